Background: an optimization exercise with open tools, aiming at small area, a short achievable clock period and few clock cycles. Do not read the settings as production practice. RTL that was checked went through simulation tests only; none was proved equivalent to the original. Order is by start time. A run may have started before the one above it ended, and the first run may already hold edits. The series may have gaps, and a smaller design here may also do less where the tests do not look. For runs 2 to 4, 6 to 8 and 19, only the layout was checked, not whether the RTL still works. Power is estimated from default activity; no workload was simulated.

**config.mk**
```make
export PLATFORM = sky130hd
export DESIGN_NAME = mul
export DESIGN_NICKNAME = mul
export VERILOG_FILES = /design/flow/design.v
export SDC_FILE = /design/flow/constraint.sdc
export NUM_CORES = 4
export LEC_CHECK = 0
export CAP_MARGIN = 20
export CORE_MARGIN = 2
export CORE_UTILIZATION = 40
export PLACE_DENSITY = 0.65
export SLEW_MARGIN = 20
```
**constraint.sdc**
```tcl
create_clock -name core_clock -period 10.0 [get_ports {clk}]
set_input_delay 2.0000 -clock core_clock [delete_from_list [all_inputs] [get_ports {clk}]]
set_output_delay 2.0000 -clock core_clock [all_outputs]
set_load 0.01 [all_outputs]
```
**design.v**
```verilog
module mul (
    input wire clk,
    input wire rst_n,
    input wire [32-1:0] multiplicand_i,   
    input wire [32-1:0] multiplier_i,     
    input wire                       valid_in,         
    input wire                       ctrl_ready_i,     
    input wire [                3:0] op_i,             
    input wire [ 5-1:0] reg_waddr_i,     
    input wire [3-1:0] commit_id_i,     
    output reg [32-1:0] result_o,         
    output reg                       valid_o,          
    output reg [ 5-1:0] reg_waddr_o,     
    output reg [3-1:0] commit_id_o      
);
    wire                       pipeline_enable = ctrl_ready_i;
    reg  [                3:0] op_s1;
    reg  [32-1:0] abs_multiplicand_s1;
    reg  [32-1:0] abs_multiplier_s1;
    reg                        result_sign_s1;
    reg [15:0] a_low_s1, a_high_s1;
    reg [15:0] b_low_s1, b_high_s1;
    reg valid_s1;
    reg [ 5-1:0] reg_waddr_s1;
    reg [3-1:0] commit_id_s1;
    reg [3:0] op_s2;
    reg result_sign_s2;
    reg [31:0] mul_blk_s2[0:3];
    reg valid_s2;
    reg [ 5-1:0] reg_waddr_s2;
    reg [3-1:0] commit_id_s2;
    wire mcand_signed = (op_i == 4'b0001) || (op_i == 4'b0010) || (op_i == 4'b0100);
    wire mplier_signed = (op_i == 4'b0001) || (op_i == 4'b0010);
    wire both_unsigned = (op_i == 4'b1000);
    wire mcand_is_neg = mcand_signed && multiplicand_i[32-1];
    wire mplier_is_neg = mplier_signed && multiplier_i[32-1];
    wire [32-1:0] mcand_tmp  = both_unsigned ? multiplicand_i : (mcand_is_neg ? -multiplicand_i : multiplicand_i);
    wire [32-1:0] mplier_tmp = both_unsigned ? multiplier_i   : (mplier_is_neg ? -multiplier_i : multiplier_i);
    always @(posedge clk) begin
        if (!rst_n) begin
            op_s1                                      <= 4'h0;
            abs_multiplicand_s1                        <= 32'h0;
            abs_multiplier_s1                          <= 32'h0;
            result_sign_s1                             <= 1'b0;
            {a_low_s1, a_high_s1, b_low_s1, b_high_s1} <= 0;
            valid_s1                                   <= 1'b0;
            reg_waddr_s1                               <= {5{1'b0}};
            commit_id_s1                               <= {3{1'b0}};
        end else if (pipeline_enable) begin
            op_s1 <= op_i;
            abs_multiplicand_s1 <= mcand_tmp;
            abs_multiplier_s1 <= mplier_tmp;
            result_sign_s1 <= both_unsigned ? 1'b0 : ((mcand_is_neg ^ mplier_is_neg) && (mcand_signed || mplier_signed));
            a_low_s1 <= mcand_tmp[15:0];
            a_high_s1 <= mcand_tmp[31:16];
            b_low_s1 <= mplier_tmp[15:0];
            b_high_s1 <= mplier_tmp[31:16];
            valid_s1 <= valid_in;
            reg_waddr_s1 <= reg_waddr_i;
            commit_id_s1 <= commit_id_i;
        end
    end
    always @(posedge clk) begin
        if (!rst_n) begin
            op_s2          <= 4'h0;
            result_sign_s2 <= 1'b0;
            mul_blk_s2[0]  <= 32'b0;
            mul_blk_s2[1]  <= 32'b0;
            mul_blk_s2[2]  <= 32'b0;
            mul_blk_s2[3]  <= 32'b0;
            valid_s2       <= 1'b0;
            reg_waddr_s2   <= {5{1'b0}};
            commit_id_s2   <= {3{1'b0}};
        end else if (pipeline_enable) begin
            op_s2          <= op_s1;
            result_sign_s2 <= result_sign_s1;
            mul_blk_s2[0]  <= a_low_s1 * b_low_s1;
            mul_blk_s2[1]  <= a_high_s1 * b_low_s1;
            mul_blk_s2[2]  <= a_low_s1 * b_high_s1;
            mul_blk_s2[3]  <= a_high_s1 * b_high_s1;
            valid_s2       <= valid_s1;
            reg_waddr_s2   <= reg_waddr_s1;
            commit_id_s2   <= commit_id_s1;
        end
    end
    always @(posedge clk) begin
        if (!rst_n) begin
            result_o <= 32'h0;
            valid_o  <= 1'b0;
            reg_waddr_o <= {5{1'b0}};
            commit_id_o <= {3{1'b0}};
        end else if (pipeline_enable) begin
            logic [2*32-1:0] final_result;
            final_result = {32'b0, mul_blk_s2[0]} +
                          ({16'b0, mul_blk_s2[1], 16'b0}) +
                          ({16'b0, mul_blk_s2[2], 16'b0}) +
                          ({mul_blk_s2[3], 32'b0});
            if (op_s2 != 4'b1000) begin
                final_result = result_sign_s2 ? -final_result : final_result;
            end
            case (op_s2)
                4'b0001: result_o <= final_result[32-1:0];   
                4'b0010:
                result_o <= final_result[2*32-1:32];   
                4'b0100:
                result_o <= final_result[2*32-1:32];   
                4'b1000:
                result_o <= final_result[2*32-1:32];   
                default: result_o <= final_result[32-1:0];
            endcase
            valid_o <= valid_s2;
            reg_waddr_o <= reg_waddr_s2;
            commit_id_o <= commit_id_s2;
        end
    end
endmodule
```
**run.sh**
```bash
#!/bin/bash
# synth_recipe.tcl (not shown) runs the flow's synth.tcl, then flattens the netlist and writes it again
# the make line also repeats each setting of config.mk as NAME=value (left out here)
make -C /OpenROAD-flow-scripts/flow DESIGN_CONFIG=/design/flow/config.mk WORK_HOME=/design/flow/orfs CLKGATE_MAP_FILE= SYNTH_SCRIPT=/design/flow/synth_recipe.tcl finish
```
==> summary.md, run 1 <==
The die covers 0.1248 mm2. The run gives 8 as the detailed-routing iteration count for the pre-antenna-repair pass. After synthesis, the cell types taking the most area are sky130_fd_sc_hd__fa_1 (33%), sky130_fd_sc_hd__ha_1 (12%), sky130_fd_sc_hd__dfxtp_1 (11%). The kind of end point of the critical path is a flop.

The fraction of final layout cells with drive strength greater than 1 is 0.03404. The initial antenna violation count was 1; the required time of the critical path was 10.48 ns. The logs give 0.58 ns for the clock insertion delay at the later pin of the skew report and 0 for the max-capacitance violation count. The die boundary height works out to 353.3 um. The async set-reset flop share out of synthesis was 0; the worst hold slack across all endpoints was 0.4376 ns. The power density normalized to cell area is 131.0 mW/mm2, and the number of failing setup endpoints in the final timing report is 0. Among all flip-flop cells after synthesis, the most frequent one is sky130_fd_sc_hd__dfxtp_1.

The logs give 0.2199 for the global routing usage summed across all routing layers and 3 for the maximum clock path buffer count. After clock tree synthesis, the clock-pin slew on the worst setup and hold paths is 0.06 ns. For this design the static power due to leakage is 25.87 nW. Final HPWL from detailed placement: 108200 um.

The worst path setup slack after routing came out at 2.381 ns. Cell with the most instances after synthesis: sky130_fd_sc_hd__inv_1. Synthesis produced 5621 cells. Horizontal extent of the die: 353.3 um. The final core utilization is 0.4352.

Setup repair after global routing left no endpoint under its margin. After detailed routing, the number of vias per cell comes to 5.273. The sink count of the clock tree came out at 261.

TritonCTS built the clock tree. The critical path contains buffers and inverters numbering 4 combined. Portion of synthesized cell area occupied by the leading cell type: 0.3319. The tools report the number of endpoints with negative hold slack in the final report as 0.

The final period utilization came out at 0.7619. The logs give 0.04880 mm2 for the post-synthesis instance area and 6.919 mW for the overall power after layout. After synthesis, the most frequently instantiated cells are sky130_fd_sc_hd__inv_1 (937), sky130_fd_sc_hd__fa_1 (809), sky130_fd_sc_hd__nand2_1 (764), sky130_fd_sc_hd__and2_1 (490), sky130_fd_sc_hd__ha_1 (451).

The remaining global-route overflow is 0, and the net count reported at finish is 6897. The critical path goes through buf_4 -> nand2_1 -> fa_1 -> fa_1 -> inv_1 -> fa_1 -> fa_1 -> fa_1 -> inv_1 -> fa_1 -> inv_1 -> ha_1 -> nand3_1 -> or3_1 -> a211o_1 -> a311oi_1 -> or3_1 -> a31o_2 -> a211oi_1 -> o21ai_0 -> o21ai_0 -> xor2_1 -> o21ai_0. The maximum operating frequency was 131.2 MHz; the average wire per cell in the routed design was 18.98 um.

Setup total negative slack on the finished layout was measured at 0 ns. Buffers inserted during clock tree synthesis total 35. For this block, the via count after detailed routing is 38010. The run finished with no timing, DRC or antenna violations. The initial core utilization is 0.4020, and the count of instances resized after the clock tree is built is 0. The root buffer cell was sky130_fd_sc_hd__clkbuf_16. The number of DRC violations after detailed routing is 0, and the area added between synthesis and finish is 8.253%. For this run, the slowest stage of the critical path takes 1.04 ns. The number of port buffers is 120.

The tools report the arrival time at the worst endpoint as 8.10 ns. The core region is 0.1214 mm2. Timing analysis after detailed placement gives a worst setup slack of 2.451 ns. The tools report the clock skew after layout as 0.01805 ns. The clock period could shrink to 7.619 ns. After synthesis the netlist holds a flip-flop and latch count of 261.

STA classifies the critical path startpoint as a flop. Post-synth net total: 6961. Entering global routing, the biggest net connects 113 pins. The run gives 93 as the distinct cell type count of the synthesized netlist. Row generation in the floorplan step produced 128 rows. The standard cell with the maximum stage delay on the critical path is sky130_fd_sc_hd__dfxtp_1. The number of global-route vias before repair is 39190. For this block, the initial DRC count from the detailed router was 2339.

The kind of critical path is flop to flop. Along the worst path, the maximum fanout reaches 20. The first global-routing pass estimated 217900 um of wire.

The final routed wirelength across all metal layers came out at 136800 um. Buffers added to address setup during post-CTS repair amount to 0. Among the stages of the critical path, the cell type that occurs most often is sky130_fd_sc_hd__fa_1. VDD sags by at most 0.1037 mV. For the number of levels the H-tree was split into, the log shows 2. Summed over all instances, the cell type with the most area after synthesis is sky130_fd_sc_hd__fa_1. The number of warnings issued by yosys was 2; the weighted congestion reported at the end of routability-driven placement was 0.9079. The number of pins exceeding their max-slew limit in the final report was 0; the part of the Yosys area used for sequential elements was 0.1071. For this design, the CTS-stage hold fixing added 0 buffers.

The synthesized area divided by synthesized cell count came out at 8.682 um2. The count of boundary I/O pins was 121. Number of synthesized flops with an enable pin: 0.

The worst slew slack as a fraction of its limit came out at 0.2107. The actual slew at the worst max-slew pin is 1.172 ns. On the critical path the largest part of the delay comes from adder cells.

The path category of the worst min-delay check is flop to flop. In this run the remaining antenna-violating nets after routing total 0.
-- per-layer routing --
| metal | up-vias | track usage | share of wire |
|---|---|---|---|
| li1 | 17470 | - | - |
| met1 | 19170 | 0.2768 | 0.40 |
| met2 | 1117 | 0.3716 | 0.48 |
| met3 | 261 | 0.02481 | 0.055 |
| met4 | 0 | 0.1146 | 0.058 |
| met5 | - | 0 | 0 |
-- worst min-delay path, delay by kind of cell, from the launching register on --
family / cells / cell delay, ns
DFF: 1 / 0.31
and+or+nand+nor: 2 / 0.09
-- cell families (layout without fill, tap and decap cells) --
group	Yosys count	after routing	synth area share
adder cells (fa/ha/maj)	1260	1260	0.4475
other	0	1	0
flip-flops	261	261	0.1071
multiplexers	121	121	0.02489
XOR/XNOR	248	248	0.04451
buffers and inverters	1244	1205	0.09604
AND/OR/NAND/NOR	1796	1796	0.1848
AO/OA/AOI/OAI	691	691	0.09520
-- layout by cell type (no fill, tap or decap), types with 133 or more instances in the layout --
cell type / synthesis / routed
sky130_fd_sc_hd__xnor2_1: 144 / 144
sky130_fd_sc_hd__nand2_1: 764 / 763
sky130_fd_sc_hd__o21ai_0: 142 / 142
sky130_fd_sc_hd__nor2b_1: 140 / 139
sky130_fd_sc_hd__inv_1: 937 / 937
sky130_fd_sc_hd__a21oi_1: 193 / 193
sky130_fd_sc_hd__nor2_1: 133 / 133
sky130_fd_sc_hd__dfxtp_1: 261 / 258
sky130_fd_sc_hd__fa_1: 809 / 809
sky130_fd_sc_hd__ha_1: 451 / 451
sky130_fd_sc_hd__and2_1: 490 / 490
-- layout make-up --
cell class                      count  area [um2]
Fill cell                       12040       68570
Timing Repair Buffer              204        1838
Tap cell                         1625        2033
Multi-Input combinational cell   4116       38930
Clock buffer                       46       977.2
Inverter                          939        3525
Clock inverter                     16       292.8
Sequential cell                   261        5229
Antenna cell                        1       2.502
-- state kept, by name, summed over array words and instances, names as in the netlist, 16 cells and up --
name / count
a_high_s1: 16
a_low_s1: 16
b_high_s1: 16
b_low_s1: 16
mul_blk_s2: 128
result_o: 32
-- worst paths after layout --
kind | cells past startpoint | from | endpoint | slack [ns]
max reg2reg | 23 | b_high_s1[2] | mul_blk_s2[2][29] | 2.38
min | 2 | result_o[9] | result_o[9] | 0.44
min reg2reg | 2 | result_o[9] | result_o[9] | 0.44
max | 23 | b_high_s1[2] | mul_blk_s2[2][29] | 2.38
-- power by group --
| group | total [mW] | switching (mW) | internal, mW |
|---|---|---|---|
| clock | 1.42 | 0.564 | 0.855 |
| combinational | 4.11 | 2.56 | 1.55 |
| sequential | 1.39 | 0.201 | 1.19 |
-- stage by stage --
step	cell area (um2)	std cells
global route	52830	7207
global placement	51550	7145
floorplan	48800	5621
finish	52830	7208
CTS	52820	7207
detailed placement	51550	7145
## Run 2: large edit since run 1, in outline
design.v: 116 -> 2931 lines; modules unchanged: 0
  mul: edited, 116 -> 2931 lines, shown in part
==> module mul, changes in run 2, first 45 of 3022 lines <==
@@ -3,57 +3,34 @@
     input wire rst_n,
-    input wire [32-1:0] multiplicand_i,   
-    input wire [32-1:0] multiplier_i,     
-    input wire                       valid_in,         
-    input wire                       ctrl_ready_i,     
-    input wire [                3:0] op_i,             
-    input wire [ 5-1:0] reg_waddr_i,     
-    input wire [3-1:0] commit_id_i,     
-    output reg [32-1:0] result_o,         
-    output reg                       valid_o,          
-    output reg [ 5-1:0] reg_waddr_o,     
-    output reg [3-1:0] commit_id_o      
+    input wire [32-1:0] multiplicand_i,
+    input wire [32-1:0] multiplier_i,
+    input wire                       valid_in,
+    input wire                       ctrl_ready_i,
+    input wire [                3:0] op_i,
+    input wire [ 5-1:0] reg_waddr_i,
+    input wire [3-1:0] commit_id_i,
+    output reg [32-1:0] result_o,
+    output reg                       valid_o,
+    output reg [ 5-1:0] reg_waddr_o,
+    output reg [3-1:0] commit_id_o
 );
-    wire                       pipeline_enable = ctrl_ready_i;
-    reg  [                3:0] op_s1;
-    reg  [32-1:0] abs_multiplicand_s1;
-    reg  [32-1:0] abs_multiplier_s1;
-    reg                        result_sign_s1;
-    reg [15:0] a_low_s1, a_high_s1;
-    reg [15:0] b_low_s1, b_high_s1;
-    reg valid_s1;
-    reg [ 5-1:0] reg_waddr_s1;
+    wire en = ctrl_ready_i;
+    wire op_mulh   = (op_i == 4'b0010);
+    wire op_mulhsu = (op_i == 4'b0100);
+    wire op_mulhu  = (op_i == 4'b1000);
+    wire a_sext = (op_mulh | op_mulhsu) & multiplicand_i[31];
+    wire b_sext = op_mulh & multiplier_i[31];
+    reg [32:0] a;
+    reg        hi_s1, valid_s1;
+    reg [5-1:0]  reg_waddr_s1;
     reg [3-1:0] commit_id_s1;
-    reg [3:0] op_s2;
--- a/config.mk
+++ b/config.mk
@@ -7,2 +7,3 @@
 export LEC_CHECK = 0
+export ABC_CLOCK_PERIOD_IN_PS = 2800
 export CAP_MARGIN = 20
==> run 2 against run 1 <==
Net effect:
- sequential share of layout area is 10 points higher
- wire length shrank 17%
- utilization is 0.96 points higher
- cell area down 29%
- synthesized cell count fell by 42%
- synthesized area fell by 31%
- flip-flop and latch count is 7 lower
==> summary.md, run 2 <==
The horizontal extent of the die is 295.1 um (-16%), and the total negative setup slack is 0 ns (unchanged). The run gives 0 (unchanged) as the number of DRC violations after detailed routing. The launching element type of the critical path was a flop. The peak fanout along the critical path was 19 (-5.0%). The count of boundary I/O pins is 121 (unchanged), and the actual slew at the worst max-slew pin is 1.016 ns (-0.1551 ns). The run gives 2 (+1) as the initial antenna violation count. The kind of end point of the critical path is a flop. The portion of synthesized cell area occupied by the leading cell type is 0.2771 (-0.05481). The worst register-to-register path begins at b[26]. The final routed wirelength across all metal layers is 113400 um (-17%), and the number of pins exceeding their max-slew limit in the final report is 0 (unchanged). The worst reg-to-reg path cell count works out to 12 (-48%). The run gives 4.24 ns (+1.86 ns) as the register-to-register path setup slack. The final HPWL from detailed placement is 72000 um (-33%).

In this run the worst hold path is classified as flop to flop. The flip-flop and latch count after synthesis is 254 (-2.7%), and the total CTS buffers is 35 (unchanged). For the clock skew after layout, the log shows 0.03373 ns (+0.01568 ns). The tools report the number of antenna cells inserted as 0 (-1). For the number of warnings issued by yosys, the log shows 1 (-1). The core area is 0.08382 mm2 (-31%), and the clock period minus worst slack is 5.756 ns (-1.863 ns).

The area added between synthesis and finish was 10.01%. The average wire per cell in the routed design was 26.15 um (+38%); the count of buffers added by post-CTS timing repair for setup was 0 (unchanged). The run gives 27080 (-31%) as the number of global-route vias before repair. In this run the critical register-to-register path is captured at r2_35_0.

The run gives 0 (unchanged) as the number of failing setup endpoints in the final timing report. The cell depth of the worst min-delay path is 0 (-2), and the number of levels the H-tree was split into is 2 (unchanged). The number of synthesized flops with an enable pin is 251 (+251), and the weighted congestion reported at the end of routability-driven placement is 0.9383 (+3.3%). TritonCTS built the clock tree. The tools report the first-pass GRT wire length as 171300 um (-21%). The worst min-delay path endpoint is commit_id_o[0].

The origin of the worst setup path is b[26]. The max-capacitance violation count came out at 0 (unchanged). The post-synthesis instance area is 0.03389 mm2 (-31%).

The net count reported at finish came out at 3858 (-44%). Cell taking the most area after synthesis: sky130_fd_sc_hd__fa_1. The required time of the critical path was 10.32 ns (-0.16 ns); the maximum clock path buffer count was 3 (unchanged). The fraction of final layout cells with drive strength greater than 1 is 0.06149 (+0.02745), and the number of fill cells is 7923 (-34%).

The number of port buffers came out at 120 (unchanged). The flow ran to the end and the layout has no timing, DRC or antenna violations. For this run, the leading register cell type out of synthesis is sky130_fd_sc_hd__edfxtp_1. The detailed-routing iteration count for the pre-antenna-repair pass was 7 (-1). The logs give 3271 (-42%) for the instance count of the mapped netlist and 106 (-17%) for the count of standard-cell rows. Setup repair after global routing left no endpoint under its margin. The total number of vias came out at 25950 (-32%). Maximum operating frequency: 173.7 MHz (+32%).

The die boundary height came out at 295.1 um (-16%). The setup path with the least slack is of type flop to flop. By area the synthesized netlist is led by sky130_fd_sc_hd__fa_1 (28%), sky130_fd_sc_hd__edfxtp_1 (22%), sky130_fd_sc_hd__a22oi_1 (11%).

The run gives 0 (unchanged) as the count of instances resized after the clock tree is built. The distinct cell type count of the synthesized netlist is 67 (-28%). The hold buffer count at CTS was 0 (unchanged); the part of the Yosys area used for sequential elements was 0.2242 (+0.1171). The clock insertion delay at the later pin of the skew report was 0.59 ns (about the same); the DRC violation total after the first TritonRoute iteration was 2922 (+25%).

Sink count of the clock tree: 254 (-2.7%). Leaving out fill and tap cells, the most frequent cell in the layout is sky130_fd_sc_hd__a22oi_1. The clock transition at the registers of the reported paths was 0.06 ns (about the same).

The average via count per standard cell came out at 5.982 (+13%). The tools report the number of nets with antenna violations after routing as 0 (unchanged). The final period utilization was 0.5756 (-0.1863).

The tools report the remaining global-route overflow as 0 (unchanged). sky130_fd_sc_hd__a22oi_1 is the most common cell in the netlist. In the final layout, the registers with the most flip-flops are a x33, b x33, result_o x32.

The synthesized area divided by synthesized cell count was 10.36 um2 (+19%); the post-synth net total was 3951 (-43%). The global routing usage summed across all routing layers is 0.2620 (+0.04209). In the layout the commonest cells are sky130_fd_sc_hd__a22oi_1 (480), sky130_fd_sc_hd__fa_1 (469), sky130_fd_sc_hd__xor2_1 (370).

The root buffer cell was sky130_fd_sc_hd__clkbuf_16. The arrival time at the worst endpoint came out at 6.08 ns (-2.02 ns). Full die area: 0.08707 mm2 (-30%).

The tools report the launch instance of the worst min-delay path as commit_id_s2[0]. After synthesis, the most frequently instantiated cells are sky130_fd_sc_hd__a22oi_1 (480), sky130_fd_sc_hd__fa_1 (469), sky130_fd_sc_hd__xor2_1 (370), sky130_fd_sc_hd__clkbuf_1 (289), sky130_fd_sc_hd__inv_1 (289). The async set-reset flop share out of synthesis is 0 (unchanged).

For the worst slew slack as a fraction of its limit, the log shows 0.3209 (+0.1102). The largest net degree at the start of global routing is 145 (+28%), and the number of endpoints with negative hold slack in the final report is 0 (unchanged). Initial core utilization: 0.4043 (+0.002298).
==> run 2: cell families after synthesis <==
group | after synthesis | share of synthesized area
XOR/XNOR | 621 | 0.1605
flip-flops | 254 | 0.2242
adder cells (fa/ha/maj) | 600 | 0.3254
buffers and inverters | 628 | 0.06956
AND/OR/NAND/NOR | 363 | 0.05320
multiplexers | 14 | 0.004209
AO/OA/AOI/OAI | 791 | 0.1629
==> run 2: critical path, stage by stage (launching register included) <==
cell	delay, ns
sky130_fd_sc_hd__edfxtp_1	0.47
sky130_fd_sc_hd__ha_1	0.25
sky130_fd_sc_hd__nor2b_1	0.51
sky130_fd_sc_hd__clkinv_1	0.66
sky130_fd_sc_hd__buf_4	0.47
sky130_fd_sc_hd__xnor2_1	0.21
sky130_fd_sc_hd__fa_1	0.44
sky130_fd_sc_hd__fa_1	0.50
sky130_fd_sc_hd__fa_1	0.51
sky130_fd_sc_hd__fa_1	0.43
sky130_fd_sc_hd__fa_1	0.49
sky130_fd_sc_hd__fa_1	0.52
sky130_fd_sc_hd__inv_1	0.04
==> run 2: final cells by class <==
class / instances / area (um2) / share of cell area
Tap cell: 1134 / 1419 / 0.03806
Timing Repair Buffer: 206 / 1872 / 0.05021
Clock inverter: 26 / 310.3 / 0.008323
Clock buffer: 37 / 883.3 / 0.02369
Sequential cell: 254 / 7597 / 0.2038
Inverter: 292 / 1096 / 0.02940
Multi-Input combinational cell: 2389 / 24100 / 0.6465
==> run 2: worst max path at each step <==
stage,slack (ns),depth (start not counted),endpoint
3_3_place_gp,4.33,12,r2_35_0
6_report,4.24,12,r2_35_0
2_1_floorplan,5.00,13,r2_34_0
4_1_cts,4.26,12,r2_35_0
5_1_grt,4.01,12,r2_35_0
3_5_place_dp,4.26,12,r2_35_0
==> run 2: layer usage <==
| metal | vias up | wire length (um) | track usage |
|---|---|---|---|
| met1 | 12920 | 43300 | 0.3354 |
| met2 | 1700 | 50740 | 0.4084 |
| met4 | 2 | 5793 | 0.1249 |
| met5 | - | 13 | 0 |
| li1 | 10960 | - | - |
| met3 | 370 | 13580 | 0.07563 |
==> run 2: metrics by stage <==
| stage | hold WS, ns | instances | cell area [um2] | worst slack [ns] | util |
|---|---|---|---|---|---|
| 5_1_grt | 0.4202 | 4338 | 37280 | 4.006 | 0.4448 |
| 2_1_floorplan | 0.4003 | 3271 | 33890 | 5.002 | - |
| 4_1_cts | 0.4168 | 4337 | 37270 | 4.262 | 0.4446 |
| 3_3_place_gp | 0.4005 | 4274 | 36070 | 4.330 | 0.4304 |
| 3_5_place_dp | 0.4045 | 4274 | 36070 | 4.256 | 0.4304 |
| 6_report | 0.4132 | 4338 | 37280 | 4.244 | 0.4448 |
Power of run 2 is not shown: default switching activity piles up to over one toggle a cycle in this logic, so the estimate is an artifact.
==> run 3, diff against run 2 <==
--- a/design.v
+++ b/design.v
@@ -1675,3 +1675,3 @@
     wire c1054;
-    reg r2_0_0, r2_0_1, r2_1_0, r2_2_0, r2_2_1, r2_3_0, r2_3_1, r2_4_0, r2_4_1, r2_5_0, r2_5_1, r2_6_0, r2_6_1, r2_7_0, r2_7_1, r2_8_0, r2_8_1, r2_9_0, r2_9_1, r2_10_0, r2_10_1, r2_11_0, r2_11_1, r2_12_0, r2_12_1, r2_13_0, r2_13_1, r2_14_0, r2_14_1, r2_15_0, r2_15_1, r2_16_0, r2_16_1, r2_17_0, r2_17_1, r2_18_0, r2_18_1, r2_19_0, r2_19_1, r2_20_0, r2_20_1, r2_21_0, r2_21_1, r2_22_0, r2_22_1, r2_23_0, r2_23_1, r2_24_0, r2_24_1, r2_25_0, r2_25_1, r2_26_0, r2_26_1, r2_27_0, r2_27_1, r2_28_0, r2_28_1, r2_29_0, r2_29_1, r2_30_0, r2_30_1, r2_31_0, r2_31_1, r2_32_0, r2_32_1, r2_33_0, r2_33_1, r2_34_0, r2_34_1, r2_35_0, r2_35_1, r2_36_0, r2_36_1, r2_37_0, r2_37_1, r2_38_0, r2_38_1, r2_39_0, r2_39_1, r2_40_0, r2_40_1, r2_41_0, r2_41_1, r2_42_0, r2_42_1, r2_43_0, r2_43_1, r2_44_0, r2_44_1, r2_45_0, r2_45_1, r2_46_0, r2_46_1, r2_47_0, r2_47_1, r2_48_0, r2_48_1, r2_49_0, r2_49_1, r2_50_0, r2_50_1, r2_51_0, r2_51_1, r2_52_0, r2_52_1, r2_53_0, r2_53_1, r2_54_0, r2_54_1, r2_55_0, r2_55_1, r2_56_0, r2_56_1, r2_57_0, r2_57_1, r2_58_0, r2_58_1, r2_59_0, r2_59_1, r2_60_0, r2_60_1, r2_61_0, r2_61_1, r2_62_0, r2_62_1, r2_63_0, r2_63_1;
+    reg r2_0_0, r2_0_1, r2_1_0, r2_2_0, r2_2_1, r2_2_2, r2_3_0, r2_3_1, r2_4_0, r2_4_1, r2_4_2, r2_5_0, r2_5_1, r2_5_2, r2_6_0, r2_6_1, r2_6_2, r2_7_0, r2_7_1, r2_7_2, r2_8_0, r2_8_1, r2_8_2, r2_9_0, r2_9_1, r2_9_2, r2_10_0, r2_10_1, r2_10_2, r2_11_0, r2_11_1, r2_11_2, r2_12_0, r2_12_1, r2_12_2, r2_13_0, r2_13_1, r2_13_2, r2_14_0, r2_14_1, r2_14_2, r2_15_0, r2_15_1, r2_15_2, r2_16_0, r2_16_1, r2_16_2, r2_17_0, r2_17_1, r2_17_2, r2_18_0, r2_18_1, r2_18_2, r2_19_0, r2_19_1, r2_19_2, r2_20_0, r2_20_1, r2_20_2, r2_21_0, r2_21_1, r2_21_2, r2_22_0, r2_22_1, r2_22_2, r2_23_0, r2_23_1, r2_23_2, r2_24_0, r2_24_1, r2_24_2, r2_25_0, r2_25_1, r2_25_2, r2_26_0, r2_26_1, r2_26_2, r2_27_0, r2_27_1, r2_27_2, r2_28_0, r2_28_1, r2_28_2, r2_29_0, r2_29_1, r2_29_2, r2_30_0, r2_30_1, r2_30_2, r2_31_0, r2_31_1, r2_31_2, r2_32_0, r2_32_1, r2_32_2, r2_33_0, r2_33_1, r2_33_2, r2_34_0, r2_34_1, r2_34_2, r2_35_0, r2_35_1, r2_35_2, r2_36_0, r2_36_1, r2_36_2, r2_37_0, r2_37_1, r2_37_2, r2_38_0, r2_38_1, r2_38_2, r2_39_0, r2_39_1, r2_39_2, r2_40_0, r2_40_1, r2_40_2, r2_41_0, r2_41_1, r2_41_2, r2_42_0, r2_42_1, r2_42_2, r2_43_0, r2_43_1, r2_43_2, r2_44_0, r2_44_1, r2_44_2, r2_45_0, r2_45_1, r2_45_2, r2_46_0, r2_46_1, r2_46_2, r2_47_0, r2_47_1, r2_47_2, r2_48_0, r2_48_1, r2_48_2, r2_49_0, r2_49_1, r2_49_2, r2_50_0, r2_50_1, r2_50_2, r2_51_0, r2_51_1, r2_51_2, r2_52_0, r2_52_1, r2_52_2, r2_53_0, r2_53_1, r2_53_2, r2_54_0, r2_54_1, r2_54_2, r2_55_0, r2_55_1, r2_55_2, r2_56_0, r2_56_1, r2_56_2, r2_57_0, r2_57_1, r2_57_2, r2_58_0, r2_58_1, r2_58_2, r2_59_0, r2_59_1, r2_59_2, r2_60_0, r2_60_1, r2_60_2, r2_61_0, r2_61_1, r2_61_2, r2_62_0, r2_62_1, r2_62_2, r2_63_0, r2_63_1, r2_63_2;
     reg        hi_s2, valid_s2;
@@ -2720,64 +2720,64 @@
     assign {c930, s929} = 1'b1 + pp15_32;
-    assign {c932, s931} = neg[1] + pp0_2;
-    assign {c934, s933} = pp0_3 + pp1_1;
-    assign {c936, s935} = pp1_2 + pp2_0 + s813;
-    assign {c938, s937} = pp2_1 + c814 + s815;
-    assign {c940, s939} = c816 + s601 + s817;
-    assign {c942, s941} = s603 + c818 + s819;
-    assign {c944, s943} = s605 + c820 + s821;
-    assign {c946, s945} = s609 + c822 + s823;
-    assign {c948, s947} = s615 + c824 + s825;
-    assign {c950, s949} = s619 + c826 + s827;
-    assign {c952, s951} = s623 + c828 + s829;
-    assign {c954, s953} = s627 + c830 + s831;
-    assign {c956, s955} = s631 + c832 + s833;
-    assign {c958, s957} = s635 + c834 + s835;
-    assign {c960, s959} = s639 + c836 + s837;
-    assign {c962, s961} = s643 + c838 + s839;
-    assign {c964, s963} = s647 + c840 + s841;
-    assign {c966, s965} = s651 + c842 + s843;
-    assign {c968, s967} = s655 + c844 + s845;
-    assign {c970, s969} = s659 + c846 + s847;
-    assign {c972, s971} = s663 + c848 + s849;
-    assign {c974, s973} = s667 + c850 + s851;
-    assign {c976, s975} = s671 + c852 + s853;
-    assign {c978, s977} = s675 + c854 + s855;
-    assign {c980, s979} = s679 + c856 + s857;
-    assign {c982, s981} = s683 + c858 + s859;
-    assign {c984, s983} = s687 + c860 + s861;
-    assign {c986, s985} = s691 + c862 + s863;
-    assign {c988, s987} = s695 + c864 + s865;
-    assign {c990, s989} = s699 + c866 + s867;
-    assign {c992, s991} = s703 + c868 + s869;
-    assign {c994, s993} = s707 + c870 + s871;
-    assign {c996, s995} = s711 + c872 + s873;
-    assign {c998, s997} = s715 + c874 + s875;
-    assign {c1000, s999} = s719 + c876 + s877;
-    assign {c1002, s1001} = s723 + c878 + s879;
-    assign {c1004, s1003} = s727 + c880 + s881;
-    assign {c1006, s1005} = s731 + c882 + s883;
-    assign {c1008, s1007} = s735 + c884 + s885;
-    assign {c1010, s1009} = s739 + c886 + s887;
-    assign {c1012, s1011} = c740 + s889 + c888;
-    assign {c1014, s1013} = c744 + s891 + c890;
-    assign {c1016, s1015} = c748 + s893 + c892;
-    assign {c1018, s1017} = s755 + c894 + s895;
-    assign {c1020, s1019} = s759 + s897 + c896;
-    assign {c1022, s1021} = s763 + c898 + s899;
-    assign {c1024, s1023} = s767 + c900 + s901;
-    assign {c1026, s1025} = c768 + c902 + s903;
-    assign {c1028, s1027} = c772 + s905 + c904;
-    assign {c1030, s1029} = c776 + s907 + c906;
-    assign {c1032, s1031} = c780 + c908 + s909;
-    assign {c1034, s1033} = s787 + s911 + c910;
-    assign {c1036, s1035} = c788 + s913 + c912;
-    assign {c1038, s1037} = s795 + c914 + s915;
-    assign {c1040, s1039} = c796 + s917 + c916;
-    assign {c1042, s1041} = c800 + s919 + c918;
-    assign {c1044, s1043} = c804 + s921 + c920;
-    assign {c1046, s1045} = s809 + s923 + c922;
-    assign {c1048, s1047} = c810 + s925 + c924;
-    assign {c1050, s1049} = c812 + s927 + c926;
-    assign {c1052, s1051} = pp16_30 + s929 + c928;
-    assign {c1054, s1053} = pps15 + pp16_31 + c930;
+    assign {c932, s931} = r2_2_0 + r2_2_1;
+    assign {c934, s933} = r2_3_0 + r2_3_1;
+    assign {c936, s935} = r2_4_0 + r2_4_1 + r2_4_2;
+    assign {c938, s937} = r2_5_0 + r2_5_1 + r2_5_2;
+    assign {c940, s939} = r2_6_0 + r2_6_1 + r2_6_2;
+    assign {c942, s941} = r2_7_0 + r2_7_1 + r2_7_2;
+    assign {c944, s943} = r2_8_0 + r2_8_1 + r2_8_2;
+    assign {c946, s945} = r2_9_0 + r2_9_1 + r2_9_2;
+    assign {c948, s947} = r2_10_0 + r2_10_1 + r2_10_2;
+    assign {c950, s949} = r2_11_0 + r2_11_1 + r2_11_2;
+    assign {c952, s951} = r2_12_0 + r2_12_1 + r2_12_2;
+    assign {c954, s953} = r2_13_0 + r2_13_1 + r2_13_2;
+    assign {c956, s955} = r2_14_0 + r2_14_1 + r2_14_2;
+    assign {c958, s957} = r2_15_0 + r2_15_1 + r2_15_2;
+    assign {c960, s959} = r2_16_0 + r2_16_1 + r2_16_2;
+    assign {c962, s961} = r2_17_0 + r2_17_1 + r2_17_2;
+    assign {c964, s963} = r2_18_0 + r2_18_1 + r2_18_2;
+    assign {c966, s965} = r2_19_0 + r2_19_1 + r2_19_2;
+    assign {c968, s967} = r2_20_0 + r2_20_1 + r2_20_2;
+    assign {c970, s969} = r2_21_0 + r2_21_1 + r2_21_2;
+    assign {c972, s971} = r2_22_0 + r2_22_1 + r2_22_2;
+    assign {c974, s973} = r2_23_0 + r2_23_1 + r2_23_2;
+    assign {c976, s975} = r2_24_0 + r2_24_1 + r2_24_2;
+    assign {c978, s977} = r2_25_0 + r2_25_1 + r2_25_2;
+    assign {c980, s979} = r2_26_0 + r2_26_1 + r2_26_2;
+    assign {c982, s981} = r2_27_0 + r2_27_1 + r2_27_2;
+    assign {c984, s983} = r2_28_0 + r2_28_1 + r2_28_2;
+    assign {c986, s985} = r2_29_0 + r2_29_1 + r2_29_2;
+    assign {c988, s987} = r2_30_0 + r2_30_1 + r2_30_2;
+    assign {c990, s989} = r2_31_0 + r2_31_1 + r2_31_2;
+    assign {c992, s991} = r2_32_0 + r2_32_1 + r2_32_2;
+    assign {c994, s993} = r2_33_0 + r2_33_1 + r2_33_2;
+    assign {c996, s995} = r2_34_0 + r2_34_1 + r2_34_2;
+    assign {c998, s997} = r2_35_0 + r2_35_1 + r2_35_2;
+    assign {c1000, s999} = r2_36_0 + r2_36_1 + r2_36_2;
+    assign {c1002, s1001} = r2_37_0 + r2_37_1 + r2_37_2;
+    assign {c1004, s1003} = r2_38_0 + r2_38_1 + r2_38_2;
+    assign {c1006, s1005} = r2_39_0 + r2_39_1 + r2_39_2;
+    assign {c1008, s1007} = r2_40_0 + r2_40_1 + r2_40_2;
+    assign {c1010, s1009} = r2_41_0 + r2_41_1 + r2_41_2;
+    assign {c1012, s1011} = r2_42_0 + r2_42_1 + r2_42_2;
+    assign {c1014, s1013} = r2_43_0 + r2_43_1 + r2_43_2;
+    assign {c1016, s1015} = r2_44_0 + r2_44_1 + r2_44_2;
+    assign {c1018, s1017} = r2_45_0 + r2_45_1 + r2_45_2;
+    assign {c1020, s1019} = r2_46_0 + r2_46_1 + r2_46_2;
+    assign {c1022, s1021} = r2_47_0 + r2_47_1 + r2_47_2;
+    assign {c1024, s1023} = r2_48_0 + r2_48_1 + r2_48_2;
+    assign {c1026, s1025} = r2_49_0 + r2_49_1 + r2_49_2;
+    assign {c1028, s1027} = r2_50_0 + r2_50_1 + r2_50_2;
+    assign {c1030, s1029} = r2_51_0 + r2_51_1 + r2_51_2;
+    assign {c1032, s1031} = r2_52_0 + r2_52_1 + r2_52_2;
+    assign {c1034, s1033} = r2_53_0 + r2_53_1 + r2_53_2;
+    assign {c1036, s1035} = r2_54_0 + r2_54_1 + r2_54_2;
+    assign {c1038, s1037} = r2_55_0 + r2_55_1 + r2_55_2;
+    assign {c1040, s1039} = r2_56_0 + r2_56_1 + r2_56_2;
+    assign {c1042, s1041} = r2_57_0 + r2_57_1 + r2_57_2;
+    assign {c1044, s1043} = r2_58_0 + r2_58_1 + r2_58_2;
+    assign {c1046, s1045} = r2_59_0 + r2_59_1 + r2_59_2;
+    assign {c1048, s1047} = r2_60_0 + r2_60_1 + r2_60_2;
+    assign {c1050, s1049} = r2_61_0 + r2_61_1 + r2_61_2;
+    assign {c1052, s1051} = r2_62_0 + r2_62_1 + r2_62_2;
+    assign {c1054, s1053} = r2_63_0 + r2_63_1 + r2_63_2;
     always @(posedge clk) begin
@@ -2789,126 +2789,187 @@
             r2_1_0 <= pp0_1;
-            r2_2_0 <= s931;
-            r2_2_1 <= pp1_0;
-            r2_3_0 <= s933;
-            r2_3_1 <= c932;
-            r2_4_0 <= s935;
-            r2_4_1 <= c934;
-            r2_5_0 <= s937;
-            r2_5_1 <= c936;
-            r2_6_0 <= s939;
-            r2_6_1 <= c938;
-            r2_7_0 <= s941;
-            r2_7_1 <= c940;
-            r2_8_0 <= s943;
-            r2_8_1 <= c942;
-            r2_9_0 <= s945;
-            r2_9_1 <= c944;
-            r2_10_0 <= s947;
-            r2_10_1 <= c946;
-            r2_11_0 <= s949;
-            r2_11_1 <= c948;
-            r2_12_0 <= s951;
-            r2_12_1 <= c950;
-            r2_13_0 <= s953;
-            r2_13_1 <= c952;
-            r2_14_0 <= s955;
-            r2_14_1 <= c954;
-            r2_15_0 <= s957;
-            r2_15_1 <= c956;
-            r2_16_0 <= s959;
-            r2_16_1 <= c958;
-            r2_17_0 <= s961;
-            r2_17_1 <= c960;
-            r2_18_0 <= s963;
-            r2_18_1 <= c962;
-            r2_19_0 <= s965;
-            r2_19_1 <= c964;
-            r2_20_0 <= s967;
-            r2_20_1 <= c966;
-            r2_21_0 <= s969;
-            r2_21_1 <= c968;
-            r2_22_0 <= s971;
-            r2_22_1 <= c970;
-            r2_23_0 <= s973;
-            r2_23_1 <= c972;
-            r2_24_0 <= s975;
-            r2_24_1 <= c974;
-            r2_25_0 <= s977;
-            r2_25_1 <= c976;
-            r2_26_0 <= s979;
-            r2_26_1 <= c978;
-            r2_27_0 <= s981;
-            r2_27_1 <= c980;
-            r2_28_0 <= s983;
-            r2_28_1 <= c982;
-            r2_29_0 <= s985;
-            r2_29_1 <= c984;
-            r2_30_0 <= s987;
-            r2_30_1 <= c986;
-            r2_31_0 <= s989;
-            r2_31_1 <= c988;
-            r2_32_0 <= s991;
-            r2_32_1 <= c990;
-            r2_33_0 <= s993;
-            r2_33_1 <= c992;
-            r2_34_0 <= s995;
-            r2_34_1 <= c994;
-            r2_35_0 <= s997;
-            r2_35_1 <= c996;
-            r2_36_0 <= s999;
-            r2_36_1 <= c998;
-            r2_37_0 <= s1001;
-            r2_37_1 <= c1000;
-            r2_38_0 <= s1003;
-            r2_38_1 <= c1002;
-            r2_39_0 <= s1005;
-            r2_39_1 <= c1004;
-            r2_40_0 <= s1007;
-            r2_40_1 <= c1006;
-            r2_41_0 <= s1009;
-            r2_41_1 <= c1008;
-            r2_42_0 <= s1011;
-            r2_42_1 <= c1010;
-            r2_43_0 <= s1013;
-            r2_43_1 <= c1012;
-            r2_44_0 <= s1015;
-            r2_44_1 <= c1014;
-            r2_45_0 <= s1017;
-            r2_45_1 <= c1016;
-            r2_46_0 <= s1019;
-            r2_46_1 <= c1018;
-            r2_47_0 <= s1021;
-            r2_47_1 <= c1020;
-            r2_48_0 <= s1023;
-            r2_48_1 <= c1022;
-            r2_49_0 <= s1025;
-            r2_49_1 <= c1024;
-            r2_50_0 <= s1027;
-            r2_50_1 <= c1026;
-            r2_51_0 <= s1029;
-            r2_51_1 <= c1028;
-            r2_52_0 <= s1031;
-            r2_52_1 <= c1030;
-            r2_53_0 <= s1033;
-            r2_53_1 <= c1032;
-            r2_54_0 <= s1035;
-            r2_54_1 <= c1034;
-            r2_55_0 <= s1037;
-            r2_55_1 <= c1036;
-            r2_56_0 <= s1039;
-            r2_56_1 <= c1038;
-            r2_57_0 <= s1041;
-            r2_57_1 <= c1040;
-            r2_58_0 <= s1043;
-            r2_58_1 <= c1042;
-            r2_59_0 <= s1045;
-            r2_59_1 <= c1044;
-            r2_60_0 <= s1047;
-            r2_60_1 <= c1046;
-            r2_61_0 <= s1049;
-            r2_61_1 <= c1048;
-            r2_62_0 <= s1051;
-            r2_62_1 <= c1050;
-            r2_63_0 <= s1053;
-            r2_63_1 <= c1052;
+            r2_2_0 <= neg[1];
+            r2_2_1 <= pp0_2;
+            r2_2_2 <= pp1_0;
+            r2_3_0 <= pp0_3;
+            r2_3_1 <= pp1_1;
+            r2_4_0 <= s813;
+            r2_4_1 <= pp1_2;
+            r2_4_2 <= pp2_0;
+            r2_5_0 <= s815;
+            r2_5_1 <= pp2_1;
+            r2_5_2 <= c814;
+            r2_6_0 <= s817;
+            r2_6_1 <= s601;
+            r2_6_2 <= c816;
+            r2_7_0 <= s819;
+            r2_7_1 <= s603;
+            r2_7_2 <= c818;
+            r2_8_0 <= s821;
+            r2_8_1 <= s605;
+            r2_8_2 <= c820;
+            r2_9_0 <= s823;
+            r2_9_1 <= s609;
+            r2_9_2 <= c822;
+            r2_10_0 <= s825;
+            r2_10_1 <= s615;
+            r2_10_2 <= c824;
+            r2_11_0 <= s827;
+            r2_11_1 <= s619;
+            r2_11_2 <= c826;
+            r2_12_0 <= s829;
+            r2_12_1 <= s623;
+            r2_12_2 <= c828;
+            r2_13_0 <= s831;
+            r2_13_1 <= s627;
+            r2_13_2 <= c830;
+            r2_14_0 <= s833;
+            r2_14_1 <= s631;
+            r2_14_2 <= c832;
+            r2_15_0 <= s835;
+            r2_15_1 <= s635;
+            r2_15_2 <= c834;
+            r2_16_0 <= s837;
+            r2_16_1 <= s639;
+            r2_16_2 <= c836;
+            r2_17_0 <= s839;
+            r2_17_1 <= s643;
+            r2_17_2 <= c838;
+            r2_18_0 <= s841;
+            r2_18_1 <= s647;
+            r2_18_2 <= c840;
+            r2_19_0 <= s843;
+            r2_19_1 <= s651;
+            r2_19_2 <= c842;
+            r2_20_0 <= s845;
+            r2_20_1 <= s655;
+            r2_20_2 <= c844;
+            r2_21_0 <= s847;
+            r2_21_1 <= s659;
+            r2_21_2 <= c846;
+            r2_22_0 <= s849;
+            r2_22_1 <= s663;
+            r2_22_2 <= c848;
+            r2_23_0 <= s851;
+            r2_23_1 <= s667;
+            r2_23_2 <= c850;
+            r2_24_0 <= s853;
+            r2_24_1 <= s671;
+            r2_24_2 <= c852;
+            r2_25_0 <= s855;
+            r2_25_1 <= s675;
+            r2_25_2 <= c854;
+            r2_26_0 <= s857;
+            r2_26_1 <= s679;
+            r2_26_2 <= c856;
+            r2_27_0 <= s859;
+            r2_27_1 <= s683;
+            r2_27_2 <= c858;
+            r2_28_0 <= s861;
+            r2_28_1 <= s687;
+            r2_28_2 <= c860;
+            r2_29_0 <= s863;
+            r2_29_1 <= s691;
+            r2_29_2 <= c862;
+            r2_30_0 <= s865;
+            r2_30_1 <= s695;
+            r2_30_2 <= c864;
+            r2_31_0 <= s867;
+            r2_31_1 <= s699;
+            r2_31_2 <= c866;
+            r2_32_0 <= s869;
+            r2_32_1 <= s703;
+            r2_32_2 <= c868;
+            r2_33_0 <= s871;
+            r2_33_1 <= s707;
+            r2_33_2 <= c870;
+            r2_34_0 <= s873;
+            r2_34_1 <= s711;
+            r2_34_2 <= c872;
+            r2_35_0 <= s875;
+            r2_35_1 <= s715;
+            r2_35_2 <= c874;
+            r2_36_0 <= s877;
+            r2_36_1 <= s719;
+            r2_36_2 <= c876;
+            r2_37_0 <= s879;
+            r2_37_1 <= s723;
+            r2_37_2 <= c878;
+            r2_38_0 <= s881;
+            r2_38_1 <= s727;
+            r2_38_2 <= c880;
+            r2_39_0 <= s883;
+            r2_39_1 <= s731;
+            r2_39_2 <= c882;
+            r2_40_0 <= s885;
+            r2_40_1 <= s735;
+            r2_40_2 <= c884;
+            r2_41_0 <= s887;
+            r2_41_1 <= s739;
+            r2_41_2 <= c886;
+            r2_42_0 <= s889;
+            r2_42_1 <= c740;
+            r2_42_2 <= c888;
+            r2_43_0 <= s891;
+            r2_43_1 <= c744;
+            r2_43_2 <= c890;
+            r2_44_0 <= s893;
+            r2_44_1 <= c748;
+            r2_44_2 <= c892;
+            r2_45_0 <= s895;
+            r2_45_1 <= s755;
+            r2_45_2 <= c894;
+            r2_46_0 <= s897;
+            r2_46_1 <= s759;
+            r2_46_2 <= c896;
+            r2_47_0 <= s899;
+            r2_47_1 <= s763;
+            r2_47_2 <= c898;
+            r2_48_0 <= s901;
+            r2_48_1 <= s767;
+            r2_48_2 <= c900;
+            r2_49_0 <= s903;
+            r2_49_1 <= c768;
+            r2_49_2 <= c902;
+            r2_50_0 <= s905;
+            r2_50_1 <= c772;
+            r2_50_2 <= c904;
+            r2_51_0 <= s907;
+            r2_51_1 <= c776;
+            r2_51_2 <= c906;
+            r2_52_0 <= s909;
+            r2_52_1 <= c780;
+            r2_52_2 <= c908;
+            r2_53_0 <= s911;
+            r2_53_1 <= s787;
+            r2_53_2 <= c910;
+            r2_54_0 <= s913;
+            r2_54_1 <= c788;
+            r2_54_2 <= c912;
+            r2_55_0 <= s915;
+            r2_55_1 <= s795;
+            r2_55_2 <= c914;
+            r2_56_0 <= s917;
+            r2_56_1 <= c796;
+            r2_56_2 <= c916;
+            r2_57_0 <= s919;
+            r2_57_1 <= c800;
+            r2_57_2 <= c918;
+            r2_58_0 <= s921;
+            r2_58_1 <= c804;
+            r2_58_2 <= c920;
+            r2_59_0 <= s923;
+            r2_59_1 <= s809;
+            r2_59_2 <= c922;
+            r2_60_0 <= s925;
+            r2_60_1 <= c810;
+            r2_60_2 <= c924;
+            r2_61_0 <= s927;
+            r2_61_1 <= c812;
+            r2_61_2 <= c926;
+            r2_62_0 <= s929;
+            r2_62_1 <= pp16_30;
+            r2_62_2 <= c928;
+            r2_63_0 <= pps15;
+            r2_63_1 <= pp16_31;
+            r2_63_2 <= c930;
             hi_s2        <= hi_s1;
@@ -2918,4 +2979,4 @@
     end
-    wire [63:0] row0 = {r2_63_0, r2_62_0, r2_61_0, r2_60_0, r2_59_0, r2_58_0, r2_57_0, r2_56_0, r2_55_0, r2_54_0, r2_53_0, r2_52_0, r2_51_0, r2_50_0, r2_49_0, r2_48_0, r2_47_0, r2_46_0, r2_45_0, r2_44_0, r2_43_0, r2_42_0, r2_41_0, r2_40_0, r2_39_0, r2_38_0, r2_37_0, r2_36_0, r2_35_0, r2_34_0, r2_33_0, r2_32_0, r2_31_0, r2_30_0, r2_29_0, r2_28_0, r2_27_0, r2_26_0, r2_25_0, r2_24_0, r2_23_0, r2_22_0, r2_21_0, r2_20_0, r2_19_0, r2_18_0, r2_17_0, r2_16_0, r2_15_0, r2_14_0, r2_13_0, r2_12_0, r2_11_0, r2_10_0, r2_9_0, r2_8_0, r2_7_0, r2_6_0, r2_5_0, r2_4_0, r2_3_0, r2_2_0, r2_1_0, r2_0_0};
-    wire [63:0] row1 = {r2_63_1, r2_62_1, r2_61_1, r2_60_1, r2_59_1, r2_58_1, r2_57_1, r2_56_1, r2_55_1, r2_54_1, r2_53_1, r2_52_1, r2_51_1, r2_50_1, r2_49_1, r2_48_1, r2_47_1, r2_46_1, r2_45_1, r2_44_1, r2_43_1, r2_42_1, r2_41_1, r2_40_1, r2_39_1, r2_38_1, r2_37_1, r2_36_1, r2_35_1, r2_34_1, r2_33_1, r2_32_1, r2_31_1, r2_30_1, r2_29_1, r2_28_1, r2_27_1, r2_26_1, r2_25_1, r2_24_1, r2_23_1, r2_22_1, r2_21_1, r2_20_1, r2_19_1, r2_18_1, r2_17_1, r2_16_1, r2_15_1, r2_14_1, r2_13_1, r2_12_1, r2_11_1, r2_10_1, r2_9_1, r2_8_1, r2_7_1, r2_6_1, r2_5_1, r2_4_1, r2_3_1, r2_2_1, 1'b0, r2_0_1};
+    wire [63:0] row0 = {s1053, s1051, s1049, s1047, s1045, s1043, s1041, s1039, s1037, s1035, s1033, s1031, s1029, s1027, s1025, s1023, s1021, s1019, s1017, s1015, s1013, s1011, s1009, s1007, s1005, s1003, s1001, s999, s997, s995, s993, s991, s989, s987, s985, s983, s981, s979, s977, s975, s973, s971, s969, s967, s965, s963, s961, s959, s957, s955, s953, s951, s949, s947, s945, s943, s941, s939, s937, s935, s933, s931, r2_1_0, r2_0_0};
+    wire [63:0] row1 = {c1052, c1050, c1048, c1046, c1044, c1042, c1040, c1038, c1036, c1034, c1032, c1030, c1028, c1026, c1024, c1022, c1020, c1018, c1016, c1014, c1012, c1010, c1008, c1006, c1004, c1002, c1000, c998, c996, c994, c992, c990, c988, c986, c984, c982, c980, c978, c976, c974, c972, c970, c968, c966, c964, c962, c960, c958, c956, c954, c952, c950, c948, c946, c944, c942, c940, c938, c936, c934, c932, r2_2_2, 1'b0, r2_0_1};
     wire [63:0] prod = row0 + row1;
==> run 3 against run 2 <==
Net effect:
- flip-flop and latch count grew 61
- still clean on timing, DRC and antenna
- via count up 3.9%
- global-route usage is 0.074 points lower
- clock skew down 0.00058 ns
- cell area grew 5.7%
- wire length up 7.3%
- cell count grew 2.5%
- sequential share of layout area up 3.5 points
- worst hold slack better by 0.0038 ns
- critical path depth down 2
==> summary.md, run 3 <==
The run finished with no timing, DRC or antenna violations. The synthesized-area fraction occupied by adder cells was 0.3067 (-0.01868); the distinct cell type count of the synthesized netlist was 80 (+19%). The run gives 0 (unchanged) as the number of DRC violations after detailed routing. In the synthesized netlist the dominant register cell turns out to be sky130_fd_sc_hd__edfxtp_1. TritonCTS built the clock tree. The final period utilization works out to 0.5198 (-0.05579).

The library cell used most frequently in the layout, excluding fill and tap cells, is sky130_fd_sc_hd__a22oi_1. Clock transition at the registers of the reported paths: 0.06 ns (about the same). The cell taking the most area after synthesis was sky130_fd_sc_hd__fa_1. The post-synthesis compound-gate area fraction came out at 0.1553 (-0.007680). Global routing usage summed across all routing layers: 0.2612 (-0.0007378). Die boundary height: 303.8 um (+3.0%).

The run gives 121 (unchanged) as the count of boundary I/O pins. The average wire per cell in the routed design is 27.39 um (+4.7%). The startpoint identified for the worst register-to-register timing path is b[20].

The required time of the critical path is 10.34 ns (+0.02 ns). The cell area after placement was 0.03805 mm2 (+5.5%). The maximum clock path buffer count was 3 (unchanged); the clock period minus worst slack was 5.198 ns (-0.5579 ns).

The post-synth net total is 4020 (+1.7%), and the fraction of final layout cells with drive strength greater than 1 is 0.06404 (+0.002558). The number of fill cells was 8177 (+3.2%). For the final routed wirelength across all metal layers, the log shows 121700 um (+7.3%). The worst setup path is captured at a flop.

For the total number of vias, the log shows 26970 (+3.9%). The full die area came out at 0.09229 mm2 (+6.0%). The portion of synthesized cell area occupied by the leading cell type was 0.2612 (-0.01590); the worst slew slack as a fraction of its limit was 0.2371 (-0.08384).

Total negative setup slack: 0 ns (unchanged). The tools report the total CTS buffers as 41 (+17%). Clock tree synthesis selected as its root buffer the cell sky130_fd_sc_hd__clkbuf_16. The number of endpoints with negative hold slack in the final report is 0 (unchanged), and the delay of the slowest cell on the worst path is 0.71 ns (+0.05 ns). Actual slew at the worst max-slew pin: 1.144 ns (+0.1279 ns). The area added between synthesis and finish came out at 9.658%. The signal on the critical path passes through ha_1 -> nor2b_1 -> inv_2 -> xnor2_1 -> fa_1 -> fa_1 -> fa_1 -> inv_1 -> fa_1 -> fa_1. Maximum operating frequency: 192.4 MHz (+11%).

The total area of sequential cells is 0.009429 mm2 (+24%). For the finished layout cell area, the log shows 0.03942 mm2 (+5.7%). The number of synthesized flops with an enable pin is 312 (+24%).

Following the worst setup path forward leads to its endpoint at r2_34_0. The largest registers in the layout are a x33, b x33, result_o x32. The logs give 27800 (+2.7%) for the number of global-route vias before repair and 83 (-43%) for the largest net degree at the start of global routing. The flip-flop and latch count after synthesis is 315 (+24%).

Ranked by total cell area, the synthesized netlist is headed by sky130_fd_sc_hd__fa_1 (26%), sky130_fd_sc_hd__edfxtp_1 (26%), sky130_fd_sc_hd__a22oi_1 (10%). The logs give 0.2623 (+0.03808) for the part of the Yosys area used for sequential elements and 0.08878 mm2 (+5.9%) for the core area. The critical path is of the flop to flop type. The net count reported at finish is 3928 (+1.8%). The total area of multi-input combinational cells was 0.02404 mm2 (-0.25%). By area, the combinational part of the netlist is dominated by adder cells.

The logs give 0 (unchanged) for the number of failing setup endpoints in the final timing report and 0 (unchanged) for the number of nets with antenna violations after routing. The remaining global-route overflow was 0 (unchanged). The xor and xnor fraction of the mapped netlist area came out at 0.1467 (-0.01384). The first-pass GRT wire length came out at 181300 um (+5.8%). For the DRC violation total after the first TritonRoute iteration, the log shows 3477 (+19%). STA classifies the critical path startpoint as a flop. The commonest cells after synthesis are sky130_fd_sc_hd__a22oi_1 (488), sky130_fd_sc_hd__fa_1 (469), sky130_fd_sc_hd__inv_1 (342), sky130_fd_sc_hd__xnor2_1 (331), sky130_fd_sc_hd__edfxtp_1 (312). The logs give 0 (unchanged) for the count of buffers added by post-CTS timing repair for setup and 2 (unchanged) for the number of levels the H-tree was split into.

The worst reg-to-reg path cell count works out to 10 (-2). The average via count per standard cell is 6.068 (+1.4%). The hold buffer count at CTS is 0 (unchanged), and the max-capacitance violation count is 0 (unchanged). The count of instances resized after the clock tree is built is 0 (unchanged), and the async set-reset flop share out of synthesis is 0 (unchanged).

The weighted congestion reported at the end of routability-driven placement came out at 0.9095 (-3.1%). In the post-synthesis netlist, the cell with the most instances is sky130_fd_sc_hd__a22oi_1. The run gives 0.03315 ns (-0.0005816 ns) as the clock skew after layout. For the post-synthesis instance area, the log shows 0.03595 mm2 (+6.1%).

The clock insertion delay at the later pin of the skew report came out at 0.60 ns (about the same). The cell that appears most often on the critical path is sky130_fd_sc_hd__fa_1. The tools report the initial antenna violation count as 3 (+1). The peak fanout along the critical path was 28 (+9).

The tools report the number of pins exceeding their max-slew limit in the final report as 0 (unchanged). The basic-gate share of the synthesized area counting and, or, nand and nor cells was 0.04472 (-0.008482); the final cell count without fillers was 4445 (+2.5%). The origin of the worst setup path is b[20]. The slowest stage of the critical path is the sky130_fd_sc_hd__nor2b_1 cell. The tools report the instance count of the mapped netlist as 3340 (+2.1%). The number of port buffers is 120 (unchanged), and the number of warnings issued by yosys is 1 (unchanged). The horizontal extent of the die came out at 303.8 um (+3.0%). In this run the critical register-to-register path is captured at r2_34_0.

The synthesized area divided by synthesized cell count works out to 10.76 um2 (+3.9%). In the layout the commonest cells are sky130_fd_sc_hd__a22oi_1 (488), sky130_fd_sc_hd__fa_1 (469), sky130_fd_sc_hd__inv_1 (342). Setup repair after global routing left no endpoint under its margin.

The sink count of the clock tree is 315 (+24%), and the cell count after placement is 4370 (+2.2%). The run gives 75690 um (+5.1%) as the final HPWL from detailed placement. The count of standard-cell rows was 109 (+2.8%); the detailed-routing iteration count for the pre-antenna-repair pass was 7 (unchanged). The initial core utilization was 0.4049 (+0.0006361); the register-to-register path setup slack was 4.80 ns (+0.56 ns). The arrival time at the worst endpoint is 5.54 ns (-0.54 ns). The min-delay analysis places its worst path in the category flop to flop.

Share of synthesized area spent on multiplexers: 0.01100 (+0.006788).
run 3: worst max-delay path, delay by kind of cell (launching register included):
kind | cells | cell delay (ns)
buf+inv | 2 | 0.73
fa+ha+maj | 6 | 2.62
xor+xnor | 1 | 0.41
flops | 1 | 0.45
simple gates | 1 | 0.71
run 3: cell families after synthesis:
group	Yosys count
buffers and inverters	683
AND/OR/NAND/NOR	315
AO/OA/AOI/OAI	786
flip-flops	315
multiplexers	39
adder cells (fa/ha/maj)	600
XOR/XNOR	602
run 3: stage by stage:
step	hold slack, ns	util	setup slack [ns]
2_1_floorplan	0.4003	-	5.341
3_3_place_gp	0.4008	0.4286	4.930
3_5_place_dp	0.4054	0.4286	4.834
4_1_cts	0.4170	0.4440	4.843
5_1_grt	0.4244	0.4440	4.628
6_report	0.4170	0.4440	4.802
run 3: per-layer routing:
metal  track usage  wire length (um)  part of all wire
met4        0.1259              6789             0.056
met3       0.09262             16820              0.14
met1        0.3430             46710              0.38
met2        0.3833             51320              0.42
met5      0.005168                95           0.00078
run 3: final cells by class:
cell class,count,share of cell area
Multi-Input combinational cell,2342,0.6098
Sequential cell,315,0.2392
Timing Repair Buffer,202,0.04621
Tap cell,1165,0.03697
Inverter,346,0.03294
Clock buffer,48,0.02669
Clock inverter,26,0.008125
Antenna cell,1,0.00006347
run 3: worst min-delay path by stage:
stage | start | end | slack (ns) | cells after the start
2_1_floorplan | commit_id_s2[0] | commit_id_o[0] | 0.40 | 0
3_3_place_gp | reg_waddr_s1[0] | reg_waddr_s2[0] | 0.40 | 0
3_5_place_dp | commit_id_s2[1] | commit_id_o[1] | 0.41 | 0
4_1_cts | reg_waddr_s2[3] | reg_waddr_o[3] | 0.42 | 0
5_1_grt | reg_waddr_s2[3] | reg_waddr_o[3] | 0.42 | 0
6_report | commit_id_s1[1] | commit_id_s2[1] | 0.42 | 0
Power of run 3 is not shown: the default activity estimate is doubtful for this run.
==> run 4, diff against run 3 <==
--- a/design.v
+++ b/design.v
@@ -21,2 +21,12 @@
     wire b_sext = op_mulh & multiplier_i[31];
+    wire [32:0] a_d  = {a_sext, multiplicand_i};
+    wire        hi_d = op_mulh | op_mulhsu | op_mulhu;
+    wire [34:0] bx = {b_sext, b_sext, multiplier_i, 1'b0};   
+    wire [16:0] one_d, two_d, neg_d;
+    genvar g;
+    generate for (g = 0; g < 17; g = g + 1) begin : enc
+        assign neg_d[g] = bx[2*g+2] & ~(bx[2*g+1] & bx[2*g]);
+        assign one_d[g] = bx[2*g+1] ^ bx[2*g];
+        assign two_d[g] = (bx[2*g+2] & ~bx[2*g+1] & ~bx[2*g]) | (~bx[2*g+2] & bx[2*g+1] & bx[2*g]);
+    end endgenerate
     reg [32:0] a;
@@ -25,5 +35,7 @@
     reg [3-1:0] commit_id_s1;
-    wire [34:0] bx = {b_sext, b_sext, multiplier_i, 1'b0};   
-    reg [34:0] b;   
     wire [16:0] one, two, neg;
+    reg [16:0] one_s1, two_s1, neg_s1;
+    assign one = one_s1;
+    assign two = two_s1;
+    assign neg = neg_s1;
     always @(posedge clk) begin
@@ -32,5 +44,7 @@
         if (en) begin
-            a            <= {a_sext, multiplicand_i};
-            b            <= bx;
-            hi_s1        <= op_mulh | op_mulhsu | op_mulhu;
+            a            <= a_d;
+            one_s1       <= one_d;
+            two_s1       <= two_d;
+            neg_s1       <= neg_d;
+            hi_s1        <= hi_d;
             reg_waddr_s1 <= reg_waddr_i;
@@ -39,8 +53,2 @@
     end
-    genvar g;
-    generate for (g = 0; g < 17; g = g + 1) begin : enc
-        assign neg[g] = b[2*g+2] & ~(b[2*g+1] & b[2*g]);
-        assign one[g] = b[2*g+1] ^ b[2*g];
-        assign two[g] = (b[2*g+2] & ~b[2*g+1] & ~b[2*g]) | (~b[2*g+2] & b[2*g+1] & b[2*g]);
-    end endgenerate
     wire pp0_0;
@@ -1675,3 +1683,3 @@
     wire c1054;
-    reg r2_0_0, r2_0_1, r2_1_0, r2_2_0, r2_2_1, r2_2_2, r2_3_0, r2_3_1, r2_4_0, r2_4_1, r2_4_2, r2_5_0, r2_5_1, r2_5_2, r2_6_0, r2_6_1, r2_6_2, r2_7_0, r2_7_1, r2_7_2, r2_8_0, r2_8_1, r2_8_2, r2_9_0, r2_9_1, r2_9_2, r2_10_0, r2_10_1, r2_10_2, r2_11_0, r2_11_1, r2_11_2, r2_12_0, r2_12_1, r2_12_2, r2_13_0, r2_13_1, r2_13_2, r2_14_0, r2_14_1, r2_14_2, r2_15_0, r2_15_1, r2_15_2, r2_16_0, r2_16_1, r2_16_2, r2_17_0, r2_17_1, r2_17_2, r2_18_0, r2_18_1, r2_18_2, r2_19_0, r2_19_1, r2_19_2, r2_20_0, r2_20_1, r2_20_2, r2_21_0, r2_21_1, r2_21_2, r2_22_0, r2_22_1, r2_22_2, r2_23_0, r2_23_1, r2_23_2, r2_24_0, r2_24_1, r2_24_2, r2_25_0, r2_25_1, r2_25_2, r2_26_0, r2_26_1, r2_26_2, r2_27_0, r2_27_1, r2_27_2, r2_28_0, r2_28_1, r2_28_2, r2_29_0, r2_29_1, r2_29_2, r2_30_0, r2_30_1, r2_30_2, r2_31_0, r2_31_1, r2_31_2, r2_32_0, r2_32_1, r2_32_2, r2_33_0, r2_33_1, r2_33_2, r2_34_0, r2_34_1, r2_34_2, r2_35_0, r2_35_1, r2_35_2, r2_36_0, r2_36_1, r2_36_2, r2_37_0, r2_37_1, r2_37_2, r2_38_0, r2_38_1, r2_38_2, r2_39_0, r2_39_1, r2_39_2, r2_40_0, r2_40_1, r2_40_2, r2_41_0, r2_41_1, r2_41_2, r2_42_0, r2_42_1, r2_42_2, r2_43_0, r2_43_1, r2_43_2, r2_44_0, r2_44_1, r2_44_2, r2_45_0, r2_45_1, r2_45_2, r2_46_0, r2_46_1, r2_46_2, r2_47_0, r2_47_1, r2_47_2, r2_48_0, r2_48_1, r2_48_2, r2_49_0, r2_49_1, r2_49_2, r2_50_0, r2_50_1, r2_50_2, r2_51_0, r2_51_1, r2_51_2, r2_52_0, r2_52_1, r2_52_2, r2_53_0, r2_53_1, r2_53_2, r2_54_0, r2_54_1, r2_54_2, r2_55_0, r2_55_1, r2_55_2, r2_56_0, r2_56_1, r2_56_2, r2_57_0, r2_57_1, r2_57_2, r2_58_0, r2_58_1, r2_58_2, r2_59_0, r2_59_1, r2_59_2, r2_60_0, r2_60_1, r2_60_2, r2_61_0, r2_61_1, r2_61_2, r2_62_0, r2_62_1, r2_62_2, r2_63_0, r2_63_1, r2_63_2;
+    reg r2_0_0, r2_0_1, r2_1_0, r2_2_0, r2_2_1, r2_2_2, r2_3_0, r2_3_1, r2_4_0, r2_4_1, r2_4_2, r2_4_3, r2_5_0, r2_5_1, r2_5_2, r2_6_0, r2_6_1, r2_6_2, r2_6_3, r2_7_0, r2_7_1, r2_7_2, r2_7_3, r2_8_0, r2_8_1, r2_8_2, r2_8_3, r2_9_0, r2_9_1, r2_9_2, r2_9_3, r2_10_0, r2_10_1, r2_10_2, r2_10_3, r2_11_0, r2_11_1, r2_11_2, r2_11_3, r2_12_0, r2_12_1, r2_12_2, r2_12_3, r2_13_0, r2_13_1, r2_13_2, r2_13_3, r2_14_0, r2_14_1, r2_14_2, r2_14_3, r2_15_0, r2_15_1, r2_15_2, r2_15_3, r2_16_0, r2_16_1, r2_16_2, r2_16_3, r2_17_0, r2_17_1, r2_17_2, r2_17_3, r2_18_0, r2_18_1, r2_18_2, r2_18_3, r2_19_0, r2_19_1, r2_19_2, r2_19_3, r2_20_0, r2_20_1, r2_20_2, r2_20_3, r2_21_0, r2_21_1, r2_21_2, r2_21_3, r2_22_0, r2_22_1, r2_22_2, r2_22_3, r2_23_0, r2_23_1, r2_23_2, r2_23_3, r2_24_0, r2_24_1, r2_24_2, r2_24_3, r2_25_0, r2_25_1, r2_25_2, r2_25_3, r2_26_0, r2_26_1, r2_26_2, r2_26_3, r2_27_0, r2_27_1, r2_27_2, r2_27_3, r2_28_0, r2_28_1, r2_28_2, r2_28_3, r2_29_0, r2_29_1, r2_29_2, r2_29_3, r2_30_0, r2_30_1, r2_30_2, r2_30_3, r2_31_0, r2_31_1, r2_31_2, r2_31_3, r2_32_0, r2_32_1, r2_32_2, r2_32_3, r2_33_0, r2_33_1, r2_33_2, r2_33_3, r2_34_0, r2_34_1, r2_34_2, r2_34_3, r2_35_0, r2_35_1, r2_35_2, r2_35_3, r2_36_0, r2_36_1, r2_36_2, r2_36_3, r2_37_0, r2_37_1, r2_37_2, r2_37_3, r2_38_0, r2_38_1, r2_38_2, r2_38_3, r2_39_0, r2_39_1, r2_39_2, r2_39_3, r2_40_0, r2_40_1, r2_40_2, r2_40_3, r2_41_0, r2_41_1, r2_41_2, r2_41_3, r2_42_0, r2_42_1, r2_42_2, r2_42_3, r2_43_0, r2_43_1, r2_43_2, r2_43_3, r2_44_0, r2_44_1, r2_44_2, r2_44_3, r2_45_0, r2_45_1, r2_45_2, r2_45_3, r2_46_0, r2_46_1, r2_46_2, r2_46_3, r2_47_0, r2_47_1, r2_47_2, r2_47_3, r2_48_0, r2_48_1, r2_48_2, r2_48_3, r2_49_0, r2_49_1, r2_49_2, r2_49_3, r2_50_0, r2_50_1, r2_50_2, r2_50_3, r2_51_0, r2_51_1, r2_51_2, r2_51_3, r2_52_0, r2_52_1, r2_52_2, r2_52_3, r2_53_0, r2_53_1, r2_53_2, r2_53_3, r2_54_0, r2_54_1, r2_54_2, r2_54_3, r2_55_0, r2_55_1, r2_55_2, r2_55_3, r2_56_0, r2_56_1, r2_56_2, r2_56_3, r2_57_0, r2_57_1, r2_57_2, r2_57_3, r2_58_0, r2_58_1, r2_58_2, r2_58_3, r2_59_0, r2_59_1, r2_59_2, r2_59_3, r2_60_0, r2_60_1, r2_60_2, r2_60_3, r2_61_0, r2_61_1, r2_61_2, r2_61_3, r2_62_1, r2_62_2, r2_63_0, r2_63_1;
     reg        hi_s2, valid_s2;
@@ -2661,123 +2669,123 @@
     assign {c812, s811} = 1'b1 + pp14_32;
-    assign {c814, s813} = neg[2] + pp0_4;
-    assign {c816, s815} = pp0_5 + pp1_3;
-    assign {c818, s817} = pp1_4 + pp2_2 + pp3_0;
-    assign {c820, s819} = pp2_3 + pp3_1 + c602;
-    assign {c822, s821} = pp4_0 + c604 + s607;
-    assign {c824, s823} = c608 + s611 + c606;
-    assign {c826, s825} = c612 + c610 + s613;
-    assign {c828, s827} = c614 + s617 + c616;
-    assign {c830, s829} = c618 + s621 + c620;
-    assign {c832, s831} = c622 + s625 + c624;
-    assign {c834, s833} = c626 + s629 + c628;
-    assign {c836, s835} = c630 + s633 + c632;
-    assign {c838, s837} = c634 + s637 + c636;
-    assign {c840, s839} = c638 + s641 + c640;
-    assign {c842, s841} = c642 + s645 + c644;
-    assign {c844, s843} = c646 + s649 + c648;
-    assign {c846, s845} = c650 + s653 + c652;
-    assign {c848, s847} = c654 + s657 + c656;
-    assign {c850, s849} = c658 + s661 + c660;
-    assign {c852, s851} = c662 + s665 + c664;
-    assign {c854, s853} = c666 + s669 + c668;
-    assign {c856, s855} = c670 + s673 + c672;
-    assign {c858, s857} = c674 + s677 + c676;
-    assign {c860, s859} = c678 + s681 + c680;
-    assign {c862, s861} = c682 + s685 + c684;
-    assign {c864, s863} = c686 + s689 + c688;
-    assign {c866, s865} = c690 + s693 + c692;
-    assign {c868, s867} = c694 + s697 + c696;
-    assign {c870, s869} = c698 + s701 + c700;
-    assign {c872, s871} = c702 + s705 + c704;
-    assign {c874, s873} = c706 + s709 + c708;
-    assign {c876, s875} = c710 + s713 + c712;
-    assign {c878, s877} = s717 + c714 + c716;
-    assign {c880, s879} = s721 + c718 + c720;
-    assign {c882, s881} = c722 + s725 + c724;
-    assign {c884, s883} = s729 + c726 + c728;
-    assign {c886, s885} = c730 + s733 + c732;
-    assign {c888, s887} = c734 + s737 + c736;
-    assign {c890, s889} = c738 + s741 + s743;
-    assign {c892, s891} = c742 + s745 + s747;
-    assign {c894, s893} = s749 + c746 + s751;
-    assign {c896, s895} = s753 + c750 + c752;
-    assign {c898, s897} = c754 + s757 + c756;
-    assign {c900, s899} = s761 + c758 + c760;
-    assign {c902, s901} = s765 + c762 + c764;
-    assign {c904, s903} = c766 + s769 + s771;
-    assign {c906, s905} = s773 + c770 + s775;
-    assign {c908, s907} = c774 + s777 + s779;
-    assign {c910, s909} = c778 + s781 + s783;
-    assign {c912, s911} = s785 + c782 + c784;
-    assign {c914, s913} = s789 + c786 + s791;
-    assign {c916, s915} = s793 + c790 + c792;
-    assign {c918, s917} = c794 + s797 + s799;
-    assign {c920, s919} = c798 + s801 + s803;
-    assign {c922, s921} = s807 + c802 + s805;
-    assign {c924, s923} = pp16_27 + c808 + c806;
-    assign {c926, s925} = pp15_30 + pp16_28 + s811;
-    assign {c928, s927} = pps14 + pp15_31 + pp16_29;
-    assign {c930, s929} = 1'b1 + pp15_32;
+    assign {c814, s813} = r2_4_0 + r2_4_1;
+    assign {c816, s815} = r2_5_0 + r2_5_1;
+    assign {c818, s817} = r2_6_0 + r2_6_1 + r2_6_2;
+    assign {c820, s819} = r2_7_0 + r2_7_1 + r2_7_2;
+    assign {c822, s821} = r2_8_0 + r2_8_1 + r2_8_2;
+    assign {c824, s823} = r2_9_0 + r2_9_1 + r2_9_2;
+    assign {c826, s825} = r2_10_0 + r2_10_1 + r2_10_2;
+    assign {c828, s827} = r2_11_0 + r2_11_1 + r2_11_2;
+    assign {c830, s829} = r2_12_0 + r2_12_1 + r2_12_2;
+    assign {c832, s831} = r2_13_0 + r2_13_1 + r2_13_2;
+    assign {c834, s833} = r2_14_0 + r2_14_1 + r2_14_2;
+    assign {c836, s835} = r2_15_0 + r2_15_1 + r2_15_2;
+    assign {c838, s837} = r2_16_0 + r2_16_1 + r2_16_2;
+    assign {c840, s839} = r2_17_0 + r2_17_1 + r2_17_2;
+    assign {c842, s841} = r2_18_0 + r2_18_1 + r2_18_2;
+    assign {c844, s843} = r2_19_0 + r2_19_1 + r2_19_2;
+    assign {c846, s845} = r2_20_0 + r2_20_1 + r2_20_2;
+    assign {c848, s847} = r2_21_0 + r2_21_1 + r2_21_2;
+    assign {c850, s849} = r2_22_0 + r2_22_1 + r2_22_2;
+    assign {c852, s851} = r2_23_0 + r2_23_1 + r2_23_2;
+    assign {c854, s853} = r2_24_0 + r2_24_1 + r2_24_2;
+    assign {c856, s855} = r2_25_0 + r2_25_1 + r2_25_2;
+    assign {c858, s857} = r2_26_0 + r2_26_1 + r2_26_2;
+    assign {c860, s859} = r2_27_0 + r2_27_1 + r2_27_2;
+    assign {c862, s861} = r2_28_0 + r2_28_1 + r2_28_2;
+    assign {c864, s863} = r2_29_0 + r2_29_1 + r2_29_2;
+    assign {c866, s865} = r2_30_0 + r2_30_1 + r2_30_2;
+    assign {c868, s867} = r2_31_0 + r2_31_1 + r2_31_2;
+    assign {c870, s869} = r2_32_0 + r2_32_1 + r2_32_2;
+    assign {c872, s871} = r2_33_0 + r2_33_1 + r2_33_2;
+    assign {c874, s873} = r2_34_0 + r2_34_1 + r2_34_2;
+    assign {c876, s875} = r2_35_0 + r2_35_1 + r2_35_2;
+    assign {c878, s877} = r2_36_0 + r2_36_1 + r2_36_2;
+    assign {c880, s879} = r2_37_0 + r2_37_1 + r2_37_2;
+    assign {c882, s881} = r2_38_0 + r2_38_1 + r2_38_2;
+    assign {c884, s883} = r2_39_0 + r2_39_1 + r2_39_2;
+    assign {c886, s885} = r2_40_0 + r2_40_1 + r2_40_2;
+    assign {c888, s887} = r2_41_0 + r2_41_1 + r2_41_2;
+    assign {c890, s889} = r2_42_0 + r2_42_1 + r2_42_2;
+    assign {c892, s891} = r2_43_0 + r2_43_1 + r2_43_2;
+    assign {c894, s893} = r2_44_0 + r2_44_1 + r2_44_2;
+    assign {c896, s895} = r2_45_0 + r2_45_1 + r2_45_2;
+    assign {c898, s897} = r2_46_0 + r2_46_1 + r2_46_2;
+    assign {c900, s899} = r2_47_0 + r2_47_1 + r2_47_2;
+    assign {c902, s901} = r2_48_0 + r2_48_1 + r2_48_2;
+    assign {c904, s903} = r2_49_0 + r2_49_1 + r2_49_2;
+    assign {c906, s905} = r2_50_0 + r2_50_1 + r2_50_2;
+    assign {c908, s907} = r2_51_0 + r2_51_1 + r2_51_2;
+    assign {c910, s909} = r2_52_0 + r2_52_1 + r2_52_2;
+    assign {c912, s911} = r2_53_0 + r2_53_1 + r2_53_2;
+    assign {c914, s913} = r2_54_0 + r2_54_1 + r2_54_2;
+    assign {c916, s915} = r2_55_0 + r2_55_1 + r2_55_2;
+    assign {c918, s917} = r2_56_0 + r2_56_1 + r2_56_2;
+    assign {c920, s919} = r2_57_0 + r2_57_1 + r2_57_2;
+    assign {c922, s921} = r2_58_0 + r2_58_1 + r2_58_2;
+    assign {c924, s923} = r2_59_0 + r2_59_1 + r2_59_2;
+    assign {c926, s925} = r2_60_0 + r2_60_1 + r2_60_2;
+    assign {c928, s927} = r2_61_0 + r2_61_1 + r2_61_2;
+    assign {c930, s929} = 1'b1 + r2_62_1;
     assign {c932, s931} = r2_2_0 + r2_2_1;
     assign {c934, s933} = r2_3_0 + r2_3_1;
-    assign {c936, s935} = r2_4_0 + r2_4_1 + r2_4_2;
-    assign {c938, s937} = r2_5_0 + r2_5_1 + r2_5_2;
-    assign {c940, s939} = r2_6_0 + r2_6_1 + r2_6_2;
-    assign {c942, s941} = r2_7_0 + r2_7_1 + r2_7_2;
-    assign {c944, s943} = r2_8_0 + r2_8_1 + r2_8_2;
-    assign {c946, s945} = r2_9_0 + r2_9_1 + r2_9_2;
-    assign {c948, s947} = r2_10_0 + r2_10_1 + r2_10_2;
-    assign {c950, s949} = r2_11_0 + r2_11_1 + r2_11_2;
-    assign {c952, s951} = r2_12_0 + r2_12_1 + r2_12_2;
-    assign {c954, s953} = r2_13_0 + r2_13_1 + r2_13_2;
-    assign {c956, s955} = r2_14_0 + r2_14_1 + r2_14_2;
-    assign {c958, s957} = r2_15_0 + r2_15_1 + r2_15_2;
-    assign {c960, s959} = r2_16_0 + r2_16_1 + r2_16_2;
-    assign {c962, s961} = r2_17_0 + r2_17_1 + r2_17_2;
-    assign {c964, s963} = r2_18_0 + r2_18_1 + r2_18_2;
-    assign {c966, s965} = r2_19_0 + r2_19_1 + r2_19_2;
-    assign {c968, s967} = r2_20_0 + r2_20_1 + r2_20_2;
-    assign {c970, s969} = r2_21_0 + r2_21_1 + r2_21_2;
-    assign {c972, s971} = r2_22_0 + r2_22_1 + r2_22_2;
-    assign {c974, s973} = r2_23_0 + r2_23_1 + r2_23_2;
-    assign {c976, s975} = r2_24_0 + r2_24_1 + r2_24_2;
-    assign {c978, s977} = r2_25_0 + r2_25_1 + r2_25_2;
-    assign {c980, s979} = r2_26_0 + r2_26_1 + r2_26_2;
-    assign {c982, s981} = r2_27_0 + r2_27_1 + r2_27_2;
-    assign {c984, s983} = r2_28_0 + r2_28_1 + r2_28_2;
-    assign {c986, s985} = r2_29_0 + r2_29_1 + r2_29_2;
-    assign {c988, s987} = r2_30_0 + r2_30_1 + r2_30_2;
-    assign {c990, s989} = r2_31_0 + r2_31_1 + r2_31_2;
-    assign {c992, s991} = r2_32_0 + r2_32_1 + r2_32_2;
-    assign {c994, s993} = r2_33_0 + r2_33_1 + r2_33_2;
-    assign {c996, s995} = r2_34_0 + r2_34_1 + r2_34_2;
-    assign {c998, s997} = r2_35_0 + r2_35_1 + r2_35_2;
-    assign {c1000, s999} = r2_36_0 + r2_36_1 + r2_36_2;
-    assign {c1002, s1001} = r2_37_0 + r2_37_1 + r2_37_2;
-    assign {c1004, s1003} = r2_38_0 + r2_38_1 + r2_38_2;
-    assign {c1006, s1005} = r2_39_0 + r2_39_1 + r2_39_2;
-    assign {c1008, s1007} = r2_40_0 + r2_40_1 + r2_40_2;
-    assign {c1010, s1009} = r2_41_0 + r2_41_1 + r2_41_2;
-    assign {c1012, s1011} = r2_42_0 + r2_42_1 + r2_42_2;
-    assign {c1014, s1013} = r2_43_0 + r2_43_1 + r2_43_2;
-    assign {c1016, s1015} = r2_44_0 + r2_44_1 + r2_44_2;
-    assign {c1018, s1017} = r2_45_0 + r2_45_1 + r2_45_2;
-    assign {c1020, s1019} = r2_46_0 + r2_46_1 + r2_46_2;
-    assign {c1022, s1021} = r2_47_0 + r2_47_1 + r2_47_2;
-    assign {c1024, s1023} = r2_48_0 + r2_48_1 + r2_48_2;
-    assign {c1026, s1025} = r2_49_0 + r2_49_1 + r2_49_2;
-    assign {c1028, s1027} = r2_50_0 + r2_50_1 + r2_50_2;
-    assign {c1030, s1029} = r2_51_0 + r2_51_1 + r2_51_2;
-    assign {c1032, s1031} = r2_52_0 + r2_52_1 + r2_52_2;
-    assign {c1034, s1033} = r2_53_0 + r2_53_1 + r2_53_2;
-    assign {c1036, s1035} = r2_54_0 + r2_54_1 + r2_54_2;
-    assign {c1038, s1037} = r2_55_0 + r2_55_1 + r2_55_2;
-    assign {c1040, s1039} = r2_56_0 + r2_56_1 + r2_56_2;
-    assign {c1042, s1041} = r2_57_0 + r2_57_1 + r2_57_2;
-    assign {c1044, s1043} = r2_58_0 + r2_58_1 + r2_58_2;
-    assign {c1046, s1045} = r2_59_0 + r2_59_1 + r2_59_2;
-    assign {c1048, s1047} = r2_60_0 + r2_60_1 + r2_60_2;
-    assign {c1050, s1049} = r2_61_0 + r2_61_1 + r2_61_2;
-    assign {c1052, s1051} = r2_62_0 + r2_62_1 + r2_62_2;
-    assign {c1054, s1053} = r2_63_0 + r2_63_1 + r2_63_2;
+    assign {c936, s935} = r2_4_2 + r2_4_3 + s813;
+    assign {c938, s937} = r2_5_2 + c814 + s815;
+    assign {c940, s939} = r2_6_3 + c816 + s817;
+    assign {c942, s941} = r2_7_3 + c818 + s819;
+    assign {c944, s943} = r2_8_3 + c820 + s821;
+    assign {c946, s945} = r2_9_3 + c822 + s823;
+    assign {c948, s947} = r2_10_3 + c824 + s825;
+    assign {c950, s949} = r2_11_3 + c826 + s827;
+    assign {c952, s951} = r2_12_3 + c828 + s829;
+    assign {c954, s953} = r2_13_3 + c830 + s831;
+    assign {c956, s955} = r2_14_3 + c832 + s833;
+    assign {c958, s957} = r2_15_3 + c834 + s835;
+    assign {c960, s959} = r2_16_3 + c836 + s837;
+    assign {c962, s961} = r2_17_3 + c838 + s839;
+    assign {c964, s963} = r2_18_3 + c840 + s841;
+    assign {c966, s965} = r2_19_3 + c842 + s843;
+    assign {c968, s967} = r2_20_3 + c844 + s845;
+    assign {c970, s969} = r2_21_3 + c846 + s847;
+    assign {c972, s971} = r2_22_3 + c848 + s849;
+    assign {c974, s973} = r2_23_3 + c850 + s851;
+    assign {c976, s975} = r2_24_3 + c852 + s853;
+    assign {c978, s977} = r2_25_3 + c854 + s855;
+    assign {c980, s979} = r2_26_3 + c856 + s857;
+    assign {c982, s981} = r2_27_3 + c858 + s859;
+    assign {c984, s983} = r2_28_3 + c860 + s861;
+    assign {c986, s985} = r2_29_3 + c862 + s863;
+    assign {c988, s987} = r2_30_3 + c864 + s865;
+    assign {c990, s989} = r2_31_3 + c866 + s867;
+    assign {c992, s991} = r2_32_3 + c868 + s869;
+    assign {c994, s993} = r2_33_3 + c870 + s871;
+    assign {c996, s995} = r2_34_3 + c872 + s873;
+    assign {c998, s997} = r2_35_3 + c874 + s875;
+    assign {c1000, s999} = r2_36_3 + c876 + s877;
+    assign {c1002, s1001} = r2_37_3 + c878 + s879;
+    assign {c1004, s1003} = r2_38_3 + c880 + s881;
+    assign {c1006, s1005} = r2_39_3 + c882 + s883;
+    assign {c1008, s1007} = r2_40_3 + c884 + s885;
+    assign {c1010, s1009} = r2_41_3 + c886 + s887;
+    assign {c1012, s1011} = r2_42_3 + c888 + s889;
+    assign {c1014, s1013} = r2_43_3 + c890 + s891;
+    assign {c1016, s1015} = r2_44_3 + c892 + s893;
+    assign {c1018, s1017} = r2_45_3 + c894 + s895;
+    assign {c1020, s1019} = r2_46_3 + c896 + s897;
+    assign {c1022, s1021} = r2_47_3 + c898 + s899;
+    assign {c1024, s1023} = r2_48_3 + c900 + s901;
+    assign {c1026, s1025} = r2_49_3 + c902 + s903;
+    assign {c1028, s1027} = r2_50_3 + c904 + s905;
+    assign {c1030, s1029} = r2_51_3 + c906 + s907;
+    assign {c1032, s1031} = r2_52_3 + c908 + s909;
+    assign {c1034, s1033} = r2_53_3 + c910 + s911;
+    assign {c1036, s1035} = r2_54_3 + c912 + s913;
+    assign {c1038, s1037} = r2_55_3 + c914 + s915;
+    assign {c1040, s1039} = r2_56_3 + c916 + s917;
+    assign {c1042, s1041} = r2_57_3 + c918 + s919;
+    assign {c1044, s1043} = r2_58_3 + c920 + s921;
+    assign {c1046, s1045} = r2_59_3 + c922 + s923;
+    assign {c1048, s1047} = r2_60_3 + c924 + s925;
+    assign {c1050, s1049} = r2_61_3 + c926 + s927;
+    assign {c1052, s1051} = r2_62_2 + s929 + c928;
+    assign {c1054, s1053} = r2_63_0 + r2_63_1 + c930;
     always @(posedge clk) begin
@@ -2794,182 +2802,237 @@
             r2_3_1 <= pp1_1;
-            r2_4_0 <= s813;
-            r2_4_1 <= pp1_2;
-            r2_4_2 <= pp2_0;
-            r2_5_0 <= s815;
-            r2_5_1 <= pp2_1;
-            r2_5_2 <= c814;
-            r2_6_0 <= s817;
-            r2_6_1 <= s601;
-            r2_6_2 <= c816;
-            r2_7_0 <= s819;
-            r2_7_1 <= s603;
-            r2_7_2 <= c818;
-            r2_8_0 <= s821;
-            r2_8_1 <= s605;
-            r2_8_2 <= c820;
-            r2_9_0 <= s823;
-            r2_9_1 <= s609;
-            r2_9_2 <= c822;
-            r2_10_0 <= s825;
+            r2_4_0 <= neg[2];
+            r2_4_1 <= pp0_4;
+            r2_4_2 <= pp1_2;
+            r2_4_3 <= pp2_0;
+            r2_5_0 <= pp0_5;
+            r2_5_1 <= pp1_3;
+            r2_5_2 <= pp2_1;
+            r2_6_0 <= s601;
+            r2_6_1 <= pp1_4;
+            r2_6_2 <= pp2_2;
+            r2_6_3 <= pp3_0;
+            r2_7_0 <= s603;
+            r2_7_1 <= pp2_3;
+            r2_7_2 <= pp3_1;
+            r2_7_3 <= c602;
+            r2_8_0 <= s605;
+            r2_8_1 <= s607;
+            r2_8_2 <= pp4_0;
+            r2_8_3 <= c604;
+            r2_9_0 <= s609;
+            r2_9_1 <= s611;
+            r2_9_2 <= c606;
+            r2_9_3 <= c608;
+            r2_10_0 <= s613;
             r2_10_1 <= s615;
-            r2_10_2 <= c824;
-            r2_11_0 <= s827;
+            r2_10_2 <= c610;
+            r2_10_3 <= c612;
+            r2_11_0 <= s617;
             r2_11_1 <= s619;
-            r2_11_2 <= c826;
-            r2_12_0 <= s829;
+            r2_11_2 <= c614;
+            r2_11_3 <= c616;
+            r2_12_0 <= s621;
             r2_12_1 <= s623;
-            r2_12_2 <= c828;
-            r2_13_0 <= s831;
+            r2_12_2 <= c618;
+            r2_12_3 <= c620;
+            r2_13_0 <= s625;
             r2_13_1 <= s627;
-            r2_13_2 <= c830;
-            r2_14_0 <= s833;
+            r2_13_2 <= c622;
+            r2_13_3 <= c624;
+            r2_14_0 <= s629;
             r2_14_1 <= s631;
-            r2_14_2 <= c832;
-            r2_15_0 <= s835;
+            r2_14_2 <= c626;
+            r2_14_3 <= c628;
+            r2_15_0 <= s633;
             r2_15_1 <= s635;
-            r2_15_2 <= c834;
-            r2_16_0 <= s837;
+            r2_15_2 <= c630;
+            r2_15_3 <= c632;
+            r2_16_0 <= s637;
             r2_16_1 <= s639;
-            r2_16_2 <= c836;
-            r2_17_0 <= s839;
+            r2_16_2 <= c634;
+            r2_16_3 <= c636;
+            r2_17_0 <= s641;
             r2_17_1 <= s643;
-            r2_17_2 <= c838;
-            r2_18_0 <= s841;
+            r2_17_2 <= c638;
+            r2_17_3 <= c640;
+            r2_18_0 <= s645;
             r2_18_1 <= s647;
-            r2_18_2 <= c840;
-            r2_19_0 <= s843;
+            r2_18_2 <= c642;
+            r2_18_3 <= c644;
+            r2_19_0 <= s649;
             r2_19_1 <= s651;
-            r2_19_2 <= c842;
-            r2_20_0 <= s845;
+            r2_19_2 <= c646;
+            r2_19_3 <= c648;
+            r2_20_0 <= s653;
             r2_20_1 <= s655;
-            r2_20_2 <= c844;
-            r2_21_0 <= s847;
+            r2_20_2 <= c650;
+            r2_20_3 <= c652;
+            r2_21_0 <= s657;
             r2_21_1 <= s659;
-            r2_21_2 <= c846;
-            r2_22_0 <= s849;
+            r2_21_2 <= c654;
+            r2_21_3 <= c656;
+            r2_22_0 <= s661;
             r2_22_1 <= s663;
-            r2_22_2 <= c848;
-            r2_23_0 <= s851;
+            r2_22_2 <= c658;
+            r2_22_3 <= c660;
+            r2_23_0 <= s665;
             r2_23_1 <= s667;
-            r2_23_2 <= c850;
-            r2_24_0 <= s853;
+            r2_23_2 <= c662;
+            r2_23_3 <= c664;
+            r2_24_0 <= s669;
             r2_24_1 <= s671;
-            r2_24_2 <= c852;
-            r2_25_0 <= s855;
+            r2_24_2 <= c666;
+            r2_24_3 <= c668;
+            r2_25_0 <= s673;
             r2_25_1 <= s675;
-            r2_25_2 <= c854;
-            r2_26_0 <= s857;
+            r2_25_2 <= c670;
+            r2_25_3 <= c672;
+            r2_26_0 <= s677;
             r2_26_1 <= s679;
-            r2_26_2 <= c856;
-            r2_27_0 <= s859;
+            r2_26_2 <= c674;
+            r2_26_3 <= c676;
+            r2_27_0 <= s681;
             r2_27_1 <= s683;
-            r2_27_2 <= c858;
-            r2_28_0 <= s861;
+            r2_27_2 <= c678;
+            r2_27_3 <= c680;
+            r2_28_0 <= s685;
             r2_28_1 <= s687;
-            r2_28_2 <= c860;
-            r2_29_0 <= s863;
+            r2_28_2 <= c682;
+            r2_28_3 <= c684;
+            r2_29_0 <= s689;
             r2_29_1 <= s691;
-            r2_29_2 <= c862;
-            r2_30_0 <= s865;
+            r2_29_2 <= c686;
+            r2_29_3 <= c688;
+            r2_30_0 <= s693;
             r2_30_1 <= s695;
-            r2_30_2 <= c864;
-            r2_31_0 <= s867;
+            r2_30_2 <= c690;
+            r2_30_3 <= c692;
+            r2_31_0 <= s697;
             r2_31_1 <= s699;
-            r2_31_2 <= c866;
-            r2_32_0 <= s869;
+            r2_31_2 <= c694;
+            r2_31_3 <= c696;
+            r2_32_0 <= s701;
             r2_32_1 <= s703;
-            r2_32_2 <= c868;
-            r2_33_0 <= s871;
+            r2_32_2 <= c698;
+            r2_32_3 <= c700;
+            r2_33_0 <= s705;
             r2_33_1 <= s707;
-            r2_33_2 <= c870;
-            r2_34_0 <= s873;
+            r2_33_2 <= c702;
+            r2_33_3 <= c704;
+            r2_34_0 <= s709;
             r2_34_1 <= s711;
-            r2_34_2 <= c872;
-            r2_35_0 <= s875;
+            r2_34_2 <= c706;
+            r2_34_3 <= c708;
+            r2_35_0 <= s713;
             r2_35_1 <= s715;
-            r2_35_2 <= c874;
-            r2_36_0 <= s877;
+            r2_35_2 <= c710;
+            r2_35_3 <= c712;
+            r2_36_0 <= s717;
             r2_36_1 <= s719;
-            r2_36_2 <= c876;
-            r2_37_0 <= s879;
+            r2_36_2 <= c714;
+            r2_36_3 <= c716;
+            r2_37_0 <= s721;
             r2_37_1 <= s723;
-            r2_37_2 <= c878;
-            r2_38_0 <= s881;
+            r2_37_2 <= c718;
+            r2_37_3 <= c720;
+            r2_38_0 <= s725;
             r2_38_1 <= s727;
-            r2_38_2 <= c880;
-            r2_39_0 <= s883;
+            r2_38_2 <= c722;
+            r2_38_3 <= c724;
+            r2_39_0 <= s729;
             r2_39_1 <= s731;
-            r2_39_2 <= c882;
-            r2_40_0 <= s885;
+            r2_39_2 <= c726;
+            r2_39_3 <= c728;
+            r2_40_0 <= s733;
             r2_40_1 <= s735;
-            r2_40_2 <= c884;
-            r2_41_0 <= s887;
+            r2_40_2 <= c730;
+            r2_40_3 <= c732;
+            r2_41_0 <= s737;
             r2_41_1 <= s739;
-            r2_41_2 <= c886;
-            r2_42_0 <= s889;
-            r2_42_1 <= c740;
-            r2_42_2 <= c888;
-            r2_43_0 <= s891;
-            r2_43_1 <= c744;
-            r2_43_2 <= c890;
-            r2_44_0 <= s893;
-            r2_44_1 <= c748;
-            r2_44_2 <= c892;
-            r2_45_0 <= s895;
+            r2_41_2 <= c734;
+            r2_41_3 <= c736;
+            r2_42_0 <= s741;
+            r2_42_1 <= s743;
+            r2_42_2 <= c738;
+            r2_42_3 <= c740;
+            r2_43_0 <= s745;
+            r2_43_1 <= s747;
+            r2_43_2 <= c742;
+            r2_43_3 <= c744;
+            r2_44_0 <= s749;
+            r2_44_1 <= s751;
+            r2_44_2 <= c746;
+            r2_44_3 <= c748;
+            r2_45_0 <= s753;
             r2_45_1 <= s755;
-            r2_45_2 <= c894;
-            r2_46_0 <= s897;
+            r2_45_2 <= c750;
+            r2_45_3 <= c752;
+            r2_46_0 <= s757;
             r2_46_1 <= s759;
-            r2_46_2 <= c896;
-            r2_47_0 <= s899;
+            r2_46_2 <= c754;
+            r2_46_3 <= c756;
+            r2_47_0 <= s761;
             r2_47_1 <= s763;
-            r2_47_2 <= c898;
-            r2_48_0 <= s901;
+            r2_47_2 <= c758;
+            r2_47_3 <= c760;
+            r2_48_0 <= s765;
             r2_48_1 <= s767;
-            r2_48_2 <= c900;
-            r2_49_0 <= s903;
-            r2_49_1 <= c768;
-            r2_49_2 <= c902;
-            r2_50_0 <= s905;
-            r2_50_1 <= c772;
-            r2_50_2 <= c904;
-            r2_51_0 <= s907;
-            r2_51_1 <= c776;
-            r2_51_2 <= c906;
-            r2_52_0 <= s909;
-            r2_52_1 <= c780;
-            r2_52_2 <= c908;
-            r2_53_0 <= s911;
+            r2_48_2 <= c762;
+            r2_48_3 <= c764;
+            r2_49_0 <= s769;
+            r2_49_1 <= s771;
+            r2_49_2 <= c766;
+            r2_49_3 <= c768;
+            r2_50_0 <= s773;
+            r2_50_1 <= s775;
+            r2_50_2 <= c770;
+            r2_50_3 <= c772;
+            r2_51_0 <= s777;
+            r2_51_1 <= s779;
+            r2_51_2 <= c774;
+            r2_51_3 <= c776;
+            r2_52_0 <= s781;
+            r2_52_1 <= s783;
+            r2_52_2 <= c778;
+            r2_52_3 <= c780;
+            r2_53_0 <= s785;
             r2_53_1 <= s787;
-            r2_53_2 <= c910;
-            r2_54_0 <= s913;
-            r2_54_1 <= c788;
-            r2_54_2 <= c912;
-            r2_55_0 <= s915;
+            r2_53_2 <= c782;
+            r2_53_3 <= c784;
+            r2_54_0 <= s789;
+            r2_54_1 <= s791;
+            r2_54_2 <= c786;
+            r2_54_3 <= c788;
+            r2_55_0 <= s793;
             r2_55_1 <= s795;
-            r2_55_2 <= c914;
-            r2_56_0 <= s917;
-            r2_56_1 <= c796;
-            r2_56_2 <= c916;
-            r2_57_0 <= s919;
-            r2_57_1 <= c800;
-            r2_57_2 <= c918;
-            r2_58_0 <= s921;
-            r2_58_1 <= c804;
-            r2_58_2 <= c920;
-            r2_59_0 <= s923;
-            r2_59_1 <= s809;
-            r2_59_2 <= c922;
-            r2_60_0 <= s925;
-            r2_60_1 <= c810;
-            r2_60_2 <= c924;
-            r2_61_0 <= s927;
-            r2_61_1 <= c812;
-            r2_61_2 <= c926;
-            r2_62_0 <= s929;
-            r2_62_1 <= pp16_30;
-            r2_62_2 <= c928;
+            r2_55_2 <= c790;
+            r2_55_3 <= c792;
+            r2_56_0 <= s797;
+            r2_56_1 <= s799;
+            r2_56_2 <= c794;
+            r2_56_3 <= c796;
+            r2_57_0 <= s801;
+            r2_57_1 <= s803;
+            r2_57_2 <= c798;
+            r2_57_3 <= c800;
+            r2_58_0 <= s805;
+            r2_58_1 <= s807;
+            r2_58_2 <= c802;
+            r2_58_3 <= c804;
+            r2_59_0 <= s809;
+            r2_59_1 <= pp16_27;
+            r2_59_2 <= c806;
+            r2_59_3 <= c808;
+            r2_60_0 <= s811;
+            r2_60_1 <= pp15_30;
+            r2_60_2 <= pp16_28;
+            r2_60_3 <= c810;
+            r2_61_0 <= pps14;
+            r2_61_1 <= pp15_31;
+            r2_61_2 <= pp16_29;
+            r2_61_3 <= c812;
+            r2_62_1 <= pp15_32;
+            r2_62_2 <= pp16_30;
             r2_63_0 <= pps15;
             r2_63_1 <= pp16_31;
-            r2_63_2 <= c930;
             hi_s2        <= hi_s1;
--- a/config.mk
+++ b/config.mk
@@ -12,2 +12,4 @@
 export PLACE_DENSITY = 0.65
+export SETUP_SLACK_MARGIN = 5
 export SLEW_MARGIN = 20
+export TNS_END_PERCENT = 100
==> run 4 against run 3 <==
Net effect:
- clock-buffer cell count increased by 10
- cell area increased by 5.9%
- wire length rose by 2.6%
- largest cell class unchanged
- synthesized cell count up 2.1%
- sequential share of layout area rose by 3.8 points
- die area increased by 5.6%
- fmax up 13%
- first-iteration DRC count grew 3.8%
==> summary.md, run 4 <==
The maximum operating frequency is 217.3 MHz (+13%), and the area added between synthesis and finish is 9.843%. The average via count per standard cell came out at 5.999 (-1.1%). Max-capacitance violation count: 0 (unchanged). The tools report the number of failing setup endpoints in the final timing report as 0 (unchanged).

The global-route track usage on met2 came out at 0.3853 (+0.002011). The total area of multi-input combinational cells is 0.02376 mm2 (-1.2%), and the total negative setup slack is 0 ns (unchanged). The async set-reset flop share out of synthesis was 0 (unchanged); the number of global-route vias before repair was 29180 (+5.0%). The worst setup path is launched from a flop.

The kind of end point of the critical path is a flop. The synthesized area divided by synthesized cell count is 11.14 um2 (+3.5%), and the final core utilization is 0.4414 (-0.002678). Cell taking the most area after synthesis: sky130_fd_sc_hd__edfxtp_1.

The number of pins exceeding their max-slew limit in the final report was 0 (unchanged). The peak fanout along the critical path works out to 5 (-82%). For the final routed wirelength across all metal layers, the log shows 125000 um (+2.6%).

Count of standard-cell rows: 113 (+3.7%). The largest registers in the layout are a x33, result_o x32. The run gives 2 (unchanged) as the number of levels the H-tree was split into. Flip-flop and latch count after synthesis: 387 (+23%).

Post-synth net total: 4090 (+1.7%). The flow ran to the end and the layout has no timing, DRC or antenna violations. The run gives 121 (unchanged) as the count of boundary I/O pins. The run gives 0 (unchanged) as the number of DRC violations after detailed routing.

The logs give 76780 um (+1.4%) for the final HPWL from detailed placement and 0.03801 mm2 (+5.7%) for the post-synthesis instance area. Instance count of the mapped netlist: 3411 (+2.1%). Among all cell types in the netlist, the one instantiated most often is sky130_fd_sc_hd__a22oi_1.

The number of fill cells was 8818 (+7.8%); the largest net degree at the start of global routing was 164 (+98%). The tools report the clock skew after layout as 0.04057 ns (+0.007415 ns). In the layout the commonest cells are sky130_fd_sc_hd__a22oi_1 (514), sky130_fd_sc_hd__fa_1 (469), sky130_fd_sc_hd__edfxtp_1 (384).

The worst slew slack as a fraction of its limit was 0.2514 (+0.01426). The met1 routing resource usage after global routing is 0.3426 (-0.0004574), and the horizontal extent of the die is 312.2 um (+2.8%). Among all flip-flop cells after synthesis, the most frequent one is sky130_fd_sc_hd__edfxtp_1. In this run the worst hold path is classified as flop to flop. The signal on the critical path passes through fa_1 -> fa_1 -> ha_1 -> a21oi_1 -> o21ai_1 -> a2111oi_0 -> a211oi_1 -> a31oi_1 -> o31ai_2 -> a32o_1 -> a21oi_1 -> xor2_1 -> mux2i_1. The number of antenna cells inserted is 0 (-1), and the delay of the slowest cell on the worst path is 0.62 ns (-0.09 ns). The tools report the distinct cell type count of the synthesized netlist as 74 (-7.5%). Number of port buffers: 120 (unchanged).

The finished layout cell area is 0.04175 mm2 (+5.9%). The register with the most flip-flops in the layout has 33 of them. The required time of the critical path is 10.32 ns (-0.02 ns). The standard cell with the maximum stage delay on the critical path was sky130_fd_sc_hd__a31oi_1. The run gives 49 (+20%) as the total CTS buffers. By count the netlist is led by sky130_fd_sc_hd__a22oi_1 (514), sky130_fd_sc_hd__fa_1 (469), sky130_fd_sc_hd__edfxtp_1 (384), sky130_fd_sc_hd__xor2_1 (383), sky130_fd_sc_hd__inv_1 (334).

The final period utilization works out to 0.4603 (-0.05955). The logs give 187900 um (+3.7%) for the first-pass GRT wire length and 4.92 ns (-0.62 ns) for the arrival time at the worst endpoint. The part of the Yosys area used for sequential elements is 0.3050 (+0.04271).

The remaining global-route overflow came out at 0 (unchanged). The tools report the number of endpoints with negative hold slack in the final report as 0 (unchanged). The clock period minus worst slack came out at 4.603 ns (-0.5955 ns). The run gives 3 (unchanged) as the maximum clock path buffer count. After synthesis, the cell types taking the most area are sky130_fd_sc_hd__edfxtp_1 (30%), sky130_fd_sc_hd__fa_1 (25%), sky130_fd_sc_hd__a22oi_1 (10%). The kind of critical path was flop to flop. The logs give 6 (-1) for the detailed-routing iteration count for the pre-antenna-repair pass and 0 (unchanged) for the hold buffer count at CTS. Count of instances resized after the clock tree is built: 0 (unchanged). The total area of sequential cells came out at 0.01159 mm2 (+23%). Setup repair after global routing left no endpoint under its margin.

The weighted congestion reported at the end of routability-driven placement is 0.9275 (+2.0%). The number of synthesized flops with an enable pin was 384 (+23%). Global routing usage summed across all routing layers: 0.2561 (-0.005138). The logs give 5.468 ns (+0.6339 ns) for the post-place setup slack and 3991 (+1.6%) for the net count reported at finish.

The actual slew at the worst max-slew pin is 1.123 ns (-0.02138 ns), and the number of nets with antenna violations after routing is 0 (unchanged). The cell area after placement came out at 0.04007 mm2 (+5.3%). The register containing the most flip-flops in the final layout was a.

The initial antenna violation count was 1 (-2). The tree is rooted in a sky130_fd_sc_hd__clkbuf_16. The global routing stage identified its most utilized layer as met2. The DRC violation total after the first TritonRoute iteration was 3609 (+3.8%); the die boundary height was 312.2 um (+2.8%).

The full die area was 0.09750 mm2 (+5.6%); the clock transition at the registers of the reported paths was 0.06 ns (about the same). The clock insertion delay at the later pin of the skew report was 0.63 ns (+0.03 ns). The library cell used most frequently in the layout, excluding fill and tap cells, is sky130_fd_sc_hd__a22oi_1. The portion of synthesized cell area occupied by the leading cell type came out at 0.3034 (+0.04224). The average wire per cell in the routed design is 27.06 um (-1.2%). The number of warnings issued by yosys was 1 (unchanged). The count of buffers added by post-CTS timing repair for setup is 0 (unchanged). TritonCTS built the clock tree. The fraction of final layout cells with drive strength greater than 1 works out to 0.05668 (-0.007361).

The core area was 0.09459 mm2 (+6.5%). The total number of vias is 27700 (+2.7%). The sink count of the clock tree is 387 (+23%), and the fraction of met3 tracks used by global routing is 0.07558 (-0.01704).

Initial core utilization: 0.4018 (-0.003123). The worst path setup slack after routing was 5.397 ns (+0.5955 ns).
run 4: cell families after synthesis:
family	synth area share
mux	0.002765
compound gates	0.1493
buf+inv	0.06979
other cells	0.00009867
fa+ha+maj	0.2898
xor+xnor	0.1473
flops	0.3050
simple gates	0.03598
run 4: final cells by class:
type                    instances  share of cell area
flip-flops and latches        387              0.2776
well taps                    1265             0.03791
multi-input cells            2333              0.5692
repair buffers                207             0.04514
clock buffers                  58             0.03069
clock inverters                33            0.009381
inverters                     334             0.03003
run 4: final timing paths:
kind / startpoint / endpoint / slack, ns / cells past startpoint
worst max register to register: r2_7_0 / result_o[4] / 5.40 / 13
worst max-delay path: r2_7_0 / result_o[4] / 5.40 / 13
worst min register to register: commit_id_s2[0] / commit_id_o[0] / 0.42 / 0
worst min-delay path: commit_id_s2[0] / commit_id_o[0] / 0.42 / 0
run 4: through the flow:
step	hold slack, ns	instances
5_1_grt	0.4216	4617
4_1_cts	0.4161	4617
3_3_place_gp	0.4008	4526
6_report	0.4184	4617
2_1_floorplan	0.4003	3411
3_5_place_dp	0.4054	4526
run 4: worst max-delay path, delay by kind of cell, from the launching register on:
| family | cells | cell delay, ns |
|---|---|---|
| xor gates and xnor gates | 1 | 0.17 |
| DFF | 1 | 0.40 |
| muxes | 1 | 0.09 |
| AOI/OAI and AO/OA | 8 | 2.27 |
| adders and majority gates | 3 | 1.37 |
run 4: routing by layer:
layer	wire [um]	up-vias
met1	48020	13710
met4	6191	0
met3	16530	439
li1	-	11440
met2	54220	2116
met5	0	-
Power of run 4 is left out: the tool's default activity adds up to more than one toggle a clock period on the data nets, which glitch-free logic cannot reach.
==> run 5, diff against run 4 <==
--- a/design.v
+++ b/design.v
@@ -1683,3 +1683,3 @@
     wire c1054;
-    reg r2_0_0, r2_0_1, r2_1_0, r2_2_0, r2_2_1, r2_2_2, r2_3_0, r2_3_1, r2_4_0, r2_4_1, r2_4_2, r2_4_3, r2_5_0, r2_5_1, r2_5_2, r2_6_0, r2_6_1, r2_6_2, r2_6_3, r2_7_0, r2_7_1, r2_7_2, r2_7_3, r2_8_0, r2_8_1, r2_8_2, r2_8_3, r2_9_0, r2_9_1, r2_9_2, r2_9_3, r2_10_0, r2_10_1, r2_10_2, r2_10_3, r2_11_0, r2_11_1, r2_11_2, r2_11_3, r2_12_0, r2_12_1, r2_12_2, r2_12_3, r2_13_0, r2_13_1, r2_13_2, r2_13_3, r2_14_0, r2_14_1, r2_14_2, r2_14_3, r2_15_0, r2_15_1, r2_15_2, r2_15_3, r2_16_0, r2_16_1, r2_16_2, r2_16_3, r2_17_0, r2_17_1, r2_17_2, r2_17_3, r2_18_0, r2_18_1, r2_18_2, r2_18_3, r2_19_0, r2_19_1, r2_19_2, r2_19_3, r2_20_0, r2_20_1, r2_20_2, r2_20_3, r2_21_0, r2_21_1, r2_21_2, r2_21_3, r2_22_0, r2_22_1, r2_22_2, r2_22_3, r2_23_0, r2_23_1, r2_23_2, r2_23_3, r2_24_0, r2_24_1, r2_24_2, r2_24_3, r2_25_0, r2_25_1, r2_25_2, r2_25_3, r2_26_0, r2_26_1, r2_26_2, r2_26_3, r2_27_0, r2_27_1, r2_27_2, r2_27_3, r2_28_0, r2_28_1, r2_28_2, r2_28_3, r2_29_0, r2_29_1, r2_29_2, r2_29_3, r2_30_0, r2_30_1, r2_30_2, r2_30_3, r2_31_0, r2_31_1, r2_31_2, r2_31_3, r2_32_0, r2_32_1, r2_32_2, r2_32_3, r2_33_0, r2_33_1, r2_33_2, r2_33_3, r2_34_0, r2_34_1, r2_34_2, r2_34_3, r2_35_0, r2_35_1, r2_35_2, r2_35_3, r2_36_0, r2_36_1, r2_36_2, r2_36_3, r2_37_0, r2_37_1, r2_37_2, r2_37_3, r2_38_0, r2_38_1, r2_38_2, r2_38_3, r2_39_0, r2_39_1, r2_39_2, r2_39_3, r2_40_0, r2_40_1, r2_40_2, r2_40_3, r2_41_0, r2_41_1, r2_41_2, r2_41_3, r2_42_0, r2_42_1, r2_42_2, r2_42_3, r2_43_0, r2_43_1, r2_43_2, r2_43_3, r2_44_0, r2_44_1, r2_44_2, r2_44_3, r2_45_0, r2_45_1, r2_45_2, r2_45_3, r2_46_0, r2_46_1, r2_46_2, r2_46_3, r2_47_0, r2_47_1, r2_47_2, r2_47_3, r2_48_0, r2_48_1, r2_48_2, r2_48_3, r2_49_0, r2_49_1, r2_49_2, r2_49_3, r2_50_0, r2_50_1, r2_50_2, r2_50_3, r2_51_0, r2_51_1, r2_51_2, r2_51_3, r2_52_0, r2_52_1, r2_52_2, r2_52_3, r2_53_0, r2_53_1, r2_53_2, r2_53_3, r2_54_0, r2_54_1, r2_54_2, r2_54_3, r2_55_0, r2_55_1, r2_55_2, r2_55_3, r2_56_0, r2_56_1, r2_56_2, r2_56_3, r2_57_0, r2_57_1, r2_57_2, r2_57_3, r2_58_0, r2_58_1, r2_58_2, r2_58_3, r2_59_0, r2_59_1, r2_59_2, r2_59_3, r2_60_0, r2_60_1, r2_60_2, r2_60_3, r2_61_0, r2_61_1, r2_61_2, r2_61_3, r2_62_1, r2_62_2, r2_63_0, r2_63_1;
+    reg r2_0_0, r2_0_1, r2_1_0, r2_2_0, r2_2_1, r2_2_2, r2_3_0, r2_3_1, r2_4_0, r2_4_1, r2_4_2, r2_5_0, r2_5_1, r2_5_2, r2_6_0, r2_6_1, r2_6_2, r2_7_0, r2_7_1, r2_7_2, r2_8_0, r2_8_1, r2_8_2, r2_9_0, r2_9_1, r2_9_2, r2_10_0, r2_10_1, r2_10_2, r2_11_0, r2_11_1, r2_11_2, r2_12_0, r2_12_1, r2_12_2, r2_13_0, r2_13_1, r2_13_2, r2_14_0, r2_14_1, r2_14_2, r2_15_0, r2_15_1, r2_15_2, r2_16_0, r2_16_1, r2_16_2, r2_17_0, r2_17_1, r2_17_2, r2_18_0, r2_18_1, r2_18_2, r2_19_0, r2_19_1, r2_19_2, r2_20_0, r2_20_1, r2_20_2, r2_21_0, r2_21_1, r2_21_2, r2_22_0, r2_22_1, r2_22_2, r2_23_0, r2_23_1, r2_23_2, r2_24_0, r2_24_1, r2_24_2, r2_25_0, r2_25_1, r2_25_2, r2_26_0, r2_26_1, r2_26_2, r2_27_0, r2_27_1, r2_27_2, r2_28_0, r2_28_1, r2_28_2, r2_29_0, r2_29_1, r2_29_2, r2_30_0, r2_30_1, r2_30_2, r2_31_0, r2_31_1, r2_31_2, r2_32_0, r2_32_1, r2_32_2, r2_33_0, r2_33_1, r2_33_2, r2_34_0, r2_34_1, r2_34_2, r2_35_0, r2_35_1, r2_35_2, r2_36_0, r2_36_1, r2_36_2, r2_37_0, r2_37_1, r2_37_2, r2_38_0, r2_38_1, r2_38_2, r2_39_0, r2_39_1, r2_39_2, r2_40_0, r2_40_1, r2_40_2, r2_41_0, r2_41_1, r2_41_2, r2_42_0, r2_42_1, r2_42_2, r2_43_0, r2_43_1, r2_43_2, r2_44_0, r2_44_1, r2_44_2, r2_45_0, r2_45_1, r2_45_2, r2_46_0, r2_46_1, r2_46_2, r2_47_0, r2_47_1, r2_47_2, r2_48_0, r2_48_1, r2_48_2, r2_49_0, r2_49_1, r2_49_2, r2_50_0, r2_50_1, r2_50_2, r2_51_0, r2_51_1, r2_51_2, r2_52_0, r2_52_1, r2_52_2, r2_53_0, r2_53_1, r2_53_2, r2_54_0, r2_54_1, r2_54_2, r2_55_0, r2_55_1, r2_55_2, r2_56_0, r2_56_1, r2_56_2, r2_57_0, r2_57_1, r2_57_2, r2_58_0, r2_58_1, r2_58_2, r2_59_0, r2_59_1, r2_59_2, r2_60_0, r2_60_1, r2_60_2, r2_61_0, r2_61_1, r2_61_2, r2_62_0, r2_62_1, r2_62_2, r2_63_0, r2_63_1, r2_63_2;
     reg        hi_s2, valid_s2;
@@ -2669,123 +2669,123 @@
     assign {c812, s811} = 1'b1 + pp14_32;
-    assign {c814, s813} = r2_4_0 + r2_4_1;
-    assign {c816, s815} = r2_5_0 + r2_5_1;
-    assign {c818, s817} = r2_6_0 + r2_6_1 + r2_6_2;
-    assign {c820, s819} = r2_7_0 + r2_7_1 + r2_7_2;
-    assign {c822, s821} = r2_8_0 + r2_8_1 + r2_8_2;
-    assign {c824, s823} = r2_9_0 + r2_9_1 + r2_9_2;
-    assign {c826, s825} = r2_10_0 + r2_10_1 + r2_10_2;
-    assign {c828, s827} = r2_11_0 + r2_11_1 + r2_11_2;
-    assign {c830, s829} = r2_12_0 + r2_12_1 + r2_12_2;
-    assign {c832, s831} = r2_13_0 + r2_13_1 + r2_13_2;
-    assign {c834, s833} = r2_14_0 + r2_14_1 + r2_14_2;
-    assign {c836, s835} = r2_15_0 + r2_15_1 + r2_15_2;
-    assign {c838, s837} = r2_16_0 + r2_16_1 + r2_16_2;
-    assign {c840, s839} = r2_17_0 + r2_17_1 + r2_17_2;
-    assign {c842, s841} = r2_18_0 + r2_18_1 + r2_18_2;
-    assign {c844, s843} = r2_19_0 + r2_19_1 + r2_19_2;
-    assign {c846, s845} = r2_20_0 + r2_20_1 + r2_20_2;
-    assign {c848, s847} = r2_21_0 + r2_21_1 + r2_21_2;
-    assign {c850, s849} = r2_22_0 + r2_22_1 + r2_22_2;
-    assign {c852, s851} = r2_23_0 + r2_23_1 + r2_23_2;
-    assign {c854, s853} = r2_24_0 + r2_24_1 + r2_24_2;
-    assign {c856, s855} = r2_25_0 + r2_25_1 + r2_25_2;
-    assign {c858, s857} = r2_26_0 + r2_26_1 + r2_26_2;
-    assign {c860, s859} = r2_27_0 + r2_27_1 + r2_27_2;
-    assign {c862, s861} = r2_28_0 + r2_28_1 + r2_28_2;
-    assign {c864, s863} = r2_29_0 + r2_29_1 + r2_29_2;
-    assign {c866, s865} = r2_30_0 + r2_30_1 + r2_30_2;
-    assign {c868, s867} = r2_31_0 + r2_31_1 + r2_31_2;
-    assign {c870, s869} = r2_32_0 + r2_32_1 + r2_32_2;
-    assign {c872, s871} = r2_33_0 + r2_33_1 + r2_33_2;
-    assign {c874, s873} = r2_34_0 + r2_34_1 + r2_34_2;
-    assign {c876, s875} = r2_35_0 + r2_35_1 + r2_35_2;
-    assign {c878, s877} = r2_36_0 + r2_36_1 + r2_36_2;
-    assign {c880, s879} = r2_37_0 + r2_37_1 + r2_37_2;
-    assign {c882, s881} = r2_38_0 + r2_38_1 + r2_38_2;
-    assign {c884, s883} = r2_39_0 + r2_39_1 + r2_39_2;
-    assign {c886, s885} = r2_40_0 + r2_40_1 + r2_40_2;
-    assign {c888, s887} = r2_41_0 + r2_41_1 + r2_41_2;
-    assign {c890, s889} = r2_42_0 + r2_42_1 + r2_42_2;
-    assign {c892, s891} = r2_43_0 + r2_43_1 + r2_43_2;
-    assign {c894, s893} = r2_44_0 + r2_44_1 + r2_44_2;
-    assign {c896, s895} = r2_45_0 + r2_45_1 + r2_45_2;
-    assign {c898, s897} = r2_46_0 + r2_46_1 + r2_46_2;
-    assign {c900, s899} = r2_47_0 + r2_47_1 + r2_47_2;
-    assign {c902, s901} = r2_48_0 + r2_48_1 + r2_48_2;
-    assign {c904, s903} = r2_49_0 + r2_49_1 + r2_49_2;
-    assign {c906, s905} = r2_50_0 + r2_50_1 + r2_50_2;
-    assign {c908, s907} = r2_51_0 + r2_51_1 + r2_51_2;
-    assign {c910, s909} = r2_52_0 + r2_52_1 + r2_52_2;
-    assign {c912, s911} = r2_53_0 + r2_53_1 + r2_53_2;
-    assign {c914, s913} = r2_54_0 + r2_54_1 + r2_54_2;
-    assign {c916, s915} = r2_55_0 + r2_55_1 + r2_55_2;
-    assign {c918, s917} = r2_56_0 + r2_56_1 + r2_56_2;
-    assign {c920, s919} = r2_57_0 + r2_57_1 + r2_57_2;
-    assign {c922, s921} = r2_58_0 + r2_58_1 + r2_58_2;
-    assign {c924, s923} = r2_59_0 + r2_59_1 + r2_59_2;
-    assign {c926, s925} = r2_60_0 + r2_60_1 + r2_60_2;
-    assign {c928, s927} = r2_61_0 + r2_61_1 + r2_61_2;
-    assign {c930, s929} = 1'b1 + r2_62_1;
+    assign {c814, s813} = neg[2] + pp0_4;
+    assign {c816, s815} = pp0_5 + pp1_3;
+    assign {c818, s817} = pp1_4 + pp2_2 + pp3_0;
+    assign {c820, s819} = pp2_3 + pp3_1 + c602;
+    assign {c822, s821} = pp4_0 + c604 + s607;
+    assign {c824, s823} = c608 + s611 + c606;
+    assign {c826, s825} = c612 + c610 + s613;
+    assign {c828, s827} = c614 + s617 + c616;
+    assign {c830, s829} = c618 + s621 + c620;
+    assign {c832, s831} = c622 + s625 + c624;
+    assign {c834, s833} = c626 + s629 + c628;
+    assign {c836, s835} = c630 + s633 + c632;
+    assign {c838, s837} = c634 + s637 + c636;
+    assign {c840, s839} = c638 + s641 + c640;
+    assign {c842, s841} = c642 + s645 + c644;
+    assign {c844, s843} = c646 + s649 + c648;
+    assign {c846, s845} = c650 + s653 + c652;
+    assign {c848, s847} = c654 + s657 + c656;
+    assign {c850, s849} = c658 + s661 + c660;
+    assign {c852, s851} = c662 + s665 + c664;
+    assign {c854, s853} = c666 + s669 + c668;
+    assign {c856, s855} = c670 + s673 + c672;
+    assign {c858, s857} = c674 + s677 + c676;
+    assign {c860, s859} = c678 + s681 + c680;
+    assign {c862, s861} = c682 + s685 + c684;
+    assign {c864, s863} = c686 + s689 + c688;
+    assign {c866, s865} = c690 + s693 + c692;
+    assign {c868, s867} = c694 + s697 + c696;
+    assign {c870, s869} = c698 + s701 + c700;
+    assign {c872, s871} = c702 + s705 + c704;
+    assign {c874, s873} = c706 + s709 + c708;
+    assign {c876, s875} = c710 + s713 + c712;
+    assign {c878, s877} = s717 + c714 + c716;
+    assign {c880, s879} = s721 + c718 + c720;
+    assign {c882, s881} = c722 + s725 + c724;
+    assign {c884, s883} = s729 + c726 + c728;
+    assign {c886, s885} = c730 + s733 + c732;
+    assign {c888, s887} = c734 + s737 + c736;
+    assign {c890, s889} = c738 + s741 + s743;
+    assign {c892, s891} = c742 + s745 + s747;
+    assign {c894, s893} = s749 + c746 + s751;
+    assign {c896, s895} = s753 + c750 + c752;
+    assign {c898, s897} = c754 + s757 + c756;
+    assign {c900, s899} = s761 + c758 + c760;
+    assign {c902, s901} = s765 + c762 + c764;
+    assign {c904, s903} = c766 + s769 + s771;
+    assign {c906, s905} = s773 + c770 + s775;
+    assign {c908, s907} = c774 + s777 + s779;
+    assign {c910, s909} = c778 + s781 + s783;
+    assign {c912, s911} = s785 + c782 + c784;
+    assign {c914, s913} = s789 + c786 + s791;
+    assign {c916, s915} = s793 + c790 + c792;
+    assign {c918, s917} = c794 + s797 + s799;
+    assign {c920, s919} = c798 + s801 + s803;
+    assign {c922, s921} = s807 + c802 + s805;
+    assign {c924, s923} = pp16_27 + c808 + c806;
+    assign {c926, s925} = pp15_30 + pp16_28 + s811;
+    assign {c928, s927} = pps14 + pp15_31 + pp16_29;
+    assign {c930, s929} = 1'b1 + pp15_32;
     assign {c932, s931} = r2_2_0 + r2_2_1;
     assign {c934, s933} = r2_3_0 + r2_3_1;
-    assign {c936, s935} = r2_4_2 + r2_4_3 + s813;
-    assign {c938, s937} = r2_5_2 + c814 + s815;
-    assign {c940, s939} = r2_6_3 + c816 + s817;
-    assign {c942, s941} = r2_7_3 + c818 + s819;
-    assign {c944, s943} = r2_8_3 + c820 + s821;
-    assign {c946, s945} = r2_9_3 + c822 + s823;
-    assign {c948, s947} = r2_10_3 + c824 + s825;
-    assign {c950, s949} = r2_11_3 + c826 + s827;
-    assign {c952, s951} = r2_12_3 + c828 + s829;
-    assign {c954, s953} = r2_13_3 + c830 + s831;
-    assign {c956, s955} = r2_14_3 + c832 + s833;
-    assign {c958, s957} = r2_15_3 + c834 + s835;
-    assign {c960, s959} = r2_16_3 + c836 + s837;
-    assign {c962, s961} = r2_17_3 + c838 + s839;
-    assign {c964, s963} = r2_18_3 + c840 + s841;
-    assign {c966, s965} = r2_19_3 + c842 + s843;
-    assign {c968, s967} = r2_20_3 + c844 + s845;
-    assign {c970, s969} = r2_21_3 + c846 + s847;
-    assign {c972, s971} = r2_22_3 + c848 + s849;
-    assign {c974, s973} = r2_23_3 + c850 + s851;
-    assign {c976, s975} = r2_24_3 + c852 + s853;
-    assign {c978, s977} = r2_25_3 + c854 + s855;
-    assign {c980, s979} = r2_26_3 + c856 + s857;
-    assign {c982, s981} = r2_27_3 + c858 + s859;
-    assign {c984, s983} = r2_28_3 + c860 + s861;
-    assign {c986, s985} = r2_29_3 + c862 + s863;
-    assign {c988, s987} = r2_30_3 + c864 + s865;
-    assign {c990, s989} = r2_31_3 + c866 + s867;
-    assign {c992, s991} = r2_32_3 + c868 + s869;
-    assign {c994, s993} = r2_33_3 + c870 + s871;
-    assign {c996, s995} = r2_34_3 + c872 + s873;
-    assign {c998, s997} = r2_35_3 + c874 + s875;
-    assign {c1000, s999} = r2_36_3 + c876 + s877;
-    assign {c1002, s1001} = r2_37_3 + c878 + s879;
-    assign {c1004, s1003} = r2_38_3 + c880 + s881;
-    assign {c1006, s1005} = r2_39_3 + c882 + s883;
-    assign {c1008, s1007} = r2_40_3 + c884 + s885;
-    assign {c1010, s1009} = r2_41_3 + c886 + s887;
-    assign {c1012, s1011} = r2_42_3 + c888 + s889;
-    assign {c1014, s1013} = r2_43_3 + c890 + s891;
-    assign {c1016, s1015} = r2_44_3 + c892 + s893;
-    assign {c1018, s1017} = r2_45_3 + c894 + s895;
-    assign {c1020, s1019} = r2_46_3 + c896 + s897;
-    assign {c1022, s1021} = r2_47_3 + c898 + s899;
-    assign {c1024, s1023} = r2_48_3 + c900 + s901;
-    assign {c1026, s1025} = r2_49_3 + c902 + s903;
-    assign {c1028, s1027} = r2_50_3 + c904 + s905;
-    assign {c1030, s1029} = r2_51_3 + c906 + s907;
-    assign {c1032, s1031} = r2_52_3 + c908 + s909;
-    assign {c1034, s1033} = r2_53_3 + c910 + s911;
-    assign {c1036, s1035} = r2_54_3 + c912 + s913;
-    assign {c1038, s1037} = r2_55_3 + c914 + s915;
-    assign {c1040, s1039} = r2_56_3 + c916 + s917;
-    assign {c1042, s1041} = r2_57_3 + c918 + s919;
-    assign {c1044, s1043} = r2_58_3 + c920 + s921;
-    assign {c1046, s1045} = r2_59_3 + c922 + s923;
-    assign {c1048, s1047} = r2_60_3 + c924 + s925;
-    assign {c1050, s1049} = r2_61_3 + c926 + s927;
-    assign {c1052, s1051} = r2_62_2 + s929 + c928;
-    assign {c1054, s1053} = r2_63_0 + r2_63_1 + c930;
+    assign {c936, s935} = r2_4_0 + r2_4_1 + r2_4_2;
+    assign {c938, s937} = r2_5_0 + r2_5_1 + r2_5_2;
+    assign {c940, s939} = r2_6_0 + r2_6_1 + r2_6_2;
+    assign {c942, s941} = r2_7_0 + r2_7_1 + r2_7_2;
+    assign {c944, s943} = r2_8_0 + r2_8_1 + r2_8_2;
+    assign {c946, s945} = r2_9_0 + r2_9_1 + r2_9_2;
+    assign {c948, s947} = r2_10_0 + r2_10_1 + r2_10_2;
+    assign {c950, s949} = r2_11_0 + r2_11_1 + r2_11_2;
+    assign {c952, s951} = r2_12_0 + r2_12_1 + r2_12_2;
+    assign {c954, s953} = r2_13_0 + r2_13_1 + r2_13_2;
+    assign {c956, s955} = r2_14_0 + r2_14_1 + r2_14_2;
+    assign {c958, s957} = r2_15_0 + r2_15_1 + r2_15_2;
+    assign {c960, s959} = r2_16_0 + r2_16_1 + r2_16_2;
+    assign {c962, s961} = r2_17_0 + r2_17_1 + r2_17_2;
+    assign {c964, s963} = r2_18_0 + r2_18_1 + r2_18_2;
+    assign {c966, s965} = r2_19_0 + r2_19_1 + r2_19_2;
+    assign {c968, s967} = r2_20_0 + r2_20_1 + r2_20_2;
+    assign {c970, s969} = r2_21_0 + r2_21_1 + r2_21_2;
+    assign {c972, s971} = r2_22_0 + r2_22_1 + r2_22_2;
+    assign {c974, s973} = r2_23_0 + r2_23_1 + r2_23_2;
+    assign {c976, s975} = r2_24_0 + r2_24_1 + r2_24_2;
+    assign {c978, s977} = r2_25_0 + r2_25_1 + r2_25_2;
+    assign {c980, s979} = r2_26_0 + r2_26_1 + r2_26_2;
+    assign {c982, s981} = r2_27_0 + r2_27_1 + r2_27_2;
+    assign {c984, s983} = r2_28_0 + r2_28_1 + r2_28_2;
+    assign {c986, s985} = r2_29_0 + r2_29_1 + r2_29_2;
+    assign {c988, s987} = r2_30_0 + r2_30_1 + r2_30_2;
+    assign {c990, s989} = r2_31_0 + r2_31_1 + r2_31_2;
+    assign {c992, s991} = r2_32_0 + r2_32_1 + r2_32_2;
+    assign {c994, s993} = r2_33_0 + r2_33_1 + r2_33_2;
+    assign {c996, s995} = r2_34_0 + r2_34_1 + r2_34_2;
+    assign {c998, s997} = r2_35_0 + r2_35_1 + r2_35_2;
+    assign {c1000, s999} = r2_36_0 + r2_36_1 + r2_36_2;
+    assign {c1002, s1001} = r2_37_0 + r2_37_1 + r2_37_2;
+    assign {c1004, s1003} = r2_38_0 + r2_38_1 + r2_38_2;
+    assign {c1006, s1005} = r2_39_0 + r2_39_1 + r2_39_2;
+    assign {c1008, s1007} = r2_40_0 + r2_40_1 + r2_40_2;
+    assign {c1010, s1009} = r2_41_0 + r2_41_1 + r2_41_2;
+    assign {c1012, s1011} = r2_42_0 + r2_42_1 + r2_42_2;
+    assign {c1014, s1013} = r2_43_0 + r2_43_1 + r2_43_2;
+    assign {c1016, s1015} = r2_44_0 + r2_44_1 + r2_44_2;
+    assign {c1018, s1017} = r2_45_0 + r2_45_1 + r2_45_2;
+    assign {c1020, s1019} = r2_46_0 + r2_46_1 + r2_46_2;
+    assign {c1022, s1021} = r2_47_0 + r2_47_1 + r2_47_2;
+    assign {c1024, s1023} = r2_48_0 + r2_48_1 + r2_48_2;
+    assign {c1026, s1025} = r2_49_0 + r2_49_1 + r2_49_2;
+    assign {c1028, s1027} = r2_50_0 + r2_50_1 + r2_50_2;
+    assign {c1030, s1029} = r2_51_0 + r2_51_1 + r2_51_2;
+    assign {c1032, s1031} = r2_52_0 + r2_52_1 + r2_52_2;
+    assign {c1034, s1033} = r2_53_0 + r2_53_1 + r2_53_2;
+    assign {c1036, s1035} = r2_54_0 + r2_54_1 + r2_54_2;
+    assign {c1038, s1037} = r2_55_0 + r2_55_1 + r2_55_2;
+    assign {c1040, s1039} = r2_56_0 + r2_56_1 + r2_56_2;
+    assign {c1042, s1041} = r2_57_0 + r2_57_1 + r2_57_2;
+    assign {c1044, s1043} = r2_58_0 + r2_58_1 + r2_58_2;
+    assign {c1046, s1045} = r2_59_0 + r2_59_1 + r2_59_2;
+    assign {c1048, s1047} = r2_60_0 + r2_60_1 + r2_60_2;
+    assign {c1050, s1049} = r2_61_0 + r2_61_1 + r2_61_2;
+    assign {c1052, s1051} = r2_62_0 + r2_62_1 + r2_62_2;
+    assign {c1054, s1053} = r2_63_0 + r2_63_1 + r2_63_2;
     always @(posedge clk) begin
@@ -2802,237 +2802,182 @@
             r2_3_1 <= pp1_1;
-            r2_4_0 <= neg[2];
-            r2_4_1 <= pp0_4;
-            r2_4_2 <= pp1_2;
-            r2_4_3 <= pp2_0;
-            r2_5_0 <= pp0_5;
-            r2_5_1 <= pp1_3;
-            r2_5_2 <= pp2_1;
-            r2_6_0 <= s601;
-            r2_6_1 <= pp1_4;
-            r2_6_2 <= pp2_2;
-            r2_6_3 <= pp3_0;
-            r2_7_0 <= s603;
-            r2_7_1 <= pp2_3;
-            r2_7_2 <= pp3_1;
-            r2_7_3 <= c602;
-            r2_8_0 <= s605;
-            r2_8_1 <= s607;
-            r2_8_2 <= pp4_0;
-            r2_8_3 <= c604;
-            r2_9_0 <= s609;
-            r2_9_1 <= s611;
-            r2_9_2 <= c606;
-            r2_9_3 <= c608;
-            r2_10_0 <= s613;
+            r2_4_0 <= s813;
+            r2_4_1 <= pp1_2;
+            r2_4_2 <= pp2_0;
+            r2_5_0 <= s815;
+            r2_5_1 <= pp2_1;
+            r2_5_2 <= c814;
+            r2_6_0 <= s817;
+            r2_6_1 <= s601;
+            r2_6_2 <= c816;
+            r2_7_0 <= s819;
+            r2_7_1 <= s603;
+            r2_7_2 <= c818;
+            r2_8_0 <= s821;
+            r2_8_1 <= s605;
+            r2_8_2 <= c820;
+            r2_9_0 <= s823;
+            r2_9_1 <= s609;
+            r2_9_2 <= c822;
+            r2_10_0 <= s825;
             r2_10_1 <= s615;
-            r2_10_2 <= c610;
-            r2_10_3 <= c612;
-            r2_11_0 <= s617;
+            r2_10_2 <= c824;
+            r2_11_0 <= s827;
             r2_11_1 <= s619;
-            r2_11_2 <= c614;
-            r2_11_3 <= c616;
-            r2_12_0 <= s621;
+            r2_11_2 <= c826;
+            r2_12_0 <= s829;
             r2_12_1 <= s623;
-            r2_12_2 <= c618;
-            r2_12_3 <= c620;
-            r2_13_0 <= s625;
+            r2_12_2 <= c828;
+            r2_13_0 <= s831;
             r2_13_1 <= s627;
-            r2_13_2 <= c622;
-            r2_13_3 <= c624;
-            r2_14_0 <= s629;
+            r2_13_2 <= c830;
+            r2_14_0 <= s833;
             r2_14_1 <= s631;
-            r2_14_2 <= c626;
-            r2_14_3 <= c628;
-            r2_15_0 <= s633;
+            r2_14_2 <= c832;
+            r2_15_0 <= s835;
             r2_15_1 <= s635;
-            r2_15_2 <= c630;
-            r2_15_3 <= c632;
-            r2_16_0 <= s637;
+            r2_15_2 <= c834;
+            r2_16_0 <= s837;
             r2_16_1 <= s639;
-            r2_16_2 <= c634;
-            r2_16_3 <= c636;
-            r2_17_0 <= s641;
+            r2_16_2 <= c836;
+            r2_17_0 <= s839;
             r2_17_1 <= s643;
-            r2_17_2 <= c638;
-            r2_17_3 <= c640;
-            r2_18_0 <= s645;
+            r2_17_2 <= c838;
+            r2_18_0 <= s841;
             r2_18_1 <= s647;
-            r2_18_2 <= c642;
-            r2_18_3 <= c644;
-            r2_19_0 <= s649;
+            r2_18_2 <= c840;
+            r2_19_0 <= s843;
             r2_19_1 <= s651;
-            r2_19_2 <= c646;
-            r2_19_3 <= c648;
-            r2_20_0 <= s653;
+            r2_19_2 <= c842;
+            r2_20_0 <= s845;
             r2_20_1 <= s655;
-            r2_20_2 <= c650;
-            r2_20_3 <= c652;
-            r2_21_0 <= s657;
+            r2_20_2 <= c844;
+            r2_21_0 <= s847;
             r2_21_1 <= s659;
-            r2_21_2 <= c654;
-            r2_21_3 <= c656;
-            r2_22_0 <= s661;
+            r2_21_2 <= c846;
+            r2_22_0 <= s849;
             r2_22_1 <= s663;
-            r2_22_2 <= c658;
-            r2_22_3 <= c660;
-            r2_23_0 <= s665;
+            r2_22_2 <= c848;
+            r2_23_0 <= s851;
             r2_23_1 <= s667;
-            r2_23_2 <= c662;
-            r2_23_3 <= c664;
-            r2_24_0 <= s669;
+            r2_23_2 <= c850;
+            r2_24_0 <= s853;
             r2_24_1 <= s671;
-            r2_24_2 <= c666;
-            r2_24_3 <= c668;
-            r2_25_0 <= s673;
+            r2_24_2 <= c852;
+            r2_25_0 <= s855;
             r2_25_1 <= s675;
-            r2_25_2 <= c670;
-            r2_25_3 <= c672;
-            r2_26_0 <= s677;
+            r2_25_2 <= c854;
+            r2_26_0 <= s857;
             r2_26_1 <= s679;
-            r2_26_2 <= c674;
-            r2_26_3 <= c676;
-            r2_27_0 <= s681;
+            r2_26_2 <= c856;
+            r2_27_0 <= s859;
             r2_27_1 <= s683;
-            r2_27_2 <= c678;
-            r2_27_3 <= c680;
-            r2_28_0 <= s685;
+            r2_27_2 <= c858;
+            r2_28_0 <= s861;
             r2_28_1 <= s687;
-            r2_28_2 <= c682;
-            r2_28_3 <= c684;
-            r2_29_0 <= s689;
+            r2_28_2 <= c860;
+            r2_29_0 <= s863;
             r2_29_1 <= s691;
-            r2_29_2 <= c686;
-            r2_29_3 <= c688;
-            r2_30_0 <= s693;
+            r2_29_2 <= c862;
+            r2_30_0 <= s865;
             r2_30_1 <= s695;
-            r2_30_2 <= c690;
-            r2_30_3 <= c692;
-            r2_31_0 <= s697;
+            r2_30_2 <= c864;
+            r2_31_0 <= s867;
             r2_31_1 <= s699;
-            r2_31_2 <= c694;
-            r2_31_3 <= c696;
-            r2_32_0 <= s701;
+            r2_31_2 <= c866;
+            r2_32_0 <= s869;
             r2_32_1 <= s703;
-            r2_32_2 <= c698;
-            r2_32_3 <= c700;
-            r2_33_0 <= s705;
+            r2_32_2 <= c868;
+            r2_33_0 <= s871;
             r2_33_1 <= s707;
-            r2_33_2 <= c702;
-            r2_33_3 <= c704;
-            r2_34_0 <= s709;
+            r2_33_2 <= c870;
+            r2_34_0 <= s873;
             r2_34_1 <= s711;
-            r2_34_2 <= c706;
-            r2_34_3 <= c708;
-            r2_35_0 <= s713;
+            r2_34_2 <= c872;
+            r2_35_0 <= s875;
             r2_35_1 <= s715;
-            r2_35_2 <= c710;
-            r2_35_3 <= c712;
-            r2_36_0 <= s717;
+            r2_35_2 <= c874;
+            r2_36_0 <= s877;
             r2_36_1 <= s719;
-            r2_36_2 <= c714;
-            r2_36_3 <= c716;
-            r2_37_0 <= s721;
+            r2_36_2 <= c876;
+            r2_37_0 <= s879;
             r2_37_1 <= s723;
-            r2_37_2 <= c718;
-            r2_37_3 <= c720;
-            r2_38_0 <= s725;
+            r2_37_2 <= c878;
+            r2_38_0 <= s881;
             r2_38_1 <= s727;
-            r2_38_2 <= c722;
-            r2_38_3 <= c724;
-            r2_39_0 <= s729;
+            r2_38_2 <= c880;
+            r2_39_0 <= s883;
             r2_39_1 <= s731;
-            r2_39_2 <= c726;
-            r2_39_3 <= c728;
-            r2_40_0 <= s733;
+            r2_39_2 <= c882;
+            r2_40_0 <= s885;
             r2_40_1 <= s735;
-            r2_40_2 <= c730;
-            r2_40_3 <= c732;
-            r2_41_0 <= s737;
+            r2_40_2 <= c884;
+            r2_41_0 <= s887;
             r2_41_1 <= s739;
-            r2_41_2 <= c734;
-            r2_41_3 <= c736;
-            r2_42_0 <= s741;
-            r2_42_1 <= s743;
-            r2_42_2 <= c738;
-            r2_42_3 <= c740;
-            r2_43_0 <= s745;
-            r2_43_1 <= s747;
-            r2_43_2 <= c742;
-            r2_43_3 <= c744;
-            r2_44_0 <= s749;
-            r2_44_1 <= s751;
-            r2_44_2 <= c746;
-            r2_44_3 <= c748;
-            r2_45_0 <= s753;
+            r2_41_2 <= c886;
+            r2_42_0 <= s889;
+            r2_42_1 <= c740;
+            r2_42_2 <= c888;
+            r2_43_0 <= s891;
+            r2_43_1 <= c744;
+            r2_43_2 <= c890;
+            r2_44_0 <= s893;
+            r2_44_1 <= c748;
+            r2_44_2 <= c892;
+            r2_45_0 <= s895;
             r2_45_1 <= s755;
-            r2_45_2 <= c750;
-            r2_45_3 <= c752;
-            r2_46_0 <= s757;
+            r2_45_2 <= c894;
+            r2_46_0 <= s897;
             r2_46_1 <= s759;
-            r2_46_2 <= c754;
-            r2_46_3 <= c756;
-            r2_47_0 <= s761;
+            r2_46_2 <= c896;
+            r2_47_0 <= s899;
             r2_47_1 <= s763;
-            r2_47_2 <= c758;
-            r2_47_3 <= c760;
-            r2_48_0 <= s765;
+            r2_47_2 <= c898;
+            r2_48_0 <= s901;
             r2_48_1 <= s767;
-            r2_48_2 <= c762;
-            r2_48_3 <= c764;
-            r2_49_0 <= s769;
-            r2_49_1 <= s771;
-            r2_49_2 <= c766;
-            r2_49_3 <= c768;
-            r2_50_0 <= s773;
-            r2_50_1 <= s775;
-            r2_50_2 <= c770;
-            r2_50_3 <= c772;
-            r2_51_0 <= s777;
-            r2_51_1 <= s779;
-            r2_51_2 <= c774;
-            r2_51_3 <= c776;
-            r2_52_0 <= s781;
-            r2_52_1 <= s783;
-            r2_52_2 <= c778;
-            r2_52_3 <= c780;
-            r2_53_0 <= s785;
+            r2_48_2 <= c900;
+            r2_49_0 <= s903;
+            r2_49_1 <= c768;
+            r2_49_2 <= c902;
+            r2_50_0 <= s905;
+            r2_50_1 <= c772;
+            r2_50_2 <= c904;
+            r2_51_0 <= s907;
+            r2_51_1 <= c776;
+            r2_51_2 <= c906;
+            r2_52_0 <= s909;
+            r2_52_1 <= c780;
+            r2_52_2 <= c908;
+            r2_53_0 <= s911;
             r2_53_1 <= s787;
-            r2_53_2 <= c782;
-            r2_53_3 <= c784;
-            r2_54_0 <= s789;
-            r2_54_1 <= s791;
-            r2_54_2 <= c786;
-            r2_54_3 <= c788;
-            r2_55_0 <= s793;
+            r2_53_2 <= c910;
+            r2_54_0 <= s913;
+            r2_54_1 <= c788;
+            r2_54_2 <= c912;
+            r2_55_0 <= s915;
             r2_55_1 <= s795;
-            r2_55_2 <= c790;
-            r2_55_3 <= c792;
-            r2_56_0 <= s797;
-            r2_56_1 <= s799;
-            r2_56_2 <= c794;
-            r2_56_3 <= c796;
-            r2_57_0 <= s801;
-            r2_57_1 <= s803;
-            r2_57_2 <= c798;
-            r2_57_3 <= c800;
-            r2_58_0 <= s805;
-            r2_58_1 <= s807;
-            r2_58_2 <= c802;
-            r2_58_3 <= c804;
-            r2_59_0 <= s809;
-            r2_59_1 <= pp16_27;
-            r2_59_2 <= c806;
-            r2_59_3 <= c808;
-            r2_60_0 <= s811;
-            r2_60_1 <= pp15_30;
-            r2_60_2 <= pp16_28;
-            r2_60_3 <= c810;
-            r2_61_0 <= pps14;
-            r2_61_1 <= pp15_31;
-            r2_61_2 <= pp16_29;
-            r2_61_3 <= c812;
-            r2_62_1 <= pp15_32;
-            r2_62_2 <= pp16_30;
+            r2_55_2 <= c914;
+            r2_56_0 <= s917;
+            r2_56_1 <= c796;
+            r2_56_2 <= c916;
+            r2_57_0 <= s919;
+            r2_57_1 <= c800;
+            r2_57_2 <= c918;
+            r2_58_0 <= s921;
+            r2_58_1 <= c804;
+            r2_58_2 <= c920;
+            r2_59_0 <= s923;
+            r2_59_1 <= s809;
+            r2_59_2 <= c922;
+            r2_60_0 <= s925;
+            r2_60_1 <= c810;
+            r2_60_2 <= c924;
+            r2_61_0 <= s927;
+            r2_61_1 <= c812;
+            r2_61_2 <= c926;
+            r2_62_0 <= s929;
+            r2_62_1 <= pp16_30;
+            r2_62_2 <= c928;
             r2_63_0 <= pps15;
             r2_63_1 <= pp16_31;
+            r2_63_2 <= c930;
             hi_s2        <= hi_s1;
==> flow/run.sh (new file) <==
#!/bin/bash
set -o pipefail
bash standard.sh SETUP_SLACK_MARGIN=7 finish > standard_flow.log 2>&1
==> standard.sh (new file) <==
#!/bin/bash
# synth_recipe.tcl (not shown) runs the flow's synth.tcl, then flattens the netlist and writes it again
# the make line also repeats each setting of config.mk as NAME=value (left out here)
make -C /OpenROAD-flow-scripts/flow DESIGN_CONFIG=/design/flow/config.mk WORK_HOME=/design/flow/orfs CLKGATE_MAP_FILE= SYNTH_SCRIPT=/design/flow/synth_recipe.tcl "${@:-finish}"
removed: run.sh
==> run 5 against run 4 <==
Net effect:
- still clean on timing, DRC and antenna
- clock skew is 0.019 ns lower
- fmax is 22% higher
- flip-flop and latch count is 55 lower
- first-iteration DRC count is 4.6% higher
- synthesized cell count is 0.73% lower
- global-route usage is 4.3 points higher
- wire length is 14% higher
- synthesized area is 4.0% lower
- register-to-register slack better by 0.84 ns
- cell area is 13% higher
- via count is 5.5% higher
==> summary.md, run 5 <==
The top cell types in the final layout, fill and taps aside, are sky130_fd_sc_hd__edfxtp_1 (329), sky130_fd_sc_hd__a22oi_1 (325), sky130_fd_sc_hd__fa_1 (317). The maximum operating frequency came out at 265.9 MHz (+22%). The horizontal extent of the die was 306.0 um (-2.0%); the count of standard-cell rows was 110 (-2.7%). The fraction of final layout cells with drive strength greater than 1 is 0.3080 (+0.2514), and the clock skew after layout is 0.02128 ns (-0.01929 ns). The number of synthesized flops with an enable pin was 329 (-14%). The endpoint identified for the worst register-to-register timing path is r2_34_0.

The worst reg-to-reg path cell count was 10 (-3). Final HPWL from detailed placement: 77230 um (+0.59%). The startpoint identified for the worst hold timing path is commit_id_s2[2].

Relative to the synthesized area, the layout overhead comes to 28.75%. The kind of cell with the highest combined delay along the critical path is adder cells. The actual slew at the worst max-slew pin came out at 0.8047 ns (-0.3183 ns).

The run gives 10.35 ns (+0.03 ns) as the required time of the critical path. For the core area, the log shows 0.09015 mm2 (-4.7%). The average via count per standard cell was 6.154 (+2.6%). The instance count of the mapped netlist was 3386 (-0.73%). Cell taking the most area after synthesis: sky130_fd_sc_hd__edfxtp_1. The run gives 0.4048 (+0.002946) as the initial core utilization. Setup repair after global routing could not meet its margin everywhere. The final period utilization is 0.3762 (-0.08414). Kind of critical path: flop to flop. Number of endpoints with negative hold slack in the final report: 0 (unchanged).

The tools report the worst slew slack as a fraction of its limit as 0.4635 (+0.2122). STA classifies the critical path startpoint as a flop. The total number of vias is 29220 (+5.5%), and the initial antenna violation count is 0 (-1). Number of DRC violations after detailed routing: 0 (unchanged).

The register-to-register path setup slack was 6.24 ns (+0.84 ns); the flip-flop and latch count after synthesis was 332 (-14%). The most repeated library cell on the critical path was sky130_fd_sc_hd__fa_2. For the weighted congestion reported at the end of routability-driven placement, the log shows 0.9041 (-2.5%).

The number of warnings issued by yosys was 1 (unchanged). The critical path goes through buf_6 -> buf_12 -> a22oi_1 -> xor2_1 -> fa_2 -> fa_2 -> fa_1 -> inv_1 -> fa_2 -> fa_2. The full die area is 0.09365 mm2 (-3.9%). For the sink count of the clock tree, the log shows 332 (-14%).

The post-synthesis instance area came out at 0.03649 mm2 (-4.0%). The die boundary height came out at 306.0 um (-2.0%). The global routing usage summed across all routing layers is 0.2988 (+0.04270), and the delay of the slowest cell on the worst path is 0.51 ns (-0.11 ns). The number of nets with antenna violations after routing is 0 (unchanged). The flow ran to the end and the layout has no timing, DRC or antenna violations.

The largest net degree at the start of global routing is 127 (-23%), and the total negative setup slack is 0 ns (unchanged). Root buffer cell: sky130_fd_sc_hd__clkbuf_16. The tools report the launching point of the worst reg2reg path as a[22]. The total CTS buffers is 44 (-10%).

The count of buffer and inverter cells on the critical path was 3 (+3). The number of pins exceeding their max-slew limit in the final report came out at 0 (unchanged). TritonCTS built the clock tree. The first-pass GRT wire length came out at 205500 um (+9.4%). Register containing the most flip-flops in the final layout: a.

The number of global-route vias before repair came out at 30300 (+3.9%). STA classifies the critical path endpoint as a flop. The async set-reset flop share out of synthesis works out to 0 (unchanged). The arrival time at the worst endpoint was 4.12 ns (-0.80 ns).

For the number of failing setup endpoints in the final timing report, the log shows 0 (unchanged). The tools report the DRC violation total after the first TritonRoute iteration as 3775 (+4.6%). By area the synthesized netlist is led by sky130_fd_sc_hd__edfxtp_1 (27%), sky130_fd_sc_hd__fa_1 (26%), sky130_fd_sc_hd__a22oi_1 (11%). The flip-flop count of the largest register, all copies and words added is 33 (unchanged), and the clock insertion delay at the later pin of the skew report is 0.63 ns (about the same). For the detailed-routing iteration count for the pre-antenna-repair pass, the log shows 7 (+1). The clock period minus worst slack is 3.762 ns (-0.8414 ns). The hold buffer count at CTS is 0 (unchanged). Ranked by instance count, the synthesized netlist is headed by sky130_fd_sc_hd__a22oi_1 (512), sky130_fd_sc_hd__fa_1 (469), sky130_fd_sc_hd__inv_1 (342), sky130_fd_sc_hd__edfxtp_1 (329), sky130_fd_sc_hd__xnor2_1 (326). The number of port buffers came out at 120 (unchanged). The cell depth of the worst min-delay path works out to 0 (unchanged).

The logs give 0 (unchanged) for the max-capacitance violation count and 2 (unchanged) for the number of levels the H-tree was split into. The tools report the maximum clock path buffer count as 3 (unchanged). The commonest non-fill, non-tap cell in the layout is sky130_fd_sc_hd__edfxtp_1.

The path category of the worst min-delay check is flop to flop. The peak fanout along the critical path was 7 (+2); the average wire per cell in the routed design was 29.93 um (+11%). The logs give 142100 um (+14%) for the final routed wirelength across all metal layers and 4065 (-0.61%) for the post-synth net total. On the critical path, the stage with the largest delay is an instance of sky130_fd_sc_hd__fa_2.

Clock transition at the registers of the reported paths: 0.06 ns (about the same). The largest registers in the layout are a x33, result_o x32. Number of fill cells: 7553 (-14%). The part of the Yosys area used for sequential elements was 0.2724 (-0.03258). The distinct cell type count of the synthesized netlist was 71 (-4.1%); the net count reported at finish was 4216 (+5.6%). The synthesized area divided by synthesized cell count works out to 10.78 um2 (-3.3%). For the remaining global-route overflow, the log shows 0 (unchanged).

The portion of synthesized cell area occupied by the leading cell type works out to 0.2708 (-0.03264). The cell with the most instances after synthesis was sky130_fd_sc_hd__a22oi_1. The tools report the count of boundary I/O pins as 121 (unchanged). Prevailing post-synth register cell: sky130_fd_sc_hd__edfxtp_1. The worst hold path terminates at commit_id_o[2].
run 5: cell types whose count changed after synthesis, moves of 5 or more:
cell                       change
sky130_fd_sc_hd__edfxtp_1     -55
sky130_fd_sc_hd__nand2b_1      +6
sky130_fd_sc_hd__a21oi_2       +8
sky130_fd_sc_hd__xor2_1       -73
sky130_fd_sc_hd__xnor2_1      +70
sky130_fd_sc_hd__buf_1         +7
sky130_fd_sc_hd__nand2_1       +6
sky130_fd_sc_hd__nand3_1       +5
sky130_fd_sc_hd__nand4_1       +8
sky130_fd_sc_hd__nor2_1       -11
sky130_fd_sc_hd__inv_1         +8
sky130_fd_sc_hd__o21ai_0       -6
run 5: per-stage QoR:
stage	cells	hold slack (ns)	util	worst slack, ns	area, um2
after global placement	4405	0.4007	0.4373	5.661	39420
after CTS	4669	0.4187	0.5043	6.341	45460
after detailed placement	4405	0.4045	0.4373	5.570	39420
after global routing	4747	0.4249	0.5211	6.185	46980
after floorplan	3386	0.4003	-	6.485	38890
final	4748	0.4172	0.5211	6.238	46980
run 5: worst max path at each step:
stage | end | cells past startpoint | startpoint | slack [ns]
after floorplan | r2_36_0 | 10 | a[26] | 6.48
after global placement | r2_36_0 | 8 | neg_s1[4] | 5.66
after detailed placement | r2_36_0 | 8 | neg_s1[4] | 5.57
after CTS | r2_36_0 | 10 | a[25] | 6.34
after global routing | r2_35_0 | 10 | a[8] | 6.18
final | r2_34_0 | 10 | a[22] | 6.24
run 5: area by class of cell:
type	instances	area [um2]	area share
diodes	1	2.502	0.00005327
clock buffers	49	1130	0.02405
clock inverters	31	414.1	0.008815
inverters	345	1331	0.02834
multi-input cells	2346	26840	0.5712
flip-flops and latches	332	9941	0.2116
well taps	1176	1471	0.03132
repair buffers	468	5854	0.1246
run 5: cell families (layout without fill, tap and decap cells):
| kind of cell | after synthesis | after routing | synth area share |
|---|---|---|---|
| AO/OA/AOI/OAI | 789 | 789 | 0.1535 |
| XOR/XNOR | 636 | 636 | 0.1527 |
| adder cells (fa/ha/maj) | 599 | 599 | 0.3019 |
| buffers and inverters | 708 | 893 | 0.07317 |
| flip-flops | 332 | 332 | 0.2724 |
| multiplexers | 15 | 15 | 0.004321 |
| other | 1 | 2 | 0.0001028 |
| AND/OR/NAND/NOR | 306 | 306 | 0.04194 |
run 5: layer usage:
metal	GRT usage	wire length, um	vias up
li1	-	-	11820
met1	0.3755	51770	14530
met2	0.4461	60540	2286
met3	0.1033	19730	579
met4	0.1748	10040	2
met5	0.002067	29	-
run 5: repair_timing:
item	CTS	global route
endpoints found under the setup margin	339	193
setup buffers	148	75
pin swaps	196	164
resized for setup	773	212
cloned	36	3
Testbench counts for the RTL of run 5, summed over its fixed seeds: cycles 8,824.
Power of run 5 is not shown: the default activity estimate is doubtful for this run.
==> run 6, diff against run 5 <==
--- a/design.v
+++ b/design.v
@@ -1683,6 +1683,132 @@
     wire c1054;
-    reg r2_0_0, r2_0_1, r2_1_0, r2_2_0, r2_2_1, r2_2_2, r2_3_0, r2_3_1, r2_4_0, r2_4_1, r2_4_2, r2_5_0, r2_5_1, r2_5_2, r2_6_0, r2_6_1, r2_6_2, r2_7_0, r2_7_1, r2_7_2, r2_8_0, r2_8_1, r2_8_2, r2_9_0, r2_9_1, r2_9_2, r2_10_0, r2_10_1, r2_10_2, r2_11_0, r2_11_1, r2_11_2, r2_12_0, r2_12_1, r2_12_2, r2_13_0, r2_13_1, r2_13_2, r2_14_0, r2_14_1, r2_14_2, r2_15_0, r2_15_1, r2_15_2, r2_16_0, r2_16_1, r2_16_2, r2_17_0, r2_17_1, r2_17_2, r2_18_0, r2_18_1, r2_18_2, r2_19_0, r2_19_1, r2_19_2, r2_20_0, r2_20_1, r2_20_2, r2_21_0, r2_21_1, r2_21_2, r2_22_0, r2_22_1, r2_22_2, r2_23_0, r2_23_1, r2_23_2, r2_24_0, r2_24_1, r2_24_2, r2_25_0, r2_25_1, r2_25_2, r2_26_0, r2_26_1, r2_26_2, r2_27_0, r2_27_1, r2_27_2, r2_28_0, r2_28_1, r2_28_2, r2_29_0, r2_29_1, r2_29_2, r2_30_0, r2_30_1, r2_30_2, r2_31_0, r2_31_1, r2_31_2, r2_32_0, r2_32_1, r2_32_2, r2_33_0, r2_33_1, r2_33_2, r2_34_0, r2_34_1, r2_34_2, r2_35_0, r2_35_1, r2_35_2, r2_36_0, r2_36_1, r2_36_2, r2_37_0, r2_37_1, r2_37_2, r2_38_0, r2_38_1, r2_38_2, r2_39_0, r2_39_1, r2_39_2, r2_40_0, r2_40_1, r2_40_2, r2_41_0, r2_41_1, r2_41_2, r2_42_0, r2_42_1, r2_42_2, r2_43_0, r2_43_1, r2_43_2, r2_44_0, r2_44_1, r2_44_2, r2_45_0, r2_45_1, r2_45_2, r2_46_0, r2_46_1, r2_46_2, r2_47_0, r2_47_1, r2_47_2, r2_48_0, r2_48_1, r2_48_2, r2_49_0, r2_49_1, r2_49_2, r2_50_0, r2_50_1, r2_50_2, r2_51_0, r2_51_1, r2_51_2, r2_52_0, r2_52_1, r2_52_2, r2_53_0, r2_53_1, r2_53_2, r2_54_0, r2_54_1, r2_54_2, r2_55_0, r2_55_1, r2_55_2, r2_56_0, r2_56_1, r2_56_2, r2_57_0, r2_57_1, r2_57_2, r2_58_0, r2_58_1, r2_58_2, r2_59_0, r2_59_1, r2_59_2, r2_60_0, r2_60_1, r2_60_2, r2_61_0, r2_61_1, r2_61_2, r2_62_0, r2_62_1, r2_62_2, r2_63_0, r2_63_1, r2_63_2;
-    reg        hi_s2, valid_s2;
-    reg [5-1:0]  reg_waddr_s2;
-    reg [3-1:0] commit_id_s2;
+    wire r2_0_0 = neg[0];
+    wire r2_0_1 = pp0_0;
+    wire r2_1_0 = pp0_1;
+    wire r2_2_0 = s931;
+    wire r2_2_1 = pp1_0;
+    wire r2_3_0 = s933;
+    wire r2_3_1 = c932;
+    wire r2_4_0 = s935;
+    wire r2_4_1 = c934;
+    wire r2_5_0 = s937;
+    wire r2_5_1 = c936;
+    wire r2_6_0 = s939;
+    wire r2_6_1 = c938;
+    wire r2_7_0 = s941;
+    wire r2_7_1 = c940;
+    wire r2_8_0 = s943;
+    wire r2_8_1 = c942;
+    wire r2_9_0 = s945;
+    wire r2_9_1 = c944;
+    wire r2_10_0 = s947;
+    wire r2_10_1 = c946;
+    wire r2_11_0 = s949;
+    wire r2_11_1 = c948;
+    wire r2_12_0 = s951;
+    wire r2_12_1 = c950;
+    wire r2_13_0 = s953;
+    wire r2_13_1 = c952;
+    wire r2_14_0 = s955;
+    wire r2_14_1 = c954;
+    wire r2_15_0 = s957;
+    wire r2_15_1 = c956;
+    wire r2_16_0 = s959;
+    wire r2_16_1 = c958;
+    wire r2_17_0 = s961;
+    wire r2_17_1 = c960;
+    wire r2_18_0 = s963;
+    wire r2_18_1 = c962;
+    wire r2_19_0 = s965;
+    wire r2_19_1 = c964;
+    wire r2_20_0 = s967;
+    wire r2_20_1 = c966;
+    wire r2_21_0 = s969;
+    wire r2_21_1 = c968;
+    wire r2_22_0 = s971;
+    wire r2_22_1 = c970;
+    wire r2_23_0 = s973;
+    wire r2_23_1 = c972;
+    wire r2_24_0 = s975;
+    wire r2_24_1 = c974;
+    wire r2_25_0 = s977;
+    wire r2_25_1 = c976;
+    wire r2_26_0 = s979;
+    wire r2_26_1 = c978;
+    wire r2_27_0 = s981;
+    wire r2_27_1 = c980;
+    wire r2_28_0 = s983;
+    wire r2_28_1 = c982;
+    wire r2_29_0 = s985;
+    wire r2_29_1 = c984;
+    wire r2_30_0 = s987;
+    wire r2_30_1 = c986;
+    wire r2_31_0 = s989;
+    wire r2_31_1 = c988;
+    wire r2_32_0 = s991;
+    wire r2_32_1 = c990;
+    wire r2_33_0 = s993;
+    wire r2_33_1 = c992;
+    wire r2_34_0 = s995;
+    wire r2_34_1 = c994;
+    wire r2_35_0 = s997;
+    wire r2_35_1 = c996;
+    wire r2_36_0 = s999;
+    wire r2_36_1 = c998;
+    wire r2_37_0 = s1001;
+    wire r2_37_1 = c1000;
+    wire r2_38_0 = s1003;
+    wire r2_38_1 = c1002;
+    wire r2_39_0 = s1005;
+    wire r2_39_1 = c1004;
+    wire r2_40_0 = s1007;
+    wire r2_40_1 = c1006;
+    wire r2_41_0 = s1009;
+    wire r2_41_1 = c1008;
+    wire r2_42_0 = s1011;
+    wire r2_42_1 = c1010;
+    wire r2_43_0 = s1013;
+    wire r2_43_1 = c1012;
+    wire r2_44_0 = s1015;
+    wire r2_44_1 = c1014;
+    wire r2_45_0 = s1017;
+    wire r2_45_1 = c1016;
+    wire r2_46_0 = s1019;
+    wire r2_46_1 = c1018;
+    wire r2_47_0 = s1021;
+    wire r2_47_1 = c1020;
+    wire r2_48_0 = s1023;
+    wire r2_48_1 = c1022;
+    wire r2_49_0 = s1025;
+    wire r2_49_1 = c1024;
+    wire r2_50_0 = s1027;
+    wire r2_50_1 = c1026;
+    wire r2_51_0 = s1029;
+    wire r2_51_1 = c1028;
+    wire r2_52_0 = s1031;
+    wire r2_52_1 = c1030;
+    wire r2_53_0 = s1033;
+    wire r2_53_1 = c1032;
+    wire r2_54_0 = s1035;
+    wire r2_54_1 = c1034;
+    wire r2_55_0 = s1037;
+    wire r2_55_1 = c1036;
+    wire r2_56_0 = s1039;
+    wire r2_56_1 = c1038;
+    wire r2_57_0 = s1041;
+    wire r2_57_1 = c1040;
+    wire r2_58_0 = s1043;
+    wire r2_58_1 = c1042;
+    wire r2_59_0 = s1045;
+    wire r2_59_1 = c1044;
+    wire r2_60_0 = s1047;
+    wire r2_60_1 = c1046;
+    wire r2_61_0 = s1049;
+    wire r2_61_1 = c1048;
+    wire r2_62_0 = s1051;
+    wire r2_62_1 = c1050;
+    wire r2_63_0 = s1053;
+    wire r2_63_1 = c1052;
+    wire        hi_s2 = hi_s1, valid_s2 = valid_s1;
+    wire [5-1:0]  reg_waddr_s2 = reg_waddr_s1;
+    wire [3-1:0] commit_id_s2 = commit_id_s1;
     assign pp0_0 = ((one[0] & a[0]) | (two[0] & 1'b0)) ^ neg[0];
@@ -2728,263 +2854,66 @@
     assign {c930, s929} = 1'b1 + pp15_32;
-    assign {c932, s931} = r2_2_0 + r2_2_1;
-    assign {c934, s933} = r2_3_0 + r2_3_1;
-    assign {c936, s935} = r2_4_0 + r2_4_1 + r2_4_2;
-    assign {c938, s937} = r2_5_0 + r2_5_1 + r2_5_2;
-    assign {c940, s939} = r2_6_0 + r2_6_1 + r2_6_2;
-    assign {c942, s941} = r2_7_0 + r2_7_1 + r2_7_2;
-    assign {c944, s943} = r2_8_0 + r2_8_1 + r2_8_2;
-    assign {c946, s945} = r2_9_0 + r2_9_1 + r2_9_2;
-    assign {c948, s947} = r2_10_0 + r2_10_1 + r2_10_2;
-    assign {c950, s949} = r2_11_0 + r2_11_1 + r2_11_2;
-    assign {c952, s951} = r2_12_0 + r2_12_1 + r2_12_2;
-    assign {c954, s953} = r2_13_0 + r2_13_1 + r2_13_2;
-    assign {c956, s955} = r2_14_0 + r2_14_1 + r2_14_2;
-    assign {c958, s957} = r2_15_0 + r2_15_1 + r2_15_2;
-    assign {c960, s959} = r2_16_0 + r2_16_1 + r2_16_2;
-    assign {c962, s961} = r2_17_0 + r2_17_1 + r2_17_2;
-    assign {c964, s963} = r2_18_0 + r2_18_1 + r2_18_2;
-    assign {c966, s965} = r2_19_0 + r2_19_1 + r2_19_2;
-    assign {c968, s967} = r2_20_0 + r2_20_1 + r2_20_2;
-    assign {c970, s969} = r2_21_0 + r2_21_1 + r2_21_2;
-    assign {c972, s971} = r2_22_0 + r2_22_1 + r2_22_2;
-    assign {c974, s973} = r2_23_0 + r2_23_1 + r2_23_2;
-    assign {c976, s975} = r2_24_0 + r2_24_1 + r2_24_2;
-    assign {c978, s977} = r2_25_0 + r2_25_1 + r2_25_2;
-    assign {c980, s979} = r2_26_0 + r2_26_1 + r2_26_2;
-    assign {c982, s981} = r2_27_0 + r2_27_1 + r2_27_2;
-    assign {c984, s983} = r2_28_0 + r2_28_1 + r2_28_2;
-    assign {c986, s985} = r2_29_0 + r2_29_1 + r2_29_2;
-    assign {c988, s987} = r2_30_0 + r2_30_1 + r2_30_2;
-    assign {c990, s989} = r2_31_0 + r2_31_1 + r2_31_2;
-    assign {c992, s991} = r2_32_0 + r2_32_1 + r2_32_2;
-    assign {c994, s993} = r2_33_0 + r2_33_1 + r2_33_2;
-    assign {c996, s995} = r2_34_0 + r2_34_1 + r2_34_2;
-    assign {c998, s997} = r2_35_0 + r2_35_1 + r2_35_2;
-    assign {c1000, s999} = r2_36_0 + r2_36_1 + r2_36_2;
-    assign {c1002, s1001} = r2_37_0 + r2_37_1 + r2_37_2;
-    assign {c1004, s1003} = r2_38_0 + r2_38_1 + r2_38_2;
-    assign {c1006, s1005} = r2_39_0 + r2_39_1 + r2_39_2;
-    assign {c1008, s1007} = r2_40_0 + r2_40_1 + r2_40_2;
-    assign {c1010, s1009} = r2_41_0 + r2_41_1 + r2_41_2;
-    assign {c1012, s1011} = r2_42_0 + r2_42_1 + r2_42_2;
-    assign {c1014, s1013} = r2_43_0 + r2_43_1 + r2_43_2;
-    assign {c1016, s1015} = r2_44_0 + r2_44_1 + r2_44_2;
-    assign {c1018, s1017} = r2_45_0 + r2_45_1 + r2_45_2;
-    assign {c1020, s1019} = r2_46_0 + r2_46_1 + r2_46_2;
-    assign {c1022, s1021} = r2_47_0 + r2_47_1 + r2_47_2;
-    assign {c1024, s1023} = r2_48_0 + r2_48_1 + r2_48_2;
-    assign {c1026, s1025} = r2_49_0 + r2_49_1 + r2_49_2;
-    assign {c1028, s1027} = r2_50_0 + r2_50_1 + r2_50_2;
-    assign {c1030, s1029} = r2_51_0 + r2_51_1 + r2_51_2;
-    assign {c1032, s1031} = r2_52_0 + r2_52_1 + r2_52_2;
-    assign {c1034, s1033} = r2_53_0 + r2_53_1 + r2_53_2;
-    assign {c1036, s1035} = r2_54_0 + r2_54_1 + r2_54_2;
-    assign {c1038, s1037} = r2_55_0 + r2_55_1 + r2_55_2;
-    assign {c1040, s1039} = r2_56_0 + r2_56_1 + r2_56_2;
-    assign {c1042, s1041} = r2_57_0 + r2_57_1 + r2_57_2;
-    assign {c1044, s1043} = r2_58_0 + r2_58_1 + r2_58_2;
-    assign {c1046, s1045} = r2_59_0 + r2_59_1 + r2_59_2;
-    assign {c1048, s1047} = r2_60_0 + r2_60_1 + r2_60_2;
-    assign {c1050, s1049} = r2_61_0 + r2_61_1 + r2_61_2;
-    assign {c1052, s1051} = r2_62_0 + r2_62_1 + r2_62_2;
-    assign {c1054, s1053} = r2_63_0 + r2_63_1 + r2_63_2;
-    always @(posedge clk) begin
-        if (!rst_n) valid_s2 <= 1'b0;
-        else if (en) valid_s2 <= valid_s1;
-        if (en) begin
-            r2_0_0 <= neg[0];
-            r2_0_1 <= pp0_0;
-            r2_1_0 <= pp0_1;
-            r2_2_0 <= neg[1];
-            r2_2_1 <= pp0_2;
-            r2_2_2 <= pp1_0;
-            r2_3_0 <= pp0_3;
-            r2_3_1 <= pp1_1;
-            r2_4_0 <= s813;
-            r2_4_1 <= pp1_2;
-            r2_4_2 <= pp2_0;
-            r2_5_0 <= s815;
-            r2_5_1 <= pp2_1;
-            r2_5_2 <= c814;
-            r2_6_0 <= s817;
-            r2_6_1 <= s601;
-            r2_6_2 <= c816;
-            r2_7_0 <= s819;
-            r2_7_1 <= s603;
-            r2_7_2 <= c818;
-            r2_8_0 <= s821;
-            r2_8_1 <= s605;
-            r2_8_2 <= c820;
-            r2_9_0 <= s823;
-            r2_9_1 <= s609;
-            r2_9_2 <= c822;
-            r2_10_0 <= s825;
-            r2_10_1 <= s615;
-            r2_10_2 <= c824;
-            r2_11_0 <= s827;
-            r2_11_1 <= s619;
-            r2_11_2 <= c826;
-            r2_12_0 <= s829;
-            r2_12_1 <= s623;
-            r2_12_2 <= c828;
-            r2_13_0 <= s831;
-            r2_13_1 <= s627;
-            r2_13_2 <= c830;
-            r2_14_0 <= s833;
-            r2_14_1 <= s631;
-            r2_14_2 <= c832;
-            r2_15_0 <= s835;
-            r2_15_1 <= s635;
-            r2_15_2 <= c834;
-            r2_16_0 <= s837;
-            r2_16_1 <= s639;
-            r2_16_2 <= c836;
-            r2_17_0 <= s839;
-            r2_17_1 <= s643;
-            r2_17_2 <= c838;
-            r2_18_0 <= s841;
-            r2_18_1 <= s647;
-            r2_18_2 <= c840;
-            r2_19_0 <= s843;
-            r2_19_1 <= s651;
-            r2_19_2 <= c842;
-            r2_20_0 <= s845;
-            r2_20_1 <= s655;
-            r2_20_2 <= c844;
-            r2_21_0 <= s847;
-            r2_21_1 <= s659;
-            r2_21_2 <= c846;
-            r2_22_0 <= s849;
-            r2_22_1 <= s663;
-            r2_22_2 <= c848;
-            r2_23_0 <= s851;
-            r2_23_1 <= s667;
-            r2_23_2 <= c850;
-            r2_24_0 <= s853;
-            r2_24_1 <= s671;
-            r2_24_2 <= c852;
-            r2_25_0 <= s855;
-            r2_25_1 <= s675;
-            r2_25_2 <= c854;
-            r2_26_0 <= s857;
-            r2_26_1 <= s679;
-            r2_26_2 <= c856;
-            r2_27_0 <= s859;
-            r2_27_1 <= s683;
-            r2_27_2 <= c858;
-            r2_28_0 <= s861;
-            r2_28_1 <= s687;
-            r2_28_2 <= c860;
-            r2_29_0 <= s863;
-            r2_29_1 <= s691;
-            r2_29_2 <= c862;
-            r2_30_0 <= s865;
-            r2_30_1 <= s695;
-            r2_30_2 <= c864;
-            r2_31_0 <= s867;
-            r2_31_1 <= s699;
-            r2_31_2 <= c866;
-            r2_32_0 <= s869;
-            r2_32_1 <= s703;
-            r2_32_2 <= c868;
-            r2_33_0 <= s871;
-            r2_33_1 <= s707;
-            r2_33_2 <= c870;
-            r2_34_0 <= s873;
-            r2_34_1 <= s711;
-            r2_34_2 <= c872;
-            r2_35_0 <= s875;
-            r2_35_1 <= s715;
-            r2_35_2 <= c874;
-            r2_36_0 <= s877;
-            r2_36_1 <= s719;
-            r2_36_2 <= c876;
-            r2_37_0 <= s879;
-            r2_37_1 <= s723;
-            r2_37_2 <= c878;
-            r2_38_0 <= s881;
-            r2_38_1 <= s727;
-            r2_38_2 <= c880;
-            r2_39_0 <= s883;
-            r2_39_1 <= s731;
-            r2_39_2 <= c882;
-            r2_40_0 <= s885;
-            r2_40_1 <= s735;
-            r2_40_2 <= c884;
-            r2_41_0 <= s887;
-            r2_41_1 <= s739;
-            r2_41_2 <= c886;
-            r2_42_0 <= s889;
-            r2_42_1 <= c740;
-            r2_42_2 <= c888;
-            r2_43_0 <= s891;
-            r2_43_1 <= c744;
-            r2_43_2 <= c890;
-            r2_44_0 <= s893;
-            r2_44_1 <= c748;
-            r2_44_2 <= c892;
-            r2_45_0 <= s895;
-            r2_45_1 <= s755;
-            r2_45_2 <= c894;
-            r2_46_0 <= s897;
-            r2_46_1 <= s759;
-            r2_46_2 <= c896;
-            r2_47_0 <= s899;
-            r2_47_1 <= s763;
-            r2_47_2 <= c898;
-            r2_48_0 <= s901;
-            r2_48_1 <= s767;
-            r2_48_2 <= c900;
-            r2_49_0 <= s903;
-            r2_49_1 <= c768;
-            r2_49_2 <= c902;
-            r2_50_0 <= s905;
-            r2_50_1 <= c772;
-            r2_50_2 <= c904;
-            r2_51_0 <= s907;
-            r2_51_1 <= c776;
-            r2_51_2 <= c906;
-            r2_52_0 <= s909;
-            r2_52_1 <= c780;
-            r2_52_2 <= c908;
-            r2_53_0 <= s911;
-            r2_53_1 <= s787;
-            r2_53_2 <= c910;
-            r2_54_0 <= s913;
-            r2_54_1 <= c788;
-            r2_54_2 <= c912;
-            r2_55_0 <= s915;
-            r2_55_1 <= s795;
-            r2_55_2 <= c914;
-            r2_56_0 <= s917;
-            r2_56_1 <= c796;
-            r2_56_2 <= c916;
-            r2_57_0 <= s919;
-            r2_57_1 <= c800;
-            r2_57_2 <= c918;
-            r2_58_0 <= s921;
-            r2_58_1 <= c804;
-            r2_58_2 <= c920;
-            r2_59_0 <= s923;
-            r2_59_1 <= s809;
-            r2_59_2 <= c922;
-            r2_60_0 <= s925;
-            r2_60_1 <= c810;
-            r2_60_2 <= c924;
-            r2_61_0 <= s927;
-            r2_61_1 <= c812;
-            r2_61_2 <= c926;
-            r2_62_0 <= s929;
-            r2_62_1 <= pp16_30;
-            r2_62_2 <= c928;
-            r2_63_0 <= pps15;
-            r2_63_1 <= pp16_31;
-            r2_63_2 <= c930;
-            hi_s2        <= hi_s1;
-            reg_waddr_s2 <= reg_waddr_s1;
-            commit_id_s2 <= commit_id_s1;
-        end
-    end
-    wire [63:0] row0 = {s1053, s1051, s1049, s1047, s1045, s1043, s1041, s1039, s1037, s1035, s1033, s1031, s1029, s1027, s1025, s1023, s1021, s1019, s1017, s1015, s1013, s1011, s1009, s1007, s1005, s1003, s1001, s999, s997, s995, s993, s991, s989, s987, s985, s983, s981, s979, s977, s975, s973, s971, s969, s967, s965, s963, s961, s959, s957, s955, s953, s951, s949, s947, s945, s943, s941, s939, s937, s935, s933, s931, r2_1_0, r2_0_0};
-    wire [63:0] row1 = {c1052, c1050, c1048, c1046, c1044, c1042, c1040, c1038, c1036, c1034, c1032, c1030, c1028, c1026, c1024, c1022, c1020, c1018, c1016, c1014, c1012, c1010, c1008, c1006, c1004, c1002, c1000, c998, c996, c994, c992, c990, c988, c986, c984, c982, c980, c978, c976, c974, c972, c970, c968, c966, c964, c962, c960, c958, c956, c954, c952, c950, c948, c946, c944, c942, c940, c938, c936, c934, c932, r2_2_2, 1'b0, r2_0_1};
+    assign {c932, s931} = neg[1] + pp0_2;
+    assign {c934, s933} = pp0_3 + pp1_1;
+    assign {c936, s935} = pp1_2 + pp2_0 + s813;
+    assign {c938, s937} = pp2_1 + c814 + s815;
+    assign {c940, s939} = c816 + s601 + s817;
+    assign {c942, s941} = s603 + c818 + s819;
+    assign {c944, s943} = s605 + c820 + s821;
+    assign {c946, s945} = s609 + c822 + s823;
+    assign {c948, s947} = s615 + c824 + s825;
+    assign {c950, s949} = s619 + c826 + s827;
+    assign {c952, s951} = s623 + c828 + s829;
+    assign {c954, s953} = s627 + c830 + s831;
+    assign {c956, s955} = s631 + c832 + s833;
+    assign {c958, s957} = s635 + c834 + s835;
+    assign {c960, s959} = s639 + c836 + s837;
+    assign {c962, s961} = s643 + c838 + s839;
+    assign {c964, s963} = s647 + c840 + s841;
+    assign {c966, s965} = s651 + c842 + s843;
+    assign {c968, s967} = s655 + c844 + s845;
+    assign {c970, s969} = s659 + c846 + s847;
+    assign {c972, s971} = s663 + c848 + s849;
+    assign {c974, s973} = s667 + c850 + s851;
+    assign {c976, s975} = s671 + c852 + s853;
+    assign {c978, s977} = s675 + c854 + s855;
+    assign {c980, s979} = s679 + c856 + s857;
+    assign {c982, s981} = s683 + c858 + s859;
+    assign {c984, s983} = s687 + c860 + s861;
+    assign {c986, s985} = s691 + c862 + s863;
+    assign {c988, s987} = s695 + c864 + s865;
+    assign {c990, s989} = s699 + c866 + s867;
+    assign {c992, s991} = s703 + c868 + s869;
+    assign {c994, s993} = s707 + c870 + s871;
+    assign {c996, s995} = s711 + c872 + s873;
+    assign {c998, s997} = s715 + c874 + s875;
+    assign {c1000, s999} = s719 + c876 + s877;
+    assign {c1002, s1001} = s723 + c878 + s879;
+    assign {c1004, s1003} = s727 + c880 + s881;
+    assign {c1006, s1005} = s731 + c882 + s883;
+    assign {c1008, s1007} = s735 + c884 + s885;
+    assign {c1010, s1009} = s739 + c886 + s887;
+    assign {c1012, s1011} = c740 + s889 + c888;
+    assign {c1014, s1013} = c744 + s891 + c890;
+    assign {c1016, s1015} = c748 + s893 + c892;
+    assign {c1018, s1017} = s755 + c894 + s895;
+    assign {c1020, s1019} = s759 + s897 + c896;
+    assign {c1022, s1021} = s763 + c898 + s899;
+    assign {c1024, s1023} = s767 + c900 + s901;
+    assign {c1026, s1025} = c768 + c902 + s903;
+    assign {c1028, s1027} = c772 + s905 + c904;
+    assign {c1030, s1029} = c776 + s907 + c906;
+    assign {c1032, s1031} = c780 + c908 + s909;
+    assign {c1034, s1033} = s787 + s911 + c910;
+    assign {c1036, s1035} = c788 + s913 + c912;
+    assign {c1038, s1037} = s795 + c914 + s915;
+    assign {c1040, s1039} = c796 + s917 + c916;
+    assign {c1042, s1041} = c800 + s919 + c918;
+    assign {c1044, s1043} = c804 + s921 + c920;
+    assign {c1046, s1045} = s809 + s923 + c922;
+    assign {c1048, s1047} = c810 + s925 + c924;
+    assign {c1050, s1049} = c812 + s927 + c926;
+    assign {c1052, s1051} = pp16_30 + s929 + c928;
+    assign {c1054, s1053} = pps15 + pp16_31 + c930;
+    wire [63:0] row0 = {r2_63_0, r2_62_0, r2_61_0, r2_60_0, r2_59_0, r2_58_0, r2_57_0, r2_56_0, r2_55_0, r2_54_0, r2_53_0, r2_52_0, r2_51_0, r2_50_0, r2_49_0, r2_48_0, r2_47_0, r2_46_0, r2_45_0, r2_44_0, r2_43_0, r2_42_0, r2_41_0, r2_40_0, r2_39_0, r2_38_0, r2_37_0, r2_36_0, r2_35_0, r2_34_0, r2_33_0, r2_32_0, r2_31_0, r2_30_0, r2_29_0, r2_28_0, r2_27_0, r2_26_0, r2_25_0, r2_24_0, r2_23_0, r2_22_0, r2_21_0, r2_20_0, r2_19_0, r2_18_0, r2_17_0, r2_16_0, r2_15_0, r2_14_0, r2_13_0, r2_12_0, r2_11_0, r2_10_0, r2_9_0, r2_8_0, r2_7_0, r2_6_0, r2_5_0, r2_4_0, r2_3_0, r2_2_0, r2_1_0, r2_0_0};
+    wire [63:0] row1 = {r2_63_1, r2_62_1, r2_61_1, r2_60_1, r2_59_1, r2_58_1, r2_57_1, r2_56_1, r2_55_1, r2_54_1, r2_53_1, r2_52_1, r2_51_1, r2_50_1, r2_49_1, r2_48_1, r2_47_1, r2_46_1, r2_45_1, r2_44_1, r2_43_1, r2_42_1, r2_41_1, r2_40_1, r2_39_1, r2_38_1, r2_37_1, r2_36_1, r2_35_1, r2_34_1, r2_33_1, r2_32_1, r2_31_1, r2_30_1, r2_29_1, r2_28_1, r2_27_1, r2_26_1, r2_25_1, r2_24_1, r2_23_1, r2_22_1, r2_21_1, r2_20_1, r2_19_1, r2_18_1, r2_17_1, r2_16_1, r2_15_1, r2_14_1, r2_13_1, r2_12_1, r2_11_1, r2_10_1, r2_9_1, r2_8_1, r2_7_1, r2_6_1, r2_5_1, r2_4_1, r2_3_1, r2_2_1, 1'b0, r2_0_1};
     wire [63:0] prod = row0 + row1;
==> flow/run.sh (replaced) <==
#!/bin/bash
set -o pipefail
bash standard.sh SETUP_SLACK_MARGIN=5.5 finish > standard_flow.log 2>&1
==> run 6 against run 5 <==
Net effect:
- wire length shrank 21%
- largest cell class unchanged
- worst setup slack worse by 2.6 ns
- sequential share of layout area is 9.9 points lower
- worst hold slack better by 0.0056 ns
- fmax shrank 41%
- critical path type unchanged
- still clean on timing, DRC and antenna
==> summary.md, run 6 <==
The tools report the detailed-routing iteration count for the pre-antenna-repair pass as 6 (-1). The largest registers in the layout are a x33, result_o x32. The tools report the hold buffer count at CTS as 0 (unchanged). The horizontal extent of the die is 279.0 um (-8.8%).

For the first-pass GRT wire length, the log shows 168200 um (-18%). The largest total area in the synthesized netlist belongs to sky130_fd_sc_hd__fa_1. For the cell count after placement, the log shows 3943 (-10%). Sink count of the clock tree: 134 (-60%). The run gives 100 (-9.1%) as the count of standard-cell rows. The distinct cell type count of the synthesized netlist was 73 (+2.8%). The flow ran to the end and the layout has no timing, DRC or antenna violations. The commonest non-fill, non-tap cell in the layout was sky130_fd_sc_hd__a22oi_1.

Number of pins exceeding their max-slew limit in the final report: 0 (unchanged). The initial core utilization was 0.4050 (about the same). The synthesized area divided by synthesized cell count was 9.653 um2 (-10%); the die boundary height was 279.0 um (-8.8%). The logs give 6.65 ns (+2.53 ns) for the arrival time at the worst endpoint and 4 (+2) for the number of levels the H-tree was split into. The final cell count without fillers was 4104 (-14%).

The launching point of the worst reg2reg path is a[27]. The run gives 2 (-1) as the maximum clock path buffer count. Kind of critical path: flop to flop. The instance count of the mapped netlist was 3134 (-7.4%). Peak fanout along the critical path: 15 (+8).

The cell depth of the worst min-delay path is 0 (unchanged), and the number of synthesized flops with an enable pin is 132 (-60%). The clock period minus worst slack works out to 6.410 ns (+2.649 ns). The count of boundary I/O pins was 121 (unchanged).

The async set-reset flop share out of synthesis came out at 0 (unchanged). Xor and xnor fraction of the mapped netlist area: 0.1827 (+0.03003). TritonCTS built the clock tree. The worst register-to-register path ends at result_o[30]. The average wire per cell in the routed design was 27.52 um (-8.1%). The basic-gate share of the synthesized area counting and, or, nand and nor cells was 0.05211 (+0.01018); the number of global-route vias before repair was 27100 (-11%). The required time of the critical path was 10.24 ns (-0.11 ns); the final HPWL from detailed placement was 71780 um (-7.1%).

The launching element type of the critical path is a flop. The worst reg-to-reg path cell count is 22 (+12), and the number of warnings issued by yosys is 1 (unchanged). Setup repair after global routing could not meet its margin everywhere. The fraction of met3 tracks used by global routing was 0.09623 (-0.007112).

The tools report the weighted congestion reported at the end of routability-driven placement as 0.9408 (+4.1%). The total CTS buffers was 17 (-61%). The largest net degree at the start of global routing was 80 (-37%); the total negative setup slack was 0 ns (unchanged).

The number of port buffers was 120 (unchanged). The full die area came out at 0.07784 mm2 (-17%). The register containing the most flip-flops in the final layout is a. STA classifies the critical path endpoint as a flop. The global routing usage summed across all routing layers was 0.2870 (-0.01175). The remaining global-route overflow is 0 (unchanged). Global-route track usage on met2: 0.4368 (-0.009296). The path class of the tightest hold or removal check is flop to flop. The run gives 0 (unchanged) as the max-capacitance violation count.

Compared with the post-synthesis result, the final layout area differs by 17.62%. Counting instances in the post-synthesis netlist gives the leading cell types as sky130_fd_sc_hd__a22oi_1 (513), sky130_fd_sc_hd__fa_1 (469), sky130_fd_sc_hd__xor2_1 (386), sky130_fd_sc_hd__clkbuf_1 (332), sky130_fd_sc_hd__inv_1 (257). The logs give 0 (unchanged) for the number of endpoints with negative hold slack in the final report and 156.0 MHz (-41%) for the maximum operating frequency. The post-synthesis instance area was 0.03025 mm2 (-17%).

The run gives 0 (unchanged) as the number of failing setup endpoints in the final timing report. The post-synthesis compound-gate area fraction is 0.1873 (+0.03376). For the post-synth net total, the log shows 3813 (-6.2%). The met1 routing resource usage after global routing was 0.3623 (-0.01319); the fraction of final layout cells with drive strength greater than 1 was 0.1579 (-0.1501).

Cell with the most instances after synthesis: sky130_fd_sc_hd__a22oi_1. The tools report the launch instance of the worst min-delay path as commit_id_s1[1]. Leaving out fill and tap cells, the most frequent cells in the layout are sky130_fd_sc_hd__a22oi_1 (465), sky130_fd_sc_hd__fa_1 (417), sky130_fd_sc_hd__xor2_1 (382). The number of nets with antenna violations after routing is 0 (unchanged), and the clock transition at the registers of the reported paths is 0.07 ns (about the same).

The number of DRC violations after detailed routing was 0 (unchanged); the post-place setup slack was 2.835 ns (-2.735 ns). The worst slew slack as a fraction of its limit is 0.4189 (-0.04470). Flip-flop and latch count after synthesis: 134 (-60%).

The net count reported at finish is 3800 (-9.9%), and the initial antenna violation count is 5 (+5). By area the synthesized netlist is led by sky130_fd_sc_hd__fa_1 (31%), sky130_fd_sc_hd__edfxtp_1 (13%), sky130_fd_sc_hd__a22oi_1 (13%). The tools report the total number of vias as 25840 (-12%).

In the synthesized netlist the dominant register cell turns out to be sky130_fd_sc_hd__edfxtp_1. The actual slew at the worst max-slew pin came out at 0.8717 ns (+0.06705 ns). Average via count per standard cell: 6.296 (+2.3%).

The root buffer cell was sky130_fd_sc_hd__clkbuf_16. The clock insertion delay at the later pin of the skew report was 0.51 ns (-0.12 ns); the worst hold slack across all endpoints was 0.4228 ns (+0.005642 ns). The global routing stage identified its most utilized layer as met2. Register-to-register path setup slack: 3.59 ns (-2.65 ns).

The final period utilization was 0.6410 (+0.2649); the share of synthesized area spent on multiplexers was 0.003392 (-0.0009290). The tools report the core area as 0.07470 mm2 (-17%). The synthesized-area fraction occupied by adder cells came out at 0.3641 (+0.06224). The clock skew after layout is 0.02502 ns (+0.003743 ns). After synthesis, the largest family of logic cells by area is adder cells. For the worst path setup slack after routing, the log shows 3.590 ns (-2.649 ns). The path with the worst hold slack has its endpoint at commit_id_o[1]. The part of the Yosys area used for sequential elements is 0.1324 (-0.1400).

The DRC violation total after the first TritonRoute iteration is 3554 (-5.9%). The portion of synthesized cell area occupied by the leading cell type came out at 0.3104 (+0.03961). The tools report the final routed wirelength across all metal layers as 112900 um (-21%).

The flip-flop count of the largest register, all copies and words added is 33 (unchanged).
## run 6: cell count changes in the layout (fill, tap and decap cells not counted), sizes merged, moves of 7 or more
cell / before / now
xor2: 310 / 386
clkdlybuf4s50: 78 / 119
edfxtp: 329 / 132
buf: 378 / 210
o21ai: 75 / 88
inv: 345 / 265
xnor2: 326 / 245
nand2: 115 / 124
nor2: 44 / 58
clkbuf: 52 / 20
nand4: 26 / 19
clkinv: 19 / 1
## run 6: per-stage QoR
| step | cell area (um2) | util |
|---|---|---|
| 2_1_floorplan | 31420 | - |
| 3_3_place_gp | 32370 | 0.4333 |
| 3_5_place_dp | 32370 | 0.4333 |
| 4_1_cts | 35070 | 0.4695 |
| 5_1_grt | 35580 | 0.4763 |
| 6_report | 35580 | 0.4763 |
## run 6: how the worst max path moves through the flow
| stage | from | cells past startpoint | slack [ns] | end |
|---|---|---|---|---|
| 2_1_floorplan | a[26] | 22 | 4.17 | result_o[29] |
| 3_3_place_gp | neg_s1[2] | 19 | 2.84 | result_o[27] |
| 3_5_place_dp | neg_s1[2] | 19 | 2.83 | result_o[27] |
| 4_1_cts | a[26] | 23 | 3.67 | result_o[24] |
| 5_1_grt | a[27] | 23 | 3.42 | result_o[26] |
| 6_report | a[27] | 22 | 3.59 | result_o[30] |
## run 6: logic make-up (layout without fill, tap and decap cells)
kind of cell,Yosys count,after routing
compound gates,807,807
xor+xnor,631,631
buf+inv,627,627
fa+ha+maj,599,599
simple gates,325,325
flops,134,134
mux,10,10
other cells,1,2
## run 6: layout make-up
type / instances / area (um2)
tap: 969 / 1212
sequential: 134 / 4004
fill: 6712 / 39120
clock inverter: 14 / 186.4
inverter: 260 / 997.2
antenna: 1 / 2.502
clock buffer: 18 / 429.2
timing repair buffer: 335 / 3558
multi-input combinational: 2373 / 25190
## run 6: what timing repair did
| action | in CTS | in global routing |
|---|---|---|
| cloned | 7 | 2 |
| gates resized for setup | 259 | 67 |
| pin swaps | 106 | 61 |
| endpoints found under the setup margin | 32 | 32 |
| setup buffers | 94 | 25 |
## run 6: routing by layer
metal	up-vias	share of wire
li1	10600	-
met5	-	0.00039
met2	1941	0.44
met3	459	0.13
met4	6	0.056
met1	12830	0.37
## run 6: worst max-delay path: stages, from the launching register on
cell	delay, ns
sky130_fd_sc_hd__edfxtp_1	0.44
sky130_fd_sc_hd__buf_12	0.19
sky130_fd_sc_hd__buf_4	0.15
sky130_fd_sc_hd__a22oi_2	0.19
sky130_fd_sc_hd__xnor2_2	0.10
sky130_fd_sc_hd__fa_1	0.56
sky130_fd_sc_hd__inv_2	0.05
sky130_fd_sc_hd__fa_1	0.51
sky130_fd_sc_hd__fa_2	0.45
sky130_fd_sc_hd__fa_2	0.35
sky130_fd_sc_hd__fa_1	0.48
sky130_fd_sc_hd__fa_2	0.60
sky130_fd_sc_hd__inv_2	0.06
sky130_fd_sc_hd__ha_4	0.23
sky130_fd_sc_hd__buf_4	0.14
sky130_fd_sc_hd__a21oi_1	0.22
sky130_fd_sc_hd__o21ai_2	0.13
sky130_fd_sc_hd__a41oi_2	0.18
sky130_fd_sc_hd__o21ai_1	0.15
sky130_fd_sc_hd__a21oi_2	0.21
sky130_fd_sc_hd__a2bb2oi_1	0.25
sky130_fd_sc_hd__o211ai_1	0.19
sky130_fd_sc_hd__a211o_1	0.31
Power of run 6 is left out: the tool's default activity adds up to more than one toggle a clock period on the data nets, which glitch-free logic cannot reach.
==> run 7, diff against run 6 <==
--- a/design.v
+++ b/design.v
@@ -31,24 +31,7 @@
     end endgenerate
-    reg [32:0] a;
-    reg        hi_s1, valid_s1;
-    reg [5-1:0]  reg_waddr_s1;
-    reg [3-1:0] commit_id_s1;
-    wire [16:0] one, two, neg;
-    reg [16:0] one_s1, two_s1, neg_s1;
-    assign one = one_s1;
-    assign two = two_s1;
-    assign neg = neg_s1;
-    always @(posedge clk) begin
-        if (!rst_n) valid_s1 <= 1'b0;
-        else if (en) valid_s1 <= valid_in;
-        if (en) begin
-            a            <= a_d;
-            one_s1       <= one_d;
-            two_s1       <= two_d;
-            neg_s1       <= neg_d;
-            hi_s1        <= hi_d;
-            reg_waddr_s1 <= reg_waddr_i;
-            commit_id_s1 <= commit_id_i;
-        end
-    end
+    wire [32:0] a = a_d;
+    wire [16:0] one = one_d, two = two_d, neg = neg_d;
+    wire        hi_s1 = hi_d, valid_s1 = valid_in;
+    wire [5-1:0]  reg_waddr_s1 = reg_waddr_i;
+    wire [3-1:0] commit_id_s1 = commit_id_i;
     wire pp0_0;
==> run.sh (new file) <==
#!/bin/bash
# synth_recipe.tcl (not shown) runs the flow's synth.tcl, then flattens the netlist and writes it again
# the make line also repeats each setting of config.mk as NAME=value (left out here)
make -C /OpenROAD-flow-scripts/flow DESIGN_CONFIG=/design/flow/config.mk WORK_HOME=/design/flow/orfs CLKGATE_MAP_FILE= SYNTH_SCRIPT=/design/flow/synth_recipe.tcl finish
--- a/config.mk
+++ b/config.mk
@@ -7,3 +7,3 @@
 export LEC_CHECK = 0
-export ABC_CLOCK_PERIOD_IN_PS = 2800
+export ABC_CLOCK_PERIOD_IN_PS = 5000
 export CAP_MARGIN = 20
@@ -12,3 +12,3 @@
 export PLACE_DENSITY = 0.65
-export SETUP_SLACK_MARGIN = 5
+export SETUP_SLACK_MARGIN = 3
 export SLEW_MARGIN = 20
removed: flow/run.sh
removed: standard.sh
==> run 7 against run 6 <==
Net effect:
- cell area shrank 1.5%
- utilization up 4.4 points
- clock skew decreased by 0.025 ns
- global-route usage is 2.0 points higher
- sequential share of layout area shrank 7.8 points
- register-to-register slack better by 5.8 ns
==> summary.md, run 7 <==
The global routing usage summed across all routing layers is 0.3066 (+0.01953). In this run the worst setup path begins at multiplier_i[5]. The largest net degree at the start of global routing was 52 (-35%); the maximum clock path buffer count was 2 (unchanged).

The number of pins exceeding their max-slew limit in the final report was 0 (unchanged). The commonest cells after synthesis are sky130_fd_sc_hd__fa_1 (469), sky130_fd_sc_hd__a22oi_1 (465), sky130_fd_sc_hd__xor2_1 (378), sky130_fd_sc_hd__clkbuf_1 (278), sky130_fd_sc_hd__inv_1 (261). Final HPWL from detailed placement: 73940 um (+3.0%).

The async set-reset flop share out of synthesis came out at 0 (unchanged). The critical register-to-register path endpoint was valid_o. The number of failing setup endpoints in the final timing report is 0 (unchanged), and the flip-flop and latch count after synthesis is 41 (-69%). In the layout the commonest cells are sky130_fd_sc_hd__a22oi_1 (399), sky130_fd_sc_hd__fa_1 (390), sky130_fd_sc_hd__xor2_1 (373).

The final period utilization was 0.7996 (+0.1586); the fraction of final layout cells with drive strength greater than 1 was 0.2713 (+0.1134). The run gives 95 (-5.0%) as the count of standard-cell rows. The logs give 0.04463 (-0.08772) for the part of the Yosys area used for sequential elements and 0 (unchanged) for the max-capacitance violation count. The most congested layer reported by global routing was met2. For the arrival time at the worst endpoint, the log shows 8.03 ns (+1.38 ns).

For the number of DRC violations after detailed routing, the log shows 0 (unchanged). The average wire per cell in the routed design works out to 26.56 um (-3.5%). The flip-flop count of the largest register, all copies and words added works out to 32 (-3.0%).

Maximum operating frequency: 125.1 MHz (-20%). The die boundary height works out to 265.6 um (-4.8%). The total area of multi-input combinational cells was 0.02600 mm2 (+3.2%); the area added between synthesis and finish was 28.11%. The tools report the first-pass GRT wire length as 165500 um (-1.6%). The actual slew at the worst max-slew pin is 0.9408 ns (+0.06911 ns). The DRC violation total after the first TritonRoute iteration was 3019 (-15%). The path with the worst hold slack has its endpoint at valid_o. Weighted congestion reported at the end of routability-driven placement: 0.9677 (+2.9%).

The run finished with no timing, DRC or antenna violations. The worst reg-to-reg path cell count was 2 (-91%); the peak fanout along the critical path was 7 (-8). The clock transition at the registers of the reported paths is 0.06 ns (about the same). The number of synthesized flops with an enable pin was 40 (-70%); the total negative setup slack was 0 ns (unchanged). sky130_fd_sc_hd__fa_1 takes more of the synthesized area than any other cell. The tools report the launching element type of the critical path as an input port. The global-route track usage on met2 is 0.4695 (+0.03271).

Average via count per standard cell: 6.174 (-1.9%). The logs give 26120 (-3.6%) for the number of global-route vias before repair and 0.4060 (+0.001023) for the initial core utilization. The tools report the number of warnings issued by yosys as 1 (unchanged). The tools report the final routed wirelength across all metal layers as 109200 um (-3.3%). The hold buffer count at CTS is 0 (unchanged), and the sink count of the clock tree is 41 (-69%). More flip-flops sit in one register than any other, and that register is result_o. The cell depth of the worst min-delay path works out to 2 (+2). The run gives 0 (-1) as the number of antenna cells inserted. TritonCTS built the clock tree.

The number of nets with antenna violations after routing is 0 (unchanged). Net count reported at finish: 3919 (+3.1%). Final cell count without fillers: 4113 (+0.22%). The tools report the launching point of the worst reg2reg path as valid_o. For the number of levels the H-tree was split into, the log shows 2 (-2).

The register-to-register path setup slack is 9.41 ns (+5.82 ns), and the number of fill cells is 5960 (-11%). Portion of synthesized cell area occupied by the leading cell type: 0.3431 (+0.03275). The distinct cell type count of the synthesized netlist is 88 (+21%), and the cell count after placement is 3832 (-2.8%). The fraction of met3 tracks used by global routing is 0.07184 (-0.02439), and the clock period minus worst slack is 7.996 ns (+1.586 ns). The library cell used most frequently in the layout, excluding fill and tap cells, is sky130_fd_sc_hd__a22oi_1.

For the core area, the log shows 0.06740 mm2 (-9.8%). Clock tree synthesis selected as its root buffer the cell sky130_fd_sc_hd__clkbuf_16. Ranked by total cell area, the synthesized netlist is headed by sky130_fd_sc_hd__fa_1 (34%), sky130_fd_sc_hd__a22oi_1 (13%), sky130_fd_sc_hd__xor2_1 (12%). The count of boundary I/O pins is 121 (unchanged), and the total CTS buffers is 5 (-12). The number of endpoints with negative hold slack in the final report came out at 0 (unchanged). The run gives 3704 (-2.9%) as the post-synth net total.

The remaining global-route overflow came out at 0 (unchanged). The clock skew after layout is 0 ns (-0.02502 ns). The most used flip-flop cell after synthesis is sky130_fd_sc_hd__edfxtp_1. The met1 routing resource usage after global routing came out at 0.4056 (+0.04331).

The detailed-routing iteration count for the pre-antenna-repair pass was 7 (+1). For the total area of sequential cells, the log shows 0.001221 mm2 (-70%). By instance count, the leading cell after synthesis is sky130_fd_sc_hd__fa_1. The run gives 10.03 ns (-0.21 ns) as the required time of the critical path. The full die area came out at 0.07052 mm2 (-9.4%). The critical path is of the input port to flop type. Setup repair after global routing could not meet its margin everywhere. The run gives 0.3728 (-0.04608) as the worst slew slack as a fraction of its limit. The largest registers in the layout are result_o x32, reg_waddr_o x5, commit_id_o x3. Path category of the worst min-delay check: flop to flop.

The total number of vias came out at 25390 (-1.7%). The number of port buffers is 120 (unchanged). Synthesized area divided by synthesized cell count: 9.046 um2 (-6.3%). Instance count of the mapped netlist: 3025 (-3.5%).

The post-synthesis instance area is 0.02736 mm2 (-9.5%). The worst hold path begins at valid_o. Horizontal extent of the die: 265.6 um (-4.8%).

Initial antenna violation count: 3 (-2). The tools report the clock insertion delay at the later pin of the skew report as 0.27 ns (-0.24 ns). The tools report the kind of end point of the critical path as a flop.
[run 7: metal layers]
metal / part of all wire / vias up
met1: 0.38 / 12550
met3: 0.12 / 407
li1: - / 10640
met2: 0.43 / 1798
met4: 0.066 / 4
met5: 0.00025 / -
[run 7: metrics by stage]
stage / worst slack [ns] / util / cell area [um2] / hold slack, ns
floorplan: 2.297 / - / 28720 / 0.5383
global placement: 0.7863 / 0.4506 / 30370 / 0.5033
detailed placement: 0.6789 / 0.4506 / 30370 / 0.5119
CTS: 2.036 / 0.5088 / 34290 / 0.5241
global route: 1.821 / 0.5201 / 35050 / 0.5504
finish: 2.004 / 0.5201 / 35050 / 0.5193
[run 7: logic make-up (layout without fill, tap and decap cells)]
| kind of cell | after synthesis | in the layout | synth area share |
|---|---|---|---|
| xor+xnor | 594 | 594 | 0.1901 |
| mux | 6 | 6 | 0.002195 |
| compound gates | 811 | 811 | 0.2106 |
| buf+inv | 602 | 817 | 0.08395 |
| flops | 41 | 41 | 0.04463 |
| fa+ha+maj | 599 | 599 | 0.4026 |
| other cells | 1 | 1 | 0.0001370 |
| simple gates | 371 | 371 | 0.06584 |
[run 7: critical path, cell delays in order]
cell and delay, ns:
sky130_fd_sc_hd__buf_4 0.16, sky130_fd_sc_hd__nand2b_4 0.15, sky130_fd_sc_hd__o21ai_4 0.16, sky130_fd_sc_hd__buf_12 0.16, sky130_fd_sc_hd__buf_6 0.15, sky130_fd_sc_hd__buf_4 0.12
sky130_fd_sc_hd__a22oi_2 0.04, sky130_fd_sc_hd__xor2_1 0.23, sky130_fd_sc_hd__fa_1 0.49, sky130_fd_sc_hd__fa_1 0.52, sky130_fd_sc_hd__fa_1 0.45, sky130_fd_sc_hd__fa_2 0.36
sky130_fd_sc_hd__fa_1 0.50, sky130_fd_sc_hd__fa_1 0.59, sky130_fd_sc_hd__inv_2 0.06, sky130_fd_sc_hd__ha_4 0.23, sky130_fd_sc_hd__nand4_1 0.18, sky130_fd_sc_hd__nor3_2 0.08
sky130_fd_sc_hd__buf_4 0.14, sky130_fd_sc_hd__buf_6 0.10, sky130_fd_sc_hd__a32o_2 0.24, sky130_fd_sc_hd__nor2_4 0.26, sky130_fd_sc_hd__a211oi_2 0.12, sky130_fd_sc_hd__or3_1 0.32
sky130_fd_sc_hd__a31o_1 0.20
[run 7: area by class of cell]
| type | instances | share of cell area |
|---|---|---|
| multi-input cells | 2382 | 0.7417 |
| repair buffers | 546 | 0.1600 |
| flip-flops and latches | 41 | 0.03484 |
| well taps | 873 | 0.03116 |
| inverters | 264 | 0.02852 |
| clock buffers | 6 | 0.003676 |
| clock inverters | 1 | 0.0001071 |
[run 7: worst max path at each step]
stage	to	slack, ns	cells past startpoint
final	result_o[27]	2.00	25
after global routing	result_o[27]	1.82	26
after CTS	result_o[31]	2.04	25
after detailed placement	result_o[30]	0.68	24
after global placement	result_o[30]	0.79	22
after floorplan	result_o[27]	2.30	23
[run 7: timing repair]
action                                  4_1_cts  5_1_grt
resized for setup                           537      115
setup buffers                               204       53
cloned                                       17        0
endpoints found under the setup margin       32       32
pin swaps                                   200      143
Power of run 7 is left out for the same reason.
==> run 8, diff against run 7 <==
==> design.v: back to that of run 4 <==
==> flow/run.sh (new file) <==
#!/bin/bash
set -o pipefail
bash standard.sh SETUP_SLACK_MARGIN=6.6 finish > standard_flow.log 2>&1
==> standard.sh (new file) <==
#!/bin/bash
# synth_recipe.tcl (not shown) runs the flow's synth.tcl, then flattens the netlist and writes it again
# the make line also repeats each setting of config.mk as NAME=value (left out here)
make -C /OpenROAD-flow-scripts/flow DESIGN_CONFIG=/design/flow/config.mk WORK_HOME=/design/flow/orfs CLKGATE_MAP_FILE= SYNTH_SCRIPT=/design/flow/synth_recipe.tcl "${@:-finish}"
--- a/config.mk
+++ b/config.mk
@@ -7,3 +7,3 @@
 export LEC_CHECK = 0
-export ABC_CLOCK_PERIOD_IN_PS = 5000
+export ABC_CLOCK_PERIOD_IN_PS = 1500
 export CAP_MARGIN = 20
@@ -12,3 +12,3 @@
 export PLACE_DENSITY = 0.65
-export SETUP_SLACK_MARGIN = 3
+export SETUP_SLACK_MARGIN = 5
 export SLEW_MARGIN = 20
removed: run.sh
==> run 8 against run 7 <==
Net effect:
- via count is 15% higher
- critical path type is now flop to flop
- flip-flop and latch count is 346 higher
- critical endpoint is now result_o[29]
- register-to-register slack worse by 3.5 ns
- cell count is 17% higher
- die area is 38% higher
- sequential share of layout area is 22 points higher
- clock-buffer cell count is 48 higher
==> summary.md, run 8 <==
For the final HPWL from detailed placement, the log shows 77830 um (+5.3%). The number of synthesized flops with an enable pin was 384 (+860%); the maximum operating frequency was 241.8 MHz (+93%). The tools report the number of pins exceeding their max-slew limit in the final report as 0 (unchanged). The tools report the full die area as 0.09750 mm2 (+38%). In the synthesized netlist, the cells that appear most often are sky130_fd_sc_hd__a22oi_1 (514), sky130_fd_sc_hd__fa_1 (469), sky130_fd_sc_hd__edfxtp_1 (384), sky130_fd_sc_hd__xor2_1 (383), sky130_fd_sc_hd__inv_1 (334). The required time of the critical path came out at 10.35 ns (+0.32 ns). The portion of synthesized cell area occupied by the leading cell type is 0.3034 (-0.03972), and the total area of multi-input combinational cells is 0.02522 mm2 (-3.0%). For the total negative setup slack, the log shows 0 ns (unchanged).

For the total area of sequential cells, the log shows 0.01159 mm2 (+850%). The run gives 4090 (+10%) as the post-synth net total. By instance count, the leading cell after synthesis is sky130_fd_sc_hd__a22oi_1. The initial antenna violation count is 2 (-1). The flip-flop and latch count after synthesis is 387 (+840%), and the sink count of the clock tree is 387 (+840%). The number of DRC violations after detailed routing is 0 (unchanged), and the clock insertion delay at the later pin of the skew report is 0.66 ns (+0.39 ns).

The post-synthesis instance area is 0.03801 mm2 (+39%). Maximum clock path buffer count: 3 (+1). The part of the Yosys area used for sequential elements was 0.3050 (+0.2604). The tools report the number of fill cells as 8364 (+40%). The remaining global-route overflow was 0 (unchanged). The DRC violation total after the first TritonRoute iteration is 4177 (+38%). The tools report the launching element type of the critical path as a flop. The peak fanout along the critical path works out to 7 (unchanged). The average wire per cell in the routed design came out at 29.07 um (+9.4%). The number of antenna cells inserted was 0 (unchanged); the arrival time at the worst endpoint was 4.49 ns (-3.54 ns). The run gives 2 (unchanged) as the number of levels the H-tree was split into. The fraction of final layout cells with drive strength greater than 1 is 0.1743 (-0.09704), and the net count reported at finish is 4175 (+6.5%). The number of global-route vias before repair is 30200 (+16%). The largest registers in the layout are a x33, result_o x32. STA classifies the critical path endpoint as a flop.

Horizontal extent of the die: 312.2 um (+18%). Ranked by total cell area, the synthesized netlist is headed by sky130_fd_sc_hd__edfxtp_1 (30%), sky130_fd_sc_hd__fa_1 (25%), sky130_fd_sc_hd__a22oi_1 (10%). The tools report the initial core utilization as 0.4018 (-0.004200). The run gives 0 (unchanged) as the max-capacitance violation count. For the total CTS buffers, the log shows 49 (+44). Leaving out fill and tap cells, the most frequent cell in the layout is sky130_fd_sc_hd__a22oi_1. The largest net degree at the start of global routing is 98 (+88%), and the clock transition at the registers of the reported paths is 0.07 ns (about the same). Number of port buffers: 120 (unchanged).

The tightest min-delay check is of the flop to flop type. Instance count of the mapped netlist: 3411 (+13%). Relative to the synthesized area, the layout overhead comes to 21.37%.

The tools report the weighted congestion reported at the end of routability-driven placement as 0.9743 (+0.68%). For the distinct cell type count of the synthesized netlist, the log shows 74 (-16%). Setup repair after global routing could not meet its margin everywhere. The count of standard-cell rows was 113 (+19%); the count of boundary I/O pins was 121 (unchanged). The synthesized area divided by synthesized cell count came out at 11.14 um2 (+23%). The tools report the first-pass GRT wire length as 200200 um (+21%). Of all cell types, the one taking the most synthesized area is sky130_fd_sc_hd__edfxtp_1. Flip-flop count of the largest register, all copies and words added: 33 (+3.1%).

For the number of failing setup endpoints in the final timing report, the log shows 0 (unchanged). The library cells used most frequently in the layout, excluding fill and tap cells, are sky130_fd_sc_hd__a22oi_1 (463), sky130_fd_sc_hd__fa_1 (442), sky130_fd_sc_hd__edfxtp_1 (384). The async set-reset flop share out of synthesis was 0 (unchanged). The register containing the most flip-flops in the final layout was a.

The core area came out at 0.09459 mm2 (+40%). The number of endpoints with negative hold slack in the final report is 0 (unchanged), and the clock skew after layout is 0.04094 ns (+0.04094 ns). The clock period minus worst slack is 4.135 ns (-3.861 ns), and the number of nets with antenna violations after routing is 0 (unchanged).

Final period utilization: 0.4135 (-0.3861). The number of warnings issued by yosys was 1 (unchanged). The critical path in this run is classified as flop to flop. The logs give 0.4383 (+0.06556) for the worst slew slack as a fraction of its limit and 8 (+1) for the detailed-routing iteration count for the pre-antenna-repair pass. The worst reg-to-reg path cell count came out at 11 (+9). Prevailing post-synth register cell: sky130_fd_sc_hd__edfxtp_1.

The final routed wirelength across all metal layers was 139500 um (+28%); the actual slew at the worst max-slew pin was 0.8425 ns (-0.09834 ns). The cell depth of the worst min-delay path works out to 0 (-2). Average via count per standard cell: 6.077 (-1.6%). The run finished with no timing, DRC or antenna violations. Die boundary height: 312.2 um (+18%). TritonCTS built the clock tree. The tools report the global routing usage summed across all routing layers as 0.2772 (-0.02936).

For the total number of vias, the log shows 29170 (+15%). The root buffer cell is sky130_fd_sc_hd__clkbuf_16.
## run 8: final cells by class
class	instances	share of cell area
Inverter	334	0.02718
Clock buffer	54	0.02699
Tap cell	1265	0.03431
Sequential cell	387	0.2513
Clock inverter	36	0.008436
Multi-Input combinational cell	2333	0.5467
Timing Repair Buffer	391	0.1052
## run 8: logic make-up (layout without fill, tap and decap cells)
| kind of cell | count (synthesis) | in the layout | share of synthesized area |
|---|---|---|---|
| AND/OR/NAND/NOR | 283 | 283 | 0.03598 |
| buffers and inverters | 691 | 815 | 0.06979 |
| multiplexers | 10 | 10 | 0.002765 |
| other | 1 | 1 | 0.00009867 |
| AO/OA/AOI/OAI | 801 | 801 | 0.1493 |
| XOR/XNOR | 639 | 639 | 0.1473 |
| adder cells (fa/ha/maj) | 599 | 599 | 0.2898 |
| flip-flops | 387 | 387 | 0.3050 |
## run 8: metrics by stage
| stage | hold slack [ns] | setup WS [ns] | instances | utilization | instance area [um2] |
|---|---|---|---|---|---|
| floorplan | 0.4003 | 6.236 | 3411 | - | 38530 |
| global placement | 0.4008 | 5.689 | 4527 | 0.4280 | 40480 |
| detailed placement | 0.4045 | 5.696 | 4527 | 0.4280 | 40480 |
| CTS | 0.4176 | 5.886 | 4721 | 0.4731 | 44750 |
| global route | 0.4230 | 5.757 | 4800 | 0.4877 | 46130 |
| finish | 0.4165 | 5.865 | 4800 | 0.4877 | 46130 |
## run 8: final timing paths
| path | start | end | slack [ns] |
|---|---|---|---|
| max | r2_26_0 | result_o[29] | 5.86 |
| min | reg_waddr_s2[0] | reg_waddr_o[0] | 0.42 |
| max reg2reg | r2_26_0 | result_o[29] | 5.86 |
| min reg2reg | reg_waddr_s2[0] | reg_waddr_o[0] | 0.42 |
## run 8: worst max-delay path: stages, from the launching register on
cell                       delay [ns]
sky130_fd_sc_hd__edfxtp_1        0.42
sky130_fd_sc_hd__fa_1            0.60
sky130_fd_sc_hd__fa_1            0.52
sky130_fd_sc_hd__ha_2            0.45
sky130_fd_sc_hd__and2_2          0.22
sky130_fd_sc_hd__nand3_1         0.11
sky130_fd_sc_hd__o41a_4          0.56
sky130_fd_sc_hd__o41ai_4         0.39
sky130_fd_sc_hd__a211oi_2        0.16
sky130_fd_sc_hd__a21oi_2         0.19
sky130_fd_sc_hd__xnor2_1         0.13
sky130_fd_sc_hd__a21oi_1         0.09
## run 8: layer usage
layer	global-route usage	share of wire	up-vias
met5	0	0.00010	-
met4	0.1579	0.067	2
met3	0.1072	0.15	584
met2	0.3997	0.42	2316
met1	0.3554	0.37	14450
li1	-	-	11820
## run 8: repair_timing
item,CTS,global route
pin swaps,78,100
endpoints found under the setup margin,113,138
gates resized for setup,358,135
hold buffers,0,0
setup buffers,79,68
hold endpoints to repair,0,0
cloned,25,11
Power of run 8 is left out for the same reason.
==> run 9, diff against run 8 <==
==> design.v: back to that of run 5 <==
==> run.sh (new file) <==
#!/bin/bash
# synth_recipe.tcl (not shown) runs the flow's synth.tcl, then flattens the netlist and writes it again
# the make line also repeats each setting of config.mk as NAME=value (left out here)
make -C /OpenROAD-flow-scripts/flow DESIGN_CONFIG=/design/flow/config.mk WORK_HOME=/design/flow/orfs CLKGATE_MAP_FILE= SYNTH_SCRIPT=/design/flow/synth_recipe.tcl finish
--- a/config.mk
+++ b/config.mk
@@ -7,3 +7,3 @@
 export LEC_CHECK = 0
-export ABC_CLOCK_PERIOD_IN_PS = 1500
+export ABC_CLOCK_PERIOD_IN_PS = 2800
 export CAP_MARGIN = 20
removed: flow/run.sh
removed: standard.sh
==> run 9 against run 8 <==
Net effect:
- register-to-register slack got worse by 0.43 ns
- sequential share of layout area fell by 0.15 points
- utilization fell by 4.6 points
- synthesized cell count fell by 0.73%
- die area fell by 3.9%
- via count fell by 7.8%
- fmax fell by 9.4%
- critical path type unchanged
- largest cell class unchanged
==> summary.md, run 9 <==
The core area is 0.09015 mm2 (-4.7%). The prevailing post-synth register cell is sky130_fd_sc_hd__edfxtp_1. In the final layout, the registers with the most flip-flops are a x33, result_o x32. For the post-place setup slack, the log shows 5.495 ns (-0.2004 ns). The biggest area contributor in the post-synthesis netlist is sky130_fd_sc_hd__edfxtp_1. The tree is rooted in a sky130_fd_sc_hd__clkbuf_16. The horizontal extent of the die came out at 306.0 um (-2.0%). The synthesized area divided by synthesized cell count was 10.78 um2 (-3.3%). After synthesis, the largest family of logic cells by area is adder cells.

Final routed wirelength across all metal layers: 121900 um (-13%). The remaining global-route overflow is 0 (unchanged), and the arrival time at the worst endpoint is 4.92 ns (+0.43 ns). Maximum operating frequency: 219.2 MHz (-9.4%).

The clock insertion delay at the later pin of the skew report was 0.61 ns (-0.05 ns). The distinct cell type count of the synthesized netlist was 71 (-4.1%); the global routing usage summed across all routing layers was 0.2604 (-0.01684). The clock skew after layout was 0.01514 ns (-0.02580 ns). TritonCTS built the clock tree.

The share of synthesized area spent on multiplexers came out at 0.004321 (+0.001555). The worst setup path is of the flop to flop kind. For the count of standard-cell rows, the log shows 110 (-2.7%).

The hold buffer count at CTS is 0 (unchanged). The die boundary height was 306.0 um (-2.0%); the total number of vias was 26900 (-7.8%). The number of DRC violations after detailed routing is 0 (unchanged), and the post-synthesis compound-gate area fraction is 0.1535 (+0.004221). The flow ran to the end and the layout has no timing, DRC or antenna violations.

The net count reported at finish is 3954 (-5.3%). Number of antenna cells inserted: 0 (unchanged). The final period utilization was 0.4562 (+0.04269); the number of nets with antenna violations after routing was 0 (unchanged).

The part of the Yosys area used for sequential elements is 0.2724 (-0.03258). For the count of instances resized after the clock tree is built, the log shows 0 (-100%). The tools report the worst hold slack across all endpoints as 0.4171 ns (+0.0006540 ns). Walking the worst path, the cells encountered are clkinv_1 -> buf_4 -> xnor2_1 -> fa_1 -> fa_1 -> fa_1 -> inv_1 -> fa_1 -> fa_1.

The number of failing setup endpoints in the final timing report came out at 0 (unchanged). The synthesized-area fraction occupied by adder cells was 0.3019 (+0.01206). Cell with the most instances after synthesis: sky130_fd_sc_hd__a22oi_1. By instance count, the cell type seen most on the critical path is sky130_fd_sc_hd__fa_1.

The xor and xnor fraction of the mapped netlist area is 0.1527 (+0.005405), and the clock period minus worst slack is 4.562 ns (+0.4268 ns). The total CTS buffers is 43 (-12%). The portion of synthesized cell area occupied by the leading cell type was 0.2708 (-0.03264). The logs give 0.4048 (+0.002946) for the initial core utilization and 78800 um (+1.2%) for the final HPWL from detailed placement. The run gives 6 (-2) as the detailed-routing iteration count for the pre-antenna-repair pass. The tools report the number of warnings issued by yosys as 1 (unchanged). The average wire per cell in the routed design works out to 27.18 um (-6.5%). The run gives 1 (-1) as the initial antenna violation count. The register containing the most flip-flops in the final layout is a. The worst slew slack as a fraction of its limit was 0.3313 (-0.1070); the clock transition at the registers of the reported paths was 0.06 ns (about the same). For the DRC violation total after the first TritonRoute iteration, the log shows 3415 (-18%). In this run the worst hold path is classified as flop to flop.

The tools report the first-pass GRT wire length as 183700 um (-8.2%). The logs give 3386 (-0.73%) for the instance count of the mapped netlist and 3 (unchanged) for the maximum clock path buffer count. The run gives 75 (-23%) as the largest net degree at the start of global routing. The commonest non-fill, non-tap cell in the layout is sky130_fd_sc_hd__a22oi_1.

The required time of the critical path was 10.36 ns (about the same). The peak fanout along the critical path is 22 (+15). The run gives 0 ns (unchanged) as the total negative setup slack. Setup repair after global routing left no endpoint under its margin. The tools report the launching element type of the critical path as a flop.

The async set-reset flop share out of synthesis is 0 (unchanged), and the worst path setup slack after routing is 5.438 ns (-0.4268 ns). The number of global-route vias before repair is 28150 (-6.8%). By count the netlist is led by sky130_fd_sc_hd__a22oi_1 (512), sky130_fd_sc_hd__fa_1 (469), sky130_fd_sc_hd__inv_1 (342), sky130_fd_sc_hd__edfxtp_1 (329), sky130_fd_sc_hd__xnor2_1 (326). The average via count per standard cell works out to 5.998 (-1.3%). The flip-flop count of the largest register, all copies and words added is 33 (unchanged), and the post-synth net total is 4065 (-0.61%).

The standard cell with the maximum stage delay on the critical path was sky130_fd_sc_hd__edfxtp_1. The full die area is 0.09365 mm2 (-3.9%), and the count of buffers added by post-CTS timing repair for setup is 0 (-100%). The kind of end point of the critical path was a flop.

The weighted congestion reported at the end of routability-driven placement is 0.8964 (-8.0%). In the post-synthesis netlist, the biggest area contributors are sky130_fd_sc_hd__edfxtp_1 (27%), sky130_fd_sc_hd__fa_1 (26%), sky130_fd_sc_hd__a22oi_1 (11%). The number of endpoints with negative hold slack in the final report came out at 0 (unchanged). In the layout the commonest cells are sky130_fd_sc_hd__a22oi_1 (512), sky130_fd_sc_hd__fa_1 (469), sky130_fd_sc_hd__inv_1 (342). The number of synthesized flops with an enable pin is 329 (-14%), and the basic-gate share of the synthesized area counting and, or, nand and nor cells is 0.04194 (+0.005954). The count of boundary I/O pins came out at 121 (unchanged). The sink count of the clock tree is 332 (-14%), and the number of pins exceeding their max-slew limit in the final report is 0 (unchanged).

The actual slew at the worst max-slew pin was 1.002 ns (+0.1591 ns); the delay of the slowest cell on the worst path was 0.56 ns (-0.04 ns). The logs give 0 (unchanged) for the max-capacitance violation count and 0.03649 mm2 (-4.0%) for the post-synthesis instance area. Fraction of final layout cells with drive strength greater than 1: 0.05381 (-0.1204). Flip-flop and latch count after synthesis: 332 (-14%).

The number of levels the H-tree was split into came out at 2 (unchanged). The number of port buffers was 120 (unchanged); the area added between synthesis and finish was 9.066%.
run 9: changes by cell type after synthesis, sizes merged, moves of 5 or more:
cell / delta
xor2: -73
nand4: +8
inv: +10
buf: +11
nor2: -11
nand3: +5
a21boi: -5
nor3: +5
nand2b: +6
a21oi: +5
nand2: +5
edfxtp: -55
a211oi: -5
xnor2: +70
run 9: stage by stage:
stage | std cells | instance area (um2) | util
floorplan | 3386 | 36490 | -
CTS | 4484 | 39800 | 0.4415
detailed placement | 4406 | 38440 | 0.4265
global placement | 4406 | 38440 | 0.4265
global route | 4484 | 39800 | 0.4415
finish | 4484 | 39800 | 0.4415
run 9: path summary, 6_finish.rpt:
| kind | startpoint | cells past startpoint | to | slack (ns) |
|---|---|---|---|---|
| max reg2reg | neg_s1[7] | 9 | r2_38_0 | 5.44 |
| min | commit_id_s1[2] | 0 | commit_id_s2[2] | 0.42 |
| min reg2reg | commit_id_s1[2] | 0 | commit_id_s2[2] | 0.42 |
| max | neg_s1[7] | 9 | r2_38_0 | 5.44 |
run 9: final cells by class:
class / count / area, um2
Tap cell: 1176 / 1471
Clock buffer: 48 / 1095
Inverter: 345 / 1295
Timing Repair Buffer: 207 / 1859
Sequential cell: 332 / 9940
Fill cell: 8324 / 50350
Multi-Input combinational cell: 2346 / 23880
Clock inverter: 30 / 257.7
run 9: cells by family after synthesis:
family,Yosys count
other,1
AOI/OAI and AO/OA,789
muxes,15
adders and majority gates,599
xor gates and xnor gates,636
and+or+nand+nor,306
buffers and inverters,708
DFF,332
run 9: critical path: cells and delay by family, from the launching register on:
kind,cells,cell delay [ns]
xor gates and xnor gates,1,0.29
buffers and inverters,3,1.03
DFF,1,0.56
adders and majority gates,5,2.40
run 9: routing by layer:
layer / global-route usage / vias to the layer above / wire length (um) / share of wire
li1: - / 11270 / - / -
met1: 0.3458 / 13330 / 47040 / 0.39
met2: 0.3892 / 1950 / 52440 / 0.43
met3: 0.08426 / 346 / 16670 / 0.14
met4: 0.1142 / 2 / 5718 / 0.047
met5: 0 / - / 12 / 0.000098
Testbench counts for the RTL of run 9, summed over its fixed seeds: cycles 8,824.
Power of run 9 is not shown: the default activity estimate is doubtful for this run.
==> run 10, diff against run 9 <==
--- a/design.v
+++ b/design.v
@@ -2989,3 +2989,396 @@
     wire [63:0] row1 = {c1052, c1050, c1048, c1046, c1044, c1042, c1040, c1038, c1036, c1034, c1032, c1030, c1028, c1026, c1024, c1022, c1020, c1018, c1016, c1014, c1012, c1010, c1008, c1006, c1004, c1002, c1000, c998, c996, c994, c992, c990, c988, c986, c984, c982, c980, c978, c976, c974, c972, c970, c968, c966, c964, c962, c960, c958, c956, c954, c952, c950, c948, c946, c944, c942, c940, c938, c936, c934, c932, r2_2_2, 1'b0, r2_0_1};
-    wire [63:0] prod = row0 + row1;
+    wire [63:0] prod;
+    wire [63:0] pg0_g = row0 & row1;
+    wire [63:0] pg0_p = row0 ^ row1;
+    wire [63:0] pg1_g, pg1_p;
+    assign pg1_g[0] = pg0_g[0]; assign pg1_p[0] = pg0_p[0];
+    assign pg1_g[1] = pg0_g[1] | (pg0_p[1] & pg0_g[0]); assign pg1_p[1] = pg0_p[1] & pg0_p[0];
+    assign pg1_g[2] = pg0_g[2]; assign pg1_p[2] = pg0_p[2];
+    assign pg1_g[3] = pg0_g[3] | (pg0_p[3] & pg0_g[2]); assign pg1_p[3] = pg0_p[3] & pg0_p[2];
+    assign pg1_g[4] = pg0_g[4]; assign pg1_p[4] = pg0_p[4];
+    assign pg1_g[5] = pg0_g[5] | (pg0_p[5] & pg0_g[4]); assign pg1_p[5] = pg0_p[5] & pg0_p[4];
+    assign pg1_g[6] = pg0_g[6]; assign pg1_p[6] = pg0_p[6];
+    assign pg1_g[7] = pg0_g[7] | (pg0_p[7] & pg0_g[6]); assign pg1_p[7] = pg0_p[7] & pg0_p[6];
+    assign pg1_g[8] = pg0_g[8]; assign pg1_p[8] = pg0_p[8];
+    assign pg1_g[9] = pg0_g[9] | (pg0_p[9] & pg0_g[8]); assign pg1_p[9] = pg0_p[9] & pg0_p[8];
+    assign pg1_g[10] = pg0_g[10]; assign pg1_p[10] = pg0_p[10];
+    assign pg1_g[11] = pg0_g[11] | (pg0_p[11] & pg0_g[10]); assign pg1_p[11] = pg0_p[11] & pg0_p[10];
+    assign pg1_g[12] = pg0_g[12]; assign pg1_p[12] = pg0_p[12];
+    assign pg1_g[13] = pg0_g[13] | (pg0_p[13] & pg0_g[12]); assign pg1_p[13] = pg0_p[13] & pg0_p[12];
+    assign pg1_g[14] = pg0_g[14]; assign pg1_p[14] = pg0_p[14];
+    assign pg1_g[15] = pg0_g[15] | (pg0_p[15] & pg0_g[14]); assign pg1_p[15] = pg0_p[15] & pg0_p[14];
+    assign pg1_g[16] = pg0_g[16]; assign pg1_p[16] = pg0_p[16];
+    assign pg1_g[17] = pg0_g[17] | (pg0_p[17] & pg0_g[16]); assign pg1_p[17] = pg0_p[17] & pg0_p[16];
+    assign pg1_g[18] = pg0_g[18]; assign pg1_p[18] = pg0_p[18];
+    assign pg1_g[19] = pg0_g[19] | (pg0_p[19] & pg0_g[18]); assign pg1_p[19] = pg0_p[19] & pg0_p[18];
+    assign pg1_g[20] = pg0_g[20]; assign pg1_p[20] = pg0_p[20];
+    assign pg1_g[21] = pg0_g[21] | (pg0_p[21] & pg0_g[20]); assign pg1_p[21] = pg0_p[21] & pg0_p[20];
+    assign pg1_g[22] = pg0_g[22]; assign pg1_p[22] = pg0_p[22];
+    assign pg1_g[23] = pg0_g[23] | (pg0_p[23] & pg0_g[22]); assign pg1_p[23] = pg0_p[23] & pg0_p[22];
+    assign pg1_g[24] = pg0_g[24]; assign pg1_p[24] = pg0_p[24];
+    assign pg1_g[25] = pg0_g[25] | (pg0_p[25] & pg0_g[24]); assign pg1_p[25] = pg0_p[25] & pg0_p[24];
+    assign pg1_g[26] = pg0_g[26]; assign pg1_p[26] = pg0_p[26];
+    assign pg1_g[27] = pg0_g[27] | (pg0_p[27] & pg0_g[26]); assign pg1_p[27] = pg0_p[27] & pg0_p[26];
+    assign pg1_g[28] = pg0_g[28]; assign pg1_p[28] = pg0_p[28];
+    assign pg1_g[29] = pg0_g[29] | (pg0_p[29] & pg0_g[28]); assign pg1_p[29] = pg0_p[29] & pg0_p[28];
+    assign pg1_g[30] = pg0_g[30]; assign pg1_p[30] = pg0_p[30];
+    assign pg1_g[31] = pg0_g[31] | (pg0_p[31] & pg0_g[30]); assign pg1_p[31] = pg0_p[31] & pg0_p[30];
+    assign pg1_g[32] = pg0_g[32]; assign pg1_p[32] = pg0_p[32];
+    assign pg1_g[33] = pg0_g[33] | (pg0_p[33] & pg0_g[32]); assign pg1_p[33] = pg0_p[33] & pg0_p[32];
+    assign pg1_g[34] = pg0_g[34]; assign pg1_p[34] = pg0_p[34];
+    assign pg1_g[35] = pg0_g[35] | (pg0_p[35] & pg0_g[34]); assign pg1_p[35] = pg0_p[35] & pg0_p[34];
+    assign pg1_g[36] = pg0_g[36]; assign pg1_p[36] = pg0_p[36];
+    assign pg1_g[37] = pg0_g[37] | (pg0_p[37] & pg0_g[36]); assign pg1_p[37] = pg0_p[37] & pg0_p[36];
+    assign pg1_g[38] = pg0_g[38]; assign pg1_p[38] = pg0_p[38];
+    assign pg1_g[39] = pg0_g[39] | (pg0_p[39] & pg0_g[38]); assign pg1_p[39] = pg0_p[39] & pg0_p[38];
+    assign pg1_g[40] = pg0_g[40]; assign pg1_p[40] = pg0_p[40];
+    assign pg1_g[41] = pg0_g[41] | (pg0_p[41] & pg0_g[40]); assign pg1_p[41] = pg0_p[41] & pg0_p[40];
+    assign pg1_g[42] = pg0_g[42]; assign pg1_p[42] = pg0_p[42];
+    assign pg1_g[43] = pg0_g[43] | (pg0_p[43] & pg0_g[42]); assign pg1_p[43] = pg0_p[43] & pg0_p[42];
+    assign pg1_g[44] = pg0_g[44]; assign pg1_p[44] = pg0_p[44];
+    assign pg1_g[45] = pg0_g[45] | (pg0_p[45] & pg0_g[44]); assign pg1_p[45] = pg0_p[45] & pg0_p[44];
+    assign pg1_g[46] = pg0_g[46]; assign pg1_p[46] = pg0_p[46];
+    assign pg1_g[47] = pg0_g[47] | (pg0_p[47] & pg0_g[46]); assign pg1_p[47] = pg0_p[47] & pg0_p[46];
+    assign pg1_g[48] = pg0_g[48]; assign pg1_p[48] = pg0_p[48];
+    assign pg1_g[49] = pg0_g[49] | (pg0_p[49] & pg0_g[48]); assign pg1_p[49] = pg0_p[49] & pg0_p[48];
+    assign pg1_g[50] = pg0_g[50]; assign pg1_p[50] = pg0_p[50];
+    assign pg1_g[51] = pg0_g[51] | (pg0_p[51] & pg0_g[50]); assign pg1_p[51] = pg0_p[51] & pg0_p[50];
+    assign pg1_g[52] = pg0_g[52]; assign pg1_p[52] = pg0_p[52];
+    assign pg1_g[53] = pg0_g[53] | (pg0_p[53] & pg0_g[52]); assign pg1_p[53] = pg0_p[53] & pg0_p[52];
+    assign pg1_g[54] = pg0_g[54]; assign pg1_p[54] = pg0_p[54];
+    assign pg1_g[55] = pg0_g[55] | (pg0_p[55] & pg0_g[54]); assign pg1_p[55] = pg0_p[55] & pg0_p[54];
+    assign pg1_g[56] = pg0_g[56]; assign pg1_p[56] = pg0_p[56];
+    assign pg1_g[57] = pg0_g[57] | (pg0_p[57] & pg0_g[56]); assign pg1_p[57] = pg0_p[57] & pg0_p[56];
+    assign pg1_g[58] = pg0_g[58]; assign pg1_p[58] = pg0_p[58];
+    assign pg1_g[59] = pg0_g[59] | (pg0_p[59] & pg0_g[58]); assign pg1_p[59] = pg0_p[59] & pg0_p[58];
+    assign pg1_g[60] = pg0_g[60]; assign pg1_p[60] = pg0_p[60];
+    assign pg1_g[61] = pg0_g[61] | (pg0_p[61] & pg0_g[60]); assign pg1_p[61] = pg0_p[61] & pg0_p[60];
+    assign pg1_g[62] = pg0_g[62]; assign pg1_p[62] = pg0_p[62];
+    assign pg1_g[63] = pg0_g[63] | (pg0_p[63] & pg0_g[62]); assign pg1_p[63] = pg0_p[63] & pg0_p[62];
+    wire [63:0] pg2_g, pg2_p;
+    assign pg2_g[0] = pg1_g[0]; assign pg2_p[0] = pg1_p[0];
+    assign pg2_g[1] = pg1_g[1]; assign pg2_p[1] = pg1_p[1];
+    assign pg2_g[2] = pg1_g[2] | (pg1_p[2] & pg1_g[1]); assign pg2_p[2] = pg1_p[2] & pg1_p[1];
+    assign pg2_g[3] = pg1_g[3] | (pg1_p[3] & pg1_g[1]); assign pg2_p[3] = pg1_p[3] & pg1_p[1];
+    assign pg2_g[4] = pg1_g[4]; assign pg2_p[4] = pg1_p[4];
+    assign pg2_g[5] = pg1_g[5]; assign pg2_p[5] = pg1_p[5];
+    assign pg2_g[6] = pg1_g[6] | (pg1_p[6] & pg1_g[5]); assign pg2_p[6] = pg1_p[6] & pg1_p[5];
+    assign pg2_g[7] = pg1_g[7] | (pg1_p[7] & pg1_g[5]); assign pg2_p[7] = pg1_p[7] & pg1_p[5];
+    assign pg2_g[8] = pg1_g[8]; assign pg2_p[8] = pg1_p[8];
+    assign pg2_g[9] = pg1_g[9]; assign pg2_p[9] = pg1_p[9];
+    assign pg2_g[10] = pg1_g[10] | (pg1_p[10] & pg1_g[9]); assign pg2_p[10] = pg1_p[10] & pg1_p[9];
+    assign pg2_g[11] = pg1_g[11] | (pg1_p[11] & pg1_g[9]); assign pg2_p[11] = pg1_p[11] & pg1_p[9];
+    assign pg2_g[12] = pg1_g[12]; assign pg2_p[12] = pg1_p[12];
+    assign pg2_g[13] = pg1_g[13]; assign pg2_p[13] = pg1_p[13];
+    assign pg2_g[14] = pg1_g[14] | (pg1_p[14] & pg1_g[13]); assign pg2_p[14] = pg1_p[14] & pg1_p[13];
+    assign pg2_g[15] = pg1_g[15] | (pg1_p[15] & pg1_g[13]); assign pg2_p[15] = pg1_p[15] & pg1_p[13];
+    assign pg2_g[16] = pg1_g[16]; assign pg2_p[16] = pg1_p[16];
+    assign pg2_g[17] = pg1_g[17]; assign pg2_p[17] = pg1_p[17];
+    assign pg2_g[18] = pg1_g[18] | (pg1_p[18] & pg1_g[17]); assign pg2_p[18] = pg1_p[18] & pg1_p[17];
+    assign pg2_g[19] = pg1_g[19] | (pg1_p[19] & pg1_g[17]); assign pg2_p[19] = pg1_p[19] & pg1_p[17];
+    assign pg2_g[20] = pg1_g[20]; assign pg2_p[20] = pg1_p[20];
+    assign pg2_g[21] = pg1_g[21]; assign pg2_p[21] = pg1_p[21];
+    assign pg2_g[22] = pg1_g[22] | (pg1_p[22] & pg1_g[21]); assign pg2_p[22] = pg1_p[22] & pg1_p[21];
+    assign pg2_g[23] = pg1_g[23] | (pg1_p[23] & pg1_g[21]); assign pg2_p[23] = pg1_p[23] & pg1_p[21];
+    assign pg2_g[24] = pg1_g[24]; assign pg2_p[24] = pg1_p[24];
+    assign pg2_g[25] = pg1_g[25]; assign pg2_p[25] = pg1_p[25];
+    assign pg2_g[26] = pg1_g[26] | (pg1_p[26] & pg1_g[25]); assign pg2_p[26] = pg1_p[26] & pg1_p[25];
+    assign pg2_g[27] = pg1_g[27] | (pg1_p[27] & pg1_g[25]); assign pg2_p[27] = pg1_p[27] & pg1_p[25];
+    assign pg2_g[28] = pg1_g[28]; assign pg2_p[28] = pg1_p[28];
+    assign pg2_g[29] = pg1_g[29]; assign pg2_p[29] = pg1_p[29];
+    assign pg2_g[30] = pg1_g[30] | (pg1_p[30] & pg1_g[29]); assign pg2_p[30] = pg1_p[30] & pg1_p[29];
+    assign pg2_g[31] = pg1_g[31] | (pg1_p[31] & pg1_g[29]); assign pg2_p[31] = pg1_p[31] & pg1_p[29];
+    assign pg2_g[32] = pg1_g[32]; assign pg2_p[32] = pg1_p[32];
+    assign pg2_g[33] = pg1_g[33]; assign pg2_p[33] = pg1_p[33];
+    assign pg2_g[34] = pg1_g[34] | (pg1_p[34] & pg1_g[33]); assign pg2_p[34] = pg1_p[34] & pg1_p[33];
+    assign pg2_g[35] = pg1_g[35] | (pg1_p[35] & pg1_g[33]); assign pg2_p[35] = pg1_p[35] & pg1_p[33];
+    assign pg2_g[36] = pg1_g[36]; assign pg2_p[36] = pg1_p[36];
+    assign pg2_g[37] = pg1_g[37]; assign pg2_p[37] = pg1_p[37];
+    assign pg2_g[38] = pg1_g[38] | (pg1_p[38] & pg1_g[37]); assign pg2_p[38] = pg1_p[38] & pg1_p[37];
+    assign pg2_g[39] = pg1_g[39] | (pg1_p[39] & pg1_g[37]); assign pg2_p[39] = pg1_p[39] & pg1_p[37];
+    assign pg2_g[40] = pg1_g[40]; assign pg2_p[40] = pg1_p[40];
+    assign pg2_g[41] = pg1_g[41]; assign pg2_p[41] = pg1_p[41];
+    assign pg2_g[42] = pg1_g[42] | (pg1_p[42] & pg1_g[41]); assign pg2_p[42] = pg1_p[42] & pg1_p[41];
+    assign pg2_g[43] = pg1_g[43] | (pg1_p[43] & pg1_g[41]); assign pg2_p[43] = pg1_p[43] & pg1_p[41];
+    assign pg2_g[44] = pg1_g[44]; assign pg2_p[44] = pg1_p[44];
+    assign pg2_g[45] = pg1_g[45]; assign pg2_p[45] = pg1_p[45];
+    assign pg2_g[46] = pg1_g[46] | (pg1_p[46] & pg1_g[45]); assign pg2_p[46] = pg1_p[46] & pg1_p[45];
+    assign pg2_g[47] = pg1_g[47] | (pg1_p[47] & pg1_g[45]); assign pg2_p[47] = pg1_p[47] & pg1_p[45];
+    assign pg2_g[48] = pg1_g[48]; assign pg2_p[48] = pg1_p[48];
+    assign pg2_g[49] = pg1_g[49]; assign pg2_p[49] = pg1_p[49];
+    assign pg2_g[50] = pg1_g[50] | (pg1_p[50] & pg1_g[49]); assign pg2_p[50] = pg1_p[50] & pg1_p[49];
+    assign pg2_g[51] = pg1_g[51] | (pg1_p[51] & pg1_g[49]); assign pg2_p[51] = pg1_p[51] & pg1_p[49];
+    assign pg2_g[52] = pg1_g[52]; assign pg2_p[52] = pg1_p[52];
+    assign pg2_g[53] = pg1_g[53]; assign pg2_p[53] = pg1_p[53];
+    assign pg2_g[54] = pg1_g[54] | (pg1_p[54] & pg1_g[53]); assign pg2_p[54] = pg1_p[54] & pg1_p[53];
+    assign pg2_g[55] = pg1_g[55] | (pg1_p[55] & pg1_g[53]); assign pg2_p[55] = pg1_p[55] & pg1_p[53];
+    assign pg2_g[56] = pg1_g[56]; assign pg2_p[56] = pg1_p[56];
+    assign pg2_g[57] = pg1_g[57]; assign pg2_p[57] = pg1_p[57];
+    assign pg2_g[58] = pg1_g[58] | (pg1_p[58] & pg1_g[57]); assign pg2_p[58] = pg1_p[58] & pg1_p[57];
+    assign pg2_g[59] = pg1_g[59] | (pg1_p[59] & pg1_g[57]); assign pg2_p[59] = pg1_p[59] & pg1_p[57];
+    assign pg2_g[60] = pg1_g[60]; assign pg2_p[60] = pg1_p[60];
+    assign pg2_g[61] = pg1_g[61]; assign pg2_p[61] = pg1_p[61];
+    assign pg2_g[62] = pg1_g[62] | (pg1_p[62] & pg1_g[61]); assign pg2_p[62] = pg1_p[62] & pg1_p[61];
+    assign pg2_g[63] = pg1_g[63] | (pg1_p[63] & pg1_g[61]); assign pg2_p[63] = pg1_p[63] & pg1_p[61];
+    wire [63:0] pg3_g, pg3_p;
+    assign pg3_g[0] = pg2_g[0]; assign pg3_p[0] = pg2_p[0];
+    assign pg3_g[1] = pg2_g[1]; assign pg3_p[1] = pg2_p[1];
+    assign pg3_g[2] = pg2_g[2]; assign pg3_p[2] = pg2_p[2];
+    assign pg3_g[3] = pg2_g[3]; assign pg3_p[3] = pg2_p[3];
+    assign pg3_g[4] = pg2_g[4] | (pg2_p[4] & pg2_g[3]); assign pg3_p[4] = pg2_p[4] & pg2_p[3];
+    assign pg3_g[5] = pg2_g[5] | (pg2_p[5] & pg2_g[3]); assign pg3_p[5] = pg2_p[5] & pg2_p[3];
+    assign pg3_g[6] = pg2_g[6] | (pg2_p[6] & pg2_g[3]); assign pg3_p[6] = pg2_p[6] & pg2_p[3];
+    assign pg3_g[7] = pg2_g[7] | (pg2_p[7] & pg2_g[3]); assign pg3_p[7] = pg2_p[7] & pg2_p[3];
+    assign pg3_g[8] = pg2_g[8]; assign pg3_p[8] = pg2_p[8];
+    assign pg3_g[9] = pg2_g[9]; assign pg3_p[9] = pg2_p[9];
+    assign pg3_g[10] = pg2_g[10]; assign pg3_p[10] = pg2_p[10];
+    assign pg3_g[11] = pg2_g[11]; assign pg3_p[11] = pg2_p[11];
+    assign pg3_g[12] = pg2_g[12] | (pg2_p[12] & pg2_g[11]); assign pg3_p[12] = pg2_p[12] & pg2_p[11];
+    assign pg3_g[13] = pg2_g[13] | (pg2_p[13] & pg2_g[11]); assign pg3_p[13] = pg2_p[13] & pg2_p[11];
+    assign pg3_g[14] = pg2_g[14] | (pg2_p[14] & pg2_g[11]); assign pg3_p[14] = pg2_p[14] & pg2_p[11];
+    assign pg3_g[15] = pg2_g[15] | (pg2_p[15] & pg2_g[11]); assign pg3_p[15] = pg2_p[15] & pg2_p[11];
+    assign pg3_g[16] = pg2_g[16]; assign pg3_p[16] = pg2_p[16];
+    assign pg3_g[17] = pg2_g[17]; assign pg3_p[17] = pg2_p[17];
+    assign pg3_g[18] = pg2_g[18]; assign pg3_p[18] = pg2_p[18];
+    assign pg3_g[19] = pg2_g[19]; assign pg3_p[19] = pg2_p[19];
+    assign pg3_g[20] = pg2_g[20] | (pg2_p[20] & pg2_g[19]); assign pg3_p[20] = pg2_p[20] & pg2_p[19];
+    assign pg3_g[21] = pg2_g[21] | (pg2_p[21] & pg2_g[19]); assign pg3_p[21] = pg2_p[21] & pg2_p[19];
+    assign pg3_g[22] = pg2_g[22] | (pg2_p[22] & pg2_g[19]); assign pg3_p[22] = pg2_p[22] & pg2_p[19];
+    assign pg3_g[23] = pg2_g[23] | (pg2_p[23] & pg2_g[19]); assign pg3_p[23] = pg2_p[23] & pg2_p[19];
+    assign pg3_g[24] = pg2_g[24]; assign pg3_p[24] = pg2_p[24];
+    assign pg3_g[25] = pg2_g[25]; assign pg3_p[25] = pg2_p[25];
+    assign pg3_g[26] = pg2_g[26]; assign pg3_p[26] = pg2_p[26];
+    assign pg3_g[27] = pg2_g[27]; assign pg3_p[27] = pg2_p[27];
+    assign pg3_g[28] = pg2_g[28] | (pg2_p[28] & pg2_g[27]); assign pg3_p[28] = pg2_p[28] & pg2_p[27];
+    assign pg3_g[29] = pg2_g[29] | (pg2_p[29] & pg2_g[27]); assign pg3_p[29] = pg2_p[29] & pg2_p[27];
+    assign pg3_g[30] = pg2_g[30] | (pg2_p[30] & pg2_g[27]); assign pg3_p[30] = pg2_p[30] & pg2_p[27];
+    assign pg3_g[31] = pg2_g[31] | (pg2_p[31] & pg2_g[27]); assign pg3_p[31] = pg2_p[31] & pg2_p[27];
+    assign pg3_g[32] = pg2_g[32]; assign pg3_p[32] = pg2_p[32];
+    assign pg3_g[33] = pg2_g[33]; assign pg3_p[33] = pg2_p[33];
+    assign pg3_g[34] = pg2_g[34]; assign pg3_p[34] = pg2_p[34];
+    assign pg3_g[35] = pg2_g[35]; assign pg3_p[35] = pg2_p[35];
+    assign pg3_g[36] = pg2_g[36] | (pg2_p[36] & pg2_g[35]); assign pg3_p[36] = pg2_p[36] & pg2_p[35];
+    assign pg3_g[37] = pg2_g[37] | (pg2_p[37] & pg2_g[35]); assign pg3_p[37] = pg2_p[37] & pg2_p[35];
+    assign pg3_g[38] = pg2_g[38] | (pg2_p[38] & pg2_g[35]); assign pg3_p[38] = pg2_p[38] & pg2_p[35];
+    assign pg3_g[39] = pg2_g[39] | (pg2_p[39] & pg2_g[35]); assign pg3_p[39] = pg2_p[39] & pg2_p[35];
+    assign pg3_g[40] = pg2_g[40]; assign pg3_p[40] = pg2_p[40];
+    assign pg3_g[41] = pg2_g[41]; assign pg3_p[41] = pg2_p[41];
+    assign pg3_g[42] = pg2_g[42]; assign pg3_p[42] = pg2_p[42];
+    assign pg3_g[43] = pg2_g[43]; assign pg3_p[43] = pg2_p[43];
+    assign pg3_g[44] = pg2_g[44] | (pg2_p[44] & pg2_g[43]); assign pg3_p[44] = pg2_p[44] & pg2_p[43];
+    assign pg3_g[45] = pg2_g[45] | (pg2_p[45] & pg2_g[43]); assign pg3_p[45] = pg2_p[45] & pg2_p[43];
+    assign pg3_g[46] = pg2_g[46] | (pg2_p[46] & pg2_g[43]); assign pg3_p[46] = pg2_p[46] & pg2_p[43];
+    assign pg3_g[47] = pg2_g[47] | (pg2_p[47] & pg2_g[43]); assign pg3_p[47] = pg2_p[47] & pg2_p[43];
+    assign pg3_g[48] = pg2_g[48]; assign pg3_p[48] = pg2_p[48];
+    assign pg3_g[49] = pg2_g[49]; assign pg3_p[49] = pg2_p[49];
+    assign pg3_g[50] = pg2_g[50]; assign pg3_p[50] = pg2_p[50];
+    assign pg3_g[51] = pg2_g[51]; assign pg3_p[51] = pg2_p[51];
+    assign pg3_g[52] = pg2_g[52] | (pg2_p[52] & pg2_g[51]); assign pg3_p[52] = pg2_p[52] & pg2_p[51];
+    assign pg3_g[53] = pg2_g[53] | (pg2_p[53] & pg2_g[51]); assign pg3_p[53] = pg2_p[53] & pg2_p[51];
+    assign pg3_g[54] = pg2_g[54] | (pg2_p[54] & pg2_g[51]); assign pg3_p[54] = pg2_p[54] & pg2_p[51];
+    assign pg3_g[55] = pg2_g[55] | (pg2_p[55] & pg2_g[51]); assign pg3_p[55] = pg2_p[55] & pg2_p[51];
+    assign pg3_g[56] = pg2_g[56]; assign pg3_p[56] = pg2_p[56];
+    assign pg3_g[57] = pg2_g[57]; assign pg3_p[57] = pg2_p[57];
+    assign pg3_g[58] = pg2_g[58]; assign pg3_p[58] = pg2_p[58];
+    assign pg3_g[59] = pg2_g[59]; assign pg3_p[59] = pg2_p[59];
+    assign pg3_g[60] = pg2_g[60] | (pg2_p[60] & pg2_g[59]); assign pg3_p[60] = pg2_p[60] & pg2_p[59];
+    assign pg3_g[61] = pg2_g[61] | (pg2_p[61] & pg2_g[59]); assign pg3_p[61] = pg2_p[61] & pg2_p[59];
+    assign pg3_g[62] = pg2_g[62] | (pg2_p[62] & pg2_g[59]); assign pg3_p[62] = pg2_p[62] & pg2_p[59];
+    assign pg3_g[63] = pg2_g[63] | (pg2_p[63] & pg2_g[59]); assign pg3_p[63] = pg2_p[63] & pg2_p[59];
+    wire [63:0] pg4_g, pg4_p;
+    assign pg4_g[0] = pg3_g[0]; assign pg4_p[0] = pg3_p[0];
+    assign pg4_g[1] = pg3_g[1]; assign pg4_p[1] = pg3_p[1];
+    assign pg4_g[2] = pg3_g[2]; assign pg4_p[2] = pg3_p[2];
+    assign pg4_g[3] = pg3_g[3]; assign pg4_p[3] = pg3_p[3];
+    assign pg4_g[4] = pg3_g[4]; assign pg4_p[4] = pg3_p[4];
+    assign pg4_g[5] = pg3_g[5]; assign pg4_p[5] = pg3_p[5];
+    assign pg4_g[6] = pg3_g[6]; assign pg4_p[6] = pg3_p[6];
+    assign pg4_g[7] = pg3_g[7]; assign pg4_p[7] = pg3_p[7];
+    assign pg4_g[8] = pg3_g[8] | (pg3_p[8] & pg3_g[7]); assign pg4_p[8] = pg3_p[8] & pg3_p[7];
+    assign pg4_g[9] = pg3_g[9] | (pg3_p[9] & pg3_g[7]); assign pg4_p[9] = pg3_p[9] & pg3_p[7];
+    assign pg4_g[10] = pg3_g[10] | (pg3_p[10] & pg3_g[7]); assign pg4_p[10] = pg3_p[10] & pg3_p[7];
+    assign pg4_g[11] = pg3_g[11] | (pg3_p[11] & pg3_g[7]); assign pg4_p[11] = pg3_p[11] & pg3_p[7];
+    assign pg4_g[12] = pg3_g[12] | (pg3_p[12] & pg3_g[7]); assign pg4_p[12] = pg3_p[12] & pg3_p[7];
+    assign pg4_g[13] = pg3_g[13] | (pg3_p[13] & pg3_g[7]); assign pg4_p[13] = pg3_p[13] & pg3_p[7];
+    assign pg4_g[14] = pg3_g[14] | (pg3_p[14] & pg3_g[7]); assign pg4_p[14] = pg3_p[14] & pg3_p[7];
+    assign pg4_g[15] = pg3_g[15] | (pg3_p[15] & pg3_g[7]); assign pg4_p[15] = pg3_p[15] & pg3_p[7];
+    assign pg4_g[16] = pg3_g[16]; assign pg4_p[16] = pg3_p[16];
+    assign pg4_g[17] = pg3_g[17]; assign pg4_p[17] = pg3_p[17];
+    assign pg4_g[18] = pg3_g[18]; assign pg4_p[18] = pg3_p[18];
+    assign pg4_g[19] = pg3_g[19]; assign pg4_p[19] = pg3_p[19];
+    assign pg4_g[20] = pg3_g[20]; assign pg4_p[20] = pg3_p[20];
+    assign pg4_g[21] = pg3_g[21]; assign pg4_p[21] = pg3_p[21];
+    assign pg4_g[22] = pg3_g[22]; assign pg4_p[22] = pg3_p[22];
+    assign pg4_g[23] = pg3_g[23]; assign pg4_p[23] = pg3_p[23];
+    assign pg4_g[24] = pg3_g[24] | (pg3_p[24] & pg3_g[23]); assign pg4_p[24] = pg3_p[24] & pg3_p[23];
+    assign pg4_g[25] = pg3_g[25] | (pg3_p[25] & pg3_g[23]); assign pg4_p[25] = pg3_p[25] & pg3_p[23];
+    assign pg4_g[26] = pg3_g[26] | (pg3_p[26] & pg3_g[23]); assign pg4_p[26] = pg3_p[26] & pg3_p[23];
+    assign pg4_g[27] = pg3_g[27] | (pg3_p[27] & pg3_g[23]); assign pg4_p[27] = pg3_p[27] & pg3_p[23];
+    assign pg4_g[28] = pg3_g[28] | (pg3_p[28] & pg3_g[23]); assign pg4_p[28] = pg3_p[28] & pg3_p[23];
+    assign pg4_g[29] = pg3_g[29] | (pg3_p[29] & pg3_g[23]); assign pg4_p[29] = pg3_p[29] & pg3_p[23];
+    assign pg4_g[30] = pg3_g[30] | (pg3_p[30] & pg3_g[23]); assign pg4_p[30] = pg3_p[30] & pg3_p[23];
+    assign pg4_g[31] = pg3_g[31] | (pg3_p[31] & pg3_g[23]); assign pg4_p[31] = pg3_p[31] & pg3_p[23];
+    assign pg4_g[32] = pg3_g[32]; assign pg4_p[32] = pg3_p[32];
+    assign pg4_g[33] = pg3_g[33]; assign pg4_p[33] = pg3_p[33];
+    assign pg4_g[34] = pg3_g[34]; assign pg4_p[34] = pg3_p[34];
+    assign pg4_g[35] = pg3_g[35]; assign pg4_p[35] = pg3_p[35];
+    assign pg4_g[36] = pg3_g[36]; assign pg4_p[36] = pg3_p[36];
+    assign pg4_g[37] = pg3_g[37]; assign pg4_p[37] = pg3_p[37];
+    assign pg4_g[38] = pg3_g[38]; assign pg4_p[38] = pg3_p[38];
+    assign pg4_g[39] = pg3_g[39]; assign pg4_p[39] = pg3_p[39];
+    assign pg4_g[40] = pg3_g[40] | (pg3_p[40] & pg3_g[39]); assign pg4_p[40] = pg3_p[40] & pg3_p[39];
+    assign pg4_g[41] = pg3_g[41] | (pg3_p[41] & pg3_g[39]); assign pg4_p[41] = pg3_p[41] & pg3_p[39];
+    assign pg4_g[42] = pg3_g[42] | (pg3_p[42] & pg3_g[39]); assign pg4_p[42] = pg3_p[42] & pg3_p[39];
+    assign pg4_g[43] = pg3_g[43] | (pg3_p[43] & pg3_g[39]); assign pg4_p[43] = pg3_p[43] & pg3_p[39];
+    assign pg4_g[44] = pg3_g[44] | (pg3_p[44] & pg3_g[39]); assign pg4_p[44] = pg3_p[44] & pg3_p[39];
+    assign pg4_g[45] = pg3_g[45] | (pg3_p[45] & pg3_g[39]); assign pg4_p[45] = pg3_p[45] & pg3_p[39];
+    assign pg4_g[46] = pg3_g[46] | (pg3_p[46] & pg3_g[39]); assign pg4_p[46] = pg3_p[46] & pg3_p[39];
+    assign pg4_g[47] = pg3_g[47] | (pg3_p[47] & pg3_g[39]); assign pg4_p[47] = pg3_p[47] & pg3_p[39];
+    assign pg4_g[48] = pg3_g[48]; assign pg4_p[48] = pg3_p[48];
+    assign pg4_g[49] = pg3_g[49]; assign pg4_p[49] = pg3_p[49];
+    assign pg4_g[50] = pg3_g[50]; assign pg4_p[50] = pg3_p[50];
+    assign pg4_g[51] = pg3_g[51]; assign pg4_p[51] = pg3_p[51];
+    assign pg4_g[52] = pg3_g[52]; assign pg4_p[52] = pg3_p[52];
+    assign pg4_g[53] = pg3_g[53]; assign pg4_p[53] = pg3_p[53];
+    assign pg4_g[54] = pg3_g[54]; assign pg4_p[54] = pg3_p[54];
+    assign pg4_g[55] = pg3_g[55]; assign pg4_p[55] = pg3_p[55];
+    assign pg4_g[56] = pg3_g[56] | (pg3_p[56] & pg3_g[55]); assign pg4_p[56] = pg3_p[56] & pg3_p[55];
+    assign pg4_g[57] = pg3_g[57] | (pg3_p[57] & pg3_g[55]); assign pg4_p[57] = pg3_p[57] & pg3_p[55];
+    assign pg4_g[58] = pg3_g[58] | (pg3_p[58] & pg3_g[55]); assign pg4_p[58] = pg3_p[58] & pg3_p[55];
+    assign pg4_g[59] = pg3_g[59] | (pg3_p[59] & pg3_g[55]); assign pg4_p[59] = pg3_p[59] & pg3_p[55];
+    assign pg4_g[60] = pg3_g[60] | (pg3_p[60] & pg3_g[55]); assign pg4_p[60] = pg3_p[60] & pg3_p[55];
+    assign pg4_g[61] = pg3_g[61] | (pg3_p[61] & pg3_g[55]); assign pg4_p[61] = pg3_p[61] & pg3_p[55];
+    assign pg4_g[62] = pg3_g[62] | (pg3_p[62] & pg3_g[55]); assign pg4_p[62] = pg3_p[62] & pg3_p[55];
+    assign pg4_g[63] = pg3_g[63] | (pg3_p[63] & pg3_g[55]); assign pg4_p[63] = pg3_p[63] & pg3_p[55];
+    wire [63:0] pg5_g, pg5_p;
+    assign pg5_g[0] = pg4_g[0]; assign pg5_p[0] = pg4_p[0];
+    assign pg5_g[1] = pg4_g[1]; assign pg5_p[1] = pg4_p[1];
+    assign pg5_g[2] = pg4_g[2]; assign pg5_p[2] = pg4_p[2];
+    assign pg5_g[3] = pg4_g[3]; assign pg5_p[3] = pg4_p[3];
+    assign pg5_g[4] = pg4_g[4]; assign pg5_p[4] = pg4_p[4];
+    assign pg5_g[5] = pg4_g[5]; assign pg5_p[5] = pg4_p[5];
+    assign pg5_g[6] = pg4_g[6]; assign pg5_p[6] = pg4_p[6];
+    assign pg5_g[7] = pg4_g[7]; assign pg5_p[7] = pg4_p[7];
+    assign pg5_g[8] = pg4_g[8]; assign pg5_p[8] = pg4_p[8];
+    assign pg5_g[9] = pg4_g[9]; assign pg5_p[9] = pg4_p[9];
+    assign pg5_g[10] = pg4_g[10]; assign pg5_p[10] = pg4_p[10];
+    assign pg5_g[11] = pg4_g[11]; assign pg5_p[11] = pg4_p[11];
+    assign pg5_g[12] = pg4_g[12]; assign pg5_p[12] = pg4_p[12];
+    assign pg5_g[13] = pg4_g[13]; assign pg5_p[13] = pg4_p[13];
+    assign pg5_g[14] = pg4_g[14]; assign pg5_p[14] = pg4_p[14];
+    assign pg5_g[15] = pg4_g[15]; assign pg5_p[15] = pg4_p[15];
+    assign pg5_g[16] = pg4_g[16] | (pg4_p[16] & pg4_g[15]); assign pg5_p[16] = pg4_p[16] & pg4_p[15];
+    assign pg5_g[17] = pg4_g[17] | (pg4_p[17] & pg4_g[15]); assign pg5_p[17] = pg4_p[17] & pg4_p[15];
+    assign pg5_g[18] = pg4_g[18] | (pg4_p[18] & pg4_g[15]); assign pg5_p[18] = pg4_p[18] & pg4_p[15];
+    assign pg5_g[19] = pg4_g[19] | (pg4_p[19] & pg4_g[15]); assign pg5_p[19] = pg4_p[19] & pg4_p[15];
+    assign pg5_g[20] = pg4_g[20] | (pg4_p[20] & pg4_g[15]); assign pg5_p[20] = pg4_p[20] & pg4_p[15];
+    assign pg5_g[21] = pg4_g[21] | (pg4_p[21] & pg4_g[15]); assign pg5_p[21] = pg4_p[21] & pg4_p[15];
+    assign pg5_g[22] = pg4_g[22] | (pg4_p[22] & pg4_g[15]); assign pg5_p[22] = pg4_p[22] & pg4_p[15];
+    assign pg5_g[23] = pg4_g[23] | (pg4_p[23] & pg4_g[15]); assign pg5_p[23] = pg4_p[23] & pg4_p[15];
+    assign pg5_g[24] = pg4_g[24] | (pg4_p[24] & pg4_g[15]); assign pg5_p[24] = pg4_p[24] & pg4_p[15];
+    assign pg5_g[25] = pg4_g[25] | (pg4_p[25] & pg4_g[15]); assign pg5_p[25] = pg4_p[25] & pg4_p[15];
+    assign pg5_g[26] = pg4_g[26] | (pg4_p[26] & pg4_g[15]); assign pg5_p[26] = pg4_p[26] & pg4_p[15];
+    assign pg5_g[27] = pg4_g[27] | (pg4_p[27] & pg4_g[15]); assign pg5_p[27] = pg4_p[27] & pg4_p[15];
+    assign pg5_g[28] = pg4_g[28] | (pg4_p[28] & pg4_g[15]); assign pg5_p[28] = pg4_p[28] & pg4_p[15];
+    assign pg5_g[29] = pg4_g[29] | (pg4_p[29] & pg4_g[15]); assign pg5_p[29] = pg4_p[29] & pg4_p[15];
+    assign pg5_g[30] = pg4_g[30] | (pg4_p[30] & pg4_g[15]); assign pg5_p[30] = pg4_p[30] & pg4_p[15];
+    assign pg5_g[31] = pg4_g[31] | (pg4_p[31] & pg4_g[15]); assign pg5_p[31] = pg4_p[31] & pg4_p[15];
+    assign pg5_g[32] = pg4_g[32]; assign pg5_p[32] = pg4_p[32];
+    assign pg5_g[33] = pg4_g[33]; assign pg5_p[33] = pg4_p[33];
+    assign pg5_g[34] = pg4_g[34]; assign pg5_p[34] = pg4_p[34];
+    assign pg5_g[35] = pg4_g[35]; assign pg5_p[35] = pg4_p[35];
+    assign pg5_g[36] = pg4_g[36]; assign pg5_p[36] = pg4_p[36];
+    assign pg5_g[37] = pg4_g[37]; assign pg5_p[37] = pg4_p[37];
+    assign pg5_g[38] = pg4_g[38]; assign pg5_p[38] = pg4_p[38];
+    assign pg5_g[39] = pg4_g[39]; assign pg5_p[39] = pg4_p[39];
+    assign pg5_g[40] = pg4_g[40]; assign pg5_p[40] = pg4_p[40];
+    assign pg5_g[41] = pg4_g[41]; assign pg5_p[41] = pg4_p[41];
+    assign pg5_g[42] = pg4_g[42]; assign pg5_p[42] = pg4_p[42];
+    assign pg5_g[43] = pg4_g[43]; assign pg5_p[43] = pg4_p[43];
+    assign pg5_g[44] = pg4_g[44]; assign pg5_p[44] = pg4_p[44];
+    assign pg5_g[45] = pg4_g[45]; assign pg5_p[45] = pg4_p[45];
+    assign pg5_g[46] = pg4_g[46]; assign pg5_p[46] = pg4_p[46];
+    assign pg5_g[47] = pg4_g[47]; assign pg5_p[47] = pg4_p[47];
+    assign pg5_g[48] = pg4_g[48] | (pg4_p[48] & pg4_g[47]); assign pg5_p[48] = pg4_p[48] & pg4_p[47];
+    assign pg5_g[49] = pg4_g[49] | (pg4_p[49] & pg4_g[47]); assign pg5_p[49] = pg4_p[49] & pg4_p[47];
+    assign pg5_g[50] = pg4_g[50] | (pg4_p[50] & pg4_g[47]); assign pg5_p[50] = pg4_p[50] & pg4_p[47];
+    assign pg5_g[51] = pg4_g[51] | (pg4_p[51] & pg4_g[47]); assign pg5_p[51] = pg4_p[51] & pg4_p[47];
+    assign pg5_g[52] = pg4_g[52] | (pg4_p[52] & pg4_g[47]); assign pg5_p[52] = pg4_p[52] & pg4_p[47];
+    assign pg5_g[53] = pg4_g[53] | (pg4_p[53] & pg4_g[47]); assign pg5_p[53] = pg4_p[53] & pg4_p[47];
+    assign pg5_g[54] = pg4_g[54] | (pg4_p[54] & pg4_g[47]); assign pg5_p[54] = pg4_p[54] & pg4_p[47];
+    assign pg5_g[55] = pg4_g[55] | (pg4_p[55] & pg4_g[47]); assign pg5_p[55] = pg4_p[55] & pg4_p[47];
+    assign pg5_g[56] = pg4_g[56] | (pg4_p[56] & pg4_g[47]); assign pg5_p[56] = pg4_p[56] & pg4_p[47];
+    assign pg5_g[57] = pg4_g[57] | (pg4_p[57] & pg4_g[47]); assign pg5_p[57] = pg4_p[57] & pg4_p[47];
+    assign pg5_g[58] = pg4_g[58] | (pg4_p[58] & pg4_g[47]); assign pg5_p[58] = pg4_p[58] & pg4_p[47];
+    assign pg5_g[59] = pg4_g[59] | (pg4_p[59] & pg4_g[47]); assign pg5_p[59] = pg4_p[59] & pg4_p[47];
+    assign pg5_g[60] = pg4_g[60] | (pg4_p[60] & pg4_g[47]); assign pg5_p[60] = pg4_p[60] & pg4_p[47];
+    assign pg5_g[61] = pg4_g[61] | (pg4_p[61] & pg4_g[47]); assign pg5_p[61] = pg4_p[61] & pg4_p[47];
+    assign pg5_g[62] = pg4_g[62] | (pg4_p[62] & pg4_g[47]); assign pg5_p[62] = pg4_p[62] & pg4_p[47];
+    assign pg5_g[63] = pg4_g[63] | (pg4_p[63] & pg4_g[47]); assign pg5_p[63] = pg4_p[63] & pg4_p[47];
+    wire [63:0] pg6_g, pg6_p;
+    assign pg6_g[0] = pg5_g[0]; assign pg6_p[0] = pg5_p[0];
+    assign pg6_g[1] = pg5_g[1]; assign pg6_p[1] = pg5_p[1];
+    assign pg6_g[2] = pg5_g[2]; assign pg6_p[2] = pg5_p[2];
+    assign pg6_g[3] = pg5_g[3]; assign pg6_p[3] = pg5_p[3];
+    assign pg6_g[4] = pg5_g[4]; assign pg6_p[4] = pg5_p[4];
+    assign pg6_g[5] = pg5_g[5]; assign pg6_p[5] = pg5_p[5];
+    assign pg6_g[6] = pg5_g[6]; assign pg6_p[6] = pg5_p[6];
+    assign pg6_g[7] = pg5_g[7]; assign pg6_p[7] = pg5_p[7];
+    assign pg6_g[8] = pg5_g[8]; assign pg6_p[8] = pg5_p[8];
+    assign pg6_g[9] = pg5_g[9]; assign pg6_p[9] = pg5_p[9];
+    assign pg6_g[10] = pg5_g[10]; assign pg6_p[10] = pg5_p[10];
+    assign pg6_g[11] = pg5_g[11]; assign pg6_p[11] = pg5_p[11];
+    assign pg6_g[12] = pg5_g[12]; assign pg6_p[12] = pg5_p[12];
+    assign pg6_g[13] = pg5_g[13]; assign pg6_p[13] = pg5_p[13];
+    assign pg6_g[14] = pg5_g[14]; assign pg6_p[14] = pg5_p[14];
+    assign pg6_g[15] = pg5_g[15]; assign pg6_p[15] = pg5_p[15];
+    assign pg6_g[16] = pg5_g[16]; assign pg6_p[16] = pg5_p[16];
+    assign pg6_g[17] = pg5_g[17]; assign pg6_p[17] = pg5_p[17];
+    assign pg6_g[18] = pg5_g[18]; assign pg6_p[18] = pg5_p[18];
+    assign pg6_g[19] = pg5_g[19]; assign pg6_p[19] = pg5_p[19];
+    assign pg6_g[20] = pg5_g[20]; assign pg6_p[20] = pg5_p[20];
+    assign pg6_g[21] = pg5_g[21]; assign pg6_p[21] = pg5_p[21];
+    assign pg6_g[22] = pg5_g[22]; assign pg6_p[22] = pg5_p[22];
+    assign pg6_g[23] = pg5_g[23]; assign pg6_p[23] = pg5_p[23];
+    assign pg6_g[24] = pg5_g[24]; assign pg6_p[24] = pg5_p[24];
+    assign pg6_g[25] = pg5_g[25]; assign pg6_p[25] = pg5_p[25];
+    assign pg6_g[26] = pg5_g[26]; assign pg6_p[26] = pg5_p[26];
+    assign pg6_g[27] = pg5_g[27]; assign pg6_p[27] = pg5_p[27];
+    assign pg6_g[28] = pg5_g[28]; assign pg6_p[28] = pg5_p[28];
+    assign pg6_g[29] = pg5_g[29]; assign pg6_p[29] = pg5_p[29];
+    assign pg6_g[30] = pg5_g[30]; assign pg6_p[30] = pg5_p[30];
+    assign pg6_g[31] = pg5_g[31]; assign pg6_p[31] = pg5_p[31];
+    assign pg6_g[32] = pg5_g[32] | (pg5_p[32] & pg5_g[31]); assign pg6_p[32] = pg5_p[32] & pg5_p[31];
+    assign pg6_g[33] = pg5_g[33] | (pg5_p[33] & pg5_g[31]); assign pg6_p[33] = pg5_p[33] & pg5_p[31];
+    assign pg6_g[34] = pg5_g[34] | (pg5_p[34] & pg5_g[31]); assign pg6_p[34] = pg5_p[34] & pg5_p[31];
+    assign pg6_g[35] = pg5_g[35] | (pg5_p[35] & pg5_g[31]); assign pg6_p[35] = pg5_p[35] & pg5_p[31];
+    assign pg6_g[36] = pg5_g[36] | (pg5_p[36] & pg5_g[31]); assign pg6_p[36] = pg5_p[36] & pg5_p[31];
+    assign pg6_g[37] = pg5_g[37] | (pg5_p[37] & pg5_g[31]); assign pg6_p[37] = pg5_p[37] & pg5_p[31];
+    assign pg6_g[38] = pg5_g[38] | (pg5_p[38] & pg5_g[31]); assign pg6_p[38] = pg5_p[38] & pg5_p[31];
+    assign pg6_g[39] = pg5_g[39] | (pg5_p[39] & pg5_g[31]); assign pg6_p[39] = pg5_p[39] & pg5_p[31];
+    assign pg6_g[40] = pg5_g[40] | (pg5_p[40] & pg5_g[31]); assign pg6_p[40] = pg5_p[40] & pg5_p[31];
+    assign pg6_g[41] = pg5_g[41] | (pg5_p[41] & pg5_g[31]); assign pg6_p[41] = pg5_p[41] & pg5_p[31];
+    assign pg6_g[42] = pg5_g[42] | (pg5_p[42] & pg5_g[31]); assign pg6_p[42] = pg5_p[42] & pg5_p[31];
+    assign pg6_g[43] = pg5_g[43] | (pg5_p[43] & pg5_g[31]); assign pg6_p[43] = pg5_p[43] & pg5_p[31];
+    assign pg6_g[44] = pg5_g[44] | (pg5_p[44] & pg5_g[31]); assign pg6_p[44] = pg5_p[44] & pg5_p[31];
+    assign pg6_g[45] = pg5_g[45] | (pg5_p[45] & pg5_g[31]); assign pg6_p[45] = pg5_p[45] & pg5_p[31];
+    assign pg6_g[46] = pg5_g[46] | (pg5_p[46] & pg5_g[31]); assign pg6_p[46] = pg5_p[46] & pg5_p[31];
+    assign pg6_g[47] = pg5_g[47] | (pg5_p[47] & pg5_g[31]); assign pg6_p[47] = pg5_p[47] & pg5_p[31];
+    assign pg6_g[48] = pg5_g[48] | (pg5_p[48] & pg5_g[31]); assign pg6_p[48] = pg5_p[48] & pg5_p[31];
+    assign pg6_g[49] = pg5_g[49] | (pg5_p[49] & pg5_g[31]); assign pg6_p[49] = pg5_p[49] & pg5_p[31];
+    assign pg6_g[50] = pg5_g[50] | (pg5_p[50] & pg5_g[31]); assign pg6_p[50] = pg5_p[50] & pg5_p[31];
+    assign pg6_g[51] = pg5_g[51] | (pg5_p[51] & pg5_g[31]); assign pg6_p[51] = pg5_p[51] & pg5_p[31];
+    assign pg6_g[52] = pg5_g[52] | (pg5_p[52] & pg5_g[31]); assign pg6_p[52] = pg5_p[52] & pg5_p[31];
+    assign pg6_g[53] = pg5_g[53] | (pg5_p[53] & pg5_g[31]); assign pg6_p[53] = pg5_p[53] & pg5_p[31];
+    assign pg6_g[54] = pg5_g[54] | (pg5_p[54] & pg5_g[31]); assign pg6_p[54] = pg5_p[54] & pg5_p[31];
+    assign pg6_g[55] = pg5_g[55] | (pg5_p[55] & pg5_g[31]); assign pg6_p[55] = pg5_p[55] & pg5_p[31];
+    assign pg6_g[56] = pg5_g[56] | (pg5_p[56] & pg5_g[31]); assign pg6_p[56] = pg5_p[56] & pg5_p[31];
+    assign pg6_g[57] = pg5_g[57] | (pg5_p[57] & pg5_g[31]); assign pg6_p[57] = pg5_p[57] & pg5_p[31];
+    assign pg6_g[58] = pg5_g[58] | (pg5_p[58] & pg5_g[31]); assign pg6_p[58] = pg5_p[58] & pg5_p[31];
+    assign pg6_g[59] = pg5_g[59] | (pg5_p[59] & pg5_g[31]); assign pg6_p[59] = pg5_p[59] & pg5_p[31];
+    assign pg6_g[60] = pg5_g[60] | (pg5_p[60] & pg5_g[31]); assign pg6_p[60] = pg5_p[60] & pg5_p[31];
+    assign pg6_g[61] = pg5_g[61] | (pg5_p[61] & pg5_g[31]); assign pg6_p[61] = pg5_p[61] & pg5_p[31];
+    assign pg6_g[62] = pg5_g[62] | (pg5_p[62] & pg5_g[31]); assign pg6_p[62] = pg5_p[62] & pg5_p[31];
+    assign pg6_g[63] = pg5_g[63] | (pg5_p[63] & pg5_g[31]); assign pg6_p[63] = pg5_p[63] & pg5_p[31];
+    assign prod = pg0_p ^ {pg6_g[62:0], 1'b0};
     always @(posedge clk) begin
--- a/config.mk
+++ b/config.mk
@@ -7,3 +7,2 @@
 export LEC_CHECK = 0
-export ABC_CLOCK_PERIOD_IN_PS = 2800
 export CAP_MARGIN = 20
==> run 10 against run 9 <==
Net effect:
- cell count shrank 4.4%
- worst setup slack gained 0.027 ns
- non-clock buffer count grew 1
- clock skew grew 0.011 ns
- flip-flop and latch count is the same
- synthesized area shrank 3.2%
==> summary.md, run 10 <==
The number of endpoints with negative hold slack in the final report is 0 (unchanged), and the flip-flop and latch count after synthesis is 332 (unchanged). For the total CTS buffers, the log shows 41 (-4.7%). The cell depth of the worst setup path works out to 8 (-1). The worst reg-to-reg path cell count is 8 (-1). The clock transition at the registers of the reported paths works out to 0.06 ns (about the same). The initial core utilization was 0.4017 (-0.003054); the flip-flop count of the largest register, all copies and words added was 33 (unchanged). The tools report the final core utilization as 0.4414 (about the same).

The run gives 0 (unchanged) as the number of pins exceeding their max-slew limit in the final report. The tools report the full die area as 0.09073 mm2 (-3.1%). The die boundary height is 301.2 um (-1.6%), and the detailed-routing iteration count for the pre-antenna-repair pass is 9 (+3). The worst setup path is launched from a flop. The total number of vias is 25540 (-5.1%). The most critical setup path has its startpoint at neg_s1[4]. Clock skew after layout: 0.02584 ns (+0.01070 ns). The run finished with no timing, DRC or antenna violations. The actual slew at the worst max-slew pin was 1.048 ns (+0.04668 ns).

The register-to-register path setup slack was 5.47 ns (+0.03 ns). By area the synthesized netlist is led by sky130_fd_sc_hd__edfxtp_1 (28%), sky130_fd_sc_hd__fa_1 (27%), sky130_fd_sc_hd__a22oi_1 (11%). The run gives 3 (unchanged) as the maximum clock path buffer count.

The largest registers in the layout are a x33, result_o x32. Register containing the most flip-flops in the final layout: a. The fraction of final layout cells with drive strength greater than 1 was 0.05415 (+0.0003404).

Worst setup path endpoint: r2_36_0. The final period utilization was 0.4535 (-0.002712). The required time of the critical path was 10.31 ns (-0.05 ns). The clock insertion delay at the later pin of the skew report is 0.60 ns (about the same), and the core area is 0.08797 mm2 (-2.4%). The number of failing setup endpoints in the final timing report came out at 0 (unchanged).

The worst setup path is captured at a flop. The setup path with the least slack is of type flop to flop. For the global routing usage summed across all routing layers, the log shows 0.2572 (-0.003195). The tools report the final HPWL from detailed placement as 71340 um (-9.5%). The share of synthesized area spent on multiplexers was 0.002372 (-0.001948). Walking the worst path, the cells encountered are inv_2 -> xnor2_1 -> fa_1 -> fa_1 -> fa_1 -> inv_1 -> fa_1 -> fa_1. For the number of antenna cells inserted, the log shows 0 (unchanged). For the total negative setup slack, the log shows 0 ns (unchanged).

The run gives 3774 (-4.6%) as the net count reported at finish. In this run the critical register-to-register path is captured at r2_36_0. The max-capacitance violation count came out at 0 (unchanged).

The met1 routing resource usage after global routing was 0.3425 (-0.003219). Portion of synthesized cell area occupied by the leading cell type: 0.2796 (+0.008830). The cell taking the most area after synthesis is sky130_fd_sc_hd__edfxtp_1. The run gives 0.2813 (+0.008883) as the part of the Yosys area used for sequential elements.

The run gives 0.03534 mm2 (-3.2%) as the post-synthesis instance area. The logs give 3175 (-6.2%) for the instance count of the mapped netlist and 4.84 ns (-0.08 ns) for the arrival time at the worst endpoint. Worst slew slack as a fraction of its limit: 0.2901 (-0.04120).

In the synthesized netlist, the cells that appear most often are sky130_fd_sc_hd__a22oi_1 (513), sky130_fd_sc_hd__fa_1 (474), sky130_fd_sc_hd__xor2_1 (358), sky130_fd_sc_hd__inv_1 (354), sky130_fd_sc_hd__edfxtp_1 (329). The xor and xnor fraction of the mapped netlist area works out to 0.1517 (-0.0009702). The synthesized area divided by synthesized cell count was 11.13 um2 (+3.3%). The weighted congestion reported at the end of routability-driven placement came out at 0.9192 (+2.5%).

The first-pass GRT wire length is 174500 um (-5.0%), and the count of buffer and inverter cells on the critical path is 2 (-1). The maximum operating frequency came out at 220.5 MHz (+0.60%). After synthesis, the largest family of logic cells by area is adder cells. The run gives 2 (+1) as the initial antenna violation count.

The post-synthesis compound-gate area fraction works out to 0.1421 (-0.01139). Count of boundary I/O pins: 121 (unchanged). By instance count, the leading cell after synthesis is sky130_fd_sc_hd__a22oi_1. For the number of warnings issued by yosys, the log shows 1 (unchanged).

Leaving out fill and tap cells, the most frequent cell in the layout is sky130_fd_sc_hd__a22oi_1. For the global-route track usage on met2, the log shows 0.3806 (-0.008540). The number of DRC violations after detailed routing came out at 0 (unchanged). The tree is rooted in a sky130_fd_sc_hd__clkbuf_16.

Hold buffer count at CTS: 0 (unchanged). Number of global-route vias before repair: 27010 (-4.0%). The sink count of the clock tree was 332 (unchanged); the largest net degree at the start of global routing was 142 (+89%). The synthesized-area fraction occupied by adder cells is 0.3146 (+0.01268), and the clock period minus worst slack is 4.535 ns (-0.02712 ns). met2 is the most crowded layer.

The horizontal extent of the die is 301.2 um (-1.6%). For this design, the slowest cell found on the critical path is sky130_fd_sc_hd__inv_2. Setup repair after global routing left no endpoint under its margin. Family with the most delay on the worst path: adder cells. The area added between synthesis and finish is 9.882%, and the distinct cell type count of the synthesized netlist is 70 (-1.4%). The count of instances resized after the clock tree is built came out at 0 (unchanged). The final routed wirelength across all metal layers came out at 115900 um (-4.9%). The tools report the remaining global-route overflow as 0 (unchanged). TritonCTS built the clock tree. The run gives 0.08551 (+0.001252) as the fraction of met3 tracks used by global routing. Number of synthesized flops with an enable pin: 329 (unchanged).

Path category of the worst min-delay check: flop to flop. The peak fanout along the critical path is 25 (+14%). The average via count per standard cell came out at 5.958 (-0.67%). The count of buffers added by post-CTS timing repair for setup was 0 (unchanged); the DRC violation total after the first TritonRoute iteration was 3503 (+2.6%).

Counting stages on the worst path, the most repeated cell is sky130_fd_sc_hd__fa_1. The average wire per cell in the routed design is 27.03 um (-0.53%), and the post-synth net total is 3859 (-5.1%). The basic-gate share of the synthesized area counting and, or, nand and nor cells is 0.03413 (-0.007803). The library cells used most frequently in the layout, excluding fill and tap cells, are sky130_fd_sc_hd__a22oi_1 (513), sky130_fd_sc_hd__fa_1 (474), sky130_fd_sc_hd__xor2_1 (358). Among all flip-flop cells after synthesis, the most frequent one is sky130_fd_sc_hd__edfxtp_1.

The async set-reset flop share out of synthesis is 0 (unchanged). The number of port buffers works out to 120 (unchanged). The worst register-to-register path begins at neg_s1[4]. The tools report the number of nets with antenna violations after routing as 0 (unchanged). The delay of the slowest cell on the worst path works out to 0.80 ns (+0.24 ns).

The run gives 109 (-0.91%) as the count of standard-cell rows. The tools report the number of levels the H-tree was split into as 2 (unchanged).
-- run 10: area by class of cell --
cell class | count | area (um2)
fillers | 8105 | 49140
inverters | 358 | 1344
flip-flops and latches | 332 | 9940
multi-input cells | 2149 | 22790
clock inverters | 25 | 339.1
well taps | 1165 | 1458
clock buffers | 49 | 1077
repair buffers | 208 | 1879
-- run 10: logic make-up (layout without fill, tap and decap cells) --
family	Yosys count	in the layout
buffers and inverters	694	640
adder cells (fa/ha/maj)	604	604
multiplexers	8	8
flip-flops	332	332
AO/OA/AOI/OAI	691	691
XOR/XNOR	612	612
other	1	1
AND/OR/NAND/NOR	233	233
-- run 10: worst min-delay path by stage --
stage                     from         endpoint  slack, ns  cells past startpoint
6_report       commit_id_s1[0]  commit_id_s2[0]       0.42                      0
5_1_grt        commit_id_s1[0]  commit_id_s2[0]       0.43                      0
4_1_cts        reg_waddr_s2[2]   reg_waddr_o[2]       0.42                      0
3_5_place_dp             hi_s1            hi_s2       0.41                      0
3_3_place_gp   reg_waddr_s1[3]  reg_waddr_s2[3]       0.40                      0
2_1_floorplan  commit_id_s2[0]   commit_id_o[0]       0.40                      0
-- run 10: per-layer routing --
metal,vias to the layer above,part of all wire
li1,10560,-
met1,12620,0.38
met2,1956,0.43
met3,400,0.14
met4,2,0.052
met5,-,0.00016
-- run 10: metrics by stage --
stage / std cells / cell area [um2] / setup WS (ns) / hold WS [ns]
after floorplan: 3175 / 35340 / 6.041 / 0.4003
after global placement: 4212 / 37410 / 5.567 / 0.4007
after detailed placement: 4212 / 37410 / 5.525 / 0.4063
after CTS: 4286 / 38830 / 5.511 / 0.4208
after global routing: 4286 / 38830 / 5.343 / 0.4295
final: 4286 / 38830 / 5.465 / 0.4199
Testbench counts for the RTL of run 10, summed over its fixed seeds: cycles 8,824.
Power of run 10 is not shown: the default activity estimate is doubtful for this run.
==> run 11, diff against run 10 <==
==> flow/run.sh (new file) <==
#!/bin/bash
set -o pipefail
bash standard.sh SETUP_SLACK_MARGIN=6.5 finish > standard_flow.log 2>&1
==> standard.sh (new file) <==
#!/bin/bash
# synth_recipe.tcl (not shown) runs the flow's synth.tcl, then flattens the netlist and writes it again
# the make line also repeats each setting of config.mk as NAME=value (left out here)
make -C /OpenROAD-flow-scripts/flow DESIGN_CONFIG=/design/flow/config.mk WORK_HOME=/design/flow/orfs CLKGATE_MAP_FILE= SYNTH_SCRIPT=/design/flow/synth_recipe.tcl "${@:-finish}"
removed: run.sh
==> run 11 against run 10 <==
Net effect:
- still clean
- clock-buffer cell count is the same
- synthesized area is the same
- worst setup slack gained 0.80 ns
- via count grew 7.5%
- global-route usage grew 3.0 points
- die area is the same
- first-iteration DRC count grew 12%
- cell count grew 4.3%
- utilization grew 6.2 points
- critical path type unchanged
==> summary.md, run 11 <==
The first-pass GRT wire length was 190100 um (+8.9%). Prevailing post-synth register cell: sky130_fd_sc_hd__edfxtp_1. The async set-reset flop share out of synthesis came out at 0 (unchanged). The post-synthesis instance area was 0.03534 mm2 (unchanged). The register containing the most flip-flops in the final layout was a.

The tools report the critical register-to-register path endpoint as r2_33_0. The tools report the distinct cell type count of the synthesized netlist as 70 (unchanged). The library cell used most frequently in the layout, excluding fill and tap cells, is sky130_fd_sc_hd__fa_1.

For the count of boundary I/O pins, the log shows 121 (unchanged). For the hold buffer count at CTS, the log shows 0 (unchanged). Die boundary height: 301.2 um (unchanged). Number of global-route vias before repair: 28200 (+4.4%). The run finished with no timing, DRC or antenna violations. In this run the most critical hold path is launched from commit_id_s2[2].

The sink count of the clock tree was 332 (unchanged); the number of pins exceeding their max-slew limit in the final report was 0 (unchanged). The number of warnings issued by yosys was 1 (unchanged); the net count reported at finish was 3953 (+4.7%). On the critical path, the stage with the largest delay is an instance of sky130_fd_sc_hd__fa_1. The logs give 0 (unchanged) for the number of failing setup endpoints in the final timing report and 0.3734 (+0.08329) for the worst slew slack as a fraction of its limit. Total number of vias: 27460 (+7.5%).

The portion of synthesized cell area occupied by the leading cell type was 0.2796 (unchanged); the maximum operating frequency was 268.1 MHz (+22%). The tools report the final HPWL from detailed placement as 71610 um (+0.38%). The most repeated library cell on the critical path was sky130_fd_sc_hd__fa_2. The number of endpoints with negative hold slack in the final report was 0 (unchanged). In the post-synthesis netlist, the biggest area contributors are sky130_fd_sc_hd__edfxtp_1 (28%), sky130_fd_sc_hd__fa_1 (27%), sky130_fd_sc_hd__a22oi_1 (11%).

The instance count of the mapped netlist is 3175 (unchanged), and the final period utilization is 0.3730 (-0.08050). The maximum clock path buffer count is 3 (unchanged), and the DRC violation total after the first TritonRoute iteration is 3926 (+12%). In the final layout, the registers with the most flip-flops are a x33, result_o x32. The worst hold slack across all endpoints came out at 0.4182 ns (-0.001691 ns). In the layout the commonest cells are sky130_fd_sc_hd__fa_1 (374), sky130_fd_sc_hd__a22oi_1 (364), sky130_fd_sc_hd__xor2_1 (339), sky130_fd_sc_hd__inv_1 (339), sky130_fd_sc_hd__edfxtp_1 (329). The logs give 9 (unchanged) for the detailed-routing iteration count for the pre-antenna-repair pass and 0 (unchanged) for the remaining global-route overflow. Kind of end point of the critical path: a flop. The delay of the slowest cell on the worst path is 0.51 ns (-0.29 ns). The kind of critical path is flop to flop. The clock period minus worst slack works out to 3.730 ns (-0.8050 ns). The tools report the largest net degree at the start of global routing as 86 (-39%). The launching point of the worst reg2reg path is a[29]. The clock insertion delay at the later pin of the skew report was 0.62 ns (+0.02 ns). The final core utilization was 0.5032 (+0.06183); the actual slew at the worst max-slew pin was 0.9399 ns (-0.1084 ns).

The flip-flop count of the largest register, all copies and words added was 33 (unchanged); the clock skew after layout was 0.03242 ns (+0.006581 ns). The tools report the origin of the worst setup path as a[29]. Number of synthesized flops with an enable pin: 329 (unchanged). The synthesized area divided by synthesized cell count is 11.13 um2 (unchanged). In this run the worst hold path is classified as flop to flop. The final routed wirelength across all metal layers is 132000 um (+14%). The arrival time at the worst endpoint was 4.09 ns (-0.75 ns); the area added between synthesis and finish was 25.27%. Cell with the most instances after synthesis: sky130_fd_sc_hd__a22oi_1. The worst setup path is launched from a flop. The worst reg-to-reg path cell count works out to 11 (+3).

Setup repair after global routing could not meet its margin everywhere. The tools report the part of the Yosys area used for sequential elements as 0.2813 (unchanged). The required time of the critical path came out at 10.36 ns (+0.05 ns).

For the number of DRC violations after detailed routing, the log shows 0 (unchanged). Walking the worst path, the cells encountered are buf_12 -> buf_6 -> a22oi_2 -> xnor2_1 -> fa_1 -> inv_1 -> fa_2 -> fa_1 -> inv_2 -> fa_2 -> fa_2. The global routing usage summed across all routing layers is 0.2870 (+0.02979). For the count of standard-cell rows, the log shows 109 (unchanged).

The commonest cells after synthesis are sky130_fd_sc_hd__a22oi_1 (513), sky130_fd_sc_hd__fa_1 (474), sky130_fd_sc_hd__xor2_1 (358), sky130_fd_sc_hd__inv_1 (354), sky130_fd_sc_hd__edfxtp_1 (329). The number of port buffers was 120 (unchanged); the number of levels the H-tree was split into was 2 (unchanged). The average via count per standard cell is 6.144 (+3.1%), and the fraction of final layout cells with drive strength greater than 1 is 0.2278 (+0.1737). The run gives 3859 (unchanged) as the post-synth net total. The total negative setup slack was 0 ns (unchanged); the average wire per cell in the routed design was 29.53 um (+9.2%).

The number of nets with antenna violations after routing was 0 (unchanged). In this run the worst setup path terminates at r2_33_0. The initial antenna violation count came out at 5 (+3). Root buffer cell: sky130_fd_sc_hd__clkbuf_16. The clock transition at the registers of the reported paths works out to 0.06 ns (about the same). The core area was 0.08797 mm2 (unchanged). The peak fanout along the critical path is 9 (-64%).

Cell taking the most area after synthesis: sky130_fd_sc_hd__edfxtp_1. The max-capacitance violation count is 0 (unchanged). The full die area is 0.09073 mm2 (unchanged), and the initial core utilization is 0.4017 (unchanged). The horizontal extent of the die is 301.2 um (unchanged).

For the register-to-register path setup slack, the log shows 6.27 ns (+0.80 ns). The run gives 0.9436 (+2.7%) as the weighted congestion reported at the end of routability-driven placement. The total CTS buffers was 42 (+2.4%); the flip-flop and latch count after synthesis was 332 (unchanged). TritonCTS built the clock tree.
==> run 11: cell count changes in the layout (fill, tap and decap cells not counted), moves of 21 or more <==
| cell | previous run | this run |
|---|---|---|
| sky130_fd_sc_hd__a22oi_1 | 513 | 364 |
| sky130_fd_sc_hd__a22oi_2 | 0 | 149 |
| sky130_fd_sc_hd__buf_12 | 1 | 66 |
| sky130_fd_sc_hd__buf_4 | 87 | 108 |
| sky130_fd_sc_hd__buf_6 | 0 | 46 |
| sky130_fd_sc_hd__clkdlybuf4s50_1 | 119 | 84 |
| sky130_fd_sc_hd__dlygate4sd2_1 | 0 | 31 |
| sky130_fd_sc_hd__fa_1 | 474 | 374 |
| sky130_fd_sc_hd__fa_2 | 0 | 100 |
| sky130_fd_sc_hd__ha_1 | 130 | 109 |
==> run 11: metrics by stage <==
step | cell area, um2 | std cells | setup WS, ns
finish | 44270 | 4469 | 6.270
detailed placement | 37700 | 4216 | 5.559
global placement | 37700 | 4216 | 5.608
global route | 44260 | 4467 | 6.180
CTS | 42670 | 4421 | 6.309
floorplan | 36330 | 3175 | 6.463
==> run 11: cells by family after synthesis <==
kind of cell    Yosys count  synth area share
simple gates            233           0.03413
buf+inv                 694           0.07372
flops                   332            0.2813
fa+ha+maj               604            0.3146
other cells               1         0.0001061
xor+xnor                612            0.1517
mux                       8          0.002372
compound gates          691            0.1421
==> run 11: area by class of cell <==
| cell class | instances | area (um2) |
|---|---|---|
| diodes | 3 | 7.507 |
| clock buffers | 49 | 1099 |
| clock inverters | 27 | 354.1 |
| fillers | 7510 | 43700 |
| inverters | 358 | 1364 |
| multi-input cells | 2149 | 24990 |
| flip-flops and latches | 332 | 9940 |
| well taps | 1165 | 1458 |
| repair buffers | 386 | 5061 |
==> run 11: worst max-delay path: cells and delay by family (launching register included) <==
kind            cells  cell delay, ns
fa+ha+maj           5            2.19
buf+inv             4            0.50
flops               1            0.44
compound gates      1            0.16
xor+xnor            1            0.16
==> run 11: repair_timing <==
| item | in CTS | in global routing |
|---|---|---|
| pin swaps | 124 | 129 |
| gates cloned | 33 | 3 |
| resized for setup | 426 | 259 |
| endpoints found under the hold margin | 0 | 0 |
| setup endpoints to repair | 216 | 176 |
| buffers inserted | 96 | 42 |
==> run 11: routing by layer <==
metal	wire, um	global-route usage	vias to the layer above	share of wire
met5	115	0	-	0.00087
met4	8879	0.1577	8	0.067
met3	19690	0.1140	549	0.15
met2	55440	0.4134	2338	0.42
met1	47830	0.3678	13630	0.36
li1	-	-	10940	-
==> run 11: worst min path at each step <==
stage | cells after the start | endpoint | slack (ns)
after global routing | 0 | reg_waddr_o[2] | 0.43
after CTS | 0 | reg_waddr_s2[0] | 0.42
after detailed placement | 0 | reg_waddr_s2[0] | 0.41
final | 0 | commit_id_o[2] | 0.42
after floorplan | 0 | commit_id_o[0] | 0.40
after global placement | 0 | reg_waddr_o[3] | 0.40
Power of run 11 is not shown: the default activity estimate is doubtful for this run.
==> run 12, diff against run 11 <==
==> flow/run.sh (replaced) <==
#!/bin/bash
set -o pipefail
bash standard.sh SETUP_SLACK_MARGIN=6.2 finish > standard_flow.log 2>&1
--- a/config.mk
+++ b/config.mk
@@ -9,4 +9,4 @@
 export CORE_MARGIN = 2
-export CORE_UTILIZATION = 40
-export PLACE_DENSITY = 0.65
+export CORE_UTILIZATION = 55
+export PLACE_DENSITY = 0.75
 export SETUP_SLACK_MARGIN = 5
==> run 12 against run 11 <==
Net effect:
- fmax shrank 2.4%
- clock-buffer cell count shrank 4
- cell count shrank 8.9%
- worst setup slack lost 0.093 ns
- clock skew shrank 0.0044 ns
- register-to-register slack lost 0.09 ns
- synthesized area is the same
- critical path depth grew 1
- non-clock buffer count shrank 79
- worst hold slack lost 0.00084 ns
- highest routed layer unchanged
==> summary.md, run 12 <==
The run finished with no timing, DRC or antenna violations. The count of boundary I/O pins came out at 121 (unchanged). Ranked by total cell area, the synthesized netlist is headed by sky130_fd_sc_hd__edfxtp_1 (28%), sky130_fd_sc_hd__fa_1 (27%), sky130_fd_sc_hd__a22oi_1 (11%).

The tools report the net count reported at finish as 3874 (-2.0%). The number of failing setup endpoints in the final timing report came out at 0 (unchanged). The run gives 0.5581 (+0.1564) as the initial core utilization. The total CTS buffers is 42 (unchanged).

The run gives 0.9235 (-2.1%) as the weighted congestion reported at the end of routability-driven placement. Register containing the most flip-flops in the final layout: a. Setup repair after global routing could not meet its margin everywhere. TritonCTS built the clock tree. The clock period minus worst slack came out at 3.823 ns (+0.09295 ns).

The run gives 0.2813 (unchanged) as the part of the Yosys area used for sequential elements. The clock transition at the registers of the reported paths was 0.06 ns (about the same). Detailed-routing iteration count for the pre-antenna-repair pass: 9 (unchanged). The count of standard-cell rows is 92 (-16%).

The synthesized area divided by synthesized cell count is 11.13 um2 (unchanged), and the total negative setup slack is 0 ns (unchanged). Prevailing post-synth register cell: sky130_fd_sc_hd__edfxtp_1. For the cell area after placement, the log shows 0.03700 mm2 (-1.9%).

The largest registers in the layout are a x33, result_o x32. The run gives 0 (unchanged) as the number of endpoints with negative hold slack in the final report. The logs give 27680 (+0.83%) for the total number of vias and 0 (unchanged) for the hold buffer count at CTS. The distinct cell type count of the synthesized netlist was 70 (unchanged); the clock skew after layout was 0.02805 ns (-0.004366 ns). CTS placed an instance of sky130_fd_sc_hd__clkbuf_16 at the clock tree root.

The maximum clock path buffer count came out at 3 (unchanged). The finished layout cell area came out at 0.04130 mm2 (-6.7%). The kind of critical path was flop to flop. The final period utilization is 0.3823 (+0.009295), and the number of levels the H-tree was split into is 2 (unchanged).

The commonest non-fill, non-tap cell in the layout is sky130_fd_sc_hd__a22oi_1. The run gives 0.60 ns (-0.02 ns) as the clock insertion delay at the later pin of the skew report. The most common cell in the synthesized netlist is sky130_fd_sc_hd__a22oi_1. The fraction of final layout cells with drive strength greater than 1 is 0.1322 (-0.09559), and the full die area is 0.06629 mm2 (-27%). The final core utilization was 0.6523 (+0.1491).

The logs give 261.6 MHz (-2.4%) for the maximum operating frequency and 122700 um (-7.0%) for the final routed wirelength across all metal layers. The number of fill cells was 4615 (-39%). The flip-flop count of the largest register, all copies and words added was 33 (unchanged); the die boundary height was 257.5 um (-15%).

The actual slew at the worst max-slew pin works out to 1.135 ns (+0.1954 ns). The initial antenna violation count is 8 (+3). The post-synth net total was 3859 (unchanged); the flip-flop and latch count after synthesis was 332 (unchanged).

The average via count per standard cell was 6.797 (+11%). Number of warnings issued by yosys: 1 (unchanged). The number of pins exceeding their max-slew limit in the final report was 0 (unchanged); the number of synthesized flops with an enable pin was 329 (unchanged). The average wire per cell in the routed design was 30.12 um (+2.0%). The sink count of the clock tree came out at 332 (unchanged). STA classifies the critical path startpoint as a flop. The worst hold slack across all endpoints is 0.4173 ns (-0.0008400 ns).

The run gives 0.2373 (-0.1361) as the worst slew slack as a fraction of its limit. The peak fanout along the critical path works out to 10 (+1). In the layout the commonest cells are sky130_fd_sc_hd__a22oi_1 (446), sky130_fd_sc_hd__fa_1 (444), sky130_fd_sc_hd__inv_1 (354). Instance count of the mapped netlist: 3175 (unchanged). Max-capacitance violation count: 0 (unchanged). Core area: 0.06331 mm2 (-28%). The worst hold path belongs to the class flop to flop. The commonest cells after synthesis are sky130_fd_sc_hd__a22oi_1 (513), sky130_fd_sc_hd__fa_1 (474), sky130_fd_sc_hd__xor2_1 (358), sky130_fd_sc_hd__inv_1 (354), sky130_fd_sc_hd__edfxtp_1 (329). Number of port buffers: 120 (unchanged). Portion of synthesized cell area occupied by the leading cell type: 0.2796 (unchanged). For the arrival time at the worst endpoint, the log shows 4.14 ns (+0.05 ns). For the post-synthesis instance area, the log shows 0.03534 mm2 (unchanged). The remaining global-route overflow is 0 (unchanged). STA classifies the critical path endpoint as a flop.

The required time of the critical path is 10.32 ns (-0.04 ns), and the area added between synthesis and finish is 16.87%. Global routing usage summed across all routing layers: 0.3640 (+0.07706). For the number of global-route vias before repair, the log shows 29220 (+3.6%). The tools report the DRC violation total after the first TritonRoute iteration as 4422 (+13%).

The logs give 70770 um (-1.2%) for the final HPWL from detailed placement and 180000 um (-5.3%) for the first-pass GRT wire length. The largest net degree at the start of global routing is 113 (+31%). The run gives 0 (unchanged) as the number of nets with antenna violations after routing.

The largest total area in the synthesized netlist belongs to sky130_fd_sc_hd__edfxtp_1. For the number of DRC violations after detailed routing, the log shows 0 (unchanged). The async set-reset flop share out of synthesis works out to 0 (unchanged).

The horizontal extent of the die was 257.5 um (-15%).
## run 12: cell families after synthesis
group	after synthesis	synth area share
buf+inv	694	0.07372
compound gates	691	0.1421
mux	8	0.002372
other cells	1	0.0001061
fa+ha+maj	604	0.3146
xor+xnor	612	0.1517
flops	332	0.2813
simple gates	233	0.03413
## run 12: layer usage
layer  GRT usage  vias up  share of wire
li1            -    10780              -
met1      0.4457    13430           0.33
met2      0.5306     2697           0.42
met3      0.1535      768           0.16
met4      0.2288       10          0.085
met5    0.009503        -         0.0013
## run 12: path summary, 6_finish.rpt
kind                          to  slack, ns  cells past startpoint       startpoint
hold reg to reg   reg_waddr_o[1]       0.42                      0  reg_waddr_s2[1]
hold / removal    reg_waddr_o[1]       0.42                      0  reg_waddr_s2[1]
setup / recovery         r2_42_0       6.18                     12            a[24]
setup reg to reg         r2_42_0       6.18                     12            a[24]
## run 12: layout make-up
cell class | count | area [um2] | share of cell area
multi-input cells | 2149 | 23620 | 0.5718
flip-flops and latches | 332 | 9940 | 0.2407
repair buffers | 307 | 3835 | 0.09286
inverters | 358 | 1354 | 0.03278
clock buffers | 45 | 1062 | 0.02572
well taps | 846 | 1059 | 0.02563
clock inverters | 31 | 421.7 | 0.01021
diodes | 5 | 12.51 | 0.0003030
## run 12: per-stage QoR
step,worst slack [ns],instances
detailed placement,5.596,3893
finish,6.177,4073
floorplan,6.155,3175
global route,6.120,4068
CTS,6.173,4029
global placement,5.654,3893
## run 12: worst max-delay path: stages, from the launching register on
cell	delay, ns
sky130_fd_sc_hd__edfxtp_1	0.41
sky130_fd_sc_hd__buf_6	0.18
sky130_fd_sc_hd__buf_4	0.13
sky130_fd_sc_hd__buf_4	0.15
sky130_fd_sc_hd__clkbuf_16	0.18
sky130_fd_sc_hd__buf_4	0.15
sky130_fd_sc_hd__a22oi_1	0.22
sky130_fd_sc_hd__xor2_1	0.21
sky130_fd_sc_hd__fa_1	0.48
sky130_fd_sc_hd__fa_1	0.44
sky130_fd_sc_hd__inv_1	0.09
sky130_fd_sc_hd__fa_1	0.44
sky130_fd_sc_hd__fa_1	0.46
## run 12: what timing repair did
item                                    4_1_cts  5_1_grt
gates cloned                                 17        8
pin swaps                                    16       77
endpoints found under the setup margin       87       61
resized for setup                           154      208
setup buffers                                43       31
Power of run 12 is not shown: the default activity estimate is doubtful for this run.
==> run 13, diff against run 12 <==
--- a/config.mk
+++ b/config.mk
@@ -9,4 +9,4 @@
 export CORE_MARGIN = 2
-export CORE_UTILIZATION = 55
-export PLACE_DENSITY = 0.75
+export CORE_UTILIZATION = 40
+export PLACE_DENSITY = 0.65
 export SETUP_SLACK_MARGIN = 5
==> run 13 against run 12 <==
Net effect:
- non-clock buffer count decreased by 1
- register-to-register slack got worse by 0.03 ns
- clock-buffer cell count decreased by 2
- flip-flop and latch count unchanged
- first-iteration DRC count decreased by 11%
- wire length increased by 0.42%
- critical path depth decreased by 3
- clock skew decreased by 0.0055 ns
==> summary.md, run 13 <==
The arrival time at the worst endpoint is 4.17 ns (+0.03 ns), and the number of pins exceeding their max-slew limit in the final report is 0 (unchanged). The async set-reset flop share out of synthesis was 0 (unchanged); the final HPWL from detailed placement was 71370 um (+0.85%). Initial antenna violation count: 4 (-4). The final period utilization came out at 0.3849 (+0.002569). Setup repair after global routing could not meet its margin everywhere. Number of synthesized flops with an enable pin: 329 (unchanged). The run gives 0 (unchanged) as the number of failing setup endpoints in the final timing report. The clock skew after layout was 0.02260 ns (-0.005450 ns).

TritonCTS built the clock tree. The average via count per standard cell works out to 5.995 (-12%). Number of port buffers: 120 (unchanged). The required time of the critical path was 10.32 ns (about the same). The synthesized area divided by synthesized cell count is 11.13 um2 (unchanged).

The max-capacitance violation count was 0 (unchanged); the worst slew slack as a fraction of its limit was 0.1664 (-0.07090). The cell with the most instances after synthesis was sky130_fd_sc_hd__a22oi_1. The run gives 0.2565 (-0.1076) as the global routing usage summed across all routing layers. The startpoint identified for the worst hold timing path is commit_id_s1[2]. For the maximum clock path buffer count, the log shows 3 (unchanged).

The logs give 259.8 MHz (-0.67%) for the maximum operating frequency and 173200 um (-3.8%) for the first-pass GRT wire length. The critical path is of the flop to flop type. The horizontal extent of the die was 301.2 um (+17%). The cell depth of the worst min-delay path is 0 (unchanged). The worst setup path is captured at a flop.

For the register-to-register path setup slack, the log shows 6.15 ns (-0.03 ns). The signal on the critical path passes through buf_8 -> a22oi_2 -> xnor2_1 -> fa_1 -> fa_1 -> fa_1 -> inv_1 -> fa_1 -> fa_1. The number of warnings issued by yosys is 1 (unchanged), and the worst reg-to-reg path cell count is 9 (-3). The number of nets with antenna violations after routing is 0 (unchanged), and the full die area is 0.09073 mm2 (+37%). After synthesis, the most frequently instantiated cells are sky130_fd_sc_hd__a22oi_1 (513), sky130_fd_sc_hd__fa_1 (474), sky130_fd_sc_hd__xor2_1 (358), sky130_fd_sc_hd__inv_1 (354), sky130_fd_sc_hd__edfxtp_1 (329).

The run gives 121 (unchanged) as the count of boundary I/O pins. The largest registers in the layout are a x33, result_o x32. The post-synthesis instance area is 0.03534 mm2 (unchanged). The worst hold path terminates at commit_id_s2[2]. The area added between synthesis and finish works out to 17.46%. The tools report the detailed-routing iteration count for the pre-antenna-repair pass as 7 (-2). The actual slew at the worst max-slew pin was 1.241 ns (+0.1055 ns). The most repeated library cell on the critical path is sky130_fd_sc_hd__fa_1. The run gives 6.151 ns (-0.02569 ns) as the worst path setup slack after routing.

Number of levels the H-tree was split into: 2 (unchanged). The startpoint identified for the worst register-to-register timing path is two[4]. The cell sitting at the root of the clock tree is a sky130_fd_sc_hd__clkbuf_16. The tools report the origin of the worst setup path as two[4]. The post-synth net total came out at 3859 (unchanged). The run gives 0.04151 mm2 (+0.50%) as the finished layout cell area. The logs give 3872 (-0.052%) for the net count reported at finish and 0.08797 mm2 (+39%) for the core area. Leaving out fill and tap cells, the most frequent cells in the layout are sky130_fd_sc_hd__a22oi_1 (462), sky130_fd_sc_hd__fa_1 (462), sky130_fd_sc_hd__inv_1 (353).

The tools report the critical register-to-register path endpoint as r2_38_0. The largest net degree at the start of global routing was 97 (-14%). The tools report the instance count of the mapped netlist as 3175 (unchanged). The portion of synthesized cell area occupied by the leading cell type was 0.2796 (unchanged); the post-place setup slack was 5.459 ns (-0.1368 ns). The slowest stage of the critical path is the sky130_fd_sc_hd__fa_1 cell. Part of the Yosys area used for sequential elements: 0.2813 (unchanged). The biggest area contributor in the post-synthesis netlist is sky130_fd_sc_hd__edfxtp_1. The logs give 0.4718 (-0.1805) for the final core utilization and 0.03743 mm2 (+1.2%) for the cell area after placement.

The flip-flop count of the largest register, all copies and words added works out to 33 (unchanged). The peak fanout along the critical path is 33 (+23), and the clock period minus worst slack is 3.849 ns (+0.02569 ns). The run gives 0.4017 (-0.1564) as the initial core utilization. For the number of global-route vias before repair, the log shows 27180 (-7.0%). a holds more flip-flops than any other register. Total negative setup slack: 0 ns (unchanged).

The path category of the worst min-delay check was flop to flop. The most used flip-flop cell after synthesis is sky130_fd_sc_hd__edfxtp_1. The flow ran to the end and the layout has no timing, DRC or antenna violations.

STA classifies the critical path startpoint as a flop. Sink count of the clock tree: 332 (unchanged). The weighted congestion reported at the end of routability-driven placement was 0.9261 (+0.28%); the flip-flop and latch count after synthesis was 332 (unchanged).

Yosys attributes the largest share of cell area to sky130_fd_sc_hd__edfxtp_1 (28%), sky130_fd_sc_hd__fa_1 (27%), sky130_fd_sc_hd__a22oi_1 (11%). The average wire per cell in the routed design is 28.10 um (-6.7%), and the final routed wirelength across all metal layers is 123200 um (+0.42%). The tools report the count of standard-cell rows as 109 (+18%).

The tools report the remaining global-route overflow as 0 (unchanged). The tools report the clock insertion delay at the later pin of the skew report as 0.59 ns (about the same). Number of fill cells: 7774 (+68%).

The clock transition at the registers of the reported paths is 0.06 ns (about the same). The logs give 0 (unchanged) for the number of endpoints with negative hold slack in the final report and 26290 (-5.0%) for the total number of vias. For the number of DRC violations after detailed routing, the log shows 0 (unchanged).

The fraction of final layout cells with drive strength greater than 1 works out to 0.1212 (-0.01102). The DRC violation total after the first TritonRoute iteration is 3932 (-11%). The distinct cell type count of the synthesized netlist came out at 70 (unchanged).

The die boundary height was 301.2 um (+17%). The delay of the slowest cell on the worst path is 0.57 ns (+0.09 ns), and the total CTS buffers is 40 (-4.8%).
run 13: cell types whose count changed in the layout (fill, tap and decap cells not counted), moves of 3 or more:
cell,before,now
sky130_fd_sc_hd__buf_4,91,84
sky130_fd_sc_hd__a22oi_1,446,462
sky130_fd_sc_hd__ha_4,7,2
sky130_fd_sc_hd__a22oi_2,67,51
sky130_fd_sc_hd__fa_2,30,12
sky130_fd_sc_hd__buf_12,36,43
sky130_fd_sc_hd__xnor2_2,6,10
sky130_fd_sc_hd__clkbuf_16,50,67
sky130_fd_sc_hd__diode_2,5,2
sky130_fd_sc_hd__fa_1,444,462
sky130_fd_sc_hd__bufbuf_16,16,3
sky130_fd_sc_hd__buf_6,12,9
sky130_fd_sc_hd__xnor2_1,248,244
sky130_fd_sc_hd__ha_1,117,122
run 13: worst max-delay path: cells and delay by family (launching register included):
kind | cells | cell delay, ns
xor+xnor | 1 | 0.17
compound gates | 1 | 0.14
fa+ha+maj | 5 | 2.52
flops | 1 | 0.35
buf+inv | 2 | 0.35
run 13: how the worst max path moves through the flow:
stage,to,cells past startpoint
2_1_floorplan,r2_37_0,9
3_3_place_gp,r2_36_0,9
3_5_place_dp,r2_33_0,9
4_1_cts,result_o[23],10
5_1_grt,r2_38_0,9
6_report,r2_38_0,9
run 13: cells by family (layout without fill, tap and decap cells):
family / Yosys count / count (layout) / synth area share
AO/OA/AOI/OAI: 691 / 691 / 0.1421
flip-flops: 332 / 332 / 0.2813
multiplexers: 8 / 8 / 0.002372
AND/OR/NAND/NOR: 233 / 233 / 0.03413
other: 1 / 3 / 0.0001061
XOR/XNOR: 612 / 612 / 0.1517
buffers and inverters: 694 / 737 / 0.07372
adder cells (fa/ha/maj): 604 / 604 / 0.3146
run 13: through the flow:
stage | hold slack [ns] | cells
after CTS | 0.4117 | 4303
after global placement | 0.4017 | 4210
final | 0.4196 | 4385
after detailed placement | 0.4052 | 4212
after floorplan | 0.4003 | 3175
after global routing | 0.4172 | 4383
run 13: cell type report:
class                   instances  area (um2)  area share
inverters                     358        1375     0.03313
diodes                          2       5.005   0.0001206
multi-input cells            2149       23430      0.5645
repair inverters                1       8.758   0.0002110
clock buffers                  43        1055     0.02541
repair buffers                306        3847     0.09270
flip-flops and latches        332        9940      0.2395
clock inverters                29       386.6    0.009315
well taps                    1165        1458     0.03512
run 13: timing repair:
| action | 4_1_cts | 5_1_grt |
|---|---|---|
| gates cloned | 3 | 25 |
| gates resized for setup | 126 | 220 |
| pin swaps | 12 | 49 |
| buffers inserted | 16 | 55 |
| endpoints found under the setup margin | 142 | 64 |
| endpoints found under the hold margin | 0 | 0 |
| hold buffers | 0 | 0 |
run 13: per-layer routing:
metal	global-route usage	wire length, um	up-vias
met4	0.1202	8802	6
met5	0	51	-
met1	0.3320	44790	12860
met3	0.09690	17760	513
li1	-	-	10770
met2	0.3788	51800	2133
Power of run 13 is not shown: the default activity estimate is doubtful for this run.
==> run 14, diff against run 13 <==
==> flow/run.sh (replaced) <==
#!/bin/bash
set -o pipefail
bash standard.sh SETUP_SLACK_MARGIN=5.8 finish > standard_flow.log 2>&1
==> run 14 against run 13 <==
Net effect:
- global-route usage up 0.10 points
- flip-flop and latch count unchanged
- critical path depth grew 1
- worst setup slack got worse by 0.29 ns
- via count is 2.7% lower
- cell area shrank 6.3%
==> summary.md, run 14 <==
The synthesized area divided by synthesized cell count works out to 11.13 um2 (unchanged). The tools report the largest net degree at the start of global routing as 142 (+46%). The share of synthesized area spent on multiplexers is 0.002372 (unchanged), and the maximum operating frequency is 241.5 MHz (-7.1%). The flip-flop count of the largest register, all copies and words added was 33 (unchanged).

Root buffer cell: sky130_fd_sc_hd__clkbuf_16. Total negative setup slack: 0 ns (unchanged). The signal on the critical path passes through buf_4 -> a22oi_1 -> xnor2_1 -> ha_1 -> inv_1 -> fa_1 -> fa_1 -> inv_1 -> fa_1 -> fa_1. In the post-synthesis netlist, the biggest area contributors are sky130_fd_sc_hd__edfxtp_1 (28%), sky130_fd_sc_hd__fa_1 (27%), sky130_fd_sc_hd__a22oi_1 (11%). The number of endpoints with negative hold slack in the final report is 0 (unchanged), and the detailed-routing iteration count for the pre-antenna-repair pass is 7 (unchanged). Setup repair after global routing could not meet its margin everywhere. After synthesis, the largest family of logic cells by area is adder cells.

Basic-gate share of the synthesized area counting and, or, nand and nor cells: 0.03413 (unchanged). The run gives 26990 (-0.68%) as the number of global-route vias before repair. Clock skew after layout: 0.02942 ns (+0.006820 ns). For this run, the leading register cell type out of synthesis is sky130_fd_sc_hd__edfxtp_1.

Grouping stages by cell kind, the critical path spends the most delay in adder cells. The tools report the worst slew slack as a fraction of its limit as 0.2969 (+0.1305). In the final layout, the registers with the most flip-flops are a x33, result_o x32. Final routed wirelength across all metal layers: 115900 um (-5.9%). The critical path is of the flop to flop type. The post-synth net total is 3859 (unchanged). Final period utilization: 0.4141 (+0.02921). The standard cell with the maximum stage delay on the critical path is sky130_fd_sc_hd__fa_1.

The post-synthesis instance area was 0.03534 mm2 (unchanged). The clock transition at the registers of the reported paths is 0.06 ns (about the same), and the part of the Yosys area used for sequential elements is 0.2813 (unchanged). The xor and xnor fraction of the mapped netlist area works out to 0.1517 (unchanged).

The total area of multi-input combinational cells came out at 0.02280 mm2 (-2.7%). Horizontal extent of the die: 301.2 um (unchanged). The post-synthesis compound-gate area fraction is 0.1421 (unchanged).

The async set-reset flop share out of synthesis is 0 (unchanged). The portion of synthesized cell area occupied by the leading cell type is 0.2796 (unchanged), and the area added between synthesis and finish is 10.03%. Counting stages on the worst path, the most repeated cell is sky130_fd_sc_hd__fa_1.

For the full die area, the log shows 0.09073 mm2 (unchanged). The count of standard-cell rows was 109 (unchanged); the number of warnings issued by yosys was 1 (unchanged). The DRC violation total after the first TritonRoute iteration was 3489 (-11%); the number of pins exceeding their max-slew limit in the final report was 0 (unchanged).

By count the netlist is led by sky130_fd_sc_hd__a22oi_1 (513), sky130_fd_sc_hd__fa_1 (474), sky130_fd_sc_hd__xor2_1 (358), sky130_fd_sc_hd__inv_1 (354), sky130_fd_sc_hd__edfxtp_1 (329). The peak fanout along the critical path came out at 33 (unchanged). Cell taking the most area after synthesis: sky130_fd_sc_hd__edfxtp_1.

The clock insertion delay at the later pin of the skew report was 0.60 ns (about the same); the initial antenna violation count was 2 (-2). The tools report the number of DRC violations after detailed routing as 0 (unchanged). Average via count per standard cell: 5.961 (-0.56%). Number of synthesized flops with an enable pin: 329 (unchanged). The library cell used most frequently in the layout, excluding fill and tap cells, is sky130_fd_sc_hd__a22oi_1. Net count reported at finish: 3777 (-2.5%).

The hold buffer count at CTS is 0 (unchanged). The instance count of the mapped netlist came out at 3175 (unchanged). The max-capacitance violation count was 0 (unchanged); the fraction of final layout cells with drive strength greater than 1 was 0.05506 (-0.06614).

The run gives 8104 (+4.2%) as the number of fill cells. The count of buffer and inverter cells on the critical path works out to 3 (+1). The maximum clock path buffer count is 3 (unchanged).

The most common cell in the synthesized netlist is sky130_fd_sc_hd__a22oi_1. The number of port buffers came out at 120 (unchanged). The worst setup path is launched from a flop. Delay of the slowest cell on the worst path: 0.54 ns (-0.03 ns). The flip-flop and latch count after synthesis is 332 (unchanged). The total area of sequential cells came out at 0.009940 mm2 (unchanged). Number of levels the H-tree was split into: 2 (unchanged). For the count of boundary I/O pins, the log shows 121 (unchanged). The die boundary height was 301.2 um (unchanged). The register containing the most flip-flops in the final layout is a. Arrival time at the worst endpoint: 4.46 ns (+0.29 ns). The flow ran to the end and the layout has no timing, DRC or antenna violations. The average wire per cell in the routed design was 27.01 um (-3.9%). For the sink count of the clock tree, the log shows 332 (unchanged). The tools report the first-pass GRT wire length as 174600 um (+0.81%).

The actual slew at the worst max-slew pin is 1.044 ns (-0.1972 ns), and the core area is 0.08797 mm2 (unchanged). The total CTS buffers is 41 (+2.5%). Path category of the worst min-delay check: flop to flop. STA classifies the critical path endpoint as a flop. The synthesized-area fraction occupied by adder cells was 0.3146 (unchanged). The tools report the global routing usage summed across all routing layers as 0.2575 (+0.001005).

The weighted congestion reported at the end of routability-driven placement is 0.9192 (-0.75%), and the number of failing setup endpoints in the final timing report is 0 (unchanged). The top cell types in the final layout, fill and taps aside, are sky130_fd_sc_hd__a22oi_1 (513), sky130_fd_sc_hd__fa_1 (474), sky130_fd_sc_hd__xor2_1 (358). The final HPWL from detailed placement came out at 71340 um (about the same).

TritonCTS built the clock tree. The initial core utilization was 0.4017 (unchanged). The remaining global-route overflow was 0 (unchanged); the total number of vias was 25570 (-2.7%). The number of nets with antenna violations after routing is 0 (unchanged), and the clock period minus worst slack is 4.141 ns (+0.2921 ns). For the distinct cell type count of the synthesized netlist, the log shows 70 (unchanged).

For the required time of the critical path, the log shows 10.32 ns (about the same).
run 14: cell types whose count changed in the layout (fill, tap and decap cells not counted), moves of 12 or more:
cell / change
sky130_fd_sc_hd__fa_2: -12
sky130_fd_sc_hd__buf_12: -42
sky130_fd_sc_hd__clkbuf_16: -25
sky130_fd_sc_hd__fa_1: +12
sky130_fd_sc_hd__buf_8: -18
sky130_fd_sc_hd__a22oi_1: +51
sky130_fd_sc_hd__a22oi_2: -51
run 14: cell families (layout without fill, tap and decap cells):
| logic type | Yosys count | count (layout) |
|---|---|---|
| adder cells (fa/ha/maj) | 604 | 604 |
| multiplexers | 8 | 8 |
| flip-flops | 332 | 332 |
| XOR/XNOR | 612 | 612 |
| buffers and inverters | 694 | 643 |
| AO/OA/AOI/OAI | 691 | 691 |
| other | 1 | 2 |
| AND/OR/NAND/NOR | 233 | 233 |
run 14: repair_timing:
item	4_1_cts	5_1_grt
buffers inserted	1	2
hold endpoints to repair	0	0
setup endpoints to repair	24	3
gates resized for setup	2	5
run 14: metal layers:
layer  global-route usage  share of wire  wire, um
met1               0.3430           0.38     44430
met2               0.3817           0.43     49450
met5                    0        0.00016        18
met4               0.1130          0.052      5986
met3              0.08537           0.14     15990
run 14: area by class of cell:
class / instances / area share
repair buffers: 211 / 0.04936
diodes: 1 / 0.00006436
inverters: 358 / 0.03463
well taps: 1165 / 0.03749
multi-input cells: 2149 / 0.5864
clock inverters: 25 / 0.008721
clock buffers: 49 / 0.02771
flip-flops and latches: 332 / 0.2556
run 14: worst reg2reg max path, cell delays in order (launching register included):
cell,delay (ns)
sky130_fd_sc_hd__edfxtp_1,0.32
sky130_fd_sc_hd__buf_4,0.49
sky130_fd_sc_hd__a22oi_1,0.26
sky130_fd_sc_hd__xnor2_1,0.44
sky130_fd_sc_hd__ha_1,0.33
sky130_fd_sc_hd__inv_1,0.11
sky130_fd_sc_hd__fa_1,0.46
sky130_fd_sc_hd__fa_1,0.54
sky130_fd_sc_hd__inv_1,0.05
sky130_fd_sc_hd__fa_1,0.41
sky130_fd_sc_hd__fa_1,0.47
run 14: metrics by stage:
stage / setup WS [ns] / std cells / util / hold WS [ns] / instance area [um2]
2_1_floorplan: 6.041 / 3175 / - / 0.4003 / 35340
3_3_place_gp: 5.567 / 4212 / 0.4253 / 0.4007 / 37410
3_5_place_dp: 5.525 / 4212 / 0.4253 / 0.4063 / 37410
4_1_cts: 5.886 / 4287 / 0.4416 / 0.4208 / 38840
5_1_grt: 5.742 / 4289 / 0.4420 / 0.4295 / 38880
6_report: 5.859 / 4290 / 0.4420 / 0.4189 / 38880
run 14: worst paths after layout:
path	start	end	slack, ns	cells after the start
worst max-delay path	a[15]	r2_30_0	5.86	10
worst min-delay path	commit_id_s1[0]	commit_id_s2[0]	0.42	0
worst max register to register	a[15]	r2_30_0	5.86	10
worst min register to register	commit_id_s1[0]	commit_id_s2[0]	0.42	0
Power of run 14 is not shown: the default activity estimate is doubtful for this run.
==> run 15, diff against run 14 <==
==> flow/run.sh (replaced) <==
#!/bin/bash
set -o pipefail
bash standard.sh SETUP_SLACK_MARGIN=6.0 finish > standard_flow.log 2>&1
--- a/config.mk
+++ b/config.mk
@@ -7,2 +7,3 @@
 export LEC_CHECK = 0
+export ABC_AREA = 1
 export CAP_MARGIN = 20
==> run 15 against run 14 <==
Net effect:
- sequential share of layout area shrank 1.1 points
- worst hold slack lost 0.0030 ns
- wire length rose by 2.6%
- clock-buffer cell count rose by 2
- via count rose by 8.5%
- global-route usage is 0.11 points lower
- critical path depth stayed put
- cell count increased by 12%
- fmax is 3.2% higher
- still clean on timing, DRC and antenna
- non-clock buffer count rose by 33
- synthesized cell count up 13%
==> summary.md, run 15 <==
The tools report the count of boundary I/O pins as 121 (unchanged). For the full die area, the log shows 0.09197 mm2 (+1.4%). The tools report the maximum clock path buffer count as 3 (unchanged). The total number of vias came out at 27750 (+8.5%). Prevailing post-synth register cell: sky130_fd_sc_hd__edfxtp_1. The async set-reset flop share out of synthesis came out at 0 (unchanged).

The fraction of final layout cells with drive strength greater than 1 came out at 0.08301 (+0.02796). The clock insertion delay at the later pin of the skew report is 0.62 ns (+0.02 ns). Required time of the critical path: 10.34 ns (+0.02 ns). The post-synth net total was 4262 (+10%); the die boundary height was 303.3 um (+0.68%). The weighted congestion reported at the end of routability-driven placement is 0.9398 (+2.2%). Clock transition at the registers of the reported paths: 0.06 ns (about the same). Post-synthesis instance area: 0.03583 mm2 (+1.4%). The number of nets with antenna violations after routing was 0 (unchanged); the number of DRC violations after detailed routing was 0 (unchanged).

Net count reported at finish: 4288 (+14%). The clock period minus worst slack is 4.011 ns (-0.1299 ns). The initial antenna violation count was 0 (-2). Kind of critical path: flop to flop. The worst hold slack across all endpoints is 0.4159 ns (-0.003008 ns), and the average via count per standard cell is 5.777 (-3.1%).

The distinct cell type count of the synthesized netlist was 41 (-41%); the number of global-route vias before repair was 27850 (+3.2%). The tools report the initial core utilization as 0.4048 (+0.003051). The portion of synthesized cell area occupied by the leading cell type was 0.2758 (-0.003818); the arrival time at the worst endpoint was 4.35 ns (-0.11 ns). The logs give 7 (unchanged) for the detailed-routing iteration count for the pre-antenna-repair pass and 0.04058 mm2 (+4.4%) for the finished layout cell area.

The worst setup path is captured at a flop. The average wire per cell in the routed design came out at 24.75 um (-8.4%). Ranked by instance count, the synthesized netlist is headed by sky130_fd_sc_hd__xor2_1 (581), sky130_fd_sc_hd__inv_1 (542), sky130_fd_sc_hd__o22ai_1 (513), sky130_fd_sc_hd__fa_1 (474), sky130_fd_sc_hd__nand2_1 (343). The run gives 5.99 ns (+0.13 ns) as the register-to-register path setup slack.

The first-pass GRT wire length was 174800 um (+0.13%). Path category of the worst min-delay check: flop to flop. The cell with the most instances after synthesis is sky130_fd_sc_hd__xor2_1. Of all cell types, the one taking the most synthesized area is sky130_fd_sc_hd__edfxtp_1. The commonest non-fill, non-tap cell in the layout was sky130_fd_sc_hd__xor2_1.

The max-capacitance violation count came out at 0 (unchanged). The synthesized area divided by synthesized cell count is 10.01 um2 (-10%), and the count of standard-cell rows is 109 (unchanged). The largest net degree at the start of global routing is 153 (+7.7%).

The flow ran to the end and the layout has no timing, DRC or antenna violations. The number of failing setup endpoints in the final timing report was 0 (unchanged). Setup repair after global routing could not meet its margin everywhere. For the final routed wirelength across all metal layers, the log shows 118900 um (+2.6%).

The DRC violation total after the first TritonRoute iteration is 3567 (+2.2%). The tools report the remaining global-route overflow as 0 (unchanged). The sink count of the clock tree was 332 (unchanged); the total CTS buffers was 44 (+7.3%). The area added between synthesis and finish came out at 13.26%. The register containing the most flip-flops in the final layout is a. The actual slew at the worst max-slew pin works out to 0.9753 ns (-0.06831 ns). The launching element type of the critical path is a flop. The number of pins exceeding their max-slew limit in the final report came out at 0 (unchanged).

For the number of fill cells, the log shows 8094 (-0.12%). The horizontal extent of the die was 303.3 um (+0.68%); the cell area after placement was 0.03807 mm2 (+1.8%). For the global routing usage summed across all routing layers, the log shows 0.2564 (-0.001111). In the final layout, the registers with the most flip-flops are a x33, result_o x32.

TritonCTS built the clock tree. The number of antenna cells inserted was 0 (-1); the number of endpoints with negative hold slack in the final report was 0 (unchanged). The number of synthesized flops with an enable pin came out at 329 (unchanged).

The final HPWL from detailed placement was 81180 um (+14%); the flip-flop and latch count after synthesis was 332 (unchanged). The instance count of the mapped netlist was 3578 (+13%). In the post-synthesis netlist, the biggest area contributors are sky130_fd_sc_hd__edfxtp_1 (28%), sky130_fd_sc_hd__fa_1 (26%), sky130_fd_sc_hd__xor2_1 (14%). The flip-flop count of the largest register, all copies and words added is 33 (unchanged). The run gives 0.3498 (+0.05289) as the worst slew slack as a fraction of its limit. The logs give 0.2774 (-0.003841) for the part of the Yosys area used for sequential elements and 0 ns (unchanged) for the total negative setup slack. In the layout the commonest cells are sky130_fd_sc_hd__xor2_1 (578), sky130_fd_sc_hd__inv_1 (522), sky130_fd_sc_hd__o22ai_1 (505). Clock tree synthesis selected as its root buffer the cell sky130_fd_sc_hd__clkbuf_16. The number of levels the H-tree was split into was 2 (unchanged). The number of port buffers came out at 120 (unchanged).

The final period utilization was 0.4011 (-0.01299). The maximum operating frequency came out at 249.3 MHz (+3.2%). The run gives 0.08851 mm2 (+0.62%) as the core area. The number of warnings issued by yosys came out at 1 (unchanged). The peak fanout along the critical path was 32 (-3.0%).

The clock skew after layout is 0.02804 ns (-0.001381 ns).
==> run 15: cell types whose count changed in the layout (fill, tap and decap cells not counted), sizes merged, moves of 33 or more <==
cell / previous run / this run
a22oi: 514 / 0
a21oi: 33 / 67
xor2: 358 / 581
o22ai: 2 / 513
inv: 359 / 550
nor2: 28 / 111
xnor2: 254 / 5
nand2: 77 / 367
o21ai: 65 / 32
nand3: 21 / 93
==> run 15: cells by family after synthesis <==
logic type,count (synthesis),synth area share
AO/OA/AOI/OAI,629,0.1084
XOR/XNOR,586,0.1433
adder cells (fa/ha/maj),604,0.3103
buffers and inverters,826,0.08902
flip-flops,332,0.2774
other,1,0.0001047
AND/OR/NAND/NOR,600,0.07146
==> run 15: layer usage <==
metal / part of all wire / GRT usage / vias up
met4: 0.060 / 0.1273 / 0
met3: 0.14 / 0.09402 / 455
met5: 0 / 0 / -
li1: - / - / 11840
met2: 0.43 / 0.3775 / 2075
met1: 0.37 / 0.3324 / 13370
==> run 15: per-stage QoR <==
step	utilization	setup WS [ns]	instances
2_1_floorplan	-	6.043	3578
3_3_place_gp	0.4301	5.490	4685
3_5_place_dp	0.4301	5.450	4685
4_1_cts	0.4514	5.993	4790
5_1_grt	0.4584	5.941	4803
6_report	0.4584	5.989	4803
==> run 15: timing repair <==
action                                  CTS  global route
hold buffers                              0             0
cloned                                    1             5
pin swaps                                 3            19
buffers inserted                         24             8
endpoints found under the setup margin   60            34
gates resized for setup                  70           128
==> run 15: final cells by class <==
type	instances	area, um2	share of cell area
clock buffers	51	1149	0.02831
clock inverters	29	285.3	0.007031
inverters	561	2203	0.05430
multi-input cells	2420	22810	0.5622
flip-flops and latches	332	9940	0.2450
well taps	1165	1458	0.03592
repair buffers	244	2724	0.06713
repair inverters	1	7.507	0.0001850
==> run 15: path summary, 6_finish.rpt <==
path / startpoint / endpoint / depth (start not counted)
worst max-delay path: one_s1[12] / r2_37_0 / 10
worst min-delay path: commit_id_s1[2] / commit_id_s2[2] / 0
worst max register to register: one_s1[12] / r2_37_0 / 10
worst min register to register: commit_id_s1[2] / commit_id_s2[2] / 0
==> run 15: worst max-delay path, stage by stage, from the launching register on <==
cell	delay, ns
sky130_fd_sc_hd__edfxtp_1	0.47
sky130_fd_sc_hd__inv_1	0.11
sky130_fd_sc_hd__buf_6	0.30
sky130_fd_sc_hd__o22ai_1	0.17
sky130_fd_sc_hd__xor2_1	0.19
sky130_fd_sc_hd__fa_1	0.47
sky130_fd_sc_hd__fa_1	0.53
sky130_fd_sc_hd__fa_1	0.52
sky130_fd_sc_hd__inv_1	0.06
sky130_fd_sc_hd__fa_1	0.44
sky130_fd_sc_hd__fa_1	0.48
Power of run 15 is not shown: the default activity estimate is doubtful for this run.
==> run 16, diff against run 15 <==
--- a/config.mk
+++ b/config.mk
@@ -7,3 +7,2 @@
 export LEC_CHECK = 0
-export ABC_AREA = 1
 export CAP_MARGIN = 20
==> run 16 against run 15 <==
Net effect:
- cell count is 11% lower
- non-clock buffer count is 28 lower
- synthesized area is 1.4% lower
- register-to-register slack better by 0.07 ns
- global-route usage is 0.11 points higher
- clock-buffer cell count is 2 lower
- critical endpoint is now result_o[15]
- still clean
- synthesized cell count is 11% lower
- fmax is 1.7% higher
- wire length is 2.4% lower
- critical path depth is 1 higher
- die area is 1.3% lower
- cell area is 3.0% lower
==> summary.md, run 16 <==
The peak fanout along the critical path came out at 3 (-91%). The main combinational cell family by area after synthesis was adder cells. TritonCTS built the clock tree.

The largest individual stage delay along the critical path comes from the cell sky130_fd_sc_hd__or4_1. The post-synthesis compound-gate area fraction works out to 0.1421 (+0.03369). The count of boundary I/O pins is 121 (unchanged). The delay of the slowest cell on the worst path is 0.61 ns (+0.08 ns), and the first-pass GRT wire length is 174600 um (-0.13%). The async set-reset flop share out of synthesis is 0 (unchanged).

For the count of standard-cell rows, the log shows 109 (unchanged). The basic-gate share of the synthesized area counting and, or, nand and nor cells is 0.03413 (-0.03732), and the flip-flop count of the largest register, all copies and words added is 33 (unchanged). The maximum operating frequency was 253.6 MHz (+1.7%); the synthesized area divided by synthesized cell count was 11.13 um2 (+11%).

For the post-synth net total, the log shows 3859 (-9.5%). Maximum clock path buffer count: 3 (unchanged). Number of levels the H-tree was split into: 2 (unchanged). The arrival time at the worst endpoint is 4.24 ns (-0.11 ns), and the initial antenna violation count is 2 (+2). The root buffer cell is sky130_fd_sc_hd__clkbuf_16.

For the number of failing setup endpoints in the final timing report, the log shows 0 (unchanged). The run gives 4212 (-10%) as the cell count after placement. The cell with the most instances after synthesis was sky130_fd_sc_hd__a22oi_1. The part of the Yosys area used for sequential elements is 0.2813 (+0.003841). The final period utilization came out at 0.3944 (-0.006672). The post-place setup slack came out at 5.525 ns (+0.07524 ns).

The tools report the number of warnings issued by yosys as 1 (unchanged). In the final layout, the registers with the most flip-flops are a x33, result_o x32. The global routing usage summed across all routing layers was 0.2574 (+0.001095).

The tools report the distinct cell type count of the synthesized netlist as 70 (+71%). The flip-flop and latch count after synthesis works out to 332 (unchanged). The tightest min-delay check is of the flop to flop type. The commonest cells after synthesis are sky130_fd_sc_hd__a22oi_1 (513), sky130_fd_sc_hd__fa_1 (474), sky130_fd_sc_hd__xor2_1 (358), sky130_fd_sc_hd__inv_1 (354), sky130_fd_sc_hd__edfxtp_1 (329). The run gives 27010 (-3.0%) as the number of global-route vias before repair. The flow ran to the end and the layout has no timing, DRC or antenna violations. The number of fill cells came out at 8047 (-0.58%). The final core utilization is 0.4476 (-0.01087), and the total area of multi-input combinational cells is 0.02287 mm2 (+0.24%). The prevailing post-synth register cell was sky130_fd_sc_hd__edfxtp_1. The logs give 0.59 ns (-0.03 ns) for the clock insertion delay at the later pin of the skew report and 71340 um (-12%) for the final HPWL from detailed placement. The tools report the sink count of the clock tree as 332 (unchanged). The net count reported at finish is 3782 (-12%), and the clock period minus worst slack is 3.944 ns (-0.06672 ns). The tools report the DRC violation total after the first TritonRoute iteration as 3451 (-3.3%). The hold buffer count at CTS is 0 (unchanged). The core area is 0.08797 mm2 (-0.62%). The number of port buffers is 120 (unchanged), and the total area of sequential cells is 0.009940 mm2 (unchanged). The total CTS buffers was 41 (-6.8%); the clock transition at the registers of the reported paths was 0.06 ns (about the same). Yosys attributes the largest share of cell area to sky130_fd_sc_hd__edfxtp_1 (28%), sky130_fd_sc_hd__fa_1 (27%), sky130_fd_sc_hd__a22oi_1 (11%).

The signal on the critical path passes through fa_1 -> ha_1 -> a21oi_1 -> o211ai_1 -> a21boi_1 -> o21ai_1 -> a21oi_1 -> o21ai_1 -> xnor2_1 -> nor2_1 -> or4_1. The final cell count without fillers is 4294 (-11%). Instance count of the mapped netlist: 3175 (-11%). The horizontal extent of the die works out to 301.2 um (-0.68%). For the full die area, the log shows 0.09073 mm2 (-1.3%). The tools report the required time of the critical path as 10.30 ns (-0.04 ns). For the number of pins exceeding their max-slew limit in the final report, the log shows 0 (unchanged).

The clock skew after layout was 0.02670 ns (-0.001342 ns). The top cell types in the final layout, fill and taps aside, are sky130_fd_sc_hd__a22oi_1 (510), sky130_fd_sc_hd__fa_1 (473), sky130_fd_sc_hd__xor2_1 (358). Average wire per cell in the routed design: 27.02 um (+9.2%). For the worst slew slack as a fraction of its limit, the log shows 0.3255 (-0.02430).

The cell taking the most area after synthesis was sky130_fd_sc_hd__edfxtp_1. The fraction of final layout cells with drive strength greater than 1 works out to 0.05944 (-0.02357). The library cell used most frequently in the layout, excluding fill and tap cells, is sky130_fd_sc_hd__a22oi_1. The logs give 0 (unchanged) for the number of antenna cells inserted and 25530 (-8.0%) for the total number of vias. The final routed wirelength across all metal layers is 116000 um (-2.4%), and the portion of synthesized cell area occupied by the leading cell type is 0.2796 (+0.003818). The largest net degree at the start of global routing came out at 142 (-7.2%). The actual slew at the worst max-slew pin is 1.001 ns (+0.02587 ns), and the max-capacitance violation count is 0 (unchanged). Number of nets with antenna violations after routing: 0 (unchanged). The run gives 0.9192 (-2.2%) as the weighted congestion reported at the end of routability-driven placement.

The xor and xnor fraction of the mapped netlist area is 0.1517 (+0.008428), and the die boundary height is 301.2 um (-0.68%). The average via count per standard cell works out to 5.945 (+2.9%). The share of synthesized area spent on multiplexers is 0.002372 (+0.002372). More flip-flops sit in one register than any other, and that register is a. Setup repair after global routing could not meet its margin everywhere.

The synthesized-area fraction occupied by adder cells is 0.3146 (+0.004296). The total negative setup slack is 0 ns (unchanged), and the detailed-routing iteration count for the pre-antenna-repair pass is 7 (unchanged). STA classifies the critical path startpoint as a flop. Area added between synthesis and finish: 11.42%. The run gives 0.4017 (-0.003051) as the initial core utilization.

For the number of endpoints with negative hold slack in the final report, the log shows 0 (unchanged). The worst path setup slack after routing came out at 6.056 ns (+0.06672 ns). The register-to-register path setup slack was 6.06 ns (+0.07 ns). Among cell families on the critical path, the largest total delay comes from compound AO/OA/AOI/OAI gates.

The number of synthesized flops with an enable pin is 329 (unchanged), and the count of buffer and inverter cells on the critical path is 0 (-3). The worst setup path is captured at a flop. The number of DRC violations after detailed routing was 0 (unchanged); the post-synthesis instance area was 0.03534 mm2 (-1.4%). The worst setup path is of the flop to flop kind.

The remaining global-route overflow is 0 (unchanged).
==> run 16: cell count changes in the layout (fill, tap and decap cells not counted), sizes merged, moves of 72 or more <==
cell	delta
inv	-191
xnor2	+249
nor2	-83
a22oi	+514
nand2	-290
o22ai	-511
nand3	-72
xor2	-223
==> run 16: cell families (layout without fill, tap and decap cells) <==
kind of cell             count (synthesis)  count (layout)
adder cells (fa/ha/maj)                604             604
multiplexers                             8               8
XOR/XNOR                               612             612
buffers and inverters                  694             648
AND/OR/NAND/NOR                        233             233
AO/OA/AOI/OAI                          691             691
flip-flops                             332             332
other                                    1               1
==> run 16: final timing paths <==
path                                 startpoint               to  depth (start not counted)
worst max register to register           r2_5_0     result_o[15]                         11
worst max-delay path                     r2_5_0     result_o[15]                         11
worst min-delay path            commit_id_s1[0]  commit_id_s2[0]                          0
worst min register to register  commit_id_s1[0]  commit_id_s2[0]                          0
==> run 16: area by class of cell <==
cell class | count | share of cell area
Clock buffer | 49 | 0.02736
Clock inverter | 25 | 0.008612
Inverter | 358 | 0.03426
Multi-Input combinational cell | 2149 | 0.5808
Sequential cell | 332 | 0.2525
Tap cell | 1165 | 0.03702
Timing Repair Buffer | 216 | 0.05949
==> run 16: timing repair <==
item | 4_1_cts | 5_1_grt
gates resized for setup | 5 | 126
gates cloned | 0 | 2
pin swaps | 0 | 2
hold endpoints to repair | 0 | 0
setup endpoints to repair | 46 | 54
buffers inserted | 1 | 5
==> run 16: layer usage <==
layer,vias to the layer above,GRT usage,wire length [um]
met5,-,0,18
met4,2,0.1136,5862
met3,392,0.08544,15690
met2,1871,0.3812,49630
met1,12680,0.3431,44840
li1,10580,-,-
==> run 16: stage by stage <==
stage / instance area, um2 / hold WS [ns]
3_3_place_gp: 37410 / 0.4007
2_1_floorplan: 35340 / 0.4003
4_1_cts: 38860 / 0.4208
6_report: 39370 / 0.4192
5_1_grt: 39370 / 0.4295
3_5_place_dp: 37410 / 0.4063
Power of run 16 is not shown: the default activity estimate is doubtful for this run.
==> run 17, diff against run 16 <==
==> flow/run.sh (replaced) <==
#!/bin/bash
set -o pipefail
bash standard.sh SETUP_SLACK_MARGIN=6.0 "BUFFER_PORTS_ARGS=-buffer_cell sky130_fd_sc_hd__buf_2" finish > standard_flow.log 2>&1
--- a/config.mk
+++ b/config.mk
@@ -10,2 +10,4 @@
 export CORE_UTILIZATION = 40
+export CTS_BUF_LIST = sky130_fd_sc_hd__clkbuf_4 sky130_fd_sc_hd__clkbuf_8
+export CTS_CLUSTER_SIZE = 30
 export PLACE_DENSITY = 0.65
==> run 17 against run 16 <==
Net effect:
- die area did not move
- cell area fell by 2.3%
- largest cell class unchanged
- non-clock buffer count did not move
- fmax fell by 0.54%
- utilization fell by 1.0 points
- clock skew rose by 0.027 ns
==> summary.md, run 17 <==
The clock period minus worst slack is 3.965 ns (+0.02137 ns). The flip-flop count of the largest register, all copies and words added was 33 (unchanged). Walking the worst path, the cells encountered are buf_4 -> xor2_1 -> fa_1 -> fa_1 -> inv_1 -> fa_1 -> fa_1. The total negative setup slack was 0 ns (unchanged); the global routing usage summed across all routing layers was 0.2573 (about the same). The number of DRC violations after detailed routing was 0 (unchanged).

The synthesized area divided by synthesized cell count works out to 11.13 um2 (unchanged). The number of warnings issued by yosys is 1 (unchanged). The count of boundary I/O pins was 121 (unchanged). Leaving out fill and tap cells, the most frequent cell in the layout is sky130_fd_sc_hd__a22oi_1. The delay of the slowest cell on the worst path works out to 0.93 ns (+0.32 ns). The peak fanout along the critical path came out at 23 (+20). In the final layout, the registers with the most flip-flops are a x33, result_o x32. Setup repair after global routing could not meet its margin everywhere.

The tools report the clock insertion delay at the later pin of the skew report as 0.73 ns (+0.14 ns). Launching element type of the critical path: a flop. The number of synthesized flops with an enable pin came out at 329 (unchanged).

The number of failing setup endpoints in the final timing report is 0 (unchanged), and the core area is 0.08797 mm2 (unchanged). The final period utilization is 0.3965 (+0.002137), and the initial antenna violation count is 5 (+3). Number of fill cells: 8233 (+2.3%). The horizontal extent of the die was 301.2 um (unchanged). Fraction of final layout cells with drive strength greater than 1: 0.1085 (+0.04910).

Prevailing post-synth register cell: sky130_fd_sc_hd__edfxtp_1. Number of endpoints with negative hold slack in the final report: 0 (unchanged). The portion of synthesized cell area occupied by the leading cell type came out at 0.2796 (unchanged).

The DRC violation total after the first TritonRoute iteration was 3338 (-3.3%); the count of standard-cell rows was 109 (unchanged). The largest net degree at the start of global routing is 91 (-36%). For the number of levels the H-tree was split into, the log shows 2 (unchanged). Number of global-route vias before repair: 27060 (+0.17%). The average wire per cell in the routed design came out at 26.80 um (-0.84%).

The clock skew after layout was 0.05378 ns (+0.02708 ns); the initial core utilization was 0.4017 (unchanged). The path category of the worst min-delay check was flop to flop. The die boundary height is 301.2 um (unchanged), and the sink count of the clock tree is 332 (unchanged). The area growth from synthesis to layout is 8.863%. The required time of the critical path came out at 10.46 ns (+0.16 ns). For the worst slew slack as a fraction of its limit, the log shows 0.2616 (-0.06388). Ranked by instance count, the synthesized netlist is headed by sky130_fd_sc_hd__a22oi_1 (513), sky130_fd_sc_hd__fa_1 (474), sky130_fd_sc_hd__xor2_1 (358), sky130_fd_sc_hd__inv_1 (354), sky130_fd_sc_hd__edfxtp_1 (329). The register with the most flip-flops in the final layout is a. The tools report the distinct cell type count of the synthesized netlist as 70 (unchanged).

The remaining global-route overflow is 0 (unchanged), and the average via count per standard cell is 5.933 (-0.21%). The run gives 0.09073 mm2 (unchanged) as the full die area. The tree is rooted in a sky130_fd_sc_hd__clkbuf_8. TritonCTS built the clock tree. For the total number of vias, the log shows 25670 (+0.56%).

The slowest stage of the critical path belongs to the cell sky130_fd_sc_hd__edfxtp_1. The flip-flop and latch count after synthesis was 332 (unchanged). For the weighted congestion reported at the end of routability-driven placement, the log shows 0.9157 (-0.38%). The arrival time at the worst endpoint is 4.42 ns (+0.18 ns). The run gives 3802 (+0.53%) as the net count reported at finish. The max-capacitance violation count is 0 (unchanged). The number of pins exceeding their max-slew limit in the final report was 0 (unchanged). The logs give 3 (unchanged) for the maximum clock path buffer count and 252.2 MHz (-0.54%) for the maximum operating frequency. STA classifies the critical path endpoint as a flop. Sorting the synthesized cells by area gives the leading types as sky130_fd_sc_hd__edfxtp_1 (28%), sky130_fd_sc_hd__fa_1 (27%), sky130_fd_sc_hd__a22oi_1 (11%).

The run finished with no timing, DRC or antenna violations. For the part of the Yosys area used for sequential elements, the log shows 0.2813 (unchanged). The number of port buffers was 120 (unchanged). For the instance count of the mapped netlist, the log shows 3175 (unchanged). The cell that appears most often on the critical path is sky130_fd_sc_hd__fa_1. In the layout the commonest cells are sky130_fd_sc_hd__a22oi_1 (505), sky130_fd_sc_hd__fa_1 (474), sky130_fd_sc_hd__xor2_1 (358). The kind of critical path is flop to flop. The tools report the total CTS buffers as 61 (+49%).

The clock transition at the registers of the reported paths was 0.07 ns (about the same); the hold buffer count at CTS was 0 (unchanged). The number of nets with antenna violations after routing was 0 (unchanged); the final routed wirelength across all metal layers was 116000 um (about the same). Actual slew at the worst max-slew pin: 1.099 ns (+0.09795 ns). The largest total area in the synthesized netlist belongs to sky130_fd_sc_hd__edfxtp_1. In the post-synthesis netlist, the cell with the most instances is sky130_fd_sc_hd__a22oi_1. The post-synth net total is 3859 (unchanged).

The detailed-routing iteration count for the pre-antenna-repair pass is 7 (unchanged), and the post-synthesis instance area is 0.03534 mm2 (unchanged). The final HPWL from detailed placement was 71590 um (+0.35%). Async set-reset flop share out of synthesis: 0 (unchanged). The first-pass GRT wire length came out at 173100 um (-0.87%).
## run 17: metrics by stage
step	worst slack (ns)	area (um2)	std cells	utilization	hold WS (ns)
global route	5.954	38470	4327	0.4373	0.4247
floorplan	6.041	35340	3175	-	0.4003
detailed placement	5.518	36810	4213	0.4185	0.4062
finish	6.035	38470	4327	0.4373	0.4164
CTS	5.983	38070	4322	0.4328	0.4192
global placement	5.552	36810	4213	0.4185	0.4003
## run 17: logic make-up (layout without fill, tap and decap cells)
family                     Yosys count  count (layout)  synth area share
buffers and inverters              694             679           0.07372
AOI/OAI and AO/OA                  691             691            0.1421
xor gates and xnor gates           612             612            0.1517
adders and majority gates          604             604            0.3146
DFF                                332             332            0.2813
and+or+nand+nor                    233             233           0.03413
muxes                                8               8          0.002372
other                                1               3         0.0001061
## run 17: path summary, 6_finish.rpt
kind / end / from / slack (ns) / cells after the start
max: r2_43_0 / neg_s1[16] / 6.03 / 7
min reg2reg: commit_id_o[0] / commit_id_s2[0] / 0.42 / 0
max reg2reg: r2_43_0 / neg_s1[16] / 6.03 / 7
min: commit_id_o[0] / commit_id_s2[0] / 0.42 / 0
## run 17: layout make-up
class	instances	area, um2	share of cell area
Sequential cell	332	9940	0.2584
Tap cell	1165	1458	0.03789
Timing Repair Buffer	216	1624	0.04222
Multi-Input combinational cell	2149	22910	0.5955
Clock inverter	22	160.2	0.004163
Antenna cell	2	5.005	0.0001301
Clock buffer	83	1023	0.02661
Inverter	358	1351	0.03513
## run 17: worst max-delay path, delay by kind of cell (launching register included)
family     cells  cell delay [ns]
xor+xnor       1             0.25
fa+ha+maj      4             1.87
buf+inv        2             0.63
flops          1             0.93
## run 17: repair_timing
item                                    4_1_cts  5_1_grt
setup buffers                                 4        3
gates resized for setup                      11       97
pin swaps                                     1        7
endpoints found under the setup margin       49       43
## run 17: per-layer routing
metal	share of wire	track usage
met1	0.38	0.3362
met3	0.14	0.09329
met2	0.42	0.3743
met4	0.058	0.1317
met5	0.00032	0
Power of run 17 is not shown: the default activity estimate is doubtful for this run.
==> run 18, diff against run 17 <==
--- a/config.mk
+++ b/config.mk
@@ -12,3 +12,3 @@
 export CTS_CLUSTER_SIZE = 30
-export PLACE_DENSITY = 0.65
+export PLACE_DENSITY = 0.8
 export SETUP_SLACK_MARGIN = 5
==> run 18 against run 17 <==
Net effect:
- synthesized cell count stayed put
- sequential share of layout area shrank 0.087 points
- synthesized area unchanged
- cell count is the same
- die area did not move
- via count rose by 2.3%
- global-route usage down 1.1 points
- critical endpoint is now result_o[21]
- critical path depth increased by 3
==> summary.md, run 18 <==
Number of synthesized flops with an enable pin: 329 (unchanged). For this run, the leading register cell type out of synthesis is sky130_fd_sc_hd__edfxtp_1. The peak fanout along the critical path is 5 (-78%). The logs give 1 (unchanged) for the number of warnings issued by yosys and 111500 um (-3.8%) for the final routed wirelength across all metal layers. Root buffer cell: sky130_fd_sc_hd__clkbuf_8. For the clock insertion delay at the later pin of the skew report, the log shows 0.76 ns (+0.03 ns).

The number of endpoints with negative hold slack in the final report is 0 (unchanged). sky130_fd_sc_hd__edfxtp_1 takes more of the synthesized area than any other cell. The portion of synthesized cell area occupied by the leading cell type is 0.2796 (unchanged), and the number of nets with antenna violations after routing is 0 (unchanged).

The horizontal extent of the die is 301.2 um (unchanged). The tools report the number of DRC violations after detailed routing as 0 (unchanged). Yosys attributes the largest share of cell area to sky130_fd_sc_hd__edfxtp_1 (28%), sky130_fd_sc_hd__fa_1 (27%), sky130_fd_sc_hd__a22oi_1 (11%).

The logs give 0.08797 mm2 (unchanged) for the core area and 0.09073 mm2 (unchanged) for the full die area. Yosys instantiated no cell more often than sky130_fd_sc_hd__a22oi_1. Initial antenna violation count: 3 (-2). The part of the Yosys area used for sequential elements was 0.2813 (unchanged); the total negative setup slack was 0 ns (unchanged). The initial core utilization was 0.4017 (unchanged). In the layout the commonest cells are sky130_fd_sc_hd__a22oi_1 (511), sky130_fd_sc_hd__fa_1 (474), sky130_fd_sc_hd__xor2_1 (357). The logs give 26270 (+2.3%) for the total number of vias and 0 (unchanged) for the hold buffer count at CTS.

The average wire per cell in the routed design is 25.77 um (-3.8%), and the post-synthesis instance area is 0.03534 mm2 (unchanged). The logs give 244.4 MHz (-3.1%) for the maximum operating frequency and 121 (unchanged) for the count of boundary I/O pins. The commonest non-fill, non-tap cell in the layout is sky130_fd_sc_hd__a22oi_1.

The clock skew after layout was 0.06193 ns (+0.008154 ns); the post-synth net total was 3859 (unchanged). Final HPWL from detailed placement: 69700 um (-2.6%). The clock transition at the registers of the reported paths came out at 0.07 ns (about the same). The tools report the worst hold slack across all endpoints as 0.4126 ns (-0.003779 ns). The count of standard-cell rows came out at 109 (unchanged). Number of port buffers: 120 (unchanged). The kind of end point of the critical path was a flop.

The maximum clock path buffer count is 3 (unchanged), and the final period utilization is 0.4091 (+0.01261). The tools report the net count reported at finish as 3794 (-0.21%). The path class of the tightest hold or removal check is flop to flop. The synthesized area divided by synthesized cell count came out at 11.13 um2 (unchanged). The flip-flop count of the largest register, all copies and words added was 33 (unchanged).

The fraction of final layout cells with drive strength greater than 1 works out to 0.1076 (-0.0009494). The cell count after placement is 4210 (-0.071%), and the largest net degree at the start of global routing is 153 (+68%). The instance count of the mapped netlist came out at 3175 (unchanged). The DRC violation total after the first TritonRoute iteration is 3656 (+9.5%). The tools report the sink count of the clock tree as 332 (unchanged). In the final layout, the registers with the most flip-flops are a x33, result_o x32. The max-capacitance violation count was 0 (unchanged). TritonCTS built the clock tree.

The remaining global-route overflow was 0 (unchanged); the number of levels the H-tree was split into was 2 (unchanged). The tools report the first-pass GRT wire length as 168800 um (-2.5%). The worst slew slack as a fraction of its limit was 0.2201 (-0.04158). In this run the critical register-to-register path is launched from r2_14_0. Setup repair after global routing could not meet its margin everywhere. The average via count per standard cell is 6.071 (+2.3%), and the number of pins exceeding their max-slew limit in the final report is 0 (unchanged). The kind of critical path is flop to flop.

The tools report the number of global-route vias before repair as 28060 (+3.7%). The flow ran to the end and the layout has no timing, DRC or antenna violations. The arrival time at the worst endpoint was 4.63 ns (+0.21 ns).

The async set-reset flop share out of synthesis is 0 (unchanged), and the flip-flop and latch count after synthesis is 332 (unchanged). Actual slew at the worst max-slew pin: 1.158 ns (+0.05860 ns). The die boundary height works out to 301.2 um (unchanged). In this run the worst setup path begins at r2_14_0. For the global routing usage summed across all routing layers, the log shows 0.2459 (-0.01133). The commonest cells after synthesis are sky130_fd_sc_hd__a22oi_1 (513), sky130_fd_sc_hd__fa_1 (474), sky130_fd_sc_hd__xor2_1 (358), sky130_fd_sc_hd__inv_1 (354), sky130_fd_sc_hd__edfxtp_1 (329).

Relative to the synthesized area, the layout overhead comes to 9.231%. Register containing the most flip-flops in the final layout: a. The required time of the critical path is 10.54 ns (+0.08 ns), and the weighted congestion reported at the end of routability-driven placement is 0.9419 (+2.9%). The total CTS buffers was 60 (-1.6%); the detailed-routing iteration count for the pre-antenna-repair pass was 12 (+5). The number of failing setup endpoints in the final timing report is 0 (unchanged). The run gives 5.91 ns (-0.13 ns) as the register-to-register path setup slack.

The worst hold path begins at reg_waddr_s1[0]. The logs give 70 (unchanged) for the distinct cell type count of the synthesized netlist and 4327 (unchanged) for the final cell count without fillers. The clock period minus worst slack is 4.091 ns (+0.1261 ns).

The worst setup path is launched from a flop.
[run 18: kinds of logic after synthesis]
logic type	count (synthesis)	synth area share
compound gates	691	0.1421
xor+xnor	612	0.1517
fa+ha+maj	604	0.3146
buf+inv	694	0.07372
flops	332	0.2813
mux	8	0.002372
other cells	1	0.0001061
simple gates	233	0.03413
[run 18: final timing paths]
check	cells after the start	endpoint
min	0	reg_waddr_s2[0]
max reg2reg	10	result_o[21]
max	10	result_o[21]
min reg2reg	0	reg_waddr_s2[0]
[run 18: layout make-up]
class | instances | area [um2]
Fill cell | 7970 | 49370
Multi-Input combinational cell | 2149 | 22870
Sequential cell | 332 | 9940
Timing Repair Buffer | 209 | 1529
Tap cell | 1165 | 1458
Inverter | 358 | 1346
Clock buffer | 69 | 893.4
Clock inverter | 43 | 553.0
Antenna cell | 2 | 5.005
[run 18: what timing repair did]
action	4_1_cts	5_1_grt
cloned	0	0
resized for setup	4	76
setup buffers	1	2
endpoints found under the hold margin	0	0
endpoints found under the setup margin	36	38
[run 18: through the flow]
step	setup slack (ns)	util	instance area, um2
CTS	5.963	0.4351	38270
global placement	5.677	0.4184	36800
detailed placement	5.628	0.4184	36800
finish	5.909	0.4388	38600
global route	5.738	0.4388	38600
floorplan	6.041	-	35340
[run 18: per-layer routing]
layer	share of wire	track usage	wire length [um]	vias to the layer above
met5	0.0018	0.009524	196	-
met4	0.078	0.1581	8752	6
met3	0.16	0.09963	17350	642
met2	0.42	0.3558	46450	2378
met1	0.35	0.3027	38780	12630
li1	-	-	-	10620
[run 18: critical path, stage by stage, from the launching register on]
cell	delay (ns)
sky130_fd_sc_hd__edfxtp_1	0.40
sky130_fd_sc_hd__fa_1	0.49
sky130_fd_sc_hd__ha_1	0.38
sky130_fd_sc_hd__a21oi_1	0.27
sky130_fd_sc_hd__nand2_1	0.10
sky130_fd_sc_hd__a221oi_2	0.42
sky130_fd_sc_hd__a21oi_1	0.16
sky130_fd_sc_hd__o21a_1	0.25
sky130_fd_sc_hd__o21a_1	0.21
sky130_fd_sc_hd__o21ai_0	0.91
sky130_fd_sc_hd__a21boi_1	0.31
Power of run 18 is not shown: the default activity estimate is doubtful for this run.
==> run 19, diff against run 18 <==
--- a/design.v
+++ b/design.v
@@ -1683,3 +1683,3 @@
     wire c1054;
-    reg r2_0_0, r2_0_1, r2_1_0, r2_2_0, r2_2_1, r2_2_2, r2_3_0, r2_3_1, r2_4_0, r2_4_1, r2_4_2, r2_5_0, r2_5_1, r2_5_2, r2_6_0, r2_6_1, r2_6_2, r2_7_0, r2_7_1, r2_7_2, r2_8_0, r2_8_1, r2_8_2, r2_9_0, r2_9_1, r2_9_2, r2_10_0, r2_10_1, r2_10_2, r2_11_0, r2_11_1, r2_11_2, r2_12_0, r2_12_1, r2_12_2, r2_13_0, r2_13_1, r2_13_2, r2_14_0, r2_14_1, r2_14_2, r2_15_0, r2_15_1, r2_15_2, r2_16_0, r2_16_1, r2_16_2, r2_17_0, r2_17_1, r2_17_2, r2_18_0, r2_18_1, r2_18_2, r2_19_0, r2_19_1, r2_19_2, r2_20_0, r2_20_1, r2_20_2, r2_21_0, r2_21_1, r2_21_2, r2_22_0, r2_22_1, r2_22_2, r2_23_0, r2_23_1, r2_23_2, r2_24_0, r2_24_1, r2_24_2, r2_25_0, r2_25_1, r2_25_2, r2_26_0, r2_26_1, r2_26_2, r2_27_0, r2_27_1, r2_27_2, r2_28_0, r2_28_1, r2_28_2, r2_29_0, r2_29_1, r2_29_2, r2_30_0, r2_30_1, r2_30_2, r2_31_0, r2_31_1, r2_31_2, r2_32_0, r2_32_1, r2_32_2, r2_33_0, r2_33_1, r2_33_2, r2_34_0, r2_34_1, r2_34_2, r2_35_0, r2_35_1, r2_35_2, r2_36_0, r2_36_1, r2_36_2, r2_37_0, r2_37_1, r2_37_2, r2_38_0, r2_38_1, r2_38_2, r2_39_0, r2_39_1, r2_39_2, r2_40_0, r2_40_1, r2_40_2, r2_41_0, r2_41_1, r2_41_2, r2_42_0, r2_42_1, r2_42_2, r2_43_0, r2_43_1, r2_43_2, r2_44_0, r2_44_1, r2_44_2, r2_45_0, r2_45_1, r2_45_2, r2_46_0, r2_46_1, r2_46_2, r2_47_0, r2_47_1, r2_47_2, r2_48_0, r2_48_1, r2_48_2, r2_49_0, r2_49_1, r2_49_2, r2_50_0, r2_50_1, r2_50_2, r2_51_0, r2_51_1, r2_51_2, r2_52_0, r2_52_1, r2_52_2, r2_53_0, r2_53_1, r2_53_2, r2_54_0, r2_54_1, r2_54_2, r2_55_0, r2_55_1, r2_55_2, r2_56_0, r2_56_1, r2_56_2, r2_57_0, r2_57_1, r2_57_2, r2_58_0, r2_58_1, r2_58_2, r2_59_0, r2_59_1, r2_59_2, r2_60_0, r2_60_1, r2_60_2, r2_61_0, r2_61_1, r2_61_2, r2_62_0, r2_62_1, r2_62_2, r2_63_0, r2_63_1, r2_63_2;
+    reg r2_0_0, r2_0_1, r2_1_0, r2_2_0, r2_2_1, r2_2_2, r2_3_0, r2_3_1, r2_4_0, r2_4_1, r2_4_2, r2_4_3, r2_5_0, r2_5_1, r2_5_2, r2_6_0, r2_6_1, r2_6_2, r2_6_3, r2_7_0, r2_7_1, r2_7_2, r2_7_3, r2_8_0, r2_8_1, r2_8_2, r2_8_3, r2_9_0, r2_9_1, r2_9_2, r2_9_3, r2_10_0, r2_10_1, r2_10_2, r2_10_3, r2_11_0, r2_11_1, r2_11_2, r2_11_3, r2_12_0, r2_12_1, r2_12_2, r2_12_3, r2_13_0, r2_13_1, r2_13_2, r2_13_3, r2_14_0, r2_14_1, r2_14_2, r2_14_3, r2_15_0, r2_15_1, r2_15_2, r2_15_3, r2_16_0, r2_16_1, r2_16_2, r2_16_3, r2_17_0, r2_17_1, r2_17_2, r2_17_3, r2_18_0, r2_18_1, r2_18_2, r2_18_3, r2_19_0, r2_19_1, r2_19_2, r2_19_3, r2_20_0, r2_20_1, r2_20_2, r2_20_3, r2_21_0, r2_21_1, r2_21_2, r2_21_3, r2_22_0, r2_22_1, r2_22_2, r2_22_3, r2_23_0, r2_23_1, r2_23_2, r2_23_3, r2_24_0, r2_24_1, r2_24_2, r2_24_3, r2_25_0, r2_25_1, r2_25_2, r2_25_3, r2_26_0, r2_26_1, r2_26_2, r2_26_3, r2_27_0, r2_27_1, r2_27_2, r2_27_3, r2_28_0, r2_28_1, r2_28_2, r2_28_3, r2_29_0, r2_29_1, r2_29_2, r2_29_3, r2_30_0, r2_30_1, r2_30_2, r2_30_3, r2_31_0, r2_31_1, r2_31_2, r2_31_3, r2_32_0, r2_32_1, r2_32_2, r2_32_3, r2_33_0, r2_33_1, r2_33_2, r2_33_3, r2_34_0, r2_34_1, r2_34_2, r2_34_3, r2_35_0, r2_35_1, r2_35_2, r2_35_3, r2_36_0, r2_36_1, r2_36_2, r2_36_3, r2_37_0, r2_37_1, r2_37_2, r2_37_3, r2_38_0, r2_38_1, r2_38_2, r2_38_3, r2_39_0, r2_39_1, r2_39_2, r2_39_3, r2_40_0, r2_40_1, r2_40_2, r2_40_3, r2_41_0, r2_41_1, r2_41_2, r2_41_3, r2_42_0, r2_42_1, r2_42_2, r2_42_3, r2_43_0, r2_43_1, r2_43_2, r2_43_3, r2_44_0, r2_44_1, r2_44_2, r2_44_3, r2_45_0, r2_45_1, r2_45_2, r2_45_3, r2_46_0, r2_46_1, r2_46_2, r2_46_3, r2_47_0, r2_47_1, r2_47_2, r2_47_3, r2_48_0, r2_48_1, r2_48_2, r2_48_3, r2_49_0, r2_49_1, r2_49_2, r2_49_3, r2_50_0, r2_50_1, r2_50_2, r2_50_3, r2_51_0, r2_51_1, r2_51_2, r2_51_3, r2_52_0, r2_52_1, r2_52_2, r2_52_3, r2_53_0, r2_53_1, r2_53_2, r2_53_3, r2_54_0, r2_54_1, r2_54_2, r2_54_3, r2_55_0, r2_55_1, r2_55_2, r2_55_3, r2_56_0, r2_56_1, r2_56_2, r2_56_3, r2_57_0, r2_57_1, r2_57_2, r2_57_3, r2_58_0, r2_58_1, r2_58_2, r2_58_3, r2_59_0, r2_59_1, r2_59_2, r2_59_3, r2_60_0, r2_60_1, r2_60_2, r2_60_3, r2_61_0, r2_61_1, r2_61_2, r2_61_3, r2_62_1, r2_62_2, r2_63_0, r2_63_1;
     reg        hi_s2, valid_s2;
@@ -2669,123 +2669,123 @@
     assign {c812, s811} = 1'b1 + pp14_32;
-    assign {c814, s813} = neg[2] + pp0_4;
-    assign {c816, s815} = pp0_5 + pp1_3;
-    assign {c818, s817} = pp1_4 + pp2_2 + pp3_0;
-    assign {c820, s819} = pp2_3 + pp3_1 + c602;
-    assign {c822, s821} = pp4_0 + c604 + s607;
-    assign {c824, s823} = c608 + s611 + c606;
-    assign {c826, s825} = c612 + c610 + s613;
-    assign {c828, s827} = c614 + s617 + c616;
-    assign {c830, s829} = c618 + s621 + c620;
-    assign {c832, s831} = c622 + s625 + c624;
-    assign {c834, s833} = c626 + s629 + c628;
-    assign {c836, s835} = c630 + s633 + c632;
-    assign {c838, s837} = c634 + s637 + c636;
-    assign {c840, s839} = c638 + s641 + c640;
-    assign {c842, s841} = c642 + s645 + c644;
-    assign {c844, s843} = c646 + s649 + c648;
-    assign {c846, s845} = c650 + s653 + c652;
-    assign {c848, s847} = c654 + s657 + c656;
-    assign {c850, s849} = c658 + s661 + c660;
-    assign {c852, s851} = c662 + s665 + c664;
-    assign {c854, s853} = c666 + s669 + c668;
-    assign {c856, s855} = c670 + s673 + c672;
-    assign {c858, s857} = c674 + s677 + c676;
-    assign {c860, s859} = c678 + s681 + c680;
-    assign {c862, s861} = c682 + s685 + c684;
-    assign {c864, s863} = c686 + s689 + c688;
-    assign {c866, s865} = c690 + s693 + c692;
-    assign {c868, s867} = c694 + s697 + c696;
-    assign {c870, s869} = c698 + s701 + c700;
-    assign {c872, s871} = c702 + s705 + c704;
-    assign {c874, s873} = c706 + s709 + c708;
-    assign {c876, s875} = c710 + s713 + c712;
-    assign {c878, s877} = s717 + c714 + c716;
-    assign {c880, s879} = s721 + c718 + c720;
-    assign {c882, s881} = c722 + s725 + c724;
-    assign {c884, s883} = s729 + c726 + c728;
-    assign {c886, s885} = c730 + s733 + c732;
-    assign {c888, s887} = c734 + s737 + c736;
-    assign {c890, s889} = c738 + s741 + s743;
-    assign {c892, s891} = c742 + s745 + s747;
-    assign {c894, s893} = s749 + c746 + s751;
-    assign {c896, s895} = s753 + c750 + c752;
-    assign {c898, s897} = c754 + s757 + c756;
-    assign {c900, s899} = s761 + c758 + c760;
-    assign {c902, s901} = s765 + c762 + c764;
-    assign {c904, s903} = c766 + s769 + s771;
-    assign {c906, s905} = s773 + c770 + s775;
-    assign {c908, s907} = c774 + s777 + s779;
-    assign {c910, s909} = c778 + s781 + s783;
-    assign {c912, s911} = s785 + c782 + c784;
-    assign {c914, s913} = s789 + c786 + s791;
-    assign {c916, s915} = s793 + c790 + c792;
-    assign {c918, s917} = c794 + s797 + s799;
-    assign {c920, s919} = c798 + s801 + s803;
-    assign {c922, s921} = s807 + c802 + s805;
-    assign {c924, s923} = pp16_27 + c808 + c806;
-    assign {c926, s925} = pp15_30 + pp16_28 + s811;
-    assign {c928, s927} = pps14 + pp15_31 + pp16_29;
-    assign {c930, s929} = 1'b1 + pp15_32;
+    assign {c814, s813} = r2_4_0 + r2_4_1;
+    assign {c816, s815} = r2_5_0 + r2_5_1;
+    assign {c818, s817} = r2_6_0 + r2_6_1 + r2_6_2;
+    assign {c820, s819} = r2_7_0 + r2_7_1 + r2_7_2;
+    assign {c822, s821} = r2_8_0 + r2_8_1 + r2_8_2;
+    assign {c824, s823} = r2_9_0 + r2_9_1 + r2_9_2;
+    assign {c826, s825} = r2_10_0 + r2_10_1 + r2_10_2;
+    assign {c828, s827} = r2_11_0 + r2_11_1 + r2_11_2;
+    assign {c830, s829} = r2_12_0 + r2_12_1 + r2_12_2;
+    assign {c832, s831} = r2_13_0 + r2_13_1 + r2_13_2;
+    assign {c834, s833} = r2_14_0 + r2_14_1 + r2_14_2;
+    assign {c836, s835} = r2_15_0 + r2_15_1 + r2_15_2;
+    assign {c838, s837} = r2_16_0 + r2_16_1 + r2_16_2;
+    assign {c840, s839} = r2_17_0 + r2_17_1 + r2_17_2;
+    assign {c842, s841} = r2_18_0 + r2_18_1 + r2_18_2;
+    assign {c844, s843} = r2_19_0 + r2_19_1 + r2_19_2;
+    assign {c846, s845} = r2_20_0 + r2_20_1 + r2_20_2;
+    assign {c848, s847} = r2_21_0 + r2_21_1 + r2_21_2;
+    assign {c850, s849} = r2_22_0 + r2_22_1 + r2_22_2;
+    assign {c852, s851} = r2_23_0 + r2_23_1 + r2_23_2;
+    assign {c854, s853} = r2_24_0 + r2_24_1 + r2_24_2;
+    assign {c856, s855} = r2_25_0 + r2_25_1 + r2_25_2;
+    assign {c858, s857} = r2_26_0 + r2_26_1 + r2_26_2;
+    assign {c860, s859} = r2_27_0 + r2_27_1 + r2_27_2;
+    assign {c862, s861} = r2_28_0 + r2_28_1 + r2_28_2;
+    assign {c864, s863} = r2_29_0 + r2_29_1 + r2_29_2;
+    assign {c866, s865} = r2_30_0 + r2_30_1 + r2_30_2;
+    assign {c868, s867} = r2_31_0 + r2_31_1 + r2_31_2;
+    assign {c870, s869} = r2_32_0 + r2_32_1 + r2_32_2;
+    assign {c872, s871} = r2_33_0 + r2_33_1 + r2_33_2;
+    assign {c874, s873} = r2_34_0 + r2_34_1 + r2_34_2;
+    assign {c876, s875} = r2_35_0 + r2_35_1 + r2_35_2;
+    assign {c878, s877} = r2_36_0 + r2_36_1 + r2_36_2;
+    assign {c880, s879} = r2_37_0 + r2_37_1 + r2_37_2;
+    assign {c882, s881} = r2_38_0 + r2_38_1 + r2_38_2;
+    assign {c884, s883} = r2_39_0 + r2_39_1 + r2_39_2;
+    assign {c886, s885} = r2_40_0 + r2_40_1 + r2_40_2;
+    assign {c888, s887} = r2_41_0 + r2_41_1 + r2_41_2;
+    assign {c890, s889} = r2_42_0 + r2_42_1 + r2_42_2;
+    assign {c892, s891} = r2_43_0 + r2_43_1 + r2_43_2;
+    assign {c894, s893} = r2_44_0 + r2_44_1 + r2_44_2;
+    assign {c896, s895} = r2_45_0 + r2_45_1 + r2_45_2;
+    assign {c898, s897} = r2_46_0 + r2_46_1 + r2_46_2;
+    assign {c900, s899} = r2_47_0 + r2_47_1 + r2_47_2;
+    assign {c902, s901} = r2_48_0 + r2_48_1 + r2_48_2;
+    assign {c904, s903} = r2_49_0 + r2_49_1 + r2_49_2;
+    assign {c906, s905} = r2_50_0 + r2_50_1 + r2_50_2;
+    assign {c908, s907} = r2_51_0 + r2_51_1 + r2_51_2;
+    assign {c910, s909} = r2_52_0 + r2_52_1 + r2_52_2;
+    assign {c912, s911} = r2_53_0 + r2_53_1 + r2_53_2;
+    assign {c914, s913} = r2_54_0 + r2_54_1 + r2_54_2;
+    assign {c916, s915} = r2_55_0 + r2_55_1 + r2_55_2;
+    assign {c918, s917} = r2_56_0 + r2_56_1 + r2_56_2;
+    assign {c920, s919} = r2_57_0 + r2_57_1 + r2_57_2;
+    assign {c922, s921} = r2_58_0 + r2_58_1 + r2_58_2;
+    assign {c924, s923} = r2_59_0 + r2_59_1 + r2_59_2;
+    assign {c926, s925} = r2_60_0 + r2_60_1 + r2_60_2;
+    assign {c928, s927} = r2_61_0 + r2_61_1 + r2_61_2;
+    assign {c930, s929} = 1'b1 + r2_62_1;
     assign {c932, s931} = r2_2_0 + r2_2_1;
     assign {c934, s933} = r2_3_0 + r2_3_1;
-    assign {c936, s935} = r2_4_0 + r2_4_1 + r2_4_2;
-    assign {c938, s937} = r2_5_0 + r2_5_1 + r2_5_2;
-    assign {c940, s939} = r2_6_0 + r2_6_1 + r2_6_2;
-    assign {c942, s941} = r2_7_0 + r2_7_1 + r2_7_2;
-    assign {c944, s943} = r2_8_0 + r2_8_1 + r2_8_2;
-    assign {c946, s945} = r2_9_0 + r2_9_1 + r2_9_2;
-    assign {c948, s947} = r2_10_0 + r2_10_1 + r2_10_2;
-    assign {c950, s949} = r2_11_0 + r2_11_1 + r2_11_2;
-    assign {c952, s951} = r2_12_0 + r2_12_1 + r2_12_2;
-    assign {c954, s953} = r2_13_0 + r2_13_1 + r2_13_2;
-    assign {c956, s955} = r2_14_0 + r2_14_1 + r2_14_2;
-    assign {c958, s957} = r2_15_0 + r2_15_1 + r2_15_2;
-    assign {c960, s959} = r2_16_0 + r2_16_1 + r2_16_2;
-    assign {c962, s961} = r2_17_0 + r2_17_1 + r2_17_2;
-    assign {c964, s963} = r2_18_0 + r2_18_1 + r2_18_2;
-    assign {c966, s965} = r2_19_0 + r2_19_1 + r2_19_2;
-    assign {c968, s967} = r2_20_0 + r2_20_1 + r2_20_2;
-    assign {c970, s969} = r2_21_0 + r2_21_1 + r2_21_2;
-    assign {c972, s971} = r2_22_0 + r2_22_1 + r2_22_2;
-    assign {c974, s973} = r2_23_0 + r2_23_1 + r2_23_2;
-    assign {c976, s975} = r2_24_0 + r2_24_1 + r2_24_2;
-    assign {c978, s977} = r2_25_0 + r2_25_1 + r2_25_2;
-    assign {c980, s979} = r2_26_0 + r2_26_1 + r2_26_2;
-    assign {c982, s981} = r2_27_0 + r2_27_1 + r2_27_2;
-    assign {c984, s983} = r2_28_0 + r2_28_1 + r2_28_2;
-    assign {c986, s985} = r2_29_0 + r2_29_1 + r2_29_2;
-    assign {c988, s987} = r2_30_0 + r2_30_1 + r2_30_2;
-    assign {c990, s989} = r2_31_0 + r2_31_1 + r2_31_2;
-    assign {c992, s991} = r2_32_0 + r2_32_1 + r2_32_2;
-    assign {c994, s993} = r2_33_0 + r2_33_1 + r2_33_2;
-    assign {c996, s995} = r2_34_0 + r2_34_1 + r2_34_2;
-    assign {c998, s997} = r2_35_0 + r2_35_1 + r2_35_2;
-    assign {c1000, s999} = r2_36_0 + r2_36_1 + r2_36_2;
-    assign {c1002, s1001} = r2_37_0 + r2_37_1 + r2_37_2;
-    assign {c1004, s1003} = r2_38_0 + r2_38_1 + r2_38_2;
-    assign {c1006, s1005} = r2_39_0 + r2_39_1 + r2_39_2;
-    assign {c1008, s1007} = r2_40_0 + r2_40_1 + r2_40_2;
-    assign {c1010, s1009} = r2_41_0 + r2_41_1 + r2_41_2;
-    assign {c1012, s1011} = r2_42_0 + r2_42_1 + r2_42_2;
-    assign {c1014, s1013} = r2_43_0 + r2_43_1 + r2_43_2;
-    assign {c1016, s1015} = r2_44_0 + r2_44_1 + r2_44_2;
-    assign {c1018, s1017} = r2_45_0 + r2_45_1 + r2_45_2;
-    assign {c1020, s1019} = r2_46_0 + r2_46_1 + r2_46_2;
-    assign {c1022, s1021} = r2_47_0 + r2_47_1 + r2_47_2;
-    assign {c1024, s1023} = r2_48_0 + r2_48_1 + r2_48_2;
-    assign {c1026, s1025} = r2_49_0 + r2_49_1 + r2_49_2;
-    assign {c1028, s1027} = r2_50_0 + r2_50_1 + r2_50_2;
-    assign {c1030, s1029} = r2_51_0 + r2_51_1 + r2_51_2;
-    assign {c1032, s1031} = r2_52_0 + r2_52_1 + r2_52_2;
-    assign {c1034, s1033} = r2_53_0 + r2_53_1 + r2_53_2;
-    assign {c1036, s1035} = r2_54_0 + r2_54_1 + r2_54_2;
-    assign {c1038, s1037} = r2_55_0 + r2_55_1 + r2_55_2;
-    assign {c1040, s1039} = r2_56_0 + r2_56_1 + r2_56_2;
-    assign {c1042, s1041} = r2_57_0 + r2_57_1 + r2_57_2;
-    assign {c1044, s1043} = r2_58_0 + r2_58_1 + r2_58_2;
-    assign {c1046, s1045} = r2_59_0 + r2_59_1 + r2_59_2;
-    assign {c1048, s1047} = r2_60_0 + r2_60_1 + r2_60_2;
-    assign {c1050, s1049} = r2_61_0 + r2_61_1 + r2_61_2;
-    assign {c1052, s1051} = r2_62_0 + r2_62_1 + r2_62_2;
-    assign {c1054, s1053} = r2_63_0 + r2_63_1 + r2_63_2;
+    assign {c936, s935} = r2_4_2 + r2_4_3 + s813;
+    assign {c938, s937} = r2_5_2 + c814 + s815;
+    assign {c940, s939} = r2_6_3 + c816 + s817;
+    assign {c942, s941} = r2_7_3 + c818 + s819;
+    assign {c944, s943} = r2_8_3 + c820 + s821;
+    assign {c946, s945} = r2_9_3 + c822 + s823;
+    assign {c948, s947} = r2_10_3 + c824 + s825;
+    assign {c950, s949} = r2_11_3 + c826 + s827;
+    assign {c952, s951} = r2_12_3 + c828 + s829;
+    assign {c954, s953} = r2_13_3 + c830 + s831;
+    assign {c956, s955} = r2_14_3 + c832 + s833;
+    assign {c958, s957} = r2_15_3 + c834 + s835;
+    assign {c960, s959} = r2_16_3 + c836 + s837;
+    assign {c962, s961} = r2_17_3 + c838 + s839;
+    assign {c964, s963} = r2_18_3 + c840 + s841;
+    assign {c966, s965} = r2_19_3 + c842 + s843;
+    assign {c968, s967} = r2_20_3 + c844 + s845;
+    assign {c970, s969} = r2_21_3 + c846 + s847;
+    assign {c972, s971} = r2_22_3 + c848 + s849;
+    assign {c974, s973} = r2_23_3 + c850 + s851;
+    assign {c976, s975} = r2_24_3 + c852 + s853;
+    assign {c978, s977} = r2_25_3 + c854 + s855;
+    assign {c980, s979} = r2_26_3 + c856 + s857;
+    assign {c982, s981} = r2_27_3 + c858 + s859;
+    assign {c984, s983} = r2_28_3 + c860 + s861;
+    assign {c986, s985} = r2_29_3 + c862 + s863;
+    assign {c988, s987} = r2_30_3 + c864 + s865;
+    assign {c990, s989} = r2_31_3 + c866 + s867;
+    assign {c992, s991} = r2_32_3 + c868 + s869;
+    assign {c994, s993} = r2_33_3 + c870 + s871;
+    assign {c996, s995} = r2_34_3 + c872 + s873;
+    assign {c998, s997} = r2_35_3 + c874 + s875;
+    assign {c1000, s999} = r2_36_3 + c876 + s877;
+    assign {c1002, s1001} = r2_37_3 + c878 + s879;
+    assign {c1004, s1003} = r2_38_3 + c880 + s881;
+    assign {c1006, s1005} = r2_39_3 + c882 + s883;
+    assign {c1008, s1007} = r2_40_3 + c884 + s885;
+    assign {c1010, s1009} = r2_41_3 + c886 + s887;
+    assign {c1012, s1011} = r2_42_3 + c888 + s889;
+    assign {c1014, s1013} = r2_43_3 + c890 + s891;
+    assign {c1016, s1015} = r2_44_3 + c892 + s893;
+    assign {c1018, s1017} = r2_45_3 + c894 + s895;
+    assign {c1020, s1019} = r2_46_3 + c896 + s897;
+    assign {c1022, s1021} = r2_47_3 + c898 + s899;
+    assign {c1024, s1023} = r2_48_3 + c900 + s901;
+    assign {c1026, s1025} = r2_49_3 + c902 + s903;
+    assign {c1028, s1027} = r2_50_3 + c904 + s905;
+    assign {c1030, s1029} = r2_51_3 + c906 + s907;
+    assign {c1032, s1031} = r2_52_3 + c908 + s909;
+    assign {c1034, s1033} = r2_53_3 + c910 + s911;
+    assign {c1036, s1035} = r2_54_3 + c912 + s913;
+    assign {c1038, s1037} = r2_55_3 + c914 + s915;
+    assign {c1040, s1039} = r2_56_3 + c916 + s917;
+    assign {c1042, s1041} = r2_57_3 + c918 + s919;
+    assign {c1044, s1043} = r2_58_3 + c920 + s921;
+    assign {c1046, s1045} = r2_59_3 + c922 + s923;
+    assign {c1048, s1047} = r2_60_3 + c924 + s925;
+    assign {c1050, s1049} = r2_61_3 + c926 + s927;
+    assign {c1052, s1051} = r2_62_2 + s929 + c928;
+    assign {c1054, s1053} = r2_63_0 + r2_63_1 + c930;
     always @(posedge clk) begin
@@ -2802,182 +2802,237 @@
             r2_3_1 <= pp1_1;
-            r2_4_0 <= s813;
-            r2_4_1 <= pp1_2;
-            r2_4_2 <= pp2_0;
-            r2_5_0 <= s815;
-            r2_5_1 <= pp2_1;
-            r2_5_2 <= c814;
-            r2_6_0 <= s817;
-            r2_6_1 <= s601;
-            r2_6_2 <= c816;
-            r2_7_0 <= s819;
-            r2_7_1 <= s603;
-            r2_7_2 <= c818;
-            r2_8_0 <= s821;
-            r2_8_1 <= s605;
-            r2_8_2 <= c820;
-            r2_9_0 <= s823;
-            r2_9_1 <= s609;
-            r2_9_2 <= c822;
-            r2_10_0 <= s825;
+            r2_4_0 <= neg[2];
+            r2_4_1 <= pp0_4;
+            r2_4_2 <= pp1_2;
+            r2_4_3 <= pp2_0;
+            r2_5_0 <= pp0_5;
+            r2_5_1 <= pp1_3;
+            r2_5_2 <= pp2_1;
+            r2_6_0 <= s601;
+            r2_6_1 <= pp1_4;
+            r2_6_2 <= pp2_2;
+            r2_6_3 <= pp3_0;
+            r2_7_0 <= s603;
+            r2_7_1 <= pp2_3;
+            r2_7_2 <= pp3_1;
+            r2_7_3 <= c602;
+            r2_8_0 <= s605;
+            r2_8_1 <= s607;
+            r2_8_2 <= pp4_0;
+            r2_8_3 <= c604;
+            r2_9_0 <= s609;
+            r2_9_1 <= s611;
+            r2_9_2 <= c606;
+            r2_9_3 <= c608;
+            r2_10_0 <= s613;
             r2_10_1 <= s615;
-            r2_10_2 <= c824;
-            r2_11_0 <= s827;
+            r2_10_2 <= c610;
+            r2_10_3 <= c612;
+            r2_11_0 <= s617;
             r2_11_1 <= s619;
-            r2_11_2 <= c826;
-            r2_12_0 <= s829;
+            r2_11_2 <= c614;
+            r2_11_3 <= c616;
+            r2_12_0 <= s621;
             r2_12_1 <= s623;
-            r2_12_2 <= c828;
-            r2_13_0 <= s831;
+            r2_12_2 <= c618;
+            r2_12_3 <= c620;
+            r2_13_0 <= s625;
             r2_13_1 <= s627;
-            r2_13_2 <= c830;
-            r2_14_0 <= s833;
+            r2_13_2 <= c622;
+            r2_13_3 <= c624;
+            r2_14_0 <= s629;
             r2_14_1 <= s631;
-            r2_14_2 <= c832;
-            r2_15_0 <= s835;
+            r2_14_2 <= c626;
+            r2_14_3 <= c628;
+            r2_15_0 <= s633;
             r2_15_1 <= s635;
-            r2_15_2 <= c834;
-            r2_16_0 <= s837;
+            r2_15_2 <= c630;
+            r2_15_3 <= c632;
+            r2_16_0 <= s637;
             r2_16_1 <= s639;
-            r2_16_2 <= c836;
-            r2_17_0 <= s839;
+            r2_16_2 <= c634;
+            r2_16_3 <= c636;
+            r2_17_0 <= s641;
             r2_17_1 <= s643;
-            r2_17_2 <= c838;
-            r2_18_0 <= s841;
+            r2_17_2 <= c638;
+            r2_17_3 <= c640;
+            r2_18_0 <= s645;
             r2_18_1 <= s647;
-            r2_18_2 <= c840;
-            r2_19_0 <= s843;
+            r2_18_2 <= c642;
+            r2_18_3 <= c644;
+            r2_19_0 <= s649;
             r2_19_1 <= s651;
-            r2_19_2 <= c842;
-            r2_20_0 <= s845;
+            r2_19_2 <= c646;
+            r2_19_3 <= c648;
+            r2_20_0 <= s653;
             r2_20_1 <= s655;
-            r2_20_2 <= c844;
-            r2_21_0 <= s847;
+            r2_20_2 <= c650;
+            r2_20_3 <= c652;
+            r2_21_0 <= s657;
             r2_21_1 <= s659;
-            r2_21_2 <= c846;
-            r2_22_0 <= s849;
+            r2_21_2 <= c654;
+            r2_21_3 <= c656;
+            r2_22_0 <= s661;
             r2_22_1 <= s663;
-            r2_22_2 <= c848;
-            r2_23_0 <= s851;
+            r2_22_2 <= c658;
+            r2_22_3 <= c660;
+            r2_23_0 <= s665;
             r2_23_1 <= s667;
-            r2_23_2 <= c850;
-            r2_24_0 <= s853;
+            r2_23_2 <= c662;
+            r2_23_3 <= c664;
+            r2_24_0 <= s669;
             r2_24_1 <= s671;
-            r2_24_2 <= c852;
-            r2_25_0 <= s855;
+            r2_24_2 <= c666;
+            r2_24_3 <= c668;
+            r2_25_0 <= s673;
             r2_25_1 <= s675;
-            r2_25_2 <= c854;
-            r2_26_0 <= s857;
+            r2_25_2 <= c670;
+            r2_25_3 <= c672;
+            r2_26_0 <= s677;
             r2_26_1 <= s679;
-            r2_26_2 <= c856;
-            r2_27_0 <= s859;
+            r2_26_2 <= c674;
+            r2_26_3 <= c676;
+            r2_27_0 <= s681;
             r2_27_1 <= s683;
-            r2_27_2 <= c858;
-            r2_28_0 <= s861;
+            r2_27_2 <= c678;
+            r2_27_3 <= c680;
+            r2_28_0 <= s685;
             r2_28_1 <= s687;
-            r2_28_2 <= c860;
-            r2_29_0 <= s863;
+            r2_28_2 <= c682;
+            r2_28_3 <= c684;
+            r2_29_0 <= s689;
             r2_29_1 <= s691;
-            r2_29_2 <= c862;
-            r2_30_0 <= s865;
+            r2_29_2 <= c686;
+            r2_29_3 <= c688;
+            r2_30_0 <= s693;
             r2_30_1 <= s695;
-            r2_30_2 <= c864;
-            r2_31_0 <= s867;
+            r2_30_2 <= c690;
+            r2_30_3 <= c692;
+            r2_31_0 <= s697;
             r2_31_1 <= s699;
-            r2_31_2 <= c866;
-            r2_32_0 <= s869;
+            r2_31_2 <= c694;
+            r2_31_3 <= c696;
+            r2_32_0 <= s701;
             r2_32_1 <= s703;
-            r2_32_2 <= c868;
-            r2_33_0 <= s871;
+            r2_32_2 <= c698;
+            r2_32_3 <= c700;
+            r2_33_0 <= s705;
             r2_33_1 <= s707;
-            r2_33_2 <= c870;
-            r2_34_0 <= s873;
+            r2_33_2 <= c702;
+            r2_33_3 <= c704;
+            r2_34_0 <= s709;
             r2_34_1 <= s711;
-            r2_34_2 <= c872;
-            r2_35_0 <= s875;
+            r2_34_2 <= c706;
+            r2_34_3 <= c708;
+            r2_35_0 <= s713;
             r2_35_1 <= s715;
-            r2_35_2 <= c874;
-            r2_36_0 <= s877;
+            r2_35_2 <= c710;
+            r2_35_3 <= c712;
+            r2_36_0 <= s717;
             r2_36_1 <= s719;
-            r2_36_2 <= c876;
-            r2_37_0 <= s879;
+            r2_36_2 <= c714;
+            r2_36_3 <= c716;
+            r2_37_0 <= s721;
             r2_37_1 <= s723;
-            r2_37_2 <= c878;
-            r2_38_0 <= s881;
+            r2_37_2 <= c718;
+            r2_37_3 <= c720;
+            r2_38_0 <= s725;
             r2_38_1 <= s727;
-            r2_38_2 <= c880;
-            r2_39_0 <= s883;
+            r2_38_2 <= c722;
+            r2_38_3 <= c724;
+            r2_39_0 <= s729;
             r2_39_1 <= s731;
-            r2_39_2 <= c882;
-            r2_40_0 <= s885;
+            r2_39_2 <= c726;
+            r2_39_3 <= c728;
+            r2_40_0 <= s733;
             r2_40_1 <= s735;
-            r2_40_2 <= c884;
-            r2_41_0 <= s887;
+            r2_40_2 <= c730;
+            r2_40_3 <= c732;
+            r2_41_0 <= s737;
             r2_41_1 <= s739;
-            r2_41_2 <= c886;
-            r2_42_0 <= s889;
-            r2_42_1 <= c740;
-            r2_42_2 <= c888;
-            r2_43_0 <= s891;
-            r2_43_1 <= c744;
-            r2_43_2 <= c890;
-            r2_44_0 <= s893;
-            r2_44_1 <= c748;
-            r2_44_2 <= c892;
-            r2_45_0 <= s895;
+            r2_41_2 <= c734;
+            r2_41_3 <= c736;
+            r2_42_0 <= s741;
+            r2_42_1 <= s743;
+            r2_42_2 <= c738;
+            r2_42_3 <= c740;
+            r2_43_0 <= s745;
+            r2_43_1 <= s747;
+            r2_43_2 <= c742;
+            r2_43_3 <= c744;
+            r2_44_0 <= s749;
+            r2_44_1 <= s751;
+            r2_44_2 <= c746;
+            r2_44_3 <= c748;
+            r2_45_0 <= s753;
             r2_45_1 <= s755;
-            r2_45_2 <= c894;
-            r2_46_0 <= s897;
+            r2_45_2 <= c750;
+            r2_45_3 <= c752;
+            r2_46_0 <= s757;
             r2_46_1 <= s759;
-            r2_46_2 <= c896;
-            r2_47_0 <= s899;
+            r2_46_2 <= c754;
+            r2_46_3 <= c756;
+            r2_47_0 <= s761;
             r2_47_1 <= s763;
-            r2_47_2 <= c898;
-            r2_48_0 <= s901;
+            r2_47_2 <= c758;
+            r2_47_3 <= c760;
+            r2_48_0 <= s765;
             r2_48_1 <= s767;
-            r2_48_2 <= c900;
-            r2_49_0 <= s903;
-            r2_49_1 <= c768;
-            r2_49_2 <= c902;
-            r2_50_0 <= s905;
-            r2_50_1 <= c772;
-            r2_50_2 <= c904;
-            r2_51_0 <= s907;
-            r2_51_1 <= c776;
-            r2_51_2 <= c906;
-            r2_52_0 <= s909;
-            r2_52_1 <= c780;
-            r2_52_2 <= c908;
-            r2_53_0 <= s911;
+            r2_48_2 <= c762;
+            r2_48_3 <= c764;
+            r2_49_0 <= s769;
+            r2_49_1 <= s771;
+            r2_49_2 <= c766;
+            r2_49_3 <= c768;
+            r2_50_0 <= s773;
+            r2_50_1 <= s775;
+            r2_50_2 <= c770;
+            r2_50_3 <= c772;
+            r2_51_0 <= s777;
+            r2_51_1 <= s779;
+            r2_51_2 <= c774;
+            r2_51_3 <= c776;
+            r2_52_0 <= s781;
+            r2_52_1 <= s783;
+            r2_52_2 <= c778;
+            r2_52_3 <= c780;
+            r2_53_0 <= s785;
             r2_53_1 <= s787;
-            r2_53_2 <= c910;
-            r2_54_0 <= s913;
-            r2_54_1 <= c788;
-            r2_54_2 <= c912;
-            r2_55_0 <= s915;
+            r2_53_2 <= c782;
+            r2_53_3 <= c784;
+            r2_54_0 <= s789;
+            r2_54_1 <= s791;
+            r2_54_2 <= c786;
+            r2_54_3 <= c788;
+            r2_55_0 <= s793;
             r2_55_1 <= s795;
-            r2_55_2 <= c914;
-            r2_56_0 <= s917;
-            r2_56_1 <= c796;
-            r2_56_2 <= c916;
-            r2_57_0 <= s919;
-            r2_57_1 <= c800;
-            r2_57_2 <= c918;
-            r2_58_0 <= s921;
-            r2_58_1 <= c804;
-            r2_58_2 <= c920;
-            r2_59_0 <= s923;
-            r2_59_1 <= s809;
-            r2_59_2 <= c922;
-            r2_60_0 <= s925;
-            r2_60_1 <= c810;
-            r2_60_2 <= c924;
-            r2_61_0 <= s927;
-            r2_61_1 <= c812;
-            r2_61_2 <= c926;
-            r2_62_0 <= s929;
-            r2_62_1 <= pp16_30;
-            r2_62_2 <= c928;
+            r2_55_2 <= c790;
+            r2_55_3 <= c792;
+            r2_56_0 <= s797;
+            r2_56_1 <= s799;
+            r2_56_2 <= c794;
+            r2_56_3 <= c796;
+            r2_57_0 <= s801;
+            r2_57_1 <= s803;
+            r2_57_2 <= c798;
+            r2_57_3 <= c800;
+            r2_58_0 <= s805;
+            r2_58_1 <= s807;
+            r2_58_2 <= c802;
+            r2_58_3 <= c804;
+            r2_59_0 <= s809;
+            r2_59_1 <= pp16_27;
+            r2_59_2 <= c806;
+            r2_59_3 <= c808;
+            r2_60_0 <= s811;
+            r2_60_1 <= pp15_30;
+            r2_60_2 <= pp16_28;
+            r2_60_3 <= c810;
+            r2_61_0 <= pps14;
+            r2_61_1 <= pp15_31;
+            r2_61_2 <= pp16_29;
+            r2_61_3 <= c812;
+            r2_62_1 <= pp15_32;
+            r2_62_2 <= pp16_30;
             r2_63_0 <= pps15;
             r2_63_1 <= pp16_31;
-            r2_63_2 <= c930;
             hi_s2        <= hi_s1;
--- a/config.mk
+++ b/config.mk
@@ -7,2 +7,3 @@
 export LEC_CHECK = 0
+export ABC_AREA = 1
 export CAP_MARGIN = 20
@@ -12,3 +13,3 @@
 export CTS_CLUSTER_SIZE = 30
-export PLACE_DENSITY = 0.8
+export PLACE_DENSITY = 0.65
 export SETUP_SLACK_MARGIN = 5
==> run 19 against run 18 <==
Net effect:
- synthesized cell count rose by 16%
- sequential share of layout area rose by 2.2 points
- largest cell class unchanged
- clock skew down 0.013 ns
- critical path type unchanged
- clock-buffer cell count grew 29
- non-clock buffer count is 18 higher
- utilization increased by 0.51 points
- cell count increased by 17%
- die area is 6.6% higher
- first-iteration DRC count rose by 0.93%
- critical path depth decreased by 1
==> summary.md, run 19 <==
The full die area was 0.09671 mm2 (+6.6%); the area added between synthesis and finish was 9.888%. STA classifies the critical path endpoint as a flop. The total area of multi-input combinational cells was 0.02280 mm2 (-0.31%); the met1 routing resource usage after global routing was 0.3306 (+0.02791). The flow ran to the end and the layout has no timing, DRC or antenna violations.

The average via count per standard cell was 5.713 (-5.9%); the actual slew at the worst max-slew pin was 1.035 ns (-0.1227 ns). STA classifies the critical path startpoint as a flop. Cell with the most instances after synthesis: sky130_fd_sc_hd__inv_1. The net count reported at finish came out at 4419 (+16%). The fraction of final layout cells with drive strength greater than 1 came out at 0.1132 (+0.005623). Global routing usage summed across all routing layers: 0.2548 (+0.008811).

After synthesis, the cell types taking the most area are sky130_fd_sc_hd__edfxtp_1 (31%), sky130_fd_sc_hd__fa_1 (25%), sky130_fd_sc_hd__xor2_1 (13%). The core area was 0.09333 mm2 (+6.1%). The part of the Yosys area used for sequential elements was 0.3075 (+0.02620). The tools report the global-route track usage on met2 as 0.3800 (+0.02419). TritonCTS built the clock tree. The total number of vias was 28880 (+9.9%). The root buffer cell was sky130_fd_sc_hd__clkbuf_8.

Prevailing post-synth register cell: sky130_fd_sc_hd__edfxtp_1. The horizontal extent of the die was 311.0 um (+3.2%). The clock transition at the registers of the reported paths works out to 0.06 ns (about the same). The final period utilization was 0.3956 (-0.01353); the maximum operating frequency was 252.8 MHz (+3.4%). The sink count of the clock tree is 387 (+17%), and the async set-reset flop share out of synthesis is 0 (unchanged). The tools report the max-capacitance violation count as 0 (unchanged).

The number of synthesized flops with an enable pin is 384 (+17%). The commonest cells after synthesis are sky130_fd_sc_hd__inv_1 (596), sky130_fd_sc_hd__xor2_1 (581), sky130_fd_sc_hd__o22ai_1 (514), sky130_fd_sc_hd__fa_1 (474), sky130_fd_sc_hd__edfxtp_1 (384). The remaining global-route overflow was 0 (unchanged); the final HPWL from detailed placement was 82160 um (+18%). The count of boundary I/O pins is 121 (unchanged), and the post-synthesis instance area is 0.03770 mm2 (+6.7%).

The tools report the number of fill cells as 8839 (+11%). Ranked by flip-flop count, first place goes to a. The delay of the slowest cell on the worst path is 0.54 ns (-0.37 ns). The number of failing setup endpoints in the final timing report was 0 (unchanged). Kind of critical path: flop to flop.

The count of standard-cell rows is 112 (+2.8%), and the initial core utilization is 0.4039 (+0.002197). The flip-flop count of the largest register, all copies and words added works out to 33 (unchanged). Portion of synthesized cell area occupied by the leading cell type: 0.3059 (+0.02631). The instance count of the mapped netlist came out at 3693 (+16%). The run gives 0.4438 (+0.005053) as the final core utilization. The worst hold path belongs to the class flop to flop. The hold buffer count at CTS came out at 0 (unchanged). The number of DRC violations after detailed routing is 0 (unchanged), and the weighted congestion reported at the end of routability-driven placement is 0.9390 (-0.31%). The run gives 0 (unchanged) as the number of endpoints with negative hold slack in the final report. The final routed wirelength across all metal layers came out at 125400 um (+12%). The distinct cell type count of the synthesized netlist was 40 (-43%); the largest net degree at the start of global routing was 151 (-1.3%). The logs give 3690 (+0.93%) for the DRC violation total after the first TritonRoute iteration and 184900 um (+9.5%) for the first-pass GRT wire length.

The average wire per cell in the routed design was 24.81 um (-3.7%). The fraction of met3 tracks used by global routing was 0.07618 (-0.02345). Leaving out fill and tap cells, the most frequent cells in the layout are sky130_fd_sc_hd__xor2_1 (581), sky130_fd_sc_hd__inv_1 (578), sky130_fd_sc_hd__o22ai_1 (514). The initial antenna violation count came out at 5 (+2). The flip-flop and latch count after synthesis is 387 (+17%), and the total CTS buffers is 76 (+27%). The peak fanout along the critical path was 21 (+16); the total negative setup slack was 0 ns (unchanged). Number of pins exceeding their max-slew limit in the final report: 0 (unchanged).

Leaving out fill and tap cells, the most frequent cell in the layout is sky130_fd_sc_hd__xor2_1. The logs give 0.04931 ns (-0.01262 ns) for the clock skew after layout and 1 (unchanged) for the number of warnings issued by yosys. The tools report the detailed-routing iteration count for the pre-antenna-repair pass as 8 (-4). The number of port buffers was 120 (unchanged).

Total area of sequential cells: 0.01159 mm2 (+17%). The cell taking the most area after synthesis is sky130_fd_sc_hd__edfxtp_1. met2 is the most crowded layer. For the required time of the critical path, the log shows 10.48 ns (-0.06 ns). The critical path goes through clkinvlp_4 -> buf_4 -> o22ai_1 -> xor2_1 -> fa_1 -> fa_1 -> fa_1 -> fa_1 -> inv_1.

The arrival time at the worst endpoint was 4.43 ns (-0.20 ns); the number of nets with antenna violations after routing was 0 (unchanged). The register-to-register path setup slack was 6.04 ns (+0.14 ns). The largest registers in the layout are a x33, result_o x32. The post-synth net total came out at 4377 (+13%).

The clock period minus worst slack was 3.956 ns (-0.1353 ns). By instance count, the cell type seen most on the critical path is sky130_fd_sc_hd__fa_1. The run gives 0.72 ns (-0.04 ns) as the clock insertion delay at the later pin of the skew report. The die boundary height was 311.0 um (+3.2%). The run gives 0.3100 (+0.08996) as the worst slew slack as a fraction of its limit. The run gives 3 (+1) as the number of levels the H-tree was split into.

Setup repair after global routing could not meet its margin everywhere. Synthesized area divided by synthesized cell count: 10.21 um2 (-8.3%). The slowest stage of the critical path belongs to the cell sky130_fd_sc_hd__fa_1. The number of global-route vias before repair was 29320 (+4.5%); the maximum clock path buffer count was 3 (unchanged).
## run 19: layout make-up
| cell class | count | share of cell area |
|---|---|---|
| diodes | 3 | 0.0001812 |
| repair buffers | 227 | 0.03522 |
| clock inverters | 43 | 0.01027 |
| inverters | 614 | 0.05612 |
| clock buffers | 98 | 0.02999 |
| well taps | 1254 | 0.03788 |
| flip-flops and latches | 387 | 0.2798 |
| multi-input cells | 2429 | 0.5505 |
## run 19: cells by family after synthesis
| logic type | share of synthesized area |
|---|---|
| other | 0.00009948 |
| adder cells (fa/ha/maj) | 0.2949 |
| AO/OA/AOI/OAI | 0.1016 |
| flip-flops | 0.3075 |
| buffers and inverters | 0.08978 |
| AND/OR/NAND/NOR | 0.07023 |
| XOR/XNOR | 0.1359 |
## run 19: path summary, 6_finish.rpt
| path | end | depth (start not counted) | start |
|---|---|---|---|
| max | r2_33_1 | 9 | one_s1[8] |
| min | reg_waddr_s2[3] | 0 | reg_waddr_s1[3] |
| max reg2reg | r2_33_1 | 9 | one_s1[8] |
| min reg2reg | reg_waddr_s2[3] | 0 | reg_waddr_s1[3] |
## run 19: what timing repair did
action,CTS,global route
pin swaps,0,2
gates cloned,0,2
buffers inserted,4,10
resized for setup,4,20
setup endpoints to repair,34,27
## run 19: per-layer routing
layer | vias to the layer above | share of wire
li1 | 12220 | -
met1 | 13920 | 0.38
met2 | 2140 | 0.43
met3 | 594 | 0.13
met4 | 6 | 0.065
met5 | - | 0.00033
## run 19: worst max-delay path, delay by kind of cell, from the launching register on
family          cells  cell delay [ns]
xor+xnor            1             0.22
buf+inv             3             0.76
fa+ha+maj           4             1.96
flops               1             0.53
compound gates      1             0.24
## run 19: stage by stage
stage	instance area, um2	cells	worst slack (ns)	hold slack [ns]
after floorplan	37700	3693	6.542	0.4003
after global placement	39520	4895	5.721	0.4038
after detailed placement	39520	4895	5.665	0.4045
after CTS	41240	5040	6.002	0.4109
after global routing	41420	5055	5.967	0.4275
final	41420	5055	6.044	0.4152
Power of run 19 is not shown: default switching activity piles up to over one toggle a cycle in this logic, so the estimate is an artifact.
==> run 20, diff against run 19 <==
==> design.v: back to that of run 10 <==
--- a/config.mk
+++ b/config.mk
@@ -7,3 +7,2 @@
 export LEC_CHECK = 0
-export ABC_AREA = 1
 export CAP_MARGIN = 20
@@ -16,2 +15,2 @@
 export SLEW_MARGIN = 20
-export TNS_END_PERCENT = 100
+export TNS_END_PERCENT = 10
==> run 20 against run 19 <==
Net effect:
- worst hold slack improved by 0.00068 ns
- global-route usage up 0.25 points
- clock skew down 0.0028 ns
- clock-buffer cell count down 15
- register-to-register slack worse by 0.11 ns
- worst setup slack worse by 0.11 ns
- utilization decreased by 0.85 points
- sequential share of layout area fell by 2.0 points
- critical path depth shrank 1
- largest cell class unchanged
==> summary.md, run 20 <==
The cell taking the most area after synthesis is sky130_fd_sc_hd__edfxtp_1. TritonCTS built the clock tree. The post-synth net total came out at 3859 (-12%).

The startpoint identified for the worst hold timing path is commit_id_s2[0]. The endpoint identified for the worst register-to-register timing path is r2_29_0. Clock transition at the registers of the reported paths: 0.05 ns (about the same).

The sink count of the clock tree is 332 (-14%), and the count of boundary I/O pins is 121 (unchanged). The average via count per standard cell works out to 5.941 (+4.0%). The run gives 4.48 ns (+0.05 ns) as the arrival time at the worst endpoint.

The number of failing setup endpoints in the final timing report was 0 (unchanged). Ranked by flip-flop count, first place goes to a. The required time of the critical path is 10.41 ns (-0.07 ns).

The logs give 173100 um (-6.4%) for the first-pass GRT wire length and 61 (-20%) for the total CTS buffers. The worst reg-to-reg path cell count was 8 (-1). The largest net degree at the start of global routing is 91 (-40%), and the remaining global-route overflow is 0 (unchanged). The worst path setup slack after routing was 5.930 ns (-0.1139 ns). The final period utilization works out to 0.4070 (+0.01139).

Counting instances in the post-synthesis netlist gives the leading cell types as sky130_fd_sc_hd__a22oi_1 (513), sky130_fd_sc_hd__fa_1 (474), sky130_fd_sc_hd__xor2_1 (358), sky130_fd_sc_hd__inv_1 (354), sky130_fd_sc_hd__edfxtp_1 (329). The tools report the worst slew slack as a fraction of its limit as 0.2918 (-0.01818). The path with the worst hold slack has its endpoint at commit_id_o[0].

The portion of synthesized cell area occupied by the leading cell type works out to 0.2796 (-0.02631). STA classifies the critical path endpoint as a flop. For the number of DRC violations after detailed routing, the log shows 0 (unchanged).

The post-place setup slack came out at 5.518 ns (-0.1468 ns). The synthesized area divided by synthesized cell count came out at 11.13 um2 (+9.0%). The count of standard-cell rows is 109 (-2.7%). The die boundary height came out at 301.2 um (-3.1%). Among all flip-flop cells after synthesis, the most frequent one is sky130_fd_sc_hd__edfxtp_1.

The post-synthesis instance area was 0.03534 mm2 (-6.3%). The run gives 70 (+75%) as the distinct cell type count of the synthesized netlist. The flow ran to the end and the layout has no timing, DRC or antenna violations. From synthesis to final layout, the design area changed by 8.370%. The weighted congestion reported at the end of routability-driven placement was 0.9157 (-2.5%); the fraction of final layout cells with drive strength greater than 1 was 0.1056 (-0.007588). The final HPWL from detailed placement came out at 71590 um (-13%). In the final layout, the registers with the most flip-flops are a x33, result_o x32.

The number of synthesized flops with an enable pin is 329 (-14%), and the detailed-routing iteration count for the pre-antenna-repair pass is 7 (-1). In the layout the commonest cells are sky130_fd_sc_hd__a22oi_1 (510), sky130_fd_sc_hd__fa_1 (474), sky130_fd_sc_hd__xor2_1 (358). The number of fill cells came out at 8238 (-6.8%). The net count reported at finish came out at 3804 (-14%). STA classifies the critical path startpoint as a flop.

The number of nets with antenna violations after routing is 0 (unchanged). The actual slew at the worst max-slew pin came out at 1.054 ns (+0.01916 ns). Flip-flop count of the largest register, all copies and words added: 33 (unchanged). The clock skew after layout came out at 0.04648 ns (-0.002828 ns). Final routed wirelength across all metal layers: 116000 um (-7.5%).

The average wire per cell in the routed design was 26.80 um (+8.0%). The min-delay analysis places its worst path in the category flop to flop. The critical path is of the flop to flop type. The initial core utilization was 0.4017 (-0.002197); the total number of vias was 25720 (-11%).

The part of the Yosys area used for sequential elements was 0.2813 (-0.02620). The library cell used most frequently in the layout, excluding fill and tap cells, is sky130_fd_sc_hd__a22oi_1. Core area: 0.08797 mm2 (-5.7%). The DRC violation total after the first TritonRoute iteration was 3232 (-12%). The cell sitting at the root of the clock tree is a sky130_fd_sc_hd__clkbuf_8. The instance count of the mapped netlist was 3175 (-14%); the number of pins exceeding their max-slew limit in the final report was 0 (unchanged). Clock period minus worst slack: 4.070 ns (+0.1139 ns). The hold buffer count at CTS is 0 (unchanged), and the horizontal extent of the die is 301.2 um (-3.1%). The run gives 0.09073 mm2 (-6.2%) as the full die area.

The tools report the total negative setup slack as 0 ns (unchanged). The maximum operating frequency is 245.7 MHz (-2.8%). The tools report the max-capacitance violation count as 0 (unchanged). The maximum clock path buffer count is 3 (unchanged), and the number of warnings issued by yosys is 1 (unchanged). The cell depth of the worst min-delay path came out at 0 (unchanged). For the clock insertion delay at the later pin of the skew report, the log shows 0.72 ns (about the same). The global routing usage summed across all routing layers was 0.2573 (+0.002520); the peak fanout along the critical path was 29 (+38%). The logs give 0 (unchanged) for the number of endpoints with negative hold slack in the final report and 2 (-1) for the number of levels the H-tree was split into. The flip-flop and latch count after synthesis was 332 (-14%); the number of port buffers was 120 (unchanged). The register-to-register path setup slack is 5.93 ns (-0.11 ns), and the number of global-route vias before repair is 27060 (-7.7%).

Setup repair after global routing could not meet its margin everywhere. The tools report the initial antenna violation count as 5 (unchanged). The launching point of the worst reg2reg path is neg_s1[14].

Sorting the synthesized cells by area gives the leading types as sky130_fd_sc_hd__edfxtp_1 (28%), sky130_fd_sc_hd__fa_1 (27%), sky130_fd_sc_hd__a22oi_1 (11%). The async set-reset flop share out of synthesis works out to 0 (unchanged). By instance count, the leading cell after synthesis is sky130_fd_sc_hd__a22oi_1.
[run 20: worst max path at each step]
stage	cells after the start	endpoint	startpoint	slack [ns]
2_1_floorplan	9	r2_37_0	neg_s1[6]	6.04
3_3_place_gp	8	r2_36_0	neg_s1[4]	5.55
3_5_place_dp	8	r2_37_0	neg_s1[4]	5.52
4_1_cts	8	r2_29_0	neg_s1[14]	5.97
5_1_grt	11	result_o[0]	r2_5_0	5.88
6_report	8	r2_29_0	neg_s1[14]	5.93
[run 20: layer usage]
metal	GRT usage	part of all wire	vias up
met5	0	0.00092	-
met4	0.1317	0.060	8
met3	0.09329	0.14	448
met2	0.3743	0.42	1998
met1	0.3362	0.38	12640
li1	-	-	10630
[run 20: logic make-up after synthesis]
| kind of cell | after synthesis | synth area share |
|---|---|---|
| AOI/OAI and AO/OA | 691 | 0.1421 |
| xor gates and xnor gates | 612 | 0.1517 |
| adders and majority gates | 604 | 0.3146 |
| buffers and inverters | 694 | 0.07372 |
| DFF | 332 | 0.2813 |
| muxes | 8 | 0.002372 |
| other | 1 | 0.0001061 |
| and+or+nand+nor | 233 | 0.03413 |
[run 20: what timing repair did]
action	CTS	global route
setup endpoints to repair	49	44
buffers inserted	4	5
gates resized for setup	10	52
pin swaps	0	3
endpoints found under the hold margin	0	0
[run 20: final cells by class]
cell class | count | area (um2) | share of cell area
flip-flops and latches | 332 | 9940 | 0.2596
well taps | 1165 | 1458 | 0.03806
repair buffers | 218 | 1535 | 0.04009
multi-input cells | 2149 | 22820 | 0.5960
inverters | 358 | 1349 | 0.03522
clock inverters | 22 | 160.2 | 0.004182
diodes | 3 | 7.507 | 0.0001960
clock buffers | 83 | 1023 | 0.02673
[run 20: critical path, stage by stage, from the launching register on]
cell and delay, ns:
sky130_fd_sc_hd__edfxtp_1 0.60, sky130_fd_sc_hd__buf_4 0.67, sky130_fd_sc_hd__fa_1 0.52, sky130_fd_sc_hd__inv_1 0.09
sky130_fd_sc_hd__fa_1 0.41, sky130_fd_sc_hd__fa_1 0.51, sky130_fd_sc_hd__inv_1 0.05, sky130_fd_sc_hd__fa_1 0.42
sky130_fd_sc_hd__fa_1 0.48
[run 20: metrics by stage]
stage,cell area (um2),hold slack (ns),cells,utilization
2_1_floorplan,35340,0.4003,3175,-
3_3_place_gp,36810,0.4003,4213,0.4185
3_5_place_dp,36810,0.4062,4213,0.4185
4_1_cts,38070,0.4192,4322,0.4328
5_1_grt,38290,0.4247,4329,0.4353
6_report,38290,0.4158,4330,0.4353
Testbench counts for the RTL of run 20, summed over its fixed seeds: cycles 8,824.
Power of run 20 is not shown: the default activity estimate is doubtful for this run.
==> run 21, diff against run 20 <==
==> flow/run.sh (replaced) <==
#!/bin/bash
set -o pipefail
bash standard.sh SETUP_SLACK_MARGIN=6.1 "BUFFER_PORTS_ARGS=-buffer_cell sky130_fd_sc_hd__buf_2" finish > standard_flow.log 2>&1
--- a/config.mk
+++ b/config.mk
@@ -15,2 +15,2 @@
 export SLEW_MARGIN = 20
-export TNS_END_PERCENT = 10
+export TNS_END_PERCENT = 100
==> run 21 against run 20 <==
Net effect:
- critical path depth increased by 1
- via count decreased by 0.36%
- cell count about the same
- wire length decreased by 0.80%
- highest routed layer unchanged
- critical endpoint is now r2_37_0
==> summary.md, run 21 <==
The number of synthesized flops with an enable pin came out at 329 (unchanged). The final period utilization works out to 0.3890 (-0.01800). The number of levels the H-tree was split into came out at 2 (unchanged). The peak fanout along the critical path is 33 (+14%).

The logs give 3 (unchanged) for the maximum clock path buffer count and 25630 (-0.36%) for the total number of vias. The die boundary height is 301.2 um (unchanged), and the post-place setup slack is 5.589 ns (+0.07058 ns). The most used flip-flop cell after synthesis is sky130_fd_sc_hd__edfxtp_1. The part of the Yosys area used for sequential elements was 0.2813 (unchanged); the actual slew at the worst max-slew pin was 1.055 ns (+0.0003796 ns). The flip-flop count of the largest register, all copies and words added is 33 (unchanged), and the initial antenna violation count is 5 (unchanged). The number of pins exceeding their max-slew limit in the final report was 0 (unchanged); the count of boundary I/O pins was 121 (unchanged). Highest metal layer used by the detailed router: met5. In this run the critical register-to-register path is launched from a[11]. The net count reported at finish is 3802 (-0.053%). The startpoint identified for the worst hold timing path is reg_waddr_s2[3].

The cell sitting at the root of the clock tree is a sky130_fd_sc_hd__clkbuf_8. Final HPWL from detailed placement: 70340 um (-1.7%). The number of nets with antenna violations after routing came out at 0 (unchanged). The number of global-route vias before repair was 26910 (-0.54%).

The maximum operating frequency came out at 257.1 MHz (+4.6%). The flip-flop and latch count after synthesis was 332 (unchanged). In the final layout, the registers with the most flip-flops are a x33, result_o x32. Kind of critical path: flop to flop.

The core area is 0.08797 mm2 (unchanged), and the synthesized area divided by synthesized cell count is 11.13 um2 (unchanged). For the number of warnings issued by yosys, the log shows 1 (unchanged). The portion of synthesized cell area occupied by the leading cell type was 0.2796 (unchanged); the sink count of the clock tree was 332 (unchanged). The distinct cell type count of the synthesized netlist is 70 (unchanged), and the count of buffer and inverter cells on the critical path is 2 (-1).

The arrival time at the worst endpoint came out at 4.32 ns (-0.16 ns). The run gives 59 (-3.3%) as the total CTS buffers. The commonest non-fill, non-tap cell in the layout was sky130_fd_sc_hd__a22oi_1. Clock period minus worst slack: 3.890 ns (-0.1800 ns).

The post-synthesis instance area is 0.03534 mm2 (unchanged). By instance count, the leading cell after synthesis is sky130_fd_sc_hd__a22oi_1. The clock transition at the registers of the reported paths is 0.07 ns (+0.02 ns), and the async set-reset flop share out of synthesis is 0 (unchanged). STA classifies the critical path endpoint as a flop. The initial core utilization came out at 0.4017 (unchanged).

Launching element type of the critical path: a flop. Path category of the worst min-delay check: flop to flop. The family with the most delay on the worst path is adder cells. Average via count per standard cell: 5.914 (-0.45%). The detailed-routing iteration count for the pre-antenna-repair pass was 8 (+1); the largest net degree at the start of global routing was 141 (+55%). For the max-capacitance violation count, the log shows 0 (unchanged). The commonest cells after synthesis are sky130_fd_sc_hd__a22oi_1 (513), sky130_fd_sc_hd__fa_1 (474), sky130_fd_sc_hd__xor2_1 (358), sky130_fd_sc_hd__inv_1 (354), sky130_fd_sc_hd__edfxtp_1 (329). The run gives 0 (unchanged) as the number of endpoints with negative hold slack in the final report. The most repeated library cell on the critical path was sky130_fd_sc_hd__fa_1. The sum of met3 wire segment lengths after detailed routing was 15840 um (-4.4%); the post-synth net total was 3859 (unchanged).

By area the synthesized netlist is led by sky130_fd_sc_hd__edfxtp_1 (28%), sky130_fd_sc_hd__fa_1 (27%), sky130_fd_sc_hd__a22oi_1 (11%). The critical path goes through buf_8 -> a22oi_1 -> xor2_1 -> fa_1 -> fa_1 -> fa_1 -> inv_1 -> fa_1 -> fa_1. The count of standard-cell rows came out at 109 (unchanged). The clock insertion delay at the later pin of the skew report was 0.72 ns (about the same).

The cell taking the most area after synthesis is sky130_fd_sc_hd__edfxtp_1. DRC violation total after the first TritonRoute iteration: 3340 (+3.3%). Fraction of final layout cells with drive strength greater than 1: 0.1165 (+0.01088). Setup repair after global routing could not meet its margin everywhere. The final routed wirelength across all metal layers is 115100 um (-0.80%).

The run finished with no timing, DRC or antenna violations. Worst slew slack as a fraction of its limit: 0.2970 (+0.005154). The run gives 0 (unchanged) as the remaining global-route overflow.

The wire length on met2 was 49310 um (+1.2%); the delay of the slowest cell on the worst path was 0.56 ns (-0.11 ns). For the worst path setup slack after routing, the log shows 6.110 ns (+0.1800 ns). For the number of failing setup endpoints in the final timing report, the log shows 0 (unchanged).

Counting flops per register, the top entry is a. Among all stages on the critical path, the largest delay is contributed by sky130_fd_sc_hd__fa_1. The horizontal extent of the die came out at 301.2 um (unchanged).

The run gives 3175 (unchanged) as the instance count of the mapped netlist. TritonCTS built the clock tree. Wire length the detailed router placed on met1: 43740 um (+0.11%).

The clock skew after layout was 0.04790 ns (+0.001422 ns). Number of DRC violations after detailed routing: 0 (unchanged). The number of port buffers is 120 (unchanged). The tools report the total negative setup slack as 0 ns (unchanged). The average wire per cell in the routed design is 26.56 um (-0.90%), and the weighted congestion reported at the end of routability-driven placement is 0.9084 (-0.80%). The required time of the critical path is 10.43 ns (+0.02 ns), and the area added between synthesis and finish is 10.33%. Leaving out fill and tap cells, the most frequent cells in the layout are sky130_fd_sc_hd__a22oi_1 (490), sky130_fd_sc_hd__fa_1 (471), sky130_fd_sc_hd__xor2_1 (354), sky130_fd_sc_hd__inv_1 (354), sky130_fd_sc_hd__edfxtp_1 (329).

The run gives 0.09073 mm2 (unchanged) as the full die area. The global routing usage summed across all routing layers came out at 0.2536 (-0.003640). The tools report the origin of the worst setup path as a[11]. The run gives 171400 um (-1.0%) as the first-pass GRT wire length.
## run 21: routing by layer
layer / up-vias / global-route usage
li1: 10630 / -
met1: 12630 / 0.3336
met2: 1950 / 0.3718
met3: 414 / 0.08688
met4: 2 / 0.1257
met5: - / 0.003704
## run 21: kinds of logic after synthesis
| family | share of synthesized area |
|---|---|
| mux | 0.002372 |
| xor+xnor | 0.1517 |
| buf+inv | 0.07372 |
| simple gates | 0.03413 |
| compound gates | 0.1421 |
| other cells | 0.0001061 |
| flops | 0.2813 |
| fa+ha+maj | 0.3146 |
## run 21: path summary, 6_finish.rpt
| path | to | slack (ns) | depth (start not counted) |
|---|---|---|---|
| worst max-delay path | r2_37_0 | 6.11 | 9 |
| worst min-delay path | reg_waddr_o[3] | 0.42 | 0 |
| worst max register to register | r2_37_0 | 6.11 | 9 |
| worst min register to register | reg_waddr_o[3] | 0.42 | 0 |
## run 21: repair_timing
item / in CTS / in global routing
pin swaps: 4 / 11
cloned: 0 / 1
gates resized for setup: 77 / 149
hold buffers: 0 / 0
buffers inserted: 2 / 6
endpoints found under the setup margin: 59 / 39
endpoints found under the hold margin: 0 / 0
## run 21: cell type report
type / count / area, um2
Clock inverter: 41 / 352.8
Multi-Input combinational cell: 2149 / 23080
Clock buffer: 69 / 893.4
Fill cell: 8131 / 48980
Timing Repair Buffer: 218 / 1894
Inverter: 358 / 1364
Antenna cell: 2 / 5.005
Tap cell: 1165 / 1458
Sequential cell: 332 / 9940
## run 21: worst register-to-register path: cells and delay by family, from the launching register on
| kind | cells | cell delay (ns) |
|---|---|---|
| compound gates | 1 | 0.18 |
| xor+xnor | 1 | 0.19 |
| fa+ha+maj | 5 | 2.48 |
| buf+inv | 2 | 0.42 |
| flops | 1 | 0.36 |
## run 21: stage by stage
stage,instances,hold slack [ns],cell area (um2),util
detailed placement,4213,0.4045,36830,0.4187
global placement,4213,0.4014,36820,0.4186
global route,4333,0.4245,38980,0.4432
floorplan,3175,0.4003,35350,-
finish,4334,0.4186,38980,0.4432
CTS,4325,0.4172,38390,0.4364
Power of run 21 is not shown: the default activity estimate is doubtful for this run.

-- port drivers added, routing unchanged --
No port has a modelled driver above. Below, the same layouts with a new extraction and two added sets of constraints. Step 1, drivers: a clkbuf_16 drives clk and a buf_2 each remaining input, both assumed. Step 2 adds t to the input delays and takes it off the output delays; t is the mean of the earliest and latest rising clock arrival at the registers after step 1. Input paths then give back, and output paths get back, about the clock's delay inside the block. Three values: ideal, step 1, step 2; two values: the first two.
run	t, ns	setup WS [ns]	worst setup path at the end	slew at the worst register clock pin (ns)
run 1	0.634	2.381 / 2.381 / 2.381	register to register	0.07 / 0.07
run 2	0.641	4.244 / 4.244 / 4.244	register to register	0.07 / 0.07
run 3	0.650	4.802 / 4.802 / 4.802	register to register	0.07 / 0.07
run 4	0.667	5.397 / 5.397 / 5.397	register to register	0.07 / 0.07
run 5	0.687	6.238 / 6.238 / 6.238	register to register	0.06 / 0.06
run 6	0.557	3.590 / 3.590 / 3.590	register to register	0.09 / 0.09
run 7	0.305	2.004 / 2.008 / 1.702	input to register	0.06 / 0.06
run 8	0.705	5.865 / 5.865 / 5.865	register to register	0.07 / 0.07
run 9	0.669	5.438 / 5.438 / 5.438	register to register	0.06 / 0.06
run 10	0.651	5.465 / 5.465 / 5.465	register to register	0.06 / 0.06
run 11	0.670	6.270 / 6.270 / 6.008	input to register	0.07 / 0.07
run 12	0.647	6.177 / 6.177 / 5.892	input to register	0.06 / 0.06
run 13	0.651	6.151 / 6.151 / 5.730	input to register	0.07 / 0.07
run 14	0.649	5.859 / 5.859 / 5.616	input to register	0.06 / 0.06
run 15	0.673	5.989 / 5.989 / 5.667	input to register	0.07 / 0.07
run 16	0.647	6.056 / 6.056 / 5.634	input to register	0.06 / 0.06
run 17	0.772	6.035 / 6.035 / 6.035	register to register	0.08 / 0.08
run 18	0.788	5.909 / 5.909 / 5.893	input to register	0.09 / 0.09
run 19	0.762	6.044 / 6.044 / 5.958	input to register	0.08 / 0.08
run 20	0.758	5.930 / 5.930 / 5.930	register to register	0.07 / 0.07
run 21	0.753	6.110 / 6.110 / 5.819	input to register	0.08 / 0.08
After both steps every run listed still meets setup and hold. The setup slack of run 16, which loses most, moves by 0.000 ns with the drivers and by -0.422 ns with both steps.
